From an optimization exercise on the open Yosys and OpenROAD flow, aimed at small area and a short achievable clock period; shortcuts taken in it are not production practice.
Where RTL was checked, it was by simulation tests only, not by an equivalence proof against the original.
Runs are listed by start time; runs that overlapped did not see each other's results, and the first one shown may already differ from the original design.
Not every run is shown, and edits may drop behaviour that the tests do not exercise.
For runs 2, 3, 11 to 16, 20 and 26, only the layout was checked, not whether the RTL still works.
Power and IR drop assume default switching activity.

==> flow/design.v <==
`timescale 1ns / 1ps
module vec_multi_core #(
    parameter int LEN = 32,
    parameter int DATA_WIDTH = 8
) (
    input logic clk,
    input logic rst_n,
    input logic i_data_valid,
    input logic i_load_weight,
    input logic [LEN*DATA_WIDTH-1:0] i_data,
    input logic [2*LEN-1:0] i_weight,
    output logic o_data_ready,
    output logic signed [31:0] o_result
);
  localparam logic [1:0] W_ZERO = 2'b01;
  localparam logic [1:0] W_POS = 2'b10;
  localparam logic [1:0] W_NEG = 2'b00;
  logic [LEN-1:0][1:0] weight_reg;
  always_ff @(posedge clk or negedge rst_n) begin : blk_weight
    if (!rst_n) begin
      weight_reg <= {LEN{W_ZERO}};
    end else if (i_load_weight) begin
      weight_reg <= i_weight;
    end
  end
  localparam int PROD_WIDTH = DATA_WIDTH + 1;
  logic signed [LEN-1:0][PROD_WIDTH-1:0] product;
  logic product_ready;
  generate
    for (genvar i = 0; i < LEN; i++) begin : gen_PE
      always_ff @(posedge clk) begin
        if (i_data_valid) begin
          case (weight_reg[i])
            W_POS:   product[i] <= {i_data[i*DATA_WIDTH+DATA_WIDTH-1], i_data[i*DATA_WIDTH+:DATA_WIDTH]};
            W_NEG:   product[i] <= -{i_data[i*DATA_WIDTH+DATA_WIDTH-1], i_data[i*DATA_WIDTH+:DATA_WIDTH]};
            W_ZERO:  product[i] <= 'sb0;
            default: product[i] <= 'sb0;
          endcase
        end
      end
    end
  endgenerate
  always_ff @(posedge clk or negedge rst_n) begin
    if (!rst_n) product_ready <= 1'b0;
    else product_ready <= i_data_valid;
  end
  localparam int TREE_DEPTH = $clog2(LEN);
  logic [TREE_DEPTH-1:0] tree_valid;
  localparam int MAX_WIDTH = PROD_WIDTH + TREE_DEPTH;
  logic [TREE_DEPTH-1:0][LEN/2-1:0][MAX_WIDTH-1:0] tree_data;
  generate
    for (genvar level = 0; level < TREE_DEPTH; level++) begin : gen_tree
      localparam int OUT_WIDTH = PROD_WIDTH + level + 1;
      localparam int NUM_NODES = LEN >> (level + 1);
      if (level == 0) begin : g_level_zero
        for (genvar k = 0; k < NUM_NODES; k++) begin : gen_loop_l0
          always_ff @(posedge clk) begin
            if (product_ready) begin
              tree_data[level][k][OUT_WIDTH-1:0] <= {product[2*k][PROD_WIDTH-1], product[2*k]} +
                                                    {product[2*k+1][PROD_WIDTH-1], product[2*k+1]};
            end
          end
        end
      end else begin : g_level_upper
        for (genvar k = 0; k < NUM_NODES; k++) begin : gen_loop_lx
          always_ff @(posedge clk) begin
            if (tree_valid[level-1]) begin
              tree_data[level][k][OUT_WIDTH-1:0] <=
                  {tree_data[level-1][2*k][OUT_WIDTH-2], tree_data[level-1][2*k][OUT_WIDTH-2:0]} +
                  {tree_data[level-1][2*k+1][OUT_WIDTH-2], tree_data[level-1][2*k+1][OUT_WIDTH-2:0]};
            end
          end
        end
      end
      if (level == 0) begin : g_valid_0
        always_ff @(posedge clk or negedge rst_n) begin
          if (!rst_n) begin
            tree_valid[level] <= 1'b0;
          end else begin
            tree_valid[level] <= product_ready;
          end
        end
      end else begin : g_valid_upper
        always_ff @(posedge clk or negedge rst_n) begin
          if (!rst_n) begin
            tree_valid[level] <= 1'b0;
          end else begin
            tree_valid[level] <= tree_valid[level-1];
          end
        end
      end
    end
  endgenerate
  assign o_result     = {{(32-MAX_WIDTH){tree_data[TREE_DEPTH-1][0][MAX_WIDTH-1]}},
                         tree_data[TREE_DEPTH-1][0][MAX_WIDTH-1:0]};
  assign o_data_ready = tree_valid[TREE_DEPTH-1];
endmodule
==> flow/run.sh <==
#!/bin/bash
# synth_recipe.tcl (not shown) runs the flow's synth.tcl, then flattens the netlist and writes it again
# the make line also repeats each setting of config.mk as NAME=value (left out here)
make -C /OpenROAD-flow-scripts/flow DESIGN_CONFIG=/design/flow/config.mk WORK_HOME=/design/flow/orfs CLKGATE_MAP_FILE= SYNTH_SCRIPT=/design/flow/synth_recipe.tcl finish
==> flow/config.mk <==
export PLATFORM = sky130hd
export DESIGN_NAME = vec_multi_core
export DESIGN_NICKNAME = vec_multi_core
export VERILOG_FILES = /design/flow/design.v
export SDC_FILE = /design/flow/constraint.sdc
export NUM_CORES = 4
export LEC_CHECK = 0
export CAP_MARGIN = 20
export CORE_MARGIN = 2
export CORE_UTILIZATION = 40
export SLEW_MARGIN = 20
==> flow/constraint.sdc <==
create_clock -name core_clock -period 3.0 [get_ports {clk}]
set_input_delay 0.6000 -clock core_clock [delete_from_list [all_inputs] [get_ports {clk}]]
set_output_delay 0.6000 -clock core_clock [all_outputs]
set_load 0.01 [all_outputs]
==> notes.md, run 1 <==
- Status: finished clean
- Chip Height: 321 µm
- Fin nets: between 4000 and 5000
- Critical-path cell list: clkdlybuf4s50_1
- WP data required: around 2.4 ns
- Max FFs per register: 322
- Net Sw Frac: 31.4%
- CTS tree: done
- Final WL: 84700 µm
- Power Density: 785 nW/µm²
- Filler Cell Count: 8947
- Most common cell in the synthesized netlist: edfxtp_1
- Net switching power: 0.0118 W
- Worst path slowest cell: edfxtp_1
- Clk network pwr share: a little over a quarter
- Clock Skew: ~0.029 ns
- Vias per cell: 5.07
- # port buffers: 356
- Clock transition at path regs: 0.06 ns
- WHS Path Cells: 1
- Syn. warnings: 1
- Pre-CTS WS: 0.502 ns
- Largest area contributor in the netlist: edfxtp_1
- GP Congestion: 0.810
- Worst hold slack: 0.353 ns
- DR DRC count: 0
- Vias: 26900
- H-tree depth: 3
- First-pass GRT wire length: 136000 µm
- Levels on crit path: 1
- Worst path bufs/invs: 1
- Critical path's top delay family: flip-flops
- Sequential power share: 39.3%
- Fmax: 0.400 GHz
- Area growth from synthesis to final layout: 19.2%
- Top cell type's share of synthesized area: 46.7%
- Post-synth top flop: edfxtp_1
- Drt initial violations: about 1200
- Die ar.: 103000 µm²
- Die Span X: 321 µm
- VDD IR-drop max: 360 µV
- Leakage: around 18 nW
- Crit start category: flip-flop
- Worst-Margin Slew: 0.664 ns
- Post_cts resized: 0
- CORE AREA: 99700 µm²
- Wirelength per Cell: 15.9 µm
- FF-to-FF setup slack: 0.71 ns
- Max-cap violations: 0
- Int Pwr: 0.0258 W
- CP Data Arrival Time: 1.90 ns
- Largest net degree at the start of global routing: just under 90
- Remaining antenna violation count: 0
- Share of cells above drive strength 1: 6.58%
- Initial antenna violation count: 13
- Total iterations of the first detailed-routing run: 5
- Synth area leaders: edfxtp_1, ha_1, xnor2_1
- Asr flop ratio synth: 10.1%
- Yosys reg bits: a little under 700
- Critical path peak fanout: 19
- Synth cell types: 69
- IO Count: 357
- RSZ-0062 raised after global routing: false
- GR Overflow Total: 0
- Finish-stage setup viols: 0
- Clk Tree Root Cell: clkbuf_16
- Logic gate share of total power: 33.5%
- Critical Path End Type: primary output
- Setup bufs post-CTS: 0
- PnR worst setup slack: 0.497 ns
- Number of global-route vias before repair: about 26000
- Mapped Area: 40100 µm²
- Fin. Hold Viols: 0
- Worst Hold Class: in -> reg
- Post-route setup TNS: 0 ns
- Clock Latency Late Sink: 0.65 ns
- CTS sink count: 694
- GR Util All Layers: 16.5%
- Max incr delay on CP: 0.64 ns
- Commonest cells post-synth: edfxtp_1, nor2_1, a21oi_1, ha_1, xnor2_1
- Critical path type: reg -> out
- Number of flops mapped to enable cells by yosys: 624
- Fin util: 48.0%
- Buffer depth of the longest clock path: 3
- R2R cell count: 6
- Initial Util: 40.2%
- CTS Buf Count: 81
- Slew Viols, Final: 0
- Fin crit share: between 80% and 90%
- Post-DP HPWL: 64300 µm
- Register area share after synthesis: 51.2%
- Post-Syn Instances: 3596
- Relative slew slack: 55.7%
- Final min period: between 2 and 3 ns
- Average size of a mapped cell: 11.2 µm²
- Rows: 116
==> worst paths after layout <==
kind | from | end
min reg2reg | product[153]$_DFFE_PP_ | tree_data[112]$_DFFE_PP_
max reg2reg | tree_data[674]$_DFFE_PP_ | o_result[11]$_DFFE_PP_
min | i_data_valid | product[264]$_DFFE_PP_
max | o_result[13]$_DFFE_PP_ | o_result[29]
max in group asynchronous | rst_n | weight_reg[38]$_DFFE_PN1P_
min in group asynchronous | rst_n | weight_reg[59]$_DFFE_PN0P_
==> what timing repair did <==
action                                  in CTS  in global routing
hold endpoints to repair                     5                  0
endpoints found under the setup margin       0                  0
hold buffers                                 1                  0
==> through the flow <==
step                      std cells  cell area [µm²]  total power (W)
final                          5315            47800           0.0376
after global routing           5314            47800           0.0402
after CTS                      5312            47800           0.0381
after detailed placement       5161            45000           0.0276
after global placement         5161            45000           0.0275
after floorplan                3596            40100           0.0240
==> power by group through the flow <==
stage	Combinational, W	Sequential (W)	Clock, W
detailed placement	0.0126	0.0150	0
global route	0.0143	0.0150	0.0109
floorplan	0.00979	0.0142	0
global placement	0.0125	0.0150	0
CTS	0.0127	0.0148	0.0106
finish	0.0126	0.0148	0.0102
==> cells by family (layout without fill, tap and decap cells) <==
kind of cell / after synthesis / after routing / synth area share [%]
simple gates: 911 / 911 / 10.7
compound gates: 840 / 840 / 12.5
flops: 694 / 694 / 51.2
fa+ha+maj: 368 / 368 / 12.1
buf+inv: 355 / 773 / 3.64
xor+xnor: 326 / 326 / 7.12
mux: 102 / 102 / 2.75
other cells: 0 / 3 / 0
==> layer usage <==
metal	vias up	global-route usage (%)	routed length [µm]
met5	-	0	61
met1	12600	21.6	38900
met4	8	4.83	2170
li1	13800	-	-
met2	440	28.2	40300
met3	126	2.83	3310
==> layout by cell type (no fill, tap or decap), types with 64 or more instances in the layout <==
cell type,count
inv_1,252
edfxtp_1,624
nand2_1,79
xnor2_1,264
clkbuf_16,84
or3_1,91
clkdlybuf4s50_1,353
mux2_2,64
a21oi_1,348
nor2b_1,79
nor2_1,438
ha_1,337
nor3_1,113
o21ai_0,203
==> layout make-up <==
type	instances	area [µm²]	area share, %
inverter	252	946	1.98
clock buffer	102	2220	4.64
multi-input combinational	2547	18100	37.9
sequential	694	20500	43.0
tap	1298	1620	3.40
timing repair buffer	371	3790	7.93
clock inverter	48	577	1.21
antenna	3	7.51	0.0157
==> run 2, diff against run 1 <==
==> flow/design.v (replaced) <==
`timescale 1ns / 1ps
module vec_multi_core #(
    parameter int LEN = 32,
    parameter int DATA_WIDTH = 8
) (
    input logic clk,
    input logic rst_n,
    input logic i_data_valid,
    input logic i_load_weight,
    input logic [LEN*DATA_WIDTH-1:0] i_data,
    input logic [2*LEN-1:0] i_weight,
    output logic o_data_ready,
    output logic signed [31:0] o_result
);
  logic [31:0] wp, wn;
  always_ff @(posedge clk or negedge rst_n) begin
    if (!rst_n) begin
      wp <= '0;
      wn <= '0;
    end else if (i_load_weight) begin
      for (int i = 0; i < 32; i++) begin
        wp[i] <= i_weight[2*i+1] & ~i_weight[2*i];
        wn[i] <= ~i_weight[2*i+1] & ~i_weight[2*i];
      end
    end
  end
  logic [255:0] pp;
  always_comb begin
    for (int i = 0; i < 32; i++) begin
      for (int j = 0; j < 8; j++) begin
        if (j == 7)
          pp[8*i+j] = ~(i_data[8*i+j] ? wp[i] : wn[i]);
        else
          pp[8*i+j] = i_data[8*i+j] ? wp[i] : wn[i];
      end
    end
  end
  logic [47:0] r1;
  wire s1;
  wire c2;
  wire s3;
  wire c4;
  wire s5;
  wire c6;
  wire s7;
  wire c8;
  wire s9;
  wire c10;
  wire s11;
  wire c12;
  wire s13;
  wire c14;
  wire s15;
  wire c16;
  wire s17;
  wire c18;
  wire s19;
  wire c20;
  wire s21;
  wire c22;
  wire s23;
  wire c24;
  wire s25;
  wire c26;
  wire s27;
  wire c28;
  wire s29;
  wire c30;
  wire s31;
  wire c32;
  wire s33;
  wire c34;
  wire s35;
  wire c36;
  wire s37;
  wire c38;
  wire s39;
  wire c40;
  wire s41;
  wire c42;
  wire s43;
  wire c44;
  wire s45;
  wire c46;
  wire s47;
  wire c48;
  wire s49;
  wire c50;
  wire s51;
  wire c52;
  wire s53;
  wire c54;
  wire s55;
  wire c56;
  wire s57;
  wire c58;
  wire s59;
  wire c60;
  wire s61;
  wire c62;
  wire s63;
  wire c64;
  wire s65;
  wire c66;
  wire s67;
  wire c68;
  wire s69;
  wire c70;
  wire s71;
  wire c72;
  wire s73;
  wire c74;
  wire s75;
  wire c76;
  wire s77;
  wire c78;
  wire s79;
  wire c80;
  wire s81;
  wire c82;
  wire s83;
  wire c84;
  wire s85;
  wire c86;
  wire s87;
  wire c88;
  wire s89;
  wire c90;
  wire s91;
  wire c92;
  wire s93;
  wire c94;
  wire s95;
  wire c96;
  wire s97;
  wire c98;
  wire s99;
  wire c100;
  wire s101;
  wire c102;
  wire s103;
  wire c104;
  wire s105;
  wire c106;
  wire s107;
  wire c108;
  wire s109;
  wire c110;
  wire s111;
  wire c112;
  wire s113;
  wire c114;
  wire s115;
  wire c116;
  wire s117;
  wire c118;
  wire s119;
  wire c120;
  wire s121;
  wire c122;
  wire s123;
  wire c124;
  wire s125;
  wire c126;
  wire s127;
  wire c128;
  wire s129;
  wire c130;
  wire s131;
  wire c132;
  wire s133;
  wire c134;
  wire s135;
  wire c136;
  wire s137;
  wire c138;
  wire s139;
  wire c140;
  wire s141;
  wire c142;
  wire s143;
  wire c144;
  wire s145;
  wire c146;
  wire s147;
  wire c148;
  wire s149;
  wire c150;
  wire s151;
  wire c152;
  wire s153;
  wire c154;
  wire s155;
  wire c156;
  wire s157;
  wire c158;
  wire s159;
  wire c160;
  wire s161;
  wire c162;
  wire s163;
  wire c164;
  wire s165;
  wire c166;
  wire s167;
  wire c168;
  wire s169;
  wire c170;
  wire s171;
  wire c172;
  wire s173;
  wire c174;
  wire s175;
  wire c176;
  wire s177;
  wire c178;
  wire s179;
  wire c180;
  wire s181;
  wire c182;
  wire s183;
  wire c184;
  wire s185;
  wire c186;
  wire s187;
  wire c188;
  wire s189;
  wire c190;
  wire s191;
  wire c192;
  wire s193;
  wire c194;
  wire s195;
  wire c196;
  wire s197;
  wire c198;
  wire s199;
  wire c200;
  wire s201;
  wire c202;
  wire s203;
  wire c204;
  wire s205;
  wire c206;
  wire s207;
  wire c208;
  wire s209;
  wire c210;
  wire s211;
  wire c212;
  wire s213;
  wire c214;
  wire s215;
  wire c216;
  wire s217;
  wire c218;
  wire s219;
  wire c220;
  wire s221;
  wire c222;
  wire s223;
  wire c224;
  wire s225;
  wire c226;
  wire s227;
  wire c228;
  wire s229;
  wire c230;
  wire s231;
  wire c232;
  wire s233;
  wire c234;
  wire s235;
  wire c236;
  wire s237;
  wire c238;
  wire s239;
  wire c240;
  wire s241;
  wire c242;
  wire s243;
  wire c244;
  wire s245;
  wire c246;
  wire s247;
  wire c248;
  wire s249;
  wire c250;
  wire s251;
  wire c252;
  wire s253;
  wire c254;
  wire s255;
  wire c256;
  wire s257;
  wire c258;
  wire s259;
  wire c260;
  wire s261;
  wire c262;
  wire s263;
  wire c264;
  wire s265;
  wire c266;
  wire s267;
  wire c268;
  wire s269;
  wire c270;
  wire s271;
  wire c272;
  wire s273;
  wire c274;
  wire s275;
  wire c276;
  wire s277;
  wire c278;
  wire s279;
  wire c280;
  wire s281;
  wire c282;
  wire s283;
  wire c284;
  wire s285;
  wire c286;
  wire s287;
  wire c288;
  wire s289;
  wire c290;
  wire s291;
  wire c292;
  wire s293;
  wire c294;
  wire s295;
  wire c296;
  wire s297;
  wire c298;
  wire s299;
  wire c300;
  wire s301;
  wire c302;
  wire s303;
  wire c304;
  wire s305;
  wire c306;
  wire s307;
  wire c308;
  wire s309;
  wire c310;
  wire s311;
  wire c312;
  wire s313;
  wire c314;
  wire s315;
  wire c316;
  wire s317;
  wire c318;
  wire s319;
  wire c320;
  wire s321;
  wire c322;
  wire s323;
  wire c324;
  wire s325;
  wire c326;
  wire s327;
  wire c328;
  wire s329;
  wire c330;
  wire s331;
  wire c332;
  wire s333;
  wire c334;
  wire s335;
  wire c336;
  wire s337;
  wire c338;
  wire s339;
  wire c340;
  wire s341;
  wire c342;
  wire s343;
  wire c344;
  wire s345;
  wire c346;
  wire s347;
  wire c348;
  wire s349;
  wire c350;
  wire s351;
  wire c352;
  wire s353;
  wire c354;
  wire s355;
  wire c356;
  wire s357;
  wire c358;
  wire s359;
  wire c360;
  wire s361;
  wire c362;
  wire s363;
  wire c364;
  wire s365;
  wire c366;
  wire s367;
  wire c368;
  wire s369;
  wire c370;
  wire s371;
  wire c372;
  wire s373;
  wire c374;
  wire s375;
  wire c376;
  wire s377;
  wire c378;
  wire s379;
  wire c380;
  wire s381;
  wire c382;
  wire s383;
  wire c384;
  wire s385;
  wire c386;
  wire s387;
  wire c388;
  wire s389;
  wire c390;
  wire s391;
  wire c392;
  wire s393;
  wire c394;
  wire s395;
  wire c396;
  wire s397;
  wire c398;
  wire s399;
  wire c400;
  wire s401;
  wire c402;
  wire s403;
  wire c404;
  wire s405;
  wire c406;
  wire s407;
  wire c408;
  wire s409;
  wire c410;
  wire s411;
  wire c412;
  wire s413;
  wire c414;
  wire s415;
  wire c416;
  wire s417;
  wire c418;
  wire s419;
  wire c420;
  wire s421;
  wire c422;
  wire s423;
  wire c424;
  wire s425;
  wire c426;
  wire s427;
  wire c428;
  wire s429;
  wire c430;
  wire s431;
  wire c432;
  wire s433;
  wire c434;
  wire s435;
  wire c436;
  wire s437;
  wire c438;
  wire s439;
  wire c440;
  wire s441;
  wire c442;
  wire s443;
  wire c444;
  wire s445;
  wire c446;
  wire s447;
  wire c448;
  wire s449;
  wire c450;
  wire s451;
  wire c452;
  wire s453;
  wire c454;
  wire s455;
  wire c456;
  wire s457;
  wire c458;
  wire s459;
  wire c460;
  wire s461;
  wire c462;
  wire s463;
  wire c464;
  wire s465;
  wire c466;
  wire s467;
  wire c468;
  wire s469;
  wire c470;
  wire s471;
  wire c472;
  wire s473;
  wire c474;
  wire s475;
  wire c476;
  wire s477;
  wire c478;
  wire s479;
  wire c480;
  wire s481;
  wire c482;
  wire s483;
  wire c484;
  wire s485;
  wire c486;
  wire s487;
  wire c488;
  wire s489;
  wire c490;
  wire s491;
  wire c492;
  wire s493;
  wire c494;
  wire s495;
  wire c496;
  wire s497;
  wire c498;
  wire s499;
  wire c500;
  wire s501;
  wire c502;
  wire s503;
  wire c504;
  wire s505;
  wire c506;
  wire s507;
  wire c508;
  wire s509;
  wire c510;
  wire s511;
  wire c512;
  wire s513;
  wire c514;
  wire s515;
  wire c516;
  wire s517;
  wire c518;
  wire s519;
  wire c520;
  wire s521;
  wire c522;
  wire s523;
  wire c524;
  wire s525;
  wire c526;
  wire s527;
  wire c528;
  wire s529;
  wire c530;
  wire s531;
  wire c532;
  wire s533;
  wire c534;
  wire s535;
  wire c536;
  wire s537;
  wire c538;
  wire s539;
  wire c540;
  wire s541;
  wire c542;
  wire s543;
  wire c544;
  wire s545;
  wire c546;
  wire s547;
  wire c548;
  assign s1 = pp[0] ^ wn[0] ^ pp[8];
  assign c2 = (pp[0] & wn[0]) | (pp[0] & pp[8]) | (wn[0] & pp[8]);
  assign s3 = wn[1] ^ pp[16] ^ wn[2];
  assign c4 = (wn[1] & pp[16]) | (wn[1] & wn[2]) | (pp[16] & wn[2]);
  assign s5 = pp[24] ^ wn[3] ^ pp[32];
  assign c6 = (pp[24] & wn[3]) | (pp[24] & pp[32]) | (wn[3] & pp[32]);
  assign s7 = wn[4] ^ pp[40] ^ wn[5];
  assign c8 = (wn[4] & pp[40]) | (wn[4] & wn[5]) | (pp[40] & wn[5]);
  assign s9 = pp[48] ^ wn[6] ^ pp[56];
  assign c10 = (pp[48] & wn[6]) | (pp[48] & pp[56]) | (wn[6] & pp[56]);
  assign s11 = wn[7] ^ pp[64] ^ wn[8];
  assign c12 = (wn[7] & pp[64]) | (wn[7] & wn[8]) | (pp[64] & wn[8]);
  assign s13 = pp[72] ^ wn[9] ^ pp[80];
  assign c14 = (pp[72] & wn[9]) | (pp[72] & pp[80]) | (wn[9] & pp[80]);
  assign s15 = wn[10] ^ pp[88] ^ wn[11];
  assign c16 = (wn[10] & pp[88]) | (wn[10] & wn[11]) | (pp[88] & wn[11]);
  assign s17 = pp[96] ^ wn[12] ^ pp[104];
  assign c18 = (pp[96] & wn[12]) | (pp[96] & pp[104]) | (wn[12] & pp[104]);
  assign s19 = wn[13] ^ pp[112] ^ wn[14];
  assign c20 = (wn[13] & pp[112]) | (wn[13] & wn[14]) | (pp[112] & wn[14]);
  assign s21 = pp[120] ^ wn[15] ^ pp[128];
  assign c22 = (pp[120] & wn[15]) | (pp[120] & pp[128]) | (wn[15] & pp[128]);
  assign s23 = wn[16] ^ pp[136] ^ wn[17];
  assign c24 = (wn[16] & pp[136]) | (wn[16] & wn[17]) | (pp[136] & wn[17]);
  assign s25 = pp[144] ^ wn[18] ^ pp[152];
  assign c26 = (pp[144] & wn[18]) | (pp[144] & pp[152]) | (wn[18] & pp[152]);
  assign s27 = wn[19] ^ pp[160] ^ wn[20];
  assign c28 = (wn[19] & pp[160]) | (wn[19] & wn[20]) | (pp[160] & wn[20]);
  assign s29 = pp[168] ^ wn[21] ^ pp[176];
  assign c30 = (pp[168] & wn[21]) | (pp[168] & pp[176]) | (wn[21] & pp[176]);
  assign s31 = wn[22] ^ pp[184] ^ wn[23];
  assign c32 = (wn[22] & pp[184]) | (wn[22] & wn[23]) | (pp[184] & wn[23]);
  assign s33 = pp[192] ^ wn[24] ^ pp[200];
  assign c34 = (pp[192] & wn[24]) | (pp[192] & pp[200]) | (wn[24] & pp[200]);
  assign s35 = wn[25] ^ pp[208] ^ wn[26];
  assign c36 = (wn[25] & pp[208]) | (wn[25] & wn[26]) | (pp[208] & wn[26]);
  assign s37 = pp[216] ^ wn[27] ^ pp[224];
  assign c38 = (pp[216] & wn[27]) | (pp[216] & pp[224]) | (wn[27] & pp[224]);
  assign s39 = wn[28] ^ pp[232] ^ wn[29];
  assign c40 = (wn[28] & pp[232]) | (wn[28] & wn[29]) | (pp[232] & wn[29]);
  assign s41 = pp[240] ^ wn[30] ^ pp[248];
  assign c42 = (pp[240] & wn[30]) | (pp[240] & pp[248]) | (wn[30] & pp[248]);
  assign s43 = wn[31] ^ s1 ^ s3;
  assign c44 = (wn[31] & s1) | (wn[31] & s3) | (s1 & s3);
  assign s45 = s5 ^ s7 ^ s9;
  assign c46 = (s5 & s7) | (s5 & s9) | (s7 & s9);
  assign s47 = s11 ^ s13 ^ s15;
  assign c48 = (s11 & s13) | (s11 & s15) | (s13 & s15);
  assign s49 = s17 ^ s19 ^ s21;
  assign c50 = (s17 & s19) | (s17 & s21) | (s19 & s21);
  assign s51 = s23 ^ s25 ^ s27;
  assign c52 = (s23 & s25) | (s23 & s27) | (s25 & s27);
  assign s53 = s29 ^ s31 ^ s33;
  assign c54 = (s29 & s31) | (s29 & s33) | (s31 & s33);
  assign s55 = s35 ^ s37 ^ s39;
  assign c56 = (s35 & s37) | (s35 & s39) | (s37 & s39);
  assign s57 = s41 ^ s43 ^ s45;
  assign c58 = (s41 & s43) | (s41 & s45) | (s43 & s45);
  assign s59 = s47 ^ s49 ^ s51;
  assign c60 = (s47 & s49) | (s47 & s51) | (s49 & s51);
  assign s61 = s53 ^ s55 ^ s57;
  assign c62 = (s53 & s55) | (s53 & s57) | (s55 & s57);
  assign s63 = pp[1] ^ pp[9] ^ pp[17];
  assign c64 = (pp[1] & pp[9]) | (pp[1] & pp[17]) | (pp[9] & pp[17]);
  assign s65 = pp[25] ^ pp[33] ^ pp[41];
  assign c66 = (pp[25] & pp[33]) | (pp[25] & pp[41]) | (pp[33] & pp[41]);
  assign s67 = pp[49] ^ pp[57] ^ pp[65];
  assign c68 = (pp[49] & pp[57]) | (pp[49] & pp[65]) | (pp[57] & pp[65]);
  assign s69 = pp[73] ^ pp[81] ^ pp[89];
  assign c70 = (pp[73] & pp[81]) | (pp[73] & pp[89]) | (pp[81] & pp[89]);
  assign s71 = pp[97] ^ pp[105] ^ pp[113];
  assign c72 = (pp[97] & pp[105]) | (pp[97] & pp[113]) | (pp[105] & pp[113]);
  assign s73 = pp[121] ^ pp[129] ^ pp[137];
  assign c74 = (pp[121] & pp[129]) | (pp[121] & pp[137]) | (pp[129] & pp[137]);
  assign s75 = pp[145] ^ pp[153] ^ pp[161];
  assign c76 = (pp[145] & pp[153]) | (pp[145] & pp[161]) | (pp[153] & pp[161]);
  assign s77 = pp[169] ^ pp[177] ^ pp[185];
  assign c78 = (pp[169] & pp[177]) | (pp[169] & pp[185]) | (pp[177] & pp[185]);
  assign s79 = pp[193] ^ pp[201] ^ pp[209];
  assign c80 = (pp[193] & pp[201]) | (pp[193] & pp[209]) | (pp[201] & pp[209]);
  assign s81 = pp[217] ^ pp[225] ^ pp[233];
  assign c82 = (pp[217] & pp[225]) | (pp[217] & pp[233]) | (pp[225] & pp[233]);
  assign s83 = pp[241] ^ pp[249] ^ c2;
  assign c84 = (pp[241] & pp[249]) | (pp[241] & c2) | (pp[249] & c2);
  assign s85 = c4 ^ c6 ^ c8;
  assign c86 = (c4 & c6) | (c4 & c8) | (c6 & c8);
  assign s87 = c10 ^ c12 ^ c14;
  assign c88 = (c10 & c12) | (c10 & c14) | (c12 & c14);
  assign s89 = c16 ^ c18 ^ c20;
  assign c90 = (c16 & c18) | (c16 & c20) | (c18 & c20);
  assign s91 = c22 ^ c24 ^ c26;
  assign c92 = (c22 & c24) | (c22 & c26) | (c24 & c26);
  assign s93 = c28 ^ c30 ^ c32;
  assign c94 = (c28 & c30) | (c28 & c32) | (c30 & c32);
  assign s95 = c34 ^ c36 ^ c38;
  assign c96 = (c34 & c36) | (c34 & c38) | (c36 & c38);
  assign s97 = c40 ^ c42 ^ s63;
  assign c98 = (c40 & c42) | (c40 & s63) | (c42 & s63);
  assign s99 = s65 ^ s67 ^ s69;
  assign c100 = (s65 & s67) | (s65 & s69) | (s67 & s69);
  assign s101 = s71 ^ s73 ^ s75;
  assign c102 = (s71 & s73) | (s71 & s75) | (s73 & s75);
  assign s103 = s77 ^ s79 ^ s81;
  assign c104 = (s77 & s79) | (s77 & s81) | (s79 & s81);
  assign s105 = c44 ^ c46 ^ c48;
  assign c106 = (c44 & c46) | (c44 & c48) | (c46 & c48);
  assign s107 = c50 ^ c52 ^ c54;
  assign c108 = (c50 & c52) | (c50 & c54) | (c52 & c54);
  assign s109 = c56 ^ s83 ^ s85;
  assign c110 = (c56 & s83) | (c56 & s85) | (s83 & s85);
  assign s111 = s87 ^ s89 ^ s91;
  assign c112 = (s87 & s89) | (s87 & s91) | (s89 & s91);
  assign s113 = s93 ^ s95 ^ s97;
  assign c114 = (s93 & s95) | (s93 & s97) | (s95 & s97);
  assign s115 = s99 ^ s101 ^ s103;
  assign c116 = (s99 & s101) | (s99 & s103) | (s101 & s103);
  assign s117 = c58 ^ c60 ^ s105;
  assign c118 = (c58 & c60) | (c58 & s105) | (c60 & s105);
  assign s119 = s107 ^ s109 ^ s111;
  assign c120 = (s107 & s109) | (s107 & s111) | (s109 & s111);
  assign s121 = s113 ^ s115 ^ c62;
  assign c122 = (s113 & s115) | (s113 & c62) | (s115 & c62);
  assign s123 = pp[2] ^ pp[10] ^ pp[18];
  assign c124 = (pp[2] & pp[10]) | (pp[2] & pp[18]) | (pp[10] & pp[18]);
  assign s125 = pp[26] ^ pp[34] ^ pp[42];
  assign c126 = (pp[26] & pp[34]) | (pp[26] & pp[42]) | (pp[34] & pp[42]);
  assign s127 = pp[50] ^ pp[58] ^ pp[66];
  assign c128 = (pp[50] & pp[58]) | (pp[50] & pp[66]) | (pp[58] & pp[66]);
  assign s129 = pp[74] ^ pp[82] ^ pp[90];
  assign c130 = (pp[74] & pp[82]) | (pp[74] & pp[90]) | (pp[82] & pp[90]);
  assign s131 = pp[98] ^ pp[106] ^ pp[114];
  assign c132 = (pp[98] & pp[106]) | (pp[98] & pp[114]) | (pp[106] & pp[114]);
  assign s133 = pp[122] ^ pp[130] ^ pp[138];
  assign c134 = (pp[122] & pp[130]) | (pp[122] & pp[138]) | (pp[130] & pp[138]);
  assign s135 = pp[146] ^ pp[154] ^ pp[162];
  assign c136 = (pp[146] & pp[154]) | (pp[146] & pp[162]) | (pp[154] & pp[162]);
  assign s137 = pp[170] ^ pp[178] ^ pp[186];
  assign c138 = (pp[170] & pp[178]) | (pp[170] & pp[186]) | (pp[178] & pp[186]);
  assign s139 = pp[194] ^ pp[202] ^ pp[210];
  assign c140 = (pp[194] & pp[202]) | (pp[194] & pp[210]) | (pp[202] & pp[210]);
  assign s141 = pp[218] ^ pp[226] ^ pp[234];
  assign c142 = (pp[218] & pp[226]) | (pp[218] & pp[234]) | (pp[226] & pp[234]);
  assign s143 = pp[242] ^ pp[250] ^ c64;
  assign c144 = (pp[242] & pp[250]) | (pp[242] & c64) | (pp[250] & c64);
  assign s145 = c66 ^ c68 ^ c70;
  assign c146 = (c66 & c68) | (c66 & c70) | (c68 & c70);
  assign s147 = c72 ^ c74 ^ c76;
  assign c148 = (c72 & c74) | (c72 & c76) | (c74 & c76);
  assign s149 = c78 ^ c80 ^ c82;
  assign c150 = (c78 & c80) | (c78 & c82) | (c80 & c82);
  assign s151 = s123 ^ s125 ^ s127;
  assign c152 = (s123 & s125) | (s123 & s127) | (s125 & s127);
  assign s153 = s129 ^ s131 ^ s133;
  assign c154 = (s129 & s131) | (s129 & s133) | (s131 & s133);
  assign s155 = s135 ^ s137 ^ s139;
  assign c156 = (s135 & s137) | (s135 & s139) | (s137 & s139);
  assign s157 = s141 ^ c84 ^ c86;
  assign c158 = (s141 & c84) | (s141 & c86) | (c84 & c86);
  assign s159 = c88 ^ c90 ^ c92;
  assign c160 = (c88 & c90) | (c88 & c92) | (c90 & c92);
  assign s161 = c94 ^ c96 ^ c98;
  assign c162 = (c94 & c96) | (c94 & c98) | (c96 & c98);
  assign s163 = c100 ^ c102 ^ c104;
  assign c164 = (c100 & c102) | (c100 & c104) | (c102 & c104);
  assign s165 = s143 ^ s145 ^ s147;
  assign c166 = (s143 & s145) | (s143 & s147) | (s145 & s147);
  assign s167 = s149 ^ s151 ^ s153;
  assign c168 = (s149 & s151) | (s149 & s153) | (s151 & s153);
  assign s169 = s155 ^ c106 ^ c108;
  assign c170 = (s155 & c106) | (s155 & c108) | (c106 & c108);
  assign s171 = c110 ^ c112 ^ c114;
  assign c172 = (c110 & c112) | (c110 & c114) | (c112 & c114);
  assign s173 = c116 ^ s157 ^ s159;
  assign c174 = (c116 & s157) | (c116 & s159) | (s157 & s159);
  assign s175 = s161 ^ s163 ^ s165;
  assign c176 = (s161 & s163) | (s161 & s165) | (s163 & s165);
  assign s177 = s167 ^ c118 ^ c120;
  assign c178 = (s167 & c118) | (s167 & c120) | (c118 & c120);
  assign s179 = s169 ^ s171 ^ s173;
  assign c180 = (s169 & s171) | (s169 & s173) | (s171 & s173);
  assign s181 = pp[3] ^ pp[11] ^ pp[19];
  assign c182 = (pp[3] & pp[11]) | (pp[3] & pp[19]) | (pp[11] & pp[19]);
  assign s183 = pp[27] ^ pp[35] ^ pp[43];
  assign c184 = (pp[27] & pp[35]) | (pp[27] & pp[43]) | (pp[35] & pp[43]);
  assign s185 = pp[51] ^ pp[59] ^ pp[67];
  assign c186 = (pp[51] & pp[59]) | (pp[51] & pp[67]) | (pp[59] & pp[67]);
  assign s187 = pp[75] ^ pp[83] ^ pp[91];
  assign c188 = (pp[75] & pp[83]) | (pp[75] & pp[91]) | (pp[83] & pp[91]);
  assign s189 = pp[99] ^ pp[107] ^ pp[115];
  assign c190 = (pp[99] & pp[107]) | (pp[99] & pp[115]) | (pp[107] & pp[115]);
  assign s191 = pp[123] ^ pp[131] ^ pp[139];
  assign c192 = (pp[123] & pp[131]) | (pp[123] & pp[139]) | (pp[131] & pp[139]);
  assign s193 = pp[147] ^ pp[155] ^ pp[163];
  assign c194 = (pp[147] & pp[155]) | (pp[147] & pp[163]) | (pp[155] & pp[163]);
  assign s195 = pp[171] ^ pp[179] ^ pp[187];
  assign c196 = (pp[171] & pp[179]) | (pp[171] & pp[187]) | (pp[179] & pp[187]);
  assign s197 = pp[195] ^ pp[203] ^ pp[211];
  assign c198 = (pp[195] & pp[203]) | (pp[195] & pp[211]) | (pp[203] & pp[211]);
  assign s199 = pp[219] ^ pp[227] ^ pp[235];
  assign c200 = (pp[219] & pp[227]) | (pp[219] & pp[235]) | (pp[227] & pp[235]);
  assign s201 = pp[243] ^ pp[251] ^ c124;
  assign c202 = (pp[243] & pp[251]) | (pp[243] & c124) | (pp[251] & c124);
  assign s203 = c126 ^ c128 ^ c130;
  assign c204 = (c126 & c128) | (c126 & c130) | (c128 & c130);
  assign s205 = c132 ^ c134 ^ c136;
  assign c206 = (c132 & c134) | (c132 & c136) | (c134 & c136);
  assign s207 = c138 ^ c140 ^ c142;
  assign c208 = (c138 & c140) | (c138 & c142) | (c140 & c142);
  assign s209 = s181 ^ s183 ^ s185;
  assign c210 = (s181 & s183) | (s181 & s185) | (s183 & s185);
  assign s211 = s187 ^ s189 ^ s191;
  assign c212 = (s187 & s189) | (s187 & s191) | (s189 & s191);
  assign s213 = s193 ^ s195 ^ s197;
  assign c214 = (s193 & s195) | (s193 & s197) | (s195 & s197);
  assign s215 = s199 ^ c144 ^ c146;
  assign c216 = (s199 & c144) | (s199 & c146) | (c144 & c146);
  assign s217 = c148 ^ c150 ^ c152;
  assign c218 = (c148 & c150) | (c148 & c152) | (c150 & c152);
  assign s219 = c154 ^ c156 ^ s201;
  assign c220 = (c154 & c156) | (c154 & s201) | (c156 & s201);
  assign s221 = s203 ^ s205 ^ s207;
  assign c222 = (s203 & s205) | (s203 & s207) | (s205 & s207);
  assign s223 = s209 ^ s211 ^ s213;
  assign c224 = (s209 & s211) | (s209 & s213) | (s211 & s213);
  assign s225 = c158 ^ c160 ^ c162;
  assign c226 = (c158 & c160) | (c158 & c162) | (c160 & c162);
  assign s227 = c164 ^ c166 ^ c168;
  assign c228 = (c164 & c166) | (c164 & c168) | (c166 & c168);
  assign s229 = s215 ^ s217 ^ s219;
  assign c230 = (s215 & s217) | (s215 & s219) | (s217 & s219);
  assign s231 = s221 ^ s223 ^ c170;
  assign c232 = (s221 & s223) | (s221 & c170) | (s223 & c170);
  assign s233 = c172 ^ c174 ^ c176;
  assign c234 = (c172 & c174) | (c172 & c176) | (c174 & c176);
  assign s235 = s225 ^ s227 ^ s229;
  assign c236 = (s225 & s227) | (s225 & s229) | (s227 & s229);
  assign s237 = pp[4] ^ pp[12] ^ pp[20];
  assign c238 = (pp[4] & pp[12]) | (pp[4] & pp[20]) | (pp[12] & pp[20]);
  assign s239 = pp[28] ^ pp[36] ^ pp[44];
  assign c240 = (pp[28] & pp[36]) | (pp[28] & pp[44]) | (pp[36] & pp[44]);
  assign s241 = pp[52] ^ pp[60] ^ pp[68];
  assign c242 = (pp[52] & pp[60]) | (pp[52] & pp[68]) | (pp[60] & pp[68]);
  assign s243 = pp[76] ^ pp[84] ^ pp[92];
  assign c244 = (pp[76] & pp[84]) | (pp[76] & pp[92]) | (pp[84] & pp[92]);
  assign s245 = pp[100] ^ pp[108] ^ pp[116];
  assign c246 = (pp[100] & pp[108]) | (pp[100] & pp[116]) | (pp[108] & pp[116]);
  assign s247 = pp[124] ^ pp[132] ^ pp[140];
  assign c248 = (pp[124] & pp[132]) | (pp[124] & pp[140]) | (pp[132] & pp[140]);
  assign s249 = pp[148] ^ pp[156] ^ pp[164];
  assign c250 = (pp[148] & pp[156]) | (pp[148] & pp[164]) | (pp[156] & pp[164]);
  assign s251 = pp[172] ^ pp[180] ^ pp[188];
  assign c252 = (pp[172] & pp[180]) | (pp[172] & pp[188]) | (pp[180] & pp[188]);
  assign s253 = pp[196] ^ pp[204] ^ pp[212];
  assign c254 = (pp[196] & pp[204]) | (pp[196] & pp[212]) | (pp[204] & pp[212]);
  assign s255 = pp[220] ^ pp[228] ^ pp[236];
  assign c256 = (pp[220] & pp[228]) | (pp[220] & pp[236]) | (pp[228] & pp[236]);
  assign s257 = pp[244] ^ pp[252] ^ c182;
  assign c258 = (pp[244] & pp[252]) | (pp[244] & c182) | (pp[252] & c182);
  assign s259 = c184 ^ c186 ^ c188;
  assign c260 = (c184 & c186) | (c184 & c188) | (c186 & c188);
  assign s261 = c190 ^ c192 ^ c194;
  assign c262 = (c190 & c192) | (c190 & c194) | (c192 & c194);
  assign s263 = c196 ^ c198 ^ c200;
  assign c264 = (c196 & c198) | (c196 & c200) | (c198 & c200);
  assign s265 = s237 ^ s239 ^ s241;
  assign c266 = (s237 & s239) | (s237 & s241) | (s239 & s241);
  assign s267 = s243 ^ s245 ^ s247;
  assign c268 = (s243 & s245) | (s243 & s247) | (s245 & s247);
  assign s269 = s249 ^ s251 ^ s253;
  assign c270 = (s249 & s251) | (s249 & s253) | (s251 & s253);
  assign s271 = s255 ^ c202 ^ c204;
  assign c272 = (s255 & c202) | (s255 & c204) | (c202 & c204);
  assign s273 = c206 ^ c208 ^ c210;
  assign c274 = (c206 & c208) | (c206 & c210) | (c208 & c210);
  assign s275 = c212 ^ c214 ^ s257;
  assign c276 = (c212 & c214) | (c212 & s257) | (c214 & s257);
  assign s277 = s259 ^ s261 ^ s263;
  assign c278 = (s259 & s261) | (s259 & s263) | (s261 & s263);
  assign s279 = s265 ^ s267 ^ s269;
  assign c280 = (s265 & s267) | (s265 & s269) | (s267 & s269);
  assign s281 = c216 ^ c218 ^ c220;
  assign c282 = (c216 & c218) | (c216 & c220) | (c218 & c220);
  assign s283 = c222 ^ c224 ^ s271;
  assign c284 = (c222 & c224) | (c222 & s271) | (c224 & s271);
  assign s285 = s273 ^ s275 ^ s277;
  assign c286 = (s273 & s275) | (s273 & s277) | (s275 & s277);
  assign s287 = s279 ^ c226 ^ c228;
  assign c288 = (s279 & c226) | (s279 & c228) | (c226 & c228);
  assign s289 = c230 ^ s281 ^ s283;
  assign c290 = (c230 & s281) | (c230 & s283) | (s281 & s283);
  assign s291 = pp[5] ^ pp[13] ^ pp[21];
  assign c292 = (pp[5] & pp[13]) | (pp[5] & pp[21]) | (pp[13] & pp[21]);
  assign s293 = pp[29] ^ pp[37] ^ pp[45];
  assign c294 = (pp[29] & pp[37]) | (pp[29] & pp[45]) | (pp[37] & pp[45]);
  assign s295 = pp[53] ^ pp[61] ^ pp[69];
  assign c296 = (pp[53] & pp[61]) | (pp[53] & pp[69]) | (pp[61] & pp[69]);
  assign s297 = pp[77] ^ pp[85] ^ pp[93];
  assign c298 = (pp[77] & pp[85]) | (pp[77] & pp[93]) | (pp[85] & pp[93]);
  assign s299 = pp[101] ^ pp[109] ^ pp[117];
  assign c300 = (pp[101] & pp[109]) | (pp[101] & pp[117]) | (pp[109] & pp[117]);
  assign s301 = pp[125] ^ pp[133] ^ pp[141];
  assign c302 = (pp[125] & pp[133]) | (pp[125] & pp[141]) | (pp[133] & pp[141]);
  assign s303 = pp[149] ^ pp[157] ^ pp[165];
  assign c304 = (pp[149] & pp[157]) | (pp[149] & pp[165]) | (pp[157] & pp[165]);
  assign s305 = pp[173] ^ pp[181] ^ pp[189];
  assign c306 = (pp[173] & pp[181]) | (pp[173] & pp[189]) | (pp[181] & pp[189]);
  assign s307 = pp[197] ^ pp[205] ^ pp[213];
  assign c308 = (pp[197] & pp[205]) | (pp[197] & pp[213]) | (pp[205] & pp[213]);
  assign s309 = pp[221] ^ pp[229] ^ pp[237];
  assign c310 = (pp[221] & pp[229]) | (pp[221] & pp[237]) | (pp[229] & pp[237]);
  assign s311 = pp[245] ^ pp[253] ^ c238;
  assign c312 = (pp[245] & pp[253]) | (pp[245] & c238) | (pp[253] & c238);
  assign s313 = c240 ^ c242 ^ c244;
  assign c314 = (c240 & c242) | (c240 & c244) | (c242 & c244);
  assign s315 = c246 ^ c248 ^ c250;
  assign c316 = (c246 & c248) | (c246 & c250) | (c248 & c250);
  assign s317 = c252 ^ c254 ^ c256;
  assign c318 = (c252 & c254) | (c252 & c256) | (c254 & c256);
  assign s319 = s291 ^ s293 ^ s295;
  assign c320 = (s291 & s293) | (s291 & s295) | (s293 & s295);
  assign s321 = s297 ^ s299 ^ s301;
  assign c322 = (s297 & s299) | (s297 & s301) | (s299 & s301);
  assign s323 = s303 ^ s305 ^ s307;
  assign c324 = (s303 & s305) | (s303 & s307) | (s305 & s307);
  assign s325 = s309 ^ c258 ^ c260;
  assign c326 = (s309 & c258) | (s309 & c260) | (c258 & c260);
  assign s327 = c262 ^ c264 ^ c266;
  assign c328 = (c262 & c264) | (c262 & c266) | (c264 & c266);
  assign s329 = c268 ^ c270 ^ s311;
  assign c330 = (c268 & c270) | (c268 & s311) | (c270 & s311);
  assign s331 = s313 ^ s315 ^ s317;
  assign c332 = (s313 & s315) | (s313 & s317) | (s315 & s317);
  assign s333 = s319 ^ s321 ^ s323;
  assign c334 = (s319 & s321) | (s319 & s323) | (s321 & s323);
  assign s335 = c272 ^ c274 ^ c276;
  assign c336 = (c272 & c274) | (c272 & c276) | (c274 & c276);
  assign s337 = c278 ^ c280 ^ s325;
  assign c338 = (c278 & c280) | (c278 & s325) | (c280 & s325);
  assign s339 = s327 ^ s329 ^ s331;
  assign c340 = (s327 & s329) | (s327 & s331) | (s329 & s331);
  assign s341 = s333 ^ c282 ^ c284;
  assign c342 = (s333 & c282) | (s333 & c284) | (c282 & c284);
  assign s343 = c286 ^ s335 ^ s337;
  assign c344 = (c286 & s335) | (c286 & s337) | (s335 & s337);
  assign s345 = pp[6] ^ pp[14] ^ pp[22];
  assign c346 = (pp[6] & pp[14]) | (pp[6] & pp[22]) | (pp[14] & pp[22]);
  assign s347 = pp[30] ^ pp[38] ^ pp[46];
  assign c348 = (pp[30] & pp[38]) | (pp[30] & pp[46]) | (pp[38] & pp[46]);
  assign s349 = pp[54] ^ pp[62] ^ pp[70];
  assign c350 = (pp[54] & pp[62]) | (pp[54] & pp[70]) | (pp[62] & pp[70]);
  assign s351 = pp[78] ^ pp[86] ^ pp[94];
  assign c352 = (pp[78] & pp[86]) | (pp[78] & pp[94]) | (pp[86] & pp[94]);
  assign s353 = pp[102] ^ pp[110] ^ pp[118];
  assign c354 = (pp[102] & pp[110]) | (pp[102] & pp[118]) | (pp[110] & pp[118]);
  assign s355 = pp[126] ^ pp[134] ^ pp[142];
  assign c356 = (pp[126] & pp[134]) | (pp[126] & pp[142]) | (pp[134] & pp[142]);
  assign s357 = pp[150] ^ pp[158] ^ pp[166];
  assign c358 = (pp[150] & pp[158]) | (pp[150] & pp[166]) | (pp[158] & pp[166]);
  assign s359 = pp[174] ^ pp[182] ^ pp[190];
  assign c360 = (pp[174] & pp[182]) | (pp[174] & pp[190]) | (pp[182] & pp[190]);
  assign s361 = pp[198] ^ pp[206] ^ pp[214];
  assign c362 = (pp[198] & pp[206]) | (pp[198] & pp[214]) | (pp[206] & pp[214]);
  assign s363 = pp[222] ^ pp[230] ^ pp[238];
  assign c364 = (pp[222] & pp[230]) | (pp[222] & pp[238]) | (pp[230] & pp[238]);
  assign s365 = pp[246] ^ pp[254] ^ c292;
  assign c366 = (pp[246] & pp[254]) | (pp[246] & c292) | (pp[254] & c292);
  assign s367 = c294 ^ c296 ^ c298;
  assign c368 = (c294 & c296) | (c294 & c298) | (c296 & c298);
  assign s369 = c300 ^ c302 ^ c304;
  assign c370 = (c300 & c302) | (c300 & c304) | (c302 & c304);
  assign s371 = c306 ^ c308 ^ c310;
  assign c372 = (c306 & c308) | (c306 & c310) | (c308 & c310);
  assign s373 = s345 ^ s347 ^ s349;
  assign c374 = (s345 & s347) | (s345 & s349) | (s347 & s349);
  assign s375 = s351 ^ s353 ^ s355;
  assign c376 = (s351 & s353) | (s351 & s355) | (s353 & s355);
  assign s377 = s357 ^ s359 ^ s361;
  assign c378 = (s357 & s359) | (s357 & s361) | (s359 & s361);
  assign s379 = s363 ^ c312 ^ c314;
  assign c380 = (s363 & c312) | (s363 & c314) | (c312 & c314);
  assign s381 = c316 ^ c318 ^ c320;
  assign c382 = (c316 & c318) | (c316 & c320) | (c318 & c320);
  assign s383 = c322 ^ c324 ^ s365;
  assign c384 = (c322 & c324) | (c322 & s365) | (c324 & s365);
  assign s385 = s367 ^ s369 ^ s371;
  assign c386 = (s367 & s369) | (s367 & s371) | (s369 & s371);
  assign s387 = s373 ^ s375 ^ s377;
  assign c388 = (s373 & s375) | (s373 & s377) | (s375 & s377);
  assign s389 = c326 ^ c328 ^ c330;
  assign c390 = (c326 & c328) | (c326 & c330) | (c328 & c330);
  assign s391 = c332 ^ c334 ^ s379;
  assign c392 = (c332 & c334) | (c332 & s379) | (c334 & s379);
  assign s393 = s381 ^ s383 ^ s385;
  assign c394 = (s381 & s383) | (s381 & s385) | (s383 & s385);
  assign s395 = s387 ^ c336 ^ c338;
  assign c396 = (s387 & c336) | (s387 & c338) | (c336 & c338);
  assign s397 = c340 ^ s389 ^ s391;
  assign c398 = (c340 & s389) | (c340 & s391) | (s389 & s391);
  assign s399 = pp[7] ^ pp[15] ^ pp[23];
  assign c400 = (pp[7] & pp[15]) | (pp[7] & pp[23]) | (pp[15] & pp[23]);
  assign s401 = pp[31] ^ pp[39] ^ pp[47];
  assign c402 = (pp[31] & pp[39]) | (pp[31] & pp[47]) | (pp[39] & pp[47]);
  assign s403 = pp[55] ^ pp[63] ^ pp[71];
  assign c404 = (pp[55] & pp[63]) | (pp[55] & pp[71]) | (pp[63] & pp[71]);
  assign s405 = pp[79] ^ pp[87] ^ pp[95];
  assign c406 = (pp[79] & pp[87]) | (pp[79] & pp[95]) | (pp[87] & pp[95]);
  assign s407 = pp[103] ^ pp[111] ^ pp[119];
  assign c408 = (pp[103] & pp[111]) | (pp[103] & pp[119]) | (pp[111] & pp[119]);
  assign s409 = pp[127] ^ pp[135] ^ pp[143];
  assign c410 = (pp[127] & pp[135]) | (pp[127] & pp[143]) | (pp[135] & pp[143]);
  assign s411 = pp[151] ^ pp[159] ^ pp[167];
  assign c412 = (pp[151] & pp[159]) | (pp[151] & pp[167]) | (pp[159] & pp[167]);
  assign s413 = pp[175] ^ pp[183] ^ pp[191];
  assign c414 = (pp[175] & pp[183]) | (pp[175] & pp[191]) | (pp[183] & pp[191]);
  assign s415 = pp[199] ^ pp[207] ^ pp[215];
  assign c416 = (pp[199] & pp[207]) | (pp[199] & pp[215]) | (pp[207] & pp[215]);
  assign s417 = pp[223] ^ pp[231] ^ pp[239];
  assign c418 = (pp[223] & pp[231]) | (pp[223] & pp[239]) | (pp[231] & pp[239]);
  assign s419 = pp[247] ^ pp[255] ^ c346;
  assign c420 = (pp[247] & pp[255]) | (pp[247] & c346) | (pp[255] & c346);
  assign s421 = c348 ^ c350 ^ c352;
  assign c422 = (c348 & c350) | (c348 & c352) | (c350 & c352);
  assign s423 = c354 ^ c356 ^ c358;
  assign c424 = (c354 & c356) | (c354 & c358) | (c356 & c358);
  assign s425 = c360 ^ c362 ^ c364;
  assign c426 = (c360 & c362) | (c360 & c364) | (c362 & c364);
  assign s427 = s399 ^ s401 ^ s403;
  assign c428 = (s399 & s401) | (s399 & s403) | (s401 & s403);
  assign s429 = s405 ^ s407 ^ s409;
  assign c430 = (s405 & s407) | (s405 & s409) | (s407 & s409);
  assign s431 = s411 ^ s413 ^ s415;
  assign c432 = (s411 & s413) | (s411 & s415) | (s413 & s415);
  assign s433 = s417 ^ c366 ^ c368;
  assign c434 = (s417 & c366) | (s417 & c368) | (c366 & c368);
  assign s435 = c370 ^ c372 ^ c374;
  assign c436 = (c370 & c372) | (c370 & c374) | (c372 & c374);
  assign s437 = c376 ^ c378 ^ s419;
  assign c438 = (c376 & c378) | (c376 & s419) | (c378 & s419);
  assign s439 = s421 ^ s423 ^ s425;
  assign c440 = (s421 & s423) | (s421 & s425) | (s423 & s425);
  assign s441 = s427 ^ s429 ^ s431;
  assign c442 = (s427 & s429) | (s427 & s431) | (s429 & s431);
  assign s443 = c380 ^ c382 ^ c384;
  assign c444 = (c380 & c382) | (c380 & c384) | (c382 & c384);
  assign s445 = c386 ^ c388 ^ s433;
  assign c446 = (c386 & c388) | (c386 & s433) | (c388 & s433);
  assign s447 = s435 ^ s437 ^ s439;
  assign c448 = (s435 & s437) | (s435 & s439) | (s437 & s439);
  assign s449 = s441 ^ c390 ^ c392;
  assign c450 = (s441 & c390) | (s441 & c392) | (c390 & c392);
  assign s451 = c394 ^ s443 ^ s445;
  assign c452 = (c394 & s443) | (c394 & s445) | (s443 & s445);
  assign s453 = c400 ^ c402 ^ c404;
  assign c454 = (c400 & c402) | (c400 & c404) | (c402 & c404);
  assign s455 = c406 ^ c408 ^ c410;
  assign c456 = (c406 & c408) | (c406 & c410) | (c408 & c410);
  assign s457 = c412 ^ c414 ^ c416;
  assign c458 = (c412 & c414) | (c412 & c416) | (c414 & c416);
  assign s459 = c418 ^ c420 ^ c422;
  assign c460 = (c418 & c420) | (c418 & c422) | (c420 & c422);
  assign s461 = c424 ^ c426 ^ c428;
  assign c462 = (c424 & c426) | (c424 & c428) | (c426 & c428);
  assign s463 = c430 ^ c432 ^ s453;
  assign c464 = (c430 & c432) | (c430 & s453) | (c432 & s453);
  assign s465 = s455 ^ s457 ^ c434;
  assign c466 = (s455 & s457) | (s455 & c434) | (s457 & c434);
  assign s467 = c436 ^ c438 ^ c440;
  assign c468 = (c436 & c438) | (c436 & c440) | (c438 & c440);
  assign s469 = c442 ^ s459 ^ s461;
  assign c470 = (c442 & s459) | (c442 & s461) | (s459 & s461);
  assign s471 = s463 ^ c444 ^ c446;
  assign c472 = (s463 & c444) | (s463 & c446) | (c444 & c446);
  assign s473 = c448 ^ s465 ^ s467;
  assign c474 = (c448 & s465) | (c448 & s467) | (s465 & s467);
  assign s475 = c454 ^ c456 ^ c458;
  assign c476 = (c454 & c456) | (c454 & c458) | (c456 & c458);
  assign s477 = c460 ^ c462 ^ c464;
  assign c478 = (c460 & c462) | (c460 & c464) | (c462 & c464);
  assign s479 = s475 ^ c466 ^ c468;
  assign c480 = (s475 & c466) | (s475 & c468) | (c466 & c468);
  assign s481 = r1[9] ^ r1[10];
  assign c482 = r1[9] & r1[10];
  assign s483 = r1[14] ^ r1[15] ^ r1[16];
  assign c484 = (r1[14] & r1[15]) | (r1[14] & r1[16]) | (r1[15] & r1[16]);
  assign s485 = r1[17] ^ r1[18];
  assign c486 = r1[17] & r1[18];
  assign s487 = r1[20] ^ r1[21] ^ r1[22];
  assign c488 = (r1[20] & r1[21]) | (r1[20] & r1[22]) | (r1[21] & r1[22]);
  assign s489 = r1[23] ^ r1[24];
  assign c490 = r1[23] & r1[24];
  assign s491 = r1[25] ^ r1[26] ^ r1[27];
  assign c492 = (r1[25] & r1[26]) | (r1[25] & r1[27]) | (r1[26] & r1[27]);
  assign s493 = r1[28] ^ r1[29];
  assign c494 = r1[28] & r1[29];
  assign s495 = r1[30] ^ r1[31] ^ r1[32];
  assign c496 = (r1[30] & r1[31]) | (r1[30] & r1[32]) | (r1[31] & r1[32]);
  assign s497 = r1[33] ^ r1[34];
  assign c498 = r1[33] & r1[34];
  assign s499 = r1[35] ^ r1[36] ^ r1[37];
  assign c500 = (r1[35] & r1[36]) | (r1[35] & r1[37]) | (r1[36] & r1[37]);
  assign s501 = r1[38] ^ r1[39];
  assign c502 = r1[38] & r1[39];
  assign s503 = r1[40] ^ r1[41] ^ r1[42];
  assign c504 = (r1[40] & r1[41]) | (r1[40] & r1[42]) | (r1[41] & r1[42]);
  assign s505 = r1[43] ^ r1[44];
  assign c506 = r1[43] & r1[44];
  assign s507 = r1[45] ^ r1[46];
  assign c508 = r1[45] & r1[46];
  assign s509 = r1[5] ^ r1[6];
  assign c510 = r1[5] & r1[6];
  assign s511 = r1[11] ^ r1[12] ^ r1[13];
  assign c512 = (r1[11] & r1[12]) | (r1[11] & r1[13]) | (r1[12] & r1[13]);
  assign s513 = r1[19] ^ s485 ^ c482;
  assign c514 = (r1[19] & s485) | (r1[19] & c482) | (s485 & c482);
  assign s515 = s489 ^ c486 ^ s487;
  assign c516 = (s489 & c486) | (s489 & s487) | (c486 & s487);
  assign s517 = s493 ^ c490 ^ s491;
  assign c518 = (s493 & c490) | (s493 & s491) | (c490 & s491);
  assign s519 = s497 ^ c494 ^ s495;
  assign c520 = (s497 & c494) | (s497 & s495) | (c494 & s495);
  assign s521 = s501 ^ c498 ^ s499;
  assign c522 = (s501 & c498) | (s501 & s499) | (c498 & s499);
  assign s523 = s505 ^ c502 ^ s503;
  assign c524 = (s505 & c502) | (s505 & s503) | (c502 & s503);
  assign s525 = r1[47] ^ s507 ^ c506;
  assign c526 = (r1[47] & s507) | (r1[47] & c506) | (s507 & c506);
  assign s527 = r1[2] ^ r1[3];
  assign c528 = r1[2] & r1[3];
  assign s529 = r1[7] ^ r1[8] ^ s509;
  assign c530 = (r1[7] & r1[8]) | (r1[7] & s509) | (r1[8] & s509);
  assign s531 = s481 ^ c510 ^ s511;
  assign c532 = (s481 & c510) | (s481 & s511) | (c510 & s511);
  assign s533 = s483 ^ c512 ^ s513;
  assign c534 = (s483 & c512) | (s483 & s513) | (c512 & s513);
  assign s535 = c484 ^ c514 ^ s515;
  assign c536 = (c484 & c514) | (c484 & s515) | (c514 & s515);
  assign s537 = c488 ^ s517 ^ c516;
  assign c538 = (c488 & s517) | (c488 & c516) | (s517 & c516);
  assign s539 = c492 ^ s519 ^ c518;
  assign c540 = (c492 & s519) | (c492 & c518) | (s519 & c518);
  assign s541 = c496 ^ s521 ^ c520;
  assign c542 = (c496 & s521) | (c496 & c520) | (s521 & c520);
  assign s543 = c500 ^ s523 ^ c522;
  assign c544 = (c500 & s523) | (c500 & c522) | (s523 & c522);
  assign s545 = c504 ^ s525 ^ c524;
  assign c546 = (c504 & s525) | (c504 & c524) | (s525 & c524);
  assign s547 = c508 ^ c526;
  assign c548 = c508 & c526;
  logic [2:1] vld;
  always_ff @(posedge clk or negedge rst_n) begin
    if (!rst_n) vld <= '0;
    else vld <= {vld[1:1], i_data_valid};
  end
  always_ff @(posedge clk) begin
      r1[0] <= s59;
      r1[1] <= s61;
      r1[2] <= s117;
      r1[3] <= s119;
      r1[4] <= s121;
      r1[5] <= s175;
      r1[6] <= c122;
      r1[7] <= s177;
      r1[8] <= s179;
      r1[9] <= c178;
      r1[10] <= c180;
      r1[11] <= s231;
      r1[12] <= s233;
      r1[13] <= s235;
      r1[14] <= s285;
      r1[15] <= c232;
      r1[16] <= c234;
      r1[17] <= c236;
      r1[18] <= s287;
      r1[19] <= s289;
      r1[20] <= s339;
      r1[21] <= c288;
      r1[22] <= c290;
      r1[23] <= s341;
      r1[24] <= s343;
      r1[25] <= s393;
      r1[26] <= c342;
      r1[27] <= c344;
      r1[28] <= s395;
      r1[29] <= s397;
      r1[30] <= s447;
      r1[31] <= c396;
      r1[32] <= c398;
      r1[33] <= s449;
      r1[34] <= s451;
      r1[35] <= s469;
      r1[36] <= c450;
      r1[37] <= c452;
      r1[38] <= s471;
      r1[39] <= s473;
      r1[40] <= c470;
      r1[41] <= s477;
      r1[42] <= c472;
      r1[43] <= c474;
      r1[44] <= s479;
      r1[45] <= c476;
      r1[46] <= c478;
      r1[47] <= c480;
  end
  logic [13:0] fa, fb, res;
  assign fa = {1'b1, 1'b1, s547, s545, s543, s541, s539, s537, s535, s533, s531, s529, r1[4], r1[0]};
  assign fb = {1'b0, c548, c546, c544, c542, c540, c538, c536, c534, c532, c530, c528, s527, r1[1]};
  always_ff @(posedge clk) res <= fa + fb;
  assign o_result = {{18{res[13]}}, res};
  assign o_data_ready = vld[2];
endmodule
==> run 2 against run 1 <==
Effect of this change:
- core utilization is 12 points higher
- global-route usage is 10 points higher
- now fails the layout checks on setup timing
- synthesized cell count is 63% lower
- combinational power is 49% higher
- routed wire length is 45% lower
- via count is 61% lower
- sequential cell count is 566 lower
- sequential share of layout area is 29 points lower
- critical path depth is 8 higher
- first-iteration DRC count is 64% lower
- non-clock buffer count is 124 higher
- clock power is 78% lower
==> notes.md, run 2 <==
- Final min period: 3.48 ns (+0.978 ns)
- CTS sink count: 128 (-82%)
- Worst hold slack: 0.220 ns (-0.133 ns)
- Die Span X: 190 µm (-41%)
- Critical path type: reg -> reg
- Critical path peak fanout: 6 (-13)
- Synth area leaders: fa_1, dfrtp_1, dfxtp_1
- Clk Tree Root Cell: clkbuf_16
- Post-DP HPWL: 39800 µm (-38%)
- Mapped Area: 13800 µm² (-65%)
- Die ar.: 36100 µm² (-65%)
- Worst path slowest cell: fa_2
- Register area: 2940 µm² (-86%)
- Wirelength per Cell: 20.9 µm (+31%)
- Critical path's top delay family: adder cells
- CTS tree: done
- CP Data Arrival Time: 3.86 ns (+1.96 ns)
- Detail Route met2 WL: 23000 µm (-43%)
- Status: finished with violations
- Syn. warnings: 1 (unchanged)
- Worst Hold Class: in -> async
- CP dominant cell by count: fa_2
- GP Congestion: 0.908 (+12%)
- Critical-path cell list: buf_6 -> mux2_4 -> fa_2 -> fa_2 -> inv_2 -> fa_2 -> fa_2 -> inv_2 -> fa_2
- Vias per cell: 4.75 (-6.3%)
- DR DRC count: 0 (unchanged)
- Max FFs per register: 48 (-85%)
- DR top layer: met4
- Max-cap violations: 0 (unchanged)
- Most common cell in the synthesized netlist: inv_1
- Register area share after synthesis: 20.9% (-30 points)
- GR Overflow Total: 0 (unchanged)
- Initial Util: 40.4% (+0.14 points)
- Most common cell after layout, fill and taps aside: clkdlybuf4s50_1
- Finish-stage setup viols: 41 (+41)
- Number of flops mapped to enable cells by yosys: 0 (-100%)
- Largest net degree at the start of global routing: 110 (+25%)
- Asr flop ratio synth: 51.6% (+41 points)
- # port buffers: 356 (unchanged)
- Rows: 68 (-41%)
- Remaining antenna violation count: 0 (unchanged)
- Chip Height: 190 µm (-41%)
- VDD IR-drop max: 1930 µV (+440%)
- Commonest non-fill, non-tap cells in the layout: clkdlybuf4s50_1, inv_1, fa_2
- Yosys reg bits: 128 (-82%)
- Initial antenna violation count: 7 (-6)
- Clock Skew: 0.0108 ns (-0.0180 ns)
- Crit start category: flip-flop
- Top cell type's share of synthesized area: 38.3% (-8.4 points)
- H-tree depth: 4 (+1)
- R2R cell count: 9 (+3)
- Number of global-route vias before repair: 11700 (-56%)
- PnR worst setup slack: -0.480 ns (-0.978 ns)
- Max incr delay on CP: 0.61 ns (-0.03 ns)
- Metal3 WL: 2330 µm (-30%)
- Fin nets: 2367 (-49%)
- Vias: 10600 (-61%)
- FF-to-FF setup slack: -0.48 ns (-1.19 ns)
- Critical Path End Type: flip-flop
- GR Util All Layers: 26.7% (+10 points)
- Fmax: 0.287 GHz (-28%)
- CORE AREA: 34300 µm² (-66%)
- Fin crit share: 116% (+33 points)
- Hold_buf cts: 0 (-1)
- Largest area contributor in the netlist: fa_1
- Post-Syn Instances: 1314 (-63%)
- Commonest cells post-synth: inv_1, fa_1, mux2i_1, mux2_2, nand2_1
- First-pass GRT wire length: 69900 µm (-49%)
- Drt initial violations: 429 (-64%)
- Final WL: 46500 µm (-45%)
- Met1 Routed Length: 19800 µm (-49%)
- CTS Buf Count: 17 (-79%)
- Total iterations of the first detailed-routing run: 5 (unchanged)
- Relative slew slack: 51.2% (-4.5 points)
- Worst-Margin Slew: 0.732 ns (+0.0676 ns)
- Slew Viols, Final: 0 (unchanged)
- Leakage: 9.33 nW (-49%)
- Reg2reg end: r1[29]$_DFF_P_
- Clock transition at path regs: 0.06 ns (about the same)
- Top reg by flops: r1
- IO Count: 357 (unchanged)
- Buffer depth of the longest clock path: 2 (-1)
- Share of cells above drive strength 1: 35.1% (+29 points)
- WP data required: 3.38 ns (+0.98 ns)
- Violated checks: setup timing
- Average size of a mapped cell: 10.5 µm² (-5.6%)
- Fin. Hold Viols: 0 (unchanged)
- Worst path bufs/invs: 3 (+2)
- Area growth from synthesis to final layout: 47.5%
- Clock Latency Late Sink: 0.43 ns (-0.22 ns)
- RSZ-0062 raised after global routing: true
- Total power: 0.0240 W (-36%)
- Power Density: 1180 nW/µm² (+50%)
- Filler Cell Count: 2923 (-67%)
- Reg2reg start: wn[7]$_DFFE_PN0P_
- Synth cell types: 38 (-45%)
- Post-synth top flop: dfrtp_1
- Multi-input logic area: 10400 µm² (-42%)
-- run 2: cell types whose count changed in the layout (fill, tap and decap cells not counted), sizes merged, moves of 112 or more --
cell | before | now
buf | 17 | 141
clkdlybuf4s50 | 353 | 215
nor3 | 113 | 1
xnor2 | 264 | 6
nor2 | 438 | 37
fa | 31 | 265
ha | 337 | 23
dlygate4sd2 | 0 | 120
edfxtp | 624 | 0
a21oi | 349 | 11
-- run 2: logic make-up after synthesis --
logic type	count (synthesis)	share of synthesized area, %
AOI/OAI and AO/OA	129	5.06
xor gates and xnor gates	9	0.570
buffers and inverters	387	11.0
and+or+nand+nor	157	5.37
adders and majority gates	288	40.4
muxes	216	16.7
DFF	128	20.9
-- run 2: cell type report --
| class | instances | area share, % |
|---|---|---|
| Antenna cell | 7 | 0.0858 |
| Timing Repair Buffer | 495 | 22.7 |
| Clock buffer | 23 | 2.55 |
| Multi-Input combinational cell | 799 | 51.1 |
| Sequential cell | 128 | 14.4 |
| Tap cell | 455 | 2.79 |
| Clock inverter | 9 | 0.570 |
| Inverter | 314 | 5.79 |
-- run 2: power by group --
part	switching (W)	internal (W)	total (W)
logic	0.00922	0.00960	0.0188
clock network	0.000880	0.00140	0.00228
registers	0.000365	0.00255	0.00291
-- run 2: worst max path at each step --
stage	from	to	slack, ns	cells past startpoint
after detailed placement	i_data[170]	r1[13]$_DFF_P_	-1.22	8
after global routing	wn[9]$_DFFE_PN0P_	r1[8]$_DFF_P_	-0.54	9
after global placement	i_data[170]	r1[13]$_DFF_P_	-1.13	8
after CTS	wn[8]$_DFFE_PN0P_	r1[24]$_DFF_P_	-0.45	8
after floorplan	i_data[75]	r1[19]$_DFF_P_	-0.43	10
final	wn[7]$_DFFE_PN0P_	r1[29]$_DFF_P_	-0.48	9
-- run 2: routing by layer --
| layer | GRT usage [%] | up-vias |
|---|---|---|
| li1 | - | 4915 |
| met1 | 35.1 | 5284 |
| met2 | 44.8 | 333 |
| met3 | 4.50 | 66 |
| met4 | 9.66 | 0 |
| met5 | 0 | - |
-- run 2: what timing repair did --
item	4_1_cts	5_1_grt
resized for setup	360	159
endpoints found under the setup margin	51	53
endpoints found under the hold margin	0	0
pin swaps	124	72
buffers inserted	21	17
-- run 2: metrics by stage --
| stage | instance area (µm²) | util (%) | setup WS [ns] | TNS [ns] | cells |
|---|---|---|---|---|---|
| 2_1_floorplan | 14200 | - | -0.432 | -7.81 | 1314 |
| 3_3_place_gp | 18700 | 54.7 | -1.13 | -38.64 | 2154 |
| 3_5_place_dp | 18700 | 54.7 | -1.22 | -39.56 | 2154 |
| 5_1_grt | 20400 | 59.5 | -0.544 | -12.48 | 2230 |
| 6_report | 20400 | 59.5 | -0.480 | -9.74 | 2230 |
| 4_1_cts | 19900 | 58.0 | -0.454 | -9.60 | 2206 |
==> run 3, diff against run 2 <==
==> flow/design.v (replaced) <==
`timescale 1ns / 1ps
module vec_multi_core #(
    parameter int LEN = 32,
    parameter int DATA_WIDTH = 8
) (
    input logic clk,
    input logic rst_n,
    input logic i_data_valid,
    input logic i_load_weight,
    input logic [LEN*DATA_WIDTH-1:0] i_data,
    input logic [2*LEN-1:0] i_weight,
    output logic o_data_ready,
    output logic signed [31:0] o_result
);
  logic [LEN-1:0] wp, wn;
  logic wv;
  always_ff @(posedge clk) begin
    if (i_load_weight) begin
      for (int i = 0; i < LEN; i++) begin
        wp[i] <= i_weight[2*i+1] & ~i_weight[2*i];
        wn[i] <= ~i_weight[2*i+1] & ~i_weight[2*i];
      end
    end
  end
  always_ff @(posedge clk or negedge rst_n) begin
    if (!rst_n) wv <= 1'b0;
    else if (i_load_weight) wv <= 1'b1;
  end
  logic [LEN*DATA_WIDTH-1:0] zq;
  always_comb begin
    for (int i = 0; i < LEN; i++) begin
      for (int j = 0; j < DATA_WIDTH; j++) begin
        if (j == DATA_WIDTH - 1) zq[8*i+j] = i_data[8*i+j] ? wp[i] : wn[i];
        else zq[8*i+j] = ~(i_data[8*i+j] ? wp[i] : wn[i]);
      end
    end
  end
  logic [89:0] r1;
  logic [28:0] r2;
  logic s1;
  logic c2;
  logic s3;
  logic c4;
  logic s5;
  logic c6;
  logic s7;
  logic c8;
  logic s9;
  logic c10;
  logic s11;
  logic c12;
  logic s13;
  logic c14;
  logic s15;
  logic c16;
  logic s17;
  logic c18;
  logic s19;
  logic c20;
  logic i21;
  logic s22;
  logic c23;
  logic s24;
  logic c25;
  logic s26;
  logic c27;
  logic s28;
  logic c29;
  logic s30;
  logic c31;
  logic s32;
  logic c33;
  logic s34;
  logic c35;
  logic s36;
  logic c37;
  logic s38;
  logic c39;
  logic s40;
  logic c41;
  logic s42;
  logic c43;
  logic s44;
  logic c45;
  logic s46;
  logic c47;
  logic s48;
  logic c49;
  logic s50;
  logic c51;
  logic s52;
  logic c53;
  logic s54;
  logic c55;
  logic i56;
  logic s57;
  logic c58;
  logic s59;
  logic c60;
  logic s61;
  logic c62;
  logic s63;
  logic c64;
  logic s65;
  logic c66;
  logic s67;
  logic c68;
  logic s69;
  logic c70;
  logic s71;
  logic c72;
  logic s73;
  logic c74;
  logic s75;
  logic c76;
  logic s77;
  logic c78;
  logic s79;
  logic c80;
  logic s81;
  logic c82;
  logic i83;
  logic s84;
  logic c85;
  logic s86;
  logic c87;
  logic s88;
  logic c89;
  logic s90;
  logic c91;
  logic s92;
  logic c93;
  logic s94;
  logic c95;
  logic s96;
  logic c97;
  logic s98;
  logic c99;
  logic s100;
  logic c101;
  logic s102;
  logic c103;
  logic i104;
  logic s105;
  logic c106;
  logic s107;
  logic c108;
  logic s109;
  logic c110;
  logic s111;
  logic c112;
  logic s113;
  logic c114;
  logic s115;
  logic c116;
  logic i117;
  logic s118;
  logic c119;
  logic s120;
  logic c121;
  logic s122;
  logic c123;
  logic s124;
  logic c125;
  logic s126;
  logic c127;
  logic s128;
  logic c129;
  logic s130;
  logic c131;
  logic s132;
  logic c133;
  logic s134;
  logic c135;
  logic s136;
  logic c137;
  logic s138;
  logic c139;
  logic s140;
  logic c141;
  logic s142;
  logic c143;
  logic s144;
  logic c145;
  logic s146;
  logic c147;
  logic s148;
  logic c149;
  logic s150;
  logic c151;
  logic s152;
  logic c153;
  logic s154;
  logic c155;
  logic s156;
  logic c157;
  logic s158;
  logic c159;
  logic s160;
  logic c161;
  logic s162;
  logic c163;
  logic i164;
  logic s165;
  logic c166;
  logic i167;
  logic s168;
  logic c169;
  logic s170;
  logic c171;
  logic s172;
  logic c173;
  logic s174;
  logic c175;
  logic s176;
  logic c177;
  logic s178;
  logic c179;
  logic s180;
  logic c181;
  logic s182;
  logic c183;
  logic s184;
  logic c185;
  logic s186;
  logic c187;
  logic s188;
  logic c189;
  logic s190;
  logic c191;
  logic s192;
  logic c193;
  logic s194;
  logic c195;
  logic s196;
  logic c197;
  logic s198;
  logic c199;
  logic s200;
  logic c201;
  logic s202;
  logic c203;
  logic s204;
  logic c205;
  logic s206;
  logic c207;
  logic s208;
  logic c209;
  logic s210;
  logic c211;
  logic s212;
  logic c213;
  logic s214;
  logic c215;
  logic s216;
  logic c217;
  logic s218;
  logic c219;
  logic s220;
  logic c221;
  logic s222;
  logic c223;
  logic s224;
  logic c225;
  logic s226;
  logic c227;
  logic s228;
  logic c229;
  logic s230;
  logic c231;
  logic s232;
  logic c233;
  logic s234;
  logic c235;
  logic s236;
  logic c237;
  logic s238;
  logic c239;
  logic s240;
  logic c241;
  logic s242;
  logic c243;
  logic s244;
  logic c245;
  logic s246;
  logic c247;
  logic s248;
  logic c249;
  logic s250;
  logic c251;
  logic s252;
  logic c253;
  logic s254;
  logic c255;
  logic s256;
  logic c257;
  logic s258;
  logic c259;
  logic s260;
  logic c261;
  logic s262;
  logic c263;
  logic s264;
  logic c265;
  logic s266;
  logic c267;
  logic s268;
  logic c269;
  logic s270;
  logic c271;
  logic s272;
  logic c273;
  logic s274;
  logic c275;
  logic s276;
  logic c277;
  logic s278;
  logic c279;
  logic s280;
  logic c281;
  logic s282;
  logic c283;
  logic s284;
  logic c285;
  logic s286;
  logic c287;
  logic s288;
  logic c289;
  logic s290;
  logic c291;
  logic s292;
  logic c293;
  logic s294;
  logic c295;
  logic s296;
  logic c297;
  logic s298;
  logic c299;
  logic s300;
  logic c301;
  logic s302;
  logic c303;
  logic s304;
  logic c305;
  logic s306;
  logic c307;
  logic s308;
  logic c309;
  logic s310;
  logic c311;
  logic s312;
  logic c313;
  logic s314;
  logic c315;
  logic s316;
  logic c317;
  logic s318;
  logic c319;
  logic s320;
  logic c321;
  logic s322;
  logic c323;
  logic s324;
  logic c325;
  logic s326;
  logic c327;
  logic s328;
  logic c329;
  logic s330;
  logic c331;
  logic s332;
  logic c333;
  logic s334;
  logic c335;
  logic s336;
  logic c337;
  logic s338;
  logic c339;
  logic s340;
  logic c341;
  logic s342;
  logic c343;
  logic s344;
  logic c345;
  logic s346;
  logic c347;
  logic s348;
  logic c349;
  logic s350;
  logic c351;
  logic s352;
  logic c353;
  logic s354;
  logic c355;
  logic s356;
  logic c357;
  logic s358;
  logic c359;
  logic s360;
  logic c361;
  logic s362;
  logic c363;
  logic s364;
  logic c365;
  logic s366;
  logic c367;
  logic s368;
  logic c369;
  logic s370;
  logic c371;
  logic s372;
  logic c373;
  logic s374;
  logic c375;
  logic s376;
  logic c377;
  logic s378;
  logic c379;
  logic s380;
  logic c381;
  logic s382;
  logic c383;
  logic s384;
  logic c385;
  logic s386;
  logic c387;
  logic s388;
  logic c389;
  logic s390;
  logic c391;
  logic s392;
  logic c393;
  logic s394;
  logic c395;
  logic s396;
  logic c397;
  logic s398;
  logic c399;
  logic s400;
  logic c401;
  logic s402;
  logic c403;
  logic i404;
  logic s405;
  logic c406;
  logic i407;
  logic s408;
  logic c409;
  logic s410;
  logic c411;
  logic s412;
  logic c413;
  logic i414;
  logic s415;
  logic c416;
  logic s417;
  logic c418;
  logic s419;
  logic c420;
  logic s421;
  logic c422;
  logic i423;
  logic s424;
  logic c425;
  logic s426;
  logic c427;
  logic i428;
  logic s429;
  logic c430;
  logic i431;
  logic s432;
  logic c433;
  logic s434;
  logic c435;
  logic s436;
  logic c437;
  logic s438;
  logic c439;
  logic i440;
  logic s441;
  logic c442;
  logic s443;
  logic c444;
  logic s445;
  logic c446;
  logic s447;
  logic c448;
  logic i449;
  logic s450;
  logic c451;
  logic s452;
  logic c453;
  logic s454;
  logic c455;
  logic s456;
  logic c457;
  logic s458;
  logic c459;
  logic s460;
  logic c461;
  logic i462;
  logic s463;
  logic c464;
  logic s465;
  logic c466;
  logic s467;
  logic c468;
  logic s469;
  logic c470;
  logic s471;
  logic c472;
  logic s473;
  logic c474;
  logic s475;
  logic c476;
  logic s477;
  logic c478;
  logic s479;
  logic c480;
  logic s481;
  logic c482;
  logic s483;
  logic c484;
  logic s485;
  logic c486;
  logic s487;
  logic c488;
  logic s489;
  logic c490;
  logic s491;
  logic c492;
  logic s493;
  logic c494;
  logic s495;
  logic c496;
  logic s497;
  logic c498;
  logic s499;
  logic c500;
  logic s501;
  logic c502;
  logic s503;
  logic c504;
  logic s505;
  logic c506;
  logic s507;
  logic c508;
  logic s509;
  logic c510;
  logic s511;
  logic c512;
  logic s513;
  logic c514;
  logic s515;
  logic c516;
  logic s517;
  logic c518;
  logic s519;
  logic c520;
  logic s521;
  logic c522;
  logic s523;
  logic c524;
  logic s525;
  logic c526;
  logic s527;
  logic c528;
  logic s529;
  logic c530;
  logic s531;
  logic c532;
  logic s533;
  logic c534;
  logic s535;
  logic c536;
  logic s537;
  logic c538;
  logic s539;
  logic c540;
  logic s541;
  logic c542;
  logic s543;
  logic c544;
  logic s545;
  logic c546;
  logic s547;
  logic c548;
  logic s549;
  logic c550;
  logic s551;
  logic c552;
  logic s553;
  logic c554;
  logic s555;
  logic c556;
  logic s557;
  logic c558;
  logic s559;
  logic c560;
  logic s561;
  logic c562;
  logic s563;
  logic c564;
  vmc_fa u_s1 (.a(wn[0]), .b(wn[1]), .c(wn[2]), .s(s1), .co(c2));
  vmc_fa u_s3 (.a(wn[3]), .b(wn[4]), .c(wn[5]), .s(s3), .co(c4));
  vmc_fa u_s5 (.a(wn[6]), .b(wn[7]), .c(wn[8]), .s(s5), .co(c6));
  vmc_fa u_s7 (.a(wn[9]), .b(wn[10]), .c(wn[11]), .s(s7), .co(c8));
  vmc_fa u_s9 (.a(wn[12]), .b(wn[13]), .c(wn[14]), .s(s9), .co(c10));
  vmc_fa u_s11 (.a(wn[15]), .b(wn[16]), .c(wn[17]), .s(s11), .co(c12));
  vmc_fa u_s13 (.a(wn[18]), .b(wn[19]), .c(wn[20]), .s(s13), .co(c14));
  vmc_fa u_s15 (.a(wn[21]), .b(wn[22]), .c(wn[23]), .s(s15), .co(c16));
  vmc_fa u_s17 (.a(wn[24]), .b(wn[25]), .c(wn[26]), .s(s17), .co(c18));
  vmc_fa u_s19 (.a(wn[27]), .b(wn[28]), .c(wn[29]), .s(s19), .co(c20));
  assign i21 = ~zq[0];
  vmc_fa u_s22 (.a(wn[30]), .b(wn[31]), .c(i21), .s(s22), .co(c23));
  vmc_fa u_s24 (.a(zq[8]), .b(zq[16]), .c(zq[24]), .s(s24), .co(c25));
  vmc_fa u_s26 (.a(zq[32]), .b(zq[40]), .c(zq[48]), .s(s26), .co(c27));
  vmc_fa u_s28 (.a(zq[56]), .b(zq[64]), .c(zq[72]), .s(s28), .co(c29));
  vmc_fa u_s30 (.a(zq[80]), .b(zq[88]), .c(zq[96]), .s(s30), .co(c31));
  vmc_fa u_s32 (.a(zq[104]), .b(zq[112]), .c(zq[120]), .s(s32), .co(c33));
  vmc_fa u_s34 (.a(zq[128]), .b(zq[136]), .c(zq[144]), .s(s34), .co(c35));
  vmc_fa u_s36 (.a(zq[152]), .b(zq[160]), .c(zq[168]), .s(s36), .co(c37));
  vmc_fa u_s38 (.a(zq[176]), .b(zq[184]), .c(zq[192]), .s(s38), .co(c39));
  vmc_fa u_s40 (.a(zq[200]), .b(zq[208]), .c(zq[216]), .s(s40), .co(c41));
  vmc_fa u_s42 (.a(zq[224]), .b(zq[232]), .c(zq[240]), .s(s42), .co(c43));
  vmc_fa u_s44 (.a(s1), .b(s3), .c(s5), .s(s44), .co(c45));
  vmc_fa u_s46 (.a(s7), .b(s9), .c(s11), .s(s46), .co(c47));
  vmc_fa u_s48 (.a(s13), .b(s15), .c(s17), .s(s48), .co(c49));
  vmc_fa u_s50 (.a(zq[248]), .b(s24), .c(s26), .s(s50), .co(c51));
  vmc_fa u_s52 (.a(s28), .b(s30), .c(s32), .s(s52), .co(c53));
  vmc_fa u_s54 (.a(s34), .b(s36), .c(s38), .s(s54), .co(c55));
  assign i56 = ~s19;
  vmc_fa u_s57 (.a(i56), .b(s40), .c(s42), .s(s57), .co(c58));
  vmc_fa u_s59 (.a(s22), .b(s44), .c(s46), .s(s59), .co(c60));
  vmc_fa u_s61 (.a(s50), .b(s52), .c(s54), .s(s61), .co(c62));
  vmc_fa u_s63 (.a(zq[1]), .b(zq[9]), .c(zq[17]), .s(s63), .co(c64));
  vmc_fa u_s65 (.a(zq[25]), .b(zq[33]), .c(zq[41]), .s(s65), .co(c66));
  vmc_fa u_s67 (.a(zq[49]), .b(zq[57]), .c(zq[65]), .s(s67), .co(c68));
  vmc_fa u_s69 (.a(zq[73]), .b(zq[81]), .c(zq[89]), .s(s69), .co(c70));
  vmc_fa u_s71 (.a(zq[97]), .b(zq[105]), .c(zq[113]), .s(s71), .co(c72));
  vmc_fa u_s73 (.a(zq[121]), .b(zq[129]), .c(zq[137]), .s(s73), .co(c74));
  vmc_fa u_s75 (.a(zq[145]), .b(zq[153]), .c(zq[161]), .s(s75), .co(c76));
  vmc_fa u_s77 (.a(zq[169]), .b(zq[177]), .c(zq[185]), .s(s77), .co(c78));
  vmc_fa u_s79 (.a(zq[193]), .b(zq[201]), .c(zq[209]), .s(s79), .co(c80));
  vmc_fa u_s81 (.a(zq[217]), .b(zq[225]), .c(zq[233]), .s(s81), .co(c82));
  assign i83 = ~c2;
  vmc_fa u_s84 (.a(zq[241]), .b(zq[249]), .c(i83), .s(s84), .co(c85));
  vmc_fa u_s86 (.a(c4), .b(c6), .c(c8), .s(s86), .co(c87));
  vmc_fa u_s88 (.a(c10), .b(c12), .c(c14), .s(s88), .co(c89));
  vmc_fa u_s90 (.a(c16), .b(c18), .c(c20), .s(s90), .co(c91));
  vmc_fa u_s92 (.a(c25), .b(c27), .c(c29), .s(s92), .co(c93));
  vmc_fa u_s94 (.a(c31), .b(c33), .c(c35), .s(s94), .co(c95));
  vmc_fa u_s96 (.a(c37), .b(c39), .c(c41), .s(s96), .co(c97));
  vmc_fa u_s98 (.a(c43), .b(s63), .c(s65), .s(s98), .co(c99));
  vmc_fa u_s100 (.a(s67), .b(s69), .c(s71), .s(s100), .co(c101));
  vmc_fa u_s102 (.a(s73), .b(s75), .c(s77), .s(s102), .co(c103));
  assign i104 = ~c23;
  vmc_fa u_s105 (.a(s79), .b(s81), .c(i104), .s(s105), .co(c106));
  vmc_fa u_s107 (.a(c45), .b(c47), .c(c49), .s(s107), .co(c108));
  vmc_fa u_s109 (.a(s86), .b(s88), .c(s90), .s(s109), .co(c110));
  vmc_fa u_s111 (.a(s84), .b(c51), .c(c53), .s(s111), .co(c112));
  vmc_fa u_s113 (.a(c55), .b(c58), .c(s92), .s(s113), .co(c114));
  vmc_fa u_s115 (.a(s94), .b(s96), .c(s98), .s(s115), .co(c116));
  assign i117 = ~s107;
  vmc_fa u_s118 (.a(s100), .b(s102), .c(i117), .s(s118), .co(c119));
  vmc_fa u_s120 (.a(zq[2]), .b(zq[10]), .c(zq[18]), .s(s120), .co(c121));
  vmc_fa u_s122 (.a(zq[26]), .b(zq[34]), .c(zq[42]), .s(s122), .co(c123));
  vmc_fa u_s124 (.a(zq[50]), .b(zq[58]), .c(zq[66]), .s(s124), .co(c125));
  vmc_fa u_s126 (.a(zq[74]), .b(zq[82]), .c(zq[90]), .s(s126), .co(c127));
  vmc_fa u_s128 (.a(zq[98]), .b(zq[106]), .c(zq[114]), .s(s128), .co(c129));
  vmc_fa u_s130 (.a(zq[122]), .b(zq[130]), .c(zq[138]), .s(s130), .co(c131));
  vmc_fa u_s132 (.a(zq[146]), .b(zq[154]), .c(zq[162]), .s(s132), .co(c133));
  vmc_fa u_s134 (.a(zq[170]), .b(zq[178]), .c(zq[186]), .s(s134), .co(c135));
  vmc_fa u_s136 (.a(zq[194]), .b(zq[202]), .c(zq[210]), .s(s136), .co(c137));
  vmc_fa u_s138 (.a(zq[218]), .b(zq[226]), .c(zq[234]), .s(s138), .co(c139));
  vmc_fa u_s140 (.a(zq[242]), .b(zq[250]), .c(c64), .s(s140), .co(c141));
  vmc_fa u_s142 (.a(c66), .b(c68), .c(c70), .s(s142), .co(c143));
  vmc_fa u_s144 (.a(c72), .b(c74), .c(c76), .s(s144), .co(c145));
  vmc_fa u_s146 (.a(c78), .b(c80), .c(c82), .s(s146), .co(c147));
  vmc_fa u_s148 (.a(c87), .b(c89), .c(c91), .s(s148), .co(c149));
  vmc_fa u_s150 (.a(s120), .b(s122), .c(s124), .s(s150), .co(c151));
  vmc_fa u_s152 (.a(s126), .b(s128), .c(s130), .s(s152), .co(c153));
  vmc_fa u_s154 (.a(s132), .b(s134), .c(s136), .s(s154), .co(c155));
  vmc_fa u_s156 (.a(s138), .b(c85), .c(c93), .s(s156), .co(c157));
  vmc_fa u_s158 (.a(c95), .b(c97), .c(c99), .s(s158), .co(c159));
  vmc_fa u_s160 (.a(c101), .b(c103), .c(s140), .s(s160), .co(c161));
  vmc_fa u_s162 (.a(s142), .b(s144), .c(s146), .s(s162), .co(c163));
  assign i164 = ~s150;
  vmc_fa u_s165 (.a(c108), .b(s148), .c(i164), .s(s165), .co(c166));
  assign i167 = ~c110;
  vmc_fa u_s168 (.a(s152), .b(s154), .c(i167), .s(s168), .co(c169));
  vmc_fa u_s170 (.a(zq[3]), .b(zq[11]), .c(zq[19]), .s(s170), .co(c171));
  vmc_fa u_s172 (.a(zq[27]), .b(zq[35]), .c(zq[43]), .s(s172), .co(c173));
  vmc_fa u_s174 (.a(zq[51]), .b(zq[59]), .c(zq[67]), .s(s174), .co(c175));
  vmc_fa u_s176 (.a(zq[75]), .b(zq[83]), .c(zq[91]), .s(s176), .co(c177));
  vmc_fa u_s178 (.a(zq[99]), .b(zq[107]), .c(zq[115]), .s(s178), .co(c179));
  vmc_fa u_s180 (.a(zq[123]), .b(zq[131]), .c(zq[139]), .s(s180), .co(c181));
  vmc_fa u_s182 (.a(zq[147]), .b(zq[155]), .c(zq[163]), .s(s182), .co(c183));
  vmc_fa u_s184 (.a(zq[171]), .b(zq[179]), .c(zq[187]), .s(s184), .co(c185));
  vmc_fa u_s186 (.a(zq[195]), .b(zq[203]), .c(zq[211]), .s(s186), .co(c187));
  vmc_fa u_s188 (.a(zq[219]), .b(zq[227]), .c(zq[235]), .s(s188), .co(c189));
  vmc_fa u_s190 (.a(zq[243]), .b(zq[251]), .c(c121), .s(s190), .co(c191));
  vmc_fa u_s192 (.a(c123), .b(c125), .c(c127), .s(s192), .co(c193));
  vmc_fa u_s194 (.a(c129), .b(c131), .c(c133), .s(s194), .co(c195));
  vmc_fa u_s196 (.a(c135), .b(c137), .c(c139), .s(s196), .co(c197));
  vmc_fa u_s198 (.a(s170), .b(s172), .c(s174), .s(s198), .co(c199));
  vmc_fa u_s200 (.a(s176), .b(s178), .c(s180), .s(s200), .co(c201));
  vmc_fa u_s202 (.a(s182), .b(s184), .c(s186), .s(s202), .co(c203));
  vmc_fa u_s204 (.a(s188), .b(c141), .c(c143), .s(s204), .co(c205));
  vmc_fa u_s206 (.a(c145), .b(c147), .c(c151), .s(s206), .co(c207));
  vmc_fa u_s208 (.a(c153), .b(c155), .c(s190), .s(s208), .co(c209));
  vmc_fa u_s210 (.a(s192), .b(s194), .c(s196), .s(s210), .co(c211));
  vmc_fa u_s212 (.a(s198), .b(s200), .c(s202), .s(s212), .co(c213));
  vmc_fa u_s214 (.a(zq[4]), .b(zq[12]), .c(zq[20]), .s(s214), .co(c215));
  vmc_fa u_s216 (.a(zq[28]), .b(zq[36]), .c(zq[44]), .s(s216), .co(c217));
  vmc_fa u_s218 (.a(zq[52]), .b(zq[60]), .c(zq[68]), .s(s218), .co(c219));
  vmc_fa u_s220 (.a(zq[76]), .b(zq[84]), .c(zq[92]), .s(s220), .co(c221));
  vmc_fa u_s222 (.a(zq[100]), .b(zq[108]), .c(zq[116]), .s(s222), .co(c223));
  vmc_fa u_s224 (.a(zq[124]), .b(zq[132]), .c(zq[140]), .s(s224), .co(c225));
  vmc_fa u_s226 (.a(zq[148]), .b(zq[156]), .c(zq[164]), .s(s226), .co(c227));
  vmc_fa u_s228 (.a(zq[172]), .b(zq[180]), .c(zq[188]), .s(s228), .co(c229));
  vmc_fa u_s230 (.a(zq[196]), .b(zq[204]), .c(zq[212]), .s(s230), .co(c231));
  vmc_fa u_s232 (.a(zq[220]), .b(zq[228]), .c(zq[236]), .s(s232), .co(c233));
  vmc_fa u_s234 (.a(zq[244]), .b(zq[252]), .c(c171), .s(s234), .co(c235));
  vmc_fa u_s236 (.a(c173), .b(c175), .c(c177), .s(s236), .co(c237));
  vmc_fa u_s238 (.a(c179), .b(c181), .c(c183), .s(s238), .co(c239));
  vmc_fa u_s240 (.a(c185), .b(c187), .c(c189), .s(s240), .co(c241));
  vmc_fa u_s242 (.a(s214), .b(s216), .c(s218), .s(s242), .co(c243));
  vmc_fa u_s244 (.a(s220), .b(s222), .c(s224), .s(s244), .co(c245));
  vmc_fa u_s246 (.a(s226), .b(s228), .c(s230), .s(s246), .co(c247));
  vmc_fa u_s248 (.a(s232), .b(c191), .c(c193), .s(s248), .co(c249));
  vmc_fa u_s250 (.a(c195), .b(c197), .c(c199), .s(s250), .co(c251));
  vmc_fa u_s252 (.a(c201), .b(c203), .c(s234), .s(s252), .co(c253));
  vmc_fa u_s254 (.a(s236), .b(s238), .c(s240), .s(s254), .co(c255));
  vmc_fa u_s256 (.a(s242), .b(s244), .c(s246), .s(s256), .co(c257));
  vmc_fa u_s258 (.a(zq[5]), .b(zq[13]), .c(zq[21]), .s(s258), .co(c259));
  vmc_fa u_s260 (.a(zq[29]), .b(zq[37]), .c(zq[45]), .s(s260), .co(c261));
  vmc_fa u_s262 (.a(zq[53]), .b(zq[61]), .c(zq[69]), .s(s262), .co(c263));
  vmc_fa u_s264 (.a(zq[77]), .b(zq[85]), .c(zq[93]), .s(s264), .co(c265));
  vmc_fa u_s266 (.a(zq[101]), .b(zq[109]), .c(zq[117]), .s(s266), .co(c267));
  vmc_fa u_s268 (.a(zq[125]), .b(zq[133]), .c(zq[141]), .s(s268), .co(c269));
  vmc_fa u_s270 (.a(zq[149]), .b(zq[157]), .c(zq[165]), .s(s270), .co(c271));
  vmc_fa u_s272 (.a(zq[173]), .b(zq[181]), .c(zq[189]), .s(s272), .co(c273));
  vmc_fa u_s274 (.a(zq[197]), .b(zq[205]), .c(zq[213]), .s(s274), .co(c275));
  vmc_fa u_s276 (.a(zq[221]), .b(zq[229]), .c(zq[237]), .s(s276), .co(c277));
  vmc_fa u_s278 (.a(zq[245]), .b(zq[253]), .c(c215), .s(s278), .co(c279));
  vmc_fa u_s280 (.a(c217), .b(c219), .c(c221), .s(s280), .co(c281));
  vmc_fa u_s282 (.a(c223), .b(c225), .c(c227), .s(s282), .co(c283));
  vmc_fa u_s284 (.a(c229), .b(c231), .c(c233), .s(s284), .co(c285));
  vmc_fa u_s286 (.a(s258), .b(s260), .c(s262), .s(s286), .co(c287));
  vmc_fa u_s288 (.a(s264), .b(s266), .c(s268), .s(s288), .co(c289));
  vmc_fa u_s290 (.a(s270), .b(s272), .c(s274), .s(s290), .co(c291));
  vmc_fa u_s292 (.a(s276), .b(c235), .c(c237), .s(s292), .co(c293));
  vmc_fa u_s294 (.a(c239), .b(c241), .c(c243), .s(s294), .co(c295));
  vmc_fa u_s296 (.a(c245), .b(c247), .c(s278), .s(s296), .co(c297));
  vmc_fa u_s298 (.a(s280), .b(s282), .c(s284), .s(s298), .co(c299));
  vmc_fa u_s300 (.a(s286), .b(s288), .c(s290), .s(s300), .co(c301));
  vmc_fa u_s302 (.a(zq[6]), .b(zq[14]), .c(zq[22]), .s(s302), .co(c303));
  vmc_fa u_s304 (.a(zq[30]), .b(zq[38]), .c(zq[46]), .s(s304), .co(c305));
  vmc_fa u_s306 (.a(zq[54]), .b(zq[62]), .c(zq[70]), .s(s306), .co(c307));
  vmc_fa u_s308 (.a(zq[78]), .b(zq[86]), .c(zq[94]), .s(s308), .co(c309));
  vmc_fa u_s310 (.a(zq[102]), .b(zq[110]), .c(zq[118]), .s(s310), .co(c311));
  vmc_fa u_s312 (.a(zq[126]), .b(zq[134]), .c(zq[142]), .s(s312), .co(c313));
  vmc_fa u_s314 (.a(zq[150]), .b(zq[158]), .c(zq[166]), .s(s314), .co(c315));
  vmc_fa u_s316 (.a(zq[174]), .b(zq[182]), .c(zq[190]), .s(s316), .co(c317));
  vmc_fa u_s318 (.a(zq[198]), .b(zq[206]), .c(zq[214]), .s(s318), .co(c319));
  vmc_fa u_s320 (.a(zq[222]), .b(zq[230]), .c(zq[238]), .s(s320), .co(c321));
  vmc_fa u_s322 (.a(zq[246]), .b(zq[254]), .c(c259), .s(s322), .co(c323));
  vmc_fa u_s324 (.a(c261), .b(c263), .c(c265), .s(s324), .co(c325));
  vmc_fa u_s326 (.a(c267), .b(c269), .c(c271), .s(s326), .co(c327));
  vmc_fa u_s328 (.a(c273), .b(c275), .c(c277), .s(s328), .co(c329));
  vmc_fa u_s330 (.a(s302), .b(s304), .c(s306), .s(s330), .co(c331));
  vmc_fa u_s332 (.a(s308), .b(s310), .c(s312), .s(s332), .co(c333));
  vmc_fa u_s334 (.a(s314), .b(s316), .c(s318), .s(s334), .co(c335));
  vmc_fa u_s336 (.a(s320), .b(c279), .c(c281), .s(s336), .co(c337));
  vmc_fa u_s338 (.a(c283), .b(c285), .c(c287), .s(s338), .co(c339));
  vmc_fa u_s340 (.a(c289), .b(c291), .c(s322), .s(s340), .co(c341));
  vmc_fa u_s342 (.a(s324), .b(s326), .c(s328), .s(s342), .co(c343));
  vmc_fa u_s344 (.a(s330), .b(s332), .c(s334), .s(s344), .co(c345));
  vmc_fa u_s346 (.a(zq[7]), .b(zq[15]), .c(zq[23]), .s(s346), .co(c347));
  vmc_fa u_s348 (.a(zq[31]), .b(zq[39]), .c(zq[47]), .s(s348), .co(c349));
  vmc_fa u_s350 (.a(zq[55]), .b(zq[63]), .c(zq[71]), .s(s350), .co(c351));
  vmc_fa u_s352 (.a(zq[79]), .b(zq[87]), .c(zq[95]), .s(s352), .co(c353));
  vmc_fa u_s354 (.a(zq[103]), .b(zq[111]), .c(zq[119]), .s(s354), .co(c355));
  vmc_fa u_s356 (.a(zq[127]), .b(zq[135]), .c(zq[143]), .s(s356), .co(c357));
  vmc_fa u_s358 (.a(zq[151]), .b(zq[159]), .c(zq[167]), .s(s358), .co(c359));
  vmc_fa u_s360 (.a(zq[175]), .b(zq[183]), .c(zq[191]), .s(s360), .co(c361));
  vmc_fa u_s362 (.a(zq[199]), .b(zq[207]), .c(zq[215]), .s(s362), .co(c363));
  vmc_fa u_s364 (.a(zq[223]), .b(zq[231]), .c(zq[239]), .s(s364), .co(c365));
  vmc_fa u_s366 (.a(zq[247]), .b(zq[255]), .c(c303), .s(s366), .co(c367));
  vmc_fa u_s368 (.a(c305), .b(c307), .c(c309), .s(s368), .co(c369));
  vmc_fa u_s370 (.a(c311), .b(c313), .c(c315), .s(s370), .co(c371));
  vmc_fa u_s372 (.a(c317), .b(c319), .c(c321), .s(s372), .co(c373));
  vmc_fa u_s374 (.a(s346), .b(s348), .c(s350), .s(s374), .co(c375));
  vmc_fa u_s376 (.a(s352), .b(s354), .c(s356), .s(s376), .co(c377));
  vmc_fa u_s378 (.a(s358), .b(s360), .c(s362), .s(s378), .co(c379));
  vmc_fa u_s380 (.a(s364), .b(c323), .c(c325), .s(s380), .co(c381));
  vmc_fa u_s382 (.a(c327), .b(c329), .c(c331), .s(s382), .co(c383));
  vmc_fa u_s384 (.a(c333), .b(c335), .c(s366), .s(s384), .co(c385));
  vmc_fa u_s386 (.a(s368), .b(s370), .c(s372), .s(s386), .co(c387));
  vmc_fa u_s388 (.a(s374), .b(s376), .c(s378), .s(s388), .co(c389));
  vmc_fa u_s390 (.a(c347), .b(c349), .c(c351), .s(s390), .co(c391));
  vmc_fa u_s392 (.a(c353), .b(c355), .c(c357), .s(s392), .co(c393));
  vmc_fa u_s394 (.a(c359), .b(c361), .c(c363), .s(s394), .co(c395));
  vmc_fa u_s396 (.a(c365), .b(c367), .c(c369), .s(s396), .co(c397));
  vmc_fa u_s398 (.a(c371), .b(c373), .c(c375), .s(s398), .co(c399));
  vmc_fa u_s400 (.a(c377), .b(c379), .c(s390), .s(s400), .co(c401));
  vmc_fa u_s402 (.a(c391), .b(c393), .c(c395), .s(s402), .co(c403));
  assign i404 = ~r1[1];
  vmc_fa u_s405 (.a(r1[0]), .b(i404), .c(r1[2]), .s(s405), .co(c406));
  assign i407 = ~r1[6];
  vmc_fa u_s408 (.a(r1[4]), .b(r1[5]), .c(i407), .s(s408), .co(c409));
  vmc_fa u_s410 (.a(r1[7]), .b(r1[8]), .c(r1[9]), .s(s410), .co(c411));
  vmc_fa u_s412 (.a(r1[10]), .b(r1[11]), .c(s410), .s(s412), .co(c413));
  assign i414 = ~s412;
  vmc_fa u_s415 (.a(c406), .b(s408), .c(i414), .s(s415), .co(c416));
  vmc_fa u_s417 (.a(r1[12]), .b(r1[13]), .c(r1[14]), .s(s417), .co(c418));
  vmc_fa u_s419 (.a(r1[15]), .b(r1[16]), .c(r1[17]), .s(s419), .co(c420));
  vmc_fa u_s421 (.a(r1[18]), .b(r1[19]), .c(r1[20]), .s(s421), .co(c422));
  assign i423 = ~r1[21];
  vmc_fa u_s424 (.a(i423), .b(r1[22]), .c(c411), .s(s424), .co(c425));
  vmc_fa u_s426 (.a(s417), .b(s419), .c(s421), .s(s426), .co(c427));
  assign i428 = ~c409;
  vmc_fa u_s429 (.a(i428), .b(c413), .c(s424), .s(s429), .co(c430));
  assign i431 = ~c416;
  vmc_fa u_s432 (.a(s426), .b(s429), .c(i431), .s(s432), .co(c433));
  vmc_fa u_s434 (.a(r1[24]), .b(r1[25]), .c(r1[26]), .s(s434), .co(c435));
  vmc_fa u_s436 (.a(r1[27]), .b(r1[28]), .c(r1[29]), .s(s436), .co(c437));
  vmc_fa u_s438 (.a(r1[30]), .b(r1[31]), .c(r1[32]), .s(s438), .co(c439));
  assign i440 = ~r1[34];
  vmc_fa u_s441 (.a(r1[23]), .b(r1[33]), .c(i440), .s(s441), .co(c442));
  vmc_fa u_s443 (.a(c418), .b(c420), .c(c422), .s(s443), .co(c444));
  vmc_fa u_s445 (.a(s434), .b(s436), .c(s438), .s(s445), .co(c446));
  vmc_fa u_s447 (.a(c425), .b(c427), .c(s443), .s(s447), .co(c448));
  assign i449 = ~s441;
  vmc_fa u_s450 (.a(i449), .b(s445), .c(c430), .s(s450), .co(c451));
  vmc_fa u_s452 (.a(r1[35]), .b(r1[36]), .c(r1[37]), .s(s452), .co(c453));
  vmc_fa u_s454 (.a(r1[38]), .b(r1[39]), .c(r1[40]), .s(s454), .co(c455));
  vmc_fa u_s456 (.a(r1[41]), .b(r1[42]), .c(r1[43]), .s(s456), .co(c457));
  vmc_fa u_s458 (.a(r1[44]), .b(c435), .c(c437), .s(s458), .co(c459));
  vmc_fa u_s460 (.a(c439), .b(s452), .c(s454), .s(s460), .co(c461));
  assign i462 = ~c442;
  vmc_fa u_s463 (.a(s456), .b(i462), .c(c444), .s(s463), .co(c464));
  vmc_fa u_s465 (.a(c446), .b(s458), .c(s460), .s(s465), .co(c466));
  vmc_fa u_s467 (.a(c448), .b(s463), .c(s465), .s(s467), .co(c468));
  vmc_fa u_s469 (.a(r1[45]), .b(r1[46]), .c(r1[47]), .s(s469), .co(c470));
  vmc_fa u_s471 (.a(r1[48]), .b(r1[49]), .c(r1[50]), .s(s471), .co(c472));
  vmc_fa u_s473 (.a(r1[51]), .b(r1[52]), .c(r1[53]), .s(s473), .co(c474));
  vmc_fa u_s475 (.a(r1[54]), .b(c453), .c(c455), .s(s475), .co(c476));
  vmc_fa u_s477 (.a(c457), .b(s469), .c(s471), .s(s477), .co(c478));
  vmc_fa u_s479 (.a(s473), .b(c459), .c(c461), .s(s479), .co(c480));
  vmc_fa u_s481 (.a(s475), .b(s477), .c(c464), .s(s481), .co(c482));
  vmc_fa u_s483 (.a(r1[55]), .b(r1[56]), .c(r1[57]), .s(s483), .co(c484));
  vmc_fa u_s485 (.a(r1[58]), .b(r1[59]), .c(r1[60]), .s(s485), .co(c486));
  vmc_fa u_s487 (.a(r1[61]), .b(r1[62]), .c(r1[63]), .s(s487), .co(c488));
  vmc_fa u_s489 (.a(r1[64]), .b(c470), .c(c472), .s(s489), .co(c490));
  vmc_fa u_s491 (.a(c474), .b(s483), .c(s485), .s(s491), .co(c492));
  vmc_fa u_s493 (.a(s487), .b(c476), .c(c478), .s(s493), .co(c494));
  vmc_fa u_s495 (.a(s489), .b(s491), .c(c480), .s(s495), .co(c496));
  vmc_fa u_s497 (.a(r1[65]), .b(r1[66]), .c(r1[67]), .s(s497), .co(c498));
  vmc_fa u_s499 (.a(r1[68]), .b(r1[69]), .c(r1[70]), .s(s499), .co(c500));
  vmc_fa u_s501 (.a(r1[71]), .b(r1[72]), .c(r1[73]), .s(s501), .co(c502));
  vmc_fa u_s503 (.a(r1[74]), .b(c484), .c(c486), .s(s503), .co(c504));
  vmc_fa u_s505 (.a(c488), .b(s497), .c(s499), .s(s505), .co(c506));
  vmc_fa u_s507 (.a(s501), .b(c490), .c(c492), .s(s507), .co(c508));
  vmc_fa u_s509 (.a(s503), .b(s505), .c(c494), .s(s509), .co(c510));
  vmc_fa u_s511 (.a(r1[75]), .b(r1[76]), .c(r1[77]), .s(s511), .co(c512));
  vmc_fa u_s513 (.a(r1[78]), .b(r1[79]), .c(r1[80]), .s(s513), .co(c514));
  vmc_fa u_s515 (.a(r1[81]), .b(r1[82]), .c(r1[83]), .s(s515), .co(c516));
  vmc_fa u_s517 (.a(r1[84]), .b(c498), .c(c500), .s(s517), .co(c518));
  vmc_fa u_s519 (.a(c502), .b(s511), .c(s513), .s(s519), .co(c520));
  vmc_fa u_s521 (.a(s515), .b(c504), .c(c506), .s(s521), .co(c522));
  vmc_fa u_s523 (.a(s517), .b(s519), .c(c508), .s(s523), .co(c524));
  vmc_fa u_s525 (.a(r1[85]), .b(r1[86]), .c(r1[87]), .s(s525), .co(c526));
  vmc_fa u_s527 (.a(r1[88]), .b(c512), .c(c514), .s(s527), .co(c528));
  vmc_fa u_s529 (.a(c516), .b(s525), .c(c518), .s(s529), .co(c530));
  vmc_fa u_s531 (.a(c520), .b(s527), .c(c522), .s(s531), .co(c532));
  vmc_fa u_s533 (.a(r1[89]), .b(c526), .c(c528), .s(s533), .co(c534));
  assign s535 = ~(r2[9] ^ r2[10]);
  assign c536 = r2[9] | r2[10];
  assign s537 = ~(r2[13] ^ r2[14]);
  assign c538 = r2[13] | r2[14];
  assign s539 = ~(r2[16] ^ r2[17]);
  assign c540 = r2[16] | r2[17];
  assign s541 = ~(r2[19] ^ r2[20]);
  assign c542 = r2[19] | r2[20];
  assign s543 = ~(r2[22] ^ r2[23]);
  assign c544 = r2[22] | r2[23];
  assign s545 = ~(r2[25] ^ r2[26]);
  assign c546 = r2[25] | r2[26];
  assign s547 = ~(r2[4] ^ r2[5]);
  assign c548 = r2[4] | r2[5];
  assign s549 = ~(r2[7] ^ r2[8]);
  assign c550 = r2[7] | r2[8];
  vmc_fa u_s551 (.a(r2[11]), .b(r2[12]), .c(s535), .s(s551), .co(c552));
  vmc_fa u_s553 (.a(r2[15]), .b(c536), .c(s537), .s(s553), .co(c554));
  vmc_fa u_s555 (.a(r2[18]), .b(c538), .c(s539), .s(s555), .co(c556));
  vmc_fa u_s557 (.a(r2[21]), .b(c540), .c(s541), .s(s557), .co(c558));
  vmc_fa u_s559 (.a(r2[24]), .b(c542), .c(s543), .s(s559), .co(c560));
  vmc_fa u_s561 (.a(r2[27]), .b(c544), .c(s545), .s(s561), .co(c562));
  assign s563 = ~(r2[28] ^ c546);
  assign c564 = r2[28] | c546;
  logic [3:1] vld;
  logic [3:1] wvp;
  always_ff @(posedge clk or negedge rst_n) begin
    if (!rst_n) vld <= '0;
    else vld <= {vld[2:1], i_data_valid};
  end
  always_ff @(posedge clk) begin
    wvp <= {wvp[2:1], wv};
  end
  always_ff @(posedge clk) begin
      r1[0] <= s48;
      r1[1] <= s57;
      r1[2] <= s59;
      r1[3] <= s61;
      r1[4] <= c60;
      r1[5] <= s109;
      r1[6] <= s105;
      r1[7] <= c62;
      r1[8] <= s111;
      r1[9] <= s113;
      r1[10] <= s115;
      r1[11] <= s118;
      r1[12] <= c106;
      r1[13] <= c112;
      r1[14] <= c114;
      r1[15] <= s156;
      r1[16] <= c116;
      r1[17] <= s158;
      r1[18] <= s160;
      r1[19] <= s162;
      r1[20] <= c119;
      r1[21] <= s165;
      r1[22] <= s168;
      r1[23] <= c149;
      r1[24] <= c157;
      r1[25] <= c159;
      r1[26] <= c161;
      r1[27] <= c163;
      r1[28] <= s204;
      r1[29] <= s206;
      r1[30] <= s208;
      r1[31] <= s210;
      r1[32] <= s212;
      r1[33] <= c166;
      r1[34] <= c169;
      r1[35] <= c205;
      r1[36] <= c207;
      r1[37] <= c209;
      r1[38] <= c211;
      r1[39] <= s248;
      r1[40] <= c213;
      r1[41] <= s250;
      r1[42] <= s252;
      r1[43] <= s254;
      r1[44] <= s256;
      r1[45] <= c249;
      r1[46] <= c251;
      r1[47] <= c253;
      r1[48] <= c255;
      r1[49] <= s292;
      r1[50] <= c257;
      r1[51] <= s294;
      r1[52] <= s296;
      r1[53] <= s298;
      r1[54] <= s300;
      r1[55] <= c293;
      r1[56] <= c295;
      r1[57] <= c297;
      r1[58] <= c299;
      r1[59] <= s336;
      r1[60] <= c301;
      r1[61] <= s338;
      r1[62] <= s340;
      r1[63] <= s342;
      r1[64] <= s344;
      r1[65] <= c337;
      r1[66] <= c339;
      r1[67] <= c341;
      r1[68] <= c343;
      r1[69] <= s380;
      r1[70] <= c345;
      r1[71] <= s382;
      r1[72] <= s384;
      r1[73] <= s386;
      r1[74] <= s388;
      r1[75] <= s392;
      r1[76] <= s394;
      r1[77] <= c381;
      r1[78] <= c383;
      r1[79] <= c385;
      r1[80] <= c387;
      r1[81] <= s396;
      r1[82] <= c389;
      r1[83] <= s398;
      r1[84] <= s400;
      r1[85] <= c397;
      r1[86] <= c399;
      r1[87] <= c401;
      r1[88] <= s402;
      r1[89] <= c403;
  end
  always_ff @(posedge clk) begin
      r2[0] <= r1[3];
      r2[1] <= s405;
      r2[2] <= s415;
      r2[3] <= s432;
      r2[4] <= s447;
      r2[5] <= s450;
      r2[6] <= c433;
      r2[7] <= c451;
      r2[8] <= s467;
      r2[9] <= s479;
      r2[10] <= c466;
      r2[11] <= s481;
      r2[12] <= c468;
      r2[13] <= s493;
      r2[14] <= c482;
      r2[15] <= s495;
      r2[16] <= s507;
      r2[17] <= c496;
      r2[18] <= s509;
      r2[19] <= s521;
      r2[20] <= c510;
      r2[21] <= s523;
      r2[22] <= s529;
      r2[23] <= c524;
      r2[24] <= s531;
      r2[25] <= c530;
      r2[26] <= s533;
      r2[27] <= c532;
      r2[28] <= c534;
  end
  logic [13:0] fa, fb, res;
  assign fa = {1'b1, 1'b1, ~s563, ~s561, ~s559, ~s557, ~s555, ~s553, ~s551, ~s549, ~r2[6], ~r2[3], r2[2], ~r2[0]};
  assign fb = {1'b0, ~c564, ~c562, ~c560, ~c558, ~c556, ~c554, ~c552, ~c550, ~c548, ~s547, 1'b0, 1'b0, r2[1]};
  always_ff @(posedge clk) res <= wvp[2] ? fa + fb : '0;
  assign o_result = {{18{res[13]}}, res};
  assign o_data_ready = vld[3];
endmodule
module vmc_fa (
    input  logic a,
    input  logic b,
    input  logic c,
    output logic s,
    output logic co
);
  assign s  = a ^ b ^ c;
  assign co = (a & b) | (a & c) | (b & c);
endmodule
module vmc_ha (
    input  logic a,
    input  logic b,
    output logic s,
    output logic co
);
  assign s  = a ^ b;
  assign co = a & b;
endmodule
--- a/flow/config.mk
+++ b/flow/config.mk
@@ -10,2 +10,3 @@
 export CORE_UTILIZATION = 40
 export SLEW_MARGIN = 20
+export SYNTH_HIERARCHICAL = 1
==> run 3 against run 2 <==
Effect of this change:
- now clean on timing, DRC and antenna
- critical path type unchanged
- critical path depth shrank 4
- clock power grew 32%
- core utilization decreased by 4.4 points
- largest power group unchanged
- sequential power rose by 67%
- fmax grew 24%
- combinational power down 38%
==> notes.md, run 3 <==
- Status: finished clean
- Top cell type's share of synthesized area: 37.6% (-0.73 points)
- CTS Buf Count: 24 (+7)
- CP Data Arrival Time: 3.21 ns (-0.65 ns)
- Final WL: 44800 µm (-3.6%)
- Largest area contributor in the netlist: fa_1
- GR Overflow Total: 0 (unchanged)
- Number of flops mapped to enable cells by yosys: 64 (+64)
- Placed cell count: 1785 (-17%)
- Synth cell types: 39 (+2.6%)
- DR DRC count: 0 (unchanged)
- Reg2reg start: wn[1]$_DFFE_PP_
- VDD IR-drop max: 875 µV (-55%)
- Critical Path End: r1[11]$_DFF_P_
- Largest family of logic cells by synthesized area: adder cells
- Remaining antenna violation count: 0 (unchanged)
- Relative slew slack: 57.9% (+6.6 points)
- Vias: 8849 (-17%)
- Initial Util: 40.8% (+0.43 points)
- Post-Syn Instances: 987 (-25%)
- Worst Setup SP: wn[1]$_DFFE_PP_
- Crit start category: flip-flop
- Worst hold slack: 0.268 ns (+0.0479 ns)
- R2R cell count: 5 (-4)
- Asr flop ratio synth: 1.97% (-50 points)
- Die ar.: 36900 µm² (+2.3%)
- Most common cell in the synthesized netlist: fa_1
- Synth Area in Simple Gates: 3.80% (-1.6 points)
- Critical-path cell list: fa_1 -> fa_1 -> fa_1 -> inv_1 -> fa_1
- Fin util: 55.2% (-4.4 points)
- Setup bufs post-CTS: 0 (-100%)
- Post_cts resized: 0 (-100%)
- Clk Tree Root Cell: clkbuf_16
- Layout Cells excl Fill: 1834 (-18%)
- Clock Latency Late Sink: 0.53 ns (+0.10 ns)
- Wirelength per Cell: 24.5 µm (+17%)
- Adder-cell share of the synthesized area: 39.4% (-1.0 points)
- Largest net degree at the start of global routing: 43 (-61%)
- Gr busiest metal: met2
- PnR worst setup slack: 0.197 ns (+0.678 ns)
- Top reg by flops: r1
- Clock Skew: 0.0114 ns (+0.000680 ns)
- Critical path's top delay family: adder cells
- Worst path bufs/invs: 1 (-2)
- First-pass GRT wire length: 64600 µm (-7.5%)
- Slew Viols, Final: 0 (unchanged)
- Most common cell after layout, fill and taps aside: clkdlybuf4s50_1
- Pre-CTS WS: -0.200 ns (+1.02 ns)
- Finish-stage setup viols: 0 (-100%)
- Number of global-route vias before repair: 10300 (-12%)
- Fin nets: 1966 (-17%)
- GP Congestion: 0.859 (-5.3%)
- H-tree depth: 1 (-3)
- Drt initial violations: 431 (+0.47%)
- Final min period: 2.80 ns (-0.678 ns)
- Leakage: 7.94 nW (-15%)
- Syn. warnings: 7 (+6)
- Hold_buf cts: 0 (unchanged)
- Vias per cell: 4.82 (+1.5%)
- Post-DP HPWL: 39200 µm (-1.4%)
- CTS sink count: 203 (+59%)
- FF-to-FF setup slack: 0.20 ns (+0.68 ns)
- Critical path peak fanout: 9 (+3)
- # port buffers: 356 (unchanged)
- Max FFs per register: 90 (+88%)
- Commonest cells post-synth: fa_1, mux2i_1, dfxtp_1, edfxtp_1, inv_1
- Clock transition at path regs: 0.06 ns (about the same)
- Die Span X: 192 µm (+1.1%)
- Mapped Area: 14200 µm² (+2.3%)
- Met1 Use GR: 31.8% (-3.3 points)
- Post-synthesis compound-gate area fraction: 1.02% (-4.0 points)
- Critical path type: reg -> reg
- WP data required: 3.40 ns (+0.02 ns)
- GR Util All Layers: 25.0% (-1.7 points)
- Worst-Margin Slew: 0.632 ns (-0.0995 ns)
- Levels on crit path: 5 (-4)
- Max-cap violations: 0 (unchanged)
- Commonest non-fill, non-tap cells in the layout: clkdlybuf4s50_1, fa_1, mux2i_1
- Chip Height: 192 µm (+1.1%)
- Rows: 68 (unchanged)
- Worst path slowest cell: fa_1
- Initial antenna violation count: 5 (-2)
- Total power: 0.0194 W (-19%)
- Post-synthesis mux area share: 18.5% (+1.9 points)
- CORE AREA: 34700 µm² (+1.2%)
- RSZ-0062 raised after global routing: false
- Share of cells above drive strength 1: 8.52% (-27 points)
- Fin. Hold Viols: 0 (unchanged)
- CTS tree: done
- Reg2reg end: r1[11]$_DFF_P_
- Worst Hold Class: in -> async
- Buffer depth of the longest clock path: 3 (+1)
- Total iterations of the first detailed-routing run: 4 (-1)
- Area growth from synthesis to final layout: 35.2%
- Met3 GRT Util: 4.44% (-0.061 points)
- Synth area leaders: fa_1, dfxtp_1, mux2i_1
- Critical Path End Type: flip-flop
- Post-synth top flop: dfxtp_1
- Max incr delay on CP: 0.60 ns (about the same)
- Register area share after synthesis: 33.4% (+12 points)
- CP dominant cell by count: fa_1
- Power Density: 1010 nW/µm² (-14%)
- Fin crit share: 93.4% (-23 points)
- Met2 Track Usage GR: 44.8% (about the same)
- Average size of a mapped cell: 14.3 µm² (+36%)
- IO Count: 357 (unchanged)
- Xor/xnor share of the synthesized area: 0.433% (-0.14 points)
- Yosys reg bits: 203 (+59%)
- Fmax: 0.357 GHz (+24%)
==> run 3: cell types whose count changed in the layout (fill, tap and decap cells not counted), sizes merged, moves of 73 or more <==
cell	delta
mux2	-81
dfxtp	+73
nand2	-74
buf	-102
dlygate4sd2	-120
o21ai	-103
clkdlybuf4s50	+140
mux2i	+123
inv	-255
==> run 3: layer usage <==
layer / part of all wire, % / vias up
met3: 5.0 / 45
met2: 52 / 265
met4: 1.8 / 0
met1: 42 / 4506
met5: 0 / -
li1: - / 4033
==> run 3: modules after synthesis (local to each module, per instance) <==
module / times used / flip-flops and latches / cell area [µm²] / cells inside
vmc_fa: 265 / 0 / 20.0 / 1
vec_multi_core: 1 / 203 / 8850 / 722
==> run 3: cell families (layout without fill, tap and decap cells) <==
family | Yosys count | count (layout)
xor+xnor | 7 | 7
mux | 258 | 258
buf+inv | 110 | 497
flops | 203 | 203
compound gates | 22 | 22
fa+ha+maj | 286 | 286
other cells | 0 | 5
simple gates | 101 | 101
==> run 3: final cells by class <==
class / instances / area, µm²
Clock buffer: 27 / 654
Fill cell: 2964 / 15600
Clock inverter: 17 / 165
Sequential cell: 203 / 4720
Timing Repair Buffer: 394 / 3860
Antenna cell: 5 / 12.5
Inverter: 59 / 221
Multi-Input combinational cell: 674 / 8940
Tap cell: 455 / 569
==> run 3: worst min path at each step <==
stage / startpoint / slack [ns] / end / depth (start not counted)
6_report: rst_n / 0.27 / vld[3]$_DFF_PN0_ / 1
5_1_grt: rst_n / 0.27 / vld[3]$_DFF_PN0_ / 1
4_1_cts: rst_n / 0.26 / wv$_DFFE_PN0P_ / 1
3_5_place_dp: wvp[0]$_DFF_P_ / 0.32 / wvp[1]$_DFF_P_ / 0
3_3_place_gp: wvp[0]$_DFF_P_ / 0.32 / wvp[1]$_DFF_P_ / 0
2_1_floorplan: rst_n / 0.30 / vld[1]$_DFF_PN0_ / 0
==> run 3: per-stage QoR <==
| stage | cell area, µm² | TNS (ns) |
|---|---|---|
| after floorplan | 14200 | 0 |
| after global placement | 18300 | -2.12 |
| after detailed placement | 18300 | -2.59 |
| after CTS | 19100 | 0 |
| after global routing | 19100 | 0 |
| final | 19100 | 0 |
==> run 3: power breakdown <==
| group | switching, W | internal (W) | leakage (nW) | total, W |
|---|---|---|---|---|
| clock network | 0.00125 | 0.00176 | 0.405 | 0.00301 |
| logic | 0.00599 | 0.00556 | 5.74 | 0.0116 |
| registers | 0.000671 | 0.00419 | 1.80 | 0.00486 |
==> run 4, diff against run 3 <==
==> flow/design.v (replaced) <==
`timescale 1ns / 1ps
module vec_multi_core #(
    parameter int LEN = 32,
    parameter int DATA_WIDTH = 8
) (
    input logic clk,
    input logic rst_n,
    input logic i_data_valid,
    input logic i_load_weight,
    input logic [LEN*DATA_WIDTH-1:0] i_data,
    input logic [2*LEN-1:0] i_weight,
    output logic o_data_ready,
    output logic signed [31:0] o_result
);
  logic [LEN-1:0] wp, wn;
  logic wv;
  always_ff @(posedge clk) begin
    if (i_load_weight) begin
      for (int i = 0; i < LEN; i++) begin
        wp[i] <= i_weight[2*i+1] & ~i_weight[2*i];
        wn[i] <= ~i_weight[2*i+1] & ~i_weight[2*i];
      end
    end
  end
  always_ff @(posedge clk or negedge rst_n) begin
    if (!rst_n) wv <= 1'b0;
    else if (i_load_weight) wv <= 1'b1;
  end
  logic [LEN*DATA_WIDTH-1:0] zq;
  always_comb begin
    for (int i = 0; i < LEN; i++) begin
      for (int j = 0; j < DATA_WIDTH; j++) begin
        if (j == DATA_WIDTH - 1) zq[8*i+j] = i_data[8*i+j] ? wp[i] : wn[i];
        else zq[8*i+j] = ~(i_data[8*i+j] ? wp[i] : wn[i]);
      end
    end
  end
  logic [134:0] r1;
  logic [49:0] r2;
  logic [22:0] r3;
  logic s1;
  logic c2;
  logic s3;
  logic c4;
  logic s5;
  logic c6;
  logic s7;
  logic c8;
  logic s9;
  logic c10;
  logic s11;
  logic c12;
  logic s13;
  logic c14;
  logic s15;
  logic c16;
  logic s17;
  logic c18;
  logic s19;
  logic c20;
  logic i21;
  logic s22;
  logic c23;
  logic s24;
  logic c25;
  logic s26;
  logic c27;
  logic s28;
  logic c29;
  logic s30;
  logic c31;
  logic s32;
  logic c33;
  logic s34;
  logic c35;
  logic s36;
  logic c37;
  logic s38;
  logic c39;
  logic s40;
  logic c41;
  logic s42;
  logic c43;
  logic s44;
  logic c45;
  logic s46;
  logic c47;
  logic s48;
  logic c49;
  logic s50;
  logic c51;
  logic s52;
  logic c53;
  logic s54;
  logic c55;
  logic s56;
  logic c57;
  logic s58;
  logic c59;
  logic s60;
  logic c61;
  logic s62;
  logic c63;
  logic s64;
  logic c65;
  logic s66;
  logic c67;
  logic s68;
  logic c69;
  logic s70;
  logic c71;
  logic s72;
  logic c73;
  logic s74;
  logic c75;
  logic i76;
  logic s77;
  logic c78;
  logic s79;
  logic c80;
  logic s81;
  logic c82;
  logic s83;
  logic c84;
  logic s85;
  logic c86;
  logic s87;
  logic c88;
  logic s89;
  logic c90;
  logic s91;
  logic c92;
  logic s93;
  logic c94;
  logic s95;
  logic c96;
  logic s97;
  logic c98;
  logic s99;
  logic c100;
  logic s101;
  logic c102;
  logic s103;
  logic c104;
  logic s105;
  logic c106;
  logic s107;
  logic c108;
  logic s109;
  logic c110;
  logic s111;
  logic c112;
  logic s113;
  logic c114;
  logic s115;
  logic c116;
  logic s117;
  logic c118;
  logic s119;
  logic c120;
  logic s121;
  logic c122;
  logic s123;
  logic c124;
  logic s125;
  logic c126;
  logic s127;
  logic c128;
  logic s129;
  logic c130;
  logic s131;
  logic c132;
  logic s133;
  logic c134;
  logic s135;
  logic c136;
  logic s137;
  logic c138;
  logic s139;
  logic c140;
  logic s141;
  logic c142;
  logic s143;
  logic c144;
  logic s145;
  logic c146;
  logic s147;
  logic c148;
  logic s149;
  logic c150;
  logic s151;
  logic c152;
  logic s153;
  logic c154;
  logic s155;
  logic c156;
  logic s157;
  logic c158;
  logic s159;
  logic c160;
  logic s161;
  logic c162;
  logic s163;
  logic c164;
  logic s165;
  logic c166;
  logic s167;
  logic c168;
  logic s169;
  logic c170;
  logic s171;
  logic c172;
  logic s173;
  logic c174;
  logic s175;
  logic c176;
  logic s177;
  logic c178;
  logic s179;
  logic c180;
  logic s181;
  logic c182;
  logic s183;
  logic c184;
  logic s185;
  logic c186;
  logic s187;
  logic c188;
  logic s189;
  logic c190;
  logic s191;
  logic c192;
  logic s193;
  logic c194;
  logic s195;
  logic c196;
  logic s197;
  logic c198;
  logic s199;
  logic c200;
  logic s201;
  logic c202;
  logic s203;
  logic c204;
  logic s205;
  logic c206;
  logic s207;
  logic c208;
  logic s209;
  logic c210;
  logic s211;
  logic c212;
  logic s213;
  logic c214;
  logic s215;
  logic c216;
  logic s217;
  logic c218;
  logic s219;
  logic c220;
  logic s221;
  logic c222;
  logic s223;
  logic c224;
  logic s225;
  logic c226;
  logic s227;
  logic c228;
  logic s229;
  logic c230;
  logic s231;
  logic c232;
  logic s233;
  logic c234;
  logic s235;
  logic c236;
  logic s237;
  logic c238;
  logic s239;
  logic c240;
  logic s241;
  logic c242;
  logic s243;
  logic c244;
  logic s245;
  logic c246;
  logic s247;
  logic c248;
  logic s249;
  logic c250;
  logic s251;
  logic c252;
  logic s253;
  logic c254;
  logic s255;
  logic c256;
  logic s257;
  logic c258;
  logic s259;
  logic c260;
  logic s261;
  logic c262;
  logic s263;
  logic c264;
  logic s265;
  logic c266;
  logic s267;
  logic c268;
  logic s269;
  logic c270;
  logic s271;
  logic c272;
  logic s273;
  logic c274;
  logic s275;
  logic c276;
  logic s277;
  logic c278;
  logic s279;
  logic c280;
  logic s281;
  logic c282;
  logic s283;
  logic c284;
  logic s285;
  logic c286;
  logic s287;
  logic c288;
  logic s289;
  logic c290;
  logic s291;
  logic c292;
  logic s293;
  logic c294;
  logic s295;
  logic c296;
  logic s297;
  logic c298;
  logic s299;
  logic c300;
  logic s301;
  logic c302;
  logic s303;
  logic c304;
  logic s305;
  logic c306;
  logic s307;
  logic c308;
  logic i309;
  logic s310;
  logic c311;
  logic s312;
  logic c313;
  logic s314;
  logic c315;
  logic i316;
  logic s317;
  logic c318;
  logic i319;
  logic s320;
  logic c321;
  logic s322;
  logic c323;
  logic s324;
  logic c325;
  logic s326;
  logic c327;
  logic s328;
  logic c329;
  logic s330;
  logic c331;
  logic i332;
  logic s333;
  logic c334;
  logic i335;
  logic s336;
  logic c337;
  logic s338;
  logic c339;
  logic s340;
  logic c341;
  logic s342;
  logic c343;
  logic s344;
  logic c345;
  logic s346;
  logic c347;
  logic s348;
  logic c349;
  logic s350;
  logic c351;
  logic s352;
  logic c353;
  logic s354;
  logic c355;
  logic s356;
  logic c357;
  logic s358;
  logic c359;
  logic s360;
  logic c361;
  logic s362;
  logic c363;
  logic s364;
  logic c365;
  logic s366;
  logic c367;
  logic s368;
  logic c369;
  logic s370;
  logic c371;
  logic s372;
  logic c373;
  logic i374;
  logic s375;
  logic c376;
  logic s377;
  logic c378;
  logic s379;
  logic c380;
  logic s381;
  logic c382;
  logic s383;
  logic c384;
  logic s385;
  logic c386;
  logic s387;
  logic c388;
  logic s389;
  logic c390;
  logic s391;
  logic c392;
  logic s393;
  logic c394;
  logic s395;
  logic c396;
  logic s397;
  logic c398;
  logic s399;
  logic c400;
  logic s401;
  logic c402;
  logic s403;
  logic c404;
  logic s405;
  logic c406;
  logic s407;
  logic c408;
  logic s409;
  logic c410;
  logic s411;
  logic c412;
  logic s413;
  logic c414;
  logic s415;
  logic c416;
  logic s417;
  logic c418;
  logic s419;
  logic c420;
  logic s421;
  logic c422;
  logic s423;
  logic c424;
  logic s425;
  logic c426;
  logic s427;
  logic c428;
  logic s429;
  logic c430;
  logic s431;
  logic c432;
  logic s433;
  logic c434;
  logic s435;
  logic c436;
  logic s437;
  logic c438;
  logic s439;
  logic c440;
  logic s441;
  logic c442;
  logic s443;
  logic c444;
  logic s445;
  logic c446;
  logic s447;
  logic c448;
  logic s449;
  logic c450;
  logic s451;
  logic c452;
  logic s453;
  logic c454;
  logic s455;
  logic c456;
  logic s457;
  logic c458;
  logic s459;
  logic c460;
  logic s461;
  logic c462;
  logic s463;
  logic c464;
  logic s465;
  logic c466;
  logic s467;
  logic c468;
  logic s469;
  logic c470;
  logic s471;
  logic c472;
  logic s473;
  logic c474;
  logic s475;
  logic c476;
  logic s477;
  logic c478;
  logic s479;
  logic c480;
  logic s481;
  logic c482;
  logic s483;
  logic c484;
  logic i485;
  logic s486;
  logic c487;
  logic i488;
  logic s489;
  logic c490;
  logic s491;
  logic c492;
  logic i493;
  logic s494;
  logic c495;
  logic s496;
  logic c497;
  logic i498;
  logic s499;
  logic c500;
  logic i501;
  logic s502;
  logic c503;
  logic s504;
  logic c505;
  logic s506;
  logic c507;
  logic s508;
  logic c509;
  logic s510;
  logic c511;
  logic s512;
  logic c513;
  logic s514;
  logic c515;
  logic s516;
  logic c517;
  logic s518;
  logic c519;
  logic s520;
  logic c521;
  logic s522;
  logic c523;
  logic s524;
  logic c525;
  logic s526;
  logic c527;
  logic s528;
  logic c529;
  logic s530;
  logic c531;
  logic s532;
  logic c533;
  logic s534;
  logic c535;
  logic s536;
  logic c537;
  logic s538;
  logic c539;
  logic s540;
  logic c541;
  logic s542;
  logic c543;
  logic i544;
  logic s545;
  logic c546;
  logic s547;
  logic c548;
  logic s549;
  logic c550;
  logic s551;
  logic c552;
  logic s553;
  logic c554;
  logic s555;
  logic c556;
  logic s557;
  logic c558;
  logic s559;
  logic c560;
  logic s561;
  logic c562;
  vmc_fa u_s1 (.a(wn[0]), .b(wn[1]), .c(wn[2]), .s(s1), .co(c2));
  vmc_fa u_s3 (.a(wn[3]), .b(wn[4]), .c(wn[5]), .s(s3), .co(c4));
  vmc_fa u_s5 (.a(wn[6]), .b(wn[7]), .c(wn[8]), .s(s5), .co(c6));
  vmc_fa u_s7 (.a(wn[9]), .b(wn[10]), .c(wn[11]), .s(s7), .co(c8));
  vmc_fa u_s9 (.a(wn[12]), .b(wn[13]), .c(wn[14]), .s(s9), .co(c10));
  vmc_fa u_s11 (.a(wn[15]), .b(wn[16]), .c(wn[17]), .s(s11), .co(c12));
  vmc_fa u_s13 (.a(wn[18]), .b(wn[19]), .c(wn[20]), .s(s13), .co(c14));
  vmc_fa u_s15 (.a(wn[21]), .b(wn[22]), .c(wn[23]), .s(s15), .co(c16));
  vmc_fa u_s17 (.a(wn[24]), .b(wn[25]), .c(wn[26]), .s(s17), .co(c18));
  vmc_fa u_s19 (.a(wn[27]), .b(wn[28]), .c(wn[29]), .s(s19), .co(c20));
  assign i21 = ~zq[0];
  vmc_fa u_s22 (.a(wn[30]), .b(wn[31]), .c(i21), .s(s22), .co(c23));
  vmc_fa u_s24 (.a(zq[8]), .b(zq[16]), .c(zq[24]), .s(s24), .co(c25));
  vmc_fa u_s26 (.a(zq[32]), .b(zq[40]), .c(zq[48]), .s(s26), .co(c27));
  vmc_fa u_s28 (.a(zq[56]), .b(zq[64]), .c(zq[72]), .s(s28), .co(c29));
  vmc_fa u_s30 (.a(zq[80]), .b(zq[88]), .c(zq[96]), .s(s30), .co(c31));
  vmc_fa u_s32 (.a(zq[104]), .b(zq[112]), .c(zq[120]), .s(s32), .co(c33));
  vmc_fa u_s34 (.a(zq[128]), .b(zq[136]), .c(zq[144]), .s(s34), .co(c35));
  vmc_fa u_s36 (.a(zq[152]), .b(zq[160]), .c(zq[168]), .s(s36), .co(c37));
  vmc_fa u_s38 (.a(zq[176]), .b(zq[184]), .c(zq[192]), .s(s38), .co(c39));
  vmc_fa u_s40 (.a(zq[200]), .b(zq[208]), .c(zq[216]), .s(s40), .co(c41));
  vmc_fa u_s42 (.a(zq[224]), .b(zq[232]), .c(zq[240]), .s(s42), .co(c43));
  vmc_fa u_s44 (.a(s1), .b(s3), .c(s5), .s(s44), .co(c45));
  vmc_fa u_s46 (.a(s7), .b(s9), .c(s11), .s(s46), .co(c47));
  vmc_fa u_s48 (.a(s13), .b(s15), .c(s17), .s(s48), .co(c49));
  vmc_fa u_s50 (.a(zq[248]), .b(s24), .c(s26), .s(s50), .co(c51));
  vmc_fa u_s52 (.a(s28), .b(s30), .c(s32), .s(s52), .co(c53));
  vmc_fa u_s54 (.a(s34), .b(s36), .c(s38), .s(s54), .co(c55));
  vmc_fa u_s56 (.a(zq[1]), .b(zq[9]), .c(zq[17]), .s(s56), .co(c57));
  vmc_fa u_s58 (.a(zq[25]), .b(zq[33]), .c(zq[41]), .s(s58), .co(c59));
  vmc_fa u_s60 (.a(zq[49]), .b(zq[57]), .c(zq[65]), .s(s60), .co(c61));
  vmc_fa u_s62 (.a(zq[73]), .b(zq[81]), .c(zq[89]), .s(s62), .co(c63));
  vmc_fa u_s64 (.a(zq[97]), .b(zq[105]), .c(zq[113]), .s(s64), .co(c65));
  vmc_fa u_s66 (.a(zq[121]), .b(zq[129]), .c(zq[137]), .s(s66), .co(c67));
  vmc_fa u_s68 (.a(zq[145]), .b(zq[153]), .c(zq[161]), .s(s68), .co(c69));
  vmc_fa u_s70 (.a(zq[169]), .b(zq[177]), .c(zq[185]), .s(s70), .co(c71));
  vmc_fa u_s72 (.a(zq[193]), .b(zq[201]), .c(zq[209]), .s(s72), .co(c73));
  vmc_fa u_s74 (.a(zq[217]), .b(zq[225]), .c(zq[233]), .s(s74), .co(c75));
  assign i76 = ~c2;
  vmc_fa u_s77 (.a(zq[241]), .b(zq[249]), .c(i76), .s(s77), .co(c78));
  vmc_fa u_s79 (.a(c4), .b(c6), .c(c8), .s(s79), .co(c80));
  vmc_fa u_s81 (.a(c10), .b(c12), .c(c14), .s(s81), .co(c82));
  vmc_fa u_s83 (.a(c16), .b(c18), .c(c20), .s(s83), .co(c84));
  vmc_fa u_s85 (.a(c25), .b(c27), .c(c29), .s(s85), .co(c86));
  vmc_fa u_s87 (.a(c31), .b(c33), .c(c35), .s(s87), .co(c88));
  vmc_fa u_s89 (.a(c37), .b(c39), .c(c41), .s(s89), .co(c90));
  vmc_fa u_s91 (.a(c43), .b(s56), .c(s58), .s(s91), .co(c92));
  vmc_fa u_s93 (.a(s60), .b(s62), .c(s64), .s(s93), .co(c94));
  vmc_fa u_s95 (.a(s66), .b(s68), .c(s70), .s(s95), .co(c96));
  vmc_fa u_s97 (.a(zq[2]), .b(zq[10]), .c(zq[18]), .s(s97), .co(c98));
  vmc_fa u_s99 (.a(zq[26]), .b(zq[34]), .c(zq[42]), .s(s99), .co(c100));
  vmc_fa u_s101 (.a(zq[50]), .b(zq[58]), .c(zq[66]), .s(s101), .co(c102));
  vmc_fa u_s103 (.a(zq[74]), .b(zq[82]), .c(zq[90]), .s(s103), .co(c104));
  vmc_fa u_s105 (.a(zq[98]), .b(zq[106]), .c(zq[114]), .s(s105), .co(c106));
  vmc_fa u_s107 (.a(zq[122]), .b(zq[130]), .c(zq[138]), .s(s107), .co(c108));
  vmc_fa u_s109 (.a(zq[146]), .b(zq[154]), .c(zq[162]), .s(s109), .co(c110));
  vmc_fa u_s111 (.a(zq[170]), .b(zq[178]), .c(zq[186]), .s(s111), .co(c112));
  vmc_fa u_s113 (.a(zq[194]), .b(zq[202]), .c(zq[210]), .s(s113), .co(c114));
  vmc_fa u_s115 (.a(zq[218]), .b(zq[226]), .c(zq[234]), .s(s115), .co(c116));
  vmc_fa u_s117 (.a(zq[242]), .b(zq[250]), .c(c57), .s(s117), .co(c118));
  vmc_fa u_s119 (.a(c59), .b(c61), .c(c63), .s(s119), .co(c120));
  vmc_fa u_s121 (.a(c65), .b(c67), .c(c69), .s(s121), .co(c122));
  vmc_fa u_s123 (.a(c71), .b(c73), .c(c75), .s(s123), .co(c124));
  vmc_fa u_s125 (.a(c80), .b(c82), .c(c84), .s(s125), .co(c126));
  vmc_fa u_s127 (.a(s97), .b(s99), .c(s101), .s(s127), .co(c128));
  vmc_fa u_s129 (.a(s103), .b(s105), .c(s107), .s(s129), .co(c130));
  vmc_fa u_s131 (.a(s109), .b(s111), .c(s113), .s(s131), .co(c132));
  vmc_fa u_s133 (.a(zq[3]), .b(zq[11]), .c(zq[19]), .s(s133), .co(c134));
  vmc_fa u_s135 (.a(zq[27]), .b(zq[35]), .c(zq[43]), .s(s135), .co(c136));
  vmc_fa u_s137 (.a(zq[51]), .b(zq[59]), .c(zq[67]), .s(s137), .co(c138));
  vmc_fa u_s139 (.a(zq[75]), .b(zq[83]), .c(zq[91]), .s(s139), .co(c140));
  vmc_fa u_s141 (.a(zq[99]), .b(zq[107]), .c(zq[115]), .s(s141), .co(c142));
  vmc_fa u_s143 (.a(zq[123]), .b(zq[131]), .c(zq[139]), .s(s143), .co(c144));
  vmc_fa u_s145 (.a(zq[147]), .b(zq[155]), .c(zq[163]), .s(s145), .co(c146));
  vmc_fa u_s147 (.a(zq[171]), .b(zq[179]), .c(zq[187]), .s(s147), .co(c148));
  vmc_fa u_s149 (.a(zq[195]), .b(zq[203]), .c(zq[211]), .s(s149), .co(c150));
  vmc_fa u_s151 (.a(zq[219]), .b(zq[227]), .c(zq[235]), .s(s151), .co(c152));
  vmc_fa u_s153 (.a(zq[243]), .b(zq[251]), .c(c98), .s(s153), .co(c154));
  vmc_fa u_s155 (.a(c100), .b(c102), .c(c104), .s(s155), .co(c156));
  vmc_fa u_s157 (.a(c106), .b(c108), .c(c110), .s(s157), .co(c158));
  vmc_fa u_s159 (.a(c112), .b(c114), .c(c116), .s(s159), .co(c160));
  vmc_fa u_s161 (.a(s133), .b(s135), .c(s137), .s(s161), .co(c162));
  vmc_fa u_s163 (.a(s139), .b(s141), .c(s143), .s(s163), .co(c164));
  vmc_fa u_s165 (.a(s145), .b(s147), .c(s149), .s(s165), .co(c166));
  vmc_fa u_s167 (.a(zq[4]), .b(zq[12]), .c(zq[20]), .s(s167), .co(c168));
  vmc_fa u_s169 (.a(zq[28]), .b(zq[36]), .c(zq[44]), .s(s169), .co(c170));
  vmc_fa u_s171 (.a(zq[52]), .b(zq[60]), .c(zq[68]), .s(s171), .co(c172));
  vmc_fa u_s173 (.a(zq[76]), .b(zq[84]), .c(zq[92]), .s(s173), .co(c174));
  vmc_fa u_s175 (.a(zq[100]), .b(zq[108]), .c(zq[116]), .s(s175), .co(c176));
  vmc_fa u_s177 (.a(zq[124]), .b(zq[132]), .c(zq[140]), .s(s177), .co(c178));
  vmc_fa u_s179 (.a(zq[148]), .b(zq[156]), .c(zq[164]), .s(s179), .co(c180));
  vmc_fa u_s181 (.a(zq[172]), .b(zq[180]), .c(zq[188]), .s(s181), .co(c182));
  vmc_fa u_s183 (.a(zq[196]), .b(zq[204]), .c(zq[212]), .s(s183), .co(c184));
  vmc_fa u_s185 (.a(zq[220]), .b(zq[228]), .c(zq[236]), .s(s185), .co(c186));
  vmc_fa u_s187 (.a(zq[244]), .b(zq[252]), .c(c134), .s(s187), .co(c188));
  vmc_fa u_s189 (.a(c136), .b(c138), .c(c140), .s(s189), .co(c190));
  vmc_fa u_s191 (.a(c142), .b(c144), .c(c146), .s(s191), .co(c192));
  vmc_fa u_s193 (.a(c148), .b(c150), .c(c152), .s(s193), .co(c194));
  vmc_fa u_s195 (.a(s167), .b(s169), .c(s171), .s(s195), .co(c196));
  vmc_fa u_s197 (.a(s173), .b(s175), .c(s177), .s(s197), .co(c198));
  vmc_fa u_s199 (.a(s179), .b(s181), .c(s183), .s(s199), .co(c200));
  vmc_fa u_s201 (.a(zq[5]), .b(zq[13]), .c(zq[21]), .s(s201), .co(c202));
  vmc_fa u_s203 (.a(zq[29]), .b(zq[37]), .c(zq[45]), .s(s203), .co(c204));
  vmc_fa u_s205 (.a(zq[53]), .b(zq[61]), .c(zq[69]), .s(s205), .co(c206));
  vmc_fa u_s207 (.a(zq[77]), .b(zq[85]), .c(zq[93]), .s(s207), .co(c208));
  vmc_fa u_s209 (.a(zq[101]), .b(zq[109]), .c(zq[117]), .s(s209), .co(c210));
  vmc_fa u_s211 (.a(zq[125]), .b(zq[133]), .c(zq[141]), .s(s211), .co(c212));
  vmc_fa u_s213 (.a(zq[149]), .b(zq[157]), .c(zq[165]), .s(s213), .co(c214));
  vmc_fa u_s215 (.a(zq[173]), .b(zq[181]), .c(zq[189]), .s(s215), .co(c216));
  vmc_fa u_s217 (.a(zq[197]), .b(zq[205]), .c(zq[213]), .s(s217), .co(c218));
  vmc_fa u_s219 (.a(zq[221]), .b(zq[229]), .c(zq[237]), .s(s219), .co(c220));
  vmc_fa u_s221 (.a(zq[245]), .b(zq[253]), .c(c168), .s(s221), .co(c222));
  vmc_fa u_s223 (.a(c170), .b(c172), .c(c174), .s(s223), .co(c224));
  vmc_fa u_s225 (.a(c176), .b(c178), .c(c180), .s(s225), .co(c226));
  vmc_fa u_s227 (.a(c182), .b(c184), .c(c186), .s(s227), .co(c228));
  vmc_fa u_s229 (.a(s201), .b(s203), .c(s205), .s(s229), .co(c230));
  vmc_fa u_s231 (.a(s207), .b(s209), .c(s211), .s(s231), .co(c232));
  vmc_fa u_s233 (.a(s213), .b(s215), .c(s217), .s(s233), .co(c234));
  vmc_fa u_s235 (.a(zq[6]), .b(zq[14]), .c(zq[22]), .s(s235), .co(c236));
  vmc_fa u_s237 (.a(zq[30]), .b(zq[38]), .c(zq[46]), .s(s237), .co(c238));
  vmc_fa u_s239 (.a(zq[54]), .b(zq[62]), .c(zq[70]), .s(s239), .co(c240));
  vmc_fa u_s241 (.a(zq[78]), .b(zq[86]), .c(zq[94]), .s(s241), .co(c242));
  vmc_fa u_s243 (.a(zq[102]), .b(zq[110]), .c(zq[118]), .s(s243), .co(c244));
  vmc_fa u_s245 (.a(zq[126]), .b(zq[134]), .c(zq[142]), .s(s245), .co(c246));
  vmc_fa u_s247 (.a(zq[150]), .b(zq[158]), .c(zq[166]), .s(s247), .co(c248));
  vmc_fa u_s249 (.a(zq[174]), .b(zq[182]), .c(zq[190]), .s(s249), .co(c250));
  vmc_fa u_s251 (.a(zq[198]), .b(zq[206]), .c(zq[214]), .s(s251), .co(c252));
  vmc_fa u_s253 (.a(zq[222]), .b(zq[230]), .c(zq[238]), .s(s253), .co(c254));
  vmc_fa u_s255 (.a(zq[246]), .b(zq[254]), .c(c202), .s(s255), .co(c256));
  vmc_fa u_s257 (.a(c204), .b(c206), .c(c208), .s(s257), .co(c258));
  vmc_fa u_s259 (.a(c210), .b(c212), .c(c214), .s(s259), .co(c260));
  vmc_fa u_s261 (.a(c216), .b(c218), .c(c220), .s(s261), .co(c262));
  vmc_fa u_s263 (.a(s235), .b(s237), .c(s239), .s(s263), .co(c264));
  vmc_fa u_s265 (.a(s241), .b(s243), .c(s245), .s(s265), .co(c266));
  vmc_fa u_s267 (.a(s247), .b(s249), .c(s251), .s(s267), .co(c268));
  vmc_fa u_s269 (.a(zq[7]), .b(zq[15]), .c(zq[23]), .s(s269), .co(c270));
  vmc_fa u_s271 (.a(zq[31]), .b(zq[39]), .c(zq[47]), .s(s271), .co(c272));
  vmc_fa u_s273 (.a(zq[55]), .b(zq[63]), .c(zq[71]), .s(s273), .co(c274));
  vmc_fa u_s275 (.a(zq[79]), .b(zq[87]), .c(zq[95]), .s(s275), .co(c276));
  vmc_fa u_s277 (.a(zq[103]), .b(zq[111]), .c(zq[119]), .s(s277), .co(c278));
  vmc_fa u_s279 (.a(zq[127]), .b(zq[135]), .c(zq[143]), .s(s279), .co(c280));
  vmc_fa u_s281 (.a(zq[151]), .b(zq[159]), .c(zq[167]), .s(s281), .co(c282));
  vmc_fa u_s283 (.a(zq[175]), .b(zq[183]), .c(zq[191]), .s(s283), .co(c284));
  vmc_fa u_s285 (.a(zq[199]), .b(zq[207]), .c(zq[215]), .s(s285), .co(c286));
  vmc_fa u_s287 (.a(zq[223]), .b(zq[231]), .c(zq[239]), .s(s287), .co(c288));
  vmc_fa u_s289 (.a(zq[247]), .b(zq[255]), .c(c236), .s(s289), .co(c290));
  vmc_fa u_s291 (.a(c238), .b(c240), .c(c242), .s(s291), .co(c292));
  vmc_fa u_s293 (.a(c244), .b(c246), .c(c248), .s(s293), .co(c294));
  vmc_fa u_s295 (.a(c250), .b(c252), .c(c254), .s(s295), .co(c296));
  vmc_fa u_s297 (.a(s269), .b(s271), .c(s273), .s(s297), .co(c298));
  vmc_fa u_s299 (.a(s275), .b(s277), .c(s279), .s(s299), .co(c300));
  vmc_fa u_s301 (.a(s281), .b(s283), .c(s285), .s(s301), .co(c302));
  vmc_fa u_s303 (.a(c270), .b(c272), .c(c274), .s(s303), .co(c304));
  vmc_fa u_s305 (.a(c276), .b(c278), .c(c280), .s(s305), .co(c306));
  vmc_fa u_s307 (.a(c282), .b(c284), .c(c286), .s(s307), .co(c308));
  assign i309 = ~r1[0];
  vmc_fa u_s310 (.a(i309), .b(r1[1]), .c(r1[2]), .s(s310), .co(c311));
  vmc_fa u_s312 (.a(r1[3]), .b(r1[4]), .c(r1[5]), .s(s312), .co(c313));
  vmc_fa u_s314 (.a(r1[7]), .b(r1[8]), .c(r1[9]), .s(s314), .co(c315));
  assign i316 = ~s314;
  vmc_fa u_s317 (.a(r1[6]), .b(s312), .c(i316), .s(s317), .co(c318));
  assign i319 = ~r1[12];
  vmc_fa u_s320 (.a(r1[10]), .b(r1[11]), .c(i319), .s(s320), .co(c321));
  vmc_fa u_s322 (.a(r1[13]), .b(r1[14]), .c(r1[15]), .s(s322), .co(c323));
  vmc_fa u_s324 (.a(r1[16]), .b(r1[17]), .c(r1[18]), .s(s324), .co(c325));
  vmc_fa u_s326 (.a(r1[19]), .b(r1[20]), .c(r1[21]), .s(s326), .co(c327));
  vmc_fa u_s328 (.a(r1[22]), .b(r1[23]), .c(r1[24]), .s(s328), .co(c329));
  vmc_fa u_s330 (.a(r1[25]), .b(r1[26]), .c(r1[27]), .s(s330), .co(c331));
  assign i332 = ~c313;
  vmc_fa u_s333 (.a(r1[28]), .b(i332), .c(c315), .s(s333), .co(c334));
  assign i335 = ~s326;
  vmc_fa u_s336 (.a(s322), .b(s324), .c(i335), .s(s336), .co(c337));
  vmc_fa u_s338 (.a(s328), .b(s330), .c(c311), .s(s338), .co(c339));
  vmc_fa u_s340 (.a(s320), .b(s333), .c(s338), .s(s340), .co(c341));
  vmc_fa u_s342 (.a(r1[29]), .b(r1[30]), .c(r1[31]), .s(s342), .co(c343));
  vmc_fa u_s344 (.a(r1[32]), .b(r1[33]), .c(r1[34]), .s(s344), .co(c345));
  vmc_fa u_s346 (.a(r1[35]), .b(r1[36]), .c(r1[37]), .s(s346), .co(c347));
  vmc_fa u_s348 (.a(r1[38]), .b(r1[39]), .c(r1[40]), .s(s348), .co(c349));
  vmc_fa u_s350 (.a(r1[42]), .b(r1[43]), .c(r1[44]), .s(s350), .co(c351));
  vmc_fa u_s352 (.a(r1[41]), .b(c323), .c(c325), .s(s352), .co(c353));
  vmc_fa u_s354 (.a(c327), .b(c329), .c(c331), .s(s354), .co(c355));
  vmc_fa u_s356 (.a(s342), .b(s344), .c(s346), .s(s356), .co(c357));
  vmc_fa u_s358 (.a(s348), .b(s350), .c(c321), .s(s358), .co(c359));
  vmc_fa u_s360 (.a(s354), .b(c334), .c(c339), .s(s360), .co(c361));
  vmc_fa u_s362 (.a(r1[45]), .b(r1[46]), .c(r1[47]), .s(s362), .co(c363));
  vmc_fa u_s364 (.a(r1[48]), .b(r1[49]), .c(r1[51]), .s(s364), .co(c365));
  vmc_fa u_s366 (.a(r1[52]), .b(r1[53]), .c(r1[54]), .s(s366), .co(c367));
  vmc_fa u_s368 (.a(r1[55]), .b(r1[56]), .c(r1[57]), .s(s368), .co(c369));
  vmc_fa u_s370 (.a(r1[58]), .b(r1[59]), .c(r1[60]), .s(s370), .co(c371));
  vmc_fa u_s372 (.a(c343), .b(c345), .c(c347), .s(s372), .co(c373));
  assign i374 = ~r1[50];
  vmc_fa u_s375 (.a(i374), .b(c349), .c(c351), .s(s375), .co(c376));
  vmc_fa u_s377 (.a(s362), .b(s364), .c(s366), .s(s377), .co(c378));
  vmc_fa u_s379 (.a(s368), .b(s370), .c(c355), .s(s379), .co(c380));
  vmc_fa u_s381 (.a(c357), .b(s372), .c(s375), .s(s381), .co(c382));
  vmc_fa u_s383 (.a(r1[61]), .b(r1[62]), .c(r1[63]), .s(s383), .co(c384));
  vmc_fa u_s385 (.a(r1[64]), .b(r1[65]), .c(r1[66]), .s(s385), .co(c386));
  vmc_fa u_s387 (.a(r1[67]), .b(r1[68]), .c(r1[69]), .s(s387), .co(c388));
  vmc_fa u_s389 (.a(r1[70]), .b(r1[71]), .c(r1[72]), .s(s389), .co(c390));
  vmc_fa u_s391 (.a(r1[73]), .b(r1[74]), .c(r1[75]), .s(s391), .co(c392));
  vmc_fa u_s393 (.a(c363), .b(c365), .c(c367), .s(s393), .co(c394));
  vmc_fa u_s395 (.a(c369), .b(c371), .c(s383), .s(s395), .co(c396));
  vmc_fa u_s397 (.a(s385), .b(s387), .c(s389), .s(s397), .co(c398));
  vmc_fa u_s399 (.a(s391), .b(c373), .c(c376), .s(s399), .co(c400));
  vmc_fa u_s401 (.a(c378), .b(s393), .c(s395), .s(s401), .co(c402));
  vmc_fa u_s403 (.a(r1[76]), .b(r1[77]), .c(r1[78]), .s(s403), .co(c404));
  vmc_fa u_s405 (.a(r1[79]), .b(r1[80]), .c(r1[81]), .s(s405), .co(c406));
  vmc_fa u_s407 (.a(r1[82]), .b(r1[83]), .c(r1[84]), .s(s407), .co(c408));
  vmc_fa u_s409 (.a(r1[85]), .b(r1[86]), .c(r1[87]), .s(s409), .co(c410));
  vmc_fa u_s411 (.a(r1[88]), .b(r1[89]), .c(r1[90]), .s(s411), .co(c412));
  vmc_fa u_s413 (.a(c384), .b(c386), .c(c388), .s(s413), .co(c414));
  vmc_fa u_s415 (.a(c390), .b(c392), .c(s403), .s(s415), .co(c416));
  vmc_fa u_s417 (.a(s405), .b(s407), .c(s409), .s(s417), .co(c418));
  vmc_fa u_s419 (.a(s411), .b(c394), .c(c396), .s(s419), .co(c420));
  vmc_fa u_s421 (.a(c398), .b(s413), .c(s415), .s(s421), .co(c422));
  vmc_fa u_s423 (.a(r1[91]), .b(r1[92]), .c(r1[93]), .s(s423), .co(c424));
  vmc_fa u_s425 (.a(r1[94]), .b(r1[95]), .c(r1[96]), .s(s425), .co(c426));
  vmc_fa u_s427 (.a(r1[97]), .b(r1[98]), .c(r1[99]), .s(s427), .co(c428));
  vmc_fa u_s429 (.a(r1[100]), .b(r1[101]), .c(r1[102]), .s(s429), .co(c430));
  vmc_fa u_s431 (.a(r1[103]), .b(r1[104]), .c(r1[105]), .s(s431), .co(c432));
  vmc_fa u_s433 (.a(c404), .b(c406), .c(c408), .s(s433), .co(c434));
  vmc_fa u_s435 (.a(c410), .b(c412), .c(s423), .s(s435), .co(c436));
  vmc_fa u_s437 (.a(s425), .b(s427), .c(s429), .s(s437), .co(c438));
  vmc_fa u_s439 (.a(s431), .b(c414), .c(c416), .s(s439), .co(c440));
  vmc_fa u_s441 (.a(c418), .b(s433), .c(s435), .s(s441), .co(c442));
  vmc_fa u_s443 (.a(r1[106]), .b(r1[107]), .c(r1[108]), .s(s443), .co(c444));
  vmc_fa u_s445 (.a(r1[109]), .b(r1[110]), .c(r1[111]), .s(s445), .co(c446));
  vmc_fa u_s447 (.a(r1[112]), .b(r1[113]), .c(r1[114]), .s(s447), .co(c448));
  vmc_fa u_s449 (.a(r1[115]), .b(r1[116]), .c(r1[117]), .s(s449), .co(c450));
  vmc_fa u_s451 (.a(r1[118]), .b(r1[119]), .c(r1[120]), .s(s451), .co(c452));
  vmc_fa u_s453 (.a(c424), .b(c426), .c(c428), .s(s453), .co(c454));
  vmc_fa u_s455 (.a(c430), .b(c432), .c(s443), .s(s455), .co(c456));
  vmc_fa u_s457 (.a(s445), .b(s447), .c(s449), .s(s457), .co(c458));
  vmc_fa u_s459 (.a(s451), .b(c434), .c(c436), .s(s459), .co(c460));
  vmc_fa u_s461 (.a(c438), .b(s453), .c(s455), .s(s461), .co(c462));
  vmc_fa u_s463 (.a(r1[121]), .b(r1[122]), .c(r1[123]), .s(s463), .co(c464));
  vmc_fa u_s465 (.a(r1[124]), .b(r1[125]), .c(r1[126]), .s(s465), .co(c466));
  vmc_fa u_s467 (.a(r1[127]), .b(r1[128]), .c(r1[129]), .s(s467), .co(c468));
  vmc_fa u_s469 (.a(r1[130]), .b(r1[131]), .c(c444), .s(s469), .co(c470));
  vmc_fa u_s471 (.a(c446), .b(c448), .c(c450), .s(s471), .co(c472));
  vmc_fa u_s473 (.a(c452), .b(s463), .c(s465), .s(s473), .co(c474));
  vmc_fa u_s475 (.a(s467), .b(c454), .c(c456), .s(s475), .co(c476));
  vmc_fa u_s477 (.a(c458), .b(s469), .c(s471), .s(s477), .co(c478));
  vmc_fa u_s479 (.a(r1[132]), .b(r1[133]), .c(r1[134]), .s(s479), .co(c480));
  vmc_fa u_s481 (.a(c464), .b(c466), .c(c468), .s(s481), .co(c482));
  vmc_fa u_s483 (.a(s479), .b(c470), .c(c472), .s(s483), .co(c484));
  assign i485 = ~r2[4];
  vmc_fa u_s486 (.a(r2[2]), .b(r2[3]), .c(i485), .s(s486), .co(c487));
  assign i488 = ~r2[6];
  vmc_fa u_s489 (.a(r2[5]), .b(i488), .c(r2[7]), .s(s489), .co(c490));
  vmc_fa u_s491 (.a(r2[8]), .b(r2[9]), .c(r2[10]), .s(s491), .co(c492));
  assign i493 = ~s491;
  vmc_fa u_s494 (.a(i493), .b(c487), .c(s489), .s(s494), .co(c495));
  vmc_fa u_s496 (.a(r2[12]), .b(r2[13]), .c(r2[14]), .s(s496), .co(c497));
  assign i498 = ~r2[11];
  vmc_fa u_s499 (.a(i498), .b(r2[15]), .c(r2[16]), .s(s499), .co(c500));
  assign i501 = ~c490;
  vmc_fa u_s502 (.a(c492), .b(s496), .c(i501), .s(s502), .co(c503));
  vmc_fa u_s504 (.a(r2[17]), .b(r2[18]), .c(r2[19]), .s(s504), .co(c505));
  vmc_fa u_s506 (.a(r2[20]), .b(r2[21]), .c(c497), .s(s506), .co(c507));
  vmc_fa u_s508 (.a(s504), .b(c500), .c(s506), .s(s508), .co(c509));
  vmc_fa u_s510 (.a(r2[22]), .b(r2[23]), .c(r2[24]), .s(s510), .co(c511));
  vmc_fa u_s512 (.a(r2[25]), .b(r2[26]), .c(c505), .s(s512), .co(c513));
  vmc_fa u_s514 (.a(s510), .b(c507), .c(s512), .s(s514), .co(c515));
  vmc_fa u_s516 (.a(r2[27]), .b(r2[28]), .c(r2[29]), .s(s516), .co(c517));
  vmc_fa u_s518 (.a(r2[30]), .b(r2[31]), .c(c511), .s(s518), .co(c519));
  vmc_fa u_s520 (.a(s516), .b(c513), .c(s518), .s(s520), .co(c521));
  vmc_fa u_s522 (.a(r2[32]), .b(r2[33]), .c(r2[34]), .s(s522), .co(c523));
  vmc_fa u_s524 (.a(r2[35]), .b(r2[36]), .c(c517), .s(s524), .co(c525));
  vmc_fa u_s526 (.a(s522), .b(c519), .c(s524), .s(s526), .co(c527));
  vmc_fa u_s528 (.a(r2[37]), .b(r2[38]), .c(r2[39]), .s(s528), .co(c529));
  vmc_fa u_s530 (.a(r2[40]), .b(r2[41]), .c(c523), .s(s530), .co(c531));
  vmc_fa u_s532 (.a(s528), .b(c525), .c(s530), .s(s532), .co(c533));
  vmc_fa u_s534 (.a(r2[42]), .b(r2[43]), .c(r2[44]), .s(s534), .co(c535));
  vmc_fa u_s536 (.a(r2[45]), .b(r2[46]), .c(c529), .s(s536), .co(c537));
  vmc_fa u_s538 (.a(s534), .b(c531), .c(s536), .s(s538), .co(c539));
  vmc_fa u_s540 (.a(r2[47]), .b(r2[48]), .c(r2[49]), .s(s540), .co(c541));
  vmc_fa u_s542 (.a(c535), .b(s540), .c(c537), .s(s542), .co(c543));
  assign i544 = ~r3[4];
  vmc_ha u_s545 (.a(i544), .b(r3[5]), .s(s545), .co(c546));
  assign s547 = ~(r3[7] ^ r3[8]);
  assign c548 = r3[7] | r3[8];
  assign s549 = ~(r3[9] ^ r3[10]);
  assign c550 = r3[9] | r3[10];
  assign s551 = ~(r3[11] ^ r3[12]);
  assign c552 = r3[11] | r3[12];
  assign s553 = ~(r3[13] ^ r3[14]);
  assign c554 = r3[13] | r3[14];
  assign s555 = ~(r3[15] ^ r3[16]);
  assign c556 = r3[15] | r3[16];
  assign s557 = ~(r3[17] ^ r3[18]);
  assign c558 = r3[17] | r3[18];
  assign s559 = ~(r3[19] ^ r3[20]);
  assign c560 = r3[19] | r3[20];
  assign s561 = ~(r3[21] ^ r3[22]);
  assign c562 = r3[21] | r3[22];
  logic [4:1] vld;
  logic [4:1] wvp;
  always_ff @(posedge clk or negedge rst_n) begin
    if (!rst_n) vld <= '0;
    else vld <= {vld[3:1], i_data_valid};
  end
  always_ff @(posedge clk) begin
    wvp <= {wvp[3:1], wv};
  end
  always_ff @(posedge clk) begin
      r1[0] <= s19;
      r1[1] <= s40;
      r1[2] <= s42;
      r1[3] <= s22;
      r1[4] <= s44;
      r1[5] <= s46;
      r1[6] <= s48;
      r1[7] <= s50;
      r1[8] <= s52;
      r1[9] <= s54;
      r1[10] <= s72;
      r1[11] <= s74;
      r1[12] <= c23;
      r1[13] <= c45;
      r1[14] <= c47;
      r1[15] <= c49;
      r1[16] <= s79;
      r1[17] <= s81;
      r1[18] <= s83;
      r1[19] <= s77;
      r1[20] <= c51;
      r1[21] <= c53;
      r1[22] <= c55;
      r1[23] <= s85;
      r1[24] <= s87;
      r1[25] <= s89;
      r1[26] <= s91;
      r1[27] <= s93;
      r1[28] <= s95;
      r1[29] <= s115;
      r1[30] <= c78;
      r1[31] <= c86;
      r1[32] <= c88;
      r1[33] <= c90;
      r1[34] <= c92;
      r1[35] <= c94;
      r1[36] <= c96;
      r1[37] <= s117;
      r1[38] <= s119;
      r1[39] <= s121;
      r1[40] <= s123;
      r1[41] <= s125;
      r1[42] <= s127;
      r1[43] <= s129;
      r1[44] <= s131;
      r1[45] <= s151;
      r1[46] <= c118;
      r1[47] <= c120;
      r1[48] <= c122;
      r1[49] <= c124;
      r1[50] <= c126;
      r1[51] <= c128;
      r1[52] <= c130;
      r1[53] <= c132;
      r1[54] <= s153;
      r1[55] <= s155;
      r1[56] <= s157;
      r1[57] <= s159;
      r1[58] <= s161;
      r1[59] <= s163;
      r1[60] <= s165;
      r1[61] <= s185;
      r1[62] <= c154;
      r1[63] <= c156;
      r1[64] <= c158;
      r1[65] <= c160;
      r1[66] <= c162;
      r1[67] <= c164;
      r1[68] <= c166;
      r1[69] <= s187;
      r1[70] <= s189;
      r1[71] <= s191;
      r1[72] <= s193;
      r1[73] <= s195;
      r1[74] <= s197;
      r1[75] <= s199;
      r1[76] <= s219;
      r1[77] <= c188;
      r1[78] <= c190;
      r1[79] <= c192;
      r1[80] <= c194;
      r1[81] <= c196;
      r1[82] <= c198;
      r1[83] <= c200;
      r1[84] <= s221;
      r1[85] <= s223;
      r1[86] <= s225;
      r1[87] <= s227;
      r1[88] <= s229;
      r1[89] <= s231;
      r1[90] <= s233;
      r1[91] <= s253;
      r1[92] <= c222;
      r1[93] <= c224;
      r1[94] <= c226;
      r1[95] <= c228;
      r1[96] <= c230;
      r1[97] <= c232;
      r1[98] <= c234;
      r1[99] <= s255;
      r1[100] <= s257;
      r1[101] <= s259;
      r1[102] <= s261;
      r1[103] <= s263;
      r1[104] <= s265;
      r1[105] <= s267;
      r1[106] <= s287;
      r1[107] <= c256;
      r1[108] <= c258;
      r1[109] <= c260;
      r1[110] <= c262;
      r1[111] <= c264;
      r1[112] <= c266;
      r1[113] <= c268;
      r1[114] <= s289;
      r1[115] <= s291;
      r1[116] <= s293;
      r1[117] <= s295;
      r1[118] <= s297;
      r1[119] <= s299;
      r1[120] <= s301;
      r1[121] <= c288;
      r1[122] <= c290;
      r1[123] <= c292;
      r1[124] <= c294;
      r1[125] <= c296;
      r1[126] <= c298;
      r1[127] <= c300;
      r1[128] <= c302;
      r1[129] <= s303;
      r1[130] <= s305;
      r1[131] <= s307;
      r1[132] <= c304;
      r1[133] <= c306;
      r1[134] <= c308;
  end
  always_ff @(posedge clk) begin
      r2[0] <= s310;
      r2[1] <= s317;
      r2[2] <= c318;
      r2[3] <= s336;
      r2[4] <= s340;
      r2[5] <= s352;
      r2[6] <= s356;
      r2[7] <= c337;
      r2[8] <= s358;
      r2[9] <= c341;
      r2[10] <= s360;
      r2[11] <= c353;
      r2[12] <= c359;
      r2[13] <= s377;
      r2[14] <= s379;
      r2[15] <= c361;
      r2[16] <= s381;
      r2[17] <= s397;
      r2[18] <= c380;
      r2[19] <= c382;
      r2[20] <= s399;
      r2[21] <= s401;
      r2[22] <= s417;
      r2[23] <= c400;
      r2[24] <= s419;
      r2[25] <= c402;
      r2[26] <= s421;
      r2[27] <= s437;
      r2[28] <= c420;
      r2[29] <= s439;
      r2[30] <= c422;
      r2[31] <= s441;
      r2[32] <= s457;
      r2[33] <= c440;
      r2[34] <= s459;
      r2[35] <= c442;
      r2[36] <= s461;
      r2[37] <= s473;
      r2[38] <= c460;
      r2[39] <= s475;
      r2[40] <= s477;
      r2[41] <= c462;
      r2[42] <= c474;
      r2[43] <= s481;
      r2[44] <= c476;
      r2[45] <= c478;
      r2[46] <= s483;
      r2[47] <= c480;
      r2[48] <= c482;
      r2[49] <= c484;
  end
  always_ff @(posedge clk) begin
      r3[0] <= r2[0];
      r3[1] <= r2[1];
      r3[2] <= s486;
      r3[3] <= s494;
      r3[4] <= s499;
      r3[5] <= c495;
      r3[6] <= s502;
      r3[7] <= c503;
      r3[8] <= s508;
      r3[9] <= c509;
      r3[10] <= s514;
      r3[11] <= c515;
      r3[12] <= s520;
      r3[13] <= c521;
      r3[14] <= s526;
      r3[15] <= c527;
      r3[16] <= s532;
      r3[17] <= c533;
      r3[18] <= s538;
      r3[19] <= c539;
      r3[20] <= s542;
      r3[21] <= c541;
      r3[22] <= c543;
  end
  logic [13:0] fa, fb, res;
  assign fa = {1'b1, 1'b1, ~s561, ~s559, ~s557, ~s555, ~s553, ~s551, ~s549, ~s547, ~r3[6], r3[3], r3[2], ~r3[0]};
  assign fb = {1'b0, ~c562, ~c560, ~c558, ~c556, ~c554, ~c552, ~c550, ~c548, c546, s545, 1'b0, 1'b0, r3[1]};
  always_ff @(posedge clk) res <= wvp[3] ? fa + fb : '0;
  assign o_result = {{18{res[13]}}, res};
  assign o_data_ready = vld[4];
endmodule
module vmc_fa (
    input  logic a,
    input  logic b,
    input  logic c,
    output logic s,
    output logic co
);
  assign s  = a ^ b ^ c;
  assign co = (a & b) | (a & c) | (b & c);
endmodule
module vmc_ha (
    input  logic a,
    input  logic b,
    output logic s,
    output logic co
);
  assign s  = a ^ b;
  assign co = a & b;
endmodule
==> run 4 against run 3 <==
Effect of this change:
- largest cell class unchanged
- first-iteration DRC count decreased by 11%
- worst setup slack better by 0.41 ns
- critical endpoint is now o_result[17]
- synthesized cell count is 6.4% higher
- global-route usage down 2.9 points
- routed wire length decreased by 1.3%
- sequential cell count rose by 91
- final area rose by 10%
- still clean
==> notes.md, run 4 <==
- Status: finished clean
- Clock Skew: 0.0134 ns (+0.00193 ns)
- Fmax: 0.418 GHz (+17%)
- Vias: 9166 (+3.6%)
- Power Density: 951 nW/µm² (-6.2%)
- WP data required: 2.40 ns (-1.00 ns)
- CTS sink count: 294 (+45%)
- Drt initial violations: 383 (-11%)
- Mapped Area: 15900 µm² (+12%)
- Post-synth top flop: dfxtp_1
- Worst-Margin Slew: 0.676 ns (+0.0437 ns)
- Hold_buf cts: 0 (unchanged)
- Final WL: 44300 µm (-1.3%)
- Number of global-route vias before repair: 10700 (+4.6%)
- Worst hold slack: 0.278 ns (+0.0104 ns)
- Total power: 0.0200 W (+3.1%)
- DR DRC count: 0 (unchanged)
- Synth area leaders: fa_1, dfxtp_1, mux2i_1
- Relative slew slack: 54.9% (-2.9 points)
- Asr flop ratio synth: 1.70% (-0.27 points)
- Commonest non-fill, non-tap cells in the layout: clkdlybuf4s50_1, fa_1, mux2i_1, dfxtp_1, edfxtp_1
- Worst path bufs/invs: 1 (unchanged)
- Largest family of logic cells by synthesized area: adder cells
- Buffer depth of the longest clock path: 3 (unchanged)
- Xor/xnor share of the synthesized area: 0.386% (-0.047 points)
- Clock Latency Late Sink: 0.54 ns (about the same)
- Clock transition at path regs: 0.06 ns (about the same)
- Post-route setup TNS: 0 ns (unchanged)
- Post-DP HPWL: 37700 µm (-4.0%)
- Top reg by flops: r1
- Wirelength per Cell: 22.8 µm (-6.9%)
- CTS tree: done
- Fin. Hold Viols: 0 (unchanged)
- H-tree depth: 2 (+1)
- Average size of a mapped cell: 15.1 µm² (+5.4%)
- Area growth from synthesis to final layout: 32.7%
- Fin util: 54.1% (-1.0 points)
- Fin nets: 2008 (+2.1%)
- Max FFs per register: 135 (+50%)
- Vias per cell: 4.71 (-2.4%)
- Max incr delay on CP: 0.64 ns (+0.04 ns)
- Largest net degree at the start of global routing: 31 (-28%)
- Chip Height: 203 µm (+5.8%)
- Synth Area in Simple Gates: 3.19% (-0.61 points)
- Slew Viols, Final: 0 (unchanged)
- Syn. warnings: 7 (unchanged)
- VDD IR-drop max: 451 µV (-48%)
- Clk Tree Root Cell: clkbuf_16
- Largest area contributor in the netlist: fa_1
- CP Data Arrival Time: 1.79 ns (-1.42 ns)
- Initial Util: 40.8% (about the same)
- Adder-cell share of the synthesized area: 35.2% (-4.2 points)
- Most common cell in the synthesized netlist: fa_1
- First-pass GRT wire length: 65400 µm (+1.2%)
- Post-Syn Instances: 1050 (+6.4%)
- Post-synthesis compound-gate area fraction: 1.01% (-0.0072 points)
- Setup bufs post-CTS: 0 (unchanged)
- Register area share after synthesis: 41.3% (+7.9 points)
- Final min period: 2.39 ns (-0.409 ns)
- Leakage: 8.60 nW (+8.2%)
- Critical path's top delay family: buffers and inverters
- Max-cap violations: 0 (unchanged)
- Post-synthesis mux area share: 16.5% (-2.0 points)
- RSZ-0062 raised after global routing: false
- Die ar.: 41300 µm² (+12%)
- Rows: 72 (+5.9%)
- Initial antenna violation count: 6 (+1)
- Share of cells above drive strength 1: 6.96% (-1.6 points)
- IO Count: 357 (unchanged)
- Filler Cell Count: 3287 (+11%)
- GR Overflow Total: 0 (unchanged)
- Critical Path End Type: primary output
- Crit start category: flip-flop
- CORE AREA: 38900 µm² (+12%)
- Number of flops mapped to enable cells by yosys: 64 (unchanged)
- GR Util All Layers: 22.1% (-2.9 points)
- Die Span X: 203 µm (+5.8%)
- PnR worst setup slack: 0.606 ns (+0.409 ns)
- Worst Hold Class: in -> async
- # port buffers: 356 (unchanged)
- Post_cts resized: 0 (unchanged)
- Total iterations of the first detailed-routing run: 4 (unchanged)
- GP Congestion: 0.911 (+6.0%)
- Worst path slowest cell: clkdlybuf4s50_1
- Fin crit share: 79.8% (-14 points)
- Yosys reg bits: 294 (+45%)
- Finish-stage setup viols: 0 (unchanged)
- Commonest cells post-synth: fa_1, dfxtp_1, mux2i_1, edfxtp_1, nor2_1
- Critical path type: reg -> out
- Top cell type's share of synthesized area: 33.6% (-4.1 points)
- Synth cell types: 38 (-2.6%)
- Critical path peak fanout: 19 (+10)
- CTS Buf Count: 35 (+46%)
- Remaining antenna violation count: 0 (unchanged)
- Critical-path cell list: clkdlybuf4s50_1
- Pre-CTS WS: 0.348 ns (+0.548 ns)
- Most common cell after layout, fill and taps aside: clkdlybuf4s50_1
## run 4: layer usage
metal  global-route usage (%)  share of wire, %
met1                     27.1                41
met2                     38.7                51
met3                     4.86               5.1
met4                     7.09               2.7
met5                        0                 0
## run 4: path summary, 6_finish.rpt
path	startpoint	endpoint	slack (ns)	cells after the start
min in group core_clock	wvp[1]$_DFF_P_	wvp[2]$_DFF_P_	0.32	0
worst max-delay path	res[13]$_SDFF_PN0_	o_result[17]	0.61	1
worst max register to register	wn[12]$_DFFE_PP_	r1[41]$_DFF_P_	0.79	3
worst min register to register	wvp[1]$_DFF_P_	wvp[2]$_DFF_P_	0.32	0
worst min-delay path	rst_n	vld[3]$_DFF_PN0_	0.28	1
max in group asynchronous	rst_n	vld[2]$_DFF_PN0_	2.54	1
## run 4: worst reg2reg max path, stage by stage, from the launching register on
cell and delay [ns]:
edfxtp_1 0.56, fa_1 0.52, fa_1 0.54, fa_1 0.48
## run 4: final cells by class
type                    count  area (µm²)  area share [%]
repair buffers            359        3580            17.0
flip-flops and latches    294        6550            31.1
well taps                 518         648            3.08
inverters                  34         128           0.606
diodes                      6        15.0          0.0713
clock buffers              50        1070            5.06
clock inverters            12         135           0.642
multi-input cells         673        8940            42.4
## run 4: cells by family (layout without fill, tap and decap cells)
kind of cell    after synthesis  after routing
flops                       294            294
fa+ha+maj                   287            287
mux                         258            258
simple gates                 99             99
buf+inv                      83            455
compound gates               22             22
xor+xnor                      7              7
other cells                   0              6
## run 4: stage by stage
stage | std cells | instance area, µm²
6_report | 1946 | 21100
3_5_place_dp | 1878 | 19800
4_1_cts | 1940 | 21000
3_3_place_gp | 1878 | 19800
2_1_floorplan | 1050 | 15900
5_1_grt | 1946 | 21100
## run 4: where the power goes
part           total, W  internal [W]  switching (W)  leakage (nW)
sequential      0.00700       0.00579        0.00121          2.57
combinational   0.00867       0.00440        0.00427          5.43
clock           0.00436       0.00266        0.00170         0.596
total            0.0200        0.0129        0.00718          8.60
## run 4: per-module statistics from Yosys, one instance, submodules excluded
module,flops+latches,area [µm²],copies in the design
vec_multi_core,294,10600,1
vmc_fa,0,20.0,265
vmc_ha,0,12.5,1
==> run 5, diff against run 4 <==
==> flow/flow/run.sh (new file) <==
#!/bin/bash
# Standard layout, except that the port buffers are buf_1 cells instead of the delay cells
# buffer_ports picks by default.
export BUFFER_PORTS_ARGS="-buffer_cell sky130_fd_sc_hd__buf_1"
bash standard.sh > standard.log 2>&1
==> flow/standard.sh (new file) <==
#!/bin/bash
# synth_recipe.tcl (not shown) runs the flow's synth.tcl, then flattens the netlist and writes it again
# the make line also repeats each setting of config.mk as NAME=value (left out here)
make -C /OpenROAD-flow-scripts/flow DESIGN_CONFIG=/design/flow/config.mk WORK_HOME=/design/flow/orfs CLKGATE_MAP_FILE= SYNTH_SCRIPT=/design/flow/synth_recipe.tcl "${@:-finish}"
removed: flow/run.sh
==> run 5 against run 4 <==
Effect of this change:
- die area unchanged
- final area down 10%
- first-iteration DRC count down 22%
- non-clock buffer count up 1
- clock skew up 0.0055 ns
- sequential share of layout area up 3.6 points
- clock power up 4%
- via count down 0.73%
- cell count down 0.36%
- worst hold slack worse by 0.11 ns
- critical path depth up 2
- critical endpoint is now r1[41]$_DFF_P_
- largest cell class unchanged
==> notes.md, run 5 <==
- Largest net degree at the start of global routing: 28 (-9.7%)
- Clk Tree Root Cell: clkbuf_16
- Vias: 9099 (-0.73%)
- Final min period: 2.18 ns (-0.216 ns)
- Worst Hold Class: in -> reg
- Drt initial violations: 297 (-22%)
- Slew Viols, Final: 0 (unchanged)
- Clock Latency Late Sink: 0.53 ns (about the same)
- Top cell type's share of synthesized area: 33.6% (unchanged)
- CP Data Arrival Time: 2.59 ns (+0.80 ns)
- Critical path peak fanout: 9 (-10)
- RSZ-0062 raised after global routing: false
- VDD IR-drop max: 475 µV (+5.3%)
- Final WL: 42200 µm (-4.7%)
- Critical path type: reg -> reg
- CORE AREA: 38900 µm² (unchanged)
- Number of global-route vias before repair: 10600 (-1.1%)
- Mapped Area: 15900 µm² (unchanged)
- Wirelength per Cell: 21.8 µm (-4.4%)
- Synth cell types: 38 (unchanged)
- Worst-Margin Slew: 0.629 ns (-0.0465 ns)
- Relative slew slack: 58.0% (+3.1 points)
- # port buffers: 356 (unchanged)
- Fin. Hold Viols: 0 (unchanged)
- Number of flops mapped to enable cells by yosys: 64 (unchanged)
- Top reg by flops: r1
- Clock transition at path regs: 0.06 ns (about the same)
- Leakage: 7.66 nW (-11%)
- Largest area contributor in the netlist: fa_1
- Synth area leaders: fa_1, dfxtp_1, mux2i_1
- Share of cells above drive strength 1: 7.11% (+0.15 points)
- Fin crit share: 72.6% (-7.2 points)
- CTS Buf Count: 34 (-2.9%)
- Max-cap violations: 0 (unchanged)
- Asr flop ratio synth: 1.70% (unchanged)
- Power Density: 1050 nW/µm² (+10%)
- GP Congestion: 0.873 (-4.2%)
- Most common cell in the synthesized netlist: fa_1
- Initial Util: 40.8% (unchanged)
- GR Util All Layers: 21.3% (-0.84 points)
- Filler Cell Count: 3443 (+4.7%)
- Register area: 6550 µm² (unchanged)
- Total iterations of the first detailed-routing run: 4 (unchanged)
- Crit start category: flip-flop
- CTS tree: done
- Buffer depth of the longest clock path: 3 (unchanged)
- Vias per cell: 4.69 (-0.37%)
- DR DRC count: 0 (unchanged)
- Finish-stage setup viols: 0 (unchanged)
- Average size of a mapped cell: 15.1 µm² (unchanged)
- Post-Syn Instances: 1050 (unchanged)
- Multi-input logic area: 8940 µm² (unchanged)
- Post_cts resized: 0 (unchanged)
- Remaining antenna violation count: 0 (unchanged)
- Register area share after synthesis: 41.3% (unchanged)
- Post-route setup TNS: 0 ns (unchanged)
- WP data required: 3.42 ns (+1.02 ns)
- Post-DP HPWL: 36000 µm (-4.5%)
- GR Overflow Total: 0 (unchanged)
- Syn. warnings: 7 (unchanged)
- Die ar.: 41300 µm² (unchanged)
- H-tree depth: 2 (unchanged)
- Fin nets: 2008 (unchanged)
- Clock Skew: 0.0188 ns (+0.00547 ns)
- Rows: 72 (unchanged)
- Yosys reg bits: 294 (unchanged)
- Area growth from synthesis to final layout: 19.1%
- Die Span X: 203 µm (unchanged)
- Ant. Diodes: 0 (-6)
- Post-synth top flop: dfxtp_1
- Status: finished clean
- Most common cell after layout, fill and taps aside: buf_1
- Max FFs per register: 135 (unchanged)
- Chip Height: 203 µm (unchanged)
- Critical Path End Type: flip-flop
- PnR worst setup slack: 0.822 ns (+0.216 ns)
- First-pass GRT wire length: 63200 µm (-3.4%)
- IO Count: 357 (unchanged)
- Fmax: 0.459 GHz (+9.9%)
- Commonest cells post-synth: fa_1, dfxtp_1, mux2i_1, edfxtp_1, nor2_1
- Pre-CTS WS: 0.753 ns (+0.405 ns)
- CTS sink count: 294 (unchanged)
- Initial antenna violation count: 1 (-5)
- Commonest non-fill, non-tap cells in the layout: buf_1, fa_1, mux2i_1, dfxtp_1, edfxtp_1
run 5: report_power, final:
| group | total, W | switching [W] | internal (W) |
|---|---|---|---|
| logic | 0.00832 | 0.00438 | 0.00393 |
| clock network | 0.00455 | 0.00170 | 0.00285 |
| registers | 0.00698 | 0.00119 | 0.00579 |
run 5: Yosys stat by module (local to each module, per instance):
| module | area (µm²) | flip-flops and latches | times used | cells |
|---|---|---|---|---|
| vmc_ha | 12.5 | 0 | 1 | 1 |
| vec_multi_core | 10600 | 294 | 1 | 784 |
| vmc_fa | 20.0 | 0 | 265 | 1 |
run 5: logic make-up (layout without fill, tap and decap cells):
| group | count (synthesis) | after routing | synth area share, % |
|---|---|---|---|
| AO/OA/AOI/OAI | 22 | 22 | 1.01 |
| XOR/XNOR | 7 | 7 | 0.386 |
| adder cells (fa/ha/maj) | 287 | 287 | 35.2 |
| buffers and inverters | 83 | 454 | 2.39 |
| flip-flops | 294 | 294 | 41.3 |
| multiplexers | 258 | 258 | 16.5 |
| AND/OR/NAND/NOR | 99 | 99 | 3.19 |
run 5: cell type report:
class | count | area share [%]
repair buffers | 360 | 7.25
inverters | 34 | 0.675
clock inverters | 16 | 1.07
multi-input cells | 673 | 47.3
well taps | 518 | 3.43
clock buffers | 44 | 5.59
flip-flops and latches | 294 | 34.7
run 5: worst paths after layout:
| check | from | to | slack (ns) | depth (start not counted) |
|---|---|---|---|---|
| worst max-delay path | wn[3]$_DFFE_PP_ | r1[41]$_DFF_P_ | 0.82 | 3 |
| worst min-delay path | i_data_valid | vld[1]$_DFF_PN0_ | 0.17 | 1 |
| worst max register to register | wn[3]$_DFFE_PP_ | r1[41]$_DFF_P_ | 0.82 | 3 |
| worst min register to register | wvp[0]$_DFF_P_ | wvp[1]$_DFF_P_ | 0.32 | 0 |
| max in group asynchronous | rst_n | vld[2]$_DFF_PN0_ | 2.33 | 2 |
| min in group asynchronous | rst_n | wv$_DFFE_PN0P_ | 0.46 | 2 |
run 5: critical path, cell delays in order (launching register included):
cell      delay [ns]
edfxtp_1        0.56
fa_1            0.53
fa_1            0.50
fa_1            0.48
run 5: stage by stage:
step           power [W]  area [µm²]  hold WS [ns]  utilization, %  std cells
4_1_cts           0.0202       18900         0.143            48.6       1939
6_report          0.0198       18900         0.166            48.6       1939
5_1_grt           0.0217       18900         0.143            48.6       1939
2_1_floorplan     0.0122       15900         0.304               -       1050
3_3_place_gp      0.0153       17600         0.314            45.3       1878
3_5_place_dp      0.0155       17600         0.313            45.3       1878
run 5: metal layers:
layer / wire length (µm) / share of wire (%) / global-route usage [%] / up-vias
met5: 0 / 0 / 0 / -
li1: - / - / - / 4187
met4: 1070 / 2.5 / 6.15 / 0
met1: 17100 / 40 / 26.1 / 4592
met3: 1980 / 4.7 / 4.19 / 55
met2: 22100 / 52 / 38.0 / 265
run 5: what timing repair did:
item,in CTS,in global routing
hold buffers,1,0
setup buffers,0,0
hold endpoints to repair,5,0
==> run 6, diff against run 5 <==
==> flow/flow/run.sh (replaced) <==
#!/bin/bash
# Standard layout, except that the port buffers are buf_2 cells instead of the delay cells
# buffer_ports picks by default.
export BUFFER_PORTS_ARGS="-buffer_cell sky130_fd_sc_hd__buf_2"
bash standard.sh > standard.log 2>&1
==> run 6 against run 5 <==
Effect of this change:
- still clean
- sequential share of layout area fell by 0.75 points
- count of clock-buffer cells in the layout increased by 7
- worst setup slack worse by 0.032 ns
- area after synthesis unchanged
- critical endpoint unchanged
- largest cell class unchanged
==> notes.md, run 6 <==
- Max-cap violations: 0 (unchanged)
- GR Util All Layers: 21.2% (-0.079 points)
- Post-synthesis compound-gate area fraction: 1.01% (unchanged)
- Post-Syn Instances: 1050 (unchanged)
- Crit start category: flip-flop
- Vias: 9079 (-0.22%)
- Total iterations of the first detailed-routing run: 4 (unchanged)
- Most common cell after layout, fill and taps aside: buf_2
- Final min period: 2.21 ns (+0.0318 ns)
- Post-synthesis mux area share: 16.5% (unchanged)
- Placed cell count: 1877 (-0.053%)
- Min-delay src: i_data_valid
- GP Congestion: 0.841 (-3.7%)
- Worst Hold Class: in -> reg
- Placed cell areas: 18100 µm² (+2.5%)
- Drt initial violations: 320 (+7.7%)
- Total power: 0.0198 W (-0.35%)
- Fin crit share: 73.6% (+1.1 points)
- Net Sw Frac: 36.6% (about the same)
- Register area share after synthesis: 41.3% (unchanged)
- IO Count: 357 (unchanged)
- Clock Skew: 0.0177 ns (-0.00112 ns)
- # port buffers: 356 (unchanged)
- Synth Area in Simple Gates: 3.19% (unchanged)
- Clock transition at path regs: 0.06 ns (about the same)
- CTS tree: done
- Remaining antenna violation count: 0 (unchanged)
- Worst-Margin Slew: 0.527 ns (-0.103 ns)
- Critical Path End: r1[41]$_DFF_P_
- Slew Viols, Final: 0 (unchanged)
- Average size of a mapped cell: 15.1 µm² (unchanged)
- CP Data Arrival Time: 2.60 ns (about the same)
- Fin. Hold Viols: 0 (unchanged)
- Top reg by flops: r1
- Adder-cell share of the synthesized area: 35.2% (unchanged)
- Share of cells above drive strength 1: 31.7% (+25 points)
- Initial antenna violation count: 9 (+8)
- Chip Height: 203 µm (unchanged)
- Asr flop ratio synth: 1.70% (unchanged)
- FF-to-FF setup slack: 0.79 ns (-0.03 ns)
- Leakage: 8.60 nW (+12%)
- Status: finished clean
- Most common cell in the synthesized netlist: fa_1
- Synth area leaders: fa_1, dfxtp_1, mux2i_1
- Vias per cell: 4.66 (-0.68%)
- VDD IR-drop max: 531 µV (+12%)
- Sequential power share: 35.2% (about the same)
- Reg2reg start: wn[3]$_DFFE_PP_
- RSZ-0062 raised after global routing: false
- Post-route setup TNS: 0 ns (unchanged)
- Largest area contributor in the netlist: fa_1
- Power Density: 1020 nW/µm² (-2.5%)
- Post-DP HPWL: 36200 µm (+0.58%)
- WP data required: 3.39 ns (-0.03 ns)
- Critical path peak fanout: 9 (unchanged)
- Net switching power: 0.00724 W (-0.42%)
- Area growth from synthesis to final layout: 21.7%
- Rows: 72 (unchanged)
- GR Overflow Total: 0 (unchanged)
- Clk Tree Root Cell: clkbuf_16
- Finish-stage setup viols: 0 (unchanged)
- Int Pwr: 0.0125 W (-0.31%)
- Largest family of logic cells by synthesized area: adder cells
- Reg2reg end: r1[41]$_DFF_P_
- Critical Path End Type: flip-flop
- Top cell type's share of synthesized area: 33.6% (unchanged)
- Xor/xnor share of the synthesized area: 0.386% (unchanged)
- Max FFs per register: 135 (unchanged)
- Die Span X: 203 µm (unchanged)
- H-tree depth: 2 (unchanged)
- Final WL: 42400 µm (+0.58%)
- CTS sink count: 294 (unchanged)
- Number of flops mapped to enable cells by yosys: 64 (unchanged)
- R2R cell count: 3 (unchanged)
- Commonest non-fill, non-tap cells in the layout: buf_2, fa_1, mux2i_1, dfxtp_1, edfxtp_1
- Post-synth top flop: dfxtp_1
- Largest net degree at the start of global routing: 48 (+71%)
- Synth cell types: 38 (unchanged)
- Clk network pwr share: 22.1% (-0.8 points)
- Commonest cells post-synth: fa_1, dfxtp_1, mux2i_1, edfxtp_1, nor2_1
- First-pass GRT wire length: 63300 µm (+0.20%)
- Worst Setup SP: wn[3]$_DFFE_PP_
- Wirelength per Cell: 21.8 µm (+0.12%)
- Critical path type: reg -> reg
- Die ar.: 41300 µm² (unchanged)
- Syn. warnings: 7 (unchanged)
- Post-Layout Inst Area: 19300 µm² (+2.2%)
- Buffer depth of the longest clock path: 3 (unchanged)
- Fin nets: 2008 (unchanged)
- Clock Latency Late Sink: 0.52 ns (about the same)
- Mapped Area: 15900 µm² (unchanged)
- CTS Buf Count: 35 (+2.9%)
- Initial Util: 40.8% (unchanged)
- Logic gate share of total power: 42.7% (+0.8 points)
- Relative slew slack: 64.9% (+6.9 points)
- Layout Cells excl Fill: 1948 (+0.46%)
- CORE AREA: 38900 µm² (unchanged)
- Yosys reg bits: 294 (unchanged)
- Setup bufs post-CTS: 0 (unchanged)
- Number of global-route vias before repair: 10700 (+0.61%)
- DR DRC count: 0 (unchanged)
- Fmax: 0.453 GHz (-1.4%)
run 6: worst min-delay path by stage:
stage	cells after the start	endpoint	slack (ns)
final	1	vld[1]$_DFF_PN0_	0.19
after floorplan	0	vld[1]$_DFF_PN0_	0.30
after detailed placement	0	r3[0]$_DFF_P_	0.31
after global routing	1	vld[1]$_DFF_PN0_	0.17
after global placement	0	wvp[1]$_DFF_P_	0.31
after CTS	1	vld[1]$_DFF_PN0_	0.17
run 6: per-module statistics from Yosys (local to each module, per instance):
module	area [µm²]	times used
vec_multi_core	10600	1
vmc_ha	12.5	1
vmc_fa	20.0	265
run 6: kinds of logic after synthesis:
family / count (synthesis)
AND/OR/NAND/NOR: 99
flip-flops: 294
XOR/XNOR: 7
buffers and inverters: 83
AO/OA/AOI/OAI: 22
adder cells (fa/ha/maj): 287
multiplexers: 258
run 6: worst max-delay path: stages (launching register included):
cell and delay (ns):
edfxtp_1 0.56, fa_1 0.54, fa_1 0.50, fa_1 0.49
run 6: area by class of cell:
type / instances / area (µm²)
fill: 3422 / 19600
sequential: 294 / 6550
multi-input combinational: 673 / 8940
tap: 518 / 648
timing repair buffer: 359 / 1820
inverter: 34 / 128
clock buffer: 51 / 1080
clock inverter: 11 / 125
antenna: 8 / 20.0
run 6: power by group through the flow:
stage,combinational [W],sequential [W],clock [W]
after floorplan,0.00568,0.00655,0
after global placement,0.00840,0.00709,0
after detailed placement,0.00854,0.00710,0
after CTS,0.00863,0.00702,0.00446
after global routing,0.00969,0.00713,0.00463
final,0.00845,0.00696,0.00436
run 6: per-stage QoR:
stage	hold WS, ns	worst slack (ns)	utilization [%]
CTS	0.167	0.775	49.6
global route	0.175	0.628	49.6
global placement	0.312	0.792	46.4
detailed placement	0.313	0.787	46.4
finish	0.192	0.791	49.6
floorplan	0.304	0.982	-
run 6: per-layer routing:
metal | GRT usage (%) | vias up | part of all wire [%]
li1 | - | 4193 | -
met1 | 25.7 | 4565 | 40
met2 | 37.9 | 264 | 53
met3 | 4.14 | 57 | 5.1
met4 | 6.75 | 0 | 2.2
met5 | 0 | - | 0
run 6: repair_timing:
action                                 CTS  global route
hold buffers                             1             0
setup endpoints to repair                0             0
resized for setup                        0             0
endpoints found under the hold margin    5             0
==> run 7, diff against run 6 <==
==> flow/flow/run.sh (replaced) <==
#!/bin/bash
# Standard layout, except that the port buffers are buf_1 cells instead of the delay cells
# buffer_ports picks by default.
export BUFFER_PORTS_ARGS="-buffer_cell sky130_fd_sc_hd__buf_1"
bash standard.sh > standard.log 2>&1
--- a/flow/config.mk
+++ b/flow/config.mk
@@ -9,4 +9,5 @@
 export CORE_MARGIN = 2
 export CORE_UTILIZATION = 40
+export SETUP_SLACK_MARGIN = 1.1
 export SLEW_MARGIN = 20
 export SYNTH_HIERARCHICAL = 1
==> run 7 against run 6 <==
Effect of this change:
- still clean
- synthesized cell count is the same
- non-clock buffer count grew 116
- via count grew 7.5%
- area after synthesis is the same
- worst setup slack gained 0.18 ns
- combinational power grew 18%
- register-to-register slack gained 0.18 ns
- core utilization grew 4.2 points
- sequential power grew 0.6%
- die area is the same
- count of clock-buffer cells in the layout shrank 6
- largest power group unchanged
==> notes.md, run 7 <==
- Pre-CTS WS: 0.766 ns (-0.0208 ns)
- Critical path peak fanout: 8 (-1)
- Largest net degree at the start of global routing: 28 (-42%)
- Critical path type: reg -> reg
- Mapped Area: 15900 µm² (unchanged)
- CTS sink count: 294 (unchanged)
- Total iterations of the first detailed-routing run: 4 (unchanged)
- Synth cell types: 38 (unchanged)
- Average size of a mapped cell: 15.1 µm² (unchanged)
- Commonest non-fill, non-tap cells in the layout: buf_1, dfxtp_1, fa_1
- Net Sw Frac: 37.0% (+0.41 points)
- Final WL: 45400 µm (+7.0%)
- Status: finished clean
- Leakage: 8.12 nW (-5.6%)
- Asr flop ratio synth: 1.70% (unchanged)
- Area growth from synthesis to final layout: 32.1%
- # port buffers: 356 (unchanged)
- Int Pwr: 0.0134 W (+7.0%)
- Critical Path End Type: flip-flop
- CORE AREA: 38900 µm² (unchanged)
- Logic gate share of total power: 47.1% (+4.4 points)
- Sequential power share: 32.9% (-2.3 points)
- Filler Cell Count: 3246 (-5.1%)
- Min-delay src: i_data_valid
- Max-cap violations: 0 (unchanged)
- Fmax: 0.493 GHz (+9.0%)
- Reg2reg end: r1[118]$_DFF_P_
- Post-route setup TNS: 0 ns (unchanged)
- Vias per cell: 4.74 (+1.7%)
- Largest family of logic cells by synthesized area: adder cells
- First-pass GRT wire length: 65700 µm (+3.9%)
- Reg2reg start: wp[1]$_DFFE_PP_
- Critical-path cell list: mux2_4 -> fa_2 -> fa_2
- Most common cell in the synthesized netlist: fa_1
- Xor/xnor share of the synthesized area: 0.386% (unchanged)
- Clk Tree Root Cell: clkbuf_16
- GR Util All Layers: 22.1% (+0.90 points)
- RSZ-0062 raised after global routing: true
- Max incr delay on CP: 0.58 ns (+0.02 ns)
- Die ar.: 41300 µm² (unchanged)
- Crit start category: flip-flop
- Remaining antenna violation count: 0 (unchanged)
- Number of global-route vias before repair: 11000 (+3.1%)
- Top reg by flops: r1
- Post-synth top flop: dfxtp_1
- Rows: 72 (unchanged)
- FF-to-FF setup slack: 0.97 ns (+0.18 ns)
- Clk network pwr share: 20.1% (-2.0 points)
- R2R cell count: 3 (unchanged)
- Final min period: 2.03 ns (-0.182 ns)
- Share of cells above drive strength 1: 28.6% (-3.1 points)
- Fin nets: 2124 (+5.8%)
- Wirelength per Cell: 22.0 µm (+1.2%)
- Finish-stage setup viols: 0 (unchanged)
- Yosys reg bits: 294 (unchanged)
- Fin crit share: 67.6% (-6.1 points)
- WP data required: 3.42 ns (+0.03 ns)
- Initial antenna violation count: 2 (-7)
- Power Density: 1020 nW/µm² (-0.77%)
- IO Count: 357 (unchanged)
- Net switching power: 0.00788 W (+8.9%)
- CP dominant cell by count: fa_2
- Relative slew slack: 56.7% (-8.2 points)
- Vias: 9758 (+7.5%)
- VDD IR-drop max: 473 µV (-11%)
- Synth area leaders: fa_1, dfxtp_1, mux2i_1
- Post-Syn Instances: 1050 (unchanged)
- Buffer depth of the longest clock path: 3 (unchanged)
- WHS Path Cells: 1 (unchanged)
- Post-synthesis compound-gate area fraction: 1.01% (unchanged)
- Slew Viols, Final: 0 (unchanged)
- Most common cell after layout, fill and taps aside: buf_1
- Adder-cell share of the synthesized area: 35.2% (unchanged)
- CTS Buf Count: 35 (unchanged)
- Max FFs per register: 135 (unchanged)
- Number of flops mapped to enable cells by yosys: 64 (unchanged)
- CTS tree: done
- Register area share after synthesis: 41.3% (unchanged)
- Top cell type's share of synthesized area: 33.6% (unchanged)
- Worst Hold Class: in -> reg
- Syn. warnings: 7 (unchanged)
- Clock Latency Late Sink: 0.54 ns (+0.02 ns)
- GP Congestion: 0.855 (+1.7%)
- Fin. Hold Viols: 0 (unchanged)
- Drt initial violations: 315 (-1.6%)
- PnR worst setup slack: 0.972 ns (+0.182 ns)
- Post-synthesis mux area share: 16.5% (unchanged)
- Chip Height: 203 µm (unchanged)
- Initial Util: 40.8% (unchanged)
- GR Overflow Total: 0 (unchanged)
- Clock Skew: 0.0183 ns (+0.000550 ns)
- Post-DP HPWL: 36200 µm (about the same)
- Hold Path End: vld[1]$_DFF_PN0_
- Commonest cells post-synth: fa_1, dfxtp_1, mux2i_1, edfxtp_1, nor2_1
- CP Data Arrival Time: 2.45 ns (-0.15 ns)
- Largest area contributor in the netlist: fa_1
- DR DRC count: 0 (unchanged)
- Die Span X: 203 µm (unchanged)
- Worst-Margin Slew: 0.650 ns (+0.123 ns)
- H-tree depth: 2 (unchanged)
- Worst path slowest cell: fa_2
- Synth Area in Simple Gates: 3.19% (unchanged)
- Clock transition at path regs: 0.06 ns (about the same)
run 7: modules after synthesis, one instance, submodules excluded:
module,cells inside,copies in the design
vec_multi_core,784,1
vmc_fa,1,265
vmc_ha,1,1
run 7: worst max-delay path: cells and delay by family, from the launching register on:
kind	cells	cell delay, ns
flip-flops	1	0.56
adder cells (fa/ha/maj)	2	1.01
multiplexers	1	0.34
run 7: through the flow:
step / instance area, µm² / power (W) / util, % / instances / hold WS (ns)
finish: 21000 / 0.0213 / 53.9 / 2059 / 0.172
global route: 21000 / 0.0232 / 53.9 / 2059 / 0.148
CTS: 20000 / 0.0210 / 51.3 / 2024 / 0.144
detailed placement: 17800 / 0.0157 / 45.7 / 1878 / 0.318
global placement: 17800 / 0.0155 / 45.7 / 1878 / 0.313
floorplan: 16000 / 0.0124 / - / 1050 / 0.304
run 7: worst max path at each step:
stage	startpoint	to	slack, ns	cells past startpoint
floorplan	i_data[71]	r1[118]$_DFF_P_	1.02	3
global placement	i_data[152]	r1[9]$_DFF_P_	0.77	4
detailed placement	i_data[152]	r1[9]$_DFF_P_	0.77	4
CTS	wn[20]$_DFFE_PP_	r1[41]$_DFF_P_	0.99	4
global route	wp[18]$_DFFE_PP_	r1[120]$_DFF_P_	0.95	3
finish	wp[1]$_DFFE_PP_	r1[118]$_DFF_P_	0.97	3
run 7: cell type report:
type | instances | area, µm² | share of cell area [%]
clock buffers | 45 | 986 | 4.70
inverters | 34 | 128 | 0.609
multi-input cells | 673 | 10100 | 48.1
repair buffers | 475 | 2330 | 11.1
well taps | 518 | 648 | 3.09
clock inverters | 18 | 173 | 0.824
diodes | 2 | 5.00 | 0.0239
flip-flops and latches | 294 | 6600 | 31.5
run 7: kinds of logic after synthesis:
logic type | count (synthesis)
buffers and inverters | 83
adder cells (fa/ha/maj) | 287
AND/OR/NAND/NOR | 99
flip-flops | 294
multiplexers | 258
AO/OA/AOI/OAI | 22
XOR/XNOR | 7
run 7: routing by layer:
layer | track usage (%) | share of wire [%]
met1 | 26.9 | 40
met3 | 4.36 | 4.6
met5 | 0 | 0
met4 | 7.06 | 3.0
met2 | 39.3 | 52
run 7: power groups by stage:
stage | Clock [W] | Combinational [W] | Sequential, W
global route | 0.00452 | 0.0115 | 0.00714
detailed placement | 0 | 0.00857 | 0.00715
finish | 0.00427 | 0.0100 | 0.00700
CTS | 0.00435 | 0.00963 | 0.00704
floorplan | 0 | 0.00590 | 0.00655
global placement | 0 | 0.00832 | 0.00715
run 7: what timing repair did:
item	4_1_cts	5_1_grt
endpoints found under the hold margin	5	0
resized for setup	102	186
pin swaps	50	78
hold buffers	1	0
setup endpoints to repair	93	90
buffers inserted	82	33
==> run 8, diff against run 7 <==
--- a/flow/config.mk
+++ b/flow/config.mk
@@ -9,5 +9,5 @@
 export CORE_MARGIN = 2
 export CORE_UTILIZATION = 40
-export SETUP_SLACK_MARGIN = 1.1
+export CTS_BUF_LIST = sky130_fd_sc_hd__clkbuf_4
 export SLEW_MARGIN = 20
 export SYNTH_HIERARCHICAL = 1
==> run 8 against run 7 <==
Effect of this change:
- sequential share of layout area is 3.6 points higher
- fmax down 8.2%
- clock power decreased by 17%
- first-iteration DRC count shrank 6.0%
- sequential power about the same
- largest cell class unchanged
==> notes.md, run 8 <==
- Synth area leaders: fa_1, dfxtp_1, mux2i_1
- Wirelength per Cell: 21.1 µm (-4.3%)
- First-pass GRT wire length: 64100 µm (-2.5%)
- Leakage: 7.64 nW (-5.9%)
- Die ar.: 41300 µm² (unchanged)
- PnR worst setup slack: 0.791 ns (-0.182 ns)
- Post_cts resized: 0 (-100%)
- Relative slew slack: 57.7% (+1.1 points)
- CTS sink count: 294 (unchanged)
- Post-Syn Instances: 1050 (unchanged)
- Synth cell types: 38 (unchanged)
- Chip Height: 203 µm (unchanged)
- Filler Cell Count: 3514 (+8.3%)
- Slew Viols, Final: 0 (unchanged)
- Critical Path End Type: flip-flop
- Area growth from synthesis to final layout: 17.6%
- Commonest non-fill, non-tap cells in the layout: buf_1, fa_1, mux2i_1, dfxtp_1, clkbuf_4
- CTS tree: done
- # port buffers: 356 (unchanged)
- Drt initial violations: 296 (-6.0%)
- Average size of a mapped cell: 15.1 µm² (unchanged)
- Final min period: 2.21 ns (+0.182 ns)
- Clock transition at path regs: 0.07 ns (about the same)
- Rows: 72 (unchanged)
- CP Data Arrival Time: 2.80 ns (+0.35 ns)
- GR Util All Layers: 21.5% (-0.55 points)
- GP Congestion: 0.873 (+2.1%)
- Fin nets: 2055 (-3.2%)
- GR Overflow Total: 0 (unchanged)
- Vias per cell: 4.66 (-1.7%)
- Yosys reg bits: 294 (unchanged)
- Syn. warnings: 7 (unchanged)
- Worst-Margin Slew: 0.634 ns (-0.0158 ns)
- CTS Buf Count: 80 (+130%)
- Die Span X: 203 µm (unchanged)
- Clk Tree Root Cell: clkbuf_4
- Initial antenna violation count: 3 (+1)
- Commonest cells post-synth: fa_1, dfxtp_1, mux2i_1, edfxtp_1, nor2_1
- Largest area contributor in the netlist: fa_1
- Status: finished clean
- Post-DP HPWL: 36000 µm (-0.49%)
- Clock Latency Late Sink: 0.74 ns (+0.20 ns)
- Max incr delay on CP: 0.50 ns (-0.08 ns)
- Fin. Hold Viols: 0 (unchanged)
- Top cell type's share of synthesized area: 33.6% (unchanged)
- Register area share after synthesis: 41.3% (unchanged)
- CORE AREA: 38900 µm² (unchanged)
- Critical path peak fanout: 4 (-4)
- Fin crit share: 73.6% (+6.1 points)
- Post-synth top flop: dfxtp_1
- Power Density: 1010 nW/µm² (-0.72%)
- Number of global-route vias before repair: 11100 (+0.41%)
- Mapped Area: 15900 µm² (unchanged)
- Critical path type: reg -> reg
- Share of cells above drive strength 1: 10.9% (-18 points)
- VDD IR-drop max: 424 µV (-10%)
- Critical-path cell list: inv_1 -> ha_1 -> ha_1 -> nand3_1 -> a2111oi_2 -> a221oi_1 -> xor2_1 -> nor2_1
- Finish-stage setup viols: 0 (unchanged)
- Total iterations of the first detailed-routing run: 4 (unchanged)
- Max FFs per register: 135 (unchanged)
- DR DRC count: 0 (unchanged)
- Worst path slowest cell: a2111oi_2
- Largest net degree at the start of global routing: 28 (unchanged)
- Initial Util: 40.8% (unchanged)
- Number of flops mapped to enable cells by yosys: 64 (unchanged)
- Pre-CTS WS: 0.753 ns (-0.0131 ns)
- Worst Hold Class: in -> reg
- Asr flop ratio synth: 1.70% (unchanged)
- Clock Skew: 0.0411 ns (+0.0229 ns)
- Remaining antenna violation count: 0 (unchanged)
- Top reg by flops: r1
- Crit start category: flip-flop
- H-tree depth: 3 (+1)
- Max-cap violations: 0 (unchanged)
- CP dominant cell by count: ha_1
- RSZ-0062 raised after global routing: false
- Most common cell in the synthesized netlist: fa_1
- WP data required: 3.59 ns (+0.17 ns)
- Vias: 9425 (-3.4%)
- Most common cell after layout, fill and taps aside: buf_1
- Final WL: 42700 µm (-5.9%)
- Fmax: 0.453 GHz (-8.2%)
- Buffer depth of the longest clock path: 3 (unchanged)
- Post-route setup TNS: 0 ns (unchanged)
- IO Count: 357 (unchanged)
==> run 8: cell counts after synthesis <==
Identical to the previous run, type by type.
==> run 8: cell type report <==
| cell class | count | area (µm²) | share of cell area (%) |
|---|---|---|---|
| inverter | 34 | 128 | 0.684 |
| clock buffer | 109 | 818 | 4.39 |
| antenna | 3 | 7.51 | 0.0402 |
| timing repair buffer | 361 | 1380 | 7.40 |
| sequential | 294 | 6550 | 35.1 |
| tap | 518 | 648 | 3.47 |
| multi-input combinational | 673 | 8940 | 47.9 |
| clock inverter | 32 | 185 | 0.992 |
==> run 8: per-layer routing <==
layer  vias to the layer above  track usage [%]  share of wire [%]
li1                       4331                -                  -
met1                      4705             25.5                 40
met5                         -                0                  0
met4                         0             8.47                3.5
met2                       296             38.0                 52
met3                        93             4.84                5.2
==> run 8: cell families after synthesis <==
family	share of synthesized area [%]
AOI/OAI and AO/OA	1.01
xor gates and xnor gates	0.386
adders and majority gates	35.2
buffers and inverters	2.39
DFF	41.3
muxes	16.5
and+or+nand+nor	3.19
==> run 8: what timing repair did <==
item / CTS / global route
setup endpoints to repair: 0 / 0
hold buffers: 2 / 0
endpoints found under the hold margin: 6 / 0
buffers inserted: 0 / 0
==> run 8: Yosys stat by module (local to each module, per instance) <==
| module | times used | cells |
|---|---|---|
| vmc_ha | 1 | 1 |
| vmc_fa | 265 | 1 |
| vec_multi_core | 1 | 784 |
==> run 8: path summary, 6_finish.rpt <==
path | from | to | slack, ns | depth (start not counted)
max | r3[4]$_DFF_P_ | res[10]$_SDFF_PN0_ | 0.79 | 8
min | i_weight[24] | wn[12]$_DFFE_PP_ | 0.13 | 2
max reg2reg | r3[4]$_DFF_P_ | res[10]$_SDFF_PN0_ | 0.79 | 8
min reg2reg | wvp[0]$_DFF_P_ | wvp[1]$_DFF_P_ | 0.33 | 0
max in group asynchronous | rst_n | vld[2]$_DFF_PN0_ | 2.52 | 2
min in group asynchronous | rst_n | wv$_DFFE_PN0P_ | 0.27 | 2
==> run 8: critical path: cells and delay by family (launching register included) <==
| family | cells | cell delay (ns) |
|---|---|---|
| xor+xnor | 1 | 0.19 |
| simple gates | 2 | 0.21 |
| buf+inv | 1 | 0.03 |
| flops | 1 | 0.31 |
| compound gates | 2 | 0.68 |
| fa+ha+maj | 2 | 0.65 |
==> run 8: where the power goes <==
part	internal, W	leakage, nW	switching (W)
Clock	0.00186	0.603	0.00168
Sequential	0.00579	2.57	0.00119
Combinational	0.00392	4.47	0.00438
Total	0.0116	7.64	0.00725
==> run 8: metrics by stage <==
step / area (µm²) / power, W / util (%) / hold slack [ns] / instances
2_1_floorplan: 15900 / 0.0122 / - / 0.304 / 1050
3_3_place_gp: 17600 / 0.0153 / 45.3 / 0.314 / 1878
3_5_place_dp: 17600 / 0.0155 / 45.3 / 0.313 / 1878
4_1_cts: 18700 / 0.0192 / 47.9 / 0.0661 / 2021
5_1_grt: 18700 / 0.0207 / 47.9 / 0.0770 / 2024
6_report: 18700 / 0.0188 / 47.9 / 0.132 / 2024
==> run 9, diff against run 8 <==
--- a/flow/config.mk
+++ b/flow/config.mk
@@ -9,5 +9,5 @@
 export CORE_MARGIN = 2
 export CORE_UTILIZATION = 40
-export CTS_BUF_LIST = sky130_fd_sc_hd__clkbuf_4
+export CTS_BUF_LIST = sky130_fd_sc_hd__clkbuf_8
 export SLEW_MARGIN = 20
 export SYNTH_HIERARCHICAL = 1
==> run 9 against run 8 <==
Effect of this change:
- die area stayed put
- still clean on timing, DRC and antenna
- combinational power hardly changed
- via count is 2.3% lower
- core utilization is 0.41 points higher
- sequential share of layout area is 0.30 points lower
==> notes.md, run 9 <==
- Initial Util: 40.8% (unchanged)
- Vias per cell: 4.67 (+0.37%)
- Critical path type: reg -> reg
- Relative slew slack: 58.5% (+0.76 points)
- Commonest cells post-synth: fa_1, dfxtp_1, mux2i_1, edfxtp_1, nor2_1
- Levels on crit path: 3 (-5)
- FF-to-FF setup slack: 0.83 ns (+0.04 ns)
- Hold_buf cts: 1 (-1)
- Chip Height: 203 µm (unchanged)
- Final WL: 42500 µm (-0.62%)
- Finish-stage setup viols: 0 (unchanged)
- First-pass GRT wire length: 63500 µm (-0.82%)
- Worst path slowest cell: edfxtp_1
- Post-route setup TNS: 0 ns (unchanged)
- PnR worst setup slack: 0.832 ns (+0.0415 ns)
- Setup bufs post-CTS: 0 (unchanged)
- Largest net degree at the start of global routing: 28 (unchanged)
- R2R cell count: 3 (-5)
- RSZ-0062 raised after global routing: false
- Syn. warnings: 7 (unchanged)
- WP data required: 3.48 ns (-0.11 ns)
- Post-Syn Instances: 1050 (unchanged)
- Status: finished clean
- Fin nets: 2025 (-1.5%)
- Total iterations of the first detailed-routing run: 4 (unchanged)
- Pre-CTS WS: 0.753 ns (unchanged)
- Worst path bufs/invs: 0 (-1)
- Register area share after synthesis: 41.3% (unchanged)
- CP Data Arrival Time: 2.65 ns (-0.15 ns)
- Power Density: 1030 nW/µm² (+2.3%)
- CTS sink count: 294 (unchanged)
- Rows: 72 (unchanged)
- Synth cell types: 38 (unchanged)
- CORE AREA: 38900 µm² (unchanged)
- Yosys reg bits: 294 (unchanged)
- Commonest non-fill, non-tap cells in the layout: buf_1, fa_1, mux2i_1, dfxtp_1, clkbuf_8
- GP Congestion: 0.873 (unchanged)
- Vias: 9212 (-2.3%)
- Logic gate share of total power: 42.6% (-1.5 points)
- Net switching power: 0.00723 W (-0.23%)
- Clk Tree Root Cell: clkbuf_8
- CTS Buf Count: 51 (-36%)
- Mapped Area: 15900 µm² (unchanged)
- Die ar.: 41300 µm² (unchanged)
- Multi-input logic area: 8940 µm² (unchanged)
- Critical-path cell list: fa_1 -> fa_1 -> fa_1
- Sequential power share: 36.0% (-1.1 points)
- Number of global-route vias before repair: 10800 (-2.6%)
- # port buffers: 356 (unchanged)
- Clock Latency Late Sink: 0.61 ns (-0.13 ns)
- CTS tree: done
- IO Count: 357 (unchanged)
- Clock Skew: 0.0182 ns (-0.0230 ns)
- Most common cell after layout, fill and taps aside: buf_1
- Clock transition at path regs: 0.06 ns (about the same)
- Top cell type's share of synthesized area: 33.6% (unchanged)
- Max FFs per register: 135 (unchanged)
- Final min period: 2.17 ns (-0.0415 ns)
- Buffer depth of the longest clock path: 3 (unchanged)
- Post-synth top flop: dfxtp_1
- Drt initial violations: 351 (+19%)
- Post-DP HPWL: 36000 µm (unchanged)
- GR Util All Layers: 21.3% (-0.19 points)
- Fin. Hold Viols: 0 (unchanged)
- Slew Viols, Final: 0 (unchanged)
- Worst Hold Class: in -> reg
- Remaining antenna violation count: 0 (unchanged)
- Layout Cells excl Fill: 1971 (-2.6%)
- Top reg by flops: r1
- Critical path peak fanout: 9 (+5)
- Register area: 6550 µm² (unchanged)
- Most common cell in the synthesized netlist: fa_1
- Fmax: 0.461 GHz (+1.9%)
- Die Span X: 203 µm (unchanged)
- Max-cap violations: 0 (unchanged)
- VDD IR-drop max: 477 µV (+12%)
- Critical Path End Type: flip-flop
- Synth area leaders: fa_1, dfxtp_1, mux2i_1
- Worst-Margin Slew: 0.623 ns (-0.0114 ns)
- Reg2reg end: r1[41]$_DFF_P_
- Filler Cell Count: 3458 (-1.6%)
- Area growth from synthesis to final layout: 18.6%
- Net Sw Frac: 37.2% (-1.3 points)
- Placed cell count: 1878 (unchanged)
- Int Pwr: 0.0122 W (+5.4%)
- Clk network pwr share: 21.4% (+2.6 points)
- Critical Path End: r1[41]$_DFF_P_
- Initial antenna violation count: 1 (-2)
- CP dominant cell by count: fa_1
- Crit start category: flip-flop
- Average size of a mapped cell: 15.1 µm² (unchanged)
- Reg2reg start: wn[3]$_DFFE_PP_
- Share of cells above drive strength 1: 8.47% (-2.4 points)
- H-tree depth: 2 (-1)
- Max incr delay on CP: 0.55 ns (+0.05 ns)
- Worst Setup SP: wn[3]$_DFFE_PP_
- Ant. Diodes: 0 (-3)
- Post_cts resized: 0 (unchanged)
- DR DRC count: 0 (unchanged)
- Leakage: 7.69 nW (+0.56%)
- GR Overflow Total: 0 (unchanged)
- Number of flops mapped to enable cells by yosys: 64 (unchanged)
- Wirelength per Cell: 21.5 µm (+2.0%)
- Fin crit share: 72.3% (-1.4 points)
- Asr flop ratio synth: 1.70% (unchanged)
- Largest area contributor in the netlist: fa_1
- Critical path's top delay family: adder cells
-- run 9: cells by family (layout without fill, tap and decap cells) --
group | after synthesis | after routing | synth area share (%)
muxes | 258 | 258 | 16.5
DFF | 294 | 294 | 41.3
AOI/OAI and AO/OA | 22 | 22 | 1.01
and+or+nand+nor | 99 | 99 | 3.19
xor gates and xnor gates | 7 | 7 | 0.386
buffers and inverters | 83 | 486 | 2.39
adders and majority gates | 287 | 287 | 35.2
-- run 9: metrics by stage --
| stage | util, % | hold slack [ns] | power [W] | instance area (µm²) |
|---|---|---|---|---|
| after floorplan | - | 0.304 | 0.0122 | 15900 |
| after global placement | 45.3 | 0.314 | 0.0153 | 17600 |
| after detailed placement | 45.3 | 0.313 | 0.0155 | 17600 |
| after CTS | 48.4 | 0.0465 | 0.0198 | 18800 |
| after global routing | 48.4 | 0.0616 | 0.0213 | 18800 |
| final | 48.4 | 0.100 | 0.0194 | 18800 |
-- run 9: layer usage --
| layer | global-route usage (%) | part of all wire, % | vias up |
|---|---|---|---|
| met2 | 38.2 | 52 | 288 |
| met1 | 25.9 | 40 | 4636 |
| met4 | 6.88 | 2.6 | 0 |
| li1 | - | - | 4228 |
| met3 | 4.03 | 5.0 | 60 |
| met5 | 0 | 0 | - |
-- run 9: worst min-delay path by stage --
| stage | from | endpoint | slack [ns] | depth (start not counted) |
|---|---|---|---|---|
| after floorplan | rst_n | vld[1]$_DFF_PN0_ | 0.30 | 0 |
| after detailed placement | r2[1]$_DFF_P_ | r3[1]$_DFF_P_ | 0.31 | 0 |
| final | i_data_valid | vld[1]$_DFF_PN0_ | 0.10 | 1 |
| after global routing | i_data_valid | vld[1]$_DFF_PN0_ | 0.06 | 1 |
| after global placement | wvp[1]$_DFF_P_ | wvp[2]$_DFF_P_ | 0.31 | 0 |
| after CTS | i_data_valid | vld[1]$_DFF_PN0_ | 0.05 | 1 |
-- run 9: final cells by class --
cell class / instances / area share, %
Sequential cell: 294 / 34.8
Clock buffer: 66 / 4.83
Timing Repair Buffer: 360 / 7.28
Inverter: 34 / 0.678
Clock inverter: 26 / 1.45
Multi-Input combinational cell: 673 / 47.5
Tap cell: 518 / 3.44
-- run 9: worst reg2reg max path, cell delays in order, from the launching register on --
cell      delay (ns)
edfxtp_1        0.55
fa_1            0.53
fa_1            0.50
fa_1            0.48
-- run 9: per-module statistics from Yosys (local to each module, per instance) --
module	cells	cell area, µm²
vec_multi_core	784	10600
vmc_fa	1	20.0
vmc_ha	1	12.5
-- run 9: power groups by stage --
stage | Combinational, W | Clock (W) | Sequential, W
after floorplan | 0.00568 | 0 | 0.00655
after global placement | 0.00821 | 0 | 0.00711
after detailed placement | 0.00841 | 0 | 0.00713
after CTS | 0.00844 | 0.00427 | 0.00704
after global routing | 0.00970 | 0.00445 | 0.00715
final | 0.00828 | 0.00415 | 0.00700
==> run 10, diff against run 9 <==
--- a/flow/config.mk
+++ b/flow/config.mk
@@ -9,5 +9,5 @@
 export CORE_MARGIN = 2
 export CORE_UTILIZATION = 40
-export CTS_BUF_LIST = sky130_fd_sc_hd__clkbuf_8
+export SETUP_SLACK_MARGIN = 0.9
 export SLEW_MARGIN = 20
 export SYNTH_HIERARCHICAL = 1
==> run 10 against run 9 <==
Effect of this change:
- final area up 2.9%
- still clean
- global-route usage up 0.060 points
- non-clock buffer count up 32
- sequential share of layout area down 0.97 points
- worst setup slack better by 0.096 ns
- combinational power up 11%
- fmax up 4.6%
- power up 6.5%
- area after synthesis unchanged
- worst hold slack better by 0.066 ns
==> notes.md, run 10 <==
- Status: finished clean
- Clock Latency Late Sink: 0.53 ns (-0.08 ns)
- Final min period: 2.07 ns (-0.0955 ns)
- Metal3 WL: 1950 µm (-8.0%)
- Top reg by flops: r1
- DR top layer: met4
- DR DRC count: 0 (unchanged)
- Remaining antenna violation count: 0 (unchanged)
- Rows: 72 (unchanged)
- Synth cell types: 38 (unchanged)
- Fmax: 0.483 GHz (+4.6%)
- Average size of a mapped cell: 15.1 µm² (unchanged)
- Post-Syn Instances: 1050 (unchanged)
- Largest net degree at the start of global routing: 28 (unchanged)
- Worst-Margin Slew: 0.637 ns (+0.0140 ns)
- GR Overflow Total: 0 (unchanged)
- CTS Buf Count: 34 (-33%)
- CTS sink count: 294 (unchanged)
- Total iterations of the first detailed-routing run: 4 (unchanged)
- H-tree depth: 2 (unchanged)
- Critical path's top delay family: adder cells
- Clk Tree Root Cell: clkbuf_16
- PnR worst setup slack: 0.928 ns (+0.0955 ns)
- Crit start category: flip-flop
- VDD IR-drop max: 476 µV (-0.22%)
- Fin nets: 2040 (+0.74%)
- Fin. Hold Viols: 0 (unchanged)
- Post-synth top flop: dfxtp_1
- # port buffers: 356 (unchanged)
- Power Density: 1070 nW/µm² (+3.5%)
- Critical Path End Type: flip-flop
- Vias: 9339 (+1.4%)
- Ant. Diodes: 0 (unchanged)
- Die ar.: 41300 µm² (unchanged)
- Max FFs per register: 135 (unchanged)
- Detail Route met2 WL: 22500 µm (+1.7%)
- Post-route setup TNS: 0 ns (unchanged)
- CTS tree: done
- Worst path slowest cell: edfxtp_1
- Syn. warnings: 7 (unchanged)
- Placed cell count: 1878 (unchanged)
- Max-cap violations: 0 (unchanged)
- Die Span X: 203 µm (unchanged)
- Drt initial violations: 334 (-4.8%)
- Most common cell in the synthesized netlist: fa_1
- GR Util All Layers: 21.4% (+0.060 points)
- Buffer depth of the longest clock path: 3 (unchanged)
- Critical-path cell list: buf_4 -> mux2i_1 -> fa_1 -> fa_1
- Worst Hold Class: in -> reg
- Layout Cells excl Fill: 1971 (unchanged)
- Clock Skew: 0.0206 ns (+0.00244 ns)
- Most common cell after layout, fill and taps aside: buf_1
- Register area: 6550 µm² (unchanged)
- RSZ-0062 raised after global routing: true
- Multi-input logic area: 9160 µm² (+2.5%)
- Critical path type: reg -> reg
- WP data required: 3.41 ns (-0.07 ns)
- Post-DP HPWL: 36000 µm (unchanged)
- Max incr delay on CP: 0.50 ns (-0.05 ns)
- Register area share after synthesis: 41.3% (unchanged)
- Number of global-route vias before repair: 10700 (-0.84%)
- Largest area contributor in the netlist: fa_1
- Wirelength per Cell: 21.9 µm (+1.6%)
- Relative slew slack: 57.5% (-0.93 points)
- Leakage: 7.82 nW (+1.8%)
- Yosys reg bits: 294 (unchanged)
- First-pass GRT wire length: 63600 µm (about the same)
- Commonest cells post-synth: fa_1, dfxtp_1, mux2i_1, edfxtp_1, nor2_1
- Commonest non-fill, non-tap cells in the layout: buf_1, fa_1, mux2i_1, dfxtp_1, edfxtp_1
- Chip Height: 203 µm (unchanged)
- GP Congestion: 0.873 (unchanged)
- Fin crit share: 69.1% (-3.2 points)
- Number of flops mapped to enable cells by yosys: 64 (unchanged)
- FF-to-FF setup slack: 0.93 ns (+0.10 ns)
- Placed cell areas: 17600 µm² (unchanged)
- Final WL: 43100 µm (+1.6%)
- CP dominant cell by count: fa_1
- Initial antenna violation count: 1 (unchanged)
- Post-Layout Inst Area: 19400 µm² (+2.9%)
- Asr flop ratio synth: 1.70% (unchanged)
- Synth area leaders: fa_1, dfxtp_1, mux2i_1
- Initial Util: 40.8% (unchanged)
- Slew Viols, Final: 0 (unchanged)
- CP Data Arrival Time: 2.48 ns (-0.17 ns)
- Clock transition at path regs: 0.06 ns (about the same)
- Share of cells above drive strength 1: 11.0% (+2.5 points)
- Worst path bufs/invs: 1 (+1)
- Met1 Routed Length: 17500 µm (+2.7%)
- Finish-stage setup viols: 0 (unchanged)
- Area growth from synthesis to final layout: 22.0%
- CORE AREA: 38900 µm² (unchanged)
- IO Count: 357 (unchanged)
- Top cell type's share of synthesized area: 33.6% (unchanged)
- Filler Cell Count: 3420 (-1.1%)
- Pre-CTS WS: 0.753 ns (unchanged)
- Critical path peak fanout: 5 (-4)
- Mapped Area: 15900 µm² (unchanged)
- Vias per cell: 4.74 (+1.4%)
[run 10: changes by cell type in the layout (fill, tap and decap cells not counted), sizes merged]
cell and change:
clkbuf -20, bufinv -2, buf +30, inv -7
clkinvlp -1
[run 10: cell type report]
class / instances / share of cell area (%)
clock buffer: 44 / 5.46
clock inverter: 16 / 1.05
inverter: 34 / 0.659
multi-input combinational: 673 / 47.3
sequential: 294 / 33.8
tap: 518 / 3.35
timing repair buffer: 392 / 8.33
[run 10: kinds of logic (layout without fill, tap and decap cells)]
group	count (synthesis)	in the layout	synth area share, %
flip-flops	294	294	41.3
adder cells (fa/ha/maj)	287	287	35.2
multiplexers	258	258	16.5
AND/OR/NAND/NOR	99	99	3.19
buffers and inverters	83	486	2.39
AO/OA/AOI/OAI	22	22	1.01
XOR/XNOR	7	7	0.386
[run 10: per-module statistics from Yosys, one instance, submodules excluded]
module,cells inside,flops+latches,area (µm²),times used
vmc_ha,1,0,12.5,1
vmc_fa,1,0,20.0,265
vec_multi_core,784,294,10600,1
[run 10: where the power goes]
part / leakage (nW) / internal, W / total [W] / switching, W
Sequential: 2.57 / 0.00579 / 0.00698 / 0.00119
Combinational: 4.63 / 0.00443 / 0.00916 / 0.00473
Clock: 0.628 / 0.00285 / 0.00456 / 0.00170
[run 10: layer usage]
layer	vias up	global-route usage, %
li1	4257	-
met1	4728	26.2
met2	297	38.1
met3	57	4.22
met4	0	6.36
met5	-	0
[run 10: path summary, 6_finish.rpt]
path | cells past startpoint | from | to
worst max-delay path | 4 | wn[6]$_DFFE_PP_ | r1[7]$_DFF_P_
worst min-delay path | 1 | i_data_valid | vld[1]$_DFF_PN0_
worst max register to register | 4 | wn[6]$_DFFE_PP_ | r1[7]$_DFF_P_
worst min register to register | 0 | wvp[0]$_DFF_P_ | wvp[1]$_DFF_P_
max in group asynchronous | 2 | rst_n | vld[2]$_DFF_PN0_
min in group asynchronous | 2 | rst_n | wv$_DFFE_PN0P_
[run 10: stage by stage]
step / power, W / utilization (%) / hold WS (ns)
final: 0.0207 / 49.7 / 0.166
after global routing: 0.0225 / 49.7 / 0.143
after CTS: 0.0204 / 48.8 / 0.143
after detailed placement: 0.0155 / 45.3 / 0.313
after global placement: 0.0153 / 45.3 / 0.314
after floorplan: 0.0122 / - / 0.304
[run 10: timing repair]
item                                    in CTS  in global routing
endpoints found under the hold margin        5                  0
gates resized for setup                      7                 28
setup buffers                                7                 25
endpoints found under the setup margin       5                 10
pin swaps                                    2                  7
cloned                                       0                  0
hold buffers                                 1                  0
--- run 11: outline of the changes from run 10 ---
flow/design.v: 1147 -> 1150 lines; modules unchanged: 2
  vec_multi_core: edited, 1127 -> 1130 lines, shown in part
==> module vec_multi_core, changes in run 11, first 123 of 1323 lines <==
@@ -35,7 +35,7 @@
     end
   end
-  logic [134:0] r1;
-  logic [49:0] r2;
-  logic [22:0] r3;
+  logic [133:0] r1;
+  logic [47:0] r2;
+  logic [24:0] r3;
   logic s1;
   logic c2;
@@ -93,49 +93,49 @@
   logic s54;
   logic c55;
-  logic s56;
-  logic c57;
-  logic s58;
-  logic c59;
-  logic s60;
-  logic c61;
-  logic s62;
-  logic c63;
-  logic s64;
-  logic c65;
-  logic s66;
-  logic c67;
-  logic s68;
-  logic c69;
-  logic s70;
-  logic c71;
-  logic s72;
-  logic c73;
-  logic s74;
-  logic c75;
-  logic i76;
+  logic i56;
+  logic s57;
+  logic c58;
+  logic s59;
+  logic c60;
+  logic s61;
+  logic c62;
+  logic s63;
+  logic c64;
+  logic s65;
+  logic c66;
+  logic s67;
+  logic c68;
+  logic s69;
+  logic c70;
+  logic s71;
+  logic c72;
+  logic s73;
+  logic c74;
+  logic s75;
+  logic c76;
   logic s77;
   logic c78;
-  logic s79;
-  logic c80;
-  logic s81;
-  logic c82;
-  logic s83;
-  logic c84;
-  logic s85;
-  logic c86;
-  logic s87;
-  logic c88;
-  logic s89;
-  logic c90;
-  logic s91;
-  logic c92;
-  logic s93;
-  logic c94;
-  logic s95;
-  logic c96;
-  logic s97;
-  logic c98;
-  logic s99;
-  logic c100;
+  logic i79;
+  logic s80;
+  logic c81;
+  logic s82;
+  logic c83;
+  logic s84;
+  logic c85;
+  logic s86;
+  logic c87;
+  logic s88;
+  logic c89;
+  logic s90;
+  logic c91;
+  logic s92;
+  logic c93;
+  logic s94;
+  logic c95;
+  logic s96;
+  logic c97;
+  logic s98;
+  logic c99;
+  logic i100;
   logic s101;
   logic c102;
@@ -346,15 +346,15 @@
   logic s307;
   logic c308;
-  logic i309;
-  logic s310;
-  logic c311;
-  logic s312;
-  logic c313;
-  logic s314;
-  logic c315;
-  logic i316;
-  logic s317;
-  logic c318;
-  logic i319;
+  logic s309;
+  logic c310;
+  logic s311;
+  logic c312;
+  logic s313;
==> flow/flow/run.sh (replaced) <==
#!/bin/bash
# Standard layout (standard.sh, unchanged synthesis) with two changes:
#  - the port buffers are buf_1 cells rather than the clkdlybuf4s50 delay cells
#    that buffer_ports picks by default (every port still gets its own buffer);
#  - clock tree synthesis runs without dummy loads, with the buffers listed below.
export BUFFER_PORTS_ARGS="-buffer_cell sky130_fd_sc_hd__buf_1"
export CTS_ARGS="-sink_clustering_enable -repair_clock_nets -dont_use_dummy_load -buf_list sky130_fd_sc_hd__clkbuf_8"
bash standard.sh > standard.log 2>&1
--- a/flow/config.mk
+++ b/flow/config.mk
@@ -9,5 +9,4 @@
 export CORE_MARGIN = 2
 export CORE_UTILIZATION = 40
-export SETUP_SLACK_MARGIN = 0.9
 export SLEW_MARGIN = 20
 export SYNTH_HIERARCHICAL = 1
==> run 11 against run 10 <==
Effect of this change:
- register-to-register slack lost 0.06 ns
- largest cell class unchanged
- fmax shrank 2.9%
- cell count grew 0.66%
- sequential power shrank 0.6%
==> notes.md, run 11 <==
- Status: finished clean
- Critical path type: reg -> reg
- Clk Tree Root Cell: clkbuf_8
- Total iterations of the first detailed-routing run: 4 (unchanged)
- Finish-stage setup viols: 0 (unchanged)
- Top cell type's share of synthesized area: 33.0% (-0.58 points)
- CTS Buf Count: 52 (+53%)
- Initial Util: 40.4% (-0.35 points)
- Area growth from synthesis to final layout: 15.5%
- Worst path slowest cell: a2111oi_0
- Worst-Margin Slew: 0.602 ns (-0.0345 ns)
- CTS tree: done
- Initial antenna violation count: 0 (-1)
- Clock Latency Late Sink: 0.59 ns (+0.06 ns)
- Critical-path cell list: inv_1 -> ha_1 -> inv_1 -> fa_1 -> and2b_1 -> o211ai_1 -> nand2_1 -> a2111oi_0 -> a2111oi_0
- Most common cell in the synthesized netlist: fa_1
- DR DRC count: 0 (unchanged)
- Worst path bufs/invs: 2 (+1)
- RSZ-0062 raised after global routing: false
- Register area: 6530 µm² (-0.31%)
- CP Data Arrival Time: 2.56 ns (+0.08 ns)
- Fin crit share: 71.1% (+2.0 points)
- Vias: 9352 (+0.14%)
- Power Density: 994 nW/µm² (-7.0%)
- Total power: 0.0184 W (-11%)
- Commonest cells post-synth: fa_1, dfxtp_1, mux2i_1, inv_1, edfxtp_1
- Vias per cell: 4.71 (-0.52%)
- Yosys reg bits: 293 (-0.34%)
- Share of cells above drive strength 1: 6.51% (-4.5 points)
- Filler Cell Count: 3634 (+6.3%)
- Post-route setup TNS: 0 ns (unchanged)
- Most common cell after layout, fill and taps aside: buf_1
- Final min period: 2.13 ns (+0.0612 ns)
- # port buffers: 356 (unchanged)
- Number of flops mapped to enable cells by yosys: 64 (unchanged)
- Mapped Area: 16000 µm² (+0.99%)
- GR Overflow Total: 0 (unchanged)
- Commonest non-fill, non-tap cells in the layout: buf_1, fa_1, mux2i_1, dfxtp_1, inv_1
- Top reg by flops: r1
- First-pass GRT wire length: 63300 µm (-0.41%)
- Largest area contributor in the netlist: fa_1
- Average size of a mapped cell: 14.6 µm² (-3.2%)
- CORE AREA: 39600 µm² (+1.9%)
- Reg2reg end: res[8]$_SDFF_PN0_
- Rows: 73 (+1.4%)
- Largest net degree at the start of global routing: 28 (unchanged)
- Critical path's top delay family: compound AO/OA/AOI/OAI gates
- H-tree depth: 2 (unchanged)
- VDD IR-drop max: 443 µV (-6.8%)
- Syn. warnings: 7 (unchanged)
- Register area share after synthesis: 40.7% (-0.53 points)
- Die Span X: 204 µm (+0.49%)
- Slew Viols, Final: 0 (unchanged)
- CTS sink count: 293 (-0.34%)
- Max FFs per register: 134 (-0.74%)
- Critical Path End Type: flip-flop
- Fin util: 46.7% (-3.0 points)
- Post-DP HPWL: 36600 µm (+1.8%)
- Number of global-route vias before repair: 10600 (-1.1%)
- Leakage: 7.61 nW (-2.7%)
- R2R cell count: 9 (+5)
- IO Count: 357 (unchanged)
- GR Util All Layers: 21.3% (-0.078 points)
- Fin nets: 2072 (+1.6%)
- WHS Path Cells: 1 (unchanged)
- Asr flop ratio synth: 1.71% (+0.0058 points)
- Worst Hold Class: in -> reg
- Clock transition at path regs: 0.06 ns (about the same)
- Crit start category: flip-flop
- Synth area leaders: fa_1, dfxtp_1, mux2i_1
- Remaining antenna violation count: 0 (unchanged)
- Final WL: 43100 µm (about the same)
- Max-cap violations: 0 (unchanged)
- Relative slew slack: 59.8% (+2.3 points)
- Buffer depth of the longest clock path: 3 (unchanged)
- Chip Height: 204 µm (+0.49%)
- FF-to-FF setup slack: 0.87 ns (-0.06 ns)
- WP data required: 3.43 ns (+0.02 ns)
- Ant. Diodes: 0 (unchanged)
- Hold Path End: vld[1]$_DFF_PN0_
- Min-delay src: i_data_valid
- Fin. Hold Viols: 0 (unchanged)
- Max incr delay on CP: 0.45 ns (-0.05 ns)
- Post-Syn Instances: 1096 (+4.4%)
- Wirelength per Cell: 21.7 µm (-0.70%)
- Die ar.: 41700 µm² (+0.98%)
- Post_cts resized: 0 (-7)
- GP Congestion: 0.855 (-2.0%)
- Reg2reg start: r3[0]$_DFF_P_
- Multi-input logic area: 8970 µm² (-2.1%)
- Critical path peak fanout: 3 (-2)
- Synth cell types: 42 (+11%)
- Clock Skew: 0.0268 ns (+0.00617 ns)
- Drt initial violations: 265 (-21%)
- Fmax: 0.469 GHz (-2.9%)
- Post-synth top flop: dfxtp_1
-- run 11: cell types whose count changed after synthesis, sizes merged, moves of 2 or more --
cell / delta
o21a: +3
o211ai: +2
nor2b: +2
inv: +39
a21oi: +2
xnor2: -3
ha: +2
a31oi: -2
nand3: +2
fa: -2
o21ai: -3
-- run 11: modules after synthesis, one instance, submodules excluded --
| module | cells inside | flip-flops and latches |
|---|---|---|
| vec_multi_core | 832 | 293 |
| vmc_ha | 1 | 0 |
| vmc_fa | 1 | 0 |
-- run 11: metal layers --
layer	vias up	track usage, %	share of wire (%)
met5	-	0	0
met4	0	8.49	3.4
met3	75	4.07	5.0
met2	280	37.3	52
met1	4687	25.9	40
li1	4310	-	-
-- run 11: report_power, final --
part | total (W) | switching, W | internal (W) | leakage [nW]
clock | 0.00296 | 0.00144 | 0.00152 | 0.374
sequential | 0.00694 | 0.00115 | 0.00579 | 2.56
combinational | 0.00851 | 0.00451 | 0.00399 | 4.68
-- run 11: through the flow --
| stage | std cells | hold WS (ns) | worst slack, ns | instance area, µm² |
|---|---|---|---|---|
| 2_1_floorplan | 1096 | 0.304 | 0.982 | 16000 |
| 3_3_place_gp | 1931 | 0.313 | 0.742 | 17800 |
| 3_5_place_dp | 1931 | 0.314 | 0.765 | 17800 |
| 4_1_cts | 1984 | 0.0445 | 0.848 | 18500 |
| 5_1_grt | 1984 | 0.0596 | 0.689 | 18500 |
| 6_report | 1984 | 0.113 | 0.866 | 18500 |
-- run 11: cell families (layout without fill, tap and decap cells) --
family,after synthesis,count (layout),share of synthesized area [%]
flops,293,293,40.7
fa+ha+maj,287,287,34.8
mux,257,257,16.3
buf+inv,122,485,3.28
simple gates,106,106,3.33
compound gates,28,28,1.41
xor+xnor,3,3,0.164
-- run 11: area by class of cell --
type | instances | area share, %
sequential | 293 | 35.3
tap | 525 | 3.55
inverter | 73 | 1.48
clock buffer | 52 | 3.86
timing repair buffer | 360 | 7.40
multi-input combinational | 681 | 48.4
-- run 11: worst max path at each step --
stage | from | cells past startpoint | endpoint | slack [ns]
detailed placement | i_data[152] | 4 | r1[6]$_DFF_P_ | 0.77
global placement | i_data[152] | 4 | r1[6]$_DFF_P_ | 0.74
finish | r3[0]$_DFF_P_ | 9 | res[8]$_SDFF_PN0_ | 0.87
global route | r3[0]$_DFF_P_ | 9 | res[8]$_SDFF_PN0_ | 0.69
CTS | r3[0]$_DFF_P_ | 9 | res[8]$_SDFF_PN0_ | 0.85
floorplan | i_data[7] | 3 | r1[117]$_DFF_P_ | 0.98
-- run 11: worst reg2reg max path: stages, from the launching register on --
cell and delay (ns):
dfxtp_1 0.29, inv_1 0.05, ha_1 0.17, inv_1 0.06, fa_1 0.37, and2b_1 0.25, o211ai_1 0.14, nand2_1 0.11
a2111oi_0 0.10, a2111oi_0 0.45
-- run 11: timing repair --
item,4_1_cts,5_1_grt
hold buffers,1,0
hold endpoints to repair,5,0
buffers inserted,0,0
==> run 12, diff against run 11 <==
--- a/flow/config.mk
+++ b/flow/config.mk
@@ -9,4 +9,5 @@
 export CORE_MARGIN = 2
 export CORE_UTILIZATION = 40
+export SETUP_SLACK_MARGIN = 0.9
 export SLEW_MARGIN = 20
 export SYNTH_HIERARCHICAL = 1
==> run 12 against run 11 <==
Effect of this change:
- critical endpoint unchanged
- final area is 0.53% higher
- clock skew fell by 0.0043 ns
- cell count rose by 0.35%
- routed wire length is 0.31% higher
- synthesized cell count unchanged
- core utilization up 0.25 points
- die area did not move
- sequential share of layout area down 0.18 points
- fmax increased by 4.8%
- clock power about the same
==> notes.md, run 12 <==
- Max-cap violations: 0 (unchanged)
- Die ar.: 41700 µm² (unchanged)
- Asr flop ratio synth: 1.71% (unchanged)
- Fin crit share: 67.8% (-3.3 points)
- Register area share after synthesis: 40.7% (unchanged)
- Mapped Area: 16000 µm² (unchanged)
- Most common cell after layout, fill and taps aside: buf_1
- VDD IR-drop max: 443 µV (about the same)
- DR DRC count: 0 (unchanged)
- Top reg by flops: r1
- Post-route setup TNS: 0 ns (unchanged)
- CTS Buf Count: 52 (unchanged)
- GP Congestion: 0.855 (unchanged)
- Worst Setup SP: r3[0]$_DFF_P_
- Total power: 0.0185 W (+0.72%)
- Critical path type: reg -> reg
- Synth cell types: 42 (unchanged)
- Critical path peak fanout: 3 (unchanged)
- Rows: 73 (unchanged)
- Number of flops mapped to enable cells by yosys: 64 (unchanged)
- Final WL: 43200 µm (+0.31%)
- Relative slew slack: 59.5% (-0.38 points)
- Die Span X: 204 µm (unchanged)
- Clock Skew: 0.0225 ns (-0.00434 ns)
- FF-to-FF setup slack: 0.96 ns (+0.10 ns)
- Vias: 9386 (+0.36%)
- Synth area leaders: fa_1, dfxtp_1, mux2i_1
- Leakage: 7.64 nW (+0.44%)
- Worst Hold Class: in -> reg
- Wirelength per Cell: 21.7 µm (about the same)
- Remaining antenna violation count: 0 (unchanged)
- Worst-Margin Slew: 0.608 ns (+0.00573 ns)
- Ant. Diodes: 0 (unchanged)
- GR Overflow Total: 0 (unchanged)
- CTS sink count: 293 (unchanged)
- Post-Syn Instances: 1096 (unchanged)
- Total iterations of the first detailed-routing run: 4 (unchanged)
- Vias per cell: 4.71 (about the same)
- Post-DP HPWL: 36600 µm (unchanged)
- Fin. Hold Viols: 0 (unchanged)
- Finish-stage setup viols: 0 (unchanged)
- CORE AREA: 39600 µm² (unchanged)
- Most common cell in the synthesized netlist: fa_1
- Fmax: 0.491 GHz (+4.8%)
- Drt initial violations: 281 (+6.0%)
- Reg2reg start: r3[0]$_DFF_P_
- Share of cells above drive strength 1: 7.50% (+0.99 points)
- Number of global-route vias before repair: 10600 (+0.019%)
- Initial antenna violation count: 0 (unchanged)
- Fin nets: 2079 (+0.34%)
- WP data required: 3.44 ns (about the same)
- H-tree depth: 2 (unchanged)
- Min-delay src: i_data_valid
- Critical Path End Type: flip-flop
- Commonest non-fill, non-tap cells in the layout: buf_1, fa_1, mux2i_1
- Chip Height: 204 µm (unchanged)
- Final min period: 2.04 ns (-0.0984 ns)
- Clock Latency Late Sink: 0.59 ns (about the same)
- Area growth from synthesis to final layout: 16.2%
- CTS tree: done
- Largest net degree at the start of global routing: 28 (unchanged)
- CP Data Arrival Time: 2.48 ns (-0.08 ns)
- Largest area contributor in the netlist: fa_1
- # port buffers: 356 (unchanged)
- Max FFs per register: 134 (unchanged)
- Buffer depth of the longest clock path: 3 (unchanged)
- Slew Viols, Final: 0 (unchanged)
- GR Util All Layers: 21.3% (unchanged)
- Clock transition at path regs: 0.06 ns (about the same)
- Initial Util: 40.4% (unchanged)
- Crit start category: flip-flop
- First-pass GRT wire length: 63300 µm (unchanged)
- Average size of a mapped cell: 14.6 µm² (unchanged)
- Power Density: 995 nW/µm² (+0.19%)
- Commonest cells post-synth: fa_1, dfxtp_1, mux2i_1, inv_1, edfxtp_1
- Status: finished clean
- Yosys reg bits: 293 (unchanged)
- Post-synth top flop: dfxtp_1
- Top cell type's share of synthesized area: 33.0% (unchanged)
- Clk Tree Root Cell: clkbuf_8
- IO Count: 357 (unchanged)
- RSZ-0062 raised after global routing: true
- Syn. warnings: 7 (unchanged)
==> run 12: cell counts after synthesis <==
Identical to the previous run, type by type.
==> run 12: area by class of cell <==
type                    count  area [µm²]
flip-flops and latches    293        6530
fillers                  3632       21000
multi-input cells         681        9010
repair buffers            367        1420
clock buffers              52         716
well taps                 525         657
inverters                  73         274
==> run 12: stage by stage <==
| step | hold slack (ns) | utilization [%] | area, µm² | setup slack, ns | cells |
|---|---|---|---|---|---|
| 2_1_floorplan | 0.304 | - | 16000 | 0.982 | 1096 |
| 3_3_place_gp | 0.313 | 44.9 | 17800 | 0.742 | 1931 |
| 3_5_place_dp | 0.314 | 44.9 | 17800 | 0.765 | 1931 |
| 4_1_cts | 0.0445 | 46.7 | 18500 | 0.939 | 1984 |
| 5_1_grt | 0.0596 | 47.0 | 18600 | 0.843 | 1991 |
| 6_report | 0.113 | 47.0 | 18600 | 0.965 | 1991 |
==> run 12: logic make-up after synthesis <==
| family | share of synthesized area [%] |
|---|---|
| xor+xnor | 0.164 |
| compound gates | 1.41 |
| flops | 40.7 |
| simple gates | 3.33 |
| buf+inv | 3.28 |
| mux | 16.3 |
| fa+ha+maj | 34.8 |
==> run 12: per-layer routing <==
layer / routed length (µm) / global-route usage, % / vias to the layer above
met3: 2110 / 4.07 / 72
li1: - / - / 4323
met5: 0 / 0 / -
met4: 1480 / 8.49 / 0
met1: 17400 / 25.9 / 4708
met2: 22300 / 37.3 / 283
==> run 12: critical path, cell delays in order (launching register included) <==
cell and delay (ns):
dfxtp_1 0.30, inv_1 0.04, ha_2 0.19, inv_2 0.06
fa_2 0.19, and2b_1 0.20, o211ai_1 0.29, nand2_1 0.17
a2111oi_4 0.39, a2111oi_2 0.07
==> run 12: report_power, final <==
part	total (W)	switching [W]	internal, W
combinational	0.00864	0.00459	0.00405
clock	0.00296	0.00144	0.00152
sequential	0.00694	0.00115	0.00579
==> run 12: what timing repair did <==
action                                  4_1_cts  5_1_grt
gates resized for setup                       0       12
cloned                                        0        0
pin swaps                                     1        6
setup buffers                                 0        7
hold endpoints to repair                      5        0
endpoints found under the setup margin        1       27
hold buffers                                  1        0
==> run 12: path summary, 6_finish.rpt <==
check	endpoint	cells past startpoint
worst max register to register	res[8]$_SDFF_PN0_	9
max in group asynchronous	wv$_DFFE_PN0P_	2
worst min register to register	wvp[2]$_DFF_P_	0
min in group asynchronous	vld[4]$_DFF_PN0_	2
worst min-delay path	vld[1]$_DFF_PN0_	1
worst max-delay path	res[8]$_SDFF_PN0_	9
==> run 12: Yosys stat by module, one instance, submodules excluded <==
module          cell area [µm²]  flip-flops and latches  cells inside  copies in the design
vec_multi_core            10800                     293           832                     1
vmc_fa                     20.0                       0             1                   263
vmc_ha                     12.5                       0             1                     1
==> run 13, diff against run 12 <==
--- a/flow/design.v
+++ b/flow/design.v
@@ -1123,8 +1123,106 @@
       r3[24] <= c563;
   end
-  logic [13:0] fa, fb, res;
+  logic [13:0] fa, fb, sum, res;
   assign fa = {1'b1, 1'b1, ~r3[22], ~r3[20], ~r3[18], ~r3[16], ~r3[14], ~r3[12], ~r3[10], ~r3[8], ~r3[6], ~r3[4], ~r3[2], ~r3[0]};
   assign fb = {1'b0, ~r3[24], ~r3[23], ~r3[21], ~r3[19], ~r3[17], ~r3[15], ~r3[13], ~r3[11], ~r3[9], ~r3[7], ~r3[5], ~r3[3], r3[1]};
-  always_ff @(posedge clk) res <= wvp[3] ? fa + fb : '0;
+  logic [13:0] pg_g0, pg_p0;
+  assign pg_g0 = fa & fb;
+  assign pg_p0 = fa ^ fb;
+  logic pg_g1_1;
+  assign pg_g1_1 = pg_g0[1] | (pg_p0[1] & pg_g0[0]);
+  logic pg_p1_1;
+  assign pg_p1_1 = pg_p0[1] & pg_p0[0];
+  logic pg_g1_3;
+  assign pg_g1_3 = pg_g0[3] | (pg_p0[3] & pg_g0[2]);
+  logic pg_p1_3;
+  assign pg_p1_3 = pg_p0[3] & pg_p0[2];
+  logic pg_g1_5;
+  assign pg_g1_5 = pg_g0[5] | (pg_p0[5] & pg_g0[4]);
+  logic pg_p1_5;
+  assign pg_p1_5 = pg_p0[5] & pg_p0[4];
+  logic pg_g1_7;
+  assign pg_g1_7 = pg_g0[7] | (pg_p0[7] & pg_g0[6]);
+  logic pg_p1_7;
+  assign pg_p1_7 = pg_p0[7] & pg_p0[6];
+  logic pg_g1_9;
+  assign pg_g1_9 = pg_g0[9] | (pg_p0[9] & pg_g0[8]);
+  logic pg_p1_9;
+  assign pg_p1_9 = pg_p0[9] & pg_p0[8];
+  logic pg_g1_11;
+  assign pg_g1_11 = pg_g0[11] | (pg_p0[11] & pg_g0[10]);
+  logic pg_p1_11;
+  assign pg_p1_11 = pg_p0[11] & pg_p0[10];
+  logic pg_g1_13;
+  assign pg_g1_13 = pg_g0[13] | (pg_p0[13] & pg_g0[12]);
+  logic pg_g2_2;
+  assign pg_g2_2 = pg_g0[2] | (pg_p0[2] & pg_g1_1);
+  logic pg_p2_2;
+  assign pg_p2_2 = pg_p0[2] & pg_p1_1;
+  logic pg_g2_3;
+  assign pg_g2_3 = pg_g1_3 | (pg_p1_3 & pg_g1_1);
+  logic pg_p2_3;
+  assign pg_p2_3 = pg_p1_3 & pg_p1_1;
+  logic pg_g2_6;
+  assign pg_g2_6 = pg_g0[6] | (pg_p0[6] & pg_g1_5);
+  logic pg_p2_6;
+  assign pg_p2_6 = pg_p0[6] & pg_p1_5;
+  logic pg_g2_7;
+  assign pg_g2_7 = pg_g1_7 | (pg_p1_7 & pg_g1_5);
+  logic pg_p2_7;
+  assign pg_p2_7 = pg_p1_7 & pg_p1_5;
+  logic pg_g2_10;
+  assign pg_g2_10 = pg_g0[10] | (pg_p0[10] & pg_g1_9);
+  logic pg_p2_10;
+  assign pg_p2_10 = pg_p0[10] & pg_p1_9;
+  logic pg_g2_11;
+  assign pg_g2_11 = pg_g1_11 | (pg_p1_11 & pg_g1_9);
+  logic pg_p2_11;
+  assign pg_p2_11 = pg_p1_11 & pg_p1_9;
+  logic pg_g3_4;
+  assign pg_g3_4 = pg_g0[4] | (pg_p0[4] & pg_g2_3);
+  logic pg_p3_4;
+  assign pg_p3_4 = pg_p0[4] & pg_p2_3;
+  logic pg_g3_5;
+  assign pg_g3_5 = pg_g1_5 | (pg_p1_5 & pg_g2_3);
+  logic pg_p3_5;
+  assign pg_p3_5 = pg_p1_5 & pg_p2_3;
+  logic pg_g3_6;
+  assign pg_g3_6 = pg_g2_6 | (pg_p2_6 & pg_g2_3);
+  logic pg_p3_6;
+  assign pg_p3_6 = pg_p2_6 & pg_p2_3;
+  logic pg_g3_7;
+  assign pg_g3_7 = pg_g2_7 | (pg_p2_7 & pg_g2_3);
+  logic pg_p3_7;
+  assign pg_p3_7 = pg_p2_7 & pg_p2_3;
+  logic pg_g3_12;
+  assign pg_g3_12 = pg_g0[12] | (pg_p0[12] & pg_g2_11);
+  logic pg_p3_12;
+  assign pg_p3_12 = pg_p0[12] & pg_p2_11;
+  logic pg_g3_13;
+  assign pg_g3_13 = pg_g1_13 | (pg_p0[13] & pg_g2_11);
+  logic pg_g4_8;
+  assign pg_g4_8 = pg_g0[8] | (pg_p0[8] & pg_g3_7);
+  logic pg_p4_8;
+  assign pg_p4_8 = pg_p0[8] & pg_p3_7;
+  logic pg_g4_9;
+  assign pg_g4_9 = pg_g1_9 | (pg_p1_9 & pg_g3_7);
+  logic pg_p4_9;
+  assign pg_p4_9 = pg_p1_9 & pg_p3_7;
+  logic pg_g4_10;
+  assign pg_g4_10 = pg_g2_10 | (pg_p2_10 & pg_g3_7);
+  logic pg_p4_10;
+  assign pg_p4_10 = pg_p2_10 & pg_p3_7;
+  logic pg_g4_11;
+  assign pg_g4_11 = pg_g2_11 | (pg_p2_11 & pg_g3_7);
+  logic pg_p4_11;
+  assign pg_p4_11 = pg_p2_11 & pg_p3_7;
+  logic pg_g4_12;
+  assign pg_g4_12 = pg_g3_12 | (pg_p3_12 & pg_g3_7);
+  logic pg_p4_12;
+  assign pg_p4_12 = pg_p3_12 & pg_p3_7;
+  logic pg_g4_13;
+  assign pg_g4_13 = pg_g3_13 | (pg_p0[13] & pg_g3_7);
+  assign sum = pg_p0 ^ {pg_g4_12, pg_g4_11, pg_g4_10, pg_g4_9, pg_g4_8, pg_g3_7, pg_g3_6, pg_g3_5, pg_g3_4, pg_g2_3, pg_g2_2, pg_g1_1, pg_g0[0], 1'b0};
+  always_ff @(posedge clk) res <= wvp[3] ? sum : '0;
   assign o_result = {{18{res[13]}}, res};
   assign o_data_ready = vld[4];
--- a/flow/config.mk
+++ b/flow/config.mk
@@ -9,5 +9,4 @@
 export CORE_MARGIN = 2
 export CORE_UTILIZATION = 40
-export SETUP_SLACK_MARGIN = 0.9
 export SLEW_MARGIN = 20
 export SYNTH_HIERARCHICAL = 1
==> run 13 against run 12 <==
Effect of this change:
- worst setup slack got worse by 0.51 ns
- power down 1.8%
- combinational power is 3.6% lower
- cell count shrank 2.1%
- first-iteration DRC count increased by 1.8%
- count of clock-buffer cells in the layout decreased by 1
- clock skew grew 0.013 ns
- synthesized cell count is 5.2% lower
- non-clock buffer count decreased by 8
- largest cell class unchanged
- largest power group unchanged
==> notes.md, run 13 <==
- Average size of a mapped cell: 15.2 µm² (+4.1%)
- Fin nets: 2046 (-1.6%)
- Critical path type: reg -> reg
- Clock Skew: 0.0354 ns (+0.0130 ns)
- Syn. warnings: 7 (unchanged)
- Max FFs per register: 134 (unchanged)
- Total iterations of the first detailed-routing run: 7 (+3)
- PnR worst setup slack: 0.456 ns (-0.509 ns)
- Fmax: 0.393 GHz (-20%)
- CTS sink count: 293 (unchanged)
- Remaining antenna violation count: 0 (unchanged)
- Synth cell types: 32 (-24%)
- Final WL: 41900 µm (-3.1%)
- Adder-cell share of the synthesized area: 35.5% (+0.77 points)
- CP Data Arrival Time: 3.02 ns (+0.54 ns)
- Vias per cell: 4.71 (-0.12%)
- CORE AREA: 38800 µm² (-2.1%)
- Yosys reg bits: 293 (unchanged)
- Filler Cell Count: 3483 (-4.1%)
- Critical-path cell list: inv_1 -> ha_1 -> fa_1 -> a21o_1 -> and4_4 -> o21a_1 -> o21ai_0 -> nand2b_1 -> fa_1 -> xnor2_1 -> nor2_1
- Power Density: 989 nW/µm² (-0.63%)
- Synth Area in Simple Gates: 2.93% (-0.40 points)
- DR DRC count: 0 (unchanged)
- Mapped Area: 15800 µm² (-1.3%)
- Final min period: 2.54 ns (+0.509 ns)
- Post-Layout Inst Area: 18400 µm² (-1.2%)
- Int Pwr: 0.0112 W (-1.3%)
- Initial antenna violation count: 0 (unchanged)
- Top reg by flops: r1
- Status: finished clean
- Worst Hold Class: in -> reg
- Register area share after synthesis: 41.3% (+0.55 points)
- Fin. Hold Viols: 0 (unchanged)
- Sequential power share: 38.0% (+0.6 points)
- Initial Util: 40.7% (+0.29 points)
- GR Util All Layers: 21.1% (-0.26 points)
- Largest net degree at the start of global routing: 31 (+11%)
- Most common cell after layout, fill and taps aside: buf_1
- Max-cap violations: 0 (unchanged)
- Fin crit share: 84.8% (+17 points)
- Area growth from synthesis to final layout: 16.3%
- H-tree depth: 2 (unchanged)
- Asr flop ratio synth: 1.71% (unchanged)
- Rows: 72 (-1.4%)
- RSZ-0062 raised after global routing: false
- Total power: 0.0182 W (-1.8%)
- Xor/xnor share of the synthesized area: 0.166% (+0.0022 points)
- WP data required: 3.48 ns (+0.04 ns)
- Clock Latency Late Sink: 0.61 ns (+0.02 ns)
- Commonest cells post-synth: fa_1, mux2i_1, dfxtp_1, inv_1, edfxtp_1
- Post-synth top flop: dfxtp_1
- Critical path peak fanout: 4 (+1)
- Vias: 9177 (-2.2%)
- CTS Buf Count: 51 (-1.9%)
- CP dominant cell by count: fa_1
- Clk network pwr share: 16.2% (+0.3 points)
- First-pass GRT wire length: 62500 µm (-1.3%)
- Chip Height: 203 µm (-0.66%)
- Post_cts resized: 0 (unchanged)
- CTS tree: done
- Slew Viols, Final: 0 (unchanged)
- Clock transition at path regs: 0.05 ns (about the same)
- Clk Tree Root Cell: clkbuf_8
- Setup bufs post-CTS: 0 (unchanged)
- Logic gate share of total power: 45.8% (-0.8 points)
- Number of flops mapped to enable cells by yosys: 64 (unchanged)
- Ant. Diodes: 0 (unchanged)
- Commonest non-fill, non-tap cells in the layout: buf_1, fa_1, mux2i_1
- Net switching power: 0.00697 W (-2.8%)
- Worst path bufs/invs: 1 (-1)
- Largest family of logic cells by synthesized area: adder cells
- Top cell type's share of synthesized area: 33.8% (+0.83 points)
- Wirelength per Cell: 21.5 µm (-1.0%)
- Critical path's top delay family: adder cells
- Finish-stage setup viols: 0 (unchanged)
- Net Sw Frac: 38.3% (-0.36 points)
- Layout Cells excl Fill: 1949 (-2.1%)
- Crit start category: flip-flop
- Post-synthesis mux area share: 16.6% (+0.29 points)
- GR Overflow Total: 0 (unchanged)
- Pre-CTS WS: 0.448 ns (-0.317 ns)
- Post-route setup TNS: 0 ns (unchanged)
- Hold_buf cts: 1 (unchanged)
- Worst-Margin Slew: 0.662 ns (+0.0545 ns)
- Share of cells above drive strength 1: 6.50% (-1.0 points)
- Post-synthesis compound-gate area fraction: 0.878% (-0.53 points)
- Largest area contributor in the netlist: fa_1
- Relative slew slack: 55.8% (-3.6 points)
- Die ar.: 41100 µm² (-1.3%)
- Most common cell in the synthesized netlist: fa_1
- Post-Syn Instances: 1039 (-5.2%)
- Critical Path End Type: flip-flop
- Synth area leaders: fa_1, dfxtp_1, mux2i_1
- Placed cell areas: 17700 µm² (-0.65%)
- Post-DP HPWL: 35600 µm (-2.9%)
- # port buffers: 356 (unchanged)
- Buffer depth of the longest clock path: 3 (unchanged)
- Leakage: 7.60 nW (-0.57%)
- Die Span X: 203 µm (-0.66%)
- Drt initial violations: 286 (+1.8%)
- Placed cell count: 1897 (-1.8%)
- Worst path slowest cell: fa_1
- IO Count: 357 (unchanged)
- GP Congestion: 0.854 (-0.12%)
- Max incr delay on CP: 0.41 ns (+0.02 ns)
- Number of global-route vias before repair: 10700 (+1.2%)
- VDD IR-drop max: 497 µV (+12%)
## run 13: cell types whose count changed after synthesis, moves of 4 or more
cell and delta:
nor3_1 -4, nor2_1 -7, a21oi_1 -4, clkbuf_1 -31, o21a_1 -4
## run 13: worst reg2reg max path, stage by stage (launching register included)
cell and delay, ns:
dfxtp_1 0.30, inv_1 0.04, ha_1 0.20, fa_1 0.41
a21o_1 0.19, and4_4 0.20, o21a_1 0.20, o21ai_0 0.22
nand2b_1 0.10, fa_1 0.39, xnor2_1 0.14, nor2_1 0.05
## run 13: kinds of logic after synthesis
| group | after synthesis |
|---|---|
| compound gates | 15 |
| xor+xnor | 3 |
| fa+ha+maj | 289 |
| buf+inv | 91 |
| flops | 293 |
| mux | 258 |
| simple gates | 90 |
## run 13: per-layer routing
| metal | global-route usage (%) | up-vias | part of all wire (%) |
|---|---|---|---|
| met5 | 0 | - | 0 |
| met4 | 5.53 | 0 | 2.3 |
| met3 | 4.11 | 56 | 4.9 |
| met2 | 37.4 | 265 | 52 |
| met1 | 26.3 | 4664 | 41 |
| li1 | - | 4192 | - |
## run 13: final timing paths
path / from / endpoint / slack (ns) / depth (start not counted)
max: r3[0]$_DFF_P_ / res[9]$_SDFF_PN0_ / 0.46 / 11
min: i_data_valid / vld[1]$_DFF_PN0_ / 0.13 / 1
max reg2reg: r3[0]$_DFF_P_ / res[9]$_SDFF_PN0_ / 0.46 / 11
min reg2reg: wvp[1]$_DFF_P_ / wvp[2]$_DFF_P_ / 0.32 / 0
max in group asynchronous: rst_n / vld[1]$_DFF_PN0_ / 2.40 / 2
min in group asynchronous: rst_n / wv$_DFFE_PN0P_ / 0.39 / 2
## run 13: modules after synthesis, one instance, submodules excluded
module          cells inside  cell area (µm²)
vec_multi_core           775            10500
vmc_ha                     1             12.5
vmc_fa                     1             20.0
## run 13: power groups by stage
stage	sequential (W)	combinational, W	clock [W]
2_1_floorplan	0.00653	0.00554	0
3_3_place_gp	0.00703	0.00824	0
3_5_place_dp	0.00705	0.00841	0
4_1_cts	0.00697	0.00844	0.00305
5_1_grt	0.00708	0.00964	0.00321
6_report	0.00692	0.00833	0.00294
## run 13: layout make-up
class                   count  area (µm²)  share of cell area [%]
well taps                 518         648                    3.52
multi-input cells         655        8870                    48.2
flip-flops and latches    293        6530                    35.5
inverters                  73         274                    1.49
clock buffers              51         702                    3.82
repair buffers            359        1360                    7.41
## run 13: metrics by stage
step	util [%]	hold slack, ns
2_1_floorplan	-	0.304
3_3_place_gp	45.5	0.315
3_5_place_dp	45.5	0.312
4_1_cts	47.4	0.0928
5_1_grt	47.4	0.0983
6_report	47.4	0.131
==> run 14, diff against run 13 <==
==> flow/design.v: back to that of run 11 <==
--- a/flow/flow/run.sh
+++ b/flow/flow/run.sh
@@ -5,4 +5,4 @@
 #  - clock tree synthesis runs without dummy loads, with the buffers listed below.
 export BUFFER_PORTS_ARGS="-buffer_cell sky130_fd_sc_hd__buf_1"
-export CTS_ARGS="-sink_clustering_enable -repair_clock_nets -dont_use_dummy_load -buf_list sky130_fd_sc_hd__clkbuf_8"
+export CTS_ARGS="-sink_clustering_enable -repair_clock_nets -dont_use_dummy_load -buf_list sky130_fd_sc_hd__clkbuf_8 -sink_clustering_size 16 -sink_clustering_max_diameter 80"
 bash standard.sh > standard.log 2>&1
==> run 14 against run 13 <==
Effect of this change:
- still clean
- worst hold slack lost 0.012 ns
- worst setup slack gained 0.42 ns
- global-route usage shrank 0.13 points
- via count grew 1.0%
- power shrank 4.2%
- die area grew 1.3%
- register-to-register slack gained 0.42 ns
- clock skew grew 0.042 ns
- critical path type unchanged
- critical endpoint is now res[8]$_SDFF_PN0_
==> notes.md, run 14 <==
- CTS Buf Count: 25 (-51%)
- Mapped Area: 16000 µm² (+1.4%)
- Filler Cell Count: 3668 (+5.3%)
- Final min period: 2.12 ns (-0.420 ns)
- Top reg by flops: r1
- Die ar.: 41700 µm² (+1.3%)
- Post-route setup TNS: 0 ns (unchanged)
- Asr flop ratio synth: 1.71% (unchanged)
- Top cell type's share of synthesized area: 33.0% (-0.83 points)
- Largest area contributor in the netlist: fa_1
- Post-synth top flop: dfxtp_1
- Final WL: 42700 µm (+1.9%)
- # port buffers: 356 (unchanged)
- Synth cell types: 42 (+31%)
- CP Data Arrival Time: 2.56 ns (-0.46 ns)
- GR Util All Layers: 20.9% (-0.13 points)
- Worst hold slack: 0.119 ns (-0.0120 ns)
- Fin util: 45.8% (-1.6 points)
- Wirelength per Cell: 21.8 µm (+1.5%)
- Fin nets: 2045 (-0.049%)
- Ant. Diodes: 0 (unchanged)
- Post-DP HPWL: 36600 µm (+3.0%)
- Post_cts resized: 0 (unchanged)
- Critical Path End: res[8]$_SDFF_PN0_
- Clk Tree Root Cell: clkbuf_8
- Clock transition at path regs: 0.07 ns (+0.02 ns)
- Worst Setup SP: r3[0]$_DFF_P_
- H-tree depth: 1 (-1)
- Syn. warnings: 7 (unchanged)
- First-pass GRT wire length: 62600 µm (+0.19%)
- Placed cell count: 1931 (+1.8%)
- Vias per cell: 4.74 (+0.61%)
- Setup bufs post-CTS: 0 (unchanged)
- Post-Syn Instances: 1096 (+5.5%)
- Number of global-route vias before repair: 10400 (-3.3%)
- Initial antenna violation count: 0 (unchanged)
- Critical path peak fanout: 3 (-1)
- Critical Path End Type: flip-flop
- Die Span X: 204 µm (+0.67%)
- Relative slew slack: 58.0% (+2.2 points)
- Average size of a mapped cell: 14.6 µm² (-3.9%)
- Max FFs per register: 134 (unchanged)
- R2R cell count: 9 (-2)
- Fmax: 0.471 GHz (+20%)
- Slew Viols, Final: 0 (unchanged)
- IO Count: 357 (unchanged)
- Status: finished clean
- Leakage: 7.42 nW (-2.4%)
- Initial Util: 40.4% (-0.29 points)
- Yosys reg bits: 293 (unchanged)
- WP data required: 3.44 ns (-0.04 ns)
- Clock Skew: 0.0778 ns (+0.0424 ns)
- Rows: 73 (+1.4%)
- Commonest non-fill, non-tap cells in the layout: buf_1, fa_1, mux2i_1, dfxtp_1, inv_1
- Worst-Margin Slew: 0.630 ns (-0.0324 ns)
- Vias: 9271 (+1.0%)
- Reg2reg start: r3[0]$_DFF_P_
- Number of flops mapped to enable cells by yosys: 64 (unchanged)
- Hold_buf cts: 1 (unchanged)
- Fin crit share: 70.8% (-14 points)
- Area growth from synthesis to final layout: 13.2%
- Most common cell in the synthesized netlist: fa_1
- Most common cell after layout, fill and taps aside: buf_1
- Register area share after synthesis: 40.7% (-0.55 points)
- Worst Hold Class: in -> reg
- Reg2reg end: res[8]$_SDFF_PN0_
- Buffer depth of the longest clock path: 3 (unchanged)
- Share of cells above drive strength 1: 4.75% (-1.8 points)
- Layout Cells excl Fill: 1957 (+0.41%)
- Pre-CTS WS: 0.765 ns (+0.317 ns)
- Commonest cells post-synth: fa_1, dfxtp_1, mux2i_1, inv_1, edfxtp_1
- Remaining antenna violation count: 0 (unchanged)
- Clock Latency Late Sink: 0.62 ns (about the same)
- Max-cap violations: 0 (unchanged)
- FF-to-FF setup slack: 0.88 ns (+0.42 ns)
- CTS sink count: 293 (unchanged)
- GP Congestion: 0.855 (+0.12%)
- Finish-stage setup viols: 0 (unchanged)
- DR DRC count: 0 (unchanged)
- RSZ-0062 raised after global routing: false
- Synth area leaders: fa_1, dfxtp_1, mux2i_1
- Critical path type: reg -> reg
- Total iterations of the first detailed-routing run: 4 (-3)
- Drt initial violations: 293 (+2.4%)
- Largest net degree at the start of global routing: 28 (-9.7%)
- Crit start category: flip-flop
- Chip Height: 204 µm (+0.67%)
- Power Density: 961 nW/µm² (-2.9%)
- GR Overflow Total: 0 (unchanged)
- Fin. Hold Viols: 0 (unchanged)
- PnR worst setup slack: 0.876 ns (+0.420 ns)
- CTS tree: done
- VDD IR-drop max: 390 µV (-22%)
- CORE AREA: 39600 µm² (+2.1%)
-- run 14: changes by cell type in the layout (fill, tap and decap cells not counted), moves of 3 or more --
cell      before  now
a21oi_1        2    6
clkbuf_8      51   25
and2_1         5    2
nor2_1        36   43
nor2b_1       32   35
fa_1         267  264
o21a_1         1    5
nor3_1         3    7
a21o_1         5    2
-- run 14: cell type report --
type / instances / area, µm² / area share [%]
sequential: 293 / 6530 / 36.0
multi-input combinational: 681 / 8970 / 49.4
tap: 525 / 657 / 3.62
clock buffer: 25 / 344 / 1.90
inverter: 73 / 274 / 1.51
timing repair buffer: 360 / 1370 / 7.55
-- run 14: worst min path at each step --
stage | cells past startpoint | startpoint | slack (ns) | end
6_report | 1 | i_data_valid | 0.12 | vld[1]$_DFF_PN0_
5_1_grt | 1 | i_data_valid | 0.08 | vld[1]$_DFF_PN0_
4_1_cts | 1 | i_data_valid | 0.07 | vld[1]$_DFF_PN0_
3_5_place_dp | 0 | wvp[1]$_DFF_P_ | 0.31 | wvp[2]$_DFF_P_
3_3_place_gp | 0 | r2[0]$_DFF_P_ | 0.31 | r3[0]$_DFF_P_
2_1_floorplan | 0 | rst_n | 0.30 | vld[1]$_DFF_PN0_
-- run 14: per-module statistics from Yosys, one instance, submodules excluded --
module / cell area [µm²] / flops+latches
vec_multi_core: 10800 / 293
vmc_fa: 20.0 / 0
vmc_ha: 12.5 / 0
-- run 14: through the flow --
step	total power (W)	instance area, µm²
2_1_floorplan	0.0123	16000
3_3_place_gp	0.0154	17800
3_5_place_dp	0.0157	17800
4_1_cts	0.0177	18100
5_1_grt	0.0192	18100
6_report	0.0174	18100
-- run 14: where the power goes --
| part | switching [W] | leakage, nW | internal [W] |
|---|---|---|---|
| combinational | 0.00451 | 4.68 | 0.00399 |
| sequential | 0.00115 | 2.56 | 0.00577 |
| clock | 0.00126 | 0.180 | 0.000743 |
| total | 0.00693 | 7.42 | 0.0105 |
-- run 14: cells by family (layout without fill, tap and decap cells) --
group                      count (synthesis)  count (layout)  share of synthesized area (%)
DFF                                      293             293                           40.7
AOI/OAI and AO/OA                         28              28                           1.41
muxes                                    257             257                           16.3
adders and majority gates                287             287                           34.8
and+or+nand+nor                          106             106                           3.33
buffers and inverters                    122             458                           3.28
xor gates and xnor gates                   3               3                          0.164
-- run 14: metal layers --
metal	share of wire [%]	up-vias	routed length (µm)	global-route usage, %
met5	0	-	0	0
met4	3.3	0	1400	6.34
met3	4.5	63	1920	3.30
met2	52	260	22200	37.4
met1	40	4694	17100	26.0
li1	-	4254	-	-
-- run 14: worst max-delay path, cell delays in order (launching register included) --
cell and delay (ns):
dfxtp_1 0.30, inv_1 0.05, ha_1 0.17, inv_1 0.06, fa_1 0.37, and2b_1 0.25, o211ai_1 0.14, nand2_1 0.11
a2111oi_0 0.10, a2111oi_0 0.44
==> run 15, diff against run 14 <==
==> flow/flow/run.sh (replaced) <==
#!/bin/bash
# Standard layout (standard.sh, unchanged synthesis) with two changes:
#  - the port buffers are buf_1 cells rather than the clkdlybuf4s50 delay cells
#    that buffer_ports picks by default (every port still gets its own buffer);
#  - clock tree synthesis runs without dummy loads, with the buffers listed below.
export BUFFER_PORTS_ARGS="-buffer_cell sky130_fd_sc_hd__buf_1"
export CTS_ARGS="-sink_clustering_enable -repair_clock_nets -dont_use_dummy_load -buf_list sky130_fd_sc_hd__clkbuf_16 -sink_clustering_size 30 -sink_clustering_max_diameter 100"
bash standard.sh > standard.log 2>&1
==> run 15 against run 14 <==
Effect of this change:
- still clean on timing, DRC and antenna
- fmax rose by 0.71%
- non-clock buffer count is the same
- final area rose by 0.17%
- die area did not move
- synthesized cell count stayed put
- routed wire length decreased by 1.1%
- power increased by 0.64%
- cell count fell by 0.51%
- critical path type unchanged
- largest cell class unchanged
==> notes.md, run 15 <==
- Post-route setup TNS: 0 ns (unchanged)
- Critical path peak fanout: 3 (unchanged)
- CORE AREA: 39600 µm² (unchanged)
- IO Count: 357 (unchanged)
- Vias: 9155 (-1.3%)
- Top cell type's share of synthesized area: 33.0% (unchanged)
- GP Congestion: 0.855 (unchanged)
- Most common cell after layout, fill and taps aside: buf_1
- Fmax: 0.474 GHz (+0.71%)
- Area growth from synthesis to final layout: 13.4%
- GR Overflow Total: 0 (unchanged)
- Reg2reg start: r3[0]$_DFF_P_
- Largest net degree at the start of global routing: 31 (+11%)
- VDD IR-drop max: 399 µV (+2.2%)
- # port buffers: 356 (unchanged)
- Slew Viols, Final: 0 (unchanged)
- Top reg by flops: r1
- Clock Latency Late Sink: 0.51 ns (-0.11 ns)
- Critical-path cell list: inv_1 -> ha_1 -> inv_1 -> fa_1 -> and2b_1 -> o211ai_1 -> nand2_1 -> a2111oi_0 -> a2111oi_0
- Leakage: 7.42 nW (about the same)
- Critical path type: reg -> reg
- CTS Buf Count: 15 (-40%)
- CTS tree: done
- Mapped Area: 16000 µm² (unchanged)
- Die Span X: 204 µm (unchanged)
- Critical Path End Type: flip-flop
- Max incr delay on CP: 0.43 ns (about the same)
- R2R cell count: 9 (unchanged)
- Min-delay src: i_data_valid
- Yosys reg bits: 293 (unchanged)
- GR Util All Layers: 20.7% (-0.22 points)
- Post_cts resized: 0 (unchanged)
- Crit start category: flip-flop
- Clock transition at path regs: 0.11 ns (+0.04 ns)
- Post-synth top flop: dfxtp_1
- DR DRC count: 0 (unchanged)
- Fin nets: 2035 (-0.49%)
- FF-to-FF setup slack: 0.89 ns (about the same)
- Power Density: 965 nW/µm² (+0.47%)
- Clk Tree Root Cell: clkbuf_16
- Clock Skew: 0.0628 ns (-0.0150 ns)
- Finish-stage setup viols: 0 (unchanged)
- Final WL: 42200 µm (-1.1%)
- Worst-Margin Slew: 0.599 ns (-0.0315 ns)
- Largest area contributor in the netlist: fa_1
- Commonest non-fill, non-tap cells in the layout: buf_1, fa_1, mux2i_1, dfxtp_1, inv_1
- Vias per cell: 4.70 (-0.74%)
- Buffer depth of the longest clock path: 3 (unchanged)
- Rows: 73 (unchanged)
- Worst Setup SP: r3[0]$_DFF_P_
- Share of cells above drive strength 1: 4.08% (-0.67 points)
- Synth cell types: 42 (unchanged)
- Max-cap violations: 0 (unchanged)
- Synth area leaders: fa_1, dfxtp_1, mux2i_1
- Post-Layout Inst Area: 18200 µm² (+0.17%)
- CP Data Arrival Time: 2.49 ns (-0.07 ns)
- Post-DP HPWL: 36600 µm (unchanged)
- Commonest cells post-synth: fa_1, dfxtp_1, mux2i_1, inv_1, edfxtp_1
- Number of flops mapped to enable cells by yosys: 64 (unchanged)
- CTS sink count: 293 (unchanged)
- Die ar.: 41700 µm² (unchanged)
- Max FFs per register: 134 (unchanged)
- Hold Path End: vld[1]$_DFF_PN0_
- Worst path slowest cell: a2111oi_0
- Fin. Hold Viols: 0 (unchanged)
- Chip Height: 204 µm (unchanged)
- WHS Path Cells: 1 (unchanged)
- Syn. warnings: 7 (unchanged)
- WP data required: 3.38 ns (-0.06 ns)
- Drt initial violations: 320 (+9.2%)
- Most common cell in the synthesized netlist: fa_1
- Ant. Diodes: 0 (unchanged)
- Status: finished clean
- Relative slew slack: 60.1% (+2.1 points)
- First-pass GRT wire length: 62100 µm (-0.76%)
- Post-Syn Instances: 1096 (unchanged)
- Asr flop ratio synth: 1.71% (unchanged)
- Wirelength per Cell: 21.7 µm (-0.55%)
- Initial antenna violation count: 0 (unchanged)
- RSZ-0062 raised after global routing: false
- Average size of a mapped cell: 14.6 µm² (unchanged)
- Final min period: 2.11 ns (-0.0150 ns)
- Worst Hold Class: in -> reg
- Reg2reg end: res[8]$_SDFF_PN0_
- H-tree depth: 1 (unchanged)
- Remaining antenna violation count: 0 (unchanged)
- Placed cell areas: 17800 µm² (unchanged)
- Fin crit share: 70.3% (-0.50 points)
- Register area share after synthesis: 40.7% (unchanged)
- Number of global-route vias before repair: 10300 (-0.62%)
- Initial Util: 40.4% (unchanged)
- Total iterations of the first detailed-routing run: 4 (unchanged)
run 15: metal layers:
layer	vias to the layer above	track usage, %	wire (µm)
met5	-	0	0
met4	0	6.13	1320
met3	54	2.73	1730
met2	241	37.3	22000
met1	4620	25.9	17100
li1	4240	-	-
run 15: power breakdown:
| group | switching (W) | internal, W |
|---|---|---|
| Clock | 0.00122 | 0.000902 |
| Sequential | 0.00115 | 0.00577 |
| Combinational | 0.00451 | 0.00400 |
| Total | 0.00688 | 0.0107 |
run 15: area by class of cell:
cell class | count | area, µm²
fill | 3659 | 21500
multi-input combinational | 681 | 8970
sequential | 293 | 6530
timing repair buffer | 360 | 1370
tap | 525 | 657
clock buffer | 15 | 375
inverter | 73 | 274
run 15: worst max-delay path by stage:
| stage | to | cells after the start |
|---|---|---|
| 6_report | res[8]$_SDFF_PN0_ | 9 |
| 5_1_grt | res[8]$_SDFF_PN0_ | 9 |
| 4_1_cts | res[8]$_SDFF_PN0_ | 9 |
| 3_5_place_dp | r1[6]$_DFF_P_ | 4 |
| 3_3_place_gp | r1[6]$_DFF_P_ | 4 |
| 2_1_floorplan | r1[117]$_DFF_P_ | 3 |
run 15: critical path: cells and delay by family, from the launching register on:
| family | cells | cell delay [ns] |
|---|---|---|
| buf+inv | 2 | 0.11 |
| compound gates | 3 | 0.67 |
| flops | 1 | 0.31 |
| simple gates | 2 | 0.36 |
| fa+ha+maj | 2 | 0.54 |
run 15: Yosys stat by module (local to each module, per instance):
module	cells inside	copies in the design	area [µm²]
vec_multi_core	832	1	10800
vmc_fa	1	263	20.0
vmc_ha	1	1	12.5
run 15: through the flow:
stage | util [%] | power [W] | hold WS [ns] | instances | setup WS, ns
global route | 45.9 | 0.0193 | 0.171 | 1947 | 0.694
global placement | 44.9 | 0.0154 | 0.313 | 1931 | 0.742
detailed placement | 44.9 | 0.0157 | 0.314 | 1931 | 0.765
finish | 45.9 | 0.0175 | 0.204 | 1947 | 0.891
floorplan | - | 0.0123 | 0.304 | 1096 | 0.982
CTS | 45.9 | 0.0178 | 0.178 | 1947 | 0.852
run 15: timing repair:
| action | 4_1_cts | 5_1_grt |
|---|---|---|
| hold buffers | 1 | 0 |
| buffers inserted | 0 | 0 |
| endpoints found under the hold margin | 5 | 0 |
run 15: logic make-up (layout without fill, tap and decap cells):
kind of cell    count (synthesis)  in the layout  share of synthesized area, %
mux                           257            257                          16.3
fa+ha+maj                     287            287                          34.8
xor+xnor                        3              3                         0.164
flops                         293            293                          40.7
compound gates                 28             28                          1.41
simple gates                  106            106                          3.33
buf+inv                       122            448                          3.28
==> run 16, diff against run 15 <==
==> flow/design.v (replaced) <==
`timescale 1ns / 1ps
module vec_multi_core #(
    parameter int LEN = 32,
    parameter int DATA_WIDTH = 8
) (
    input logic clk,
    input logic rst_n,
    input logic i_data_valid,
    input logic i_load_weight,
    input logic [LEN*DATA_WIDTH-1:0] i_data,
    input logic [2*LEN-1:0] i_weight,
    output logic o_data_ready,
    output logic signed [31:0] o_result
);
  logic [LEN-1:0] wp, wn;
  logic wv;
  always_ff @(posedge clk) begin
    if (i_load_weight) begin
      for (int i = 0; i < LEN; i++) begin
        wp[i] <= i_weight[2*i+1] & ~i_weight[2*i];
        wn[i] <= ~i_weight[2*i+1] & ~i_weight[2*i];
      end
    end
  end
  always_ff @(posedge clk or negedge rst_n) begin
    if (!rst_n) wv <= 1'b0;
    else if (i_load_weight) wv <= 1'b1;
  end
  logic [LEN*DATA_WIDTH-1:0] zq;
  always_comb begin
    for (int i = 0; i < LEN; i++) begin
      for (int j = 0; j < DATA_WIDTH; j++) begin
        if (j == DATA_WIDTH - 1) zq[8*i+j] = i_data[8*i+j] ? wp[i] : wn[i];
        else zq[8*i+j] = ~(i_data[8*i+j] ? wp[i] : wn[i]);
      end
    end
  end
  logic [91:0] r1;
  logic [36:0] r2;
  logic [23:0] r3;
  logic s1;
  logic c2;
  logic s3;
  logic c4;
  logic s5;
  logic c6;
  logic s7;
  logic c8;
  logic s9;
  logic c10;
  logic s11;
  logic c12;
  logic s13;
  logic c14;
  logic s15;
  logic c16;
  logic s17;
  logic c18;
  logic s19;
  logic c20;
  logic i21;
  logic s22;
  logic c23;
  logic s24;
  logic c25;
  logic s26;
  logic c27;
  logic s28;
  logic c29;
  logic s30;
  logic c31;
  logic s32;
  logic c33;
  logic s34;
  logic c35;
  logic s36;
  logic c37;
  logic s38;
  logic c39;
  logic s40;
  logic c41;
  logic s42;
  logic c43;
  logic s44;
  logic c45;
  logic s46;
  logic c47;
  logic s48;
  logic c49;
  logic s50;
  logic c51;
  logic s52;
  logic c53;
  logic s54;
  logic c55;
  logic i56;
  logic s57;
  logic c58;
  logic s59;
  logic c60;
  logic s61;
  logic c62;
  logic s63;
  logic c64;
  logic s65;
  logic c66;
  logic s67;
  logic c68;
  logic s69;
  logic c70;
  logic s71;
  logic c72;
  logic s73;
  logic c74;
  logic s75;
  logic c76;
  logic s77;
  logic c78;
  logic s79;
  logic c80;
  logic s81;
  logic c82;
  logic i83;
  logic s84;
  logic c85;
  logic s86;
  logic c87;
  logic s88;
  logic c89;
  logic s90;
  logic c91;
  logic s92;
  logic c93;
  logic s94;
  logic c95;
  logic s96;
  logic c97;
  logic s98;
  logic c99;
  logic s100;
  logic c101;
  logic s102;
  logic c103;
  logic i104;
  logic s105;
  logic c106;
  logic s107;
  logic c108;
  logic s109;
  logic c110;
  logic s111;
  logic c112;
  logic s113;
  logic c114;
  logic s115;
  logic c116;
  logic s117;
  logic c118;
  logic s119;
  logic c120;
  logic s121;
  logic c122;
  logic s123;
  logic c124;
  logic s125;
  logic c126;
  logic s127;
  logic c128;
  logic s129;
  logic c130;
  logic s131;
  logic c132;
  logic s133;
  logic c134;
  logic s135;
  logic c136;
  logic s137;
  logic c138;
  logic s139;
  logic c140;
  logic s141;
  logic c142;
  logic s143;
  logic c144;
  logic s145;
  logic c146;
  logic s147;
  logic c148;
  logic s149;
  logic c150;
  logic s151;
  logic c152;
  logic s153;
  logic c154;
  logic s155;
  logic c156;
  logic s157;
  logic c158;
  logic s159;
  logic c160;
  logic s161;
  logic c162;
  logic s163;
  logic c164;
  logic s165;
  logic c166;
  logic s167;
  logic c168;
  logic s169;
  logic c170;
  logic s171;
  logic c172;
  logic s173;
  logic c174;
  logic s175;
  logic c176;
  logic s177;
  logic c178;
  logic s179;
  logic c180;
  logic s181;
  logic c182;
  logic s183;
  logic c184;
  logic s185;
  logic c186;
  logic s187;
  logic c188;
  logic s189;
  logic c190;
  logic s191;
  logic c192;
  logic s193;
  logic c194;
  logic s195;
  logic c196;
  logic s197;
  logic c198;
  logic s199;
  logic c200;
  logic s201;
  logic c202;
  logic s203;
  logic c204;
  logic s205;
  logic c206;
  logic s207;
  logic c208;
  logic s209;
  logic c210;
  logic s211;
  logic c212;
  logic s213;
  logic c214;
  logic s215;
  logic c216;
  logic s217;
  logic c218;
  logic s219;
  logic c220;
  logic s221;
  logic c222;
  logic s223;
  logic c224;
  logic s225;
  logic c226;
  logic s227;
  logic c228;
  logic s229;
  logic c230;
  logic s231;
  logic c232;
  logic s233;
  logic c234;
  logic s235;
  logic c236;
  logic s237;
  logic c238;
  logic s239;
  logic c240;
  logic s241;
  logic c242;
  logic s243;
  logic c244;
  logic s245;
  logic c246;
  logic s247;
  logic c248;
  logic s249;
  logic c250;
  logic s251;
  logic c252;
  logic s253;
  logic c254;
  logic s255;
  logic c256;
  logic s257;
  logic c258;
  logic s259;
  logic c260;
  logic s261;
  logic c262;
  logic s263;
  logic c264;
  logic s265;
  logic c266;
  logic s267;
  logic c268;
  logic s269;
  logic c270;
  logic s271;
  logic c272;
  logic s273;
  logic c274;
  logic s275;
  logic c276;
  logic s277;
  logic c278;
  logic s279;
  logic c280;
  logic s281;
  logic c282;
  logic s283;
  logic c284;
  logic s285;
  logic c286;
  logic s287;
  logic c288;
  logic s289;
  logic c290;
  logic s291;
  logic c292;
  logic s293;
  logic c294;
  logic s295;
  logic c296;
  logic s297;
  logic c298;
  logic s299;
  logic c300;
  logic s301;
  logic c302;
  logic s303;
  logic c304;
  logic s305;
  logic c306;
  logic s307;
  logic c308;
  logic s309;
  logic c310;
  logic s311;
  logic c312;
  logic s313;
  logic c314;
  logic s315;
  logic c316;
  logic s317;
  logic c318;
  logic s319;
  logic c320;
  logic s321;
  logic c322;
  logic s323;
  logic c324;
  logic s325;
  logic c326;
  logic s327;
  logic c328;
  logic s329;
  logic c330;
  logic s331;
  logic c332;
  logic s333;
  logic c334;
  logic s335;
  logic c336;
  logic s337;
  logic c338;
  logic s339;
  logic c340;
  logic s341;
  logic c342;
  logic s343;
  logic c344;
  logic s345;
  logic c346;
  logic s347;
  logic c348;
  logic s349;
  logic c350;
  logic s351;
  logic c352;
  logic s353;
  logic c354;
  logic s355;
  logic c356;
  logic s357;
  logic c358;
  logic s359;
  logic c360;
  logic s361;
  logic c362;
  logic s363;
  logic c364;
  logic s365;
  logic c366;
  logic s367;
  logic c368;
  logic s369;
  logic c370;
  logic s371;
  logic c372;
  logic s373;
  logic c374;
  logic s375;
  logic c376;
  logic s377;
  logic c378;
  logic s379;
  logic c380;
  logic s381;
  logic c382;
  logic s383;
  logic c384;
  logic s385;
  logic c386;
  logic s387;
  logic c388;
  logic s389;
  logic c390;
  logic s391;
  logic c392;
  logic s393;
  logic c394;
  logic s395;
  logic c396;
  logic i397;
  logic s398;
  logic c399;
  logic s400;
  logic c401;
  logic s402;
  logic c403;
  logic s404;
  logic c405;
  logic s406;
  logic c407;
  logic i408;
  logic s409;
  logic c410;
  logic s411;
  logic c412;
  logic s413;
  logic c414;
  logic s415;
  logic c416;
  logic s417;
  logic c418;
  logic i419;
  logic s420;
  logic c421;
  logic s422;
  logic c423;
  logic i424;
  logic s425;
  logic c426;
  logic s427;
  logic c428;
  logic s429;
  logic c430;
  logic s431;
  logic c432;
  logic i433;
  logic s434;
  logic c435;
  logic s436;
  logic c437;
  logic s438;
  logic c439;
  logic s440;
  logic c441;
  logic s442;
  logic c443;
  logic s444;
  logic c445;
  logic s446;
  logic c447;
  logic s448;
  logic c449;
  logic s450;
  logic c451;
  logic s452;
  logic c453;
  logic i454;
  logic s455;
  logic c456;
  logic s457;
  logic c458;
  logic s459;
  logic c460;
  logic s461;
  logic c462;
  logic s463;
  logic c464;
  logic s465;
  logic c466;
  logic s467;
  logic c468;
  logic s469;
  logic c470;
  logic s471;
  logic c472;
  logic s473;
  logic c474;
  logic s475;
  logic c476;
  logic s477;
  logic c478;
  logic s479;
  logic c480;
  logic s481;
  logic c482;
  logic s483;
  logic c484;
  logic s485;
  logic c486;
  logic s487;
  logic c488;
  logic s489;
  logic c490;
  logic s491;
  logic c492;
  logic s493;
  logic c494;
  logic s495;
  logic c496;
  logic s497;
  logic c498;
  logic s499;
  logic c500;
  logic s501;
  logic c502;
  logic s503;
  logic c504;
  logic s505;
  logic c506;
  logic s507;
  logic c508;
  logic s509;
  logic c510;
  logic s511;
  logic c512;
  logic s513;
  logic c514;
  logic s515;
  logic c516;
  logic s517;
  logic c518;
  logic s519;
  logic c520;
  logic s521;
  logic c522;
  logic i523;
  logic s524;
  logic c525;
  logic s526;
  logic c527;
  logic s528;
  logic c529;
  logic s530;
  logic c531;
  logic s532;
  logic c533;
  logic s534;
  logic c535;
  logic s536;
  logic c537;
  logic s538;
  logic c539;
  logic s540;
  logic c541;
  logic s542;
  logic c543;
  logic s544;
  logic c545;
  logic s546;
  logic c547;
  logic s548;
  logic c549;
  logic s550;
  logic c551;
  logic s552;
  logic c553;
  logic s554;
  logic c555;
  logic s556;
  logic c557;
  logic s558;
  logic c559;
  vmc_fa u_s1 (.a(wn[0]), .b(wn[1]), .c(wn[2]), .s(s1), .co(c2));
  vmc_fa u_s3 (.a(wn[3]), .b(wn[4]), .c(wn[5]), .s(s3), .co(c4));
  vmc_fa u_s5 (.a(wn[6]), .b(wn[7]), .c(wn[8]), .s(s5), .co(c6));
  vmc_fa u_s7 (.a(wn[9]), .b(wn[10]), .c(wn[11]), .s(s7), .co(c8));
  vmc_fa u_s9 (.a(wn[12]), .b(wn[13]), .c(wn[14]), .s(s9), .co(c10));
  vmc_fa u_s11 (.a(wn[15]), .b(wn[16]), .c(wn[17]), .s(s11), .co(c12));
  vmc_fa u_s13 (.a(wn[18]), .b(wn[19]), .c(wn[20]), .s(s13), .co(c14));
  vmc_fa u_s15 (.a(wn[21]), .b(wn[22]), .c(wn[23]), .s(s15), .co(c16));
  vmc_fa u_s17 (.a(wn[24]), .b(wn[25]), .c(wn[26]), .s(s17), .co(c18));
  vmc_fa u_s19 (.a(wn[27]), .b(wn[28]), .c(wn[29]), .s(s19), .co(c20));
  assign i21 = ~zq[0];
  vmc_fa u_s22 (.a(wn[30]), .b(wn[31]), .c(i21), .s(s22), .co(c23));
  vmc_fa u_s24 (.a(zq[8]), .b(zq[16]), .c(zq[24]), .s(s24), .co(c25));
  vmc_fa u_s26 (.a(zq[32]), .b(zq[40]), .c(zq[48]), .s(s26), .co(c27));
  vmc_fa u_s28 (.a(zq[56]), .b(zq[64]), .c(zq[72]), .s(s28), .co(c29));
  vmc_fa u_s30 (.a(zq[80]), .b(zq[88]), .c(zq[96]), .s(s30), .co(c31));
  vmc_fa u_s32 (.a(zq[104]), .b(zq[112]), .c(zq[120]), .s(s32), .co(c33));
  vmc_fa u_s34 (.a(zq[128]), .b(zq[136]), .c(zq[144]), .s(s34), .co(c35));
  vmc_fa u_s36 (.a(zq[152]), .b(zq[160]), .c(zq[168]), .s(s36), .co(c37));
  vmc_fa u_s38 (.a(zq[176]), .b(zq[184]), .c(zq[192]), .s(s38), .co(c39));
  vmc_fa u_s40 (.a(zq[200]), .b(zq[208]), .c(zq[216]), .s(s40), .co(c41));
  vmc_fa u_s42 (.a(zq[224]), .b(zq[232]), .c(zq[240]), .s(s42), .co(c43));
  vmc_fa u_s44 (.a(s1), .b(s3), .c(s5), .s(s44), .co(c45));
  vmc_fa u_s46 (.a(s7), .b(s9), .c(s11), .s(s46), .co(c47));
  vmc_fa u_s48 (.a(s13), .b(s15), .c(s17), .s(s48), .co(c49));
  vmc_fa u_s50 (.a(zq[248]), .b(s24), .c(s26), .s(s50), .co(c51));
  vmc_fa u_s52 (.a(s28), .b(s30), .c(s32), .s(s52), .co(c53));
  vmc_fa u_s54 (.a(s34), .b(s36), .c(s38), .s(s54), .co(c55));
  assign i56 = ~s19;
  vmc_fa u_s57 (.a(i56), .b(s40), .c(s42), .s(s57), .co(c58));
  vmc_fa u_s59 (.a(s22), .b(s44), .c(s46), .s(s59), .co(c60));
  vmc_fa u_s61 (.a(s50), .b(s52), .c(s54), .s(s61), .co(c62));
  vmc_fa u_s63 (.a(zq[1]), .b(zq[9]), .c(zq[17]), .s(s63), .co(c64));
  vmc_fa u_s65 (.a(zq[25]), .b(zq[33]), .c(zq[41]), .s(s65), .co(c66));
  vmc_fa u_s67 (.a(zq[49]), .b(zq[57]), .c(zq[65]), .s(s67), .co(c68));
  vmc_fa u_s69 (.a(zq[73]), .b(zq[81]), .c(zq[89]), .s(s69), .co(c70));
  vmc_fa u_s71 (.a(zq[97]), .b(zq[105]), .c(zq[113]), .s(s71), .co(c72));
  vmc_fa u_s73 (.a(zq[121]), .b(zq[129]), .c(zq[137]), .s(s73), .co(c74));
  vmc_fa u_s75 (.a(zq[145]), .b(zq[153]), .c(zq[161]), .s(s75), .co(c76));
  vmc_fa u_s77 (.a(zq[169]), .b(zq[177]), .c(zq[185]), .s(s77), .co(c78));
  vmc_fa u_s79 (.a(zq[193]), .b(zq[201]), .c(zq[209]), .s(s79), .co(c80));
  vmc_fa u_s81 (.a(zq[217]), .b(zq[225]), .c(zq[233]), .s(s81), .co(c82));
  assign i83 = ~c2;
  vmc_fa u_s84 (.a(zq[241]), .b(zq[249]), .c(i83), .s(s84), .co(c85));
  vmc_fa u_s86 (.a(c4), .b(c6), .c(c8), .s(s86), .co(c87));
  vmc_fa u_s88 (.a(c10), .b(c12), .c(c14), .s(s88), .co(c89));
  vmc_fa u_s90 (.a(c16), .b(c18), .c(c20), .s(s90), .co(c91));
  vmc_fa u_s92 (.a(c25), .b(c27), .c(c29), .s(s92), .co(c93));
  vmc_fa u_s94 (.a(c31), .b(c33), .c(c35), .s(s94), .co(c95));
  vmc_fa u_s96 (.a(c37), .b(c39), .c(c41), .s(s96), .co(c97));
  vmc_fa u_s98 (.a(c43), .b(s63), .c(s65), .s(s98), .co(c99));
  vmc_fa u_s100 (.a(s67), .b(s69), .c(s71), .s(s100), .co(c101));
  vmc_fa u_s102 (.a(s73), .b(s75), .c(s77), .s(s102), .co(c103));
  assign i104 = ~c23;
  vmc_fa u_s105 (.a(s79), .b(s81), .c(i104), .s(s105), .co(c106));
  vmc_fa u_s107 (.a(c45), .b(c47), .c(c49), .s(s107), .co(c108));
  vmc_fa u_s109 (.a(s86), .b(s88), .c(s90), .s(s109), .co(c110));
  vmc_fa u_s111 (.a(s84), .b(c51), .c(c53), .s(s111), .co(c112));
  vmc_fa u_s113 (.a(c55), .b(c58), .c(s92), .s(s113), .co(c114));
  vmc_fa u_s115 (.a(s94), .b(s96), .c(s98), .s(s115), .co(c116));
  vmc_fa u_s117 (.a(zq[2]), .b(zq[10]), .c(zq[18]), .s(s117), .co(c118));
  vmc_fa u_s119 (.a(zq[26]), .b(zq[34]), .c(zq[42]), .s(s119), .co(c120));
  vmc_fa u_s121 (.a(zq[50]), .b(zq[58]), .c(zq[66]), .s(s121), .co(c122));
  vmc_fa u_s123 (.a(zq[74]), .b(zq[82]), .c(zq[90]), .s(s123), .co(c124));
  vmc_fa u_s125 (.a(zq[98]), .b(zq[106]), .c(zq[114]), .s(s125), .co(c126));
  vmc_fa u_s127 (.a(zq[122]), .b(zq[130]), .c(zq[138]), .s(s127), .co(c128));
  vmc_fa u_s129 (.a(zq[146]), .b(zq[154]), .c(zq[162]), .s(s129), .co(c130));
  vmc_fa u_s131 (.a(zq[170]), .b(zq[178]), .c(zq[186]), .s(s131), .co(c132));
  vmc_fa u_s133 (.a(zq[194]), .b(zq[202]), .c(zq[210]), .s(s133), .co(c134));
  vmc_fa u_s135 (.a(zq[218]), .b(zq[226]), .c(zq[234]), .s(s135), .co(c136));
  vmc_fa u_s137 (.a(zq[242]), .b(zq[250]), .c(c64), .s(s137), .co(c138));
  vmc_fa u_s139 (.a(c66), .b(c68), .c(c70), .s(s139), .co(c140));
  vmc_fa u_s141 (.a(c72), .b(c74), .c(c76), .s(s141), .co(c142));
  vmc_fa u_s143 (.a(c78), .b(c80), .c(c82), .s(s143), .co(c144));
  vmc_fa u_s145 (.a(s117), .b(s119), .c(s121), .s(s145), .co(c146));
  vmc_fa u_s147 (.a(s123), .b(s125), .c(s127), .s(s147), .co(c148));
  vmc_fa u_s149 (.a(s129), .b(s131), .c(s133), .s(s149), .co(c150));
  vmc_fa u_s151 (.a(c87), .b(c89), .c(c91), .s(s151), .co(c152));
  vmc_fa u_s153 (.a(s135), .b(c85), .c(c93), .s(s153), .co(c154));
  vmc_fa u_s155 (.a(c95), .b(c97), .c(c99), .s(s155), .co(c156));
  vmc_fa u_s157 (.a(c101), .b(c103), .c(s137), .s(s157), .co(c158));
  vmc_fa u_s159 (.a(s139), .b(s141), .c(s143), .s(s159), .co(c160));
  vmc_fa u_s161 (.a(s145), .b(s147), .c(s149), .s(s161), .co(c162));
  vmc_fa u_s163 (.a(zq[3]), .b(zq[11]), .c(zq[19]), .s(s163), .co(c164));
  vmc_fa u_s165 (.a(zq[27]), .b(zq[35]), .c(zq[43]), .s(s165), .co(c166));
  vmc_fa u_s167 (.a(zq[51]), .b(zq[59]), .c(zq[67]), .s(s167), .co(c168));
  vmc_fa u_s169 (.a(zq[75]), .b(zq[83]), .c(zq[91]), .s(s169), .co(c170));
  vmc_fa u_s171 (.a(zq[99]), .b(zq[107]), .c(zq[115]), .s(s171), .co(c172));
  vmc_fa u_s173 (.a(zq[123]), .b(zq[131]), .c(zq[139]), .s(s173), .co(c174));
  vmc_fa u_s175 (.a(zq[147]), .b(zq[155]), .c(zq[163]), .s(s175), .co(c176));
  vmc_fa u_s177 (.a(zq[171]), .b(zq[179]), .c(zq[187]), .s(s177), .co(c178));
  vmc_fa u_s179 (.a(zq[195]), .b(zq[203]), .c(zq[211]), .s(s179), .co(c180));
  vmc_fa u_s181 (.a(zq[219]), .b(zq[227]), .c(zq[235]), .s(s181), .co(c182));
  vmc_fa u_s183 (.a(zq[243]), .b(zq[251]), .c(c118), .s(s183), .co(c184));
  vmc_fa u_s185 (.a(c120), .b(c122), .c(c124), .s(s185), .co(c186));
  vmc_fa u_s187 (.a(c126), .b(c128), .c(c130), .s(s187), .co(c188));
  vmc_fa u_s189 (.a(c132), .b(c134), .c(c136), .s(s189), .co(c190));
  vmc_fa u_s191 (.a(s163), .b(s165), .c(s167), .s(s191), .co(c192));
  vmc_fa u_s193 (.a(s169), .b(s171), .c(s173), .s(s193), .co(c194));
  vmc_fa u_s195 (.a(s175), .b(s177), .c(s179), .s(s195), .co(c196));
  vmc_fa u_s197 (.a(s181), .b(c138), .c(c140), .s(s197), .co(c198));
  vmc_fa u_s199 (.a(c142), .b(c144), .c(c146), .s(s199), .co(c200));
  vmc_fa u_s201 (.a(c148), .b(c150), .c(s183), .s(s201), .co(c202));
  vmc_fa u_s203 (.a(s185), .b(s187), .c(s189), .s(s203), .co(c204));
  vmc_fa u_s205 (.a(s191), .b(s193), .c(s195), .s(s205), .co(c206));
  vmc_fa u_s207 (.a(zq[4]), .b(zq[12]), .c(zq[20]), .s(s207), .co(c208));
  vmc_fa u_s209 (.a(zq[28]), .b(zq[36]), .c(zq[44]), .s(s209), .co(c210));
  vmc_fa u_s211 (.a(zq[52]), .b(zq[60]), .c(zq[68]), .s(s211), .co(c212));
  vmc_fa u_s213 (.a(zq[76]), .b(zq[84]), .c(zq[92]), .s(s213), .co(c214));
  vmc_fa u_s215 (.a(zq[100]), .b(zq[108]), .c(zq[116]), .s(s215), .co(c216));
  vmc_fa u_s217 (.a(zq[124]), .b(zq[132]), .c(zq[140]), .s(s217), .co(c218));
  vmc_fa u_s219 (.a(zq[148]), .b(zq[156]), .c(zq[164]), .s(s219), .co(c220));
  vmc_fa u_s221 (.a(zq[172]), .b(zq[180]), .c(zq[188]), .s(s221), .co(c222));
  vmc_fa u_s223 (.a(zq[196]), .b(zq[204]), .c(zq[212]), .s(s223), .co(c224));
  vmc_fa u_s225 (.a(zq[220]), .b(zq[228]), .c(zq[236]), .s(s225), .co(c226));
  vmc_fa u_s227 (.a(zq[244]), .b(zq[252]), .c(c164), .s(s227), .co(c228));
  vmc_fa u_s229 (.a(c166), .b(c168), .c(c170), .s(s229), .co(c230));
  vmc_fa u_s231 (.a(c172), .b(c174), .c(c176), .s(s231), .co(c232));
  vmc_fa u_s233 (.a(c178), .b(c180), .c(c182), .s(s233), .co(c234));
  vmc_fa u_s235 (.a(s207), .b(s209), .c(s211), .s(s235), .co(c236));
  vmc_fa u_s237 (.a(s213), .b(s215), .c(s217), .s(s237), .co(c238));
  vmc_fa u_s239 (.a(s219), .b(s221), .c(s223), .s(s239), .co(c240));
  vmc_fa u_s241 (.a(s225), .b(c184), .c(c186), .s(s241), .co(c242));
  vmc_fa u_s243 (.a(c188), .b(c190), .c(c192), .s(s243), .co(c244));
  vmc_fa u_s245 (.a(c194), .b(c196), .c(s227), .s(s245), .co(c246));
  vmc_fa u_s247 (.a(s229), .b(s231), .c(s233), .s(s247), .co(c248));
  vmc_fa u_s249 (.a(s235), .b(s237), .c(s239), .s(s249), .co(c250));
  vmc_fa u_s251 (.a(zq[5]), .b(zq[13]), .c(zq[21]), .s(s251), .co(c252));
  vmc_fa u_s253 (.a(zq[29]), .b(zq[37]), .c(zq[45]), .s(s253), .co(c254));
  vmc_fa u_s255 (.a(zq[53]), .b(zq[61]), .c(zq[69]), .s(s255), .co(c256));
  vmc_fa u_s257 (.a(zq[77]), .b(zq[85]), .c(zq[93]), .s(s257), .co(c258));
  vmc_fa u_s259 (.a(zq[101]), .b(zq[109]), .c(zq[117]), .s(s259), .co(c260));
  vmc_fa u_s261 (.a(zq[125]), .b(zq[133]), .c(zq[141]), .s(s261), .co(c262));
  vmc_fa u_s263 (.a(zq[149]), .b(zq[157]), .c(zq[165]), .s(s263), .co(c264));
  vmc_fa u_s265 (.a(zq[173]), .b(zq[181]), .c(zq[189]), .s(s265), .co(c266));
  vmc_fa u_s267 (.a(zq[197]), .b(zq[205]), .c(zq[213]), .s(s267), .co(c268));
  vmc_fa u_s269 (.a(zq[221]), .b(zq[229]), .c(zq[237]), .s(s269), .co(c270));
  vmc_fa u_s271 (.a(zq[245]), .b(zq[253]), .c(c208), .s(s271), .co(c272));
  vmc_fa u_s273 (.a(c210), .b(c212), .c(c214), .s(s273), .co(c274));
  vmc_fa u_s275 (.a(c216), .b(c218), .c(c220), .s(s275), .co(c276));
  vmc_fa u_s277 (.a(c222), .b(c224), .c(c226), .s(s277), .co(c278));
  vmc_fa u_s279 (.a(s251), .b(s253), .c(s255), .s(s279), .co(c280));
  vmc_fa u_s281 (.a(s257), .b(s259), .c(s261), .s(s281), .co(c282));
  vmc_fa u_s283 (.a(s263), .b(s265), .c(s267), .s(s283), .co(c284));
  vmc_fa u_s285 (.a(s269), .b(c228), .c(c230), .s(s285), .co(c286));
  vmc_fa u_s287 (.a(c232), .b(c234), .c(c236), .s(s287), .co(c288));
  vmc_fa u_s289 (.a(c238), .b(c240), .c(s271), .s(s289), .co(c290));
  vmc_fa u_s291 (.a(s273), .b(s275), .c(s277), .s(s291), .co(c292));
  vmc_fa u_s293 (.a(s279), .b(s281), .c(s283), .s(s293), .co(c294));
  vmc_fa u_s295 (.a(zq[6]), .b(zq[14]), .c(zq[22]), .s(s295), .co(c296));
  vmc_fa u_s297 (.a(zq[30]), .b(zq[38]), .c(zq[46]), .s(s297), .co(c298));
  vmc_fa u_s299 (.a(zq[54]), .b(zq[62]), .c(zq[70]), .s(s299), .co(c300));
  vmc_fa u_s301 (.a(zq[78]), .b(zq[86]), .c(zq[94]), .s(s301), .co(c302));
  vmc_fa u_s303 (.a(zq[102]), .b(zq[110]), .c(zq[118]), .s(s303), .co(c304));
  vmc_fa u_s305 (.a(zq[126]), .b(zq[134]), .c(zq[142]), .s(s305), .co(c306));
  vmc_fa u_s307 (.a(zq[150]), .b(zq[158]), .c(zq[166]), .s(s307), .co(c308));
  vmc_fa u_s309 (.a(zq[174]), .b(zq[182]), .c(zq[190]), .s(s309), .co(c310));
  vmc_fa u_s311 (.a(zq[198]), .b(zq[206]), .c(zq[214]), .s(s311), .co(c312));
  vmc_fa u_s313 (.a(zq[222]), .b(zq[230]), .c(zq[238]), .s(s313), .co(c314));
  vmc_fa u_s315 (.a(zq[246]), .b(zq[254]), .c(c252), .s(s315), .co(c316));
  vmc_fa u_s317 (.a(c254), .b(c256), .c(c258), .s(s317), .co(c318));
  vmc_fa u_s319 (.a(c260), .b(c262), .c(c264), .s(s319), .co(c320));
  vmc_fa u_s321 (.a(c266), .b(c268), .c(c270), .s(s321), .co(c322));
  vmc_fa u_s323 (.a(s295), .b(s297), .c(s299), .s(s323), .co(c324));
  vmc_fa u_s325 (.a(s301), .b(s303), .c(s305), .s(s325), .co(c326));
  vmc_fa u_s327 (.a(s307), .b(s309), .c(s311), .s(s327), .co(c328));
  vmc_fa u_s329 (.a(s313), .b(c272), .c(c274), .s(s329), .co(c330));
  vmc_fa u_s331 (.a(c276), .b(c278), .c(c280), .s(s331), .co(c332));
  vmc_fa u_s333 (.a(c282), .b(c284), .c(s315), .s(s333), .co(c334));
  vmc_fa u_s335 (.a(s317), .b(s319), .c(s321), .s(s335), .co(c336));
  vmc_fa u_s337 (.a(s323), .b(s325), .c(s327), .s(s337), .co(c338));
  vmc_fa u_s339 (.a(zq[7]), .b(zq[15]), .c(zq[23]), .s(s339), .co(c340));
  vmc_fa u_s341 (.a(zq[31]), .b(zq[39]), .c(zq[47]), .s(s341), .co(c342));
  vmc_fa u_s343 (.a(zq[55]), .b(zq[63]), .c(zq[71]), .s(s343), .co(c344));
  vmc_fa u_s345 (.a(zq[79]), .b(zq[87]), .c(zq[95]), .s(s345), .co(c346));
  vmc_fa u_s347 (.a(zq[103]), .b(zq[111]), .c(zq[119]), .s(s347), .co(c348));
  vmc_fa u_s349 (.a(zq[127]), .b(zq[135]), .c(zq[143]), .s(s349), .co(c350));
  vmc_fa u_s351 (.a(zq[151]), .b(zq[159]), .c(zq[167]), .s(s351), .co(c352));
  vmc_fa u_s353 (.a(zq[175]), .b(zq[183]), .c(zq[191]), .s(s353), .co(c354));
  vmc_fa u_s355 (.a(zq[199]), .b(zq[207]), .c(zq[215]), .s(s355), .co(c356));
  vmc_fa u_s357 (.a(zq[223]), .b(zq[231]), .c(zq[239]), .s(s357), .co(c358));
  vmc_fa u_s359 (.a(zq[247]), .b(zq[255]), .c(c296), .s(s359), .co(c360));
  vmc_fa u_s361 (.a(c298), .b(c300), .c(c302), .s(s361), .co(c362));
  vmc_fa u_s363 (.a(c304), .b(c306), .c(c308), .s(s363), .co(c364));
  vmc_fa u_s365 (.a(c310), .b(c312), .c(c314), .s(s365), .co(c366));
  vmc_fa u_s367 (.a(s339), .b(s341), .c(s343), .s(s367), .co(c368));
  vmc_fa u_s369 (.a(s345), .b(s347), .c(s349), .s(s369), .co(c370));
  vmc_fa u_s371 (.a(s351), .b(s353), .c(s355), .s(s371), .co(c372));
  vmc_fa u_s373 (.a(s357), .b(c316), .c(c318), .s(s373), .co(c374));
  vmc_fa u_s375 (.a(c320), .b(c322), .c(c324), .s(s375), .co(c376));
  vmc_fa u_s377 (.a(c326), .b(c328), .c(s359), .s(s377), .co(c378));
  vmc_fa u_s379 (.a(s361), .b(s363), .c(s365), .s(s379), .co(c380));
  vmc_fa u_s381 (.a(s367), .b(s369), .c(s371), .s(s381), .co(c382));
  vmc_fa u_s383 (.a(c340), .b(c342), .c(c344), .s(s383), .co(c384));
  vmc_fa u_s385 (.a(c346), .b(c348), .c(c350), .s(s385), .co(c386));
  vmc_fa u_s387 (.a(c352), .b(c354), .c(c356), .s(s387), .co(c388));
  vmc_fa u_s389 (.a(c358), .b(c360), .c(c362), .s(s389), .co(c390));
  vmc_fa u_s391 (.a(c364), .b(c366), .c(c368), .s(s391), .co(c392));
  vmc_fa u_s393 (.a(c370), .b(c372), .c(s383), .s(s393), .co(c394));
  vmc_fa u_s395 (.a(c384), .b(c386), .c(c388), .s(s395), .co(c396));
  assign i397 = ~r1[1];
  vmc_fa u_s398 (.a(r1[0]), .b(i397), .c(r1[2]), .s(s398), .co(c399));
  vmc_fa u_s400 (.a(r1[4]), .b(r1[5]), .c(r1[6]), .s(s400), .co(c401));
  vmc_fa u_s402 (.a(r1[7]), .b(r1[8]), .c(r1[9]), .s(s402), .co(c403));
  vmc_fa u_s404 (.a(r1[10]), .b(r1[11]), .c(r1[12]), .s(s404), .co(c405));
  vmc_fa u_s406 (.a(r1[13]), .b(s400), .c(s404), .s(s406), .co(c407));
  assign i408 = ~s406;
  vmc_fa u_s409 (.a(s402), .b(c399), .c(i408), .s(s409), .co(c410));
  vmc_fa u_s411 (.a(r1[15]), .b(r1[16]), .c(r1[17]), .s(s411), .co(c412));
  vmc_fa u_s413 (.a(r1[14]), .b(r1[18]), .c(r1[19]), .s(s413), .co(c414));
  vmc_fa u_s415 (.a(r1[20]), .b(r1[21]), .c(r1[22]), .s(s415), .co(c416));
  vmc_fa u_s417 (.a(r1[23]), .b(r1[24]), .c(r1[25]), .s(s417), .co(c418));
  assign i419 = ~c403;
  vmc_fa u_s420 (.a(c401), .b(i419), .c(c405), .s(s420), .co(c421));
  vmc_fa u_s422 (.a(s413), .b(s415), .c(s417), .s(s422), .co(c423));
  assign i424 = ~s411;
  vmc_fa u_s425 (.a(i424), .b(c407), .c(s422), .s(s425), .co(c426));
  vmc_fa u_s427 (.a(r1[27]), .b(r1[28]), .c(r1[29]), .s(s427), .co(c428));
  vmc_fa u_s429 (.a(r1[30]), .b(r1[31]), .c(r1[32]), .s(s429), .co(c430));
  vmc_fa u_s431 (.a(r1[33]), .b(r1[34]), .c(r1[35]), .s(s431), .co(c432));
  assign i433 = ~r1[36];
  vmc_fa u_s434 (.a(r1[26]), .b(i433), .c(c412), .s(s434), .co(c435));
  vmc_fa u_s436 (.a(c414), .b(c416), .c(c418), .s(s436), .co(c437));
  vmc_fa u_s438 (.a(s427), .b(s429), .c(s431), .s(s438), .co(c439));
  vmc_fa u_s440 (.a(c423), .b(s436), .c(s438), .s(s440), .co(c441));
  vmc_fa u_s442 (.a(r1[37]), .b(r1[38]), .c(r1[39]), .s(s442), .co(c443));
  vmc_fa u_s444 (.a(r1[40]), .b(r1[41]), .c(r1[42]), .s(s444), .co(c445));
  vmc_fa u_s446 (.a(r1[43]), .b(r1[44]), .c(r1[45]), .s(s446), .co(c447));
  vmc_fa u_s448 (.a(r1[46]), .b(c428), .c(c430), .s(s448), .co(c449));
  vmc_fa u_s450 (.a(c432), .b(s442), .c(s444), .s(s450), .co(c451));
  vmc_fa u_s452 (.a(s446), .b(c437), .c(c439), .s(s452), .co(c453));
  assign i454 = ~c435;
  vmc_fa u_s455 (.a(i454), .b(s448), .c(s450), .s(s455), .co(c456));
  vmc_fa u_s457 (.a(r1[47]), .b(r1[48]), .c(r1[49]), .s(s457), .co(c458));
  vmc_fa u_s459 (.a(r1[50]), .b(r1[51]), .c(r1[52]), .s(s459), .co(c460));
  vmc_fa u_s461 (.a(r1[53]), .b(r1[54]), .c(r1[55]), .s(s461), .co(c462));
  vmc_fa u_s463 (.a(r1[56]), .b(c443), .c(c445), .s(s463), .co(c464));
  vmc_fa u_s465 (.a(c447), .b(s457), .c(s459), .s(s465), .co(c466));
  vmc_fa u_s467 (.a(s461), .b(c449), .c(c451), .s(s467), .co(c468));
  vmc_fa u_s469 (.a(r1[57]), .b(r1[58]), .c(r1[59]), .s(s469), .co(c470));
  vmc_fa u_s471 (.a(r1[60]), .b(r1[61]), .c(r1[62]), .s(s471), .co(c472));
  vmc_fa u_s473 (.a(r1[63]), .b(r1[64]), .c(r1[65]), .s(s473), .co(c474));
  vmc_fa u_s475 (.a(r1[66]), .b(c458), .c(c460), .s(s475), .co(c476));
  vmc_fa u_s477 (.a(c462), .b(s469), .c(s471), .s(s477), .co(c478));
  vmc_fa u_s479 (.a(s473), .b(c464), .c(c466), .s(s479), .co(c480));
  vmc_fa u_s481 (.a(r1[67]), .b(r1[68]), .c(r1[69]), .s(s481), .co(c482));
  vmc_fa u_s483 (.a(r1[70]), .b(r1[71]), .c(r1[72]), .s(s483), .co(c484));
  vmc_fa u_s485 (.a(r1[73]), .b(r1[74]), .c(r1[75]), .s(s485), .co(c486));
  vmc_fa u_s487 (.a(r1[76]), .b(c470), .c(c472), .s(s487), .co(c488));
  vmc_fa u_s489 (.a(c474), .b(s481), .c(s483), .s(s489), .co(c490));
  vmc_fa u_s491 (.a(s485), .b(c476), .c(c478), .s(s491), .co(c492));
  vmc_fa u_s493 (.a(r1[77]), .b(r1[78]), .c(r1[79]), .s(s493), .co(c494));
  vmc_fa u_s495 (.a(r1[80]), .b(r1[81]), .c(r1[82]), .s(s495), .co(c496));
  vmc_fa u_s497 (.a(r1[83]), .b(r1[84]), .c(r1[85]), .s(s497), .co(c498));
  vmc_fa u_s499 (.a(r1[86]), .b(c482), .c(c484), .s(s499), .co(c500));
  vmc_fa u_s501 (.a(c486), .b(s493), .c(s495), .s(s501), .co(c502));
  vmc_fa u_s503 (.a(s497), .b(c488), .c(c490), .s(s503), .co(c504));
  vmc_fa u_s505 (.a(r1[87]), .b(r1[88]), .c(r1[89]), .s(s505), .co(c506));
  vmc_fa u_s507 (.a(r1[90]), .b(c494), .c(c496), .s(s507), .co(c508));
  vmc_fa u_s509 (.a(c498), .b(s505), .c(c500), .s(s509), .co(c510));
  vmc_fa u_s511 (.a(r1[91]), .b(c506), .c(c508), .s(s511), .co(c512));
  assign s513 = ~(r2[13] ^ r2[14]);
  assign c514 = r2[13] | r2[14];
  assign s515 = ~(r2[18] ^ r2[19]);
  assign c516 = r2[18] | r2[19];
  assign s517 = ~(r2[22] ^ r2[23]);
  assign c518 = r2[22] | r2[23];
  assign s519 = ~(r2[26] ^ r2[27]);
  assign c520 = r2[26] | r2[27];
  assign s521 = ~(r2[30] ^ r2[31]);
  assign c522 = r2[30] | r2[31];
  assign i523 = ~r2[6];
  assign s524 = ~(i523 ^ r2[7]);
  assign c525 = i523 | r2[7];
  assign s526 = ~(r2[10] ^ r2[11]);
  assign c527 = r2[10] | r2[11];
  vmc_fa u_s528 (.a(r2[15]), .b(r2[16]), .c(r2[17]), .s(s528), .co(c529));
  vmc_fa u_s530 (.a(r2[20]), .b(r2[21]), .c(s515), .s(s530), .co(c531));
  vmc_fa u_s532 (.a(r2[24]), .b(r2[25]), .c(s517), .s(s532), .co(c533));
  vmc_fa u_s534 (.a(r2[28]), .b(r2[29]), .c(s519), .s(s534), .co(c535));
  vmc_fa u_s536 (.a(r2[32]), .b(r2[33]), .c(s521), .s(s536), .co(c537));
  assign s538 = ~(r2[34] ^ r2[35]);
  assign c539 = r2[34] | r2[35];
  assign s540 = ~(r2[3] ^ r2[4]);
  assign c541 = r2[3] | r2[4];
  vmc_fa u_s542 (.a(r2[8]), .b(r2[9]), .c(s524), .s(s542), .co(c543));
  vmc_fa u_s544 (.a(r2[12]), .b(s526), .c(c525), .s(s544), .co(c545));
  vmc_fa u_s546 (.a(s513), .b(c527), .c(s528), .s(s546), .co(c547));
  vmc_fa u_s548 (.a(c514), .b(c529), .c(s530), .s(s548), .co(c549));
  vmc_fa u_s550 (.a(c516), .b(s532), .c(c531), .s(s550), .co(c551));
  vmc_fa u_s552 (.a(c518), .b(s534), .c(c533), .s(s552), .co(c553));
  vmc_fa u_s554 (.a(c520), .b(s536), .c(c535), .s(s554), .co(c555));
  vmc_fa u_s556 (.a(c522), .b(s538), .c(c537), .s(s556), .co(c557));
  assign s558 = ~(r2[36] ^ c539);
  assign c559 = r2[36] | c539;
  logic [4:1] vld;
  logic [4:1] wvp;
  always_ff @(posedge clk or negedge rst_n) begin
    if (!rst_n) vld <= '0;
    else vld <= {vld[3:1], i_data_valid};
  end
  always_ff @(posedge clk) begin
    wvp <= {wvp[3:1], wv};
  end
  always_ff @(posedge clk) begin
      r1[0] <= s48;
      r1[1] <= s57;
      r1[2] <= s59;
      r1[3] <= s61;
      r1[4] <= s100;
      r1[5] <= s102;
      r1[6] <= s105;
      r1[7] <= c60;
      r1[8] <= s107;
      r1[9] <= s109;
      r1[10] <= c62;
      r1[11] <= s111;
      r1[12] <= s113;
      r1[13] <= s115;
      r1[14] <= c106;
      r1[15] <= c108;
      r1[16] <= c110;
      r1[17] <= s151;
      r1[18] <= c112;
      r1[19] <= c114;
      r1[20] <= c116;
      r1[21] <= s153;
      r1[22] <= s155;
      r1[23] <= s157;
      r1[24] <= s159;
      r1[25] <= s161;
      r1[26] <= c152;
      r1[27] <= c154;
      r1[28] <= c156;
      r1[29] <= c158;
      r1[30] <= c160;
      r1[31] <= c162;
      r1[32] <= s197;
      r1[33] <= s199;
      r1[34] <= s201;
      r1[35] <= s203;
      r1[36] <= s205;
      r1[37] <= c198;
      r1[38] <= c200;
      r1[39] <= c202;
      r1[40] <= c204;
      r1[41] <= c206;
      r1[42] <= s241;
      r1[43] <= s243;
      r1[44] <= s245;
      r1[45] <= s247;
      r1[46] <= s249;
      r1[47] <= c242;
      r1[48] <= c244;
      r1[49] <= c246;
      r1[50] <= c248;
      r1[51] <= c250;
      r1[52] <= s285;
      r1[53] <= s287;
      r1[54] <= s289;
      r1[55] <= s291;
      r1[56] <= s293;
      r1[57] <= c286;
      r1[58] <= c288;
      r1[59] <= c290;
      r1[60] <= c292;
      r1[61] <= c294;
      r1[62] <= s329;
      r1[63] <= s331;
      r1[64] <= s333;
      r1[65] <= s335;
      r1[66] <= s337;
      r1[67] <= c330;
      r1[68] <= c332;
      r1[69] <= c334;
      r1[70] <= c336;
      r1[71] <= c338;
      r1[72] <= s373;
      r1[73] <= s375;
      r1[74] <= s377;
      r1[75] <= s379;
      r1[76] <= s381;
      r1[77] <= s385;
      r1[78] <= s387;
      r1[79] <= c374;
      r1[80] <= c376;
      r1[81] <= c378;
      r1[82] <= c380;
      r1[83] <= c382;
      r1[84] <= s389;
      r1[85] <= s391;
      r1[86] <= s393;
      r1[87] <= c390;
      r1[88] <= c392;
      r1[89] <= c394;
      r1[90] <= s395;
      r1[91] <= c396;
  end
  always_ff @(posedge clk) begin
      r2[0] <= r1[3];
      r2[1] <= s398;
      r2[2] <= s409;
      r2[3] <= s420;
      r2[4] <= s425;
      r2[5] <= c410;
      r2[6] <= s434;
      r2[7] <= c421;
      r2[8] <= c426;
      r2[9] <= s440;
      r2[10] <= c441;
      r2[11] <= s452;
      r2[12] <= s455;
      r2[13] <= s463;
      r2[14] <= s465;
      r2[15] <= c453;
      r2[16] <= s467;
      r2[17] <= c456;
      r2[18] <= s475;
      r2[19] <= s477;
      r2[20] <= c468;
      r2[21] <= s479;
      r2[22] <= s487;
      r2[23] <= s489;
      r2[24] <= c480;
      r2[25] <= s491;
      r2[26] <= s499;
      r2[27] <= s501;
      r2[28] <= c492;
      r2[29] <= s503;
      r2[30] <= c502;
      r2[31] <= s507;
      r2[32] <= c504;
      r2[33] <= s509;
      r2[34] <= c510;
      r2[35] <= s511;
      r2[36] <= c512;
  end
  always_ff @(posedge clk) begin
      r3[0] <= r2[0];
      r3[1] <= r2[1];
      r3[2] <= r2[2];
      r3[3] <= r2[5];
      r3[4] <= s540;
      r3[5] <= s542;
      r3[6] <= c541;
      r3[7] <= s544;
      r3[8] <= c543;
      r3[9] <= s546;
      r3[10] <= c545;
      r3[11] <= s548;
      r3[12] <= c547;
      r3[13] <= s550;
      r3[14] <= c549;
      r3[15] <= s552;
      r3[16] <= c551;
      r3[17] <= s554;
      r3[18] <= c553;
      r3[19] <= s556;
      r3[20] <= c555;
      r3[21] <= s558;
      r3[22] <= c557;
      r3[23] <= c559;
  end
  logic [13:0] fa, fb, sum, res;
  assign fa = {1'b1, 1'b1, ~r3[21], ~r3[19], ~r3[17], ~r3[15], ~r3[13], ~r3[11], ~r3[9], ~r3[7], ~r3[5], r3[3], r3[2], ~r3[0]};
  assign fb = {1'b0, ~r3[23], ~r3[22], ~r3[20], ~r3[18], ~r3[16], ~r3[14], ~r3[12], ~r3[10], ~r3[8], ~r3[6], ~r3[4], 1'b0, r3[1]};
  assign sum = fa + fb;
  always_ff @(posedge clk) res <= wvp[3] ? sum : '0;
  assign o_result = {{18{res[13]}}, res};
  assign o_data_ready = vld[4];
endmodule
module vmc_fa (
    input  logic a,
    input  logic b,
    input  logic c,
    output logic s,
    output logic co
);
  assign s  = a ^ b ^ c;
  assign co = (a & b) | (a & c) | (b & c);
endmodule
module vmc_ha (
    input  logic a,
    input  logic b,
    output logic s,
    output logic co
);
  assign s  = a ^ b;
  assign co = a & b;
endmodule
--- a/flow/config.mk
+++ b/flow/config.mk
@@ -9,4 +9,5 @@
 export CORE_MARGIN = 2
 export CORE_UTILIZATION = 40
+export SETUP_SLACK_MARGIN = 0.8
 export SLEW_MARGIN = 20
 export SYNTH_HIERARCHICAL = 1
==> run 16 against run 15 <==
Effect of this change:
- still clean
- sequential share of layout area down 7.1 points
- synthesized cell count down 5.9%
- clock skew down 0.014 ns
- clock power down 14%
- combinational power up 8.2%
- critical endpoint is now r1[25]$_DFF_P_
==> notes.md, run 16 <==
- Placed cell count: 1820 (-5.7%)
- Buffer depth of the longest clock path: 3 (unchanged)
- Largest area contributor in the netlist: fa_1
- First-pass GRT wire length: 65700 µm (+5.8%)
- Total iterations of the first detailed-routing run: 5 (+1)
- Remaining antenna violation count: 0 (unchanged)
- Final WL: 45900 µm (+8.6%)
- Rows: 70 (-4.1%)
- Drt initial violations: 460 (+44%)
- Commonest cells post-synth: fa_1, mux2i_1, dfxtp_1, inv_1, edfxtp_1
- CTS sink count: 239 (-18%)
- Critical path peak fanout: 8 (+5)
- Max incr delay on CP: 0.61 ns (+0.18 ns)
- Worst-Margin Slew: 0.700 ns (+0.102 ns)
- Relative slew slack: 53.3% (-6.8 points)
- Fmax: 0.389 GHz (-18%)
- Syn. warnings: 7 (unchanged)
- Number of global-route vias before repair: 10600 (+3.5%)
- # port buffers: 356 (unchanged)
- Average size of a mapped cell: 14.4 µm² (-1.2%)
- Fin crit share: 85.6% (+15 points)
- Largest net degree at the start of global routing: 41 (+32%)
- GP Congestion: 0.886 (+3.6%)
- Crit start category: flip-flop
- Synth cell types: 40 (-4.8%)
- PnR worst setup slack: 0.432 ns (-0.459 ns)
- DR DRC count: 0 (unchanged)
- Post-DP HPWL: 38500 µm (+5.2%)
- Post-route setup TNS: 0 ns (unchanged)
- Critical-path cell list: mux2i_2 -> fa_1 -> fa_2 -> fa_2
- Die Span X: 197 µm (-3.5%)
- CTS Buf Count: 13 (-2)
- Post-synth top flop: dfxtp_1
- Critical path type: reg -> reg
- WHS Path Cells: 1 (unchanged)
- Fin. Hold Viols: 0 (unchanged)
- Asr flop ratio synth: 2.09% (+0.39 points)
- Vias: 9448 (+3.2%)
- RSZ-0062 raised after global routing: true
- Die ar.: 38800 µm² (-6.9%)
- Chip Height: 197 µm (-3.5%)
- Leakage: 7.33 nW (-1.3%)
- CORE AREA: 36600 µm² (-7.6%)
- Hold Path End: vld[1]$_DFF_PN0_
- Finish-stage setup viols: 0 (unchanged)
- H-tree depth: 1 (unchanged)
- Pre-CTS WS: 0.206 ns (-0.559 ns)
- Worst Hold Class: in -> reg
- Slew Viols, Final: 0 (unchanged)
- FF-to-FF setup slack: 0.43 ns (-0.46 ns)
- IO Count: 357 (unchanged)
- WP data required: 3.38 ns (about the same)
- CP Data Arrival Time: 2.95 ns (+0.46 ns)
- Filler Cell Count: 3211 (-12%)
- Yosys reg bits: 239 (-18%)
- Power Density: 876 nW/µm² (-9.3%)
- CP dominant cell by count: fa_2
- Max-cap violations: 0 (unchanged)
- Top cell type's share of synthesized area: 35.5% (+2.5 points)
- Mapped Area: 14900 µm² (-7.1%)
- Layout Cells excl Fill: 1950 (+0.15%)
- Post-Syn Instances: 1031 (-5.9%)
- Wirelength per Cell: 23.5 µm (+8.4%)
- Initial antenna violation count: 4 (+4)
- Final min period: 2.57 ns (+0.459 ns)
- Most common cell after layout, fill and taps aside: buf_1
- Min-delay src: i_data_valid
- GR Overflow Total: 0 (unchanged)
- CTS tree: done
- Share of cells above drive strength 1: 27.6% (+24 points)
- Initial Util: 40.7% (+0.25 points)
- Max FFs per register: 92 (-31%)
- Register area share after synthesis: 36.6% (-4.2 points)
- R2R cell count: 4 (-5)
- Reg2reg end: r1[25]$_DFF_P_
- Clock Latency Late Sink: 0.49 ns (-0.02 ns)
- Clk Tree Root Cell: clkbuf_16
- Number of flops mapped to enable cells by yosys: 64 (unchanged)
- Clock Skew: 0.0492 ns (-0.0137 ns)
- Area growth from synthesis to final layout: 27.1%
- Fin nets: 2089 (+2.7%)
- Status: finished clean
- GR Util All Layers: 23.9% (+3.2 points)
- Vias per cell: 4.85 (+3.0%)
- Clock transition at path regs: 0.11 ns (about the same)
- Commonest non-fill, non-tap cells in the layout: buf_1, dfxtp_1, fa_1
- Synth area leaders: fa_1, dfxtp_1, mux2i_1
- Most common cell in the synthesized netlist: fa_1
- Top reg by flops: r1
- Worst path slowest cell: fa_2
- Critical Path End Type: flip-flop
- VDD IR-drop max: 526 µV (+32%)
- Reg2reg start: wp[7]$_DFFE_PP_
-- run 16: stage by stage --
stage               area (µm²)  power, W  util, %  hold WS [ns]
floorplan                15400    0.0112        -         0.304
global route             18900    0.0182     51.7         0.218
detailed placement       17100    0.0146     46.8         0.312
finish                   18900    0.0166     51.7         0.226
global placement         17100    0.0143     46.8         0.311
CTS                      18400    0.0167     50.4         0.217
-- run 16: area by class of cell --
| class | instances | area (µm²) | share of cell area (%) |
|---|---|---|---|
| inverters | 67 | 251 | 1.33 |
| flip-flops and latches | 239 | 5450 | 28.8 |
| clock buffers | 13 | 325 | 1.72 |
| diodes | 5 | 12.5 | 0.0661 |
| multi-input cells | 676 | 9890 | 52.2 |
| well taps | 468 | 586 | 3.09 |
| repair buffers | 482 | 2410 | 12.7 |
-- run 16: how the worst max path moves through the flow --
| stage | to | cells after the start | from |
|---|---|---|---|
| 2_1_floorplan | r1[76]$_DFF_P_ | 4 | i_data[215] |
| 3_3_place_gp | r1[25]$_DFF_P_ | 5 | i_data[146] |
| 3_5_place_dp | r1[76]$_DFF_P_ | 5 | i_data[215] |
| 4_1_cts | r1[56]$_DFF_P_ | 5 | wn[19]$_DFFE_PP_ |
| 5_1_grt | r1[36]$_DFF_P_ | 5 | wn[25]$_DFFE_PP_ |
| 6_report | r1[25]$_DFF_P_ | 4 | wp[7]$_DFFE_PP_ |
-- run 16: worst max-delay path, delay by kind of cell (launching register included) --
kind / cells / cell delay (ns)
adders and majority gates: 3 / 1.55
DFF: 1 / 0.58
muxes: 1 / 0.33
-- run 16: what timing repair did --
action | 4_1_cts | 5_1_grt
setup buffers | 96 | 15
setup endpoints to repair | 82 | 81
gates resized for setup | 71 | 80
pin swaps | 28 | 42
hold buffers | 1 | 0
endpoints found under the hold margin | 5 | 0
-- run 16: power by group --
| group | switching (W) | total (W) | leakage [nW] | internal, W |
|---|---|---|---|---|
| sequential | 0.000682 | 0.00553 | 2.11 | 0.00485 |
| combinational | 0.00489 | 0.00921 | 5.06 | 0.00433 |
| clock | 0.00105 | 0.00183 | 0.160 | 0.000784 |
| total | 0.00662 | 0.0166 | 7.33 | 0.00996 |
-- run 16: cell families after synthesis --
group / count (synthesis) / share of synthesized area [%]
and+or+nand+nor: 102 / 3.56
xor gates and xnor gates: 6 / 0.353
buffers and inverters: 116 / 3.38
adders and majority gates: 286 / 37.3
muxes: 258 / 17.6
DFF: 239 / 36.6
AOI/OAI and AO/OA: 24 / 1.16
-- run 16: Yosys stat by module (local to each module, per instance) --
module          times used  flip-flops and latches  cells inside  cell area, µm²
vmc_fa                 264                       0             1            20.0
vec_multi_core           1                     239           767            9610
-- run 16: metal layers --
metal | track usage [%] | vias to the layer above | wire length (µm)
li1 | - | 4284 | -
met1 | 29.9 | 4806 | 18500
met2 | 43.0 | 287 | 23600
met3 | 3.58 | 69 | 2170
met4 | 7.21 | 2 | 1610
met5 | 0 | - | 12
==> run 17, diff against run 16 <==
==> flow/design.v (replaced) <==
`timescale 1ns / 1ps
module vec_multi_core #(
    parameter int LEN = 32,
    parameter int DATA_WIDTH = 8
) (
    input logic clk,
    input logic rst_n,
    input logic i_data_valid,
    input logic i_load_weight,
    input logic [LEN*DATA_WIDTH-1:0] i_data,
    input logic [2*LEN-1:0] i_weight,
    output logic o_data_ready,
    output logic signed [31:0] o_result
);
  logic [LEN-1:0] wp, wn;
  logic wv;
  always_ff @(posedge clk) begin
    if (i_load_weight) begin
      for (int i = 0; i < LEN; i++) begin
        wp[i] <= i_weight[2*i+1] & ~i_weight[2*i];
        wn[i] <= ~i_weight[2*i+1] & ~i_weight[2*i];
      end
    end
  end
  always_ff @(posedge clk or negedge rst_n) begin
    if (!rst_n) wv <= 1'b0;
    else if (i_load_weight) wv <= 1'b1;
  end
  logic [LEN*DATA_WIDTH-1:0] zq;
  always_comb begin
    for (int i = 0; i < LEN; i++) begin
      for (int j = 0; j < DATA_WIDTH; j++) begin
        if (j == DATA_WIDTH - 1) zq[8*i+j] = i_data[8*i+j] ? wp[i] : wn[i];
        else zq[8*i+j] = ~(i_data[8*i+j] ? wp[i] : wn[i]);
      end
    end
  end
  logic [133:0] r1;
  logic [47:0] r2;
  logic [24:0] r3;
  logic s1;
  logic c2;
  logic s3;
  logic c4;
  logic s5;
  logic c6;
  logic s7;
  logic c8;
  logic s9;
  logic c10;
  logic s11;
  logic c12;
  logic s13;
  logic c14;
  logic s15;
  logic c16;
  logic s17;
  logic c18;
  logic s19;
  logic c20;
  logic i21;
  logic s22;
  logic c23;
  logic s24;
  logic c25;
  logic s26;
  logic c27;
  logic s28;
  logic c29;
  logic s30;
  logic c31;
  logic s32;
  logic c33;
  logic s34;
  logic c35;
  logic s36;
  logic c37;
  logic s38;
  logic c39;
  logic s40;
  logic c41;
  logic s42;
  logic c43;
  logic s44;
  logic c45;
  logic s46;
  logic c47;
  logic s48;
  logic c49;
  logic s50;
  logic c51;
  logic s52;
  logic c53;
  logic s54;
  logic c55;
  logic i56;
  logic s57;
  logic c58;
  logic s59;
  logic c60;
  logic s61;
  logic c62;
  logic s63;
  logic c64;
  logic s65;
  logic c66;
  logic s67;
  logic c68;
  logic s69;
  logic c70;
  logic s71;
  logic c72;
  logic s73;
  logic c74;
  logic s75;
  logic c76;
  logic s77;
  logic c78;
  logic i79;
  logic s80;
  logic c81;
  logic s82;
  logic c83;
  logic s84;
  logic c85;
  logic s86;
  logic c87;
  logic s88;
  logic c89;
  logic s90;
  logic c91;
  logic s92;
  logic c93;
  logic s94;
  logic c95;
  logic s96;
  logic c97;
  logic s98;
  logic c99;
  logic i100;
  logic s101;
  logic c102;
  logic s103;
  logic c104;
  logic s105;
  logic c106;
  logic s107;
  logic c108;
  logic s109;
  logic c110;
  logic s111;
  logic c112;
  logic s113;
  logic c114;
  logic s115;
  logic c116;
  logic s117;
  logic c118;
  logic s119;
  logic c120;
  logic s121;
  logic c122;
  logic s123;
  logic c124;
  logic s125;
  logic c126;
  logic s127;
  logic c128;
  logic s129;
  logic c130;
  logic s131;
  logic c132;
  logic s133;
  logic c134;
  logic s135;
  logic c136;
  logic s137;
  logic c138;
  logic s139;
  logic c140;
  logic s141;
  logic c142;
  logic s143;
  logic c144;
  logic s145;
  logic c146;
  logic s147;
  logic c148;
  logic s149;
  logic c150;
  logic s151;
  logic c152;
  logic s153;
  logic c154;
  logic s155;
  logic c156;
  logic s157;
  logic c158;
  logic s159;
  logic c160;
  logic s161;
  logic c162;
  logic s163;
  logic c164;
  logic s165;
  logic c166;
  logic s167;
  logic c168;
  logic s169;
  logic c170;
  logic s171;
  logic c172;
  logic s173;
  logic c174;
  logic s175;
  logic c176;
  logic s177;
  logic c178;
  logic s179;
  logic c180;
  logic s181;
  logic c182;
  logic s183;
  logic c184;
  logic s185;
  logic c186;
  logic s187;
  logic c188;
  logic s189;
  logic c190;
  logic s191;
  logic c192;
  logic s193;
  logic c194;
  logic s195;
  logic c196;
  logic s197;
  logic c198;
  logic s199;
  logic c200;
  logic s201;
  logic c202;
  logic s203;
  logic c204;
  logic s205;
  logic c206;
  logic s207;
  logic c208;
  logic s209;
  logic c210;
  logic s211;
  logic c212;
  logic s213;
  logic c214;
  logic s215;
  logic c216;
  logic s217;
  logic c218;
  logic s219;
  logic c220;
  logic s221;
  logic c222;
  logic s223;
  logic c224;
  logic s225;
  logic c226;
  logic s227;
  logic c228;
  logic s229;
  logic c230;
  logic s231;
  logic c232;
  logic s233;
  logic c234;
  logic s235;
  logic c236;
  logic s237;
  logic c238;
  logic s239;
  logic c240;
  logic s241;
  logic c242;
  logic s243;
  logic c244;
  logic s245;
  logic c246;
  logic s247;
  logic c248;
  logic s249;
  logic c250;
  logic s251;
  logic c252;
  logic s253;
  logic c254;
  logic s255;
  logic c256;
  logic s257;
  logic c258;
  logic s259;
  logic c260;
  logic s261;
  logic c262;
  logic s263;
  logic c264;
  logic s265;
  logic c266;
  logic s267;
  logic c268;
  logic s269;
  logic c270;
  logic s271;
  logic c272;
  logic s273;
  logic c274;
  logic s275;
  logic c276;
  logic s277;
  logic c278;
  logic s279;
  logic c280;
  logic s281;
  logic c282;
  logic s283;
  logic c284;
  logic s285;
  logic c286;
  logic s287;
  logic c288;
  logic s289;
  logic c290;
  logic s291;
  logic c292;
  logic s293;
  logic c294;
  logic s295;
  logic c296;
  logic s297;
  logic c298;
  logic s299;
  logic c300;
  logic s301;
  logic c302;
  logic s303;
  logic c304;
  logic s305;
  logic c306;
  logic s307;
  logic c308;
  logic s309;
  logic c310;
  logic s311;
  logic c312;
  logic s313;
  logic c314;
  logic s315;
  logic c316;
  logic i317;
  logic s318;
  logic c319;
  logic s320;
  logic c321;
  logic s322;
  logic c323;
  logic s324;
  logic c325;
  logic s326;
  logic c327;
  logic s328;
  logic c329;
  logic s330;
  logic c331;
  logic s332;
  logic c333;
  logic s334;
  logic c335;
  logic i336;
  logic s337;
  logic c338;
  logic s339;
  logic c340;
  logic s341;
  logic c342;
  logic s343;
  logic c344;
  logic s345;
  logic c346;
  logic s347;
  logic c348;
  logic s349;
  logic c350;
  logic i351;
  logic s352;
  logic c353;
  logic s354;
  logic c355;
  logic s356;
  logic c357;
  logic s358;
  logic c359;
  logic s360;
  logic c361;
  logic s362;
  logic c363;
  logic s364;
  logic c365;
  logic s366;
  logic c367;
  logic s368;
  logic c369;
  logic s370;
  logic c371;
  logic s372;
  logic c373;
  logic s374;
  logic c375;
  logic s376;
  logic c377;
  logic s378;
  logic c379;
  logic i380;
  logic s381;
  logic c382;
  logic s383;
  logic c384;
  logic s385;
  logic c386;
  logic s387;
  logic c388;
  logic s389;
  logic c390;
  logic s391;
  logic c392;
  logic s393;
  logic c394;
  logic s395;
  logic c396;
  logic s397;
  logic c398;
  logic s399;
  logic c400;
  logic s401;
  logic c402;
  logic s403;
  logic c404;
  logic s405;
  logic c406;
  logic s407;
  logic c408;
  logic s409;
  logic c410;
  logic s411;
  logic c412;
  logic s413;
  logic c414;
  logic s415;
  logic c416;
  logic s417;
  logic c418;
  logic s419;
  logic c420;
  logic s421;
  logic c422;
  logic s423;
  logic c424;
  logic s425;
  logic c426;
  logic s427;
  logic c428;
  logic s429;
  logic c430;
  logic s431;
  logic c432;
  logic s433;
  logic c434;
  logic s435;
  logic c436;
  logic s437;
  logic c438;
  logic s439;
  logic c440;
  logic s441;
  logic c442;
  logic s443;
  logic c444;
  logic s445;
  logic c446;
  logic s447;
  logic c448;
  logic s449;
  logic c450;
  logic s451;
  logic c452;
  logic s453;
  logic c454;
  logic s455;
  logic c456;
  logic s457;
  logic c458;
  logic s459;
  logic c460;
  logic s461;
  logic c462;
  logic s463;
  logic c464;
  logic s465;
  logic c466;
  logic s467;
  logic c468;
  logic s469;
  logic c470;
  logic s471;
  logic c472;
  logic s473;
  logic c474;
  logic s475;
  logic c476;
  logic s477;
  logic c478;
  logic s479;
  logic c480;
  logic s481;
  logic c482;
  logic s483;
  logic c484;
  logic s485;
  logic c486;
  logic s487;
  logic c488;
  logic i489;
  logic s490;
  logic c491;
  logic i492;
  logic s493;
  logic c494;
  logic s495;
  logic c496;
  logic s497;
  logic c498;
  logic s499;
  logic c500;
  logic s501;
  logic c502;
  logic s503;
  logic c504;
  logic s505;
  logic c506;
  logic s507;
  logic c508;
  logic s509;
  logic c510;
  logic s511;
  logic c512;
  logic s513;
  logic c514;
  logic s515;
  logic c516;
  logic s517;
  logic c518;
  logic i519;
  logic s520;
  logic c521;
  logic i522;
  logic s523;
  logic c524;
  logic s525;
  logic c526;
  logic s527;
  logic c528;
  logic s529;
  logic c530;
  logic s531;
  logic c532;
  logic s533;
  logic c534;
  logic s535;
  logic c536;
  logic s537;
  logic c538;
  logic i539;
  logic s540;
  logic c541;
  logic i542;
  logic s543;
  logic c544;
  logic i545;
  logic s546;
  logic c547;
  logic s548;
  logic c549;
  logic s550;
  logic c551;
  logic s552;
  logic c553;
  logic s554;
  logic c555;
  logic s556;
  logic c557;
  logic s558;
  logic c559;
  logic s560;
  logic c561;
  logic s562;
  logic c563;
  vmc_fa u_s1 (.a(wn[0]), .b(wn[1]), .c(wn[2]), .s(s1), .co(c2));
  vmc_fa u_s3 (.a(wn[3]), .b(wn[4]), .c(wn[5]), .s(s3), .co(c4));
  vmc_fa u_s5 (.a(wn[6]), .b(wn[7]), .c(wn[8]), .s(s5), .co(c6));
  vmc_fa u_s7 (.a(wn[9]), .b(wn[10]), .c(wn[11]), .s(s7), .co(c8));
  vmc_fa u_s9 (.a(wn[12]), .b(wn[13]), .c(wn[14]), .s(s9), .co(c10));
  vmc_fa u_s11 (.a(wn[15]), .b(wn[16]), .c(wn[17]), .s(s11), .co(c12));
  vmc_fa u_s13 (.a(wn[18]), .b(wn[19]), .c(wn[20]), .s(s13), .co(c14));
  vmc_fa u_s15 (.a(wn[21]), .b(wn[22]), .c(wn[23]), .s(s15), .co(c16));
  vmc_fa u_s17 (.a(wn[24]), .b(wn[25]), .c(wn[26]), .s(s17), .co(c18));
  vmc_fa u_s19 (.a(wn[27]), .b(wn[28]), .c(wn[29]), .s(s19), .co(c20));
  assign i21 = ~zq[0];
  vmc_fa u_s22 (.a(wn[30]), .b(wn[31]), .c(i21), .s(s22), .co(c23));
  vmc_fa u_s24 (.a(zq[8]), .b(zq[16]), .c(zq[24]), .s(s24), .co(c25));
  vmc_fa u_s26 (.a(zq[32]), .b(zq[40]), .c(zq[48]), .s(s26), .co(c27));
  vmc_fa u_s28 (.a(zq[56]), .b(zq[64]), .c(zq[72]), .s(s28), .co(c29));
  vmc_fa u_s30 (.a(zq[80]), .b(zq[88]), .c(zq[96]), .s(s30), .co(c31));
  vmc_fa u_s32 (.a(zq[104]), .b(zq[112]), .c(zq[120]), .s(s32), .co(c33));
  vmc_fa u_s34 (.a(zq[128]), .b(zq[136]), .c(zq[144]), .s(s34), .co(c35));
  vmc_fa u_s36 (.a(zq[152]), .b(zq[160]), .c(zq[168]), .s(s36), .co(c37));
  vmc_fa u_s38 (.a(zq[176]), .b(zq[184]), .c(zq[192]), .s(s38), .co(c39));
  vmc_fa u_s40 (.a(zq[200]), .b(zq[208]), .c(zq[216]), .s(s40), .co(c41));
  vmc_fa u_s42 (.a(zq[224]), .b(zq[232]), .c(zq[240]), .s(s42), .co(c43));
  vmc_fa u_s44 (.a(s1), .b(s3), .c(s5), .s(s44), .co(c45));
  vmc_fa u_s46 (.a(s7), .b(s9), .c(s11), .s(s46), .co(c47));
  vmc_fa u_s48 (.a(s13), .b(s15), .c(s17), .s(s48), .co(c49));
  vmc_fa u_s50 (.a(zq[248]), .b(s24), .c(s26), .s(s50), .co(c51));
  vmc_fa u_s52 (.a(s28), .b(s30), .c(s32), .s(s52), .co(c53));
  vmc_fa u_s54 (.a(s34), .b(s36), .c(s38), .s(s54), .co(c55));
  assign i56 = ~s19;
  vmc_fa u_s57 (.a(i56), .b(s40), .c(s42), .s(s57), .co(c58));
  vmc_fa u_s59 (.a(zq[1]), .b(zq[9]), .c(zq[17]), .s(s59), .co(c60));
  vmc_fa u_s61 (.a(zq[25]), .b(zq[33]), .c(zq[41]), .s(s61), .co(c62));
  vmc_fa u_s63 (.a(zq[49]), .b(zq[57]), .c(zq[65]), .s(s63), .co(c64));
  vmc_fa u_s65 (.a(zq[73]), .b(zq[81]), .c(zq[89]), .s(s65), .co(c66));
  vmc_fa u_s67 (.a(zq[97]), .b(zq[105]), .c(zq[113]), .s(s67), .co(c68));
  vmc_fa u_s69 (.a(zq[121]), .b(zq[129]), .c(zq[137]), .s(s69), .co(c70));
  vmc_fa u_s71 (.a(zq[145]), .b(zq[153]), .c(zq[161]), .s(s71), .co(c72));
  vmc_fa u_s73 (.a(zq[169]), .b(zq[177]), .c(zq[185]), .s(s73), .co(c74));
  vmc_fa u_s75 (.a(zq[193]), .b(zq[201]), .c(zq[209]), .s(s75), .co(c76));
  vmc_fa u_s77 (.a(zq[217]), .b(zq[225]), .c(zq[233]), .s(s77), .co(c78));
  assign i79 = ~c2;
  vmc_fa u_s80 (.a(zq[241]), .b(zq[249]), .c(i79), .s(s80), .co(c81));
  vmc_fa u_s82 (.a(c4), .b(c6), .c(c8), .s(s82), .co(c83));
  vmc_fa u_s84 (.a(c10), .b(c12), .c(c14), .s(s84), .co(c85));
  vmc_fa u_s86 (.a(c16), .b(c18), .c(c20), .s(s86), .co(c87));
  vmc_fa u_s88 (.a(c25), .b(c27), .c(c29), .s(s88), .co(c89));
  vmc_fa u_s90 (.a(c31), .b(c33), .c(c35), .s(s90), .co(c91));
  vmc_fa u_s92 (.a(c37), .b(c39), .c(c41), .s(s92), .co(c93));
  vmc_fa u_s94 (.a(c43), .b(s59), .c(s61), .s(s94), .co(c95));
  vmc_fa u_s96 (.a(s63), .b(s65), .c(s67), .s(s96), .co(c97));
  vmc_fa u_s98 (.a(s69), .b(s71), .c(s73), .s(s98), .co(c99));
  assign i100 = ~c23;
  vmc_fa u_s101 (.a(s75), .b(s77), .c(i100), .s(s101), .co(c102));
  vmc_fa u_s103 (.a(zq[2]), .b(zq[10]), .c(zq[18]), .s(s103), .co(c104));
  vmc_fa u_s105 (.a(zq[26]), .b(zq[34]), .c(zq[42]), .s(s105), .co(c106));
  vmc_fa u_s107 (.a(zq[50]), .b(zq[58]), .c(zq[66]), .s(s107), .co(c108));
  vmc_fa u_s109 (.a(zq[74]), .b(zq[82]), .c(zq[90]), .s(s109), .co(c110));
  vmc_fa u_s111 (.a(zq[98]), .b(zq[106]), .c(zq[114]), .s(s111), .co(c112));
  vmc_fa u_s113 (.a(zq[122]), .b(zq[130]), .c(zq[138]), .s(s113), .co(c114));
  vmc_fa u_s115 (.a(zq[146]), .b(zq[154]), .c(zq[162]), .s(s115), .co(c116));
  vmc_fa u_s117 (.a(zq[170]), .b(zq[178]), .c(zq[186]), .s(s117), .co(c118));
  vmc_fa u_s119 (.a(zq[194]), .b(zq[202]), .c(zq[210]), .s(s119), .co(c120));
  vmc_fa u_s121 (.a(zq[218]), .b(zq[226]), .c(zq[234]), .s(s121), .co(c122));
  vmc_fa u_s123 (.a(zq[242]), .b(zq[250]), .c(c60), .s(s123), .co(c124));
  vmc_fa u_s125 (.a(c62), .b(c64), .c(c66), .s(s125), .co(c126));
  vmc_fa u_s127 (.a(c68), .b(c70), .c(c72), .s(s127), .co(c128));
  vmc_fa u_s129 (.a(c74), .b(c76), .c(c78), .s(s129), .co(c130));
  vmc_fa u_s131 (.a(s103), .b(s105), .c(s107), .s(s131), .co(c132));
  vmc_fa u_s133 (.a(s109), .b(s111), .c(s113), .s(s133), .co(c134));
  vmc_fa u_s135 (.a(s115), .b(s117), .c(s119), .s(s135), .co(c136));
  vmc_fa u_s137 (.a(zq[3]), .b(zq[11]), .c(zq[19]), .s(s137), .co(c138));
  vmc_fa u_s139 (.a(zq[27]), .b(zq[35]), .c(zq[43]), .s(s139), .co(c140));
  vmc_fa u_s141 (.a(zq[51]), .b(zq[59]), .c(zq[67]), .s(s141), .co(c142));
  vmc_fa u_s143 (.a(zq[75]), .b(zq[83]), .c(zq[91]), .s(s143), .co(c144));
  vmc_fa u_s145 (.a(zq[99]), .b(zq[107]), .c(zq[115]), .s(s145), .co(c146));
  vmc_fa u_s147 (.a(zq[123]), .b(zq[131]), .c(zq[139]), .s(s147), .co(c148));
  vmc_fa u_s149 (.a(zq[147]), .b(zq[155]), .c(zq[163]), .s(s149), .co(c150));
  vmc_fa u_s151 (.a(zq[171]), .b(zq[179]), .c(zq[187]), .s(s151), .co(c152));
  vmc_fa u_s153 (.a(zq[195]), .b(zq[203]), .c(zq[211]), .s(s153), .co(c154));
  vmc_fa u_s155 (.a(zq[219]), .b(zq[227]), .c(zq[235]), .s(s155), .co(c156));
  vmc_fa u_s157 (.a(zq[243]), .b(zq[251]), .c(c104), .s(s157), .co(c158));
  vmc_fa u_s159 (.a(c106), .b(c108), .c(c110), .s(s159), .co(c160));
  vmc_fa u_s161 (.a(c112), .b(c114), .c(c116), .s(s161), .co(c162));
  vmc_fa u_s163 (.a(c118), .b(c120), .c(c122), .s(s163), .co(c164));
  vmc_fa u_s165 (.a(s137), .b(s139), .c(s141), .s(s165), .co(c166));
  vmc_fa u_s167 (.a(s143), .b(s145), .c(s147), .s(s167), .co(c168));
  vmc_fa u_s169 (.a(s149), .b(s151), .c(s153), .s(s169), .co(c170));
  vmc_fa u_s171 (.a(zq[4]), .b(zq[12]), .c(zq[20]), .s(s171), .co(c172));
  vmc_fa u_s173 (.a(zq[28]), .b(zq[36]), .c(zq[44]), .s(s173), .co(c174));
  vmc_fa u_s175 (.a(zq[52]), .b(zq[60]), .c(zq[68]), .s(s175), .co(c176));
  vmc_fa u_s177 (.a(zq[76]), .b(zq[84]), .c(zq[92]), .s(s177), .co(c178));
  vmc_fa u_s179 (.a(zq[100]), .b(zq[108]), .c(zq[116]), .s(s179), .co(c180));
  vmc_fa u_s181 (.a(zq[124]), .b(zq[132]), .c(zq[140]), .s(s181), .co(c182));
  vmc_fa u_s183 (.a(zq[148]), .b(zq[156]), .c(zq[164]), .s(s183), .co(c184));
  vmc_fa u_s185 (.a(zq[172]), .b(zq[180]), .c(zq[188]), .s(s185), .co(c186));
  vmc_fa u_s187 (.a(zq[196]), .b(zq[204]), .c(zq[212]), .s(s187), .co(c188));
  vmc_fa u_s189 (.a(zq[220]), .b(zq[228]), .c(zq[236]), .s(s189), .co(c190));
  vmc_fa u_s191 (.a(zq[244]), .b(zq[252]), .c(c138), .s(s191), .co(c192));
  vmc_fa u_s193 (.a(c140), .b(c142), .c(c144), .s(s193), .co(c194));
  vmc_fa u_s195 (.a(c146), .b(c148), .c(c150), .s(s195), .co(c196));
  vmc_fa u_s197 (.a(c152), .b(c154), .c(c156), .s(s197), .co(c198));
  vmc_fa u_s199 (.a(s171), .b(s173), .c(s175), .s(s199), .co(c200));
  vmc_fa u_s201 (.a(s177), .b(s179), .c(s181), .s(s201), .co(c202));
  vmc_fa u_s203 (.a(s183), .b(s185), .c(s187), .s(s203), .co(c204));
  vmc_fa u_s205 (.a(zq[5]), .b(zq[13]), .c(zq[21]), .s(s205), .co(c206));
  vmc_fa u_s207 (.a(zq[29]), .b(zq[37]), .c(zq[45]), .s(s207), .co(c208));
  vmc_fa u_s209 (.a(zq[53]), .b(zq[61]), .c(zq[69]), .s(s209), .co(c210));
  vmc_fa u_s211 (.a(zq[77]), .b(zq[85]), .c(zq[93]), .s(s211), .co(c212));
  vmc_fa u_s213 (.a(zq[101]), .b(zq[109]), .c(zq[117]), .s(s213), .co(c214));
  vmc_fa u_s215 (.a(zq[125]), .b(zq[133]), .c(zq[141]), .s(s215), .co(c216));
  vmc_fa u_s217 (.a(zq[149]), .b(zq[157]), .c(zq[165]), .s(s217), .co(c218));
  vmc_fa u_s219 (.a(zq[173]), .b(zq[181]), .c(zq[189]), .s(s219), .co(c220));
  vmc_fa u_s221 (.a(zq[197]), .b(zq[205]), .c(zq[213]), .s(s221), .co(c222));
  vmc_fa u_s223 (.a(zq[221]), .b(zq[229]), .c(zq[237]), .s(s223), .co(c224));
  vmc_fa u_s225 (.a(zq[245]), .b(zq[253]), .c(c172), .s(s225), .co(c226));
  vmc_fa u_s227 (.a(c174), .b(c176), .c(c178), .s(s227), .co(c228));
  vmc_fa u_s229 (.a(c180), .b(c182), .c(c184), .s(s229), .co(c230));
  vmc_fa u_s231 (.a(c186), .b(c188), .c(c190), .s(s231), .co(c232));
  vmc_fa u_s233 (.a(s205), .b(s207), .c(s209), .s(s233), .co(c234));
  vmc_fa u_s235 (.a(s211), .b(s213), .c(s215), .s(s235), .co(c236));
  vmc_fa u_s237 (.a(s217), .b(s219), .c(s221), .s(s237), .co(c238));
  vmc_fa u_s239 (.a(zq[6]), .b(zq[14]), .c(zq[22]), .s(s239), .co(c240));
  vmc_fa u_s241 (.a(zq[30]), .b(zq[38]), .c(zq[46]), .s(s241), .co(c242));
  vmc_fa u_s243 (.a(zq[54]), .b(zq[62]), .c(zq[70]), .s(s243), .co(c244));
  vmc_fa u_s245 (.a(zq[78]), .b(zq[86]), .c(zq[94]), .s(s245), .co(c246));
  vmc_fa u_s247 (.a(zq[102]), .b(zq[110]), .c(zq[118]), .s(s247), .co(c248));
  vmc_fa u_s249 (.a(zq[126]), .b(zq[134]), .c(zq[142]), .s(s249), .co(c250));
  vmc_fa u_s251 (.a(zq[150]), .b(zq[158]), .c(zq[166]), .s(s251), .co(c252));
  vmc_fa u_s253 (.a(zq[174]), .b(zq[182]), .c(zq[190]), .s(s253), .co(c254));
  vmc_fa u_s255 (.a(zq[198]), .b(zq[206]), .c(zq[214]), .s(s255), .co(c256));
  vmc_fa u_s257 (.a(zq[222]), .b(zq[230]), .c(zq[238]), .s(s257), .co(c258));
  vmc_fa u_s259 (.a(zq[246]), .b(zq[254]), .c(c206), .s(s259), .co(c260));
  vmc_fa u_s261 (.a(c208), .b(c210), .c(c212), .s(s261), .co(c262));
  vmc_fa u_s263 (.a(c214), .b(c216), .c(c218), .s(s263), .co(c264));
  vmc_fa u_s265 (.a(c220), .b(c222), .c(c224), .s(s265), .co(c266));
  vmc_fa u_s267 (.a(s239), .b(s241), .c(s243), .s(s267), .co(c268));
  vmc_fa u_s269 (.a(s245), .b(s247), .c(s249), .s(s269), .co(c270));
  vmc_fa u_s271 (.a(s251), .b(s253), .c(s255), .s(s271), .co(c272));
  vmc_fa u_s273 (.a(zq[7]), .b(zq[15]), .c(zq[23]), .s(s273), .co(c274));
  vmc_fa u_s275 (.a(zq[31]), .b(zq[39]), .c(zq[47]), .s(s275), .co(c276));
  vmc_fa u_s277 (.a(zq[55]), .b(zq[63]), .c(zq[71]), .s(s277), .co(c278));
  vmc_fa u_s279 (.a(zq[79]), .b(zq[87]), .c(zq[95]), .s(s279), .co(c280));
  vmc_fa u_s281 (.a(zq[103]), .b(zq[111]), .c(zq[119]), .s(s281), .co(c282));
  vmc_fa u_s283 (.a(zq[127]), .b(zq[135]), .c(zq[143]), .s(s283), .co(c284));
  vmc_fa u_s285 (.a(zq[151]), .b(zq[159]), .c(zq[167]), .s(s285), .co(c286));
  vmc_fa u_s287 (.a(zq[175]), .b(zq[183]), .c(zq[191]), .s(s287), .co(c288));
  vmc_fa u_s289 (.a(zq[199]), .b(zq[207]), .c(zq[215]), .s(s289), .co(c290));
  vmc_fa u_s291 (.a(zq[223]), .b(zq[231]), .c(zq[239]), .s(s291), .co(c292));
  vmc_fa u_s293 (.a(zq[247]), .b(zq[255]), .c(c240), .s(s293), .co(c294));
  vmc_fa u_s295 (.a(c242), .b(c244), .c(c246), .s(s295), .co(c296));
  vmc_fa u_s297 (.a(c248), .b(c250), .c(c252), .s(s297), .co(c298));
  vmc_fa u_s299 (.a(c254), .b(c256), .c(c258), .s(s299), .co(c300));
  vmc_fa u_s301 (.a(s273), .b(s275), .c(s277), .s(s301), .co(c302));
  vmc_fa u_s303 (.a(s279), .b(s281), .c(s283), .s(s303), .co(c304));
  vmc_fa u_s305 (.a(s285), .b(s287), .c(s289), .s(s305), .co(c306));
  vmc_fa u_s307 (.a(c274), .b(c276), .c(c278), .s(s307), .co(c308));
  vmc_fa u_s309 (.a(c280), .b(c282), .c(c284), .s(s309), .co(c310));
  vmc_fa u_s311 (.a(c286), .b(c288), .c(c290), .s(s311), .co(c312));
  vmc_fa u_s313 (.a(r1[0]), .b(r1[1]), .c(r1[2]), .s(s313), .co(c314));
  vmc_fa u_s315 (.a(r1[4]), .b(r1[5]), .c(r1[6]), .s(s315), .co(c316));
  assign i317 = ~r1[7];
  vmc_fa u_s318 (.a(r1[3]), .b(i317), .c(s313), .s(s318), .co(c319));
  vmc_fa u_s320 (.a(r1[8]), .b(r1[9]), .c(r1[10]), .s(s320), .co(c321));
  vmc_fa u_s322 (.a(r1[11]), .b(r1[12]), .c(r1[13]), .s(s322), .co(c323));
  vmc_fa u_s324 (.a(r1[14]), .b(r1[15]), .c(r1[16]), .s(s324), .co(c325));
  vmc_fa u_s326 (.a(r1[17]), .b(r1[18]), .c(r1[19]), .s(s326), .co(c327));
  vmc_fa u_s328 (.a(r1[20]), .b(r1[21]), .c(r1[22]), .s(s328), .co(c329));
  vmc_fa u_s330 (.a(r1[23]), .b(r1[24]), .c(r1[25]), .s(s330), .co(c331));
  vmc_fa u_s332 (.a(c314), .b(s320), .c(s322), .s(s332), .co(c333));
  vmc_fa u_s334 (.a(c316), .b(s324), .c(s326), .s(s334), .co(c335));
  assign i336 = ~c319;
  vmc_fa u_s337 (.a(s328), .b(s330), .c(i336), .s(s337), .co(c338));
  vmc_fa u_s339 (.a(r1[27]), .b(r1[28]), .c(r1[29]), .s(s339), .co(c340));
  vmc_fa u_s341 (.a(r1[26]), .b(r1[30]), .c(r1[31]), .s(s341), .co(c342));
  vmc_fa u_s343 (.a(r1[32]), .b(r1[33]), .c(r1[34]), .s(s343), .co(c344));
  vmc_fa u_s345 (.a(r1[35]), .b(r1[36]), .c(r1[37]), .s(s345), .co(c346));
  vmc_fa u_s347 (.a(r1[38]), .b(r1[39]), .c(r1[40]), .s(s347), .co(c348));
  vmc_fa u_s349 (.a(r1[41]), .b(r1[42]), .c(r1[43]), .s(s349), .co(c350));
  assign i351 = ~r1[44];
  vmc_fa u_s352 (.a(i351), .b(c321), .c(c323), .s(s352), .co(c353));
  vmc_fa u_s354 (.a(c325), .b(c327), .c(c329), .s(s354), .co(c355));
  vmc_fa u_s356 (.a(c331), .b(s341), .c(s343), .s(s356), .co(c357));
  vmc_fa u_s358 (.a(s345), .b(s347), .c(s349), .s(s358), .co(c359));
  vmc_fa u_s360 (.a(s339), .b(c333), .c(s352), .s(s360), .co(c361));
  vmc_fa u_s362 (.a(c335), .b(s354), .c(s356), .s(s362), .co(c363));
  vmc_fa u_s364 (.a(r1[45]), .b(r1[46]), .c(r1[47]), .s(s364), .co(c365));
  vmc_fa u_s366 (.a(r1[48]), .b(r1[49]), .c(r1[50]), .s(s366), .co(c367));
  vmc_fa u_s368 (.a(r1[51]), .b(r1[52]), .c(r1[53]), .s(s368), .co(c369));
  vmc_fa u_s370 (.a(r1[54]), .b(r1[55]), .c(r1[56]), .s(s370), .co(c371));
  vmc_fa u_s372 (.a(r1[57]), .b(r1[58]), .c(r1[59]), .s(s372), .co(c373));
  vmc_fa u_s374 (.a(c342), .b(c344), .c(c346), .s(s374), .co(c375));
  vmc_fa u_s376 (.a(c348), .b(c350), .c(s364), .s(s376), .co(c377));
  vmc_fa u_s378 (.a(s366), .b(s368), .c(s370), .s(s378), .co(c379));
  assign i380 = ~s372;
  vmc_fa u_s381 (.a(c340), .b(i380), .c(c353), .s(s381), .co(c382));
  vmc_fa u_s383 (.a(c355), .b(c357), .c(c359), .s(s383), .co(c384));
  vmc_fa u_s385 (.a(s374), .b(s376), .c(s378), .s(s385), .co(c386));
  vmc_fa u_s387 (.a(r1[60]), .b(r1[61]), .c(r1[62]), .s(s387), .co(c388));
  vmc_fa u_s389 (.a(r1[63]), .b(r1[64]), .c(r1[65]), .s(s389), .co(c390));
  vmc_fa u_s391 (.a(r1[66]), .b(r1[67]), .c(r1[68]), .s(s391), .co(c392));
  vmc_fa u_s393 (.a(r1[69]), .b(r1[70]), .c(r1[71]), .s(s393), .co(c394));
  vmc_fa u_s395 (.a(r1[72]), .b(r1[73]), .c(r1[74]), .s(s395), .co(c396));
  vmc_fa u_s397 (.a(c365), .b(c367), .c(c369), .s(s397), .co(c398));
  vmc_fa u_s399 (.a(c371), .b(c373), .c(s387), .s(s399), .co(c400));
  vmc_fa u_s401 (.a(s389), .b(s391), .c(s393), .s(s401), .co(c402));
  vmc_fa u_s403 (.a(s395), .b(c375), .c(c377), .s(s403), .co(c404));
  vmc_fa u_s405 (.a(c379), .b(s397), .c(s399), .s(s405), .co(c406));
  vmc_fa u_s407 (.a(r1[75]), .b(r1[76]), .c(r1[77]), .s(s407), .co(c408));
  vmc_fa u_s409 (.a(r1[78]), .b(r1[79]), .c(r1[80]), .s(s409), .co(c410));
  vmc_fa u_s411 (.a(r1[81]), .b(r1[82]), .c(r1[83]), .s(s411), .co(c412));
  vmc_fa u_s413 (.a(r1[84]), .b(r1[85]), .c(r1[86]), .s(s413), .co(c414));
  vmc_fa u_s415 (.a(r1[87]), .b(r1[88]), .c(r1[89]), .s(s415), .co(c416));
  vmc_fa u_s417 (.a(c388), .b(c390), .c(c392), .s(s417), .co(c418));
  vmc_fa u_s419 (.a(c394), .b(c396), .c(s407), .s(s419), .co(c420));
  vmc_fa u_s421 (.a(s409), .b(s411), .c(s413), .s(s421), .co(c422));
  vmc_fa u_s423 (.a(s415), .b(c398), .c(c400), .s(s423), .co(c424));
  vmc_fa u_s425 (.a(c402), .b(s417), .c(s419), .s(s425), .co(c426));
  vmc_fa u_s427 (.a(r1[90]), .b(r1[91]), .c(r1[92]), .s(s427), .co(c428));
  vmc_fa u_s429 (.a(r1[93]), .b(r1[94]), .c(r1[95]), .s(s429), .co(c430));
  vmc_fa u_s431 (.a(r1[96]), .b(r1[97]), .c(r1[98]), .s(s431), .co(c432));
  vmc_fa u_s433 (.a(r1[99]), .b(r1[100]), .c(r1[101]), .s(s433), .co(c434));
  vmc_fa u_s435 (.a(r1[102]), .b(r1[103]), .c(r1[104]), .s(s435), .co(c436));
  vmc_fa u_s437 (.a(c408), .b(c410), .c(c412), .s(s437), .co(c438));
  vmc_fa u_s439 (.a(c414), .b(c416), .c(s427), .s(s439), .co(c440));
  vmc_fa u_s441 (.a(s429), .b(s431), .c(s433), .s(s441), .co(c442));
  vmc_fa u_s443 (.a(s435), .b(c418), .c(c420), .s(s443), .co(c444));
  vmc_fa u_s445 (.a(c422), .b(s437), .c(s439), .s(s445), .co(c446));
  vmc_fa u_s447 (.a(r1[105]), .b(r1[106]), .c(r1[107]), .s(s447), .co(c448));
  vmc_fa u_s449 (.a(r1[108]), .b(r1[109]), .c(r1[110]), .s(s449), .co(c450));
  vmc_fa u_s451 (.a(r1[111]), .b(r1[112]), .c(r1[113]), .s(s451), .co(c452));
  vmc_fa u_s453 (.a(r1[114]), .b(r1[115]), .c(r1[116]), .s(s453), .co(c454));
  vmc_fa u_s455 (.a(r1[117]), .b(r1[118]), .c(r1[119]), .s(s455), .co(c456));
  vmc_fa u_s457 (.a(c428), .b(c430), .c(c432), .s(s457), .co(c458));
  vmc_fa u_s459 (.a(c434), .b(c436), .c(s447), .s(s459), .co(c460));
  vmc_fa u_s461 (.a(s449), .b(s451), .c(s453), .s(s461), .co(c462));
  vmc_fa u_s463 (.a(s455), .b(c438), .c(c440), .s(s463), .co(c464));
  vmc_fa u_s465 (.a(c442), .b(s457), .c(s459), .s(s465), .co(c466));
  vmc_fa u_s467 (.a(r1[120]), .b(r1[121]), .c(r1[122]), .s(s467), .co(c468));
  vmc_fa u_s469 (.a(r1[123]), .b(r1[124]), .c(r1[125]), .s(s469), .co(c470));
  vmc_fa u_s471 (.a(r1[126]), .b(r1[127]), .c(r1[128]), .s(s471), .co(c472));
  vmc_fa u_s473 (.a(r1[129]), .b(r1[130]), .c(c448), .s(s473), .co(c474));
  vmc_fa u_s475 (.a(c450), .b(c452), .c(c454), .s(s475), .co(c476));
  vmc_fa u_s477 (.a(c456), .b(s467), .c(s469), .s(s477), .co(c478));
  vmc_fa u_s479 (.a(s471), .b(c458), .c(c460), .s(s479), .co(c480));
  vmc_fa u_s481 (.a(c462), .b(s473), .c(s475), .s(s481), .co(c482));
  vmc_fa u_s483 (.a(r1[131]), .b(r1[132]), .c(r1[133]), .s(s483), .co(c484));
  vmc_fa u_s485 (.a(c468), .b(c470), .c(c472), .s(s485), .co(c486));
  vmc_fa u_s487 (.a(s483), .b(c474), .c(c476), .s(s487), .co(c488));
  assign i489 = ~r2[9];
  assign s490 = ~(i489 ^ r2[10]);
  assign c491 = i489 | r2[10];
  assign i492 = ~r2[15];
  vmc_fa u_s493 (.a(r2[14]), .b(i492), .c(r2[16]), .s(s493), .co(c494));
  assign s495 = ~(r2[17] ^ r2[18]);
  assign c496 = r2[17] | r2[18];
  vmc_fa u_s497 (.a(r2[20]), .b(r2[21]), .c(r2[22]), .s(s497), .co(c498));
  assign s499 = ~(r2[23] ^ r2[24]);
  assign c500 = r2[23] | r2[24];
  vmc_fa u_s501 (.a(r2[25]), .b(r2[26]), .c(r2[27]), .s(s501), .co(c502));
  assign s503 = ~(r2[28] ^ r2[29]);
  assign c504 = r2[28] | r2[29];
  vmc_fa u_s505 (.a(r2[30]), .b(r2[31]), .c(r2[32]), .s(s505), .co(c506));
  assign s507 = ~(r2[33] ^ r2[34]);
  assign c508 = r2[33] | r2[34];
  vmc_fa u_s509 (.a(r2[35]), .b(r2[36]), .c(r2[37]), .s(s509), .co(c510));
  assign s511 = ~(r2[38] ^ r2[39]);
  assign c512 = r2[38] | r2[39];
  vmc_fa u_s513 (.a(r2[40]), .b(r2[41]), .c(r2[42]), .s(s513), .co(c514));
  assign s515 = ~(r2[43] ^ r2[44]);
  assign c516 = r2[43] | r2[44];
  assign s517 = ~(r2[45] ^ r2[46]);
  assign c518 = r2[45] | r2[46];
  assign i519 = ~r2[5];
  vmc_ha u_s520 (.a(i519), .b(r2[6]), .s(s520), .co(c521));
  assign i522 = ~r2[11];
  vmc_fa u_s523 (.a(i522), .b(r2[12]), .c(r2[13]), .s(s523), .co(c524));
  vmc_fa u_s525 (.a(r2[19]), .b(s495), .c(c491), .s(s525), .co(c526));
  vmc_fa u_s527 (.a(s499), .b(c496), .c(s497), .s(s527), .co(c528));
  vmc_fa u_s529 (.a(s503), .b(c500), .c(s501), .s(s529), .co(c530));
  vmc_fa u_s531 (.a(s507), .b(c504), .c(s505), .s(s531), .co(c532));
  vmc_fa u_s533 (.a(s511), .b(c508), .c(s509), .s(s533), .co(c534));
  vmc_fa u_s535 (.a(s515), .b(c512), .c(s513), .s(s535), .co(c536));
  vmc_fa u_s537 (.a(r2[47]), .b(s517), .c(c516), .s(s537), .co(c538));
  assign i539 = ~r2[2];
  assign s540 = ~(i539 ^ r2[3]);
  assign c541 = i539 | r2[3];
  assign i542 = ~s520;
  vmc_fa u_s543 (.a(r2[7]), .b(r2[8]), .c(i542), .s(s543), .co(c544));
  assign i545 = ~c521;
  vmc_fa u_s546 (.a(s490), .b(i545), .c(s523), .s(s546), .co(c547));
  vmc_fa u_s548 (.a(s493), .b(c524), .c(s525), .s(s548), .co(c549));
  vmc_fa u_s550 (.a(c494), .b(c526), .c(s527), .s(s550), .co(c551));
  vmc_fa u_s552 (.a(c498), .b(s529), .c(c528), .s(s552), .co(c553));
  vmc_fa u_s554 (.a(c502), .b(s531), .c(c530), .s(s554), .co(c555));
  vmc_fa u_s556 (.a(c506), .b(s533), .c(c532), .s(s556), .co(c557));
  vmc_fa u_s558 (.a(c510), .b(s535), .c(c534), .s(s558), .co(c559));
  vmc_fa u_s560 (.a(c514), .b(s537), .c(c536), .s(s560), .co(c561));
  assign s562 = ~(c518 ^ c538);
  assign c563 = c518 | c538;
  logic [4:1] vld;
  logic [4:1] wvp;
  always_ff @(posedge clk or negedge rst_n) begin
    if (!rst_n) vld <= '0;
    else vld <= {vld[3:1], i_data_valid};
  end
  always_ff @(posedge clk) begin
    wvp <= {wvp[3:1], wv};
  end
  always_ff @(posedge clk) begin
      r1[0] <= s22;
      r1[1] <= s44;
      r1[2] <= s46;
      r1[3] <= s48;
      r1[4] <= s50;
      r1[5] <= s52;
      r1[6] <= s54;
      r1[7] <= s57;
      r1[8] <= c45;
      r1[9] <= c47;
      r1[10] <= c49;
      r1[11] <= s82;
      r1[12] <= s84;
      r1[13] <= s86;
      r1[14] <= s80;
      r1[15] <= c51;
      r1[16] <= c53;
      r1[17] <= c55;
      r1[18] <= c58;
      r1[19] <= s88;
      r1[20] <= s90;
      r1[21] <= s92;
      r1[22] <= s94;
      r1[23] <= s96;
      r1[24] <= s98;
      r1[25] <= s101;
      r1[26] <= s121;
      r1[27] <= c83;
      r1[28] <= c85;
      r1[29] <= c87;
      r1[30] <= c81;
      r1[31] <= c89;
      r1[32] <= c91;
      r1[33] <= c93;
      r1[34] <= c95;
      r1[35] <= c97;
      r1[36] <= c99;
      r1[37] <= s123;
      r1[38] <= s125;
      r1[39] <= s127;
      r1[40] <= s129;
      r1[41] <= s131;
      r1[42] <= s133;
      r1[43] <= s135;
      r1[44] <= c102;
      r1[45] <= s155;
      r1[46] <= c124;
      r1[47] <= c126;
      r1[48] <= c128;
      r1[49] <= c130;
      r1[50] <= c132;
      r1[51] <= c134;
      r1[52] <= c136;
      r1[53] <= s157;
      r1[54] <= s159;
      r1[55] <= s161;
      r1[56] <= s163;
      r1[57] <= s165;
      r1[58] <= s167;
      r1[59] <= s169;
      r1[60] <= s189;
      r1[61] <= c158;
      r1[62] <= c160;
      r1[63] <= c162;
      r1[64] <= c164;
      r1[65] <= c166;
      r1[66] <= c168;
      r1[67] <= c170;
      r1[68] <= s191;
      r1[69] <= s193;
      r1[70] <= s195;
      r1[71] <= s197;
      r1[72] <= s199;
      r1[73] <= s201;
      r1[74] <= s203;
      r1[75] <= s223;
      r1[76] <= c192;
      r1[77] <= c194;
      r1[78] <= c196;
      r1[79] <= c198;
      r1[80] <= c200;
      r1[81] <= c202;
      r1[82] <= c204;
      r1[83] <= s225;
      r1[84] <= s227;
      r1[85] <= s229;
      r1[86] <= s231;
      r1[87] <= s233;
      r1[88] <= s235;
      r1[89] <= s237;
      r1[90] <= s257;
      r1[91] <= c226;
      r1[92] <= c228;
      r1[93] <= c230;
      r1[94] <= c232;
      r1[95] <= c234;
      r1[96] <= c236;
      r1[97] <= c238;
      r1[98] <= s259;
      r1[99] <= s261;
      r1[100] <= s263;
      r1[101] <= s265;
      r1[102] <= s267;
      r1[103] <= s269;
      r1[104] <= s271;
      r1[105] <= s291;
      r1[106] <= c260;
      r1[107] <= c262;
      r1[108] <= c264;
      r1[109] <= c266;
      r1[110] <= c268;
      r1[111] <= c270;
      r1[112] <= c272;
      r1[113] <= s293;
      r1[114] <= s295;
      r1[115] <= s297;
      r1[116] <= s299;
      r1[117] <= s301;
      r1[118] <= s303;
      r1[119] <= s305;
      r1[120] <= c292;
      r1[121] <= c294;
      r1[122] <= c296;
      r1[123] <= c298;
      r1[124] <= c300;
      r1[125] <= c302;
      r1[126] <= c304;
      r1[127] <= c306;
      r1[128] <= s307;
      r1[129] <= s309;
      r1[130] <= s311;
      r1[131] <= c308;
      r1[132] <= c310;
      r1[133] <= c312;
  end
  always_ff @(posedge clk) begin
      r2[0] <= s315;
      r2[1] <= s318;
      r2[2] <= s332;
      r2[3] <= s334;
      r2[4] <= s337;
      r2[5] <= s358;
      r2[6] <= s360;
      r2[7] <= s362;
      r2[8] <= c338;
      r2[9] <= c361;
      r2[10] <= c363;
      r2[11] <= s381;
      r2[12] <= s383;
      r2[13] <= s385;
      r2[14] <= s401;
      r2[15] <= c382;
      r2[16] <= c384;
      r2[17] <= c386;
      r2[18] <= s403;
      r2[19] <= s405;
      r2[20] <= s421;
      r2[21] <= c404;
      r2[22] <= c406;
      r2[23] <= s423;
      r2[24] <= s425;
      r2[25] <= s441;
      r2[26] <= c424;
      r2[27] <= c426;
      r2[28] <= s443;
      r2[29] <= s445;
      r2[30] <= s461;
      r2[31] <= c444;
      r2[32] <= c446;
      r2[33] <= s463;
      r2[34] <= s465;
      r2[35] <= s477;
      r2[36] <= c464;
      r2[37] <= c466;
      r2[38] <= s479;
      r2[39] <= s481;
      r2[40] <= c478;
      r2[41] <= s485;
      r2[42] <= c480;
      r2[43] <= c482;
      r2[44] <= s487;
      r2[45] <= c484;
      r2[46] <= c486;
      r2[47] <= c488;
  end
  always_ff @(posedge clk) begin
      r3[0] <= r2[0];
      r3[1] <= r2[1];
      r3[2] <= r2[4];
      r3[3] <= s540;
      r3[4] <= s543;
      r3[5] <= c541;
      r3[6] <= s546;
      r3[7] <= c544;
      r3[8] <= s548;
      r3[9] <= c547;
      r3[10] <= s550;
      r3[11] <= c549;
      r3[12] <= s552;
      r3[13] <= c551;
      r3[14] <= s554;
      r3[15] <= c553;
      r3[16] <= s556;
      r3[17] <= c555;
      r3[18] <= s558;
      r3[19] <= c557;
      r3[20] <= s560;
      r3[21] <= c559;
      r3[22] <= s562;
      r3[23] <= c561;
      r3[24] <= c563;
  end
  logic [13:0] fa, fb, sum, res;
  assign fa = {1'b1, 1'b1, ~r3[22], ~r3[20], ~r3[18], ~r3[16], ~r3[14], ~r3[12], ~r3[10], ~r3[8], ~r3[6], ~r3[4], ~r3[2], ~r3[0]};
  assign fb = {1'b0, ~r3[24], ~r3[23], ~r3[21], ~r3[19], ~r3[17], ~r3[15], ~r3[13], ~r3[11], ~r3[9], ~r3[7], ~r3[5], ~r3[3], r3[1]};
  assign sum = fa + fb;
  always_ff @(posedge clk) res <= wvp[3] ? sum : '0;
  assign o_result = {{18{res[13]}}, res};
  assign o_data_ready = vld[4];
endmodule
module vmc_fa (
    input  logic a,
    input  logic b,
    input  logic c,
    output logic s,
    output logic co
);
  assign s  = a ^ b ^ c;
  assign co = (a & b) | (a & c) | (b & c);
endmodule
module vmc_ha (
    input  logic a,
    input  logic b,
    output logic s,
    output logic co
);
  assign s  = a ^ b;
  assign co = a & b;
endmodule
--- a/flow/config.mk
+++ b/flow/config.mk
@@ -9,5 +9,5 @@
 export CORE_MARGIN = 2
 export CORE_UTILIZATION = 40
-export SETUP_SLACK_MARGIN = 0.8
+export SETUP_SLACK_MARGIN = 0.9
 export SLEW_MARGIN = 20
 export SYNTH_HIERARCHICAL = 1
==> run 17 against run 16 <==
Effect of this change:
- count of clock-buffer cells in the layout grew 2
- critical path depth decreased by 1
- area after synthesis is 7.0% higher
- critical path type unchanged
- core utilization shrank 5.5 points
- sequential power is 25% higher
- non-clock buffer count shrank 114
- sequential cell count is 54 higher
- combinational power shrank 6.4%
- worst hold slack better by 0.017 ns
- register-to-register slack improved by 0.51 ns
- still clean on timing, DRC and antenna
==> notes.md, run 17 <==
- Fin crit share: 68.5% (-17 points)
- Post-Syn Instances: 1063 (+3.1%)
- CP dominant cell by count: fa_1
- Max incr delay on CP: 0.57 ns (-0.04 ns)
- GR Util All Layers: 20.6% (-3.3 points)
- Rows: 73 (+4.3%)
- Die Span X: 204 µm (+3.4%)
- Synth Area in Simple Gates: 3.22% (-0.34 points)
- Critical path type: reg -> reg
- Total iterations of the first detailed-routing run: 4 (-1)
- Mapped Area: 15900 µm² (+7.0%)
- Number of flops mapped to enable cells by yosys: 64 (unchanged)
- Clock Latency Late Sink: 0.51 ns (+0.02 ns)
- DR DRC count: 0 (unchanged)
- Post-synth top flop: dfxtp_1
- Critical path peak fanout: 9 (+1)
- Slew Viols, Final: 0 (unchanged)
- Power Density: 968 nW/µm² (+11%)
- Post-Layout Inst Area: 18300 µm² (-3.5%)
- H-tree depth: 1 (unchanged)
- Largest area contributor in the netlist: fa_1
- CTS sink count: 293 (+23%)
- Average size of a mapped cell: 15.0 µm² (+3.8%)
- Synth cell types: 43 (+7.5%)
- Placed cell areas: 17800 µm² (+3.8%)
- Pre-CTS WS: 0.743 ns (+0.537 ns)
- Post-DP HPWL: 36000 µm (-6.4%)
- Critical-path cell list: mux2_2 -> fa_1 -> fa_1
- Critical path's top delay family: adder cells
- Top reg by flops: r1
- GR Overflow Total: 0 (unchanged)
- Most common cell after layout, fill and taps aside: buf_1
- WP data required: 3.39 ns (about the same)
- Gr busiest metal: met2
- CORE AREA: 39500 µm² (+8.0%)
- GP Congestion: 0.876 (-1.1%)
- Final min period: 2.05 ns (-0.514 ns)
- Fmax: 0.487 GHz (+25%)
- Commonest non-fill, non-tap cells in the layout: buf_1, fa_1, mux2i_1
- Clock transition at path regs: 0.11 ns (about the same)
- Post-synthesis compound-gate area fraction: 1.38% (+0.22 points)
- Most common cell in the synthesized netlist: fa_1
- Status: finished clean
- Filler Cell Count: 3566 (+11%)
- Top cell type's share of synthesized area: 33.2% (-2.3 points)
- Fin. Hold Viols: 0 (unchanged)
- Critical Path End Type: flip-flop
- Clk Tree Root Cell: clkbuf_16
- Number of global-route vias before repair: 10300 (-3.7%)
- Leakage: 7.47 nW (+2.0%)
- PnR worst setup slack: 0.946 ns (+0.514 ns)
- Initial Util: 40.3% (-0.39 points)
- Final WL: 41800 µm (-8.8%)
- Post-synthesis mux area share: 16.6% (-1.0 points)
- Area growth from synthesis to final layout: 14.6%
- Share of cells above drive strength 1: 5.12% (-23 points)
- Asr flop ratio synth: 1.71% (-0.39 points)
- # port buffers: 356 (unchanged)
- Met2 Track Usage GR: 37.6% (-5.4 points)
- Chip Height: 204 µm (+3.4%)
- Crit start category: flip-flop
- First-pass GRT wire length: 61700 µm (-6.2%)
- Worst-Margin Slew: 0.697 ns (-0.00344 ns)
- Syn. warnings: 7 (unchanged)
- CTS Buf Count: 15 (+2)
- Buffer depth of the longest clock path: 3 (unchanged)
- VDD IR-drop max: 609 µV (+16%)
- IO Count: 357 (unchanged)
- Worst path slowest cell: edfxtp_1
- Relative slew slack: 53.5% (+0.23 points)
- Clock Skew: 0.0415 ns (-0.00769 ns)
- CP Data Arrival Time: 2.45 ns (-0.50 ns)
- Wirelength per Cell: 21.4 µm (-8.9%)
- Finish-stage setup viols: 0 (unchanged)
- Drt initial violations: 399 (-13%)
- Max FFs per register: 134 (+46%)
- Vias per cell: 4.70 (-2.9%)
- Largest net degree at the start of global routing: 32 (-22%)
- CTS tree: done
- Yosys reg bits: 293 (+23%)
- Max-cap violations: 0 (unchanged)
- Vias: 9185 (-2.8%)
- Post-route setup TNS: 0 ns (unchanged)
- Die ar.: 41400 µm² (+6.8%)
- RSZ-0062 raised after global routing: true
- Met1 Use GR: 26.0% (-4.0 points)
- Worst Hold Class: in -> reg
- Register area share after synthesis: 41.0% (+4.4 points)
- Synth area leaders: fa_1, dfxtp_1, mux2i_1
- Worst path bufs/invs: 0 (unchanged)
- Commonest cells post-synth: fa_1, mux2i_1, dfxtp_1, inv_1, edfxtp_1
- Xor/xnor share of the synthesized area: 0.220% (-0.13 points)
- Largest family of logic cells by synthesized area: adder cells
- Met3 GRT Util: 2.44% (-1.1 points)
- Adder-cell share of the synthesized area: 35.0% (-2.4 points)
- Remaining antenna violation count: 0 (unchanged)
- Fin nets: 2040 (-2.3%)
- Initial antenna violation count: 1 (-3)
[run 17: final timing paths]
| check | from | to | slack, ns | cells past startpoint |
|---|---|---|---|---|
| max | wn[9]$_DFFE_PP_ | r1[118]$_DFF_P_ | 0.95 | 3 |
| min reg2reg | vld[1]$_DFF_PN0_ | vld[2]$_DFF_PN0_ | 0.32 | 0 |
| max in group asynchronous | rst_n | vld[1]$_DFF_PN0_ | 2.30 | 2 |
| max reg2reg | wn[9]$_DFFE_PP_ | r1[118]$_DFF_P_ | 0.95 | 3 |
| min in group asynchronous | rst_n | vld[4]$_DFF_PN0_ | 0.46 | 2 |
| min | i_data_valid | vld[1]$_DFF_PN0_ | 0.24 | 1 |
[run 17: cell families after synthesis]
logic type | Yosys count
flip-flops | 293
adder cells (fa/ha/maj) | 287
multiplexers | 260
AND/OR/NAND/NOR | 98
buffers and inverters | 93
AO/OA/AOI/OAI | 28
XOR/XNOR | 4
[run 17: routing by layer]
metal / vias to the layer above / wire, µm
met2: 248 / 22100
li1: 4230 / -
met5: - / 0
met1: 4664 / 17000
met4: 0 / 1040
met3: 43 / 1690
[run 17: area by class of cell]
type	instances	area, µm²	area share (%)
Antenna cell	1	2.50	0.0137
Clock buffer	15	375	2.06
Inverter	74	278	1.52
Sequential cell	293	6530	35.8
Multi-Input combinational cell	677	8990	49.2
Timing Repair Buffer	368	1430	7.82
Tap cell	525	657	3.60
[run 17: repair_timing]
action,4_1_cts,5_1_grt
hold endpoints to repair,5,0
gates resized for setup,0,1
setup buffers,0,9
setup endpoints to repair,0,6
hold buffers,1,0
[run 17: per-module statistics from Yosys (local to each module, per instance)]
module	flops+latches	cells	cell area, µm²
vmc_ha	0	1	12.5
vmc_fa	0	1	20.0
vec_multi_core	293	799	10700
[run 17: power breakdown]
group	internal [W]	total, W	switching, W	leakage, nW
combinational	0.00407	0.00862	0.00455	4.73
sequential	0.00577	0.00691	0.00114	2.56
clock	0.000904	0.00214	0.00124	0.185
total	0.0107	0.0177	0.00693	7.47
[run 17: per-stage QoR]
stage	utilization [%]	hold slack [ns]	std cells	power (W)
after global routing	46.2	0.231	1952	0.0194
after global placement	45.0	0.314	1927	0.0155
final	46.2	0.243	1953	0.0177
after CTS	46.0	0.245	1943	0.0179
after floorplan	-	0.304	1063	0.0123
after detailed placement	45.0	0.312	1927	0.0157
==> run 18, diff against run 17 <==
--- a/flow/config.mk
+++ b/flow/config.mk
@@ -8,5 +8,5 @@
 export CAP_MARGIN = 20
 export CORE_MARGIN = 2
-export CORE_UTILIZATION = 40
+export CORE_UTILIZATION = 60
 export SETUP_SLACK_MARGIN = 0.9
 export SLEW_MARGIN = 20
==> run 18 against run 17 <==
Effect of this change:
- still clean
- sequential cell count is the same
- largest power group unchanged
- clock skew down 0.010 ns
- critical path type unchanged
- combinational power shrank 2.4%
- largest cell class unchanged
==> notes.md, run 18 <==
- Most common cell in the synthesized netlist: fa_1
- Max incr delay on CP: 0.56 ns (about the same)
- Most common cell after layout, fill and taps aside: buf_1
- Clk network pwr share: 11.7% (-0.4 points)
- Die Span X: 167 µm (-18%)
- Syn. warnings: 7 (unchanged)
- Top reg by flops: r1
- Post-synth top flop: dfxtp_1
- Commonest non-fill, non-tap cells in the layout: buf_1, fa_1, mux2i_1
- Wirelength per Cell: 21.7 µm (+1.4%)
- Worst Hold Class: in -> reg
- Met1 Routed Length: 16100 µm (-5.5%)
- Area growth from synthesis to final layout: 12.9%
- Clock transition at path regs: 0.10 ns (about the same)
- Max FFs per register: 134 (unchanged)
- Ant. Diodes: 0 (-1)
- Initial Util: 61.1% (+21 points)
- Total iterations of the first detailed-routing run: 5 (+1)
- Max-cap violations: 0 (unchanged)
- CTS tree: done
- Finish-stage setup viols: 0 (unchanged)
- Chip Height: 167 µm (-18%)
- Critical Path End Type: flip-flop
- Int Pwr: 0.0106 W (-1.2%)
- Fin util: 69.0% (+23 points)
- Crit start category: flip-flop
- Initial antenna violation count: 0 (-1)
- Critical path peak fanout: 9 (unchanged)
- WP data required: 3.35 ns (-0.04 ns)
- Asr flop ratio synth: 1.71% (unchanged)
- Sequential power share: 39.7% (+0.6 points)
- Pre-CTS WS: 0.757 ns (+0.0139 ns)
- Number of flops mapped to enable cells by yosys: 64 (unchanged)
- Remaining antenna violation count: 0 (unchanged)
- Commonest cells post-synth: fa_1, mux2i_1, dfxtp_1, inv_1, edfxtp_1
- Slew Viols, Final: 0 (unchanged)
- Die ar.: 27900 µm² (-33%)
- CP Data Arrival Time: 2.40 ns (-0.05 ns)
- Fin nets: 2038 (-0.098%)
- DR DRC count: 0 (unchanged)
- DR top layer: met4
- Worst path bufs/invs: 0 (unchanged)
- Share of cells above drive strength 1: 4.98% (-0.13 points)
- GR Util All Layers: 28.0% (+7.4 points)
- Power Density: 962 nW/µm² (-0.60%)
- CTS Buf Count: 14 (-1)
- Leakage: 7.46 nW (-0.24%)
- Top cell type's share of synthesized area: 33.2% (unchanged)
- Average size of a mapped cell: 15.0 µm² (unchanged)
- Worst hold slack: 0.208 ns (-0.0359 ns)
- Metal3 WL: 2070 µm (+23%)
- RSZ-0062 raised after global routing: true
- Net Sw Frac: 38.7% (-0.53 points)
- Buffer depth of the longest clock path: 3 (unchanged)
- Post-DP HPWL: 32600 µm (-9.5%)
- Fmax: 0.488 GHz (+0.27%)
- CTS sink count: 293 (unchanged)
- Post-route setup TNS: 0 ns (unchanged)
- Fin. Hold Viols: 0 (unchanged)
- Post-Syn Instances: 1063 (unchanged)
- Drt initial violations: 505 (+27%)
- Largest area contributor in the netlist: fa_1
- GR Overflow Total: 0 (unchanged)
- H-tree depth: 1 (unchanged)
- Clock Skew: 0.0310 ns (-0.0104 ns)
- Status: finished clean
- Critical path's top delay family: adder cells
- Final min period: 2.05 ns (-0.00544 ns)
- Register area share after synthesis: 41.0% (unchanged)
- Number of global-route vias before repair: 10200 (-0.89%)
- # port buffers: 356 (unchanged)
- Total power: 0.0173 W (-2.1%)
- Logic gate share of total power: 48.6% (-0.2 points)
- Final WL: 38300 µm (-8.6%)
- VDD IR-drop max: 868 µV (+43%)
- IO Count: 357 (unchanged)
- Largest net degree at the start of global routing: 31 (-3.1%)
- Synth cell types: 43 (unchanged)
- CORE AREA: 26100 µm² (-34%)
- Clk Tree Root Cell: clkbuf_16
- Worst path slowest cell: edfxtp_1
- Mapped Area: 15900 µm² (unchanged)
- Vias per cell: 5.22 (+11%)
- First-pass GRT wire length: 57500 µm (-6.8%)
- Synth area leaders: fa_1, dfxtp_1, mux2i_1
- Worst-Margin Slew: 0.511 ns (-0.186 ns)
- GP Congestion: 0.864 (-1.4%)
- CP dominant cell by count: fa_1
- Net switching power: 0.00669 W (-3.4%)
- Clock Latency Late Sink: 0.49 ns (-0.02 ns)
- Fin crit share: 68.3% (-0.18 points)
- PnR worst setup slack: 0.951 ns (+0.00544 ns)
- Critical-path cell list: mux2_2 -> fa_1 -> fa_1
- Vias: 9192 (+0.076%)
- Detail Route met2 WL: 19100 µm (-13%)
- Critical path type: reg -> reg
- Yosys reg bits: 293 (unchanged)
- Relative slew slack: 65.9% (+12 points)
- Rows: 59 (-19%)
## run 18: cell counts after synthesis
No cell type changed its count.
## run 18: what timing repair did
item | 4_1_cts | 5_1_grt
buffers inserted | 0 | 8
resized for setup | 0 | 1
hold buffers | 1 | 0
hold endpoints to repair | 5 | 0
endpoints found under the setup margin | 0 | 5
## run 18: layout make-up
type	count	area [µm²]
Sequential cell	293	6530
Timing Repair Buffer	367	1420
Clock buffer	14	350
Multi-Input combinational cell	677	8990
Fill cell	1924	8070
Tap cell	335	419
Inverter	74	278
## run 18: worst paths after layout
check	startpoint	end	slack, ns	cells past startpoint
max	wn[9]$_DFFE_PP_	r1[118]$_DFF_P_	0.95	3
min	i_data_valid	vld[1]$_DFF_PN0_	0.21	1
max reg2reg	wn[9]$_DFFE_PP_	r1[118]$_DFF_P_	0.95	3
min reg2reg	wvp[0]$_DFF_P_	wvp[1]$_DFF_P_	0.34	0
max in group asynchronous	rst_n	vld[3]$_DFF_PN0_	2.28	2
min in group asynchronous	rst_n	vld[2]$_DFF_PN0_	0.50	2
## run 18: logic make-up (layout without fill, tap and decap cells)
kind of cell               count (synthesis)  count (layout)  synth area share (%)
xor gates and xnor gates                   4               4                 0.220
AOI/OAI and AO/OA                         28              28                  1.38
muxes                                    260             260                  16.6
adders and majority gates                287             287                  35.0
DFF                                      293             293                  41.0
and+or+nand+nor                           98              98                  3.22
buffers and inverters                     93             455                  2.62
## run 18: Yosys stat by module, one instance, submodules excluded
module	flip-flops and latches	copies in the design	cell area, µm²	cells inside
vmc_ha	0	1	12.5	1
vmc_fa	0	263	20.0	1
vec_multi_core	293	1	10700	799
## run 18: metrics by stage
stage	instance area, µm²	cells
2_1_floorplan	15900	1063
5_1_grt	18000	1760
4_1_cts	17900	1752
6_report	18000	1760
3_5_place_dp	17600	1737
3_3_place_gp	17600	1737
## run 18: power groups by stage
stage	clock network (W)	logic, W	registers [W]
6_report	0.00202	0.00841	0.00687
3_5_place_dp	0	0.00847	0.00700
3_3_place_gp	0	0.00818	0.00699
4_1_cts	0.00206	0.00850	0.00691
2_1_floorplan	0	0.00581	0.00653
5_1_grt	0.00219	0.00980	0.00701
## run 18: metal layers
layer | track usage (%) | up-vias
met5 | 0 | -
met4 | 6.48 | 0
met3 | 5.11 | 45
met2 | 47.7 | 295
met1 | 37.7 | 4619
li1 | - | 4233
==> run 19, diff against run 18 <==
--- a/flow/config.mk
+++ b/flow/config.mk
@@ -8,6 +8,6 @@
 export CAP_MARGIN = 20
 export CORE_MARGIN = 2
-export CORE_UTILIZATION = 60
-export SETUP_SLACK_MARGIN = 0.9
+export CORE_UTILIZATION = 40
+export SETUP_SLACK_MARGIN = 1.0
 export SLEW_MARGIN = 20
 export SYNTH_HIERARCHICAL = 1
==> run 19 against run 18 <==
Effect of this change:
- still clean on timing, DRC and antenna
- cell count rose by 14%
- routed wire length rose by 12%
- largest power group unchanged
- critical path type unchanged
- highest routed layer unchanged
- non-clock buffer count rose by 52
- via count rose by 1.1%
- worst hold slack barely moved
- power rose by 2.5%
- clock skew rose by 0.027 ns
- worst setup slack improved by 0.056 ns
- sequential power barely moved
- register-to-register slack improved by 0.06 ns
- clock power rose by 4%
- global-route usage fell by 6.8 points
==> notes.md, run 19 <==
- Status: finished clean
- Logic gate share of total power: 49.3% (+0.7 points)
- Number of flops mapped to enable cells by yosys: 64 (unchanged)
- CP Data Arrival Time: 2.35 ns (-0.05 ns)
- Largest area contributor in the netlist: fa_1
- Chip Height: 204 µm (+22%)
- Rows: 73 (+24%)
- Critical Path End Type: flip-flop
- GR Overflow Total: 0 (unchanged)
- Clk Tree Root Cell: clkbuf_16
- CTS tree: done
- Pre-CTS WS: 0.734 ns (-0.0228 ns)
- # port buffers: 356 (unchanged)
- Top reg by flops: r1
- Fin crit share: 66.4% (-1.9 points)
- Die ar.: 41400 µm² (+49%)
- Vias: 9295 (+1.1%)
- Initial Util: 40.3% (-21 points)
- Share of cells above drive strength 1: 10.4% (+5.4 points)
- Clock Latency Late Sink: 0.51 ns (+0.02 ns)
- Final WL: 42700 µm (+12%)
- PnR worst setup slack: 1.01 ns (+0.0564 ns)
- DR DRC count: 0 (unchanged)
- Post-Syn Instances: 1063 (unchanged)
- Post-synth top flop: dfxtp_1
- Fin. Hold Viols: 0 (unchanged)
- Commonest non-fill, non-tap cells in the layout: buf_1, fa_1, mux2i_1, dfxtp_1, inv_1
- Int Pwr: 0.0108 W (+2.2%)
- H-tree depth: 1 (unchanged)
- Synth area leaders: fa_1, dfxtp_1, mux2i_1
- Layout Cells excl Fill: 2004 (+14%)
- Top cell type's share of synthesized area: 33.2% (unchanged)
- Crit start category: flip-flop
- Fmax: 0.502 GHz (+2.8%)
- Post-route setup TNS: 0 ns (unchanged)
- Wirelength per Cell: 21.3 µm (-2.0%)
- Most common cell in the synthesized netlist: fa_1
- Buffer depth of the longest clock path: 3 (unchanged)
- CORE AREA: 39500 µm² (+52%)
- Most common cell after layout, fill and taps aside: buf_1
- Critical path peak fanout: 8 (-1)
- Max-cap violations: 0 (unchanged)
- Remaining antenna violation count: 0 (unchanged)
- IO Count: 357 (unchanged)
- Max FFs per register: 134 (unchanged)
- Final min period: 1.99 ns (-0.0564 ns)
- Net Sw Frac: 38.9% (+0.20 points)
- Clock transition at path regs: 0.11 ns (about the same)
- Relative slew slack: 53.8% (-12 points)
- Power Density: 944 nW/µm² (-1.8%)
- Worst hold slack: 0.208 ns (+0.000471 ns)
- Net switching power: 0.00690 W (+3.1%)
- Fin nets: 2091 (+2.6%)
- Total iterations of the first detailed-routing run: 4 (-1)
- Post-DP HPWL: 36100 µm (+11%)
- VDD IR-drop max: 483 µV (-44%)
- Finish-stage setup viols: 0 (unchanged)
- GP Congestion: 0.901 (+4.3%)
- Critical path type: reg -> reg
- Leakage: 7.74 nW (+3.8%)
- Synth cell types: 43 (unchanged)
- Sequential power share: 38.7% (-1.0 points)
- Register area share after synthesis: 41.0% (unchanged)
- Worst Hold Class: in -> reg
- Largest net degree at the start of global routing: 32 (+3.2%)
- Initial antenna violation count: 1 (+1)
- Number of global-route vias before repair: 10600 (+3.9%)
- Mapped Area: 15900 µm² (unchanged)
- CTS sink count: 293 (unchanged)
- Fin util: 47.5% (-22 points)
- Area growth from synthesis to final layout: 17.9%
- GR Util All Layers: 21.1% (-6.8 points)
- Syn. warnings: 7 (unchanged)
- Yosys reg bits: 293 (unchanged)
- CTS Buf Count: 15 (+1)
- Die Span X: 204 µm (+22%)
- Asr flop ratio synth: 1.71% (unchanged)
- Drt initial violations: 377 (-25%)
- WP data required: 3.36 ns (about the same)
- Slew Viols, Final: 0 (unchanged)
- First-pass GRT wire length: 63500 µm (+10%)
- Clock Skew: 0.0576 ns (+0.0265 ns)
- RSZ-0062 raised after global routing: true
- Average size of a mapped cell: 15.0 µm² (unchanged)
- Commonest cells post-synth: fa_1, mux2i_1, dfxtp_1, inv_1, edfxtp_1
- Vias per cell: 4.64 (-11%)
- Placed cell count: 1927 (+11%)
- Clk network pwr share: 11.9% (+0.2 points)
- Worst-Margin Slew: 0.692 ns (+0.181 ns)
==> run 19: final cells by class <==
type | count | area [µm²]
antenna | 1 | 2.50
multi-input combinational | 677 | 9120
tap | 525 | 657
sequential | 293 | 6550
timing repair buffer | 419 | 1810
fill | 3605 | 20800
inverter | 74 | 278
clock buffer | 15 | 375
==> run 19: modules after synthesis (local to each module, per instance) <==
module	times used	cell area [µm²]	flops+latches	cells inside
vmc_ha	1	12.5	0	1
vec_multi_core	1	10700	293	799
vmc_fa	263	20.0	0	1
==> run 19: final timing paths <==
kind | slack [ns] | endpoint | start | cells past startpoint
worst max register to register | 1.01 | r1[117]$_DFF_P_ | wp[1]$_DFFE_PP_ | 3
worst min-delay path | 0.21 | vld[1]$_DFF_PN0_ | i_data_valid | 1
max in group asynchronous | 2.33 | wv$_DFFE_PN0P_ | rst_n | 2
worst min register to register | 0.34 | wvp[2]$_DFF_P_ | wvp[1]$_DFF_P_ | 0
worst max-delay path | 1.01 | r1[117]$_DFF_P_ | wp[1]$_DFFE_PP_ | 3
min in group asynchronous | 0.46 | vld[4]$_DFF_PN0_ | rst_n | 2
==> run 19: logic make-up (layout without fill, tap and decap cells) <==
kind of cell	after synthesis	count (layout)	synth area share, %
and+or+nand+nor	98	98	3.22
buffers and inverters	93	508	2.62
other	0	1	0
DFF	293	293	41.0
muxes	260	260	16.6
AOI/OAI and AO/OA	28	28	1.38
xor gates and xnor gates	4	4	0.220
adders and majority gates	287	287	35.0
==> run 19: metal layers <==
metal  track usage, %  routed length [µm]  part of all wire [%]  vias up
met5                0                   0                     0        -
met4             4.28                 922                   2.2        0
met1             27.0               17700                    42     4669
met2             38.9               22600                    53      245
li1                 -                   -                     -     4333
met3             2.00                1400                   3.3       48
==> run 19: critical path, stage by stage (launching register included) <==
cell and delay (ns):
edfxtp_1 0.53, mux2_2 0.34, fa_2 0.58, fa_1 0.41
==> run 19: stage by stage <==
stage               area, µm²  power, W
floorplan               16000    0.0123
global placement        17800    0.0155
detailed placement      17800    0.0157
CTS                     18400    0.0179
global route            18800    0.0196
finish                  18800    0.0177
==> run 19: power by group through the flow <==
stage	registers (W)	logic, W	clock network (W)
floorplan	0.00654	0.00581	0
global placement	0.00706	0.00843	0
detailed placement	0.00706	0.00865	0
CTS	0.00696	0.00876	0.00219
global route	0.00703	0.0102	0.00232
finish	0.00687	0.00875	0.00211
==> run 19: repair_timing <==
action,CTS,global route
gates cloned,0,0
gates resized for setup,8,31
hold endpoints to repair,5,0
pin swaps,0,18
hold buffers,1,0
setup endpoints to repair,11,55
setup buffers,21,39
==> run 20, diff against run 19 <==
--- a/flow/design.v
+++ b/flow/design.v
@@ -602,4 +602,5 @@
   logic s562;
   logic c563;
+  logic i564;
   vmc_fa u_s1 (.a(wn[0]), .b(wn[1]), .c(wn[2]), .s(s1), .co(c2));
   vmc_fa u_s3 (.a(wn[3]), .b(wn[4]), .c(wn[5]), .s(s3), .co(c4));
@@ -851,27 +852,19 @@
   vmc_fa u_s487 (.a(s483), .b(c474), .c(c476), .s(s487), .co(c488));
   assign i489 = ~r2[9];
-  assign s490 = ~(i489 ^ r2[10]);
-  assign c491 = i489 | r2[10];
+  vmc_fa u_s490 (.a(i489), .b(r2[10]), .c(1'b1), .s(s490), .co(c491));
   assign i492 = ~r2[15];
   vmc_fa u_s493 (.a(r2[14]), .b(i492), .c(r2[16]), .s(s493), .co(c494));
-  assign s495 = ~(r2[17] ^ r2[18]);
-  assign c496 = r2[17] | r2[18];
+  vmc_fa u_s495 (.a(r2[17]), .b(r2[18]), .c(1'b1), .s(s495), .co(c496));
   vmc_fa u_s497 (.a(r2[20]), .b(r2[21]), .c(r2[22]), .s(s497), .co(c498));
-  assign s499 = ~(r2[23] ^ r2[24]);
-  assign c500 = r2[23] | r2[24];
+  vmc_fa u_s499 (.a(r2[23]), .b(r2[24]), .c(1'b1), .s(s499), .co(c500));
   vmc_fa u_s501 (.a(r2[25]), .b(r2[26]), .c(r2[27]), .s(s501), .co(c502));
-  assign s503 = ~(r2[28] ^ r2[29]);
-  assign c504 = r2[28] | r2[29];
+  vmc_fa u_s503 (.a(r2[28]), .b(r2[29]), .c(1'b1), .s(s503), .co(c504));
   vmc_fa u_s505 (.a(r2[30]), .b(r2[31]), .c(r2[32]), .s(s505), .co(c506));
-  assign s507 = ~(r2[33] ^ r2[34]);
-  assign c508 = r2[33] | r2[34];
+  vmc_fa u_s507 (.a(r2[33]), .b(r2[34]), .c(1'b1), .s(s507), .co(c508));
   vmc_fa u_s509 (.a(r2[35]), .b(r2[36]), .c(r2[37]), .s(s509), .co(c510));
-  assign s511 = ~(r2[38] ^ r2[39]);
-  assign c512 = r2[38] | r2[39];
+  vmc_fa u_s511 (.a(r2[38]), .b(r2[39]), .c(1'b1), .s(s511), .co(c512));
   vmc_fa u_s513 (.a(r2[40]), .b(r2[41]), .c(r2[42]), .s(s513), .co(c514));
-  assign s515 = ~(r2[43] ^ r2[44]);
-  assign c516 = r2[43] | r2[44];
-  assign s517 = ~(r2[45] ^ r2[46]);
-  assign c518 = r2[45] | r2[46];
+  vmc_fa u_s515 (.a(r2[43]), .b(r2[44]), .c(1'b1), .s(s515), .co(c516));
+  vmc_fa u_s517 (.a(r2[45]), .b(r2[46]), .c(1'b1), .s(s517), .co(c518));
   assign i519 = ~r2[5];
   vmc_ha u_s520 (.a(i519), .b(r2[6]), .s(s520), .co(c521));
@@ -886,6 +879,5 @@
   vmc_fa u_s537 (.a(r2[47]), .b(s517), .c(c516), .s(s537), .co(c538));
   assign i539 = ~r2[2];
-  assign s540 = ~(i539 ^ r2[3]);
-  assign c541 = i539 | r2[3];
+  vmc_fa u_s540 (.a(i539), .b(r2[3]), .c(1'b1), .s(s540), .co(c541));
   assign i542 = ~s520;
   vmc_fa u_s543 (.a(r2[7]), .b(r2[8]), .c(i542), .s(s543), .co(c544));
@@ -899,6 +891,6 @@
   vmc_fa u_s558 (.a(c510), .b(s535), .c(c534), .s(s558), .co(c559));
   vmc_fa u_s560 (.a(c514), .b(s537), .c(c536), .s(s560), .co(c561));
-  assign s562 = ~(c518 ^ c538);
-  assign c563 = c518 | c538;
+  vmc_fa u_s562 (.a(c518), .b(c538), .c(1'b1), .s(s562), .co(c563));
+  assign i564 = ~r3[1];
   logic [4:1] vld;
   logic [4:1] wvp;
@@ -1124,7 +1116,7 @@
   end
   logic [13:0] fa, fb, sum, res;
-  assign fa = {1'b1, 1'b1, ~r3[22], ~r3[20], ~r3[18], ~r3[16], ~r3[14], ~r3[12], ~r3[10], ~r3[8], ~r3[6], ~r3[4], ~r3[2], ~r3[0]};
-  assign fb = {1'b0, ~r3[24], ~r3[23], ~r3[21], ~r3[19], ~r3[17], ~r3[15], ~r3[13], ~r3[11], ~r3[9], ~r3[7], ~r3[5], ~r3[3], r3[1]};
-  assign sum = fa + fb;
+  assign fa = {1'b0, 1'b0, r3[22], r3[20], r3[18], r3[16], r3[14], r3[12], r3[10], r3[8], r3[6], r3[4], r3[2], r3[0]};
+  assign fb = {1'b1, r3[24], r3[23], r3[21], r3[19], r3[17], r3[15], r3[13], r3[11], r3[9], r3[7], r3[5], r3[3], i564};
+  assign sum = ~(fa + fb + 14'd1);
   always_ff @(posedge clk) res <= wvp[3] ? sum : '0;
   assign o_result = {{18{res[13]}}, res};
--- a/flow/config.mk
+++ b/flow/config.mk
@@ -9,5 +9,5 @@
 export CORE_MARGIN = 2
 export CORE_UTILIZATION = 40
-export SETUP_SLACK_MARGIN = 1.0
+export SETUP_SLACK_MARGIN = 0.9
 export SLEW_MARGIN = 20
 export SYNTH_HIERARCHICAL = 1
==> run 20 against run 19 <==
Effect of this change:
- core utilization shrank 0.84 points
- critical path depth grew 6
- count of clock-buffer cells in the layout grew 1
- largest cell class unchanged
==> notes.md, run 20 <==
- Filler Cell Count: 3541 (-1.8%)
- Critical-path cell list: inv_1 -> ha_2 -> inv_1 -> fa_2 -> a21o_1 -> a221oi_4 -> and3b_1 -> or4_4 -> a21oi_2
- Rows: 72 (-1.4%)
- Clock transition at path regs: 0.11 ns (about the same)
- Commonest cells post-synth: fa_1, mux2i_1, dfxtp_1, edfxtp_1, nor2_1
- Worst path bufs/invs: 2 (+2)
- Critical path's top delay family: compound AO/OA/AOI/OAI gates
- Register area share after synthesis: 41.2% (+0.20 points)
- Slew Viols, Final: 0 (unchanged)
- Critical Path End Type: flip-flop
- Synth cell types: 36 (-16%)
- Status: finished clean
- Drt initial violations: 385 (+2.1%)
- Most common cell after layout, fill and taps aside: buf_1
- Post-route setup TNS: 0 ns (unchanged)
- Worst-Margin Slew: 0.621 ns (-0.0715 ns)
- Relative slew slack: 58.6% (+4.8 points)
- Clk network pwr share: 12.5% (+0.6 points)
- Critical path type: reg -> reg
- Max incr delay on CP: 0.41 ns (-0.17 ns)
- Largest net degree at the start of global routing: 31 (-3.1%)
- CTS tree: done
- Post-synth top flop: dfxtp_1
- Initial antenna violation count: 0 (-1)
- Asr flop ratio synth: 1.71% (unchanged)
- Ant. Diodes: 0 (-1)
- Yosys reg bits: 293 (unchanged)
- Total power: 0.0177 W (-0.34%)
- Average size of a mapped cell: 15.3 µm² (+2.2%)
- Commonest non-fill, non-tap cells in the layout: buf_1, fa_1, mux2i_1
- Most common cell in the synthesized netlist: fa_1
- Vias per cell: 4.79 (+3.2%)
- WP data required: 3.48 ns (+0.12 ns)
- Buffer depth of the longest clock path: 3 (unchanged)
- Number of flops mapped to enable cells by yosys: 64 (unchanged)
- Area growth from synthesis to final layout: 14.5%
- Fin util: 46.7% (-0.84 points)
- Largest area contributor in the netlist: fa_1
- Final WL: 42500 µm (-0.45%)
- GR Overflow Total: 0 (unchanged)
- Final min period: 2.30 ns (+0.312 ns)
- Power Density: 974 nW/µm² (+3.1%)
- Die Span X: 203 µm (-0.24%)
- Logic gate share of total power: 48.1% (-1.2 points)
- Net Sw Frac: 38.9% (+0.070 points)
- Sequential power share: 39.4% (+0.7 points)
- Critical path peak fanout: 4 (-4)
- Die ar.: 41200 µm² (-0.49%)
- Total iterations of the first detailed-routing run: 4 (unchanged)
- RSZ-0062 raised after global routing: true
- Clock Latency Late Sink: 0.52 ns (about the same)
- Max-cap violations: 0 (unchanged)
- CTS sink count: 293 (unchanged)
- Worst hold slack: 0.191 ns (-0.0170 ns)
- Fin nets: 1994 (-4.6%)
- Post-DP HPWL: 36300 µm (+0.48%)
- H-tree depth: 1 (unchanged)
- Top cell type's share of synthesized area: 34.6% (+1.4 points)
- IO Count: 357 (unchanged)
- Int Pwr: 0.0108 W (-0.46%)
- GP Congestion: 0.888 (-1.4%)
- GR Util All Layers: 21.1% (+0.037 points)
- Clk Tree Root Cell: clkbuf_16
- Remaining antenna violation count: 0 (unchanged)
- Max FFs per register: 134 (unchanged)
- Fin. Hold Viols: 0 (unchanged)
- CP dominant cell by count: inv_1
- CTS Buf Count: 16 (+1)
- Mapped Area: 15900 µm² (-0.49%)
- Vias: 9091 (-2.2%)
- Crit start category: flip-flop
- Finish-stage setup viols: 0 (unchanged)
- Worst path slowest cell: or4_4
- Clock Skew: 0.0725 ns (+0.0149 ns)
- Fin crit share: 76.8% (+10 points)
- Syn. warnings: 7 (unchanged)
- Synth area leaders: fa_1, dfxtp_1, mux2i_1
- Wirelength per Cell: 22.4 µm (+5.1%)
- Leakage: 7.26 nW (-6.2%)
- VDD IR-drop max: 514 µV (+6.3%)
- Worst Hold Class: in -> reg
- First-pass GRT wire length: 62900 µm (-0.79%)
- Chip Height: 203 µm (-0.24%)
- Net switching power: 0.00689 W (-0.16%)
- Initial Util: 40.7% (+0.45 points)
- Number of global-route vias before repair: 10300 (-2.1%)
- CP Data Arrival Time: 2.78 ns (+0.43 ns)
- # port buffers: 356 (unchanged)
- Top reg by flops: r1
- Fmax: 0.434 GHz (-14%)
- CORE AREA: 38900 µm² (-1.6%)
- DR DRC count: 0 (unchanged)
- Share of cells above drive strength 1: 5.36% (-5.1 points)
- Post-Syn Instances: 1035 (-2.6%)
==> run 20: through the flow <==
step,worst slack [ns],area [µm²],cells
3_3_place_gp,0.763,17600,1870
3_5_place_dp,0.727,17600,1870
4_1_cts,0.737,18100,1888
5_1_grt,0.581,18200,1899
6_report,0.695,18200,1899
2_1_floorplan,0.893,15900,1044
==> run 20: path summary, 6_finish.rpt <==
path | end | slack (ns) | from | depth (start not counted)
min reg2reg | r3[0]$_DFF_P_ | 0.29 | r2[0]$_DFF_P_ | 0
max in group asynchronous | vld[2]$_DFF_PN0_ | 2.30 | rst_n | 2
min in group asynchronous | vld[1]$_DFF_PN0_ | 0.46 | rst_n | 2
max reg2reg | res[12]$_SDFF_PN0_ | 0.70 | r3[0]$_DFF_P_ | 9
max | res[12]$_SDFF_PN0_ | 0.70 | r3[0]$_DFF_P_ | 9
min | vld[1]$_DFF_PN0_ | 0.19 | i_data_valid | 1
==> run 20: layout make-up <==
| class | instances | area, µm² | area share, % |
|---|---|---|---|
| Tap cell | 518 | 648 | 3.57 |
| Multi-Input combinational cell | 682 | 9050 | 49.9 |
| Clock buffer | 16 | 400 | 2.21 |
| Timing Repair Buffer | 371 | 1450 | 8.00 |
| Sequential cell | 293 | 6530 | 36.0 |
| Inverter | 19 | 71.3 | 0.393 |
==> run 20: cells by family after synthesis <==
family	Yosys count	share of synthesized area [%]
xor+xnor	6	0.332
simple gates	94	2.98
other cells	1	0.0237
mux	259	16.6
flops	293	41.2
fa+ha+maj	287	35.6
buf+inv	69	2.06
compound gates	26	1.17
==> run 20: power groups by stage <==
stage	combinational (W)	sequential (W)	clock, W
2_1_floorplan	0.00566	0.00654	0
3_3_place_gp	0.00821	0.00712	0
3_5_place_dp	0.00850	0.00713	0
4_1_cts	0.00853	0.00704	0.00230
5_1_grt	0.00982	0.00712	0.00242
6_report	0.00850	0.00697	0.00221
==> run 20: timing repair <==
| item | 4_1_cts | 5_1_grt |
|---|---|---|
| endpoints found under the setup margin | 1 | 6 |
| buffers inserted | 1 | 11 |
| pin swaps | 1 | 3 |
| gates resized for setup | 1 | 4 |
| endpoints found under the hold margin | 5 | 0 |
| hold buffers | 1 | 0 |
==> run 20: per-layer routing <==
| metal | track usage, % | wire length, µm | up-vias |
|---|---|---|---|
| met5 | 0 | 0 | - |
| met4 | 5.60 | 1210 | 0 |
| met3 | 3.05 | 1850 | 53 |
| met2 | 37.7 | 22000 | 253 |
| met1 | 26.9 | 17400 | 4673 |
| li1 | - | - | 4112 |
==> run 20: modules after synthesis (local to each module, per instance) <==
| module | area (µm²) | times used | flops+latches |
|---|---|---|---|
| vec_multi_core | 10400 | 1 | 293 |
| vmc_fa | 20.0 | 273 | 0 |
| vmc_ha | 12.5 | 1 | 0 |
==> run 21, diff against run 20 <==
--- a/flow/design.v
+++ b/flow/design.v
@@ -602,5 +602,4 @@
   logic s562;
   logic c563;
-  logic i564;
   vmc_fa u_s1 (.a(wn[0]), .b(wn[1]), .c(wn[2]), .s(s1), .co(c2));
   vmc_fa u_s3 (.a(wn[3]), .b(wn[4]), .c(wn[5]), .s(s3), .co(c4));
@@ -892,5 +891,4 @@
   vmc_fa u_s560 (.a(c514), .b(s537), .c(c536), .s(s560), .co(c561));
   vmc_fa u_s562 (.a(c518), .b(c538), .c(1'b1), .s(s562), .co(c563));
-  assign i564 = ~r3[1];
   logic [4:1] vld;
   logic [4:1] wvp;
@@ -1116,7 +1114,7 @@
   end
   logic [13:0] fa, fb, sum, res;
-  assign fa = {1'b0, 1'b0, r3[22], r3[20], r3[18], r3[16], r3[14], r3[12], r3[10], r3[8], r3[6], r3[4], r3[2], r3[0]};
-  assign fb = {1'b1, r3[24], r3[23], r3[21], r3[19], r3[17], r3[15], r3[13], r3[11], r3[9], r3[7], r3[5], r3[3], i564};
-  assign sum = ~(fa + fb + 14'd1);
+  assign fa = {1'b1, 1'b1, ~r3[22], ~r3[20], ~r3[18], ~r3[16], ~r3[14], ~r3[12], ~r3[10], ~r3[8], ~r3[6], ~r3[4], ~r3[2], ~r3[0]};
+  assign fb = {1'b0, ~r3[24], ~r3[23], ~r3[21], ~r3[19], ~r3[17], ~r3[15], ~r3[13], ~r3[11], ~r3[9], ~r3[7], ~r3[5], ~r3[3], r3[1]};
+  assign sum = fa + fb;
   always_ff @(posedge clk) res <= wvp[3] ? sum : '0;
   assign o_result = {{18{res[13]}}, res};
--- a/flow/config.mk
+++ b/flow/config.mk
@@ -9,5 +9,5 @@
 export CORE_MARGIN = 2
 export CORE_UTILIZATION = 40
-export SETUP_SLACK_MARGIN = 0.9
+export SETUP_SLACK_MARGIN = 0.8
 export SLEW_MARGIN = 20
 export SYNTH_HIERARCHICAL = 1
==> run 21 against run 20 <==
Effect of this change:
- still clean on timing, DRC and antenna
- cell count is 0.63% higher
- synthesized cell count is 0.68% lower
- global-route usage is 0.29 points lower
- die area is 0.12% lower
- via count is 0.45% lower
- combinational power is 2% lower
- clock power is 3% lower
- final area is 0.22% lower
- clock skew is 0.022 ns lower
- worst setup slack better by 0.21 ns
- critical path type unchanged
- critical endpoint is now r1[24]$_DFF_P_
==> notes.md, run 21 <==
- Status: finished clean
- CP Data Arrival Time: 2.49 ns (-0.29 ns)
- Yosys reg bits: 293 (unchanged)
- GR Overflow Total: 0 (unchanged)
- Die ar.: 41200 µm² (-0.12%)
- Remaining antenna violation count: 0 (unchanged)
- Clk Tree Root Cell: clkbuf_16
- GP Congestion: 0.844 (-5.0%)
- Register area share after synthesis: 41.2% (+0.052 points)
- CORE AREA: 38800 µm² (-0.23%)
- WHS Path Cells: 1 (unchanged)
- Wirelength per Cell: 22.2 µm (-0.97%)
- Number of global-route vias before repair: 10300 (-0.56%)
- Post-Syn Instances: 1028 (-0.68%)
- Leakage: 7.31 nW (+0.73%)
- Relative slew slack: 58.5% (about the same)
- Max incr delay on CP: 0.76 ns (+0.35 ns)
- Post-synth top flop: dfxtp_1
- Largest net degree at the start of global routing: 31 (unchanged)
- Fin crit share: 69.7% (-7.2 points)
- Final WL: 42300 µm (-0.34%)
- Slew Viols, Final: 0 (unchanged)
- Worst Hold Class: in -> reg
- H-tree depth: 1 (unchanged)
- Levels on crit path: 3 (-6)
- Top cell type's share of synthesized area: 34.6% (+0.044 points)
- Synth cell types: 39 (+8.3%)
- Number of flops mapped to enable cells by yosys: 64 (unchanged)
- Initial Util: 40.8% (+0.043 points)
- Initial antenna violation count: 1 (+1)
- Final min period: 2.09 ns (-0.215 ns)
- R2R cell count: 3 (-6)
- CTS Buf Count: 15 (-1)
- First-pass GRT wire length: 62100 µm (-1.3%)
- CP dominant cell by count: fa_1
- Total power: 0.0174 W (-1.4%)
- VDD IR-drop max: 399 µV (-22%)
- Fin. Hold Viols: 0 (unchanged)
- CTS sink count: 293 (unchanged)
- Most common cell after layout, fill and taps aside: buf_1
- Average size of a mapped cell: 15.4 µm² (+0.55%)
- # port buffers: 356 (unchanged)
- Post-DP HPWL: 36300 µm (about the same)
- Share of cells above drive strength 1: 4.24% (-1.1 points)
- Finish-stage setup viols: 0 (unchanged)
- Register area: 6530 µm² (unchanged)
- Critical-path cell list: mux2i_1 -> fa_1 -> fa_1
- Critical path type: reg -> reg
- Critical Path End Type: flip-flop
- Post-route setup TNS: 0 ns (unchanged)
- Worst path slowest cell: fa_1
- Chip Height: 203 µm (about the same)
- Max-cap violations: 0 (unchanged)
- Commonest non-fill, non-tap cells in the layout: buf_1, fa_1, mux2i_1
- Max FFs per register: 134 (unchanged)
- Vias per cell: 4.74 (-1.1%)
- Syn. warnings: 7 (unchanged)
- Rows: 72 (unchanged)
- Mapped Area: 15800 µm² (-0.13%)
- RSZ-0062 raised after global routing: false
- Post_cts resized: 0 (-1)
- Multi-input logic area: 9040 µm² (-0.11%)
- Fmax: 0.478 GHz (+10%)
- Die Span X: 203 µm (about the same)
- WP data required: 3.40 ns (-0.08 ns)
- Worst path bufs/invs: 0 (-2)
- Placed cell count: 1894 (+1.3%)
- Most common cell in the synthesized netlist: fa_1
- IO Count: 357 (unchanged)
- Largest area contributor in the netlist: fa_1
- Filler Cell Count: 3539 (-0.056%)
- Total iterations of the first detailed-routing run: 5 (+1)
- Crit start category: flip-flop
- Critical path's top delay family: adder cells
- Top reg by flops: r1
- Critical path peak fanout: 9 (+5)
- Clock Latency Late Sink: 0.51 ns (about the same)
- Asr flop ratio synth: 1.71% (unchanged)
- Fin nets: 2005 (+0.55%)
- DR DRC count: 0 (unchanged)
- Buffer depth of the longest clock path: 3 (unchanged)
- Area growth from synthesis to final layout: 14.4% (about the same)
- Power Density: 962 nW/µm² (-1.2%)
- Layout Cells excl Fill: 1911 (+0.63%)
- Drt initial violations: 326 (-15%)
- Commonest cells post-synth: fa_1, mux2i_1, dfxtp_1, edfxtp_1, inv_1
- GR Util All Layers: 20.9% (-0.29 points)
- Vias: 9050 (-0.45%)
- Worst-Margin Slew: 0.622 ns (+0.000849 ns)
- CTS tree: done
- Clock Skew: 0.0508 ns (-0.0216 ns)
- Clock transition at path regs: 0.11 ns (about the same)
- Synth area leaders: fa_1, dfxtp_1, mux2i_1
run 21: path summary, 6_finish.rpt:
kind / start / to / slack [ns]
worst max-delay path: wn[18]$_DFFE_PP_ / r1[24]$_DFF_P_ / 0.91
max in group asynchronous: rst_n / wv$_DFFE_PN0P_ / 2.31
worst max register to register: wn[18]$_DFFE_PP_ / r1[24]$_DFF_P_ / 0.91
worst min-delay path: i_data_valid / vld[1]$_DFF_PN0_ / 0.20
worst min register to register: wvp[1]$_DFF_P_ / wvp[2]$_DFF_P_ / 0.34
min in group asynchronous: rst_n / vld[4]$_DFF_PN0_ / 0.48
run 21: through the flow:
step	hold slack, ns	area (µm²)	worst slack (ns)	util, %
3_3_place_gp	0.314	17700	0.722	45.7
4_1_cts	0.184	18100	0.914	46.7
5_1_grt	0.176	18100	0.854	46.7
2_1_floorplan	0.304	15900	0.982	-
6_report	0.203	18100	0.910	46.7
3_5_place_dp	0.314	17700	0.729	45.7
run 21: timing repair:
action	CTS	global route
endpoints found under the hold margin	5	0
hold buffers	1	0
buffers inserted	0	0
run 21: kinds of logic after synthesis:
family / after synthesis / synth area share (%)
compound gates: 27 / 1.19
other cells: 1 / 0.0237
fa+ha+maj: 287 / 35.7
simple gates: 97 / 3.16
mux: 260 / 16.7
flops: 293 / 41.2
buf+inv: 60 / 1.85
xor+xnor: 3 / 0.166
run 21: final cells by class:
class	instances	share of cell area, %
Tap cell	518	3.58
Inverter	41	0.849
Timing Repair Buffer	359	7.52
Antenna cell	1	0.0138
Multi-Input combinational cell	684	49.9
Sequential cell	293	36.0
Clock buffer	15	2.07
run 21: per-layer routing:
layer | routed length, µm | global-route usage [%]
met5 | 0 | 0
met4 | 1160 | 5.81
met3 | 1800 | 2.87
met2 | 21700 | 36.9
met1 | 17700 | 26.9
run 21: power by group:
| group | switching [W] | internal, W |
|---|---|---|
| Sequential | 0.00119 | 0.00577 |
| Clock | 0.00125 | 0.000904 |
| Combinational | 0.00437 | 0.00396 |
| Total | 0.00680 | 0.0106 |
run 21: per-module statistics from Yosys, one instance, submodules excluded:
module          times used  area [µm²]
vec_multi_core           1       10400
vmc_ha                   1        12.5
vmc_fa                 273        20.0
run 21: worst register-to-register path: stages, from the launching register on:
cell and delay, ns:
edfxtp_1 0.58, mux2i_1 0.17, fa_1 0.76, fa_1 0.47
==> run 22, diff against run 21 <==
--- a/flow/config.mk
+++ b/flow/config.mk
@@ -8,6 +8,6 @@
 export CAP_MARGIN = 20
 export CORE_MARGIN = 2
-export CORE_UTILIZATION = 40
-export SETUP_SLACK_MARGIN = 0.8
+export CORE_UTILIZATION = 55
+export SETUP_SLACK_MARGIN = 0.9
 export SLEW_MARGIN = 20
 export SYNTH_HIERARCHICAL = 1
==> run 22 against run 21 <==
Effect of this change:
- largest power group unchanged
- fmax up 0.95%
- final area down 0.72%
- worst hold slack better by 0.010 ns
- worst setup slack better by 0.020 ns
- count of clock-buffer cells in the layout down 1
- clock skew down 0.025 ns
- critical endpoint is now r1[6]$_DFF_P_
- clock power down 5%
- register-to-register slack better by 0.02 ns
- non-clock buffer count up 8
- sequential share of layout area up 0.26 points
- sequential cell count unchanged
- core utilization up 16 points
==> notes.md, run 22 <==
- Die Span X: 174 µm (-14%)
- Post-Layout Inst Area: 18000 µm² (-0.72%)
- Register area: 6530 µm² (unchanged)
- Area growth from synthesis to final layout: 13.6%
- RSZ-0062 raised after global routing: false
- Drt initial violations: 362 (+11%)
- Max incr delay on CP: 0.56 ns (-0.20 ns)
- Commonest non-fill, non-tap cells in the layout: buf_1, fa_1, mux2i_1
- Mapped Area: 15800 µm² (unchanged)
- Fmax: 0.483 GHz (+0.95%)
- Post-DP HPWL: 33900 µm (-6.6%)
- Logic gate share of total power: 48.2% (+0.5 points)
- Reg2reg end: r1[6]$_DFF_P_
- Net Sw Frac: 38.8% (-0.19 points)
- WP data required: 3.37 ns (-0.03 ns)
- Final min period: 2.07 ns (-0.0196 ns)
- Top reg by flops: r1
- Multi-input logic area: 9040 µm² (unchanged)
- Int Pwr: 0.0106 W (-0.24%)
- Post-synth top flop: dfxtp_1
- Initial antenna violation count: 3 (+2)
- WHS Path Cells: 1 (unchanged)
- Status: finished clean
- CORE AREA: 28500 µm² (-26%)
- Vias per cell: 5.08 (+7.3%)
- Largest net degree at the start of global routing: 31 (unchanged)
- Xor/xnor share of the synthesized area: 0.166% (unchanged)
- Leakage: 7.34 nW (+0.35%)
- Power Density: 964 nW/µm² (+0.17%)
- Number of global-route vias before repair: 10200 (-0.27%)
- Clock Latency Late Sink: 0.50 ns (about the same)
- Share of cells above drive strength 1: 4.72% (+0.48 points)
- Critical-path cell list: mux2i_1 -> fa_1 -> fa_1
- Synth cell types: 39 (unchanged)
- Finish-stage setup viols: 0 (unchanged)
- IO Count: 357 (unchanged)
- Critical path's top delay family: adder cells
- Worst path slowest cell: edfxtp_1
- Yosys reg bits: 293 (unchanged)
- GR Overflow Total: 0 (unchanged)
- Post-route setup TNS: 0 ns (unchanged)
- Clock transition at path regs: 0.11 ns (about the same)
- CTS Buf Count: 14 (-1)
- Filler Cell Count: 2274 (-36%)
- Reg2reg start: wn[21]$_DFFE_PP_
- Max-cap violations: 0 (unchanged)
- Post-synthesis compound-gate area fraction: 1.19% (unchanged)
- CP dominant cell by count: fa_1
- Critical path peak fanout: 9 (unchanged)
- First-pass GRT wire length: 59500 µm (-4.3%)
- GR Util All Layers: 27.1% (+6.2 points)
- Total power: 0.0173 W (-0.55%)
- Synth area leaders: fa_1, dfxtp_1, mux2i_1
- Syn. warnings: 7 (unchanged)
- GP Congestion: 0.870 (+3.1%)
- Post-Syn Instances: 1028 (unchanged)
- Worst hold slack: 0.213 ns (+0.0100 ns)
- Min-delay src: i_data_valid
- Adder-cell share of the synthesized area: 35.7% (unchanged)
- VDD IR-drop max: 479 µV (+20%)
- Rows: 62 (-14%)
- Buffer depth of the longest clock path: 3 (unchanged)
- Post-synthesis mux area share: 16.7% (unchanged)
- Initial Util: 55.5% (+15 points)
- Worst Hold Class: in -> reg
- Crit start category: flip-flop
- Most common cell after layout, fill and taps aside: buf_1
- Clock Skew: 0.0261 ns (-0.0248 ns)
- Synth Area in Simple Gates: 3.16% (unchanged)
- Final WL: 40000 µm (-5.5%)
- Fin util: 63.0% (+16 points)
- Vias: 9079 (+0.32%)
- # port buffers: 356 (unchanged)
- DR DRC count: 0 (unchanged)
- FF-to-FF setup slack: 0.93 ns (+0.02 ns)
- Placed cell areas: 17600 µm² (-0.90%)
- Max FFs per register: 134 (unchanged)
- CP Data Arrival Time: 2.44 ns (-0.05 ns)
- Top cell type's share of synthesized area: 34.6% (unchanged)
- Largest family of logic cells by synthesized area: adder cells
- Worst Setup SP: wn[21]$_DFFE_PP_
- Clk Tree Root Cell: clkbuf_16
- Average size of a mapped cell: 15.4 µm² (unchanged)
- Die ar.: 30200 µm² (-27%)
- Commonest cells post-synth: fa_1, mux2i_1, dfxtp_1, edfxtp_1, inv_1
- Wirelength per Cell: 22.4 µm (+1.1%)
- Worst-Margin Slew: 0.589 ns (-0.0326 ns)
- Largest area contributor in the netlist: fa_1
- Critical Path End Type: flip-flop
- Total iterations of the first detailed-routing run: 4 (-1)
- Hold Path End: vld[1]$_DFF_PN0_
- Sequential power share: 40.0% (about the same)
- Remaining antenna violation count: 0 (unchanged)
- Relative slew slack: 60.7% (+2.2 points)
- Net switching power: 0.00673 W (-1.0%)
- Asr flop ratio synth: 1.71% (unchanged)
- Number of flops mapped to enable cells by yosys: 64 (unchanged)
- Fin crit share: 69.0% (-0.65 points)
- CTS sink count: 293 (unchanged)
- DR top layer: met4
- Metal3 WL: 1720 µm (-4.2%)
- Critical path type: reg -> reg
- Fin. Hold Viols: 0 (unchanged)
- CTS tree: done
- H-tree depth: 1 (unchanged)
- R2R cell count: 3 (unchanged)
- Chip Height: 174 µm (-14%)
- Most common cell in the synthesized netlist: fa_1
- Detail Route met2 WL: 20300 µm (-6.2%)
- Register area share after synthesis: 41.2% (unchanged)
- Clk network pwr share: 11.8% (-0.5 points)
- Worst path bufs/invs: 0 (unchanged)
- Fin nets: 2012 (+0.35%)
- Slew Viols, Final: 0 (unchanged)
- Met1 Routed Length: 17100 µm (-3.3%)
-- run 22: cell counts after synthesis --
No cell type changed its count.
-- run 22: per-stage QoR --
| step | cells | worst slack, ns |
|---|---|---|
| 2_1_floorplan | 1037 | 0.982 |
| 3_3_place_gp | 1761 | 0.772 |
| 3_5_place_dp | 1761 | 0.760 |
| 4_1_cts | 1777 | 0.914 |
| 5_1_grt | 1786 | 0.896 |
| 6_report | 1786 | 0.930 |
-- run 22: repair_timing --
action / CTS / global route
setup endpoints to repair: 1 / 2
resized for setup: 0 / 0
hold buffers: 1 / 0
buffers inserted: 1 / 6
gates cloned: 0 / 0
endpoints found under the hold margin: 5 / 0
-- run 22: worst max path at each step --
stage | depth (start not counted) | slack [ns] | end
floorplan | 3 | 0.98 | r1[117]$_DFF_P_
global placement | 4 | 0.77 | r1[6]$_DFF_P_
detailed placement | 4 | 0.76 | r1[6]$_DFF_P_
CTS | 3 | 0.91 | r1[118]$_DFF_P_
global route | 4 | 0.90 | r1[43]$_DFF_P_
finish | 3 | 0.93 | r1[6]$_DFF_P_
-- run 22: power groups by stage --
stage | clock [W] | combinational, W | sequential (W)
after floorplan | 0 | 0.00567 | 0.00657
after global placement | 0 | 0.00823 | 0.00707
after detailed placement | 0 | 0.00847 | 0.00707
after CTS | 0.00210 | 0.00850 | 0.00698
after global routing | 0.00223 | 0.00965 | 0.00709
final | 0.00205 | 0.00836 | 0.00694
-- run 22: final cells by class --
| cell class | count | share of cell area [%] |
|---|---|---|
| Antenna cell | 3 | 0.0417 |
| Clock buffer | 14 | 1.95 |
| Inverter | 41 | 0.856 |
| Multi-Input combinational cell | 684 | 50.3 |
| Sequential cell | 293 | 36.3 |
| Tap cell | 384 | 2.67 |
| Timing Repair Buffer | 367 | 7.90 |
-- run 22: logic make-up after synthesis --
group | count (synthesis)
compound gates | 27
xor+xnor | 3
fa+ha+maj | 287
buf+inv | 60
flops | 293
mux | 260
other cells | 1
simple gates | 97
-- run 22: per-layer routing --
metal,vias to the layer above,GRT usage [%]
met4,0,5.67
met3,43,3.20
met1,4618,36.9
li1,4158,-
met2,260,47.3
met5,-,0
-- run 22: worst reg2reg max path: cells and delay by family, from the launching register on --
kind	cells	cell delay [ns]
flops	1	0.56
fa+ha+maj	2	1.07
mux	1	0.31
-- run 22: Yosys stat by module (local to each module, per instance) --
| module | flops+latches | cell area (µm²) |
|---|---|---|
| vec_multi_core | 293 | 10400 |
| vmc_fa | 0 | 20.0 |
| vmc_ha | 0 | 12.5 |
==> run 23, diff against run 22 <==
--- a/flow/config.mk
+++ b/flow/config.mk
@@ -8,5 +8,5 @@
 export CAP_MARGIN = 20
 export CORE_MARGIN = 2
-export CORE_UTILIZATION = 55
+export CORE_UTILIZATION = 70
 export SETUP_SLACK_MARGIN = 0.9
 export SLEW_MARGIN = 20
==> run 23 against run 22 <==
Effect of this change:
- largest cell class unchanged
- sequential cell count is the same
- global-route usage grew 8.6 points
- register-to-register slack is essentially flat
- sequential share of layout area grew 0.21 points
- highest routed layer unchanged
- worst hold slack gained 0.013 ns
==> notes.md, run 23 <==
- Status: finished clean
- Synth area leaders: fa_1, dfxtp_1, mux2i_1
- CP Data Arrival Time: 2.42 ns (-0.02 ns)
- Fin crit share: 68.8% (-0.21 points)
- Max FFs per register: 134 (unchanged)
- CTS Buf Count: 13 (-1)
- Syn. warnings: 7 (unchanged)
- VDD IR-drop max: 502 µV (+4.8%)
- Post-DP HPWL: 33500 µm (-1.1%)
- Area growth from synthesis to final layout: 12.9%
- DR DRC count: 0 (unchanged)
- Crit start category: flip-flop
- Critical path type: reg -> reg
- Clk Tree Root Cell: clkbuf_16
- Largest net degree at the start of global routing: 31 (unchanged)
- Rows: 55 (-11%)
- Chip Height: 154 µm (-11%)
- Clock transition at path regs: 0.11 ns (about the same)
- IO Count: 357 (unchanged)
- Die Span X: 154 µm (-11%)
- Largest area contributor in the netlist: fa_1
- Remaining antenna violation count: 0 (unchanged)
- Pre-CTS WS: 0.786 ns (+0.0255 ns)
- Clock Skew: 0.0181 ns (-0.00798 ns)
- Critical Path End: r1[119]$_DFF_P_
- Relative slew slack: 44.1% (-17 points)
- Fmax: 0.484 GHz (+0.31%)
- Wirelength per Cell: 24.1 µm (+7.7%)
- GP Congestion: 0.924 (+6.2%)
- Vias per cell: 5.69 (+12%)
- Synth cell types: 39 (unchanged)
- Fin nets: 2015 (+0.15%)
- Worst Setup SP: wn[21]$_DFFE_PP_
- Final min period: 2.06 ns (-0.00640 ns)
- Commonest cells post-synth: fa_1, mux2i_1, dfxtp_1, edfxtp_1, inv_1
- WP data required: 3.36 ns (about the same)
- Number of global-route vias before repair: 11000 (+7.4%)
- Drt initial violations: 672 (+86%)
- FF-to-FF setup slack: 0.94 ns (about the same)
- # port buffers: 356 (unchanged)
- Post-synth top flop: dfxtp_1
- CTS sink count: 293 (unchanged)
- Commonest non-fill, non-tap cells in the layout: buf_1, fa_1, mux2i_1
- Post-Layout Inst Area: 17900 µm² (-0.58%)
- CORE AREA: 22400 µm² (-21%)
- Buffer depth of the longest clock path: 3 (unchanged)
- RSZ-0062 raised after global routing: false
- Ant. Diodes: 0 (-3)
- PnR worst setup slack: 0.936 ns (+0.00640 ns)
- Final WL: 40700 µm (+1.8%)
- Critical Path End Type: flip-flop
- Clock Latency Late Sink: 0.49 ns (about the same)
- Placed cell areas: 17500 µm² (-0.51%)
- Most common cell after layout, fill and taps aside: buf_1
- Yosys reg bits: 293 (unchanged)
- Most common cell in the synthesized netlist: fa_1
- Vias: 9606 (+5.8%)
- Total power: 0.0175 W (+1.2%)
- Register area share after synthesis: 41.2% (unchanged)
- Initial Util: 70.6% (+15 points)
- H-tree depth: 1 (unchanged)
- Worst-Margin Slew: 0.838 ns (+0.249 ns)
- Leakage: 7.35 nW (+0.18%)
- Top cell type's share of synthesized area: 34.6% (unchanged)
- R2R cell count: 3 (unchanged)
- Mapped Area: 15800 µm² (unchanged)
- Finish-stage setup viols: 0 (unchanged)
- Max-cap violations: 0 (unchanged)
- Number of flops mapped to enable cells by yosys: 64 (unchanged)
- First-pass GRT wire length: 61600 µm (+3.6%)
- Asr flop ratio synth: 1.71% (unchanged)
- Share of cells above drive strength 1: 4.92% (+0.20 points)
- Post-route setup TNS: 0 ns (unchanged)
- Initial antenna violation count: 0 (-3)
- Top reg by flops: r1
- CTS tree: done
- Fin util: 79.7% (+17 points)
- Reg2reg start: wn[21]$_DFFE_PP_
- Reg2reg end: r1[119]$_DFF_P_
- GR Overflow Total: 0 (unchanged)
- Total iterations of the first detailed-routing run: 5 (+1)
- GR Util All Layers: 35.7% (+8.6 points)
- Average size of a mapped cell: 15.4 µm² (unchanged)
- Slew Viols, Final: 0 (unchanged)
- Die ar.: 23800 µm² (-21%)
- Worst Hold Class: in -> reg
- Critical path peak fanout: 9 (unchanged)
- Post-Syn Instances: 1028 (unchanged)
- Power Density: 981 nW/µm² (+1.7%)
- Fin. Hold Viols: 0 (unchanged)
## run 23: changes by cell type in the layout (fill, tap and decap cells not counted)
cell | previous run | this run
buf_4 | 9 | 12
diode_2 | 3 | 0
buf_2 | 2 | 0
clkbuf_2 | 0 | 2
buf_12 | 0 | 1
clkbuf_16 | 14 | 13
o31ai_2 | 1 | 0
o31ai_4 | 0 | 1
## run 23: per-layer routing
| layer | wire (µm) | vias to the layer above | share of wire [%] | global-route usage (%) |
|---|---|---|---|---|
| li1 | - | 4167 | - | - |
| met1 | 15200 | 4928 | 37 | 44.8 |
| met2 | 21800 | 426 | 53 | 65.2 |
| met3 | 2400 | 85 | 5.9 | 4.93 |
| met4 | 1340 | 0 | 3.3 | 10.4 |
| met5 | 0 | - | 0 | 0 |
## run 23: cell type report
class,count,area [µm²]
Fill cell,1368,4550
Timing Repair Buffer,371,1460
Tap cell,285,357
Sequential cell,293,6530
Inverter,41,154
Multi-Input combinational cell,684,9050
Clock buffer,13,325
## run 23: report_power, final
group          total [W]  leakage [nW]  switching [W]  internal [W]
clock network    0.00194         0.160        0.00115      0.000788
logic            0.00866          4.63        0.00456       0.00410
registers        0.00695          2.56        0.00117       0.00577
total             0.0175          7.35        0.00688        0.0107
## run 23: how the worst min path moves through the flow
stage	slack, ns	cells past startpoint	start	to
after floorplan	0.30	0	rst_n	vld[1]$_DFF_PN0_
after global placement	0.31	0	r2[4]$_DFF_P_	r3[2]$_DFF_P_
after detailed placement	0.32	0	wvp[1]$_DFF_P_	wvp[2]$_DFF_P_
after CTS	0.21	1	i_data_valid	vld[1]$_DFF_PN0_
after global routing	0.23	1	i_data_valid	vld[1]$_DFF_PN0_
final	0.23	1	i_data_valid	vld[1]$_DFF_PN0_
## run 23: modules after synthesis (local to each module, per instance)
module	flops+latches	cells	area, µm²
vmc_ha	0	1	12.5
vmc_fa	0	1	20.0
vec_multi_core	293	754	10400
## run 23: critical path, cell delays in order, from the launching register on
cell	delay [ns]
edfxtp_1	0.60
mux2_2	0.37
fa_1	0.56
fa_1	0.42
## run 23: what timing repair did
| action | CTS | global route |
|---|---|---|
| endpoints found under the hold margin | 5 | 0 |
| resized for setup | 0 | 1 |
| cloned | 0 | 0 |
| hold buffers | 1 | 0 |
| pin swaps | 0 | 0 |
| buffers inserted | 2 | 6 |
| endpoints found under the setup margin | 2 | 4 |
## run 23: kinds of logic after synthesis
family	count (synthesis)	synth area share, %
fa+ha+maj	287	35.7
flops	293	41.2
xor+xnor	3	0.166
simple gates	97	3.16
other cells	1	0.0237
buf+inv	60	1.85
compound gates	27	1.19
mux	260	16.7
## run 23: through the flow
stage	hold slack (ns)	cells
6_report	0.226	1687
5_1_grt	0.227	1687
4_1_cts	0.214	1681
3_5_place_dp	0.315	1665
3_3_place_gp	0.310	1665
2_1_floorplan	0.304	1037
==> run 24, diff against run 23 <==
--- a/flow/config.mk
+++ b/flow/config.mk
@@ -8,5 +8,5 @@
 export CAP_MARGIN = 20
 export CORE_MARGIN = 2
-export CORE_UTILIZATION = 70
+export CORE_UTILIZATION = 40
 export SETUP_SLACK_MARGIN = 0.9
 export SLEW_MARGIN = 20
==> run 24 against run 23 <==
Effect of this change:
- sequential cell count is the same
- highest routed layer unchanged
- count of clock-buffer cells in the layout is 2 higher
- register-to-register slack is essentially flat
- critical path depth is 2 higher
==> notes.md, run 24 <==
- Status: finished clean
- DR DRC count: 0 (unchanged)
- Worst Hold Class: in -> reg
- Most common cell in the synthesized netlist: fa_1
- Logic gate share of total power: 47.8% (-1.6 points)
- Multi-input logic area: 9050 µm² (about the same)
- Fin nets: 2016 (+0.050%)
- RSZ-0062 raised after global routing: true
- Worst-Margin Slew: 0.623 ns (-0.215 ns)
- Wirelength per Cell: 22.1 µm (-8.5%)
- Fin. Hold Viols: 0 (unchanged)
- Synth cell types: 39 (unchanged)
- Synth area leaders: fa_1, dfxtp_1, mux2i_1
- WHS Path Cells: 1 (unchanged)
- Max FFs per register: 134 (unchanged)
- Average size of a mapped cell: 15.4 µm² (unchanged)
- Register area: 6530 µm² (unchanged)
- GR Overflow Total: 0 (unchanged)
- CTS tree: done
- Relative slew slack: 58.5% (+14 points)
- Area growth from synthesis to final layout: 14.9%
- Initial Util: 40.8% (-30 points)
- Net Sw Frac: 39.0% (-0.24 points)
- IO Count: 357 (unchanged)
- Vias: 9064 (-5.6%)
- Die ar.: 41200 µm² (+73%)
- Fin crit share: 68.4% (-0.41 points)
- Largest net degree at the start of global routing: 31 (unchanged)
- First-pass GRT wire length: 62100 µm (+0.87%)
- Int Pwr: 0.0106 W (about the same)
- Number of flops mapped to enable cells by yosys: 64 (unchanged)
- CTS sink count: 293 (unchanged)
- Remaining antenna violation count: 0 (unchanged)
- Filler Cell Count: 3534 (+160%)
- Final min period: 2.05 ns (-0.0123 ns)
- Post-Syn Instances: 1028 (unchanged)
- Clk Tree Root Cell: clkbuf_16
- Asr flop ratio synth: 1.71% (unchanged)
- GP Congestion: 0.844 (-8.7%)
- Die Span X: 203 µm (+31%)
- Final WL: 42400 µm (+4.3%)
- H-tree depth: 1 (unchanged)
- CORE AREA: 38800 µm² (+73%)
- Total iterations of the first detailed-routing run: 4 (-1)
- GR Util All Layers: 20.9% (-15 points)
- Drt initial violations: 336 (-50%)
- Critical path type: reg -> reg
- Largest area contributor in the netlist: fa_1
- Crit start category: flip-flop
- Fin util: 46.9% (-33 points)
- Commonest cells post-synth: fa_1, mux2i_1, dfxtp_1, edfxtp_1, inv_1
- Net switching power: 0.00680 W (-1.1%)
- Finish-stage setup viols: 0 (unchanged)
- Post-route setup TNS: 0 ns (unchanged)
- Initial antenna violation count: 1 (+1)
- CTS Buf Count: 15 (+2)
- Commonest non-fill, non-tap cells in the layout: buf_1, fa_1, mux2i_1
- Share of cells above drive strength 1: 5.06% (+0.14 points)
- Vias per cell: 4.72 (-17%)
- Power Density: 959 nW/µm² (-2.2%)
- # port buffers: 356 (unchanged)
- Buffer depth of the longest clock path: 3 (unchanged)
- Mapped Area: 15800 µm² (unchanged)
- Top reg by flops: r1
- Max-cap violations: 0 (unchanged)
- Clock Skew: 0.0514 ns (+0.0333 ns)
- Most common cell after layout, fill and taps aside: buf_1
- Placed cell areas: 17700 µm² (+1.4%)
- Slew Viols, Final: 0 (unchanged)
- Register area share after synthesis: 41.2% (unchanged)
- CP Data Arrival Time: 2.45 ns (+0.03 ns)
- Clock Latency Late Sink: 0.51 ns (+0.02 ns)
- Leakage: 7.36 nW (+0.17%)
- Number of global-route vias before repair: 10300 (-6.7%)
- VDD IR-drop max: 399 µV (-20%)
- Post-DP HPWL: 36300 µm (+8.3%)
- Chip Height: 203 µm (+31%)
- Clk network pwr share: 12.3% (+1.3 points)
- WP data required: 3.40 ns (+0.04 ns)
- Clock transition at path regs: 0.12 ns (about the same)
- Fmax: 0.487 GHz (+0.60%)
- Top cell type's share of synthesized area: 34.6% (unchanged)
- Post-synth top flop: dfxtp_1
- R2R cell count: 5 (+2)
- Critical Path End Type: flip-flop
- Post-Layout Inst Area: 18200 µm² (+1.8%)
- Critical path peak fanout: 6 (-3)
- Sequential power share: 39.9% (+0.3 points)
- Rows: 72 (+31%)
- Syn. warnings: 7 (unchanged)
- Yosys reg bits: 293 (unchanged)
## run 24: routing by layer
| metal | up-vias | wire length, µm | track usage (%) |
|---|---|---|---|
| li1 | 4160 | - | - |
| met1 | 4602 | 17700 | 26.9 |
| met2 | 250 | 21700 | 36.9 |
| met3 | 52 | 1790 | 2.87 |
| met4 | 0 | 1190 | 5.81 |
| met5 | - | 0 | 0 |
## run 24: stage by stage
step           cells  worst slack (ns)  hold WS, ns  power (W)
6_report        1922             0.948        0.205     0.0175
5_1_grt         1922             0.874        0.176     0.0192
4_1_cts         1910             0.914        0.184     0.0177
3_5_place_dp    1894             0.729        0.314     0.0156
3_3_place_gp    1894             0.722        0.314     0.0153
2_1_floorplan   1037             0.982        0.304     0.0122
## run 24: timing repair
action,4_1_cts,5_1_grt
endpoints found under the hold margin,5,0
buffers inserted,0,11
setup endpoints to repair,0,6
hold buffers,1,0
gates resized for setup,0,1
## run 24: layout make-up
type	count	area share, %
inverter	41	0.846
antenna	1	0.0137
sequential	293	35.9
timing repair buffer	370	7.93
multi-input combinational	684	49.7
clock buffer	15	2.06
tap	518	3.56
## run 24: final timing paths
path                                 startpoint               end  slack [ns]
max in group asynchronous                 rst_n    wv$_DFFE_PN0P_        2.31
worst max register to register  wn[0]$_DFFE_PP_    r1[25]$_DFF_P_        0.95
worst max-delay path            wn[0]$_DFFE_PP_    r1[25]$_DFF_P_        0.95
worst min-delay path               i_data_valid  vld[1]$_DFF_PN0_        0.20
min in group asynchronous                 rst_n  vld[4]$_DFF_PN0_        0.48
worst min register to register   wvp[1]$_DFF_P_    wvp[2]$_DFF_P_        0.34
## run 24: logic make-up (layout without fill, tap and decap cells)
group,count (synthesis),count (layout),synth area share [%]
AO/OA/AOI/OAI,27,27,1.19
XOR/XNOR,3,3,0.166
adder cells (fa/ha/maj),287,287,35.7
buffers and inverters,60,426,1.85
flip-flops,293,293,41.2
multiplexers,260,260,16.7
other,1,11,0.0237
AND/OR/NAND/NOR,97,97,3.16
## run 24: worst max-delay path, cell delays in order (launching register included)
cell and delay [ns]:
edfxtp_1 0.50, buf_2 0.21, mux2_2 0.28, fa_1 0.36
inv_1 0.17, fa_1 0.43
## run 24: power by group through the flow
stage          registers (W)  logic [W]  clock network, W
2_1_floorplan        0.00657    0.00567                 0
3_3_place_gp         0.00711    0.00821                 0
3_5_place_dp         0.00712    0.00843                 0
4_1_cts              0.00702    0.00844           0.00221
5_1_grt              0.00711    0.00968           0.00237
6_report             0.00696    0.00835           0.00215
## run 24: per-module statistics from Yosys (local to each module, per instance)
module	cell area, µm²	cells inside	copies in the design	flops+latches
vec_multi_core	10400	754	1	293
vmc_ha	12.5	1	1	0
vmc_fa	20.0	1	273	0
==> run 25, diff against run 24 <==
--- a/flow/config.mk
+++ b/flow/config.mk
@@ -9,5 +9,5 @@
 export CORE_MARGIN = 2
 export CORE_UTILIZATION = 40
-export SETUP_SLACK_MARGIN = 0.9
+export SETUP_SLACK_MARGIN = 0.95
 export SLEW_MARGIN = 20
 export SYNTH_HIERARCHICAL = 1
==> run 25 against run 24 <==
Effect of this change:
- still clean
- core utilization grew 0.15 points
- worst hold slack is essentially flat
- cell count grew 0.21%
- worst setup slack lost 0.0056 ns
- routed wire length grew 0.16%
- clock power is essentially flat
- die area is the same
- power grew 0.31%
- clock skew is essentially flat
- synthesized cell count is the same
- fmax shrank 0.27%
- sequential power is essentially flat
- critical path type unchanged
==> notes.md, run 25 <==
- Initial Util: 40.8% (unchanged)
- Status: finished clean
- Largest area contributor in the netlist: fa_1
- Buffer depth of the longest clock path: 3 (unchanged)
- Max incr delay on CP: 0.62 ns (+0.12 ns)
- Net Sw Frac: 39.0% (about the same)
- Remaining antenna violation count: 0 (unchanged)
- GR Overflow Total: 0 (unchanged)
- CTS sink count: 293 (unchanged)
- Post-DP HPWL: 36300 µm (unchanged)
- Placed cell areas: 17700 µm² (unchanged)
- Clk network pwr share: 12.3% (about the same)
- Top cell type's share of synthesized area: 34.6% (unchanged)
- Fin nets: 2020 (+0.20%)
- Worst Hold Class: in -> reg
- Leakage: 7.38 nW (+0.22%)
- Fin crit share: 68.6% (+0.19 points)
- Post-synthesis compound-gate area fraction: 1.19% (unchanged)
- Clock Skew: 0.0514 ns (+0.00000850 ns)
- CORE AREA: 38800 µm² (unchanged)
- GR Util All Layers: 20.9% (+0.028 points)
- Chip Height: 203 µm (unchanged)
- Share of cells above drive strength 1: 5.61% (+0.55 points)
- Top reg by flops: r1
- Clock transition at path regs: 0.09 ns (-0.03 ns)
- Vias: 9080 (+0.18%)
- Int Pwr: 0.0107 W (+0.25%)
- Die ar.: 41200 µm² (unchanged)
- H-tree depth: 1 (unchanged)
- WP data required: 3.37 ns (-0.03 ns)
- Crit start category: flip-flop
- Adder-cell share of the synthesized area: 35.7% (unchanged)
- Syn. warnings: 7 (unchanged)
- Commonest cells post-synth: fa_1, mux2i_1, dfxtp_1, edfxtp_1, inv_1
- Reg2reg start: wn[0]$_DFFE_PP_
- Xor/xnor share of the synthesized area: 0.166% (unchanged)
- Drt initial violations: 323 (-3.9%)
- Fmax: 0.486 GHz (-0.27%)
- Max FFs per register: 134 (unchanged)
- Finish-stage setup viols: 0 (unchanged)
- VDD IR-drop max: 397 µV (-0.66%)
- Net switching power: 0.00683 W (+0.41%)
- Fin. Hold Viols: 0 (unchanged)
- Sequential power share: 39.7% (-0.2 points)
- Yosys reg bits: 293 (unchanged)
- Worst Setup SP: wn[0]$_DFFE_PP_
- IO Count: 357 (unchanged)
- Post-synthesis mux area share: 16.7% (unchanged)
- # port buffers: 356 (unchanged)
- CTS Buf Count: 15 (unchanged)
- Post-Layout Inst Area: 18300 µm² (+0.32%)
- Post-synth top flop: dfxtp_1
- Slew Viols, Final: 0 (unchanged)
- Relative slew slack: 58.6% (+0.11 points)
- Critical path peak fanout: 9 (+3)
- Synth area leaders: fa_1, dfxtp_1, mux2i_1
- Vias per cell: 4.71 (about the same)
- Min-delay src: i_data_valid
- GP Congestion: 0.844 (unchanged)
- Power Density: 959 nW/µm² (about the same)
- Worst path slowest cell: fa_2
- Rows: 72 (unchanged)
- Die Span X: 203 µm (unchanged)
- Synth Area in Simple Gates: 3.16% (unchanged)
- Final WL: 42500 µm (+0.16%)
- Final min period: 2.06 ns (+0.00564 ns)
- Average size of a mapped cell: 15.4 µm² (unchanged)
- Synth cell types: 39 (unchanged)
- Post-route setup TNS: 0 ns (unchanged)
- Area growth from synthesis to final layout: 15.3%
- DR DRC count: 0 (unchanged)
- Register area share after synthesis: 41.2% (unchanged)
- First-pass GRT wire length: 62200 µm (about the same)
- Post-Syn Instances: 1028 (unchanged)
- Critical Path End Type: flip-flop
- Commonest non-fill, non-tap cells in the layout: buf_1, fa_1, mux2i_1
- Most common cell in the synthesized netlist: fa_1
- Clk Tree Root Cell: clkbuf_16
- Critical-path cell list: mux2_2 -> fa_2 -> fa_1
- Largest family of logic cells by synthesized area: adder cells
- Wirelength per Cell: 22.1 µm (about the same)
- Worst-Margin Slew: 0.621 ns (-0.00169 ns)
- Largest net degree at the start of global routing: 31 (unchanged)
- Logic gate share of total power: 48.0% (+0.2 points)
- RSZ-0062 raised after global routing: true
- Initial antenna violation count: 1 (unchanged)
- Total iterations of the first detailed-routing run: 4 (unchanged)
- Mapped Area: 15800 µm² (unchanged)
- Number of flops mapped to enable cells by yosys: 64 (unchanged)
- CP Data Arrival Time: 2.43 ns (-0.02 ns)
- Asr flop ratio synth: 1.71% (unchanged)
- Critical path type: reg -> reg
- Clock Latency Late Sink: 0.51 ns (about the same)
- Most common cell after layout, fill and taps aside: buf_1
- Max-cap violations: 0 (unchanged)
- CTS tree: done
- Number of global-route vias before repair: 10300 (-0.058%)
## run 25: cell counts after synthesis
Identical to the previous run, type by type.
## run 25: final cells by class
cell class / count / area, µm²
timing repair buffer: 374 / 1470
antenna: 1 / 2.50
inverter: 41 / 154
clock buffer: 15 / 375
tap: 518 / 648
multi-input combinational: 684 / 9070
sequential: 293 / 6530
fill: 3534 / 20600
## run 25: metrics by stage
stage	power, W	std cells	util [%]	hold WS, ns	setup slack [ns]
floorplan	0.0122	1037	-	0.304	0.982
global placement	0.0153	1894	45.7	0.314	0.722
detailed placement	0.0156	1894	45.7	0.314	0.729
CTS	0.0177	1914	46.7	0.184	0.938
global route	0.0192	1926	47.0	0.176	0.910
finish	0.0175	1926	47.0	0.205	0.943
## run 25: kinds of logic after synthesis
logic type,count (synthesis)
AOI/OAI and AO/OA,27
xor gates and xnor gates,3
adders and majority gates,287
buffers and inverters,60
DFF,293
muxes,260
other,1
and+or+nand+nor,97
## run 25: worst max-delay path: cells and delay by family, from the launching register on
family     cells  cell delay (ns)
flops          1             0.56
fa+ha+maj      2             1.01
mux            1             0.35
## run 25: repair_timing
item                                   4_1_cts  5_1_grt
hold buffers                                 1        0
endpoints found under the hold margin        5        0
pin swaps                                    0        1
setup endpoints to repair                    5       13
buffers inserted                             4       11
resized for setup                            0        7
## run 25: layer usage
metal  vias up  part of all wire, %  global-route usage [%]
met2       257                   51                    36.9
met4         0                  2.8                    5.81
met1      4605                   42                    26.9
met5         -                    0                       0
li1       4166                    -                       -
met3        52                  4.1                    2.87
## run 25: path summary, 6_finish.rpt
kind | slack (ns) | to | cells after the start
min in group asynchronous | 0.48 | vld[4]$_DFF_PN0_ | 2
max in group asynchronous | 2.31 | wv$_DFFE_PN0P_ | 2
worst max-delay path | 0.94 | r1[117]$_DFF_P_ | 3
worst min-delay path | 0.21 | vld[1]$_DFF_PN0_ | 1
worst max register to register | 0.94 | r1[117]$_DFF_P_ | 3
worst min register to register | 0.34 | wvp[2]$_DFF_P_ | 0
## run 25: power groups by stage
| stage | Clock [W] | Combinational, W | Sequential [W] |
|---|---|---|---|
| finish | 0.00215 | 0.00840 | 0.00695 |
| global route | 0.00237 | 0.00975 | 0.00711 |
| CTS | 0.00221 | 0.00845 | 0.00702 |
| detailed placement | 0 | 0.00843 | 0.00712 |
| global placement | 0 | 0.00821 | 0.00711 |
| floorplan | 0 | 0.00567 | 0.00657 |
## run 25: modules after synthesis, one instance, submodules excluded
| module | cell area [µm²] | flip-flops and latches |
|---|---|---|
| vmc_fa | 20.0 | 0 |
| vec_multi_core | 10400 | 293 |
| vmc_ha | 12.5 | 0 |
==> run 26, diff against run 25 <==
--- a/flow/design.v
+++ b/flow/design.v
@@ -13,12 +13,14 @@
     output logic signed [31:0] o_result
 );
+  logic [2*LEN-1:0] wreg;
   logic [LEN-1:0] wp, wn;
   logic wv;
   always_ff @(posedge clk) begin
-    if (i_load_weight) begin
-      for (int i = 0; i < LEN; i++) begin
-        wp[i] <= i_weight[2*i+1] & ~i_weight[2*i];
-        wn[i] <= ~i_weight[2*i+1] & ~i_weight[2*i];
-      end
+    if (i_load_weight) wreg <= i_weight;
+  end
+  always_comb begin
+    for (int i = 0; i < LEN; i++) begin
+      wp[i] = wreg[2*i+1] & ~wreg[2*i];
+      wn[i] = ~wreg[2*i+1] & ~wreg[2*i];
     end
   end
@@ -27,9 +29,10 @@
     else if (i_load_weight) wv <= 1'b1;
   end
+  localparam int MSB_TRUE = 0;
   logic [LEN*DATA_WIDTH-1:0] zq;
   always_comb begin
     for (int i = 0; i < LEN; i++) begin
       for (int j = 0; j < DATA_WIDTH; j++) begin
-        if (j == DATA_WIDTH - 1) zq[8*i+j] = i_data[8*i+j] ? wp[i] : wn[i];
+        if (j == DATA_WIDTH - 1 && MSB_TRUE == 0) zq[8*i+j] = i_data[8*i+j] ? wp[i] : wn[i];
         else zq[8*i+j] = ~(i_data[8*i+j] ? wp[i] : wn[i]);
       end
--- a/flow/config.mk
+++ b/flow/config.mk
@@ -9,5 +9,5 @@
 export CORE_MARGIN = 2
 export CORE_UTILIZATION = 40
-export SETUP_SLACK_MARGIN = 0.95
+export SETUP_SLACK_MARGIN = 0.9
 export SLEW_MARGIN = 20
 export SYNTH_HIERARCHICAL = 1
==> run 26 against run 25 <==
Effect of this change:
- still clean
- worst setup slack improved by 0.025 ns
- cell count increased by 15%
- global-route usage decreased by 0.69 points
- critical endpoint is now r1[24]$_DFF_P_
==> notes.md, run 26 <==
- Adder-cell share of the synthesized area: 33.2% (-2.5 points)
- Post-DP HPWL: 37900 µm (+4.2%)
- Commonest cells post-synth: fa_1, nand2b_1, xnor2_1, dfxtp_1, nor2_1
- Fin crit share: 67.7% (-0.84 points)
- Clock Latency Late Sink: 0.53 ns (+0.02 ns)
- Power Density: 860 nW/µm² (-10%)
- Crit start category: flip-flop
- Max FFs per register: 134 (unchanged)
- Xor/xnor share of the synthesized area: 13.4% (+13 points)
- Most common cell after layout, fill and taps aside: buf_1
- Post-synthesis compound-gate area fraction: 1.00% (-0.18 points)
- Slew Viols, Final: 0 (unchanged)
- Number of global-route vias before repair: 11100 (+8.5%)
- Register area: 6530 µm² (unchanged)
- Vias: 10100 (+11%)
- Worst Hold Class: in -> reg
- Clk Tree Root Cell: clkbuf_16
- Register area share after synthesis: 38.4% (-2.8 points)
- Layout Cells excl Fill: 2222 (+15%)
- # port buffers: 356 (unchanged)
- CTS sink count: 293 (unchanged)
- Post-synthesis mux area share: 0.235% (-16 points)
- Clock Skew: 0.0553 ns (+0.00383 ns)
- CORE AREA: 41900 µm² (+8.0%)
- Synth Area in Simple Gates: 11.1% (+7.9 points)
- Placed cell count: 2151 (+14%)
- Buffer depth of the longest clock path: 3 (unchanged)
- Largest family of logic cells by synthesized area: adder cells
- Critical Path End Type: flip-flop
- GR Overflow Total: 0 (unchanged)
- WP data required: 3.38 ns (about the same)
- Rows: 75 (+4.2%)
- Leakage: 7.01 nW (-5.1%)
- Critical path peak fanout: 9 (unchanged)
- Synth cell types: 36 (-7.7%)
- Area growth from synthesis to final layout: 15.9%
- IO Count: 357 (unchanged)
- Commonest non-fill, non-tap cells in the layout: buf_1, fa_1, nand2b_1
- Fin nets: 2296 (+14%)
- Top reg by flops: r1
- Filler Cell Count: 3831 (+8.4%)
- Status: finished clean
- Fmax: 0.492 GHz (+1.2%)
- Remaining antenna violation count: 0 (unchanged)
- Chip Height: 210 µm (+3.6%)
- H-tree depth: 1 (unchanged)
- RSZ-0062 raised after global routing: false
- Multi-input logic area: 10100 µm² (+11%)
- Largest net degree at the start of global routing: 43 (+39%)
- Final WL: 44300 µm (+4.2%)
- Final min period: 2.03 ns (-0.0252 ns)
- Fin. Hold Viols: 0 (unchanged)
- Total iterations of the first detailed-routing run: 4 (unchanged)
- Worst hold slack: 0.212 ns (+0.00699 ns)
- Top cell type's share of synthesized area: 32.2% (-2.4 points)
- Critical path type: reg -> reg
- Asr flop ratio synth: 1.71% (unchanged)
- Vias per cell: 4.52 (-4.1%)
- Die Span X: 210 µm (+3.6%)
- Drt initial violations: 410 (+27%)
- Share of cells above drive strength 1: 5.11% (-0.50 points)
- CTS tree: done
- Initial Util: 40.5% (-0.23 points)
- CTS Buf Count: 16 (+1)
- CP Data Arrival Time: 2.41 ns (-0.02 ns)
- Wirelength per Cell: 19.9 µm (-9.7%)
- Average size of a mapped cell: 13.1 µm² (-15%)
- GP Congestion: 0.851 (+0.77%)
- Largest area contributor in the netlist: fa_1
- Die ar.: 44200 µm² (+7.3%)
- Relative slew slack: 57.8% (-0.79 points)
- Synth area leaders: fa_1, dfxtp_1, xnor2_1
- Post-synth top flop: dfxtp_1
- Most common cell in the synthesized netlist: fa_1
- Initial antenna violation count: 1 (unchanged)
- First-pass GRT wire length: 65100 µm (+4.7%)
- Post-route setup TNS: 0 ns (unchanged)
- Number of flops mapped to enable cells by yosys: 64 (unchanged)
- Max-cap violations: 0 (unchanged)
- Syn. warnings: 7 (unchanged)
- Yosys reg bits: 293 (unchanged)
- VDD IR-drop max: 452 µV (+14%)
- Clock transition at path regs: 0.11 ns (+0.02 ns)
- Finish-stage setup viols: 0 (unchanged)
- Worst-Margin Slew: 0.633 ns (+0.0119 ns)
- Mapped Area: 17000 µm² (+7.4%)
- GR Util All Layers: 20.2% (-0.69 points)
- DR DRC count: 0 (unchanged)
- Post-Syn Instances: 1296 (+26%)
- Ant. Diodes: 0 (-1)
==> run 26: cell types whose count changed after synthesis, sizes merged, moves of 31 or more <==
cell	delta
xnor2	+225
nor2	+35
nor2b	-31
xor2	+32
nand2b	+226
mux2i	-223
mux2	-33
buf	+32
==> run 26: area by class of cell <==
class / instances / share of cell area [%]
Sequential cell: 293 / 33.1
Clock buffer: 16 / 2.03
Inverter: 39 / 0.743
Timing Repair Buffer: 414 / 9.51
Tap cell: 539 / 3.42
Multi-Input combinational cell: 921 / 51.2
==> run 26: repair_timing <==
item,CTS,global route
endpoints found under the setup margin,26,37
resized for setup,0,9
hold buffers,1,0
hold endpoints to repair,5,0
pin swaps,0,2
buffers inserted,35,19
==> run 26: metal layers <==
metal	GRT usage, %	part of all wire, %
met1	25.3	41
met2	36.9	53
met3	2.41	4.0
met4	5.45	2.6
met5	0	0
==> run 26: through the flow <==
step / util, % / area [µm²] / total power, W / setup slack [ns]
2_1_floorplan: - / 17000 / 0.0118 / 1.10
3_3_place_gp: 44.8 / 18800 / 0.0146 / 0.777
3_5_place_dp: 44.8 / 18800 / 0.0148 / 0.735
4_1_cts: 46.5 / 19500 / 0.0172 / 0.904
5_1_grt: 47.0 / 19700 / 0.0184 / 0.900
6_report: 47.0 / 19700 / 0.0170 / 0.968
==> run 26: cells by family (layout without fill, tap and decap cells) <==
logic type	count (synthesis)	count (layout)
buf+inv	91	469
other cells	1	10
compound gates	24	24
xor+xnor	260	260
fa+ha+maj	287	287
mux	4	4
simple gates	336	336
flops	293	293
==> run 26: worst max-delay path, stage by stage, from the launching register on <==
cell and delay, ns:
edfxtp_1 0.38, buf_4 0.19, xnor2_1 0.17, nand2b_1 0.11
fa_2 0.65, fa_1 0.40
==> run 26: modules after synthesis (local to each module, per instance) <==
module,flops+latches,area [µm²],cells inside
vmc_fa,0,20.0,1
vec_multi_core,293,11500,1022
vmc_ha,0,12.5,1
==> run 26: worst paths after layout <==
check | start | to | slack (ns) | depth (start not counted)
min in group asynchronous | rst_n | vld[4]$_DFF_PN0_ | 0.48 | 2
worst max-delay path | wreg[31]$_DFFE_PP_ | r1[24]$_DFF_P_ | 0.97 | 5
worst min-delay path | i_data_valid | vld[1]$_DFF_PN0_ | 0.21 | 1
worst min register to register | wvp[1]$_DFF_P_ | wvp[2]$_DFF_P_ | 0.33 | 0
max in group asynchronous | rst_n | wv$_DFFE_PN0P_ | 2.31 | 2
worst max register to register | wreg[31]$_DFFE_PP_ | r1[24]$_DFF_P_ | 0.97 | 5
==> run 26: power breakdown <==
part	internal (W)	total (W)	switching (W)
registers	0.00558	0.00658	0.000995
logic	0.00389	0.00815	0.00426
clock network	0.000961	0.00223	0.00127
==> run 27, diff against run 26 <==
--- a/flow/design.v
+++ b/flow/design.v
@@ -13,14 +13,12 @@
     output logic signed [31:0] o_result
 );
-  logic [2*LEN-1:0] wreg;
   logic [LEN-1:0] wp, wn;
   logic wv;
   always_ff @(posedge clk) begin
-    if (i_load_weight) wreg <= i_weight;
-  end
-  always_comb begin
-    for (int i = 0; i < LEN; i++) begin
-      wp[i] = wreg[2*i+1] & ~wreg[2*i];
-      wn[i] = ~wreg[2*i+1] & ~wreg[2*i];
+    if (i_load_weight) begin
+      for (int i = 0; i < LEN; i++) begin
+        wp[i] <= i_weight[2*i+1] & ~i_weight[2*i];
+        wn[i] <= ~i_weight[2*i+1] & ~i_weight[2*i];
+      end
     end
   end
@@ -29,10 +27,9 @@
     else if (i_load_weight) wv <= 1'b1;
   end
-  localparam int MSB_TRUE = 0;
   logic [LEN*DATA_WIDTH-1:0] zq;
   always_comb begin
     for (int i = 0; i < LEN; i++) begin
       for (int j = 0; j < DATA_WIDTH; j++) begin
-        if (j == DATA_WIDTH - 1 && MSB_TRUE == 0) zq[8*i+j] = i_data[8*i+j] ? wp[i] : wn[i];
+        if (j == DATA_WIDTH - 1) zq[8*i+j] = i_data[8*i+j] ? wp[i] : wn[i];
         else zq[8*i+j] = ~(i_data[8*i+j] ? wp[i] : wn[i]);
       end
==> flow/flow/run.sh (replaced) <==
#!/bin/bash
# Standard layout (standard.sh, unchanged synthesis) with two changes:
#  - the port buffers are buf_1 cells rather than the clkdlybuf4s50 delay cells
#    that buffer_ports picks by default (every port still gets its own buffer);
#  - clock tree synthesis runs without dummy loads, with the buffers listed below.
export BUFFER_PORTS_ARGS="-buffer_cell sky130_fd_sc_hd__buf_1"
export CTS_ARGS="-sink_clustering_enable -repair_clock_nets -dont_use_dummy_load -buf_list sky130_fd_sc_hd__clkbuf_8 -sink_clustering_size 16 -sink_clustering_max_diameter 80"
bash standard.sh > standard.log 2>&1
==> run 27 against run 26 <==
Effect of this change:
- clock power down 15%
- count of clock-buffer cells in the layout up 6
- sequential share of layout area up 2.9 points
- routed wire length down 4.6%
- power up 1.2%
- worst hold slack worse by 0.064 ns
- combinational power up 2%
- critical endpoint is now r1[118]$_DFF_P_
- largest power group unchanged
- highest routed layer unchanged
==> notes.md, run 27 <==
- Vias per cell: 4.70 (+3.8%)
- Most common cell after layout, fill and taps aside: buf_1
- CTS tree: done
- Relative slew slack: 58.3% (+0.50 points)
- Pre-CTS WS: 0.729 ns (-0.00556 ns)
- Clock Skew: 0.0261 ns (-0.0292 ns)
- Fin. Hold Viols: 0 (unchanged)
- Finish-stage setup viols: 0 (unchanged)
- IO Count: 357 (unchanged)
- Leakage: 7.31 nW (+4.4%)
- Max incr delay on CP: 0.57 ns (-0.08 ns)
- Register area share after synthesis: 41.2% (+2.8 points)
- Fmax: 0.485 GHz (-1.4%)
- Final min period: 2.06 ns (+0.0288 ns)
- VDD IR-drop max: 597 µV (+32%)
- Max-cap violations: 0 (unchanged)
- Worst-Margin Slew: 0.626 ns (-0.00754 ns)
- Number of flops mapped to enable cells by yosys: 64 (unchanged)
- WP data required: 3.43 ns (+0.05 ns)
- Chip Height: 203 µm (-3.4%)
- Filler Cell Count: 3541 (-7.6%)
- Worst path slowest cell: edfxtp_1
- Worst Setup SP: wn[9]$_DFFE_PP_
- Layout Cells excl Fill: 1925 (-13%)
- Buffer depth of the longest clock path: 3 (unchanged)
- Critical path's top delay family: adder cells
- Asr flop ratio synth: 1.71% (unchanged)
- Fin nets: 2019 (-12%)
- Drt initial violations: 309 (-25%)
- Clock Latency Late Sink: 0.57 ns (+0.04 ns)
- Initial antenna violation count: 1 (unchanged)
- Die ar.: 41200 µm² (-6.8%)
- CTS sink count: 293 (unchanged)
- Crit start category: flip-flop
- Reg2reg start: wn[9]$_DFFE_PP_
- Slew Viols, Final: 0 (unchanged)
- CP Data Arrival Time: 2.49 ns (+0.08 ns)
- Clk Tree Root Cell: clkbuf_8
- Commonest cells post-synth: fa_1, mux2i_1, dfxtp_1, edfxtp_1, inv_1
- Wirelength per Cell: 22.0 µm (+10%)
- Final WL: 42300 µm (-4.6%)
- Yosys reg bits: 293 (unchanged)
- Max FFs per register: 134 (unchanged)
- Initial Util: 40.8% (+0.23 points)
- Status: finished clean
- Area growth from synthesis to final layout: 14.4%
- DR DRC count: 0 (unchanged)
- Post-route setup TNS: 0 ns (unchanged)
- GP Congestion: 0.844 (-0.76%)
- FF-to-FF setup slack: 0.94 ns (-0.03 ns)
- H-tree depth: 1 (unchanged)
- Fin crit share: 68.7% (+0.96 points)
- Number of global-route vias before repair: 10300 (-7.1%)
- Largest area contributor in the netlist: fa_1
- Critical path peak fanout: 9 (unchanged)
- Commonest non-fill, non-tap cells in the layout: buf_1, fa_1, mux2i_1
- Top cell type's share of synthesized area: 34.6% (+2.4 points)
- Clock transition at path regs: 0.10 ns (about the same)
- Average size of a mapped cell: 15.4 µm² (+17%)
- Syn. warnings: 7 (unchanged)
- CTS Buf Count: 22 (+6)
- Multi-input logic area: 9050 µm² (-10%)
- Synth area leaders: fa_1, dfxtp_1, mux2i_1
- Die Span X: 203 µm (-3.4%)
- Critical-path cell list: mux2_2 -> fa_1 -> fa_1
- Rows: 72 (-4.0%)
- Post-Syn Instances: 1028 (-21%)
- Placed cell count: 1894 (-12%)
- Vias: 9038 (-10%)
- Total iterations of the first detailed-routing run: 4 (unchanged)
- Post-synth top flop: dfxtp_1
- GR Util All Layers: 20.9% (+0.67 points)
- Synth cell types: 39 (+8.3%)
- Register area: 6530 µm² (about the same)
- Min-delay src: i_data_valid
- PnR worst setup slack: 0.939 ns (-0.0288 ns)
- Remaining antenna violation count: 0 (unchanged)
- First-pass GRT wire length: 62300 µm (-4.4%)
- Critical path type: reg -> reg
- CP dominant cell by count: fa_1
- Worst Hold Class: in -> reg
- Most common cell in the synthesized netlist: fa_1
- Post-DP HPWL: 36300 µm (-4.1%)
- CORE AREA: 38800 µm² (-7.4%)
- RSZ-0062 raised after global routing: true
- Top reg by flops: r1
- # port buffers: 356 (unchanged)
- Power Density: 948 nW/µm² (+10%)
- Critical Path End Type: flip-flop
- GR Overflow Total: 0 (unchanged)
- Mapped Area: 15800 µm² (-6.9%)
- Worst path bufs/invs: 0 (-1)
- Largest net degree at the start of global routing: 28 (-35%)
- Share of cells above drive strength 1: 5.48% (+0.37 points)
-- run 27: kinds of logic (layout without fill, tap and decap cells) --
family | Yosys count | in the layout | synth area share [%]
buf+inv | 60 | 429 | 1.85
fa+ha+maj | 287 | 287 | 35.7
other cells | 1 | 11 | 0.0237
compound gates | 27 | 27 | 1.19
flops | 293 | 293 | 41.2
simple gates | 97 | 97 | 3.16
xor+xnor | 3 | 3 | 0.166
mux | 260 | 260 | 16.7
-- run 27: metal layers --
metal,track usage [%],vias to the layer above,share of wire [%]
li1,-,4167,-
met2,37.2,245,52
met4,5.66,0,2.7
met1,26.7,4571,42
met5,0,-,0
met3,2.86,55,4.1
-- run 27: repair_timing --
action	4_1_cts	5_1_grt
endpoints found under the hold margin	5	0
hold buffers	1	0
setup endpoints to repair	0	22
buffers inserted	0	7
gates resized for setup	0	4
-- run 27: layout make-up --
cell class | count | area share (%)
antenna | 1 | 0.0138
sequential | 293 | 36.1
tap | 518 | 3.58
timing repair buffer | 366 | 7.81
multi-input combinational | 684 | 50.0
clock buffer | 22 | 1.67
inverter | 41 | 0.850
-- run 27: path summary, 6_finish.rpt --
path                                     to  cells past startpoint
hold reg to reg               r3[1]$_DFF_P_                      0
hold / removal             vld[1]$_DFF_PN0_                      1
max in group asynchronous    wv$_DFFE_PN0P_                      2
setup / recovery            r1[118]$_DFF_P_                      3
min in group asynchronous  vld[4]$_DFF_PN0_                      2
setup reg to reg            r1[118]$_DFF_P_                      3
-- run 27: Yosys stat by module, one instance, submodules excluded --
module,cells,cell area [µm²],copies in the design,flip-flops and latches
vmc_fa,1,20.0,273,0
vmc_ha,1,12.5,1,0
vec_multi_core,754,10400,1,293
-- run 27: power by group --
group | total (W) | leakage, nW | switching, W | internal (W)
clock network | 0.00189 | 0.158 | 0.00123 | 0.000660
logic | 0.00832 | 4.59 | 0.00436 | 0.00396
registers | 0.00696 | 2.56 | 0.00118 | 0.00578
total | 0.0172 | 7.31 | 0.00677 | 0.0104
-- run 27: through the flow --
step           cell area [µm²]  util, %  hold slack (ns)  total power (W)
2_1_floorplan            15900        -            0.304           0.0122
3_3_place_gp             17700     45.7            0.314           0.0153
3_5_place_dp             17700     45.7            0.314           0.0156
4_1_cts                  18000     46.5            0.111           0.0174
5_1_grt                  18100     46.6            0.110           0.0189
6_report                 18100     46.6            0.148           0.0172
==> run 28, diff against run 27 <==
==> flow/flow/run.sh (replaced) <==
#!/bin/bash
# Standard layout (standard.sh, unchanged synthesis) with two changes:
#  - the port buffers are buf_1 cells rather than the clkdlybuf4s50 delay cells
#    that buffer_ports picks by default (every port still gets its own buffer);
#  - clock tree synthesis runs without dummy loads, with the buffers listed below.
export BUFFER_PORTS_ARGS="-buffer_cell sky130_fd_sc_hd__buf_1"
export CTS_ARGS="-sink_clustering_enable -repair_clock_nets -dont_use_dummy_load -buf_list sky130_fd_sc_hd__clkbuf_16 -sink_clustering_size 30 -sink_clustering_max_diameter 100"
bash standard.sh > standard.log 2>&1
--- a/flow/config.mk
+++ b/flow/config.mk
@@ -6,4 +6,5 @@
 export NUM_CORES = 4
 export LEC_CHECK = 0
+export ABC_AREA = 1
 export CAP_MARGIN = 20
 export CORE_MARGIN = 2
==> run 28 against run 27 <==
Effect of this change:
- sequential power fell by 3.2%
- still clean
- via count grew 20%
- critical path type unchanged
- sequential share of layout area shrank 0.17 points
- combinational power grew 3.1%
- non-clock buffer count decreased by 1
- area after synthesis is essentially flat
- critical endpoint is now r1[6]$_DFF_P_
- cell count increased by 21%
- power increased by 2.0%
- fmax decreased by 0.18%
- global-route usage up 0.98 points
- first-iteration DRC count is 87% higher
- highest routed layer unchanged
- final area is 0.48% higher
==> notes.md, run 28 <==
- Status: finished clean
- Most common cell in the synthesized netlist: nand2_1
- Power Density: 962 nW/µm² (+1.5%)
- Register area share after synthesis: 41.3% (about the same)
- RSZ-0062 raised after global routing: true
- Relative slew slack: 57.1% (-1.2 points)
- Crit start category: flip-flop
- Max FFs per register: 134 (unchanged)
- PnR worst setup slack: 0.935 ns (-0.00366 ns)
- GR Util All Layers: 21.9% (+0.98 points)
- CP dominant cell by count: fa_1
- Pre-CTS WS: 0.565 ns (-0.165 ns)
- GP Congestion: 0.878 (+4.0%)
- Chip Height: 203 µm (about the same)
- Vias: 10900 (+20%)
- Most common cell after layout, fill and taps aside: buf_1
- Clock Skew: 0.0525 ns (+0.0264 ns)
- Remaining antenna violation count: 0 (unchanged)
- Area growth from synthesis to final layout: 14.9%
- Commonest cells post-synth: nand2_1, fa_1, o21ai_0, dfxtp_1, inv_1
- Total iterations of the first detailed-routing run: 7 (+3)
- Worst-Margin Slew: 0.643 ns (+0.0176 ns)
- Top reg by flops: r1
- Max-cap violations: 0 (unchanged)
- WHS Path Cells: 1 (unchanged)
- Yosys reg bits: 293 (unchanged)
- Post-route setup TNS: 0 ns (unchanged)
- IO Count: 357 (unchanged)
- Top cell type's share of synthesized area: 34.7% (about the same)
- Initial antenna violation count: 2 (+1)
- GR Overflow Total: 0 (unchanged)
- CTS Buf Count: 16 (-27%)
- VDD IR-drop max: 468 µV (-22%)
- CTS sink count: 293 (unchanged)
- Fin nets: 2415 (+20%)
- Finish-stage setup viols: 0 (unchanged)
- Syn. warnings: 7 (unchanged)
- Die ar.: 41200 µm² (about the same)
- Fin crit share: 68.8% (+0.12 points)
- Worst Hold Class: in -> reg
- CORE AREA: 38800 µm² (unchanged)
- Initial Util: 40.8% (about the same)
- Drt initial violations: 578 (+87%)
- Leakage: 7.46 nW (+2.0%)
- Largest area contributor in the netlist: fa_1
- Clock transition at path regs: 0.08 ns (-0.02 ns)
- Critical path peak fanout: 9 (unchanged)
- Largest net degree at the start of global routing: 42 (+50%)
- Critical Path End Type: flip-flop
- Worst path slowest cell: fa_1
- Rows: 72 (unchanged)
- Layout Cells excl Fill: 2322 (+21%)
- Worst path bufs/invs: 0 (unchanged)
- Mapped Area: 15800 µm² (about the same)
- First-pass GRT wire length: 65800 µm (+5.7%)
- # port buffers: 356 (unchanged)
- Synth area leaders: fa_1, dfxtp_1, edfxtp_1
- Placed cell count: 2297 (+21%)
- Number of flops mapped to enable cells by yosys: 64 (unchanged)
- Filler Cell Count: 3659 (+3.3%)
- Post-synth top flop: dfxtp_1
- R2R cell count: 3 (unchanged)
- CP Data Arrival Time: 2.43 ns (-0.06 ns)
- Critical-path cell list: o21ai_0 -> fa_1 -> fa_1
- Post-Layout Inst Area: 18200 µm² (+0.48%)
- Wirelength per Cell: 19.1 µm (-13%)
- Clock Latency Late Sink: 0.52 ns (-0.05 ns)
- H-tree depth: 1 (unchanged)
- Share of cells above drive strength 1: 1.89% (-3.6 points)
- Post-Syn Instances: 1431 (+39%)
- Final min period: 2.06 ns (+0.00366 ns)
- Fin. Hold Viols: 0 (unchanged)
- Asr flop ratio synth: 1.71% (unchanged)
- Critical path's top delay family: adder cells
- Die Span X: 203 µm (about the same)
- Commonest non-fill, non-tap cells in the layout: buf_1, nand2_1, fa_1
- Synth cell types: 20 (-49%)
- Number of global-route vias before repair: 11600 (+12%)
- CTS tree: done
- Levels on crit path: 3 (unchanged)
- DR DRC count: 0 (unchanged)
- WP data required: 3.37 ns (-0.06 ns)
- Clk Tree Root Cell: clkbuf_16
- Slew Viols, Final: 0 (unchanged)
- Max incr delay on CP: 0.71 ns (+0.14 ns)
- Post-DP HPWL: 38300 µm (+5.4%)
- Average size of a mapped cell: 11.1 µm² (-28%)
- Buffer depth of the longest clock path: 3 (unchanged)
- Placed cell areas: 17700 µm² (about the same)
- Fmax: 0.484 GHz (-0.18%)
- Final WL: 44400 µm (+5.0%)
- Vias per cell: 4.67 (-0.43%)
- Critical path type: reg -> reg
==> run 28: where the power goes <==
part           internal [W]  switching (W)  total, W
registers           0.00572        0.00103   0.00674
clock network      0.000960        0.00123   0.00219
logic               0.00381        0.00477   0.00858
total                0.0105        0.00702    0.0175
==> run 28: through the flow <==
stage | hold WS, ns | total power [W] | utilization, %
detailed placement | 0.314 | 0.0156 | 45.7
global placement | 0.314 | 0.0153 | 45.7
finish | 0.209 | 0.0175 | 46.9
CTS | 0.191 | 0.0178 | 46.8
floorplan | 0.304 | 0.0121 | -
global route | 0.214 | 0.0192 | 46.9
==> run 28: Yosys stat by module, one instance, submodules excluded <==
module	copies in the design	cells inside	cell area (µm²)	flip-flops and latches
vec_multi_core	1	1157	10400	293
vmc_fa	273	1	20.0	0
vmc_ha	1	1	12.5	0
==> run 28: cell families (layout without fill, tap and decap cells) <==
kind of cell               after synthesis  count (layout)  synth area share (%)
adders and majority gates              287             287                  35.7
xor gates and xnor gates                 1               1                0.0553
and+or+nand+nor                        420             420                  10.2
other                                    1              12                0.0237
buffers and inverters                  158             520                  4.20
DFF                                    293             293                  41.3
AOI/OAI and AO/OA                      271             271                  8.59
==> run 28: layer usage <==
metal / GRT usage (%) / vias up / part of all wire [%]
li1: - / 5246 / -
met4: 6.20 / 0 / 2.9
met2: 40.1 / 320 / 52
met1: 26.9 / 5225 / 40
met3: 2.79 / 64 / 4.3
met5: 0 / - / 0
==> run 28: worst register-to-register path, cell delays in order, from the launching register on <==
cell	delay [ns]
edfxtp_1	0.56
o21ai_0	0.21
fa_1	0.71
fa_1	0.46
==> run 28: layout make-up <==
| type | instances | area (µm²) | area share (%) |
|---|---|---|---|
| antenna | 2 | 5.00 | 0.0275 |
| timing repair buffer | 365 | 1420 | 7.80 |
| clock buffer | 16 | 400 | 2.20 |
| inverter | 139 | 522 | 2.87 |
| tap | 518 | 648 | 3.56 |
| sequential | 293 | 6530 | 35.9 |
| multi-input combinational | 989 | 8670 | 47.6 |
==> run 28: worst paths after layout <==
check                                       from          endpoint  slack [ns]
worst max-delay path            wn[19]$_DFFE_PP_     r1[6]$_DFF_P_        0.94
worst min-delay path                i_data_valid  vld[1]$_DFF_PN0_        0.21
worst max register to register  wn[19]$_DFFE_PP_     r1[6]$_DFF_P_        0.94
worst min register to register     r2[4]$_DFF_P_     r3[2]$_DFF_P_        0.34
max in group asynchronous                  rst_n    wv$_DFFE_PN0P_        2.28
min in group asynchronous                  rst_n  vld[4]$_DFF_PN0_        0.49
==> run 28: timing repair <==
action                                  in CTS  in global routing
hold buffers                                 1                  0
hold endpoints to repair                     5                  0
pin swaps                                    0                  0
gates resized for setup                      3                 15
setup buffers                                1                  5
endpoints found under the setup margin       4                 19

-- re-timing with driven ports --
How much do the figures lean on ideal ports? The routed layouts below were timed once more, with nothing changed but the port constraints. Step 1, drivers: a clkbuf_16 drives clk and a buf_2 each remaining input, both assumed. Step 2, shift: input delay + t, output delay - t, t = (earliest + latest rising clock arrival at the registers) / 2. This alone moves slack from input paths to output paths. Three values: ideal ports, drivers, drivers and shift; two values: the first two.
run	t (ns)	setup WS [ns]	clock arrival spread, ns	worst register clock-pin slew, ns	worst slew at a driven data input, ns
run 1	0.701	0.497 / 0.430 / 0.497	0.031 / 0.031	0.06 / 0.06	0.14
run 2	0.477	-0.480 / -0.480 / -0.938	0.012 / 0.012	0.06 / 0.06	0.08
run 3	0.577	0.197 / 0.197 / -0.215	0.012 / 0.011	0.07 / 0.07	0.08
run 4	0.591	0.606 / 0.553 / 0.364	0.015 / 0.015	0.06 / 0.06	0.10
run 5	0.579	0.822 / 0.822 / 0.765	0.021 / 0.021	0.06 / 0.06	0.07
run 6	0.570	0.791 / 0.791 / 0.783	0.019 / 0.020	0.06 / 0.06	0.07
run 7	0.587	0.972 / 0.972 / 0.732	0.025 / 0.025	0.06 / 0.06	0.08
run 8	0.772	0.791 / 0.791 / 0.762	0.042 / 0.042	0.07 / 0.07	0.07
run 9	0.651	0.832 / 0.832 / 0.770	0.021 / 0.021	0.07 / 0.07	0.07
run 10	0.580	0.928 / 0.928 / 0.758	0.024 / 0.024	0.07 / 0.07	0.07
run 11	0.631	0.866 / 0.866 / 0.749	0.027 / 0.028	0.06 / 0.06	0.07
run 12	0.629	0.965 / 0.965 / 0.738	0.023 / 0.023	0.06 / 0.06	0.07
run 13	0.641	0.456 / 0.456 / 0.456	0.036 / 0.036	0.06 / 0.06	0.07
run 14	0.628	0.876 / 0.876 / 0.779	0.078 / 0.078	0.11 / 0.11	0.07
run 15	0.531	0.891 / 0.891 / 0.805	0.065 / 0.065	0.11 / 0.11	0.07
run 16	0.529	0.432 / 0.432 / 0.233	0.071 / 0.071	0.12 / 0.12	0.10
run 17	0.542	0.946 / 0.946 / 0.756	0.043 / 0.044	0.11 / 0.11	0.07
run 18	0.530	0.951 / 0.951 / 0.791	0.031 / 0.031	0.11 / 0.11	0.05
run 19	0.532	1.007 / 1.007 / 0.778	0.059 / 0.059	0.11 / 0.11	0.08
run 20	0.541	0.695 / 0.695 / 0.695	0.083 / 0.083	0.11 / 0.11	0.07
run 21	0.540	0.910 / 0.910 / 0.763	0.051 / 0.051	0.12 / 0.12	0.08
run 22	0.539	0.930 / 0.930 / 0.780	0.027 / 0.026	0.11 / 0.11	0.08
run 23	0.528	0.936 / 0.936 / 0.736	0.026 / 0.026	0.12 / 0.12	0.07
run 24	0.541	0.948 / 0.948 / 0.756	0.052 / 0.052	0.12 / 0.12	0.07
run 25	0.541	0.943 / 0.943 / 0.758	0.052 / 0.052	0.12 / 0.12	0.07
run 26	0.556	0.968 / 0.968 / 0.833	0.057 / 0.057	0.11 / 0.11	0.07
run 27	0.601	0.939 / 0.939 / 0.746	0.027 / 0.027	0.11 / 0.11	0.08
run 28	0.551	0.935 / 0.935 / 0.766	0.060 / 0.060	0.11 / 0.11	0.08
Met with ideal ports but missed after step 2: setup timing in run 3. For run 2, which loses most, drivers alone change the setup slack by 0.000 ns; drivers and shift together by -0.458 ns.
